Context: an optimization exercise on an open-source flow, tuned for small area. The choices shown serve that exercise and are no tape-out recipe. RTL that was checked went through simulation tests only; none was proved equivalent to the original. Order is by start time. A run may have started before the one above it ended, and the first run may already hold edits. Not every run is shown, and edits may drop behaviour that the tests do not exercise. For run 3, only the layout was checked, not whether the RTL still works. The clock port is modelled as an ideal driver; clocking choices that lean on that would not hold on a real chip. Power figures rest on the tool's default switching activity, not on a simulated workload.

==> flow/design.v <==
module Core (clk, addr_to_sram, read_data_sram, write_data, write_enable, sram_req, rom_req, addr_rom, read_data_rom, sram_op_done, clr, reg_write_enable, reg_read_index_1, reg_read_index_2, reg_write_index, reg_write_data, reg_read_data_1, reg_read_data_2);
	input clk, clr, sram_op_done;  
	output reg[18:0] addr_to_sram;
	output reg[17:0] addr_rom;  
	input[7:0] read_data_sram, read_data_rom;  
	output reg write_enable, sram_req, rom_req;  
	output reg[7:0] write_data;  
	output reg reg_write_enable;
	output reg[3:0] reg_read_index_1, reg_read_index_2, reg_write_index;
	output reg[18:0] reg_write_data;
	input[18:0] reg_read_data_1, reg_read_data_2;
	parameter ADD = 5'b00000;
	parameter SUB = 5'b00001;
	parameter CMP = 5'b00010;
	parameter AND = 5'b00011;
	parameter OR = 5'b00100;
	parameter XOR = 5'b00101;
	parameter MOV = 5'b00110;
	parameter BLT = 5'b00111;
	parameter BLTE = 5'b01000;
	parameter LOAD = 5'b01001;
	parameter STORE = 5'b01010;
	parameter JR = 5'b01011;
	parameter BE = 5'b01100;
	parameter BNE = 5'b01101;
	parameter SHIFTLI = 5'b01110;
	parameter SHIFTRI = 5'b01111;
	parameter INC = 5'b11111;
	parameter ADDI = 5'b10000;
	parameter SUBI = 5'b10001;
	parameter CMPI = 5'b10010;
	parameter ANDI = 5'b10011;
	parameter ORI = 5'b10100;
	parameter XORI = 5'b10101;
	parameter MOVI = 5'b10110;
	parameter LOADI = 5'b10111;
	parameter STOREI = 5'b11000;
	parameter JA = 5'b11001;
	parameter BEI = 5'b11010;
	parameter BNEI = 5'b11011;
	parameter BLTI = 5'b11100;
	parameter BLTEI = 5'b11101;
	parameter JS = 5'b11110;	
	parameter FETCH1 = 0;
	parameter DECODE1 = 1;
	parameter FETCH2 = 2;
	parameter DECODE2 = 3;
	parameter FETCH3 = 15;
	parameter DECODE3 = 16;
	parameter FETCH4 = 17;
	parameter DECODE4 = 18;
	parameter OPERATION = 4;
	parameter BRANCH = 5;
	parameter LOADSTATE = 6;
	parameter STORESTATE = 7;
	parameter I_OPERATION = 8;
	parameter I_BRANCH = 9;
	parameter I_LOAD = 10;
	parameter I_STORE = 11;
	parameter I_STORE2 = 19;
	parameter LOADSTATE2 = 12;
	parameter I_LOAD2 = 13;
	parameter STORESTATE2 = 14;
	reg[4:0] state; 
	reg[17:0] PC; 
	reg neg_flag; 
	reg zero_flag; 
	reg[4:0] OPCODE; 
	reg[19:0] immd; 
	reg load_sram; 
	always @ (*) begin
		addr_rom = 19'd0;
		sram_req = 1'b0;
		write_enable = 0;
		reg_write_data = 0;
		write_data = 0;
		reg_write_enable = 0;
		rom_req = 0;
		addr_to_sram = 0;
			if(state == FETCH1) begin
				rom_req = 1'b1;
				addr_rom = PC;
			end
			else if(state == DECODE1) begin
			end
			else if(state == FETCH2) begin
				rom_req = 1;
				addr_rom = PC;
			end
			else if(state == DECODE2) begin
			end
			if(state == FETCH3) begin
				rom_req = 1;
				addr_rom = PC;
			end
			else if(state == DECODE3) begin
			end
			else if(state == FETCH4) begin
				rom_req = 1;
				addr_rom = PC;
			end
			else if(state == DECODE4) begin
			end
			else if(state == OPERATION) begin
				reg_write_enable = 1'b1;
				case(OPCODE)
					ADD: begin
							reg_write_data = reg_read_data_1 + reg_read_data_2;
					end
					SUB: begin
							reg_write_data = reg_read_data_1 - reg_read_data_2;
					end
					CMP: begin
							reg_write_data = reg_read_data_1 - reg_read_data_2;
					end
					AND: begin
							reg_write_data = reg_read_data_1 & reg_read_data_2;
					end
					OR: begin
							reg_write_data = reg_read_data_1 | reg_read_data_2;
					end
					XOR: begin
							reg_write_data = reg_read_data_1 ^ reg_read_data_2;
					end
					MOV: begin
							reg_write_data = reg_read_data_2;
					end
					SHIFTLI: begin
							reg_write_data = reg_read_data_1 << reg_read_index_2;
					end
					SHIFTRI: begin
							reg_write_data = reg_read_data_1 >> reg_read_index_2;
					end
					INC: begin
							reg_write_data = reg_read_data_1 + 1'b1;
					end
				endcase
				if(OPCODE == CMP) begin
					reg_write_enable = 1'b0;
				end
			end
			else if(state == I_BRANCH) begin
				if(OPCODE == JS) begin
						reg_write_data = PC;  
						reg_write_enable = 1;
				end
			end
			else if(state == LOADSTATE) begin
				if(reg_read_data_2 <= 20'hF)
					sram_req = 1'b1;
				else
					rom_req = 1;
				addr_to_sram = {reg_read_data_2};  
				addr_rom = {reg_read_data_2};
			end
			else if(state == LOADSTATE2) begin
				reg_write_data = load_sram ? read_data_sram : read_data_rom;  
				reg_write_enable = 1;
			end
			else if(state == I_LOAD) begin
				if(immd <= 20'hF)
					sram_req = 1'b1;
				else
					rom_req = 1;
				addr_to_sram = {immd};
				addr_rom = {immd};
			end
			else if(state == I_LOAD2) begin
				reg_write_data = load_sram ? read_data_sram : read_data_rom;  
				reg_write_enable = 1;
			end
			else if(state == STORESTATE) begin
				sram_req = 1'b1;
				write_enable = 1;
				addr_to_sram = {reg_read_data_2};
				write_data = reg_read_data_1[7:0];
			end 
			else if(state == I_STORE) begin
				sram_req = 1'b1;
				addr_to_sram = {immd};
				write_data = reg_read_data_1[7:0];
				write_enable = 1;
			end
			else if(state == I_OPERATION) begin
				reg_write_enable = 1'b1;
				case(OPCODE)
					ADDI: begin
							reg_write_data = reg_read_data_1 + immd;
					end
					SUBI:begin
							reg_write_data = reg_read_data_1 - immd;
					end
					CMPI: begin
							reg_write_data = reg_read_data_1 - immd;
					end
					ANDI: begin
							reg_write_data = reg_read_data_1 & immd;
					end
					ORI: begin
							reg_write_data = reg_read_data_1 | immd;
					end
					XORI: begin
							reg_write_data = reg_read_data_1 ^ immd;
					end
					MOVI: begin
							reg_write_data = immd;
					end
				endcase
				if(OPCODE == CMPI) begin
					reg_write_enable = 1'b0;
				end
			end
	end
	always @ (posedge clk or negedge clr) begin
			if(~clr) begin
				state <= FETCH1;
				PC <= 0;
			end
			else if(state == FETCH1) begin
				state <= DECODE1;
				PC <= PC + 1'b1;
			end
			else if(state == DECODE1) begin
				OPCODE <= read_data_rom[7:3];
				state <= FETCH2;
			end
			else if(state == FETCH2) begin
				state <= DECODE2;
				PC <= PC + 1'b1;
			end
			else if(state == DECODE2) begin
					reg_read_index_1 <= read_data_rom[7:4];	
					reg_read_index_2 <= read_data_rom[3:0];
					reg_write_index <= read_data_rom[7:4];
					immd[19:16] <= read_data_rom[3:0];
					if(OPCODE == INC || OPCODE <= MOV || OPCODE == SHIFTLI || OPCODE == SHIFTRI) begin
						state <= OPERATION;
					end
					else if(OPCODE[4] == 1'b1) begin
						state <= FETCH3;
					end
					else if(OPCODE == LOAD) begin
						state <= LOADSTATE;
					end
					else if(OPCODE == STORE) begin
						state <= STORESTATE;
					end
					else begin
						state <= BRANCH;
					end
			end
			else if(state == FETCH3) begin
				state <= DECODE3;
				PC <= PC + 1'b1;
			end
			else if(state == DECODE3) begin
				state <= FETCH4;
				immd[15:8] <= read_data_rom;
			end
			else if(state == FETCH4) begin
				state <= DECODE4;
				PC <= PC + 1'b1;
			end
			else if(state == DECODE4) begin
				immd[7:0] <= read_data_rom;
				if(OPCODE <= MOVI) 
					state <= I_OPERATION;
				else if(OPCODE == LOADI)
					state <= I_LOAD;
				else if(OPCODE == STOREI)
					state <= I_STORE;
				else begin
					if(OPCODE == JS) 
						reg_write_index <= 4'd3;
					state <= I_BRANCH;
				end
			end
			else if(state == OPERATION || state == I_OPERATION) begin
				if(reg_write_data == 0) begin
					zero_flag <= 1; 
				end
				else begin
					zero_flag <= 0;
				end
				if(reg_write_data[18] == 1'b1) begin
					neg_flag <= 1;
				end
				else begin
					neg_flag <= 0;
				end
				state <= FETCH1;
			end
			else if(state == BRANCH) begin
				case(OPCODE)
					BLT: begin
						if(neg_flag) 
							PC <= reg_read_data_1;
					end
					BLTE: begin
						if(neg_flag || zero_flag) 
							PC <= reg_read_data_1;
					end
					JR: begin
						PC <= reg_read_data_1;
					end
					BE: begin
						if(zero_flag)
							PC <= reg_read_data_1;
					end
					BNE: begin
						if(!zero_flag) 
							PC <= reg_read_data_1;
					end
				endcase
				state <= FETCH1;
			end 
			else if(state == I_BRANCH) begin
				case(OPCODE)
					BLTI: begin
						if(neg_flag) 
							PC <= immd;
					end
					BLTEI: begin
						if(neg_flag || zero_flag) 
							PC <= immd;
					end
					JA: begin
						PC <= immd;
					end
					JS: begin
						PC <= immd;
					end
					BEI: begin
						if(zero_flag)
							PC <= immd;
					end
					BNEI: begin
						if(!zero_flag) 
							PC <= immd;
					end
				endcase
				state <= FETCH1;
			end
			else if(state == STORESTATE) begin
				state <= STORESTATE2;
			end
			else if(state == STORESTATE2) begin
				if(sram_op_done)
					state <= FETCH1;
				else
					state <= STORESTATE;
			end
			else if(state == I_STORE) begin
				state <= I_STORE2;
			end
			else if(state == I_STORE2) begin
				if(sram_op_done)
					state <= FETCH1;
				else
					state <= I_STORE;
			end
			else if(state == LOADSTATE) begin
				if(reg_read_data_2 <= 20'hF)
					load_sram <= 1'b1;
				else 
					load_sram <= 1'b0;
				state <= LOADSTATE2;
			end
			else if(state == LOADSTATE2) begin
				if((sram_op_done && load_sram) || ~load_sram)
					state <= FETCH1;
				else 
					state <= LOADSTATE;
			end
			else if(state == I_LOAD) begin
				if(immd <= 20'hF)
					load_sram <= 1'b1;
				else
					load_sram <= 1'b0;
				state <= I_LOAD2;
			end
			else if(state == I_LOAD2) begin
				if((sram_op_done && load_sram) || ~load_sram)
					state <= FETCH1;
				else
					state <= I_LOAD;
			end
	end
endmodule
module Register_File (clk,
					  we,
					  read_index_1,
					  read_index_2,
					  write_index,
					  write_data,
					  read_data_1,
					  read_data_2);
	input clk, we;
	input[3:0] read_index_1, read_index_2, write_index;
	input[18:0] write_data;
	output reg[18:0] read_data_1, read_data_2;
	reg [15:0] sp;
	reg [15:0] fp;
	reg [18:0] ra;
	reg [18:0] a0;
	reg [18:0] a1;
	reg [15:0] m0;
	reg [15:0] m1;
	reg [15:0] rv;
	reg [15:0] v0;
	reg [15:0] v1;
	reg [15:0] p0;
	reg [15:0] p1;
	reg [15:0] p2;
	reg [15:0] p3;
	reg [15:0] p4;
	always@(*) 
	begin
		case(read_index_1)
			0: read_data_1 = 0;
			1: read_data_1 = sp;
			2: read_data_1 = fp;
			3: read_data_1 = ra;
			4: read_data_1 = a0;
			5: read_data_1 = a1;
			6: read_data_1 = m0;
			7: read_data_1 = m1;
			8: read_data_1 = rv;
			9: read_data_1 = v0;
			10: read_data_1 = v1;
			11: read_data_1 = p0;
			12: read_data_1 = p1;
			13: read_data_1 = p2;
			14: read_data_1 = p3;
			15: read_data_1 = p4;
		endcase
	end
	always@(*) 
	begin
		case(read_index_2)
			0: read_data_2 = 0;
			1: read_data_2 = sp;
			2: read_data_2 = fp;
			3: read_data_2 = ra;
			4: read_data_2 = a0;
			5: read_data_2 = a1;
			6: read_data_2 = m0;
			7: read_data_2 = m1;
			8: read_data_2 = rv;
			9: read_data_2 = v0;
			10: read_data_2 = v1;
			11: read_data_2 = p0;
			12: read_data_2 = p1;
			13: read_data_2 = p2;
			14: read_data_2 = p3;
			15: read_data_2 = p4;
		endcase
	end
	always@(posedge clk)begin
		if(we) begin
			case(write_index)
				1: sp <= write_data;
				2: fp <= write_data;
				3: ra <= write_data;
				4: a0 <= write_data;
				5: a1 <= write_data;
				6: m0 <= write_data;
				7: m1 <= write_data;
				8: rv <= write_data;
				9: v0 <= write_data;
				10: v1 <= write_data;
				11: p0 <= write_data;
				12: p1 <= write_data;
				13: p2 <= write_data;
				14: p3 <= write_data;
				15: p4 <= write_data;
		endcase
	end
	end
endmodule
module IOController(clk, clr, mem_data, button, data_ready, we, write_data, req, addr, LED, audio_req, start, stopPos, audio_done, audio_addr);
	input clk, clr;
	input[7:0] mem_data;
	input[7:0] button;
	input data_ready;
	output reg we;
	output reg [7:0] write_data;
	output reg req;
	output reg[18:0] addr;
	output reg LED;	
	input audio_req;
	output reg start;
	output reg[18:0] stopPos;
	input audio_done;
	input[18:0] audio_addr;
	parameter BUTTON0 = 1;
	parameter BUTTON1 = 2;
	parameter BUTTON2 = 3;
	parameter BUTTON3 = 4;
	parameter BUTTON4 = 5;
	parameter BUTTON5 = 6;
	parameter BUTTON6 = 7;
	parameter BUTTON7 = 14;
	parameter WAITCORE = 8;
	parameter WAITPOSITION = 9;
	parameter GETPOSITION = 10;
	parameter STARTAUDIO = 11;
	parameter STARTAUDIO2 = 12;
	parameter WAITAUDIO = 13;
	reg[9:0] counter;
	reg[4:0] state;
	reg but8;
	always@(*) begin
		we  = 0;
		write_data = 0;
		addr = 0;
		req = 0;
		LED = 0;
		start = 0;
		case(state)
				BUTTON0:begin
					write_data = 8'd1;  
					we = 1;		
					req = 1;
				end
				BUTTON1:begin
					write_data = 8'd2;  
					we = 1;	
					req = 1;
				end
				BUTTON2:begin
					write_data = 8'd3;  
					we = 1;	
					req = 1;
				end
				BUTTON3:begin
					write_data = 8'd4;  
					we = 1;	
					req = 1;
				end
				BUTTON4:begin
					write_data = 8'd5;  
					we = 1;	
					req = 1;
				end
				BUTTON5:begin
					write_data = 8'd6;  
					we = 1;	
					req = 1;
				end
				BUTTON6:begin
					write_data = 8'd7;  
					we = 1;
					req = 1;
				end
				BUTTON7:begin
					if(but8 == 1) begin
						write_data = 8'd0;
					end
					else
						write_data = 8'd1;
					addr = 2;
					we = 1;
					req = 1;
				end
				WAITPOSITION: begin
				end
				GETPOSITION:begin
					req = 1;
					addr = 1;
				end
				STARTAUDIO: begin
					start = 1;
				end
				WAITAUDIO: begin
					req = audio_req;
					addr = audio_addr;
				end
				WAITCORE: begin
					LED = 1;
					if(counter == 0) begin
						req = 1;
					end
				end
		endcase
	end
	always@(posedge clk or negedge clr) begin
		if(~clr) begin
			state <= 0;
			counter <= 0;
			but8 <= 0;
			stopPos <= 0;
		end
		else begin
			case(state)
				0: begin
					if(button[0]) begin
						state <= BUTTON0;
					end
					else if(button[1]) begin
						state <= BUTTON1;
					end
					else if(button[2]) begin
						state <= BUTTON2;
					end
					else if(button[3]) begin
						state <= BUTTON3;
					end
						else if(button[4]) begin
						state <= BUTTON4;
					end
					else if(button[5]) begin  
						state <= BUTTON5;
					end
					else if(button[6]) begin  
						state <= BUTTON6;
					end
					else if(button[7]) begin
						state <= BUTTON7;
					end
				end
				BUTTON0:begin
					state <= WAITCORE;	
				end
				BUTTON1:begin
					state <= WAITCORE;	
				end
				BUTTON2:begin
					state <= WAITCORE;	
				end
				BUTTON3:begin
					state <= WAITCORE;	
				end
				BUTTON4:begin
					state <= WAITCORE;	
				end
				BUTTON5:begin
					state <= WAITCORE;	
				end
				BUTTON6:begin
					state <= GETPOSITION;
					counter <= 0;
				end
				BUTTON7: begin
					state <= 0;
					but8 <= ~but8;
				end
				WAITPOSITION: begin
					counter <= counter + 1'b1;
					if(counter == 100) begin
						state <= GETPOSITION;
					end
				end
				GETPOSITION:begin
					state <= STARTAUDIO;
				end
				STARTAUDIO: begin
					state <= WAITAUDIO;
					stopPos <= mem_data * 16000;  
				end
				WAITAUDIO: begin
					if(audio_done)
						state <= 0;
				end
				WAITCORE:begin
					counter <= counter + 1'b1;
					if(mem_data == 0) begin
						state <= 0;
					end
				end
			endcase
		end
	end
endmodule
module MemoryController (clk, sram_we, sram_addr, sram_data_in, sram_data_out, rom_data, rom_oe, rom_ce, rom_addr,
core_we, core_sram_addr, core_rom_addr, core_sram_req, core_rom_req, core_write_data, core_op_done, core_sram_data, 
core_rom_data, IO_we, IO_addr, IO_req, IO_write_data, IO_data, EN, clr, IO_ready);
	input clk, clr;
	output reg sram_we;
	output reg[18:0] sram_addr;
	input[7:0] sram_data_in;
	output reg[7:0] sram_data_out;
	output EN;
	input[7:0] rom_data;
	output reg rom_oe;
	output reg rom_ce;
	output reg[17:0] rom_addr;
	input core_we;
	input[18:0] core_sram_addr;
	input[17:0] core_rom_addr;
	input core_sram_req;
	input core_rom_req;
	input[7:0] core_write_data;
	output reg core_op_done;
	output reg[7:0] core_sram_data;
	output reg[7:0] core_rom_data;
	input IO_we;
	input[18:0] IO_addr;
	input IO_req;
	input[7:0] IO_write_data;
	output reg[7:0] IO_data;
	output reg IO_ready;
	reg[1:0] sram_state;
	parameter IO = 0;
	parameter CORE = 1;
	parameter IDLE = 2;
	assign EN = ~sram_we ? 1'b1 : 1'b0;
	always@(*) begin
		IO_data = 0;
		core_sram_data = 0;
		core_op_done = 0;
		IO_ready = 0;
		core_rom_data = rom_data;
		if(sram_we) begin  
			if(sram_state == IO) begin
				IO_data = sram_data_in;
				IO_ready = 1;
			end
			else if(sram_state == CORE) begin
				core_sram_data = sram_data_in;
				core_op_done = 1;
			end
		end
		else begin
			if(sram_state == IO) begin
				IO_ready = 1;
			end
			else if(sram_state == CORE) begin
				core_op_done = 1;
			end
		end
	end
	always@(posedge clk or negedge clr) begin
		if(~clr) begin
			sram_state <= IDLE;
			rom_addr <= 0;
			rom_ce <= 1;
			rom_oe <= 1;
			sram_we <= 1;
			sram_addr <= 0;
			sram_data_out <= 0;
		end
		else begin
			if(core_rom_req) begin
				rom_ce <= 0;
				rom_oe <= 0;
				rom_addr <= core_rom_addr;
			end
			else begin
				rom_ce <= 1;
				rom_oe <= 1;
			end
			if(sram_state == IDLE) begin
				if(IO_req) begin
					sram_addr <= IO_addr;
					sram_we <= ~IO_we;
					sram_state <= IO;
					if(IO_we) begin
						sram_data_out <= IO_write_data;
					end
				end
				else if(core_sram_req) begin
					sram_addr <= core_sram_addr;
					sram_we <= ~core_we;
					sram_state <= CORE;
					if(core_we) begin
						sram_data_out <= core_write_data;
					end
				end
			end
			else begin
				if(IO_req) begin
					sram_addr <= IO_addr;
					sram_we <= ~IO_we;
					sram_state <= IO;
					if(IO_we) begin
						sram_data_out <= IO_write_data;
					end
				end
				else if(core_sram_req) begin
					sram_addr <= core_sram_addr;
					sram_we <= ~core_we;
					sram_state <= CORE;
					if(core_we) begin
						sram_data_out <= core_write_data;
					end
				end
				else begin
					sram_state <= IDLE;
				end
			end
		end
	end
endmodule
module audioController(clk, clr, mem_data, addr, data, NC, gain, stop, req, data_ready, start, stopPos, done);
	input clk, clr;
	input[7:0] mem_data;
	output reg[18:0] addr;
	output reg data;
	output NC, gain, stop;
	output reg req;
	input data_ready;
	input start;
	input[18:0] stopPos;
	output reg done;
	assign NC = 0;  
	assign gain  = 0;  
	assign stop = 0;  
	reg[18:0] currentPosition;
	reg[2:0] bitCounter;
	reg[6:0] counter;
	reg[7:0] data_saved;
	always@(*) begin
		req = 0;
		if(bitCounter == 0 && addr <= currentPosition)
			req = 1;
	end
	always@(posedge clk or negedge clr) begin
		if(~clr) begin
			counter <= 0;
			addr <= 0;
			bitCounter <= 0;
			currentPosition <= 0;
			data <= 0;
			data_saved = 0;
		end
		else if(start) begin
			addr <= 0;
			currentPosition <= stopPos;
			done <= 0;
		end
		else begin
			if(addr <= currentPosition) begin
				counter <= counter + 1'b1;
				if(data_ready) begin
					data_saved = mem_data;
				end
				if(counter == 78) begin
					data = data_saved[bitCounter];
					bitCounter <= bitCounter + 1'b1;
					if(bitCounter == 7) begin
						addr <= addr + 1'b1;
					end	
					counter <= 0;
				end
			end
			else
				done <= 1;
		end
	end
endmodule
module top (input clk,
			input clr,
			input[7:0] sram_data_in,
			input[7:0] rom_data,
			output sram_we,
			output[18:0] sram_addr,
			output[7:0] sram_data_out,
			output rom_oe,
			output rom_ce,
			output[17:0] rom_addr,
			output EN,
			output LED,
			output sram_oe,
			output sram_ce,
			output sram_NC,
			output rom_pgm,
			output audio_stop,
			output audio_gain,
			output audio_NC,
			output audio_data,
			input[7:0] buttons
			);
	assign sram_oe = 0;  
	assign sram_ce = 0;  
	assign sram_NC = 1;  
	assign rom_pgm = 1;  
	wire core_we, core_sram_req, core_rom_req, core_op_done;
	wire[18:0] core_sram_addr;
	wire[17:0] core_rom_addr;
	wire[7:0] core_write_data, core_sram_data, core_rom_data;
	wire IO_we, IO_req, IO_ready;
	wire[7:0] IO_data, IO_write_data;
	wire[18:0] IO_addr;
	wire[18:0] audio_addr;
	wire audio_req;
	wire start;
	wire[18:0] stopPos;
	wire audio_done;
	IOController _IOController(.clk(clk), 
							   .clr(clr), 
							   .mem_data(IO_data), 
							   .button(buttons), 
							   .data_ready(IO_ready), 
							   .we(IO_we), 
							   .write_data(IO_write_data), 
							   .req(IO_req), 
							   .addr(IO_addr), 
							   .LED(LED),
							   .audio_req(audio_req),
							   .start(start),
							   .stopPos(stopPos),
								.audio_done(audio_done),
								.audio_addr(audio_addr));
	audioController _audioController(.clk(clk),
			.clr(clr),
			.mem_data(IO_data),
			.addr(audio_addr),
			.data(audio_data), 
			.NC(audio_NC), 
			.gain(audio_gain), 
			.stop(audio_stop), 
			.req(audio_req), 
			.data_ready(IO_ready),
			.start(start), 
			.stopPos(stopPos), 
			.done(audio_done)); 
 MemoryController _MemoryController(.clk(clk), 
									.sram_we(sram_we), 
									.sram_addr(sram_addr), 
									.sram_data_in(sram_data_in), 
									.sram_data_out(sram_data_out), 
									.rom_data(rom_data), 
									.rom_oe(rom_oe), 
									.rom_ce(rom_ce), 
									.rom_addr(rom_addr),
									.core_we(core_we), 
									.core_sram_addr(core_sram_addr), 
									.core_rom_addr(core_rom_addr), 
									.core_sram_req(core_sram_req), 
									.core_rom_req(core_rom_req), 
									.core_write_data(core_write_data), 
									.core_op_done(core_op_done), 
									.core_sram_data(core_sram_data), 
									.core_rom_data(core_rom_data), 
									.IO_we(IO_we), 
									.IO_addr(IO_addr), 
									.IO_req(IO_req), 
									.IO_write_data(IO_write_data), 
									.IO_data(IO_data), 
									.IO_ready(IO_ready),
									.EN(EN), 
									.clr(clr));
	wire reg_write_enable;
	wire[3:0] reg_read_index_1, reg_read_index_2, reg_write_index;
	wire[18:0] reg_write_data, reg_read_data_1, reg_read_data_2;
	Core _Core(.clk(clk), 
			   .addr_to_sram(core_sram_addr),
			   .read_data_sram(core_sram_data),
 			   .write_data(core_write_data), 
               .write_enable(core_we), 
               .sram_req(core_sram_req), 
			   .rom_req(core_rom_req), 
			   .addr_rom(core_rom_addr), 
			   .read_data_rom(core_rom_data), 
			   .sram_op_done(core_op_done), 
			   .clr(clr), 
			   .reg_write_enable(reg_write_enable), 
			   .reg_read_index_1(reg_read_index_1), 
			   .reg_read_index_2(reg_read_index_2), 
			   .reg_write_index(reg_write_index), 
			   .reg_write_data(reg_write_data), 
			   .reg_read_data_1(reg_read_data_1), 
			   .reg_read_data_2(reg_read_data_2));
	Register_File _RegisterFile(.clk(clk),
		  					    .we(reg_write_enable),
		  					    .read_index_1(reg_read_index_1),
		  					    .read_index_2(reg_read_index_2),
		  					    .write_index(reg_write_index),
		  					    .write_data(reg_write_data),
		  					    .read_data_1(reg_read_data_1),
		  					    .read_data_2(reg_read_data_2));
endmodule
==> flow/run.sh <==
#!/bin/bash
# synth_recipe.tcl (not shown) runs the flow's synth.tcl, then flattens the netlist and writes it again
# the make line also repeats each setting of config.mk as NAME=value (left out here)
make -C /OpenROAD-flow-scripts/flow DESIGN_CONFIG=/design/flow/config.mk WORK_HOME=/design/flow/orfs CLKGATE_MAP_FILE= SYNTH_SCRIPT=/design/flow/synth_recipe.tcl finish
==> flow/config.mk <==
export PLATFORM = sky130hd
export DESIGN_NAME = top
export DESIGN_NICKNAME = top
export VERILOG_FILES = /design/flow/design.v
export SDC_FILE = /design/flow/constraint.sdc
export NUM_CORES = 4
export LEC_CHECK = 0
export CAP_MARGIN = 20
export CORE_MARGIN = 2
export CORE_UTILIZATION = 40
export PLACE_DENSITY = 0.6
export SLEW_MARGIN = 20
==> flow/constraint.sdc <==
create_clock -name core_clock -period 10.0 [get_ports {clk}]
set_input_delay 2.0000 -clock core_clock [delete_from_list [all_inputs] [get_ports {clk}]]
set_output_delay 2.0000 -clock core_clock [all_outputs]
set_load 0.01 [all_outputs]
==> metrics.yaml, run 1 <==
outcome:
  status: "timing/DRC/antenna clean"
detailed_routing:
  wirelength_um: 124000
  vias: 28100
  drt_first_pass_iters: 6
  antenna_left: 0
  avgRoutedWirePerCell_um: 28.4
  viasPerCell: 6.47
  drtIter0Drc: 4390
  drc_errors: 0
setup_path:
  start_kind: "register"
  critPathMaxFanout: 58
  cp.required_ps: 10450
  path_common_cell: "a21oi_1"
  worst-setup-path-type: "reg2reg"
  cp.arrival_ps: 8630
  slowest_stage: "nor4_1"
  end_kind: "register"
  cp_slowest_stage_delay_ps: 880
timing:
  max_slew_margin_pct: 20.5
  hold_violations: 0
  rsz0062_at_grt: "false"
  timing.setup.tns_ps: 0
  drv_slew: 0
  max_freq_mhz: 122
  tightest_slew_ps: 1190
  setup_viol: 0
  post-route-period-util_pct: 81.8
  clock_skew_ps: 60.7
  fin_crit_ps: 8180
synthesis:
  yosysTopAreaCell: "edfxtp_1"
  synth_edf_count: 286
  ys_seq_area_share_pct: 39.7
  yosys.area.top_type_share_pct: 27.7
  synth_flop_cell: "edfxtp_1"
  yosys.cell_types.count: 103
  synthTopCellsByArea: "edfxtp_1 28%, dfrtp_1 12%, ha_1 6.5%"
  ys_ff_latch: 435
  yosys_warnings: 5
  syn-mean-instance-area_sq_um: 9.53
  netlist_area_sq_mm: 0.0310
  async_flop_share_pct: 34.3
  syn_inst: 3252
clock_tree:
  clkSlewWorstSetupHoldPaths_ps: 60
  clockBufferDepth: 3
  cts_max_level: 2
  clock_latency_ps: 640
  cts_resized: 0
  cts-root-buf: "clkbuf_16"
  postCtsSetupBuffers: 0
  clock-sinks: 435
  cts_hold_buf: 0
  cts_tree: "yes"
  cts_buffers: 51
power_and_ir_drop:
  switching_power_mw: 2.99
  seq_power_share_pct: 33.0
  p_int_mw: 4.31
  power_frac_clock_pct: 25.7
  swShare_pct: 40.9
  p_leak_nw: 13.4
  p_per_area_mw_per_mm2: 210
  vdd_drop_max_mv: 0.126
  power_frac_comb_pct: 41.4
finish:
  drive_above_1_share_pct: 10.6
  final_cell_area_sq_mm: 0.0347
  nFillCells: 7440
  final_cell_mix: "334 x nand2_1, 286 x edfxtp_1, 209 x a21oi_1, 206 x o21ai_0, 192 x nor2_1"
  utilization_pct: 45.0
  final_nets: 3474
  mostFrequentLayoutCell: "nand2_1"
  seqCellArea_sq_mm: 0.0123
  area_growth_syn_to_layout_pct: 11.9
  multiInputGateArea_sq_mm: 0.0172
placed_design:
  dp_hpwl_um: 89800
  io_buffer_count: 76
  place_area_sq_mm: 0.0330
  place_congestion: 1.00
floorplanning:
  dieHeight_um: 282
  dieArea_sq_mm: 0.0798
  die_x_um: 282
  initial_core_util_pct: 40.2
  num_rows: 102
  io_pins: 84
  coreArea_sq_mm: 0.0771
global_routing:
  grt_pass1_wl_um: 180000
  grt_start_max_net_pins: 71
  grt_pass1_vias: 26100
  antenna_found_initial: 7
  track_usage_pct: 30.6
  grt-ovfl-total: 0
job:
  max_cap_violations: 0
hold_path:
  hp-class: "reg2reg"
==> per-layer routing <==
| metal | GRT usage (%) | up-vias | share of wire (%) |
|---|---|---|---|
| met5 | 0 | - | 0.057 |
| met4 | 14.2 | 10 | 5.3 |
| met3 | 8.39 | 368 | 12 |
| met2 | 44.6 | 1845 | 42 |
| met1 | 42.0 | 13600 | 41 |
| li1 | - | 12300 | - |
==> area by class of cell <==
class	count	area share, %
timing repair buffer	184	4.61
clock inverter	40	1.10
multi-input combinational	2436	49.5
antenna	2	0.0144
clock buffer	55	3.78
inverter	156	1.69
tap	1040	3.75
sequential	435	35.5
==> worst max-delay path: cells and delay by family (launching register included) <==
family          cells  cell delay [ps]
compound gates     13             3040
simple gates        7             2640
flops               1              760
buf+inv             3              750
fa+ha+maj           2              550
xor+xnor            1              210
==> sequential cells by signal (all words and copies together) (netlist names), 12 cells and up <==
name,count
_audioController.addr,19
_RegisterFile.m0,16
_RegisterFile.fp,16
_RegisterFile.p2,16
_RegisterFile.v1,16
_RegisterFile.p1,16
_RegisterFile.p4,16
_RegisterFile.p0,16
_IOController.stopPos,12
_MemoryController.rom_addr,18
_RegisterFile.p3,16
_RegisterFile.a1,19
_RegisterFile.m1,16
_RegisterFile.ra,19
_Core.immd,16
_Core.PC,18
_RegisterFile.a0,19
_RegisterFile.sp,16
_RegisterFile.rv,16
_RegisterFile.v0,16
_MemoryController.sram_addr,19
_audioController.currentPosition,12
==> synth_stat cells (19+ instances only) <==
| master | count |
|---|---|
| and3_1 | 37 |
| nand3_1 | 91 |
| a22oi_1 | 64 |
| nand2_1 | 334 |
| nand2b_1 | 37 |
| a21oi_1 | 210 |
| nand3b_1 | 29 |
| o21ai_0 | 208 |
| o211ai_1 | 19 |
| nor3_1 | 69 |
| a32oi_1 | 21 |
| nor2_1 | 208 |
| nand4_1 | 29 |
| mux4_2 | 28 |
| inv_1 | 148 |
| a21o_1 | 26 |
| edfxtp_1 | 286 |
| clkbuf_1 | 142 |
| or3_1 | 20 |
| mux2_2 | 46 |
| mux2i_1 | 108 |
| a211oi_1 | 22 |
| a31oi_1 | 40 |
| xnor2_1 | 68 |
| a221oi_1 | 39 |
| buf_4 | 21 |
| nor2b_1 | 46 |
| o22ai_1 | 35 |
| nor4_1 | 21 |
| a22o_1 | 23 |
| fa_1 | 22 |
| ha_1 | 162 |
| dfrtp_1 | 146 |
| a32o_1 | 19 |
| xor2_1 | 21 |
| buf_2 | 44 |
==> cell families (layout without fill, tap and decap cells) <==
family / after synthesis / in the layout / synth area share (%)
simple gates: 1017 / 1017 / 16.2
compound gates: 948 / 948 / 20.7
flops: 435 / 435 / 39.7
buf+inv: 386 / 435 / 5.38
mux: 191 / 191 / 7.54
fa+ha+maj: 184 / 184 / 7.96
xor+xnor: 89 / 89 / 2.51
other cells: 2 / 9 / 0.0242
==> stage by stage <==
stage / setup WS, ps / total power, mW / std cells / hold slack, ps
floorplan: 4140 / 4.25 / 3257 / 439
global placement: 2330 / 5.35 / 4248 / 457
detailed placement: 2150 / 5.36 / 4249 / 463
CTS: 2130 / 7.24 / 4344 / 478
global route: 1570 / 7.62 / 4348 / 495
finish: 1820 / 7.30 / 4348 / 473
==> worst paths after layout <==
path                                               start                             to  slack (ps)  cells past startpoint
setup / recovery               _Core.reg_read_index_2[1]                _Core.zero_flag        1820                     26
hold / removal             _MemoryController.rom_addr[7]  _MemoryController.rom_addr[7]         470                      2
setup reg to reg               _Core.reg_read_index_2[1]                _Core.zero_flag        1820                     26
hold reg to reg            _MemoryController.rom_addr[7]  _MemoryController.rom_addr[7]         470                      2
max in group asynchronous                            clr       _audioController.addr[9]        7540                      2
min in group asynchronous                            clr                 _Core.state[0]        1270                      1
==> power by group through the flow <==
stage	sequential (mW)	combinational (mW)	clock (mW)
after floorplan	2.35	1.90	0
after global placement	2.43	2.92	0
after detailed placement	2.43	2.92	0
after CTS	2.40	2.94	1.90
after global routing	2.43	3.23	1.96
final	2.41	3.02	1.87
==> run 2: changes to the inputs <==
==> flow/design.v (replaced) <==
module Core (clk, clr, rom_data, sram_data, op_done,
	rom_req, rom_addr, sram_req, we, sram_addr, write_data);
	input clk, clr;
	input [7:0] rom_data;
	input [7:0] sram_data;    
	input op_done;            
	output rom_req;
	output [17:0] rom_addr;
	output sram_req, we;
	output [18:0] sram_addr;
	output [7:0] write_data;
	parameter LOAD = 5'd9;
	parameter STORE = 5'd10;
	parameter JS = 5'd30;
	parameter INC = 5'd31;
	parameter FETCH1 = 4'd0;
	parameter DECODE1 = 4'd1;
	parameter FETCH2 = 4'd2;
	parameter DECODE2 = 4'd3;
	parameter FETCH3 = 4'd4;
	parameter DECODE3 = 4'd5;
	parameter FETCH4 = 4'd6;
	parameter DECODE4 = 4'd7;
	parameter OPERATION = 4'd8;
	parameter BRANCH = 4'd9;
	parameter LOADSTATE = 4'd10;
	parameter LOADSTATE2 = 4'd11;
	parameter STORESTATE = 4'd12;
	parameter STORESTATE2 = 4'd13;
	reg [3:0] state;
	reg [17:0] PC;
	reg [4:0] OPCODE;
	reg [19:0] immd;
	reg [3:0] index;      
	reg neg_flag, zero_flag;
	reg load_sram;
	reg same;             
	wire fetch = ~state[3] & ~state[0];
	wire low_addr = immd[19:4] == 16'd0;
	wire is_inc = OPCODE == INC;
	wire is_shift = OPCODE[4:1] == 4'b0111;
	wire is_js = OPCODE == JS;
	wire is_reg_branch = OPCODE == 5'd7 || OPCODE == 5'd8 || OPCODE == 5'd11 ||
	                     OPCODE == 5'd12 || OPCODE == 5'd13;
	wire hi_from_rom = (OPCODE[4] & ~is_inc) | is_shift;
	wire [18:0] rdata;
	wire [3:0] read_index = (state == DECODE2) ?
		(is_reg_branch ? rom_data[7:4] : (is_inc ? 4'd0 : rom_data[3:0])) : index;
	wire sub = ~OPCODE[3] & (OPCODE[2:0] == 3'd1 || OPCODE[2:0] == 3'd2);
	wire [18:0] b = immd[18:0];
	wire [18:0] sum = rdata + (b ^ {19{sub}}) + {18'd0, sub | is_inc};
	reg [18:0] result;
	always @(*) begin
		if (OPCODE[3]) begin
			if (OPCODE[4])
				result = sum;                        
			else if (OPCODE[0])
				result = rdata >> immd[19:16];       
			else
				result = rdata << immd[19:16];       
		end
		else begin
			case (OPCODE[2:0])
				3'd3: result = rdata & b;
				3'd4: result = rdata | b;
				3'd5: result = rdata ^ b;
				3'd6: result = b;
				default: result = sum;               
			endcase
		end
	end
	wire [7:0] load_byte = load_sram ? sram_data : rom_data;
	wire reg_we = (state == OPERATION && OPCODE[3:0] != 4'd2) ||
	              (state == BRANCH && is_js) || state == LOADSTATE2;
	wire [18:0] reg_wdata = (state == OPERATION) ? result :
	                        (state == BRANCH) ? {1'b0, PC} : {11'd0, load_byte};
	Register_File _RegisterFile(.clk(clk), .we(reg_we), .read_index(read_index),
		.write_index(index), .write_data(reg_wdata), .read_data(rdata));
	reg taken;
	always @(*) begin
		case (OPCODE)
			5'd7, 5'd28: taken = neg_flag;                   
			5'd8, 5'd29: taken = neg_flag | zero_flag;       
			5'd12, 5'd26: taken = zero_flag;                 
			5'd13, 5'd27: taken = ~zero_flag;                
			default: taken = 1'b1;                           
		endcase
	end
	assign rom_req = fetch | (state == LOADSTATE & ~low_addr);
	assign rom_addr = fetch ? PC : immd[17:0];
	assign sram_req = (state == LOADSTATE & low_addr) | state == STORESTATE;
	assign we = state == STORESTATE;
	assign sram_addr = immd[18:0];
	assign write_data = rdata[7:0];
	always @(posedge clk or negedge clr) begin
		if (~clr) begin
			state <= FETCH1;
			PC <= 18'd0;
		end
		else begin
			if (fetch) begin
				PC <= PC + 1'b1;
				state <= state + 1'b1;
			end
			else case (state)
				DECODE1: state <= FETCH2;
				DECODE2: begin
					if (OPCODE == INC || OPCODE <= 5'd6 || is_shift)
						state <= OPERATION;
					else if (OPCODE[4])
						state <= FETCH3;
					else if (OPCODE == LOAD)
						state <= LOADSTATE;
					else if (OPCODE == STORE)
						state <= STORESTATE;
					else
						state <= BRANCH;
				end
				DECODE3: state <= FETCH4;
				DECODE4: begin
					if (OPCODE[3:0] <= 4'd6)
						state <= OPERATION;
					else if (OPCODE[3:0] == 4'd7)
						state <= LOADSTATE;
					else if (OPCODE[3:0] == 4'd8)
						state <= STORESTATE;
					else
						state <= BRANCH;
				end
				BRANCH: begin
					if (taken)
						PC <= immd[17:0];
					state <= FETCH1;
				end
				LOADSTATE: state <= LOADSTATE2;
				LOADSTATE2: state <= (load_sram & ~op_done) ? LOADSTATE : FETCH1;
				STORESTATE: state <= STORESTATE2;
				STORESTATE2: state <= op_done ? FETCH1 : STORESTATE;
				default: state <= FETCH1;            
			endcase
		end
	end
	always @(posedge clk) begin
		case (state)
			DECODE1: OPCODE <= rom_data[7:3];
			DECODE2: begin
				index <= is_js ? 4'd3 : rom_data[7:4];
				same <= ~OPCODE[4] & (rom_data[7:4] == rom_data[3:0]);
				immd[19] <= hi_from_rom & rom_data[3];
				immd[18:16] <= hi_from_rom ? rom_data[2:0] : rdata[18:16];
				immd[15:0] <= rdata[15:0];
			end
			DECODE3: immd[15:8] <= rom_data;
			DECODE4: immd[7:0] <= rom_data;
			OPERATION: begin
				zero_flag <= result == 19'd0;
				neg_flag <= result[18];
			end
			LOADSTATE: load_sram <= low_addr;
			LOADSTATE2: if (same) immd[3:0] <= 4'd0;
			default: ;
		endcase
	end
endmodule
module Register_File (clk, we, read_index, write_index, write_data, read_data);
	input clk, we;
	input [3:0] read_index, write_index;
	input [18:0] write_data;
	output reg [18:0] read_data;
	reg [18:0] r [1:15];
	genvar k;
	generate
		for (k = 1; k < 16; k = k + 1) begin : regs
			if (k >= 3 && k <= 5) begin : wide
				always @(posedge clk)
					if (we && write_index == k)
						r[k] <= write_data;
			end
			else begin : narrow
				always @(posedge clk)
					if (we && write_index == k)
						r[k][15:0] <= write_data[15:0];
			end
		end
	endgenerate
	always @(*) begin
		read_data = 19'd0;
		case (read_index)
			4'd1: read_data[15:0] = r[1][15:0];
			4'd2: read_data[15:0] = r[2][15:0];
			4'd3: read_data = r[3];
			4'd4: read_data = r[4];
			4'd5: read_data = r[5];
			4'd6: read_data[15:0] = r[6][15:0];
			4'd7: read_data[15:0] = r[7][15:0];
			4'd8: read_data[15:0] = r[8][15:0];
			4'd9: read_data[15:0] = r[9][15:0];
			4'd10: read_data[15:0] = r[10][15:0];
			4'd11: read_data[15:0] = r[11][15:0];
			4'd12: read_data[15:0] = r[12][15:0];
			4'd13: read_data[15:0] = r[13][15:0];
			4'd14: read_data[15:0] = r[14][15:0];
			4'd15: read_data[15:0] = r[15][15:0];
			default: read_data = 19'd0;
		endcase
	end
endmodule
module IOController (clk, clr, button, mem_data, req, we, addr, write_data, LED,
	audio_req, audio_addr, audio_done, start, stop_len);
	input clk, clr;
	input [7:0] button;
	input [7:0] mem_data;
	output req, we;
	output [18:0] addr;
	output [7:0] write_data;
	output LED;
	input audio_req;
	input [18:0] audio_addr;
	input audio_done;
	output start;
	output reg [7:0] stop_len;
	parameter IDLE = 4'd0;
	parameter BUTTON6 = 4'd7;
	parameter BUTTON7 = 4'd8;
	parameter WAITCORE = 4'd9;
	parameter GETPOSITION = 4'd10;
	parameter STARTAUDIO = 4'd11;
	parameter WAITAUDIO = 4'd12;
	reg [3:0] state;
	reg [9:0] counter;
	reg but8;
	wire s_button = (state != IDLE) & (~state[3] | state == BUTTON7);
	wire s_waitcore = state == WAITCORE;
	wire s_getpos = state == GETPOSITION;
	wire s_waitaudio = state == WAITAUDIO;
	assign we = s_button;
	assign write_data = {5'd0, state[2:1], state[3] ? ~but8 : state[0]};
	assign req = s_button | s_getpos | (s_waitaudio & audio_req) | (s_waitcore & counter == 10'd0);
	assign addr = s_waitaudio ? audio_addr : {17'd0, state == BUTTON7, s_getpos};
	assign LED = s_waitcore;
	assign start = state == STARTAUDIO;
	always @(posedge clk or negedge clr) begin
		if (~clr) begin
			state <= IDLE;
			counter <= 10'd0;
			but8 <= 1'b0;
			stop_len <= 8'd0;
		end
		else begin
			case (state)
				IDLE: begin
					if (button[0]) state <= 4'd1;
					else if (button[1]) state <= 4'd2;
					else if (button[2]) state <= 4'd3;
					else if (button[3]) state <= 4'd4;
					else if (button[4]) state <= 4'd5;
					else if (button[5]) state <= 4'd6;
					else if (button[6]) state <= 4'd7;
					else if (button[7]) state <= BUTTON7;
				end
				BUTTON6: begin
					state <= GETPOSITION;
					counter <= 10'd0;
				end
				BUTTON7: begin
					state <= IDLE;
					but8 <= ~but8;
				end
				WAITCORE: begin
					counter <= counter + 1'b1;
					state <= IDLE;
				end
				GETPOSITION: state <= STARTAUDIO;
				STARTAUDIO: begin
					state <= WAITAUDIO;
					stop_len <= mem_data;
				end
				WAITAUDIO: begin
					if (audio_done)
						state <= IDLE;
				end
				default: state <= WAITCORE;  
			endcase
		end
	end
endmodule
module MemoryController (clk, clr, sram_we, sram_addr, sram_data_in, sram_data_out,
	rom_oe, rom_ce, rom_addr, EN,
	core_rom_req, core_rom_addr, core_sram_req, core_we, core_sram_addr, core_write_data,
	core_op_done, core_sram_data,
	IO_req, IO_we, IO_addr, IO_write_data, IO_data, IO_ready);
	input clk, clr;
	output reg sram_we;
	output reg [18:0] sram_addr;
	input [7:0] sram_data_in;
	output reg [7:0] sram_data_out;
	output rom_oe, rom_ce;
	output reg [17:0] rom_addr;
	output EN;
	input core_rom_req;
	input [17:0] core_rom_addr;
	input core_sram_req, core_we;
	input [18:0] core_sram_addr;
	input [7:0] core_write_data;
	output core_op_done;
	output [7:0] core_sram_data;
	input IO_req, IO_we;
	input [18:0] IO_addr;
	input [7:0] IO_write_data;
	output [7:0] IO_data;
	output IO_ready;
	reg own_io, own_core, rom_off;
	assign EN = ~sram_we;
	assign rom_oe = rom_off;
	assign rom_ce = rom_off;
	assign IO_ready = own_io;
	assign core_op_done = own_core;
	assign IO_data = (own_io & sram_we) ? sram_data_in : 8'd0;
	assign core_sram_data = (own_core & sram_we) ? sram_data_in : 8'd0;
	always @(posedge clk or negedge clr) begin
		if (~clr) begin
			own_io <= 1'b0;
			own_core <= 1'b0;
			rom_off <= 1'b1;
			rom_addr <= 18'd0;
			sram_we <= 1'b1;
			sram_addr <= 19'd0;
			sram_data_out <= 8'd0;
		end
		else begin
			rom_off <= ~core_rom_req;
			if (core_rom_req)
				rom_addr <= core_rom_addr;
			own_io <= IO_req;
			own_core <= ~IO_req & core_sram_req;
			if (IO_req) begin
				sram_addr <= IO_addr;
				sram_we <= ~IO_we;
				if (IO_we)
					sram_data_out <= IO_write_data;
			end
			else if (core_sram_req) begin
				sram_addr <= core_sram_addr;
				sram_we <= ~core_we;
				if (core_we)
					sram_data_out <= core_write_data;
			end
		end
	end
endmodule
module audioController (clk, clr, mem_data, data_ready, start, stop_len, addr, req, done, data);
	input clk, clr;
	input [7:0] mem_data;
	input data_ready;
	input start;
	input [7:0] stop_len;
	output reg [18:0] addr;
	output req;
	output reg done;
	output reg data;
	reg [7:0] len;           
	reg [2:0] bitCounter;
	reg [6:0] counter;
	reg [7:0] data_saved;
	wire [11:0] endpos = {len[4:0], 7'd0} - {len, 1'b0} - {4'd0, len};
	wire active = addr <= {endpos, 7'd0};
	wire [7:0] sample = data_ready ? mem_data : data_saved;
	assign req = (bitCounter == 3'd0) & active;
	always @(posedge clk or negedge clr) begin
		if (~clr) begin
			counter <= 7'd0;
			addr <= 19'd0;
			bitCounter <= 3'd0;
			len <= 8'd0;
			data <= 1'b0;
			data_saved <= 8'd0;
		end
		else if (start) begin
			addr <= 19'd0;
			len <= stop_len;
		end
		else if (active) begin
			counter <= counter + 1'b1;
			data_saved <= sample;
			if (counter == 7'd78) begin
				data <= sample[bitCounter];
				bitCounter <= bitCounter + 1'b1;
				if (bitCounter == 3'd7)
					addr <= addr + 1'b1;
				counter <= 7'd0;
			end
		end
	end
	always @(posedge clk)
		done <= ~start & ~active;
endmodule
module top (input clk,
			input clr,
			input[7:0] sram_data_in,
			input[7:0] rom_data,
			output sram_we,
			output[18:0] sram_addr,
			output[7:0] sram_data_out,
			output rom_oe,
			output rom_ce,
			output[17:0] rom_addr,
			output EN,
			output LED,
			output sram_oe,
			output sram_ce,
			output sram_NC,
			output rom_pgm,
			output audio_stop,
			output audio_gain,
			output audio_NC,
			output audio_data,
			input[7:0] buttons
			);
	assign sram_oe = 1'b0;
	assign sram_ce = 1'b0;
	assign sram_NC = 1'b1;
	assign rom_pgm = 1'b1;
	assign audio_stop = 1'b0;
	assign audio_gain = 1'b0;
	assign audio_NC = 1'b0;
	wire core_rom_req, core_sram_req, core_we, core_op_done;
	wire [17:0] core_rom_addr;
	wire [18:0] core_sram_addr;
	wire [7:0] core_write_data, core_sram_data;
	wire IO_req, IO_we, IO_ready;
	wire [18:0] IO_addr;
	wire [7:0] IO_write_data, IO_data;
	wire start, audio_req, audio_done;
	wire [7:0] stop_len;
	wire [18:0] audio_addr;
	Core _Core(.clk(clk), .clr(clr),
		.rom_data(rom_data), .sram_data(core_sram_data), .op_done(core_op_done),
		.rom_req(core_rom_req), .rom_addr(core_rom_addr),
		.sram_req(core_sram_req), .we(core_we), .sram_addr(core_sram_addr),
		.write_data(core_write_data));
	MemoryController _MemoryController(.clk(clk), .clr(clr),
		.sram_we(sram_we), .sram_addr(sram_addr), .sram_data_in(sram_data_in),
		.sram_data_out(sram_data_out), .rom_oe(rom_oe), .rom_ce(rom_ce), .rom_addr(rom_addr),
		.EN(EN),
		.core_rom_req(core_rom_req), .core_rom_addr(core_rom_addr),
		.core_sram_req(core_sram_req), .core_we(core_we), .core_sram_addr(core_sram_addr),
		.core_write_data(core_write_data), .core_op_done(core_op_done), .core_sram_data(core_sram_data),
		.IO_req(IO_req), .IO_we(IO_we), .IO_addr(IO_addr), .IO_write_data(IO_write_data),
		.IO_data(IO_data), .IO_ready(IO_ready));
	IOController _IOController(.clk(clk), .clr(clr), .button(buttons),
		.mem_data(IO_data), .req(IO_req), .we(IO_we), .addr(IO_addr),
		.write_data(IO_write_data), .LED(LED),
		.audio_req(audio_req), .audio_addr(audio_addr), .audio_done(audio_done),
		.start(start), .stop_len(stop_len));
	audioController _audioController(.clk(clk), .clr(clr),
		.mem_data(IO_data), .data_ready(IO_ready), .start(start), .stop_len(stop_len),
		.addr(audio_addr), .req(audio_req), .done(audio_done), .data(audio_data));
endmodule
--- a/flow/config.mk
+++ b/flow/config.mk
@@ -5,8 +5,9 @@
 export SDC_FILE = /design/flow/constraint.sdc
 export NUM_CORES = 4
 export LEC_CHECK = 0
+export ABC_AREA = 1
 export CAP_MARGIN = 20
 export CORE_MARGIN = 2
-export CORE_UTILIZATION = 40
-export PLACE_DENSITY = 0.6
+export CORE_UTILIZATION = 60
+export PLACE_DENSITY = 0.75
 export SLEW_MARGIN = 20
==> metrics.yaml, run 2 <==
outcome:
  status: "timing/DRC/antenna clean"
setup_path:
  cp.arrival_ps: 8570  # -60 ps
  cp_slowest_stage_delay_ps: 760  # -120 ps
  start_kind: "primary input"
  end_kind: "register"
  slowest_stage: "nor2_4"
  critPathMaxFanout: 27  # -53%
  cp.required_ps: 10260  # -190 ps
  path_common_cell: "nand2_1"
  r2r_setup_slack_ps: 1930  # +110 ps
  worst-setup-path-type: "in2reg"
detailed_routing:
  wirelength_um: 83000  # -33%
  drc_errors: 0  # unchanged
  drt_first_pass_iters: 6  # unchanged
  avgRoutedWirePerCell_um: 24.0  # -16%
  antenna_left: 0  # unchanged
  drtIter0Drc: 3379  # -23%
  viasPerCell: 6.28  # -2.9%
  vias: 21700  # -23%
global_routing:
  antenna_found_initial: 2  # -5
  grt-ovfl-total: 0  # unchanged
  track_usage_pct: 39.9  # +9.3 points
  grt_pass1_wl_um: 125000  # -31%
  grt_start_max_net_pins: 76  # +7.0%
  grt_pass1_vias: 20300  # -22%
clock_tree:
  clkSlewWorstSetupHoldPaths_ps: 60  # about the same
  clock_latency_ps: 600  # -40 ps
  clock-sinks: 423  # -2.8%
  cts_buffers: 44  # -14%
  clockBufferDepth: 3  # unchanged
  cts_resized: 0  # unchanged
  cts_tree: "yes"
  cts_hold_buf: 0  # unchanged
  cts-root-buf: "clkbuf_16"
  postCtsSetupBuffers: 0  # unchanged
  cts_max_level: 2  # unchanged
synthesis:
  yosysTopAreaCell: "edfxtp_1"
  ys_seq_area_share_pct: 49.4  # +9.6 points
  syn_inst: 2847  # -12%
  ys_top_cells_by_count: "624 x nand2_1, 374 x nand3_1, 282 x edfxtp_1"
  syn-mean-instance-area_sq_um: 8.53  # -10%
  synthTopCellsByArea: "edfxtp_1 35%, dfrtp_1 14%, nand2_1 9.6%"
  netlist_area_sq_mm: 0.0243  # -22%
  async_flop_share_pct: 33.1  # -1.2 points
  yosys.cell_types.count: 69  # -33%
  yosys.area.top_type_share_pct: 34.9  # +7.2 points
  synth_flop_cell: "edfxtp_1"
  synth_most_common_cell: "nand2_1"
  ys_ff_latch: 423  # -2.8%
  synth_edf_count: 282  # -1.4%
  yosys_warnings: 6  # +1
floorplanning:
  num_rows: 73  # -28%
  die_x_um: 205  # -27%
  dieArea_sq_mm: 0.0421  # -47%
  dieHeight_um: 205  # -27%
  coreArea_sq_mm: 0.0398  # -48%
  io_pins: 84  # unchanged
  initial_core_util_pct: 61.0  # +21 points
finish:
  diodes: 0  # -2
  final_cell_mix: "624 x nand2_1, 374 x nand3_1, 282 x edfxtp_1, 277 x inv_1, 232 x nor2_1"
  top_regs: "_Core._RegisterFile.r (249), _Core.immd (20)"
  nFillCells: 3196  # -57%
  largest_reg_flops: 249
  regMostFlops: "_Core._RegisterFile.r"
  area_growth_syn_to_layout_pct: 11.1
  drive_above_1_share_pct: 6.62  # -4.0 points
  final_nets: 3020  # -13%
  mostFrequentLayoutCell: "nand2_1"
placed_design:
  dp_hpwl_um: 59100  # -34%
  io_buffer_count: 76  # unchanged
  pre_cts_ws_ps: 1230  # -922 ps
  place_congestion: 1.04  # +3.1%
power_and_ir_drop:
  swShare_pct: 51.8  # +11 points
  vdd_drop_max_mv: 0.225  # +79%
  power_frac_clock_pct: 16.3  # -9.4 points
  p_leak_nw: 11.8  # -12%
  p_per_area_mw_per_mm2: 381  # +81%
  seq_power_share_pct: 24.0  # -9.0 points
  switching_power_mw: 5.33  # +78%
  p_int_mw: 4.97  # +15%
  power_frac_comb_pct: 59.7  # +18 points
timing:
  hold_violations: 0  # unchanged
  max_slew_margin_pct: 21.1  # +0.62 points
  max_freq_mhz: 120  # -1.6%
  fin_crit_ps: 8310  # +131 ps
  timing.setup.tns_ps: 0  # unchanged
  worst_slack_ps: 1690  # -131 ps
  clock_skew_ps: 21.5  # -39.2 ps
  drv_slew: 0  # unchanged
  hold_slack_ps: 466  # -7.08 ps
  post-route-period-util_pct: 83.1  # +1.3 points
  rsz0062_at_grt: "false"
  setup_viol: 0  # unchanged
  tightest_slew_ps: 1180  # -12.7 ps
hold_path:
  hp-class: "reg2reg"
job:
  max_cap_violations: 0  # unchanged
[run 2: changes by cell type after synthesis, moves of 62 or more]
cell	before	now
a21oi_1	210	104
a22oi_1	64	2
clkbuf_1	142	66
ha_1	162	95
inv_1	148	277
mux2i_1	108	8
nand2_1	334	624
nand3_1	91	374
[run 2: worst paths after layout]
path | from | endpoint | cells after the start
setup / recovery | rom_data[0] | _Core._RegisterFile.r[4][17] | 32
hold / removal | _IOController.but8 | _IOController.but8 | 1
setup reg to reg | _Core.OPCODE[3] | _Core._RegisterFile.r[4][17] | 35
hold reg to reg | _IOController.but8 | _IOController.but8 | 1
max in group asynchronous | clr | _IOController.counter[8] | 2
min in group asynchronous | clr | _audioController.addr[17] | 1
[run 2: routing by layer]
metal	track usage (%)	up-vias	routed length (um)
li1	-	9790	-
met1	55.8	10400	32500
met2	59.0	1364	36400
met3	10.3	211	10600
met4	17.2	0	3580
met5	0	-	0
[run 2: cell families after synthesis]
logic type      share of synthesized area, %
compound gates                          11.4
flops                                   49.4
xor+xnor                                1.83
mux                                    0.330
fa+ha+maj                               5.14
other cells                           0.0309
simple gates                            24.5
buf+inv                                 7.36
[run 2: metrics by stage]
stage | power (mW) | cell area [sq um] | util, % | cells
after floorplan | 6.40 | 24300 | - | 2852
after global placement | 8.25 | 25500 | 63.9 | 3372
after detailed placement | 8.38 | 25500 | 64.1 | 3374
after CTS | 10.1 | 27000 | 67.7 | 3456
after global routing | 10.9 | 27000 | 67.8 | 3457
final | 10.3 | 27000 | 67.8 | 3457
[run 2: power groups by stage]
stage	combinational, mW	clock [mW]	sequential, mW
finish	6.15	1.68	2.47
global route	6.63	1.74	2.49
CTS	5.94	1.68	2.46
detailed placement	5.90	0	2.49
global placement	5.77	0	2.48
floorplan	4.00	0	2.40
[run 2: final cells by class]
cell class | count | area [sq um] | area share [%]
multi-input cells | 2004 | 10600 | 39.2
repair buffers | 128 | 1190 | 4.42
clock buffers | 55 | 1140 | 4.23
flip-flops and latches | 423 | 12000 | 44.4
inverters | 295 | 1110 | 4.12
clock inverters | 27 | 308 | 1.14
well taps | 525 | 657 | 2.43
[run 2: critical path: cells and delay by family]
family                   cells  cell delay, ps
AND/OR/NAND/NOR             17            2600
AO/OA/AOI/OAI               10            2440
buffers and inverters        3             920
adder cells (fa/ha/maj)      1             310
XOR/XNOR                     1             280
==> run 3: changes to the inputs <==
--- a/flow/design.v
+++ b/flow/design.v
@@ -1,11 +1,11 @@
 module Core (clk, clr, rom_data, sram_data, op_done,
-	rom_req, rom_addr, sram_req, we, sram_addr, write_data);
+	rom_addr, rom_off, sram_req, we, sram_addr, write_data);
 	input clk, clr;
 	input [7:0] rom_data;
 	input [7:0] sram_data;    
 	input op_done;            
-	output rom_req;
-	output [17:0] rom_addr;
+	output reg [17:0] rom_addr;
+	output reg rom_off;       
 	output sram_req, we;
 	output [18:0] sram_addr;
 	output [7:0] write_data;
@@ -28,52 +28,70 @@
 	parameter STORESTATE = 4'd12;
 	parameter STORESTATE2 = 4'd13;
 	reg [3:0] state;
-	reg [17:0] PC;
 	reg [4:0] OPCODE;
 	reg [19:0] immd;
 	reg [3:0] index;      
 	reg neg_flag, zero_flag;
 	reg load_sram;
 	reg same;             
+	reg seq;              
+	reg pc_in_immd;       
 	wire fetch = ~state[3] & ~state[0];
 	wire low_addr = immd[19:4] == 16'd0;
+	wire rom_load = state == LOADSTATE & ~low_addr;
+	wire [17:0] pc;
+	wire [18:0] pc_c;
+	assign pc_c[0] = seq;
+	genvar i;
+	generate
+		for (i = 0; i < 18; i = i + 1) begin : pcinc
+			assign pc[i] = rom_addr[i] ^ pc_c[i];
+			assign pc_c[i+1] = rom_addr[i] & pc_c[i];
+		end
+	endgenerate
 	wire is_inc = OPCODE == INC;
 	wire is_shift = OPCODE[4:1] == 4'b0111;
 	wire is_js = OPCODE == JS;
+	wire is_mov = ~OPCODE[3] & OPCODE[2:0] == 3'd6;    
 	wire is_reg_branch = OPCODE == 5'd7 || OPCODE == 5'd8 || OPCODE == 5'd11 ||
 	                     OPCODE == 5'd12 || OPCODE == 5'd13;
 	wire hi_from_rom = (OPCODE[4] & ~is_inc) | is_shift;
 	wire [18:0] rdata;
 	wire [3:0] read_index = (state == DECODE2) ?
-		(is_reg_branch ? rom_data[7:4] : (is_inc ? 4'd0 : rom_data[3:0])) : index;
+		(is_reg_branch ? rom_data[7:4] : (is_inc ? 4'd0 : rom_data[3:0])) :
+		(is_mov ? 4'd0 : index);
 	wire sub = ~OPCODE[3] & (OPCODE[2:0] == 3'd1 || OPCODE[2:0] == 3'd2);
-	wire [18:0] b = immd[18:0];
-	wire [18:0] sum = rdata + (b ^ {19{sub}}) + {18'd0, sub | is_inc};
-	reg [18:0] result;
-	always @(*) begin
-		if (OPCODE[3]) begin
-			if (OPCODE[4])
-				result = sum;                        
-			else if (OPCODE[0])
-				result = rdata >> immd[19:16];       
-			else
-				result = rdata << immd[19:16];       
+	wire [18:0] b = immd[18:0] ^ {19{sub}};
+	wire [18:0] p = rdata ^ b;
+	wire [18:0] g = rdata & b;
+	wire [19:0] c;
+	assign c[0] = sub | is_inc;
+	generate
+		for (i = 0; i < 19; i = i + 1) begin : carry
+			assign c[i+1] = g[i] | (p[i] & c[i]);
 		end
-		else begin
-			case (OPCODE[2:0])
-				3'd3: result = rdata & b;
-				3'd4: result = rdata | b;
-				3'd5: result = rdata ^ b;
-				3'd6: result = b;
-				default: result = sum;               
-			endcase
+	endgenerate
+	wire op_and = ~OPCODE[3] & OPCODE[2:0] == 3'd3;
+	wire op_or = ~OPCODE[3] & OPCODE[2:0] == 3'd4;
+	wire op_xor = ~OPCODE[3] & OPCODE[2:0] == 3'd5;
+	wire [18:0] logic_r = ((p & {19{~op_and}}) | (g & {19{op_and | op_or}})) ^
+	                      (c[18:0] & {19{~(op_and | op_or | op_xor)}});
+	wire shr = OPCODE[0];
+	wire [18:0] rrev, srev;
+	wire [18:0] shl_in = shr ? rrev : rdata;
+	wire [18:0] shl_out = shl_in << immd[19:16];
+	generate
+		for (i = 0; i < 19; i = i + 1) begin : rev
+			assign rrev[i] = rdata[18-i];
+			assign srev[i] = shl_out[18-i];
 		end
-	end
+	endgenerate
+	wire [18:0] result = (OPCODE[3] & ~OPCODE[4]) ? (shr ? srev : shl_out) : logic_r;
 	wire [7:0] load_byte = load_sram ? sram_data : rom_data;
 	wire reg_we = (state == OPERATION && OPCODE[3:0] != 4'd2) ||
 	              (state == BRANCH && is_js) || state == LOADSTATE2;
 	wire [18:0] reg_wdata = (state == OPERATION) ? result :
-	                        (state == BRANCH) ? {1'b0, PC} : {11'd0, load_byte};
+	                        (state == BRANCH) ? {1'b0, pc} : {11'd0, load_byte};
 	Register_File _RegisterFile(.clk(clk), .we(reg_we), .read_index(read_index),
 		.write_index(index), .write_data(reg_wdata), .read_data(rdata));
 	reg taken;
@@ -86,8 +104,6 @@
 			default: taken = 1'b1;                           
 		endcase
 	end
-	assign rom_req = fetch | (state == LOADSTATE & ~low_addr);
-	assign rom_addr = fetch ? PC : immd[17:0];
 	assign sram_req = (state == LOADSTATE & low_addr) | state == STORESTATE;
 	assign we = state == STORESTATE;
 	assign sram_addr = immd[18:0];
@@ -95,13 +111,26 @@
 	always @(posedge clk or negedge clr) begin
 		if (~clr) begin
 			state <= FETCH1;
-			PC <= 18'd0;
+			rom_addr <= 18'd0;
+			rom_off <= 1'b1;
+			seq <= 1'b0;
+			pc_in_immd <= 1'b0;
 		end
 		else begin
-			if (fetch) begin
-				PC <= PC + 1'b1;
+			seq <= 1'b1;
+			rom_off <= ~(fetch | rom_load);
+			if (fetch)
+				rom_addr <= pc_in_immd ? immd[17:0] : pc;
+			else if (rom_load)
+				rom_addr <= immd[17:0];
+			if (fetch)
+				pc_in_immd <= 1'b0;
+			else if (state == BRANCH)
+				pc_in_immd <= taken;
+			else if (state == LOADSTATE)
+				pc_in_immd <= ~low_addr;
+			if (fetch)
 				state <= state + 1'b1;
-			end
 			else case (state)
 				DECODE1: state <= FETCH2;
 				DECODE2: begin
@@ -127,11 +156,6 @@
 					else
 						state <= BRANCH;
 				end
-				BRANCH: begin
-					if (taken)
-						PC <= immd[17:0];
-					state <= FETCH1;
-				end
 				LOADSTATE: state <= LOADSTATE2;
 				LOADSTATE2: state <= (load_sram & ~op_done) ? LOADSTATE : FETCH1;
 				STORESTATE: state <= STORESTATE2;
@@ -156,8 +180,12 @@
 				zero_flag <= result == 19'd0;
 				neg_flag <= result[18];
 			end
-			LOADSTATE: load_sram <= low_addr;
-			LOADSTATE2: if (same) immd[3:0] <= 4'd0;
+			LOADSTATE: begin
+				load_sram <= low_addr;
+				if (~low_addr)
+					immd[17:0] <= pc;               
+			end
+			LOADSTATE2: if (same & load_sram) immd[3:0] <= 4'd0;
 			default: ;
 		endcase
 	end
@@ -227,8 +255,18 @@
 	parameter STARTAUDIO = 4'd11;
 	parameter WAITAUDIO = 4'd12;
 	reg [3:0] state;
-	reg [9:0] counter;
+	reg [9:0] counter;       
 	reg but8;
+	wire [9:0] counter_inc;
+	wire [10:0] cc;
+	assign cc[0] = state == WAITCORE;
+	genvar i;
+	generate
+		for (i = 0; i < 10; i = i + 1) begin : cinc
+			assign counter_inc[i] = counter[i] ^ cc[i];
+			assign cc[i+1] = counter[i] & cc[i];
+		end
+	endgenerate
 	wire s_button = (state != IDLE) & (~state[3] | state == BUTTON7);
 	wire s_waitcore = state == WAITCORE;
 	wire s_getpos = state == GETPOSITION;
@@ -247,6 +285,8 @@
 			stop_len <= 8'd0;
 		end
 		else begin
+			counter <= counter_inc & {10{state != BUTTON6}};
+			but8 <= but8 ^ (state == BUTTON7);
 			case (state)
 				IDLE: begin
 					if (button[0]) state <= 4'd1;
@@ -258,18 +298,9 @@
 					else if (button[6]) state <= 4'd7;
 					else if (button[7]) state <= BUTTON7;
 				end
-				BUTTON6: begin
-					state <= GETPOSITION;
-					counter <= 10'd0;
-				end
-				BUTTON7: begin
-					state <= IDLE;
-					but8 <= ~but8;
-				end
-				WAITCORE: begin
-					counter <= counter + 1'b1;
-					state <= IDLE;
-				end
+				BUTTON6: state <= GETPOSITION;
+				BUTTON7: state <= IDLE;
+				WAITCORE: state <= IDLE;
 				GETPOSITION: state <= STARTAUDIO;
 				STARTAUDIO: begin
 					state <= WAITAUDIO;
@@ -284,21 +315,15 @@
 		end
 	end
 endmodule
-module MemoryController (clk, clr, sram_we, sram_addr, sram_data_in, sram_data_out,
-	rom_oe, rom_ce, rom_addr, EN,
-	core_rom_req, core_rom_addr, core_sram_req, core_we, core_sram_addr, core_write_data,
-	core_op_done, core_sram_data,
+module MemoryController (clk, clr, sram_we, sram_addr, sram_data_in, sram_data_out, EN,
+	core_sram_req, core_we, core_sram_addr, core_write_data, core_op_done, core_sram_data,
 	IO_req, IO_we, IO_addr, IO_write_data, IO_data, IO_ready);
 	input clk, clr;
 	output reg sram_we;
 	output reg [18:0] sram_addr;
 	input [7:0] sram_data_in;
 	output reg [7:0] sram_data_out;
-	output rom_oe, rom_ce;
-	output reg [17:0] rom_addr;
 	output EN;
-	input core_rom_req;
-	input [17:0] core_rom_addr;
 	input core_sram_req, core_we;
 	input [18:0] core_sram_addr;
 	input [7:0] core_write_data;
@@ -309,10 +334,8 @@
 	input [7:0] IO_write_data;
 	output [7:0] IO_data;
 	output IO_ready;
-	reg own_io, own_core, rom_off;
+	reg own_io, own_core;
 	assign EN = ~sram_we;
-	assign rom_oe = rom_off;
-	assign rom_ce = rom_off;
 	assign IO_ready = own_io;
 	assign core_op_done = own_core;
 	assign IO_data = (own_io & sram_we) ? sram_data_in : 8'd0;
@@ -321,16 +344,11 @@
 		if (~clr) begin
 			own_io <= 1'b0;
 			own_core <= 1'b0;
-			rom_off <= 1'b1;
-			rom_addr <= 18'd0;
 			sram_we <= 1'b1;
 			sram_addr <= 19'd0;
 			sram_data_out <= 8'd0;
 		end
 		else begin
-			rom_off <= ~core_rom_req;
-			if (core_rom_req)
-				rom_addr <= core_rom_addr;
 			own_io <= IO_req;
 			own_core <= ~IO_req & core_sram_req;
 			if (IO_req) begin
@@ -362,9 +380,54 @@
 	reg [2:0] bitCounter;
 	reg [6:0] counter;
 	reg [7:0] data_saved;
-	wire [11:0] endpos = {len[4:0], 7'd0} - {len, 1'b0} - {4'd0, len};
-	wire active = addr <= {endpos, 7'd0};
+	wire [9:0] len3;
+	wire [11:0] endpos;
+	wire [10:0] c3;
+	wire [12:0] bw;
+	assign c3[0] = 1'b0;
+	assign bw[0] = 1'b0;
+	genvar i;
+	generate
+		for (i = 0; i < 10; i = i + 1) begin : times3
+			wire x = (i < 8) ? len[i] : 1'b0;
+			wire y = (i >= 1 && i < 9) ? len[i-1] : 1'b0;
+			assign len3[i] = x ^ y ^ c3[i];
+			assign c3[i+1] = (x & y) | (c3[i] & (x ^ y));
+		end
+		for (i = 0; i < 12; i = i + 1) begin : minus
+			wire x = (i >= 7) ? len[i-7] : 1'b0;
+			wire y = (i < 10) ? len3[i] : 1'b0;
+			assign endpos[i] = x ^ y ^ bw[i];
+			assign bw[i+1] = (~x & y) | (bw[i] & ~(x ^ y));
+		end
+	endgenerate
+	wire [12:0] gt;
+	assign gt[0] = |addr[6:0];
+	generate
+		for (i = 0; i < 12; i = i + 1) begin : cmp
+			assign gt[i+1] = (addr[i+7] & ~endpos[i]) | (~(addr[i+7] ^ endpos[i]) & gt[i]);
+		end
+	endgenerate
+	wire active = ~gt[12];
 	wire [7:0] sample = data_ready ? mem_data : data_saved;
+	wire run = ~start & active;
+	wire bit_end = run & counter == 7'd78;
+	wire [19:0] ac;
+	wire [7:0] cc;
+	assign ac[0] = bit_end & bitCounter == 3'd7;
+	assign cc[0] = run;
+	wire [18:0] addr_inc;
+	wire [6:0] counter_inc;
+	generate
+		for (i = 0; i < 19; i = i + 1) begin : ainc
+			assign addr_inc[i] = addr[i] ^ ac[i];
+			assign ac[i+1] = addr[i] & ac[i];
+		end
+		for (i = 0; i < 7; i = i + 1) begin : cinc
+			assign counter_inc[i] = counter[i] ^ cc[i];
+			assign cc[i+1] = counter[i] & cc[i];
+		end
+	endgenerate
 	assign req = (bitCounter == 3'd0) & active;
 	always @(posedge clk or negedge clr) begin
 		if (~clr) begin
@@ -375,20 +438,16 @@
 			data <= 1'b0;
 			data_saved <= 8'd0;
 		end
-		else if (start) begin
-			addr <= 19'd0;
-			len <= stop_len;
-		end
-		else if (active) begin
-			counter <= counter + 1'b1;
-			data_saved <= sample;
-			if (counter == 7'd78) begin
+		else begin
+			addr <= addr_inc & {19{~start}};
+			counter <= counter_inc & {7{~bit_end}};
+			bitCounter <= bitCounter + bit_end;
+			if (start)
+				len <= stop_len;
+			if (run)
+				data_saved <= sample;
+			if (bit_end)
 				data <= sample[bitCounter];
-				bitCounter <= bitCounter + 1'b1;
-				if (bitCounter == 3'd7)
-					addr <= addr + 1'b1;
-				counter <= 7'd0;
-			end
 		end
 	end
 	always @(posedge clk)
@@ -423,8 +482,9 @@
 	assign audio_stop = 1'b0;
 	assign audio_gain = 1'b0;
 	assign audio_NC = 1'b0;
-	wire core_rom_req, core_sram_req, core_we, core_op_done;
-	wire [17:0] core_rom_addr;
+	assign rom_oe = rom_off;
+	assign rom_ce = rom_off;
+	wire core_sram_req, core_we, core_op_done, rom_off;
 	wire [18:0] core_sram_addr;
 	wire [7:0] core_write_data, core_sram_data;
 	wire IO_req, IO_we, IO_ready;
@@ -435,14 +495,12 @@
 	wire [18:0] audio_addr;
 	Core _Core(.clk(clk), .clr(clr),
 		.rom_data(rom_data), .sram_data(core_sram_data), .op_done(core_op_done),
-		.rom_req(core_rom_req), .rom_addr(core_rom_addr),
+		.rom_addr(rom_addr), .rom_off(rom_off),
 		.sram_req(core_sram_req), .we(core_we), .sram_addr(core_sram_addr),
 		.write_data(core_write_data));
 	MemoryController _MemoryController(.clk(clk), .clr(clr),
 		.sram_we(sram_we), .sram_addr(sram_addr), .sram_data_in(sram_data_in),
-		.sram_data_out(sram_data_out), .rom_oe(rom_oe), .rom_ce(rom_ce), .rom_addr(rom_addr),
-		.EN(EN),
-		.core_rom_req(core_rom_req), .core_rom_addr(core_rom_addr),
+		.sram_data_out(sram_data_out), .EN(EN),
 		.core_sram_req(core_sram_req), .core_we(core_we), .core_sram_addr(core_sram_addr),
 		.core_write_data(core_write_data), .core_op_done(core_op_done), .core_sram_data(core_sram_data),
 		.IO_req(IO_req), .IO_we(IO_we), .IO_addr(IO_addr), .IO_write_data(IO_write_data),
==> flow/flow/run.sh (new file) <==
#!/bin/bash
# Own layout flow: the standard flow, except that synthesis maps the logic
# with an area-oriented ABC script (flow/area.abc) and leaves adders to ABC
# instead of extracting half/full adder cells. Registers, their names and cell
# types are those of the standard synthesis (ABC maps only combinational logic).
set -euo pipefail
W=$PWD
{
	echo "proc abc {args} { set i [lsearch \$args -script]; lset args [expr {\$i + 1}] $W/flow/area.abc; yosys abc {*}\$args }"
	cat synth_recipe.tcl
} > my_synth.tcl
sed -e "s#SYNTH_SCRIPT=[^ ]*#SYNTH_SCRIPT=$W/my_synth.tcl ADDER_MAP_FILE=#" standard.sh > my_standard.sh
grep -q "my_synth.tcl ADDER_MAP_FILE=" my_standard.sh
bash my_standard.sh finish > flow.log 2>&1
test -s out/final.def
==> flow/flow/area.abc (new file) <==
strash
dc2
dch -f
amap
mfs2
strash
dch -f
amap
topo
==> flow/standard.sh (new file) <==
#!/bin/bash
# synth_recipe.tcl (not shown) runs the flow's synth.tcl, then flattens the netlist and writes it again
# the make line also repeats each setting of config.mk as NAME=value (left out here)
make -C /OpenROAD-flow-scripts/flow DESIGN_CONFIG=/design/flow/config.mk WORK_HOME=/design/flow/orfs CLKGATE_MAP_FILE= SYNTH_SCRIPT=/design/flow/synth_recipe.tcl "${@:-finish}"
==> flow/config.mk (replaced) <==
export PLATFORM = sky130hd
export DESIGN_NAME = top
export DESIGN_NICKNAME = top
export VERILOG_FILES = /design/flow/design.v
export SDC_FILE = /design/flow/constraint.sdc
export NUM_CORES = 4
export LEC_CHECK = 0
export CAP_MARGIN = 20
export CORE_MARGIN = 2
export CORE_UTILIZATION = 40
export PLACE_DENSITY = 0.6
export SLEW_MARGIN = 20
removed: flow/run.sh
==> metrics.yaml, run 3 <==
power_and_ir_drop:
  power_frac_comb_pct: 48.8  # -11 points
  switching_power_mw: 3.43  # -36%
  vdd_drop_max_mv: 0.187  # -17%
  power_frac_clock_pct: 20.6  # +4.3 points
  p_int_mw: 4.35  # -12%
  p_leak_nw: 7.86  # -33%
  p_per_area_mw_per_mm2: 345  # -9.5%
  seq_power_share_pct: 30.6  # +6.6 points
  swShare_pct: 44.1  # -7.6 points
synthesis:
  syn_inst: 1749  # -39%
  yosysTopAreaCell: "edfxtp_1"
  synthTopCellsByArea: "edfxtp_1 45%, dfrtp_1 16%, nor2_1 4.7%"
  synth_edf_count: 282  # unchanged
  ys_top_cells_by_count: "282 x edfxtp_1, 236 x nor2_1, 164 x clkinv_1"
  synth_flop_cell: "edfxtp_1"
  netlist_area_sq_mm: 0.0188  # -22%
  synth_mux_area_share_pct: 0  # -0.33 points
  ys_seq_area_share_pct: 61.5  # +12 points
  yosys_warnings: 6  # unchanged
  synth_most_common_cell: "edfxtp_1"
  yosys.cell_types.count: 53  # -23%
  yosys.area.top_type_share_pct: 44.9  # +10 points
  synth-simple-area-share_pct: 13.2  # -11 points
  ys_ff_latch: 407  # -3.8%
  syn-mean-instance-area_sq_um: 10.8  # +26%
  async_flop_share_pct: 30.5  # -2.6 points
  synth_adder_area_share_pct: 0  # -5.1 points
  synth_compound_area_share_pct: 21.6  # +10 points
  synth_top_family_by_area: "compound AO/OA/AOI/OAI gates"
  synth_xor_xnor_area_share_pct: 0  # -1.8 points
setup_path:
  start_kind: "register"
  startpoint: "_Core.OPCODE[0]"
  worst-setup-path-type: "reg2reg"
  cp_top_family: "compound AO/OA/AOI/OAI gates"
  path_common_cell: "nor2_1"
  slowest_stage: "o21ai_0"
  end_kind: "register"
  cp.arrival_ps: 9380  # +810 ps
  path_buf_inv: 8  # +5
  cp_slowest_stage_delay_ps: 590  # -170 ps
  reg2reg_from: "_Core.OPCODE[0]"
  critPathMaxFanout: 26  # -3.7%
  cp.required_ps: 10410  # +150 ps
detailed_routing:
  drt_first_pass_iters: 6  # unchanged
  viasPerCell: 6.14  # -2.4%
  antenna_left: 0  # unchanged
  wirelength_um: 63200  # -24%
  drtIter0Drc: 2111  # -38%
  avgRoutedWirePerCell_um: 24.4  # +1.6%
  drc_errors: 0  # unchanged
  vias: 15900  # -27%
clock_tree:
  clock-sinks: 407  # -3.8%
  clock_latency_ps: 610  # about the same
  cts_max_level: 2  # unchanged
  postCtsSetupBuffers: 0  # unchanged
  cts-root-buf: "clkbuf_16"
  cts_buffers: 44  # unchanged
  cts_tree: "yes"
  cts_hold_buf: 0  # unchanged
  clkSlewWorstSetupHoldPaths_ps: 60  # about the same
  clockBufferDepth: 3  # unchanged
timing:
  hold_violations: 0  # unchanged
  rsz0062_at_grt: "false"
  tightest_slew_ps: 1010  # -162 ps
  setup_viol: 0  # unchanged
  post-route-period-util_pct: 89.6  # +6.5 points
  timing.setup.tns_ps: 0  # unchanged
  max_freq_mhz: 112  # -7.3%
  clock_skew_ps: 76.7  # +55.2 ps
  fin_crit_ps: 8960  # +653 ps
  drv_slew: 0  # unchanged
  max_slew_margin_pct: 31.9  # +11 points
floorplanning:
  initial_core_util_pct: 40.5  # -21 points
  coreArea_sq_mm: 0.0466  # +17%
  num_rows: 79  # +8.2%
  dieHeight_um: 221  # +7.7%
  die_x_um: 221  # +7.7%
  io_pins: 84  # unchanged
  dieArea_sq_mm: 0.0488  # +16%
finish:
  drive_above_1_share_pct: 9.08  # +2.5 points
  regMostFlops: "_Core._RegisterFile.r"
  diodes: 0  # unchanged
  nFillCells: 4185  # +31%
  largest_reg_flops: 249  # unchanged
  mostFrequentLayoutCell: "edfxtp_1"
  area_growth_syn_to_layout_pct: 19.6
  final_nets: 1977  # -35%
  stdcell_count: 2590  # -25%
  final_cell_mix: "282 x edfxtp_1, 223 x nor2_1, 169 x clkinv_1, 150 x nand2_1, 142 x o21ai_0"
  top_regs: "_Core._RegisterFile.r (249), _Core.immd (20)"
global_routing:
  grt-ovfl-total: 0  # unchanged
  antenna_found_initial: 1  # -1
  track_usage_pct: 25.2  # -15 points
  grt_pass1_vias: 14800  # -27%
  grt_pass1_wl_um: 93400  # -25%
  grt_start_max_net_pins: 64  # -16%
placed_design:
  dp_hpwl_um: 43500  # -26%
  placed_cells: 2512  # -26%
  place_congestion: 0.971  # -6.3%
  io_buffer_count: 76  # unchanged
outcome:
  status: "timing/DRC/antenna clean"
job:
  max_cap_violations: 0  # unchanged
hold_path:
  hp-start: "_audioController.counter[6]"
  hp-class: "reg2reg"
## run 3: changes by cell type after synthesis, sizes merged, moves of 56 or more
cell	delta
buf	-56
clkbuf	-66
clkinv	+156
ha	-95
inv	-287
nand2	-489
nand3	-351
o21ai	-103
o22ai	+61
## run 3: cell type report
type	instances	area (sq um)	share of cell area [%]
flip-flops and latches	407	11600	51.5
multi-input cells	1176	6770	30.1
repair buffers	158	1370	6.10
clock buffers	60	1210	5.38
well taps	607	759	3.37
inverters	164	616	2.73
clock inverters	18	200	0.889
## run 3: repair_timing
action                                  CTS  global route
gates resized for setup                   0             1
hold endpoints to repair                  0             0
endpoints found under the setup margin    0             1
## run 3: cells by family (layout without fill, tap and decap cells)
group | count (synthesis) | in the layout
AOI/OAI and AO/OA | 598 | 598
DFF | 407 | 407
other | 2 | 8
buffers and inverters | 172 | 400
and+or+nand+nor | 570 | 570
## run 3: path summary, 6_finish.rpt
kind	cells past startpoint	slack (ps)	endpoint
setup / recovery	48	1040	_Core.zero_flag
hold / removal	1	470	_audioController.counter[6]
setup reg to reg	48	1040	_Core.zero_flag
hold reg to reg	1	470	_audioController.counter[6]
max in group asynchronous	2	7120	_Core.rom_addr[9]
min in group asynchronous	1	1480	_IOController.state[2]
## run 3: through the flow
stage	setup slack, ps	hold WS [ps]	cell area [sq um]	total power [mW]	util [%]
floorplan	413	431	18900	4.61	-
global placement	614	461	21100	6.07	45.3
detailed placement	405	470	21100	6.09	45.3
CTS	1010	477	22500	7.70	48.4
global route	93.0	517	22500	8.20	48.4
finish	1040	472	22500	7.78	48.4
## run 3: worst reg2reg max path, delay by kind of cell, from the launching register on
kind            cells  cell delay, ps
compound gates     20            4010
buf+inv             8            1460
simple gates       20            2890
flops               1             400
## run 3: metal layers
metal / track usage (%) / wire length, um
met1: 34.2 / 26200
met3: 4.25 / 5360
met5: 0 / 0
met2: 41.0 / 29600
met4: 8.66 / 2070
## run 3: power groups by stage
stage / logic (mW) / clock network, mW / registers (mW)
3_3_place_gp: 3.66 / 0 / 2.40
5_1_grt: 4.11 / 1.69 / 2.40
4_1_cts: 3.70 / 1.63 / 2.38
6_report: 3.80 / 1.60 / 2.38
2_1_floorplan: 2.24 / 0 / 2.36
3_5_place_dp: 3.69 / 0 / 2.41
==> run 4: changes to the inputs <==
--- a/flow/design.v
+++ b/flow/design.v
@@ -5,7 +5,7 @@
 	input [7:0] sram_data;    
 	input op_done;            
 	output reg [17:0] rom_addr;
-	output reg rom_off;       
+	output rom_off;           
 	output sram_req, we;
 	output [18:0] sram_addr;
 	output [7:0] write_data;
@@ -32,7 +32,6 @@
 	reg [19:0] immd;
 	reg [3:0] index;      
 	reg neg_flag, zero_flag;
-	reg load_sram;
 	reg same;             
 	reg seq;              
 	reg pc_in_immd;       
@@ -87,7 +86,7 @@
 		end
 	endgenerate
 	wire [18:0] result = (OPCODE[3] & ~OPCODE[4]) ? (shr ? srev : shl_out) : logic_r;
-	wire [7:0] load_byte = load_sram ? sram_data : rom_data;
+	wire [7:0] load_byte = pc_in_immd ? rom_data : sram_data;
 	wire reg_we = (state == OPERATION && OPCODE[3:0] != 4'd2) ||
 	              (state == BRANCH && is_js) || state == LOADSTATE2;
 	wire [18:0] reg_wdata = (state == OPERATION) ? result :
@@ -104,6 +103,7 @@
 			default: taken = 1'b1;                           
 		endcase
 	end
+	assign rom_off = ~((~state[3] & state[0]) | (state == LOADSTATE2 & pc_in_immd));
 	assign sram_req = (state == LOADSTATE & low_addr) | state == STORESTATE;
 	assign we = state == STORESTATE;
 	assign sram_addr = immd[18:0];
@@ -112,13 +112,11 @@
 		if (~clr) begin
 			state <= FETCH1;
 			rom_addr <= 18'd0;
-			rom_off <= 1'b1;
 			seq <= 1'b0;
 			pc_in_immd <= 1'b0;
 		end
 		else begin
 			seq <= 1'b1;
-			rom_off <= ~(fetch | rom_load);
 			if (fetch)
 				rom_addr <= pc_in_immd ? immd[17:0] : pc;
 			else if (rom_load)
@@ -157,7 +155,7 @@
 						state <= BRANCH;
 				end
 				LOADSTATE: state <= LOADSTATE2;
-				LOADSTATE2: state <= (load_sram & ~op_done) ? LOADSTATE : FETCH1;
+				LOADSTATE2: state <= (~pc_in_immd & ~op_done) ? LOADSTATE : FETCH1;
 				STORESTATE: state <= STORESTATE2;
 				STORESTATE2: state <= op_done ? FETCH1 : STORESTATE;
 				default: state <= FETCH1;            
@@ -181,11 +179,10 @@
 				neg_flag <= result[18];
 			end
 			LOADSTATE: begin
-				load_sram <= low_addr;
 				if (~low_addr)
 					immd[17:0] <= pc;               
 			end
-			LOADSTATE2: if (same & load_sram) immd[3:0] <= 4'd0;
+			LOADSTATE2: if (same & ~pc_in_immd) immd[3:0] <= 4'd0;
 			default: ;
 		endcase
 	end
@@ -244,7 +241,7 @@
 	output LED;
 	input audio_req;
 	input [18:0] audio_addr;
-	input audio_done;
+	input audio_done;        
 	output start;
 	output reg [7:0] stop_len;
 	parameter IDLE = 4'd0;
@@ -254,6 +251,7 @@
 	parameter GETPOSITION = 4'd10;
 	parameter STARTAUDIO = 4'd11;
 	parameter WAITAUDIO = 4'd12;
+	parameter ENDAUDIO = 4'd13;
 	reg [3:0] state;
 	reg [9:0] counter;       
 	reg but8;
@@ -306,9 +304,10 @@
 					state <= WAITAUDIO;
 					stop_len <= mem_data;
 				end
+				ENDAUDIO: state <= IDLE;
 				WAITAUDIO: begin
 					if (audio_done)
-						state <= IDLE;
+						state <= ENDAUDIO;
 				end
 				default: state <= WAITCORE;  
 			endcase
@@ -374,7 +373,7 @@
 	input [7:0] stop_len;
 	output reg [18:0] addr;
 	output req;
-	output reg done;
+	output done;
 	output reg data;
 	reg [7:0] len;           
 	reg [2:0] bitCounter;
@@ -450,8 +449,7 @@
 				data <= sample[bitCounter];
 		end
 	end
-	always @(posedge clk)
-		done <= ~start & ~active;
+	assign done = ~active;
 endmodule
 module top (input clk,
 			input clr,
==> flow/flow/run.sh (replaced) <==
#!/bin/bash
# Own layout flow: the standard flow (standard.sh, ORFS), with these changes:
#  - synthesis maps the logic with an area-oriented ABC script (flow/area.abc)
#    and leaves adders to ABC instead of extracting half/full adder cells;
#    registers, their names and cell types are the standard synthesis's
#    (ABC maps only combinational logic);
#  - port buffers are buf_1 cells;
#  - clock tree synthesis uses small clock buffers and no dummy loads.
# Each tool's output goes to flow.log here and to ORFS's own logs under orfs/logs.
set -euo pipefail
W=$PWD
{
	echo "proc abc {args} { set i [lsearch \$args -script]; lset args [expr {\$i + 1}] $W/flow/area.abc; yosys abc {*}\$args }"
	cat synth_recipe.tcl
} > my_synth.tcl
CTS="-sink_clustering_enable -repair_clock_nets -dont_use_dummy_load -buf_list sky130_fd_sc_hd__clkbuf_4"
sed -e "s#SYNTH_SCRIPT=[^ ]*#SYNTH_SCRIPT=$W/my_synth.tcl ADDER_MAP_FILE= 'CTS_ARGS=$CTS' 'BUFFER_PORTS_ARGS=-buffer_cell sky130_fd_sc_hd__buf_1'#" standard.sh > my_standard.sh
grep -q "my_synth.tcl ADDER_MAP_FILE=" my_standard.sh
bash my_standard.sh finish > flow.log 2>&1
test -s out/final.def
==> flow/flow/area.abc (replaced) <==
strash
dc2
dch -f
amap
mfs2
strash
dc2
dch -f
amap
mfs2
strash
dch -f
amap
topo
--- a/flow/config.mk
+++ b/flow/config.mk
@@ -7,6 +7,6 @@
 export LEC_CHECK = 0
 export CAP_MARGIN = 20
 export CORE_MARGIN = 2
-export CORE_UTILIZATION = 40
-export PLACE_DENSITY = 0.6
+export CORE_UTILIZATION = 60
+export PLACE_DENSITY = 0.75
 export SLEW_MARGIN = 20
==> metrics.yaml, run 4 <==
clock_tree:
  clock_latency_ps: 830  # +220 ps
  cts-root-buf: "clkbuf_4"
  clock-sinks: 404  # -0.74%
  cts_max_level: 3  # +1
  cts_tree: "yes"
  cts_buffers: 99  # +130%
  clockBufferDepth: 3  # unchanged
  clkSlewWorstSetupHoldPaths_ps: 60  # about the same
hold_path:
  hp-class: "reg2reg"
  hp-start: "_IOController.counter[9]"
  whs_path_depth: 1  # unchanged
  worstHoldEndpoint: "_IOController.counter[9]"
finish:
  largest_reg_flops: 249  # unchanged
  drive_above_1_share_pct: 9.90  # +0.83 points
  regMostFlops: "_Core._RegisterFile.r"
  mostFrequentLayoutCell: "edfxtp_1"
  final_cell_area_sq_mm: 0.0208  # -7.6%
  final_cell_mix: "281 x edfxtp_1, 246 x nor2_1, 156 x nand2_1, 153 x clkinv_1, 139 x o21ai_0"
  nFillCells: 2350  # -44%
  top_regs: "_Core._RegisterFile.r (249), _Core.immd (20)"
  area_growth_syn_to_layout_pct: 11.6
  stdcell_count: 2377  # -8.2%
  final_nets: 2007  # +1.5%
  utilization_pct: 68.1  # +20 points
timing:
  timing.setup.tns_ps: 0  # unchanged
  drv_slew: 0  # unchanged
  hold_violations: 0  # unchanged
  clock_skew_ps: 97.1  # +20.5 ps
  fin_crit_ps: 8690  # -273 ps
  tightest_slew_ps: 1130  # +117 ps
  worst_slack_ps: 1310  # +273 ps
  max_freq_mhz: 115  # +3.1%
  max_slew_margin_pct: 24.7  # -7.3 points
  setup_viol: 0  # unchanged
  post-route-period-util_pct: 86.9  # -2.7 points
  rsz0062_at_grt: "false"
  hold_slack_ps: 478  # +5.36 ps
setup_path:
  worst-setup-path-type: "reg2reg"
  rr_endpoint: "_Core.zero_flag"
  end_kind: "register"
  cp.required_ps: 10580  # +170 ps
  cp.arrival_ps: 9270  # -110 ps
  worst_r2r_path_depth: 43  # -10%
  start_kind: "register"
  slowest_stage: "a222oi_1"
  cp_slowest_stage_delay_ps: 470  # -120 ps
  reg2reg_from: "_Core.OPCODE[0]"
  r2r_setup_slack_ps: 1310  # +270 ps
  critPathMaxFanout: 41  # +58%
detailed_routing:
  drt_first_pass_iters: 11  # +5
  drtIter0Drc: 2348  # +11%
  antenna_left: 0  # unchanged
  vias: 16300  # +2.7%
  wirelength_um: 62800  # -0.68%
  drc_errors: 0  # unchanged
  viasPerCell: 6.87  # +12%
  avgRoutedWirePerCell_um: 26.4  # +8.2%
synthesis:
  ys_top_cells_by_count: "281 x edfxtp_1, 254 x nor2_1, 156 x nand2_1"
  synthTopCellsByArea: "edfxtp_1 45%, dfrtp_1 16%, nor2_1 5.1%"
  synth_most_common_cell: "edfxtp_1"
  synth_edf_count: 281  # -0.35%
  syn-mean-instance-area_sq_um: 10.8  # about the same
  synth_flop_cell: "edfxtp_1"
  async_flop_share_pct: 30.4  # about the same
  ys_seq_area_share_pct: 61.7  # +0.19 points
  yosys_warnings: 6  # unchanged
  syn_inst: 1731  # -1.0%
  ys_ff_latch: 404  # -0.74%
  yosys.area.top_type_share_pct: 45.2  # +0.27 points
  yosysTopAreaCell: "edfxtp_1"
  yosys.cell_types.count: 44  # -17%
  netlist_area_sq_mm: 0.0187  # -0.96%
placed_design:
  dp_hpwl_um: 45000  # +3.5%
  pre_cts_ws_ps: 817  # +412 ps
  place_congestion: 1.04  # +6.9%
  place_area_sq_mm: 0.0200  # -5.1%
  io_buffer_count: 76  # unchanged
  placed_cells: 2275  # -9.4%
global_routing:
  met1_usage_pct: 48.0  # +14 points
  use_met2_pct: 61.7  # +21 points
  grt_pass1_wl_um: 94200  # +0.87%
  use_met3_pct: 8.43  # +4.2 points
  track_usage_pct: 38.7  # +14 points
  grt_busiest_layer: "met2"
  antenna_found_initial: 3  # +2
  grt_pass1_vias: 15900  # +7.4%
  grt_start_max_net_pins: 65  # +1.6%
  grt-ovfl-total: 0  # unchanged
floorplanning:
  num_rows: 64  # -19%
  coreArea_sq_mm: 0.0306  # -34%
  dieHeight_um: 180  # -18%
  initial_core_util_pct: 61.0  # +21 points
  io_pins: 84  # unchanged
  die_x_um: 180  # -18%
  dieArea_sq_mm: 0.0325  # -33%
power_and_ir_drop:
  p_leak_nw: 7.41  # -5.7%
  p_per_area_mw_per_mm2: 337  # -2.3%
  vdd_drop_max_mv: 0.199  # +6.3%
  finalPower_mw: 7.02  # -9.7%
outcome:
  status: "timing/DRC/antenna clean"
job:
  max_cap_violations: 0  # unchanged
## run 4: cell types whose count changed after synthesis, moves of 6 or more
| cell | change |
|---|---|
| nor3_1 | -29 |
| nor2_1 | +18 |
| a22oi_1 | +14 |
| a221o_1 | -12 |
| clkinv_1 | -11 |
| nor4_1 | -11 |
| o32ai_1 | +8 |
| a32oi_1 | +6 |
| nand2_1 | +6 |
| nor2b_1 | -6 |
## run 4: cell families after synthesis
| kind of cell | Yosys count | synth area share, % |
|---|---|---|
| AOI/OAI and AO/OA | 611 | 22.2 |
| DFF | 404 | 61.7 |
| buffers and inverters | 161 | 3.40 |
| other | 2 | 0.0402 |
| and+or+nand+nor | 553 | 12.7 |
## run 4: cell type report
class                           instances  area [sq um]  share of cell area [%]
Antenna cell                            2          5.00                  0.0240
Inverter                              153           574                    2.76
Clock buffer                           99           743                    3.57
Sequential cell                       404         11500                    55.3
Multi-Input combinational cell       1172          6630                    31.9
Timing Repair Buffer                  151           852                    4.09
Tap cell                              396           495                    2.38
## run 4: metal layers
layer	part of all wire, %	vias up
met2	47	1115
li1	-	7203
met4	7.4	0
met5	0	-
met3	10	296
met1	36	7707
## run 4: where the power goes
part           internal, mW  switching (mW)  total [mW]
logic                  1.17            2.45        3.62
registers              2.16           0.219        2.38
clock network         0.447           0.576        1.02
## run 4: critical path: cells and delay by family (launching register included)
family / cells / cell delay (ps)
AOI/OAI and AO/OA: 20 / 4570
and+or+nand+nor: 18 / 2490
DFF: 1 / 390
buffers and inverters: 5 / 1010
## run 4: worst max-delay path by stage
stage	from	end	slack (ps)	cells after the start
2_1_floorplan	_Core.OPCODE[0]	_Core.zero_flag	1370	40
3_3_place_gp	rom_data[0]	_Core._RegisterFile.r[10][15]	1110	33
3_5_place_dp	rom_data[3]	_Core._RegisterFile.r[12][15]	820	35
4_1_cts	_audioController.len[2]	_audioController.addr[18]	1080	54
5_1_grt	_audioController.len[3]	_audioController.addr[18]	90	52
6_report	_Core.OPCODE[0]	_Core.zero_flag	1310	43
## run 4: timing repair
action,in CTS,in global routing
buffers inserted,0,0
resized for setup,0,2
hold buffers,0,0
hold endpoints to repair,0,0
endpoints found under the setup margin,0,3
==> run 5: changes to the inputs <==
--- a/flow/design.v
+++ b/flow/design.v
@@ -1,9 +1,9 @@
-module Core (clk, clr, rom_data, sram_data, op_done,
+module Core (clk, clr, rom_data, sram_data_in, io_owns_sram,
 	rom_addr, rom_off, sram_req, we, sram_addr, write_data);
 	input clk, clr;
 	input [7:0] rom_data;
-	input [7:0] sram_data;    
-	input op_done;            
+	input [7:0] sram_data_in;
+	input io_owns_sram;
 	output reg [17:0] rom_addr;
 	output rom_off;           
 	output sram_req, we;
@@ -86,7 +86,7 @@
 		end
 	endgenerate
 	wire [18:0] result = (OPCODE[3] & ~OPCODE[4]) ? (shr ? srev : shl_out) : logic_r;
-	wire [7:0] load_byte = pc_in_immd ? rom_data : sram_data;
+	wire [7:0] load_byte = pc_in_immd ? rom_data : (io_owns_sram ? 8'd0 : sram_data_in);
 	wire reg_we = (state == OPERATION && OPCODE[3:0] != 4'd2) ||
 	              (state == BRANCH && is_js) || state == LOADSTATE2;
 	wire [18:0] reg_wdata = (state == OPERATION) ? result :
@@ -155,9 +155,9 @@
 						state <= BRANCH;
 				end
 				LOADSTATE: state <= LOADSTATE2;
-				LOADSTATE2: state <= (~pc_in_immd & ~op_done) ? LOADSTATE : FETCH1;
+				LOADSTATE2: state <= (~pc_in_immd & io_owns_sram) ? LOADSTATE : FETCH1;
 				STORESTATE: state <= STORESTATE2;
-				STORESTATE2: state <= op_done ? FETCH1 : STORESTATE;
+				STORESTATE2: state <= io_owns_sram ? STORESTATE : FETCH1;
 				default: state <= FETCH1;            
 			endcase
 		end
@@ -315,7 +315,7 @@
 	end
 endmodule
 module MemoryController (clk, clr, sram_we, sram_addr, sram_data_in, sram_data_out, EN,
-	core_sram_req, core_we, core_sram_addr, core_write_data, core_op_done, core_sram_data,
+	core_sram_req, core_we, core_sram_addr, core_write_data,
 	IO_req, IO_we, IO_addr, IO_write_data, IO_data, IO_ready);
 	input clk, clr;
 	output reg sram_we;
@@ -326,30 +326,24 @@
 	input core_sram_req, core_we;
 	input [18:0] core_sram_addr;
 	input [7:0] core_write_data;
-	output core_op_done;
-	output [7:0] core_sram_data;
 	input IO_req, IO_we;
 	input [18:0] IO_addr;
 	input [7:0] IO_write_data;
 	output [7:0] IO_data;
 	output IO_ready;
-	reg own_io, own_core;
+	reg own_io;           
 	assign EN = ~sram_we;
 	assign IO_ready = own_io;
-	assign core_op_done = own_core;
 	assign IO_data = (own_io & sram_we) ? sram_data_in : 8'd0;
-	assign core_sram_data = (own_core & sram_we) ? sram_data_in : 8'd0;
 	always @(posedge clk or negedge clr) begin
 		if (~clr) begin
 			own_io <= 1'b0;
-			own_core <= 1'b0;
 			sram_we <= 1'b1;
 			sram_addr <= 19'd0;
 			sram_data_out <= 8'd0;
 		end
 		else begin
 			own_io <= IO_req;
-			own_core <= ~IO_req & core_sram_req;
 			if (IO_req) begin
 				sram_addr <= IO_addr;
 				sram_we <= ~IO_we;
@@ -482,9 +476,9 @@
 	assign audio_NC = 1'b0;
 	assign rom_oe = rom_off;
 	assign rom_ce = rom_off;
-	wire core_sram_req, core_we, core_op_done, rom_off;
+	wire core_sram_req, core_we, rom_off;
 	wire [18:0] core_sram_addr;
-	wire [7:0] core_write_data, core_sram_data;
+	wire [7:0] core_write_data;
 	wire IO_req, IO_we, IO_ready;
 	wire [18:0] IO_addr;
 	wire [7:0] IO_write_data, IO_data;
@@ -492,7 +486,7 @@
 	wire [7:0] stop_len;
 	wire [18:0] audio_addr;
 	Core _Core(.clk(clk), .clr(clr),
-		.rom_data(rom_data), .sram_data(core_sram_data), .op_done(core_op_done),
+		.rom_data(rom_data), .sram_data_in(sram_data_in), .io_owns_sram(IO_ready),
 		.rom_addr(rom_addr), .rom_off(rom_off),
 		.sram_req(core_sram_req), .we(core_we), .sram_addr(core_sram_addr),
 		.write_data(core_write_data));
@@ -500,7 +494,7 @@
 		.sram_we(sram_we), .sram_addr(sram_addr), .sram_data_in(sram_data_in),
 		.sram_data_out(sram_data_out), .EN(EN),
 		.core_sram_req(core_sram_req), .core_we(core_we), .core_sram_addr(core_sram_addr),
-		.core_write_data(core_write_data), .core_op_done(core_op_done), .core_sram_data(core_sram_data),
+		.core_write_data(core_write_data),
 		.IO_req(IO_req), .IO_we(IO_we), .IO_addr(IO_addr), .IO_write_data(IO_write_data),
 		.IO_data(IO_data), .IO_ready(IO_ready));
 	IOController _IOController(.clk(clk), .clr(clr), .button(buttons),
--- a/flow/flow/run.sh
+++ b/flow/flow/run.sh
@@ -13,7 +13,7 @@
 	echo "proc abc {args} { set i [lsearch \$args -script]; lset args [expr {\$i + 1}] $W/flow/area.abc; yosys abc {*}\$args }"
 	cat synth_recipe.tcl
 } > my_synth.tcl
-CTS="-sink_clustering_enable -repair_clock_nets -dont_use_dummy_load -buf_list sky130_fd_sc_hd__clkbuf_4"
+CTS="-sink_clustering_enable -repair_clock_nets -dont_use_dummy_load -buf_list sky130_fd_sc_hd__clkbuf_16 -sink_clustering_size 36 -sink_clustering_max_diameter 80"
 sed -e "s#SYNTH_SCRIPT=[^ ]*#SYNTH_SCRIPT=$W/my_synth.tcl ADDER_MAP_FILE= 'CTS_ARGS=$CTS' 'BUFFER_PORTS_ARGS=-buffer_cell sky130_fd_sc_hd__buf_1'#" standard.sh > my_standard.sh
 grep -q "my_synth.tcl ADDER_MAP_FILE=" my_standard.sh
 bash my_standard.sh finish > flow.log 2>&1
==> metrics.yaml, run 5 <==
finish:
  utilization_pct: 67.7  # -0.36 points
  top_regs: "_Core._RegisterFile.r (249), _Core.immd (20)"
  final_nets: 1944  # -3.1%
  area_growth_syn_to_layout_pct: 10.6
  final_cell_area_sq_mm: 0.0208  # -0.27%
  mostFrequentLayoutCell: "edfxtp_1"
  final_cell_mix: "281 x edfxtp_1, 242 x nor2_1, 171 x nand2_1, 153 x clkinv_1, 121 x dfrtp_1"
  drive_above_1_share_pct: 6.42  # -3.5 points
  stdcell_count: 2313  # -2.7%
  largest_reg_flops: 249  # unchanged
  regMostFlops: "_Core._RegisterFile.r"
floorplanning:
  io_pins: 84  # unchanged
  dieHeight_um: 181  # +0.30%
  initial_core_util_pct: 61.2  # +0.22 points
  num_rows: 64  # unchanged
  coreArea_sq_mm: 0.0307  # +0.26%
  die_x_um: 181  # +0.30%
  dieArea_sq_mm: 0.0327  # +0.61%
power_and_ir_drop:
  vdd_drop_max_mv: 0.193  # -3.1%
  finalPower_mw: 7.36  # +4.9%
  p_leak_nw: 7.17  # -3.2%
  p_per_area_mw_per_mm2: 355  # +5.2%
hold_path:
  hp-start: "_IOController.but8"
  hp-class: "reg2reg"
  worstHoldEndpoint: "_IOController.but8"
  whs_path_depth: 1  # unchanged
detailed_routing:
  drt_first_pass_iters: 8  # -3
  viasPerCell: 6.94  # +1.1%
  vias: 16100  # -1.6%
  wirelength_um: 59800  # -4.7%
  avgRoutedWirePerCell_um: 25.9  # -2.0%
  drtIter0Drc: 2464  # +4.9%
  drc_errors: 0  # unchanged
  antenna_left: 0  # unchanged
clock_tree:
  cts-root-buf: "clkbuf_16"
  clockBufferDepth: 3  # unchanged
  cts_resized: 0  # unchanged
  clock-sinks: 403  # -0.25%
  cts_hold_buf: 0  # unchanged
  clkSlewWorstSetupHoldPaths_ps: 110  # +50 ps
  cts_tree: "yes"
  cts_buffers: 21  # -79%
  clock_latency_ps: 580  # -250 ps
  cts_max_level: 1  # -2
  postCtsSetupBuffers: 0  # unchanged
setup_path:
  slowest_stage: "a32oi_1"
  end_kind: "register"
  rr_endpoint: "_Core.zero_flag"
  path_buf_inv: 5  # unchanged
  path_common_cell: "nor2_1"
  worst_r2r_path_depth: 44  # +2.3%
  cp_slowest_stage_delay_ps: 550  # +80 ps
  r2r_setup_slack_ps: 780  # -530 ps
  cp.arrival_ps: 9590  # +320 ps
  worst-setup-path-type: "in2reg"
  start_kind: "primary input"
  reg2reg_from: "_Core.OPCODE[1]"
  cp.required_ps: 10340  # -240 ps
  critPathMaxFanout: 16  # -61%
  cp_top_family: "compound AO/OA/AOI/OAI gates"
synthesis:
  ys_ff_latch: 403  # -0.25%
  yosys.cell_types.count: 51  # +16%
  syn_inst: 1753  # +1.3%
  ys_top_cells_by_count: "281 x edfxtp_1, 250 x nor2_1, 171 x nand2_1"
  synth_most_common_cell: "edfxtp_1"
  syn-mean-instance-area_sq_um: 10.7  # -0.64%
  yosys.area.top_type_share_pct: 44.9  # -0.28 points
  synthTopCellsByArea: "edfxtp_1 45%, dfrtp_1 16%, nor2_1 5.0%"
  synth_edf_count: 281  # unchanged
  async_flop_share_pct: 30.3  # -0.17 points
  synth_flop_cell: "edfxtp_1"
  yosys_warnings: 6  # unchanged
  netlist_area_sq_mm: 0.0188  # +0.62%
  ys_seq_area_share_pct: 61.2  # -0.52 points
  yosysTopAreaCell: "edfxtp_1"
timing:
  tightest_slew_ps: 1120  # -10.4 ps
  clock_skew_ps: 83.3  # -13.9 ps
  hold_violations: 0  # unchanged
  max_slew_margin_pct: 25.0  # +0.35 points
  post-route-period-util_pct: 92.5  # +5.6 points
  max_freq_mhz: 108  # -6.0%
  drv_slew: 0  # unchanged
  setup_viol: 0  # unchanged
  rsz0062_at_grt: "true"
  fin_crit_ps: 9250  # +559 ps
job:
  max_cap_violations: 0  # unchanged
global_routing:
  grt_start_max_net_pins: 79  # +22%
  antenna_found_initial: 1  # -2
  grt_pass1_vias: 14800  # -6.8%
  track_usage_pct: 36.2  # -2.5 points
  grt_pass1_wl_um: 90100  # -4.3%
  grt-ovfl-total: 0  # unchanged
outcome:
  status: "timing/DRC/antenna clean"
placed_design:
  place_area_sq_mm: 0.0202  # +0.66%
  place_congestion: 1.01  # -2.8%
  placed_cells: 2290  # +0.66%
  io_buffer_count: 76  # unchanged
  dp_hpwl_um: 42000  # -6.6%
-- run 5: worst reg2reg max path, delay by kind of cell (launching register included) --
kind	cells	cell delay (ps)
simple gates	18	2880
buf+inv	7	1500
compound gates	19	4120
flops	1	520
-- run 5: worst max-delay path by stage --
stage,from,end,slack (ps),depth (start not counted)
finish,rom_data[1],_Core.zero_flag,750,39
global route,_audioController.len[2],_audioController.addr[18],-50,54
CTS,_Core.state[0],_Core._RegisterFile.r[1][15],750,34
detailed placement,rom_data[1],_Core._RegisterFile.r[6][15],250,34
global placement,rom_data[1],_Core._RegisterFile.r[12][14],850,33
floorplan,_Core.OPCODE[0],_Core.zero_flag,1490,40
-- run 5: power breakdown --
| group | switching [mW] | leakage [nW] | internal, mW |
|---|---|---|---|
| logic | 2.69 | 2.80 | 1.30 |
| registers | 0.249 | 4.12 | 2.25 |
| clock network | 0.507 | 0.259 | 0.375 |
| total | 3.45 | 7.17 | 3.92 |
-- run 5: routing by layer --
metal / vias up / GRT usage, % / share of wire (%)
li1: 7095 / - / -
met1: 7691 / 54.6 / 40
met2: 1127 / 53.3 / 43
met3: 145 / 7.24 / 13
met4: 0 / 11.6 / 3.6
met5: - / 0 / 0
-- run 5: logic make-up (layout without fill, tap and decap cells) --
group | after synthesis | in the layout | share of synthesized area [%]
AO/OA/AOI/OAI | 595 | 595 | 21.7
AND/OR/NAND/NOR | 592 | 592 | 13.6
flip-flops | 403 | 403 | 61.2
other | 2 | 9 | 0.0400
buffers and inverters | 161 | 318 | 3.38
-- run 5: metrics by stage --
stage	hold slack, ps	setup slack (ps)	setup TNS [ps]
3_5_place_dp	470	255	0
2_1_floorplan	442	1490	0
6_report	493	750	0
4_1_cts	489	745	0
5_1_grt	508	-49.9	-49.9
3_3_place_gp	459	846	0
-- run 5: final cells by class --
| class | count | area, sq um |
|---|---|---|
| diodes | 1 | 2.50 |
| multi-input cells | 1195 | 6850 |
| inverters | 153 | 574 |
| clock buffers | 21 | 526 |
| fillers | 2347 | 9910 |
| well taps | 396 | 495 |
| repair buffers | 144 | 827 |
| flip-flops and latches | 403 | 11500 |
==> run 6: changes to the inputs <==
--- a/flow/flow/run.sh
+++ b/flow/flow/run.sh
@@ -13,7 +13,7 @@
 	echo "proc abc {args} { set i [lsearch \$args -script]; lset args [expr {\$i + 1}] $W/flow/area.abc; yosys abc {*}\$args }"
 	cat synth_recipe.tcl
 } > my_synth.tcl
-CTS="-sink_clustering_enable -repair_clock_nets -dont_use_dummy_load -buf_list sky130_fd_sc_hd__clkbuf_16 -sink_clustering_size 36 -sink_clustering_max_diameter 80"
+CTS="-sink_clustering_enable -repair_clock_nets -dont_use_dummy_load -buf_list sky130_fd_sc_hd__clkbuf_8 -sink_clustering_size 18 -sink_clustering_max_diameter 60"
 sed -e "s#SYNTH_SCRIPT=[^ ]*#SYNTH_SCRIPT=$W/my_synth.tcl ADDER_MAP_FILE= 'CTS_ARGS=$CTS' 'BUFFER_PORTS_ARGS=-buffer_cell sky130_fd_sc_hd__buf_1'#" standard.sh > my_standard.sh
 grep -q "my_synth.tcl ADDER_MAP_FILE=" my_standard.sh
 bash my_standard.sh finish > flow.log 2>&1
==> metrics.yaml, run 6 <==
timing:
  tightest_slew_ps: 1140  # +20.3 ps
  post-route-period-util_pct: 91.7  # -0.82 points
  rsz0062_at_grt: "true"
  max_freq_mhz: 109  # +0.90%
  max_slew_margin_pct: 23.4  # -1.6 points
  hold_slack_ps: 492  # -0.855 ps
  hold_violations: 0  # unchanged
  setup_viol: 0  # unchanged
  worst_slack_ps: 833  # +82.4 ps
  clock_skew_ps: 76.2  # -7.10 ps
  drv_slew: 0  # unchanged
  fin_crit_ps: 9170  # -82.4 ps
detailed_routing:
  vias: 16100  # +0.46%
  antenna_left: 0  # unchanged
  drtIter0Drc: 2402  # -2.5%
  drt_first_pass_iters: 6  # -2
  drc_errors: 0  # unchanged
  wirelength_um: 59700  # -0.24%
  avgRoutedWirePerCell_um: 25.6  # -0.84%
  viasPerCell: 6.93  # -0.14%
synthesis:
  yosys.area.top_type_share_pct: 44.9  # unchanged
  ys_ff_latch: 403  # unchanged
  yosysTopAreaCell: "edfxtp_1"
  yosys_warnings: 6  # unchanged
  syn_inst: 1753  # unchanged
  syn-mean-instance-area_sq_um: 10.7  # unchanged
  ys_top_cells_by_count: "281 x edfxtp_1, 250 x nor2_1, 171 x nand2_1"
  ys_seq_area_share_pct: 61.2  # unchanged
  synthTopCellsByArea: "edfxtp_1 45%, dfrtp_1 16%, nor2_1 5.0%"
  synth_most_common_cell: "edfxtp_1"
  yosys.cell_types.count: 51  # unchanged
  synth_edf_count: 281  # unchanged
  synth_flop_cell: "edfxtp_1"
  async_flop_share_pct: 30.3  # unchanged
  netlist_area_sq_mm: 0.0188  # unchanged
finish:
  mostFrequentLayoutCell: "edfxtp_1"
  final_cell_mix: "281 x edfxtp_1, 242 x nor2_1, 171 x nand2_1, 153 x clkinv_1, 121 x dfrtp_1"
  multiInputGateArea_sq_mm: 0.00685  # about the same
  top_regs: "_Core._RegisterFile.r (249), _Core.immd (20)"
  largest_reg_flops: 249  # unchanged
  final_nets: 1958  # +0.72%
  area_growth_syn_to_layout_pct: 10.4
  drive_above_1_share_pct: 7.15  # +0.73 points
  seqCellArea_sq_mm: 0.0115  # unchanged
  nFillCells: 2369  # +0.94%
  regMostFlops: "_Core._RegisterFile.r"
setup_path:
  slowest_stage: "a32oi_1"
  cp_slowest_stage_delay_ps: 550  # about the same
  r2r_setup_slack_ps: 850  # +70 ps
  end_kind: "register"
  worst_r2r_path_depth: 44  # unchanged
  worst-setup-path-type: "in2reg"
  rr_endpoint: "_Core.zero_flag"
  path_common_cell: "nor2_1"
  reg2reg_from: "_Core.OPCODE[1]"
  cp.required_ps: 10350  # about the same
  critPathMaxFanout: 16  # unchanged
  start_kind: "primary input"
  cp.arrival_ps: 9520  # -70 ps
clock_tree:
  postCtsSetupBuffers: 0  # unchanged
  clock-sinks: 403  # unchanged
  cts-root-buf: "clkbuf_8"
  cts_tree: "yes"
  cts_buffers: 35  # +67%
  clockBufferDepth: 3  # unchanged
  cts_resized: 0  # unchanged
  cts_max_level: 2  # +1
  clkSlewWorstSetupHoldPaths_ps: 90  # -20 ps
  cts_hold_buf: 0  # unchanged
  clock_latency_ps: 590  # about the same
global_routing:
  track_usage_pct: 36.4  # +0.13 points
  antenna_found_initial: 0  # -1
  grt_pass1_vias: 14900  # +1.0%
  grt_busiest_layer: "met1"
  grt_start_max_net_pins: 79  # unchanged
  met1_usage_pct: 54.8  # +0.19 points
  grt_pass1_wl_um: 90500  # +0.41%
  use_met3_pct: 6.99  # -0.24 points
  use_met2_pct: 53.2  # -0.091 points
  grt-ovfl-total: 0  # unchanged
placed_design:
  pre_cts_ws_ps: 255  # unchanged
  dp_hpwl_um: 42000  # unchanged
  place_congestion: 1.01  # unchanged
  io_buffer_count: 76  # unchanged
power_and_ir_drop:
  vdd_drop_max_mv: 0.205  # +6.4%
  p_per_area_mw_per_mm2: 353  # -0.61%
  p_leak_nw: 7.17  # about the same
floorplanning:
  initial_core_util_pct: 61.2  # unchanged
  dieArea_sq_mm: 0.0327  # unchanged
  coreArea_sq_mm: 0.0307  # unchanged
  io_pins: 84  # unchanged
  dieHeight_um: 181  # unchanged
  num_rows: 64  # unchanged
  die_x_um: 181  # unchanged
job:
  max_cap_violations: 0  # unchanged
hold_path:
  hp-start: "_IOController.but8"
  whs_path_depth: 1  # unchanged
  hp-class: "reg2reg"
  worstHoldEndpoint: "_IOController.but8"
outcome:
  status: "timing/DRC/antenna clean"
-- run 6: cell counts after synthesis --
Identical to the previous run, type by type.
-- run 6: logic make-up (layout without fill, tap and decap cells) --
logic type	after synthesis	after routing	share of synthesized area, %
AO/OA/AOI/OAI	595	595	21.7
other	2	9	0.0400
AND/OR/NAND/NOR	592	592	13.6
flip-flops	403	403	61.2
buffers and inverters	161	332	3.38
-- run 6: worst max-delay path by stage --
stage,end,start,cells after the start
finish,_Core.zero_flag,rom_data[1],39
global route,_audioController.addr[18],_audioController.len[2],54
CTS,_Core._RegisterFile.r[15][15],_Core.state[0],34
detailed placement,_Core._RegisterFile.r[6][15],rom_data[1],34
global placement,_Core._RegisterFile.r[12][14],rom_data[1],33
floorplan,_Core.zero_flag,_Core.OPCODE[0],40
-- run 6: worst max-delay path: cells and delay by family --
| kind | cells | cell delay [ps] |
|---|---|---|
| buffers and inverters | 5 | 1240 |
| AND/OR/NAND/NOR | 16 | 2320 |
| AO/OA/AOI/OAI | 18 | 3980 |
-- run 6: where the power goes --
group	switching [mW]	internal (mW)
registers	0.250	2.25
clock network	0.509	0.315
logic	2.69	1.30
-- run 6: through the flow --
stage / area, sq um / TNS (ps) / utilization [%] / power [mW] / std cells
global placement: 20100 / 0 / 65.7 / 6.30 / 2289
finish: 20700 / 0 / 67.6 / 7.31 / 2327
global route: 20700 / -6.36 / 67.6 / 7.72 / 2326
detailed placement: 20200 / 0 / 65.7 / 6.35 / 2290
floorplan: 18800 / 0 / - / 4.92 / 1759
CTS: 20600 / 0 / 67.3 / 7.16 / 2325
-- run 6: layout make-up --
class	instances	area share [%]
diodes	1	0.0121
multi-input cells	1195	33.1
repair buffers	144	3.99
well taps	396	2.39
flip-flops and latches	403	55.5
clock buffers	35	2.32
inverters	153	2.77
-- run 6: metal layers --
layer  share of wire (%)  up-vias  wire, um
met1                  41     7750     24400
met3                  12      164      7240
met5                   0        -         0
li1                    -     7130         -
met4                 3.9        0      2310
met2                  43     1088     25800
==> run 7: changes to the inputs <==
==> flow/flow/area.abc (replaced) <==
strash
&get -n
&deepsyn -T 30
&put
dch -f
amap
mfs2
strash
dch -f
amap
topo
--- a/flow/config.mk
+++ b/flow/config.mk
@@ -8,5 +8,6 @@
 export CAP_MARGIN = 20
 export CORE_MARGIN = 2
 export CORE_UTILIZATION = 60
+export GPL_TIMING_DRIVEN = 0
 export PLACE_DENSITY = 0.75
 export SLEW_MARGIN = 20
==> metrics.yaml, run 7 <==
outcome:
  status: "timing/DRC/antenna clean"
global_routing:
  grt_start_max_net_pins: 32  # -59%
  track_usage_pct: 35.1  # -1.2 points
  grt_pass1_vias: 14900  # +0.10%
  grt_pass1_wl_um: 86700  # -4.2%
  grt-ovfl-total: 0  # unchanged
  antenna_found_initial: 0  # unchanged
timing:
  setup_viol: 0  # unchanged
  timing.setup.tns_ps: 0  # unchanged
  hold_slack_ps: 489  # -3.03 ps
  max_slew_margin_pct: 21.1  # -2.3 points
  worst_slack_ps: 665  # -167 ps
  max_freq_mhz: 107  # -1.8%
  rsz0062_at_grt: "false"
  post-route-period-util_pct: 93.3  # +1.7 points
  clock_skew_ps: 110  # +33.8 ps
  hold_violations: 0  # unchanged
  drv_slew: 0  # unchanged
  tightest_slew_ps: 1180  # +39.3 ps
  fin_crit_ps: 9330  # +167 ps
detailed_routing:
  wirelength_um: 57600  # -3.5%
  antenna_left: 0  # unchanged
  drc_errors: 0  # unchanged
  drtIter0Drc: 1896  # -21%
  avgRoutedWirePerCell_um: 25.5  # -0.72%
  drt_first_pass_iters: 8  # +2
  viasPerCell: 6.91  # -0.30%
  vias: 15600  # -3.1%
synthesis:
  synth_adder_area_share_pct: 0  # unchanged
  synth_most_common_cell: "edfxtp_1"
  yosysTopAreaCell: "edfxtp_1"
  synth_top_family_by_area: "compound AO/OA/AOI/OAI gates"
  yosys.cell_types.count: 51  # unchanged
  ys_ff_latch: 403  # unchanged
  synth-simple-area-share_pct: 12.2  # -1.4 points
  yosys_warnings: 6  # unchanged
  yosys.area.top_type_share_pct: 45.7  # +0.73 points
  ys_top_cells_by_count: "281 x edfxtp_1, 214 x nor2_1, 162 x clkinv_1"
  synth_compound_area_share_pct: 21.9  # +0.21 points
  syn-mean-instance-area_sq_um: 10.9  # +2.1%
  synthTopCellsByArea: "edfxtp_1 46%, dfrtp_1 16%, nor2_1 4.3%"
  synth_xor_xnor_area_share_pct: 0  # unchanged
  synth_flop_cell: "edfxtp_1"
  ys_seq_area_share_pct: 62.2  # +1.0 points
  synth_mux_area_share_pct: 0  # unchanged
  synth_edf_count: 281  # unchanged
  async_flop_share_pct: 30.3  # unchanged
  syn_inst: 1690  # -3.6%
  netlist_area_sq_mm: 0.0185  # -1.6%
hold_path:
  hp-start: "_audioController.counter[6]"
  hp-class: "reg2reg"
power_and_ir_drop:
  vdd_drop_max_mv: 0.203  # -1.2%
  p_leak_nw: 7.05  # -1.6%
  p_per_area_mw_per_mm2: 331  # -6.2%
finish:
  regMostFlops: "_Core._RegisterFile.r"
  seqCellArea_sq_mm: 0.0115  # about the same
  largest_reg_flops: 249  # unchanged
  nFillCells: 2290  # -3.3%
  final_nets: 1893  # -3.3%
  final_cell_area_sq_mm: 0.0207  # -0.19%
  final_cell_mix: "281 x edfxtp_1, 191 x nor2_1, 160 x clkinv_1, 145 x nand2_1, 133 x o21ai_0"
  top_regs: "_Core._RegisterFile.r (249), _Core.immd (20)"
  diodes: 0  # -1
  mostFrequentLayoutCell: "edfxtp_1"
  area_growth_syn_to_layout_pct: 12.0
  drive_above_1_share_pct: 9.01  # +1.9 points
  utilization_pct: 68.0  # +0.41 points
  multiInputGateArea_sq_mm: 0.00671  # -2.1%
clock_tree:
  clock-sinks: 403  # unchanged
  cts_tree: "yes"
  clock_latency_ps: 600  # about the same
  cts_max_level: 2  # unchanged
  cts-root-buf: "clkbuf_8"
  cts_hold_buf: 0  # unchanged
  cts_buffers: 34  # -2.9%
  clkSlewWorstSetupHoldPaths_ps: 80  # about the same
  clockBufferDepth: 3  # unchanged
setup_path:
  critPathMaxFanout: 9  # -7
  cp_slowest_stage_delay_ps: 480  # -70 ps
  slowest_stage: "dfrtp_2"
  worst-setup-path-type: "reg2reg"
  r2r_setup_slack_ps: 670  # -180 ps
  end_kind: "register"
  start_kind: "register"
  reg2reg_from: "_Core.state[0]"
  cp.required_ps: 10350  # about the same
  startpoint: "_Core.state[0]"
  path_common_cell: "a22oi_1"
  cp.arrival_ps: 9680  # +160 ps
floorplanning:
  initial_core_util_pct: 60.7  # -0.51 points
  dieArea_sq_mm: 0.0322  # -1.6%
  num_rows: 64  # unchanged
  io_pins: 84  # unchanged
  coreArea_sq_mm: 0.0304  # -0.78%
  dieHeight_um: 179  # -0.79%
  die_x_um: 179  # -0.79%
placed_design:
  io_buffer_count: 76  # unchanged
  pre_cts_ws_ps: -1210  # -1470 ps
  place_area_sq_mm: 0.0201  # -0.42%
  dp_hpwl_um: 41300  # -1.8%
  place_congestion: 0.951  # -5.7%
job:
  max_cap_violations: 0  # unchanged
[run 7: critical path: cells and delay by family (launching register included)]
family          cells  cell delay [ps]
simple gates       10             2090
flops               1              480
compound gates     23             5240
buf+inv             7             1340
[run 7: power by group]
group	total, mW	switching [mW]	leakage [nW]	internal [mW]
Combinational	3.58	2.43	2.69	1.15
Clock	0.807	0.501	0.244	0.306
Sequential	2.45	0.244	4.12	2.21
[run 7: logic make-up (layout without fill, tap and decap cells)]
family | Yosys count | in the layout
flops | 403 | 403
buf+inv | 170 | 339
simple gates | 516 | 516
compound gates | 599 | 599
other cells | 2 | 8
[run 7: final timing paths]
| path | endpoint | cells past startpoint |
|---|---|---|
| min in group asynchronous | _Core.rom_addr[2] | 1 |
| worst max-delay path | _Core.zero_flag | 40 |
| worst min register to register | _audioController.counter[6] | 1 |
| worst max register to register | _Core.zero_flag | 40 |
| worst min-delay path | _audioController.counter[6] | 1 |
| max in group asynchronous | _Core.rom_addr[12] | 3 |
[run 7: repair_timing]
item                       4_1_cts  5_1_grt
pin swaps                        1        0
gates resized for setup          5       13
setup buffers                    3        0
setup endpoints to repair      101       43
cloned                           0        0
[run 7: area by class of cell]
type                       instances  share of cell area (%)
sequential                       403                    55.6
multi-input combinational       1123                    32.4
timing repair buffer             135                    4.11
inverter                         162                    2.96
tap                              396                    2.40
clock buffer                      34                    2.26
buffer                             8                   0.290
[run 7: through the flow]
stage               std cells  total power [mW]
floorplan                1696              4.62
finish                   2261              6.84
detailed placement       2223              5.89
global placement         2168              5.67
CTS                      2260              6.70
global route             2261              7.21
[run 7: routing by layer]
layer	global-route usage (%)	vias to the layer above	wire, um
met5	0	-	0
met4	17.2	0	3090
met3	5.33	203	5460
met2	57.2	913	27300
met1	46.5	7583	21700
li1	-	6928	-
==> run 8: changes to the inputs <==
--- a/flow/flow/run.sh
+++ b/flow/flow/run.sh
@@ -14,7 +14,7 @@
 	cat synth_recipe.tcl
 } > my_synth.tcl
 CTS="-sink_clustering_enable -repair_clock_nets -dont_use_dummy_load -buf_list sky130_fd_sc_hd__clkbuf_8 -sink_clustering_size 18 -sink_clustering_max_diameter 60"
-sed -e "s#SYNTH_SCRIPT=[^ ]*#SYNTH_SCRIPT=$W/my_synth.tcl ADDER_MAP_FILE= 'CTS_ARGS=$CTS' 'BUFFER_PORTS_ARGS=-buffer_cell sky130_fd_sc_hd__buf_1'#" standard.sh > my_standard.sh
+sed -e "s#SYNTH_SCRIPT=[^ ]*#SYNTH_SCRIPT=$W/my_synth.tcl ADDER_MAP_FILE= 'CTS_ARGS=$CTS' 'BUFFER_PORTS_ARGS=-buffer_cell sky130_fd_sc_hd__buf_1' PRE_FLOORPLAN_TCL=$W/flow/small_bufs.tcl PRE_GLOBAL_PLACE_TCL=$W/flow/small_bufs.tcl PRE_RESIZE_TCL=$W/flow/small_bufs.tcl PRE_CTS_TCL=$W/flow/small_bufs.tcl PRE_GLOBAL_ROUTE_TCL=$W/flow/small_bufs.tcl#" standard.sh > my_standard.sh
 grep -q "my_synth.tcl ADDER_MAP_FILE=" my_standard.sh
 bash my_standard.sh finish > flow.log 2>&1
 test -s out/final.def
==> flow/flow/small_bufs.tcl (new file) <==
# Repair buffers: the smaller sizes only.
set_dont_use {sky130_fd_sc_hd__buf_6 sky130_fd_sc_hd__buf_8 sky130_fd_sc_hd__buf_12 sky130_fd_sc_hd__buf_16}
==> metrics.yaml, run 8 <==
finish:
  final_cell_mix: "281 x edfxtp_1, 192 x nor2_1, 160 x clkinv_1, 145 x nand2_1, 132 x o21ai_0"
  area_growth_syn_to_layout_pct: 11.6
  final_nets: 1892  # -0.053%
  final_cell_area_sq_mm: 0.0206  # -0.38%
  diodes: 0  # unchanged
  drive_above_1_share_pct: 8.74  # -0.26 points
  utilization_pct: 67.7  # -0.25 points
  largest_reg_flops: 249  # unchanged
  mostFrequentLayoutCell: "edfxtp_1"
  regMostFlops: "_Core._RegisterFile.r"
  top_regs: "_Core._RegisterFile.r (249), _Core.immd (20)"
detailed_routing:
  avgRoutedWirePerCell_um: 25.4  # -0.29%
  vias: 15600  # -0.38%
  drt_first_pass_iters: 10  # +2
  antenna_left: 0  # unchanged
  drc_errors: 0  # unchanged
  viasPerCell: 6.89  # -0.34%
  wirelength_um: 57400  # -0.34%
  drtIter0Drc: 1944  # +2.5%
setup_path:
  slowest_stage: "dfrtp_2"
  end_kind: "register"
  worst_r2r_path_depth: 40  # unchanged
  cp.arrival_ps: 9760  # +80 ps
  crit_end: "_Core.zero_flag"
  r2r_setup_slack_ps: 590  # -70 ps
  reg2reg_from: "_Core.state[0]"
  worst-setup-path-type: "reg2reg"
  path_common_cell: "a22oi_1"
  critPathMaxFanout: 9  # unchanged
  rr_endpoint: "_Core.zero_flag"
  cp_slowest_stage_delay_ps: 480  # about the same
  cp.required_ps: 10350  # about the same
  start_kind: "register"
  startpoint: "_Core.state[0]"
floorplanning:
  dieArea_sq_mm: 0.0322  # unchanged
  initial_core_util_pct: 60.7  # unchanged
  io_pins: 84  # unchanged
  num_rows: 64  # unchanged
  coreArea_sq_mm: 0.0304  # unchanged
  dieHeight_um: 179  # unchanged
  die_x_um: 179  # unchanged
placed_design:
  dp_hpwl_um: 41200  # -0.29%
  pre_cts_ws_ps: -1130  # +78.8 ps
  place_congestion: 0.951  # unchanged
  place_area_sq_mm: 0.0200  # -0.32%
  io_buffer_count: 76  # unchanged
power_and_ir_drop:
  seq_power_share_pct: 35.9  # about the same
  p_per_area_mw_per_mm2: 331  # +0.13%
  swShare_pct: 46.5  # +0.064 points
  power_frac_comb_pct: 52.1  # -0.3 points
  switching_power_mw: 3.18  # -0.11%
  p_leak_nw: 7.06  # +0.11%
  vdd_drop_max_mv: 0.250  # +23%
  power_frac_clock_pct: 11.9  # about the same
  p_int_mw: 3.65  # -0.36%
synthesis:
  yosys_warnings: 6  # unchanged
  synth_edf_count: 281  # unchanged
  syn_inst: 1690  # unchanged
  async_flop_share_pct: 30.3  # unchanged
  netlist_area_sq_mm: 0.0185  # unchanged
  synth_flop_cell: "edfxtp_1"
  ys_top_cells_by_count: "281 x edfxtp_1, 214 x nor2_1, 162 x clkinv_1"
  synthTopCellsByArea: "edfxtp_1 46%, dfrtp_1 16%, nor2_1 4.3%"
  yosys.area.top_type_share_pct: 45.7  # unchanged
  syn-mean-instance-area_sq_um: 10.9  # unchanged
  ys_seq_area_share_pct: 62.2  # unchanged
  yosys.cell_types.count: 51  # unchanged
  synth_most_common_cell: "edfxtp_1"
  ys_ff_latch: 403  # unchanged
  yosysTopAreaCell: "edfxtp_1"
timing:
  fin_crit_ps: 9410  # +71.8 ps
  drv_slew: 0  # unchanged
  max_freq_mhz: 106  # -0.76%
  timing.setup.tns_ps: 0  # unchanged
  hold_slack_ps: 491  # +1.27 ps
  clock_skew_ps: 116  # +6.42 ps
  post-route-period-util_pct: 94.1  # +0.72 points
  tightest_slew_ps: 1170  # -9.51 ps
  worst_slack_ps: 593  # -71.8 ps
  hold_violations: 0  # unchanged
  setup_viol: 0  # unchanged
  max_slew_margin_pct: 21.7  # +0.64 points
clock_tree:
  cts_tree: "yes"
  clkSlewWorstSetupHoldPaths_ps: 90  # about the same
  clock_latency_ps: 600  # about the same
  cts_buffers: 34  # unchanged
  clock-sinks: 403  # unchanged
  cts_hold_buf: 0  # unchanged
global_routing:
  grt_start_max_net_pins: 33  # +3.1%
  grt_pass1_vias: 14700  # -1.3%
  track_usage_pct: 35.0  # -0.090 points
  grt_pass1_wl_um: 86600  # -0.14%
  grt-ovfl-total: 0  # unchanged
  antenna_found_initial: 0  # unchanged
outcome:
  status: "timing/DRC/antenna clean"
hold_path:
  hp-start: "_audioController.counter[6]"
  hp-class: "reg2reg"
job:
  max_cap_violations: 0  # unchanged
run 8: cells by family (layout without fill, tap and decap cells):
group	Yosys count	count (layout)	synth area share, %
AND/OR/NAND/NOR	516	516	12.2
other	2	8	0.0407
buffers and inverters	170	338	3.62
AO/OA/AOI/OAI	599	599	21.9
flip-flops	403	403	62.2
run 8: final cells by class:
class                   instances  area (sq um)
flip-flops and latches        403         11500
fillers                      2264          9820
multi-input cells            1123          6700
repair buffers                134           782
inverters                     162           613
well taps                     396           495
clock buffers                  34           468
plain buffers                   8          60.1
run 8: how the worst min path moves through the flow:
stage	to	slack [ps]	cells past startpoint
finish	_audioController.counter[6]	490	1
CTS	_audioController.counter[6]	490	1
global route	_audioController.counter[6]	510	1
detailed placement	_audioController.counter[6]	480	1
floorplan	_audioController.counter[6]	450	1
global placement	_audioController.counter[6]	470	1
run 8: worst max-delay path, delay by kind of cell, from the launching register on:
kind            cells  cell delay (ps)
compound gates     23             5330
simple gates       10             2080
buf+inv             7             1300
flops               1              480
run 8: repair_timing:
item,CTS,global route
resized for setup,6,13
pin swaps,1,0
setup buffers,3,0
endpoints found under the setup margin,86,44
run 8: power by group through the flow:
stage               combinational [mW]  clock [mW]  sequential, mW
floorplan                         2.17           0            2.44
global placement                  3.19           0            2.48
detailed placement                3.39           0            2.48
CTS                               3.43       0.813            2.44
global route                      3.84       0.874            2.48
finish                            3.56       0.814            2.45
run 8: per-layer routing:
layer  part of all wire (%)  routed length (um)  global-route usage (%)
met5                      0                   0                       0
met4                    5.3                3040                    18.0
met3                    9.9                5670                    5.94
met2                     48               27400                    56.8
met1                     37               21300                    46.0
run 8: stage by stage:
stage          power (mW)  cells
3_5_place_dp         5.87   2223
2_1_floorplan        4.62   1696
6_report             6.82   2260
4_1_cts              6.68   2260
5_1_grt              7.19   2260
3_3_place_gp         5.67   2168
==> run 9: changes to the inputs <==
--- a/flow/flow/run.sh
+++ b/flow/flow/run.sh
@@ -14,7 +14,7 @@
 	cat synth_recipe.tcl
 } > my_synth.tcl
 CTS="-sink_clustering_enable -repair_clock_nets -dont_use_dummy_load -buf_list sky130_fd_sc_hd__clkbuf_8 -sink_clustering_size 18 -sink_clustering_max_diameter 60"
-sed -e "s#SYNTH_SCRIPT=[^ ]*#SYNTH_SCRIPT=$W/my_synth.tcl ADDER_MAP_FILE= 'CTS_ARGS=$CTS' 'BUFFER_PORTS_ARGS=-buffer_cell sky130_fd_sc_hd__buf_1' PRE_FLOORPLAN_TCL=$W/flow/small_bufs.tcl PRE_GLOBAL_PLACE_TCL=$W/flow/small_bufs.tcl PRE_RESIZE_TCL=$W/flow/small_bufs.tcl PRE_CTS_TCL=$W/flow/small_bufs.tcl PRE_GLOBAL_ROUTE_TCL=$W/flow/small_bufs.tcl#" standard.sh > my_standard.sh
+sed -e "s#SYNTH_SCRIPT=[^ ]*#SYNTH_SCRIPT=$W/my_synth.tcl ADDER_MAP_FILE= 'CTS_ARGS=$CTS' 'BUFFER_PORTS_ARGS=-buffer_cell sky130_fd_sc_hd__buf_1'#" standard.sh > my_standard.sh
 grep -q "my_synth.tcl ADDER_MAP_FILE=" my_standard.sh
 bash my_standard.sh finish > flow.log 2>&1
 test -s out/final.def
--- a/flow/config.mk
+++ b/flow/config.mk
@@ -5,9 +5,9 @@
 export SDC_FILE = /design/flow/constraint.sdc
 export NUM_CORES = 4
 export LEC_CHECK = 0
-export CAP_MARGIN = 20
+export CAP_MARGIN = 0
 export CORE_MARGIN = 2
 export CORE_UTILIZATION = 60
 export GPL_TIMING_DRIVEN = 0
 export PLACE_DENSITY = 0.75
-export SLEW_MARGIN = 20
+export SLEW_MARGIN = 0
removed: flow/flow/small_bufs.tcl
==> metrics.yaml, run 9 <==
detailed_routing:
  drt_first_pass_iters: 8  # -2
  vias: 15700  # +0.85%
  wirelength_um: 57600  # +0.41%
  drtIter0Drc: 1998  # +2.8%
  antenna_left: 0  # unchanged
  viasPerCell: 6.93  # +0.63%
  avgRoutedWirePerCell_um: 25.4  # +0.19%
  drc_errors: 0  # unchanged
synthesis:
  yosys.area.top_type_share_pct: 45.7  # unchanged
  syn-mean-instance-area_sq_um: 10.9  # unchanged
  yosys_warnings: 6  # unchanged
  synth_most_common_cell: "edfxtp_1"
  yosysTopAreaCell: "edfxtp_1"
  syn_inst: 1690  # unchanged
  synth_flop_cell: "edfxtp_1"
  synth_edf_count: 281  # unchanged
  ys_seq_area_share_pct: 62.2  # unchanged
  ys_top_cells_by_count: "281 x edfxtp_1, 214 x nor2_1, 162 x clkinv_1"
  ys_ff_latch: 403  # unchanged
  yosys.cell_types.count: 51  # unchanged
  netlist_area_sq_mm: 0.0185  # unchanged
  synthTopCellsByArea: "edfxtp_1 46%, dfrtp_1 16%, nor2_1 4.3%"
  async_flop_share_pct: 30.3  # unchanged
hold_path:
  worstHoldEndpoint: "_audioController.counter[6]"
  hp-start: "_audioController.counter[6]"
  hp-class: "reg2reg"
  whs_path_depth: 1  # unchanged
timing:
  tightest_slew_ps: 1330  # +156 ps
  post-route-period-util_pct: 93.5  # -0.53 points
  hold_violations: 0  # unchanged
  clock_skew_ps: 106  # -10.9 ps
  max_slew_margin_pct: 11.6  # -10 points
  setup_viol: 0  # unchanged
  drv_slew: 0  # unchanged
  fin_crit_ps: 9350  # -53.2 ps
  max_freq_mhz: 107  # +0.57%
setup_path:
  slowest_stage: "nor3_4"
  cp.required_ps: 10290  # -60 ps
  reg2reg_from: "_Core.state[0]"
  rr_endpoint: "_Core._RegisterFile.r[3][17]"
  start_kind: "primary input"
  cp.arrival_ps: 9640  # -120 ps
  worst-setup-path-type: "in2reg"
  cp_slowest_stage_delay_ps: 680  # +200 ps
  critPathMaxFanout: 9  # unchanged
  path_common_cell: "a22oi_1"
  worst_r2r_path_depth: 40  # unchanged
  end_kind: "register"
  r2r_setup_slack_ps: 680  # +90 ps
floorplanning:
  coreArea_sq_mm: 0.0304  # unchanged
  die_x_um: 179  # unchanged
  dieArea_sq_mm: 0.0322  # unchanged
  io_pins: 84  # unchanged
  num_rows: 64  # unchanged
  initial_core_util_pct: 60.7  # unchanged
  dieHeight_um: 179  # unchanged
finish:
  area_growth_syn_to_layout_pct: 12.7
  utilization_pct: 68.4  # +0.72 points
  mostFrequentLayoutCell: "edfxtp_1"
  largest_reg_flops: 249  # unchanged
  final_cell_mix: "281 x edfxtp_1, 194 x nor2_1, 159 x clkinv_1, 145 x nand2_1, 132 x o21ai_0"
  regMostFlops: "_Core._RegisterFile.r"
  final_nets: 1897  # +0.26%
  multiInputGateArea_sq_mm: 0.00660  # -1.4%
  seqCellArea_sq_mm: 0.0115  # unchanged
  diodes: 0  # unchanged
  nFillCells: 2278  # +0.62%
  top_regs: "_Core._RegisterFile.r (249), _Core.immd (20)"
  final_cell_area_sq_mm: 0.0208  # +1.1%
  drive_above_1_share_pct: 8.67  # -0.077 points
power_and_ir_drop:
  power_frac_clock_pct: 11.7  # -0.2 points
  swShare_pct: 46.3  # -0.21 points
  p_int_mw: 3.68  # +1.0%
  p_leak_nw: 7.11  # +0.65%
  seq_power_share_pct: 35.8  # about the same
  p_per_area_mw_per_mm2: 330  # -0.40%
  vdd_drop_max_mv: 0.197  # -21%
  switching_power_mw: 3.18  # +0.20%
  power_frac_comb_pct: 52.5  # +0.4 points
clock_tree:
  clockBufferDepth: 3
  cts_buffers: 34  # unchanged
  clkSlewWorstSetupHoldPaths_ps: 90  # about the same
  cts_max_level: 2
  cts_hold_buf: 0  # unchanged
  cts_tree: "yes"
  clock_latency_ps: 590  # about the same
  clock-sinks: 403  # unchanged
  cts-root-buf: "clkbuf_8"
job:
  max_cap_violations: 0  # unchanged
global_routing:
  grt_pass1_wl_um: 86800  # +0.32%
  grt-ovfl-total: 0  # unchanged
  antenna_found_initial: 0  # unchanged
  track_usage_pct: 35.1  # +0.040 points
  grt_start_max_net_pins: 42  # +27%
  grt_pass1_vias: 14900  # +1.2%
placed_design:
  place_congestion: 0.951  # unchanged
  place_area_sq_mm: 0.0202  # +0.93%
  dp_hpwl_um: 41700  # +1.3%
  io_buffer_count: 76  # unchanged
outcome:
  status: "timing/DRC/antenna clean"
## run 9: timing repair
| action | 4_1_cts | 5_1_grt |
|---|---|---|
| pin swaps | 1 | 1 |
| endpoints found under the hold margin | 0 | 0 |
| buffers inserted | 2 | 6 |
| gates resized for setup | 8 | 16 |
| endpoints found under the setup margin | 116 | 59 |
| cloned | 0 | 0 |
## run 9: cell type report
cell class              count  share of cell area [%]
plain buffers               8                   0.288
clock buffers              34                    2.25
inverters                 162                    2.98
multi-input cells        1123                    31.7
flip-flops and latches    403                    55.2
well taps                 396                    2.38
repair buffers            139                    5.21
## run 9: cells by family (layout without fill, tap and decap cells)
kind of cell	count (synthesis)	in the layout	synth area share (%)
AOI/OAI and AO/OA	599	599	21.9
DFF	403	403	62.2
other	2	8	0.0407
and+or+nand+nor	516	516	12.2
buffers and inverters	170	343	3.62
## run 9: power groups by stage
stage / logic, mW / registers, mW / clock network (mW)
finish: 3.61 / 2.46 / 0.802
global placement: 3.19 / 2.48 / 0
global route: 3.89 / 2.48 / 0.861
detailed placement: 3.42 / 2.48 / 0
floorplan: 2.17 / 2.44 / 0
CTS: 3.46 / 2.45 / 0.804
## run 9: worst max-delay path: cells and delay by family
kind	cells	cell delay [ps]
and+or+nand+nor	8	1980
AOI/OAI and AO/OA	21	5070
buffers and inverters	2	570
## run 9: routing by layer
layer / vias to the layer above / part of all wire, % / GRT usage [%]
met5: - / 0 / 0
met4: 0 / 5.4 / 17.0
met3: 205 / 9.1 / 4.62
met2: 953 / 48 / 57.1
met1: 7613 / 38 / 47.1
li1: 6929 / - / -
## run 9: worst max path at each step
| stage | slack, ps | end | depth (start not counted) | startpoint |
|---|---|---|---|---|
| after floorplan | 1540 | _Core.zero_flag | 35 | _Core.OPCODE[0] |
| after global placement | -3790 | _Core.zero_flag | 32 | _Core.OPCODE[0] |
| after detailed placement | -1480 | _Core._RegisterFile.r[2][15] | 35 | _Core.state[0] |
| after CTS | 20 | _Core.zero_flag | 39 | _Core.OPCODE[0] |
| after global routing | -40 | _Core._RegisterFile.r[3][17] | 40 | _Core.state[0] |
| final | 650 | _Core._RegisterFile.r[3][17] | 31 | rom_data[0] |
## run 9: metrics by stage
stage	power, mW	setup TNS (ps)	std cells	hold slack (ps)	setup WS (ps)
final	6.87	0	2265	494	647
after global routing	7.23	-116	2265	518	-40.8
after CTS	6.71	0	2259	496	22.9
after detailed placement	5.90	-74410	2223	482	-1480
after global placement	5.67	-725440	2168	467	-3790
after floorplan	4.62	0	1696	448	1540
==> run 10: changes to the inputs <==
--- a/flow/flow/run.sh
+++ b/flow/flow/run.sh
@@ -14,7 +14,7 @@
 	cat synth_recipe.tcl
 } > my_synth.tcl
 CTS="-sink_clustering_enable -repair_clock_nets -dont_use_dummy_load -buf_list sky130_fd_sc_hd__clkbuf_8 -sink_clustering_size 18 -sink_clustering_max_diameter 60"
-sed -e "s#SYNTH_SCRIPT=[^ ]*#SYNTH_SCRIPT=$W/my_synth.tcl ADDER_MAP_FILE= 'CTS_ARGS=$CTS' 'BUFFER_PORTS_ARGS=-buffer_cell sky130_fd_sc_hd__buf_1'#" standard.sh > my_standard.sh
+sed -e "s#SYNTH_SCRIPT=[^ ]*#SYNTH_SCRIPT=$W/my_synth.tcl ADDER_MAP_FILE= 'CTS_ARGS=$CTS' 'BUFFER_PORTS_ARGS=-buffer_cell sky130_fd_sc_hd__buf_1' PRE_FLOORPLAN_TCL=$W/flow/small_bufs.tcl PRE_GLOBAL_PLACE_TCL=$W/flow/small_bufs.tcl PRE_RESIZE_TCL=$W/flow/small_bufs.tcl PRE_CTS_TCL=$W/flow/small_bufs.tcl PRE_GLOBAL_ROUTE_TCL=$W/flow/small_bufs.tcl#" standard.sh > my_standard.sh
 grep -q "my_synth.tcl ADDER_MAP_FILE=" my_standard.sh
 bash my_standard.sh finish > flow.log 2>&1
 test -s out/final.def
==> flow/flow/small_bufs.tcl (new file) <==
# Repair buffers: the smaller sizes only.
set_dont_use {sky130_fd_sc_hd__buf_4 sky130_fd_sc_hd__buf_6 sky130_fd_sc_hd__buf_8 sky130_fd_sc_hd__buf_12 sky130_fd_sc_hd__buf_16 sky130_fd_sc_hd__bufbuf_8 sky130_fd_sc_hd__bufbuf_16}
--- a/flow/config.mk
+++ b/flow/config.mk
@@ -5,9 +5,9 @@
 export SDC_FILE = /design/flow/constraint.sdc
 export NUM_CORES = 4
 export LEC_CHECK = 0
-export CAP_MARGIN = 0
+export CAP_MARGIN = 20
 export CORE_MARGIN = 2
 export CORE_UTILIZATION = 60
 export GPL_TIMING_DRIVEN = 0
 export PLACE_DENSITY = 0.75
-export SLEW_MARGIN = 0
+export SLEW_MARGIN = 20
==> metrics.yaml, run 10 <==
clock_tree:
  clkSlewWorstSetupHoldPaths_ps: 90  # about the same
  cts_hold_buf: 0  # unchanged
  cts_tree: "yes"
  clock-sinks: 403  # unchanged
  clock_latency_ps: 650  # +60 ps
  cts_buffers: 31  # -8.8%
global_routing:
  grt-ovfl-total: 0  # unchanged
  met1_usage_pct: 46.1  # -0.99 points
  grt_pass1_wl_um: 86800  # about the same
  grt_busiest_layer: "met2"
  use_met2_pct: 57.3  # +0.20 points
  use_met3_pct: 4.76  # +0.14 points
  antenna_found_initial: 1  # +1
  track_usage_pct: 34.9  # -0.19 points
  grt_start_max_net_pins: 33  # -21%
  grt_pass1_vias: 14800  # -0.70%
finish:
  drive_above_1_share_pct: 8.76  # +0.091 points
  multiInputGateArea_sq_mm: 0.00671  # +1.6%
  mostFrequentLayoutCell: "edfxtp_1"
  top_regs: "_Core._RegisterFile.r (249), _Core.immd (20)"
  final_nets: 1889  # -0.42%
  area_growth_syn_to_layout_pct: 10.3
  final_cell_area_sq_mm: 0.0204  # -2.1%
  nFillCells: 2314  # +1.6%
  largest_reg_flops: 249  # unchanged
  regMostFlops: "_Core._RegisterFile.r"
  final_cell_mix: "281 x edfxtp_1, 191 x nor2_1, 160 x clkinv_1, 145 x nand2_1, 131 x o21ai_0"
  seqCellArea_sq_mm: 0.0115  # unchanged
timing:
  timing.setup.tns_ps: 0  # unchanged
  drv_slew: 0  # unchanged
  max_freq_mhz: 106  # -0.52%
  setup_viol: 0  # unchanged
  rsz0062_at_grt: "false"
  fin_crit_ps: 9400  # +48.9 ps
  tightest_slew_ps: 1130  # -191 ps
  hold_violations: 0  # unchanged
  post-route-period-util_pct: 94.0  # +0.49 points
  clock_skew_ps: 90.8  # -14.8 ps
  max_slew_margin_pct: 24.1  # +12 points
setup_path:
  cp.required_ps: 10360  # +70 ps
  start_kind: "register"
  slowest_stage: "nor2_1"
  worst-setup-path-type: "reg2reg"
  cp.arrival_ps: 9760  # +120 ps
  path_common_cell: "a22oi_1"
  critPathMaxFanout: 14  # +5
  end_kind: "register"
  cp_slowest_stage_delay_ps: 890  # +210 ps
power_and_ir_drop:
  swShare_pct: 46.9  # +0.58 points
  finalPower_mw: 6.76  # -1.5%
  power_frac_clock_pct: 11.3  # -0.4 points
  seq_power_share_pct: 36.3  # +0.5 points
  p_leak_nw: 6.97  # -1.9%
  power_frac_comb_pct: 52.4  # about the same
  p_int_mw: 3.59  # -2.5%
  switching_power_mw: 3.17  # -0.26%
  vdd_drop_max_mv: 0.267  # +36%
  p_per_area_mw_per_mm2: 332  # +0.68%
floorplanning:
  initial_core_util_pct: 60.7  # unchanged
  coreArea_sq_mm: 0.0304  # unchanged
  die_x_um: 179  # unchanged
  io_pins: 84  # unchanged
  dieHeight_um: 179  # unchanged
  dieArea_sq_mm: 0.0322  # unchanged
  num_rows: 64  # unchanged
outcome:
  status: "timing/DRC/antenna clean"
detailed_routing:
  vias: 15600  # -0.71%
  drtIter0Drc: 1944  # -2.7%
  antenna_left: 0  # unchanged
  drt_first_pass_iters: 9  # +1
  wirelength_um: 57400  # -0.37%
  avgRoutedWirePerCell_um: 25.4  # about the same
  viasPerCell: 6.90  # -0.41%
  drc_errors: 0  # unchanged
synthesis:
  yosys_warnings: 6  # unchanged
  syn_inst: 1690  # unchanged
  async_flop_share_pct: 30.3  # unchanged
  yosys.cell_types.count: 51  # unchanged
  yosysTopAreaCell: "edfxtp_1"
  netlist_area_sq_mm: 0.0185  # unchanged
  synth_edf_count: 281  # unchanged
  ys_top_cells_by_count: "281 x edfxtp_1, 214 x nor2_1, 162 x clkinv_1"
  synthTopCellsByArea: "edfxtp_1 46%, dfrtp_1 16%, nor2_1 4.3%"
  synth_flop_cell: "edfxtp_1"
  ys_ff_latch: 403  # unchanged
  ys_seq_area_share_pct: 62.2  # unchanged
  synth_most_common_cell: "edfxtp_1"
  yosys.area.top_type_share_pct: 45.7  # unchanged
  syn-mean-instance-area_sq_um: 10.9  # unchanged
placed_design:
  dp_hpwl_um: 41100  # -1.5%
  place_area_sq_mm: 0.0198  # -1.9%
  place_congestion: 0.951  # unchanged
  io_buffer_count: 76  # unchanged
job:
  max_cap_violations: 0  # unchanged
hold_path:
  hp-class: "reg2reg"
## run 10: cell counts after synthesis
Identical to the previous run, type by type.
## run 10: path summary, 6_finish.rpt
kind	from	endpoint	slack (ps)	cells after the start
setup reg to reg	_Core.OPCODE[0]	_Core.zero_flag	600	29
hold / removal	_audioController.counter[6]	_audioController.counter[6]	490	1
min in group asynchronous	clr	_Core.rom_addr[2]	1300	1
max in group asynchronous	clr	_MemoryController.sram_addr[14]	6950	3
hold reg to reg	_audioController.counter[6]	_audioController.counter[6]	490	1
setup / recovery	_Core.OPCODE[0]	_Core.zero_flag	600	29
## run 10: critical path, delay by kind of cell, from the launching register on
kind,cells,cell delay [ps]
and+or+nand+nor,5,2470
buffers and inverters,4,1950
DFF,1,440
AOI/OAI and AO/OA,20,4310
## run 10: timing repair
item / 4_1_cts / 5_1_grt
buffers inserted: 3 / 0
pin swaps: 1 / 0
gates cloned: 0 / 0
resized for setup: 6 / 16
endpoints found under the setup margin: 101 / 44
## run 10: routing by layer
layer / share of wire, % / wire length (um) / vias up
met5: 0 / 0 / -
met2: 48 / 27500 / 986
met4: 5.6 / 3240 / 0
li1: - / - / 6903
met1: 37 / 21000 / 7499
met3: 9.8 / 5650 / 200
## run 10: area by class of cell
class / count / share of cell area (%)
Antenna cell: 1 / 0.0123
Buffer: 8 / 0.295
Clock buffer: 31 / 2.09
Inverter: 162 / 3.01
Multi-Input combinational cell: 1123 / 32.9
Sequential cell: 403 / 56.4
Tap cell: 396 / 2.43
Timing Repair Buffer: 134 / 2.82
## run 10: kinds of logic after synthesis
group | count (synthesis) | share of synthesized area [%]
compound gates | 599 | 21.9
buf+inv | 170 | 3.62
other cells | 2 | 0.0407
simple gates | 516 | 12.2
flops | 403 | 62.2
## run 10: stage by stage
step | setup WS [ps] | std cells | utilization (%) | hold WS (ps)
global route | 17.2 | 2257 | 67.0 | 504
CTS | 20.1 | 2257 | 66.6 | 489
finish | 598 | 2258 | 67.0 | 492
global placement | -3790 | 2168 | 63.4 | 467
floorplan | 1540 | 1696 | - | 448
detailed placement | -1190 | 2223 | 65.1 | 471
## run 10: power by group through the flow
stage	logic (mW)	clock network (mW)	registers, mW
2_1_floorplan	2.17	0	2.44
3_3_place_gp	3.19	0	2.48
3_5_place_dp	3.35	0	2.48
4_1_cts	3.40	0.766	2.44
5_1_grt	3.83	0.825	2.48
6_report	3.54	0.767	2.46
==> run 11: changes to the inputs <==
==> flow/flow/run.sh (replaced) <==
#!/bin/bash
# Own layout flow: the standard flow (standard.sh, ORFS), with these changes:
#  - synthesis maps the logic with an area-oriented ABC script (flow/area.abc)
#    and leaves adders to ABC instead of extracting half/full adder cells;
#    registers, their names and cell types are the standard synthesis's
#    (ABC maps only combinational logic);
#  - port buffers are buf_1 cells;
#  - clock tree synthesis uses small clock buffers and no dummy loads.
# Each tool's output goes to flow.log here and to ORFS's own logs under orfs/logs.
set -euo pipefail
W=$PWD
{
	echo "proc abc {args} { set i [lsearch \$args -script]; lset args [expr {\$i + 1}] $W/flow/area.abc; yosys abc {*}\$args }"
	cat synth_recipe.tcl
} > my_synth.tcl
CTS="-sink_clustering_enable -repair_clock_nets -dont_use_dummy_load -buf_list sky130_fd_sc_hd__clkbuf_8 -sink_clustering_size 20 -sink_clustering_max_diameter 40"
sed -e "s#SYNTH_SCRIPT=[^ ]*#SYNTH_SCRIPT=$W/my_synth.tcl ADDER_MAP_FILE= SYNTH_INSBUF=0 'CTS_ARGS=$CTS' 'BUFFER_PORTS_ARGS=-buffer_cell sky130_fd_sc_hd__buf_1' PRE_FLOORPLAN_TCL=$W/flow/small_bufs.tcl PRE_GLOBAL_PLACE_TCL=$W/flow/small_bufs.tcl PRE_RESIZE_TCL=$W/flow/small_bufs.tcl PRE_CTS_TCL=$W/flow/small_bufs.tcl PRE_GLOBAL_ROUTE_TCL=$W/flow/small_bufs.tcl#" standard.sh > my_standard.sh
grep -q "my_synth.tcl ADDER_MAP_FILE=" my_standard.sh
bash my_standard.sh finish > flow.log 2>&1
test -s out/final.def
==> metrics.yaml, run 11 <==
synthesis:
  netlist_area_sq_mm: 0.0184  # -0.33%
  ys_seq_area_share_pct: 62.4  # +0.20 points
  synth_most_common_cell: "edfxtp_1"
  syn_inst: 1682  # -0.47%
  synth_flop_cell: "edfxtp_1"
  yosysTopAreaCell: "edfxtp_1"
  async_flop_share_pct: 30.3  # unchanged
  yosys.area.top_type_share_pct: 45.8  # +0.15 points
  yosys.cell_types.count: 50  # -2.0%
  ys_top_cells_by_count: "281 x edfxtp_1, 214 x nor2_1, 162 x clkinv_1"
  synthTopCellsByArea: "edfxtp_1 46%, dfrtp_1 16%, nor2_1 4.4%"
  yosys_warnings: 6  # unchanged
  synth_edf_count: 281  # unchanged
  syn-mean-instance-area_sq_um: 10.9  # +0.15%
  ys_ff_latch: 403  # unchanged
power_and_ir_drop:
  vdd_drop_max_mv: 0.184  # -31%
  p_per_area_mw_per_mm2: 338  # +1.9%
  finalPower_mw: 6.96  # +2.9%
  p_leak_nw: 7.08  # +1.6%
finish:
  final_nets: 1903  # +0.74%
  area_growth_syn_to_layout_pct: 11.8
  nFillCells: 2289  # -1.1%
  stdcell_count: 2271  # +0.58%
  utilization_pct: 67.6  # +0.67 points
  final_cell_area_sq_mm: 0.0206  # +1.0%
  mostFrequentLayoutCell: "edfxtp_1"
  drive_above_1_share_pct: 9.33  # +0.57 points
  largest_reg_flops: 249  # unchanged
  top_regs: "_Core._RegisterFile.r (249), _Core.immd (20)"
  diodes: 0  # -1
  regMostFlops: "_Core._RegisterFile.r"
  final_cell_mix: "281 x edfxtp_1, 192 x nor2_1, 160 x clkinv_1, 144 x nand2_1, 133 x o21ai_0"
setup_path:
  critPathMaxFanout: 28  # +14
  start_kind: "register"
  cp_slowest_stage_delay_ps: 500  # -390 ps
  reg2reg_from: "_Core.OPCODE[0]"
  worst-setup-path-type: "reg2reg"
  cp.arrival_ps: 9760  # about the same
  startpoint: "_Core.OPCODE[0]"
  cp_top_family: "compound AO/OA/AOI/OAI gates"
  cp.required_ps: 10410  # +50 ps
  path_buf_inv: 8  # +4
  path_common_cell: "a22oi_1"
  slowest_stage: "edfxtp_1"
  end_kind: "register"
placed_design:
  place_area_sq_mm: 0.0198  # -0.27%
  placed_cells: 2216  # -0.31%
  io_buffer_count: 76  # unchanged
  place_congestion: 0.945  # -0.59%
  dp_hpwl_um: 40900  # -0.25%
clock_tree:
  clock_latency_ps: 630  # -20 ps
  cts_buffers: 48  # +55%
  clkSlewWorstSetupHoldPaths_ps: 60  # -30 ps
  cts_tree: "yes"
  clock-sinks: 403  # unchanged
hold_path:
  hp-class: "reg2reg"
  hp-start: "_Core.OPCODE[2]"
floorplanning:
  num_rows: 64  # unchanged
  dieArea_sq_mm: 0.0321  # -0.32%
  dieHeight_um: 179  # -0.16%
  io_pins: 84  # unchanged
  die_x_um: 179  # -0.16%
  coreArea_sq_mm: 0.0304  # unchanged
  initial_core_util_pct: 60.5  # -0.20 points
detailed_routing:
  vias: 15600  # +0.077%
  viasPerCell: 6.87  # -0.50%
  drtIter0Drc: 2002  # +3.0%
  avgRoutedWirePerCell_um: 25.4  # -0.25%
  wirelength_um: 57600  # +0.33%
  drt_first_pass_iters: 8  # -1
  drc_errors: 0  # unchanged
  antenna_left: 0  # unchanged
outcome:
  status: "timing/DRC/antenna clean"
global_routing:
  use_met3_pct: 6.06  # +1.3 points
  grt_busiest_layer: "met2"
  antenna_found_initial: 1  # unchanged
  grt_start_max_net_pins: 33  # unchanged
  grt-ovfl-total: 0  # unchanged
  grt_pass1_wl_um: 85400  # -1.6%
  track_usage_pct: 36.1  # +1.3 points
  met1_usage_pct: 46.9  # +0.82 points
  grt_pass1_vias: 14700  # -0.92%
  use_met2_pct: 58.4  # +1.1 points
timing:
  hold_violations: 0  # unchanged
  tightest_slew_ps: 1200  # +65.3 ps
  fin_crit_ps: 9350  # -56.4 ps
  setup_viol: 0  # unchanged
  timing.setup.tns_ps: 0  # unchanged
  drv_slew: 0  # unchanged
  post-route-period-util_pct: 93.5  # -0.56 points
  clock_skew_ps: 87.5  # -3.28 ps
  max_freq_mhz: 107  # +0.60%
  max_slew_margin_pct: 19.7  # -4.4 points
job:
  max_cap_violations: 0  # unchanged
[run 11: changes by cell type in the layout (fill, tap and decap cells not counted), moves of 2 or more]
cell      delta
buf_4        -8
clkbuf_8    +17
o21ai_0      +2
o21ai_1      -2
buf_2        +3
[run 11: metrics by stage]
stage          worst slack [ps]  hold slack, ps
2_1_floorplan              1540             448
3_3_place_gp              -3370             464
3_5_place_dp              -1330             480
4_1_cts                    93.9             469
5_1_grt                   -89.2             506
6_report                    654             453
[run 11: final cells by class]
cell class | count | area [sq um] | area share [%]
sequential | 403 | 11500 | 55.8
multi-input combinational | 1123 | 6720 | 32.6
clock buffer | 48 | 661 | 3.21
inverter | 162 | 614 | 2.98
timing repair buffer | 139 | 599 | 2.91
tap | 396 | 495 | 2.41
[run 11: kinds of logic (layout without fill, tap and decap cells)]
logic type | after synthesis | after routing | synth area share (%)
AND/OR/NAND/NOR | 516 | 516 | 12.2
other | 2 | 8 | 0.0408
AO/OA/AOI/OAI | 599 | 599 | 22.0
flip-flops | 403 | 403 | 62.4
buffers and inverters | 162 | 349 | 3.30
[run 11: where the power goes]
part / switching [mW] / internal [mW]
combinational: 2.44 / 1.11
sequential: 0.235 / 2.21
clock: 0.539 / 0.424
total: 3.22 / 3.74
[run 11: repair_timing]
action	4_1_cts	5_1_grt
setup buffers	1	5
resized for setup	10	14
hold buffers	0	0
endpoints found under the setup margin	116	57
pin swaps	0	2
[run 11: worst paths after layout]
kind | to | slack, ps | depth (start not counted)
min reg2reg | _Core.state[1] | 450 | 1
max reg2reg | _Core.zero_flag | 650 | 39
max in group asynchronous | _MemoryController.sram_addr[18] | 6920 | 3
min | _Core.state[1] | 450 | 1
min in group asynchronous | _IOController.stop_len[5] | 1300 | 1
max | _Core.zero_flag | 650 | 39
[run 11: metal layers]
layer	part of all wire (%)	vias to the layer above
li1	-	6945
met1	37	7466
met2	47	976
met3	10	213
met4	5.4	0
met5	0	-
==> run 12: changes to the inputs <==
==> flow/flow/run.sh (replaced) <==
#!/bin/bash
# Own layout flow: the standard flow (standard.sh, ORFS), with these changes:
#  - synthesis maps the logic with an area-oriented ABC script (flow/area.abc)
#    and leaves adders to ABC instead of extracting half/full adder cells;
#    registers, their names and cell types are the standard synthesis's
#    (ABC maps only combinational logic);
#  - port buffers are buf_1 cells;
#  - clock tree synthesis uses small clock buffers and no dummy loads.
# Each tool's output goes to flow.log here and to ORFS's own logs under orfs/logs.
set -euo pipefail
W=$PWD
{
	echo "proc abc {args} { set i [lsearch \$args -script]; lset args [expr {\$i + 1}] $W/flow/area.abc; yosys abc {*}\$args }"
	cat synth_recipe.tcl
} > my_synth.tcl
CTS="-sink_clustering_enable -repair_clock_nets -dont_use_dummy_load -buf_list sky130_fd_sc_hd__clkbuf_8 -sink_clustering_size 18 -sink_clustering_max_diameter 60"
sed -e "s#SYNTH_SCRIPT=[^ ]*#SYNTH_SCRIPT=$W/my_synth.tcl ADDER_MAP_FILE= 'CTS_ARGS=$CTS' 'BUFFER_PORTS_ARGS=-buffer_cell sky130_fd_sc_hd__buf_1' PRE_FLOORPLAN_TCL=$W/flow/small_bufs.tcl PRE_GLOBAL_PLACE_TCL=$W/flow/small_bufs.tcl PRE_RESIZE_TCL=$W/flow/small_bufs.tcl PRE_CTS_TCL=$W/flow/small_bufs.tcl PRE_GLOBAL_ROUTE_TCL=$W/flow/small_bufs.tcl#" standard.sh > my_standard.sh
grep -q "my_synth.tcl ADDER_MAP_FILE=" my_standard.sh
bash my_standard.sh finish > flow.log 2>&1
test -s out/final.def
--- a/flow/config.mk
+++ b/flow/config.mk
@@ -7,7 +7,7 @@
 export LEC_CHECK = 0
 export CAP_MARGIN = 20
 export CORE_MARGIN = 2
-export CORE_UTILIZATION = 60
+export CORE_UTILIZATION = 65
 export GPL_TIMING_DRIVEN = 0
-export PLACE_DENSITY = 0.75
+export PLACE_DENSITY = 0.8
 export SLEW_MARGIN = 20
==> metrics.yaml, run 12 <==
outcome:
  status: "timing/DRC/antenna clean"
detailed_routing:
  viasPerCell: 7.14  # +3.9%
  drt_first_pass_iters: 8  # unchanged
  wirelength_um: 60800  # +5.6%
  avgRoutedWirePerCell_um: 27.0  # +6.4%
  drc_errors: 0  # unchanged
  drtIter0Drc: 2437  # +22%
  antenna_left: 0  # unchanged
  vias: 16100  # +3.2%
setup_path:
  cp.arrival_ps: 9790  # +30 ps
  worst_r2r_path_depth: 39  # unchanged
  reg2reg_from: "_Core.OPCODE[0]"
  cp.required_ps: 10300  # -110 ps
  end_kind: "register"
  r2r_setup_slack_ps: 520  # -140 ps
  slowest_stage: "nor2_1"
  cp_slowest_stage_delay_ps: 600  # +100 ps
  worst-setup-path-type: "reg2reg"
  start_kind: "register"
  path_common_cell: "a22oi_1"
  critPathMaxFanout: 28  # unchanged
  rr_endpoint: "_Core.zero_flag"
synthesis:
  yosys_warnings: 6  # unchanged
  ys_seq_area_share_pct: 62.2  # -0.20 points
  syn-mean-instance-area_sq_um: 10.9  # -0.15%
  syn_inst: 1690  # +0.48%
  yosys.cell_types.count: 51  # +2.0%
  ys_top_cells_by_count: "281 x edfxtp_1, 214 x nor2_1, 162 x clkinv_1"
  synthTopCellsByArea: "edfxtp_1 46%, dfrtp_1 16%, nor2_1 4.3%"
  netlist_area_sq_mm: 0.0185  # +0.33%
  yosysTopAreaCell: "edfxtp_1"
  yosys.area.top_type_share_pct: 45.7  # -0.15 points
  synth_most_common_cell: "edfxtp_1"
  async_flop_share_pct: 30.3  # unchanged
  synth_edf_count: 281  # unchanged
  synth_flop_cell: "edfxtp_1"
  ys_ff_latch: 403  # unchanged
floorplanning:
  num_rows: 61  # -4.7%
  die_x_um: 173  # -3.7%
  dieHeight_um: 173  # -3.7%
  io_pins: 84  # unchanged
  dieArea_sq_mm: 0.0298  # -7.2%
  initial_core_util_pct: 66.3  # +5.8 points
  coreArea_sq_mm: 0.0279  # -8.4%
placed_design:
  io_buffer_count: 76  # unchanged
  place_congestion: 0.969  # +2.5%
  dp_hpwl_um: 42400  # +3.5%
clock_tree:
  clock-sinks: 403  # unchanged
  cts_tree: "yes"
  cts_buffers: 34  # -29%
  clock_latency_ps: 590  # -40 ps
  clkSlewWorstSetupHoldPaths_ps: 90  # +30 ps
global_routing:
  grt_pass1_vias: 15400  # +4.7%
  grt_start_max_net_pins: 33  # unchanged
  track_usage_pct: 40.2  # +4.0 points
  grt_pass1_wl_um: 90600  # +6.1%
  antenna_found_initial: 1  # unchanged
  grt-ovfl-total: 0  # unchanged
timing:
  post-route-period-util_pct: 94.8  # +1.4 points
  clock_skew_ps: 92.5  # +5.02 ps
  max_slew_margin_pct: 20.8  # +1.0 points
  tightest_slew_ps: 1190  # -11.2 ps
  setup_viol: 0  # unchanged
  hold_slack_ps: 490  # +36.7 ps
  max_freq_mhz: 105  # -1.4%
  hold_violations: 0  # unchanged
  drv_slew: 0  # unchanged
  fin_crit_ps: 9480  # +136 ps
finish:
  nFillCells: 1914  # -16%
  top_regs: "_Core._RegisterFile.r (249), _Core.immd (20)"
  regMostFlops: "_Core._RegisterFile.r"
  largest_reg_flops: 249  # unchanged
  utilization_pct: 73.4  # +5.7 points
  area_growth_syn_to_layout_pct: 10.6
  mostFrequentLayoutCell: "edfxtp_1"
  final_cell_mix: "281 x edfxtp_1, 189 x nor2_1, 160 x clkinv_1, 146 x nand2_1, 133 x o21ai_0"
  drive_above_1_share_pct: 9.33  # unchanged
  final_nets: 1903  # unchanged
hold_path:
  hp-class: "reg2reg"
  hp-start: "_MemoryController.sram_data_out[5]"
  whs_path_depth: 2  # +1
  worstHoldEndpoint: "_MemoryController.sram_data_out[5]"
power_and_ir_drop:
  vdd_drop_max_mv: 0.243  # +32%
  p_leak_nw: 7.04  # -0.60%
  p_per_area_mw_per_mm2: 338  # +0.10%
job:
  max_cap_violations: 0  # unchanged
-- run 12: how the worst max path moves through the flow --
stage	start	to	slack (ps)	cells past startpoint
2_1_floorplan	_Core.OPCODE[0]	_Core.zero_flag	1540	35
3_3_place_gp	_Core.OPCODE[0]	_Core.zero_flag	-3580	30
3_5_place_dp	_Core.OPCODE[0]	_Core.zero_flag	-1620	37
4_1_cts	_Core.OPCODE[0]	_Core.zero_flag	10	37
5_1_grt	_Core.OPCODE[0]	_Core.zero_flag	-70	39
6_report	_Core.OPCODE[0]	_Core.zero_flag	520	39
-- run 12: report_power, final --
part           total [mW]  switching (mW)  internal, mW
sequential           2.45           0.241          2.21
combinational        3.63            2.51          1.12
clock               0.833           0.526         0.307
total                6.92            3.28          3.64
-- run 12: through the flow --
step | cells | total power, mW | cell area (sq um) | setup slack [ps] | TNS, ps
floorplan | 1696 | 4.62 | 18500 | 1540 | 0
global placement | 2150 | 5.67 | 19300 | -3580 | -617790
detailed placement | 2206 | 5.87 | 19800 | -1620 | -102630
CTS | 2242 | 6.71 | 20300 | 14.5 | 0
global route | 2253 | 7.23 | 20400 | -72.5 | -72.5
finish | 2255 | 6.92 | 20400 | 518 | 0
-- run 12: repair_timing --
action	4_1_cts	5_1_grt
resized for setup	10	12
buffers inserted	2	9
hold buffers	0	0
endpoints found under the setup margin	116	59
pin swaps	1	2
-- run 12: logic make-up (layout without fill, tap and decap cells) --
kind of cell	Yosys count	in the layout	synth area share [%]
simple gates	516	516	12.2
buf+inv	170	349	3.62
flops	403	403	62.2
other cells	2	10	0.0407
compound gates	599	599	21.9
-- run 12: area by class of cell --
type	count	area, sq um	share of cell area, %
diodes	2	5.00	0.0245
plain buffers	8	60.1	0.294
clock buffers	34	468	2.29
inverters	162	613	3.00
multi-input cells	1123	6700	32.8
flip-flops and latches	403	11500	56.2
well taps	378	473	2.31
repair buffers	145	629	3.08
-- run 12: critical path, delay by kind of cell, from the launching register on --
kind            cells  cell delay (ps)
buf+inv             6             1260
simple gates       12             2540
flops               1              510
compound gates     21             4930
-- run 12: per-layer routing --
metal,part of all wire [%],global-route usage [%],vias up
met5,0,0,-
met4,6.2,21.2,0
met3,11,7.61,280
met2,47,67.0,1242
met1,35,50.3,7634
li1,-,-,6944
==> run 13: changes to the inputs <==
--- a/flow/flow/run.sh
+++ b/flow/flow/run.sh
@@ -14,7 +14,7 @@
 	cat synth_recipe.tcl
 } > my_synth.tcl
 CTS="-sink_clustering_enable -repair_clock_nets -dont_use_dummy_load -buf_list sky130_fd_sc_hd__clkbuf_8 -sink_clustering_size 18 -sink_clustering_max_diameter 60"
-sed -e "s#SYNTH_SCRIPT=[^ ]*#SYNTH_SCRIPT=$W/my_synth.tcl ADDER_MAP_FILE= 'CTS_ARGS=$CTS' 'BUFFER_PORTS_ARGS=-buffer_cell sky130_fd_sc_hd__buf_1' PRE_FLOORPLAN_TCL=$W/flow/small_bufs.tcl PRE_GLOBAL_PLACE_TCL=$W/flow/small_bufs.tcl PRE_RESIZE_TCL=$W/flow/small_bufs.tcl PRE_CTS_TCL=$W/flow/small_bufs.tcl PRE_GLOBAL_ROUTE_TCL=$W/flow/small_bufs.tcl#" standard.sh > my_standard.sh
+sed -e "s#SYNTH_SCRIPT=[^ ]*#SYNTH_SCRIPT=$W/my_synth.tcl ADDER_MAP_FILE= SYNTH_INSBUF=0 'CTS_ARGS=$CTS' 'BUFFER_PORTS_ARGS=-buffer_cell sky130_fd_sc_hd__buf_1' PRE_FLOORPLAN_TCL=$W/flow/small_bufs.tcl PRE_GLOBAL_PLACE_TCL=$W/flow/small_bufs.tcl PRE_RESIZE_TCL=$W/flow/small_bufs.tcl PRE_CTS_TCL=$W/flow/small_bufs.tcl PRE_GLOBAL_ROUTE_TCL=$W/flow/small_bufs.tcl#" standard.sh > my_standard.sh
 grep -q "my_synth.tcl ADDER_MAP_FILE=" my_standard.sh
 bash my_standard.sh finish > flow.log 2>&1
 test -s out/final.def
--- a/flow/config.mk
+++ b/flow/config.mk
@@ -7,7 +7,7 @@
 export LEC_CHECK = 0
 export CAP_MARGIN = 20
 export CORE_MARGIN = 2
-export CORE_UTILIZATION = 65
+export CORE_UTILIZATION = 60
 export GPL_TIMING_DRIVEN = 0
-export PLACE_DENSITY = 0.8
+export PLACE_DENSITY = 0.75
 export SLEW_MARGIN = 20
==> metrics.yaml, run 13 <==
outcome:
  status: "timing/DRC/antenna clean"
synthesis:
  ys_seq_area_share_pct: 62.4  # +0.20 points
  synth_edf_count: 281  # unchanged
  yosys.cell_types.count: 50  # -2.0%
  synthTopCellsByArea: "edfxtp_1 46%, dfrtp_1 16%, nor2_1 4.4%"
  synth_flop_cell: "edfxtp_1"
  synth-simple-area-share_pct: 12.2  # +0.040 points
  ys_ff_latch: 403  # unchanged
  yosysTopAreaCell: "edfxtp_1"
  synth_compound_area_share_pct: 22.0  # +0.072 points
  syn_inst: 1682  # -0.47%
  synth_adder_area_share_pct: 0  # unchanged
  yosys.area.top_type_share_pct: 45.8  # +0.15 points
  netlist_area_sq_mm: 0.0184  # -0.33%
  async_flop_share_pct: 30.3  # unchanged
  synth_mux_area_share_pct: 0  # unchanged
  ys_top_cells_by_count: "281 x edfxtp_1, 214 x nor2_1, 162 x clkinv_1"
  synth_most_common_cell: "edfxtp_1"
  synth_top_family_by_area: "compound AO/OA/AOI/OAI gates"
  syn-mean-instance-area_sq_um: 10.9  # +0.15%
  yosys_warnings: 6  # unchanged
  synth_xor_xnor_area_share_pct: 0  # unchanged
detailed_routing:
  wirelength_um: 58100  # -4.5%
  antenna_left: 0  # unchanged
  avgRoutedWirePerCell_um: 25.7  # -4.6%
  viasPerCell: 6.91  # -3.2%
  drt_first_pass_iters: 6  # -2
  drc_errors: 0  # unchanged
  drtIter0Drc: 2101  # -14%
  vias: 15600  # -3.1%
clock_tree:
  cts_tree: "yes"
  cts_buffers: 35  # +2.9%
  clock_latency_ps: 600  # about the same
  clock-sinks: 403  # unchanged
  clkSlewWorstSetupHoldPaths_ps: 90  # about the same
placed_design:
  pre_cts_ws_ps: -1330  # +295 ps
  dp_hpwl_um: 40900  # -3.4%
  place_area_sq_mm: 0.0198  # -0.11%
  place_congestion: 0.945  # -2.5%
  io_buffer_count: 76  # unchanged
global_routing:
  grt_pass1_wl_um: 85800  # -5.2%
  use_met3_pct: 5.85  # -1.8 points
  grt-ovfl-total: 0  # unchanged
  use_met2_pct: 58.9  # -8.1 points
  track_usage_pct: 36.2  # -3.9 points
  grt_busiest_layer: "met2"
  met1_usage_pct: 47.2  # -3.1 points
  grt_start_max_net_pins: 33  # unchanged
  antenna_found_initial: 0  # -1
  grt_pass1_vias: 14600  # -4.8%
setup_path:
  end_kind: "register"
  worst-setup-path-type: "in2reg"
  slowest_stage: "o221ai_2"
  worst_r2r_path_depth: 39  # unchanged
  path_common_cell: "a22oi_1"
  cp.arrival_ps: 9770  # -20 ps
  cp_slowest_stage_delay_ps: 660  # +60 ps
  start_kind: "primary input"
  critPathMaxFanout: 9  # -68%
  cp.required_ps: 10320  # +20 ps
finish:
  final_nets: 1889  # -0.74%
  top_regs: "_Core._RegisterFile.r (249), _Core.immd (20)"
  drive_above_1_share_pct: 8.76  # -0.57 points
  final_cell_area_sq_mm: 0.0204  # -0.20%
  regMostFlops: "_Core._RegisterFile.r"
  diodes: 0  # -2
  largest_reg_flops: 249  # unchanged
  area_growth_syn_to_layout_pct: 10.8
  mostFrequentLayoutCell: "edfxtp_1"
  utilization_pct: 67.0  # -6.3 points
  final_cell_mix: "281 x edfxtp_1, 190 x nor2_1, 160 x clkinv_1, 144 x nand2_1, 133 x o21ai_0"
power_and_ir_drop:
  vdd_drop_max_mv: 0.212  # -13%
  p_leak_nw: 6.98  # -0.77%
  finalPower_mw: 6.84  # -1.1%
  p_per_area_mw_per_mm2: 335  # -0.94%
floorplanning:
  initial_core_util_pct: 60.5  # -5.8 points
  num_rows: 64  # +4.9%
  die_x_um: 179  # +3.8%
  dieArea_sq_mm: 0.0321  # +7.8%
  dieHeight_um: 179  # +3.8%
  coreArea_sq_mm: 0.0304  # +9.2%
  io_pins: 84  # unchanged
timing:
  rsz0062_at_grt: "false"
  hold_violations: 0  # unchanged
  drv_slew: 0  # unchanged
  hold_slack_ps: 499  # +9.40 ps
  worst_slack_ps: 553  # +35.4 ps
  post-route-period-util_pct: 94.5  # -0.35 points
  max_freq_mhz: 106  # +0.37%
  max_slew_margin_pct: 25.9  # +5.1 points
  setup_viol: 0  # unchanged
  clock_skew_ps: 103  # +10.2 ps
  fin_crit_ps: 9450  # -35.4 ps
  tightest_slew_ps: 1100  # -83.9 ps
hold_path:
  hp-class: "reg2reg"
  whs_path_depth: 1  # -1
job:
  max_cap_violations: 0  # unchanged
## run 13: changes by cell type after synthesis, sizes merged
| cell | before | now |
|---|---|---|
| buf | 8 | 0 |
## run 13: what timing repair did
action / in CTS / in global routing
endpoints found under the setup margin: 102 / 56
pin swaps: 0 / 2
endpoints found under the hold margin: 0 / 0
hold buffers: 0 / 0
setup buffers: 1 / 4
gates resized for setup: 8 / 14
## run 13: metal layers
layer,wire length [um],share of wire (%),vias to the layer above
met5,0,0,-
met4,3070,5.3,0
met3,5800,10,196
met2,27300,47,920
met1,21900,38,7557
li1,-,-,6924
## run 13: final cells by class
| class | count | area [sq um] |
|---|---|---|
| Sequential cell | 403 | 11500 |
| Timing Repair Buffer | 138 | 596 |
| Fill cell | 2303 | 10000 |
| Multi-Input combinational cell | 1123 | 6720 |
| Clock buffer | 35 | 482 |
| Inverter | 162 | 612 |
| Tap cell | 396 | 495 |
## run 13: metrics by stage
stage | TNS [ps] | std cells
6_report | 0 | 2257
5_1_grt | 0 | 2257
4_1_cts | 0 | 2252
3_5_place_dp | -67010 | 2216
3_3_place_gp | -612690 | 2160
2_1_floorplan | 0 | 1688
## run 13: critical path: cells and delay by family
| kind | cells | cell delay (ps) |
|---|---|---|
| AND/OR/NAND/NOR | 7 | 2020 |
| AO/OA/AOI/OAI | 20 | 4690 |
| buffers and inverters | 4 | 1030 |
## run 13: power breakdown
| group | switching [mW] | internal (mW) | total (mW) |
|---|---|---|---|
| Clock | 0.508 | 0.315 | 0.822 |
| Sequential | 0.238 | 2.21 | 2.45 |
| Combinational | 2.46 | 1.11 | 3.57 |
## run 13: final timing paths
| check | end | startpoint | slack [ps] |
|---|---|---|---|
| setup reg to reg | _Core.zero_flag | _Core.state[0] | 690 |
| hold reg to reg | _audioController.counter[6] | _audioController.counter[6] | 500 |
| max in group asynchronous | _Core.rom_addr[14] | clr | 6920 |
| hold / removal | _audioController.counter[6] | _audioController.counter[6] | 500 |
| setup / recovery | _Core.zero_flag | rom_data[0] | 550 |
| min in group asynchronous | _IOController.stop_len[5] | clr | 1360 |
## run 13: kinds of logic after synthesis
kind of cell | after synthesis
and+or+nand+nor | 516
other | 2
buffers and inverters | 162
AOI/OAI and AO/OA | 599
DFF | 403
==> run 14: changes to the inputs <==
--- a/flow/flow/run.sh
+++ b/flow/flow/run.sh
@@ -14,7 +14,7 @@
 	cat synth_recipe.tcl
 } > my_synth.tcl
 CTS="-sink_clustering_enable -repair_clock_nets -dont_use_dummy_load -buf_list sky130_fd_sc_hd__clkbuf_8 -sink_clustering_size 18 -sink_clustering_max_diameter 60"
-sed -e "s#SYNTH_SCRIPT=[^ ]*#SYNTH_SCRIPT=$W/my_synth.tcl ADDER_MAP_FILE= SYNTH_INSBUF=0 'CTS_ARGS=$CTS' 'BUFFER_PORTS_ARGS=-buffer_cell sky130_fd_sc_hd__buf_1' PRE_FLOORPLAN_TCL=$W/flow/small_bufs.tcl PRE_GLOBAL_PLACE_TCL=$W/flow/small_bufs.tcl PRE_RESIZE_TCL=$W/flow/small_bufs.tcl PRE_CTS_TCL=$W/flow/small_bufs.tcl PRE_GLOBAL_ROUTE_TCL=$W/flow/small_bufs.tcl#" standard.sh > my_standard.sh
+sed -e "s#SYNTH_SCRIPT=[^ ]*#SYNTH_SCRIPT=$W/my_synth.tcl ADDER_MAP_FILE= SYNTH_INSBUF=0 'CTS_ARGS=$CTS' 'BUFFER_PORTS_ARGS=-buffer_cell sky130_fd_sc_hd__buf_1' PRE_FLOORPLAN_TCL=$W/flow/small_bufs.tcl PRE_GLOBAL_PLACE_TCL=$W/flow/small_bufs.tcl PRE_RESIZE_TCL=$W/flow/small_bufs.tcl PRE_CTS_TCL=$W/flow/small_bufs.tcl PRE_GLOBAL_ROUTE_TCL=$W/flow/small_bufs.tcl POST_CTS_TCL=$W/flow/recover.tcl#" standard.sh > my_standard.sh
 grep -q "my_synth.tcl ADDER_MAP_FILE=" my_standard.sh
 bash my_standard.sh finish > flow.log 2>&1
 test -s out/final.def
==> flow/flow/recover.tcl (new file) <==
# Downsize cells off the critical paths, then legalize again.
estimate_parasitics -placement
repair_timing -recover_power 100
detailed_placement
check_placement -verbose
==> metrics.yaml, run 14 <==
outcome:
  status: "timing/DRC/antenna clean"
setup_path:
  path_common_cell: "a22oi_1"
  slowest_stage: "nor2_4"
  end_kind: "register"
  critPathMaxFanout: 19  # +10
  start_kind: "primary input"
  cp.arrival_ps: 9740  # -30 ps
  cp_slowest_stage_delay_ps: 730  # +70 ps
  cp_top_family: "compound AO/OA/AOI/OAI gates"
  worst-setup-path-type: "in2reg"
  path_buf_inv: 3  # -1
  cp.required_ps: 10340  # +20 ps
placed_design:
  io_buffer_count: 76  # unchanged
  placed_cells: 2216  # unchanged
  dp_hpwl_um: 40900  # unchanged
  pre_cts_ws_ps: -1330  # unchanged
  place_congestion: 0.945  # unchanged
timing:
  setup_viol: 0  # unchanged
  max_slew_margin_pct: 24.9  # -1.0 points
  clock_skew_ps: 110  # +7.73 ps
  tightest_slew_ps: 1120  # +18.5 ps
  worst_slack_ps: 600  # +46.2 ps
  fin_crit_ps: 9400  # -46.2 ps
  post-route-period-util_pct: 94.0  # -0.46 points
  drv_slew: 0  # unchanged
  max_freq_mhz: 106  # +0.49%
  hold_violations: 0  # unchanged
synthesis:
  synth_most_common_cell: "edfxtp_1"
  yosys_warnings: 6  # unchanged
  ys_seq_area_share_pct: 62.4  # unchanged
  syn-mean-instance-area_sq_um: 10.9  # unchanged
  syn_inst: 1682  # unchanged
  netlist_area_sq_mm: 0.0184  # unchanged
  ys_ff_latch: 403  # unchanged
  yosysTopAreaCell: "edfxtp_1"
  synthTopCellsByArea: "edfxtp_1 46%, dfrtp_1 16%, nor2_1 4.4%"
  async_flop_share_pct: 30.3  # unchanged
  synth_edf_count: 281  # unchanged
  ys_top_cells_by_count: "281 x edfxtp_1, 214 x nor2_1, 162 x clkinv_1"
  synth_flop_cell: "edfxtp_1"
  yosys.cell_types.count: 50  # unchanged
  yosys.area.top_type_share_pct: 45.8  # unchanged
detailed_routing:
  drtIter0Drc: 2122  # +1.0%
  antenna_left: 0  # unchanged
  wirelength_um: 58200  # +0.19%
  vias: 15600  # +0.019%
  drc_errors: 0  # unchanged
  viasPerCell: 6.90  # -0.11%
  avgRoutedWirePerCell_um: 25.7  # about the same
  drt_first_pass_iters: 6  # unchanged
finish:
  regMostFlops: "_Core._RegisterFile.r"
  nFillCells: 2325  # +0.96%
  largest_reg_flops: 249  # unchanged
  stdcell_count: 2260  # +0.13%
  diodes: 0  # unchanged
  final_nets: 1892  # +0.16%
  drive_above_1_share_pct: 7.24  # -1.5 points
  final_cell_mix: "281 x edfxtp_1, 195 x nor2_1, 160 x clkinv_1, 144 x nand2_1, 137 x o21ai_0"
  area_growth_syn_to_layout_pct: 10.6
  mostFrequentLayoutCell: "edfxtp_1"
  top_regs: "_Core._RegisterFile.r (249), _Core.immd (20)"
floorplanning:
  io_pins: 84  # unchanged
  num_rows: 64  # unchanged
  die_x_um: 179  # unchanged
  initial_core_util_pct: 60.5  # unchanged
  dieHeight_um: 179  # unchanged
  dieArea_sq_mm: 0.0321  # unchanged
  coreArea_sq_mm: 0.0304  # unchanged
global_routing:
  antenna_found_initial: 1  # +1
  grt_pass1_wl_um: 85700  # -0.16%
  grt_start_max_net_pins: 33  # unchanged
  grt_pass1_vias: 14600  # -0.034%
  track_usage_pct: 36.2  # -0.056 points
  grt-ovfl-total: 0  # unchanged
clock_tree:
  clkSlewWorstSetupHoldPaths_ps: 90  # about the same
  cts_tree: "yes"
  clock-sinks: 403  # unchanged
  clock_latency_ps: 600  # about the same
power_and_ir_drop:
  switching_power_mw: 3.20  # about the same
  swShare_pct: 46.9  # about the same
  p_int_mw: 3.62  # -0.22%
  power_frac_clock_pct: 12.1  # about the same
  p_per_area_mw_per_mm2: 335  # about the same
  vdd_drop_max_mv: 0.211  # -0.49%
  seq_power_share_pct: 35.9  # about the same
  power_frac_comb_pct: 52.1  # about the same
  finalPower_mw: 6.83  # -0.15%
  p_leak_nw: 6.92  # -0.96%
hold_path:
  hp-class: "reg2reg"
job:
  max_cap_violations: 0  # unchanged
==> run 14: kinds of logic (layout without fill, tap and decap cells) <==
kind of cell	Yosys count	count (layout)	synth area share, %
compound gates	599	599	22.0
buf+inv	162	338	3.30
flops	403	403	62.4
other cells	2	8	0.0408
simple gates	516	516	12.2
==> run 14: final timing paths <==
check,from,endpoint,slack [ps],depth (start not counted)
worst max-delay path,rom_data[0],_Core.zero_flag,600,31
worst min-delay path,_audioController.counter[6],_audioController.counter[6],500,1
worst max register to register,_Core.state[0],_Core.zero_flag,650,39
worst min register to register,_audioController.counter[6],_audioController.counter[6],500,1
max in group asynchronous,clr,_MemoryController.sram_addr[14],7170,4
min in group asynchronous,clr,_IOController.stop_len[5],1380,1
==> run 14: area by class of cell <==
type	count	area [sq um]	area share (%)
Sequential cell	403	11500	56.4
Multi-Input combinational cell	1123	6670	32.8
Inverter	162	612	3.00
Timing Repair Buffer	141	609	2.99
Tap cell	396	495	2.43
Clock buffer	35	482	2.37
==> run 14: worst register-to-register path, delay by kind of cell, from the launching register on <==
kind | cells | cell delay, ps
AND/OR/NAND/NOR | 10 | 2000
AO/OA/AOI/OAI | 23 | 5440
buffers and inverters | 6 | 1200
flip-flops | 1 | 500
==> run 14: metrics by stage <==
stage / hold WS, ps / setup TNS (ps) / util, % / area [sq um]
finish: 499 / 0 / 66.9 / 20400
global route: 524 / -47.2 / 66.9 / 20400
detailed placement: 480 / -67010 / 64.9 / 19800
global placement: 464 / -612690 / 63.2 / 19200
floorplan: 448 / 0 / - / 18400
==> run 14: layer usage <==
| layer | track usage, % | vias to the layer above | routed length [um] |
|---|---|---|---|
| met5 | 0 | - | 0 |
| met4 | 18.9 | 0 | 3320 |
| met3 | 6.09 | 215 | 6060 |
| li1 | - | 6927 | - |
| met2 | 58.9 | 960 | 27200 |
| met1 | 46.9 | 7498 | 21600 |
==> run 14: power groups by stage <==
stage          Combinational, mW  Clock (mW)  Sequential [mW]
6_report                    3.55       0.825             2.45
5_1_grt                     3.83       0.880             2.48
3_5_place_dp                3.38           0             2.48
3_3_place_gp                3.20           0             2.47
2_1_floorplan               2.17           0             2.44
==> run 15: changes to the inputs <==
--- a/flow/flow/run.sh
+++ b/flow/flow/run.sh
@@ -1,12 +1,16 @@
 #!/bin/bash
-# Own layout flow: the standard flow (standard.sh, ORFS), with these changes:
+# Own layout flow: the standard flow (standard.sh, ORFS) with these changes:
 #  - synthesis maps the logic with an area-oriented ABC script (flow/area.abc)
 #    and leaves adders to ABC instead of extracting half/full adder cells;
 #    registers, their names and cell types are the standard synthesis's
-#    (ABC maps only combinational logic);
-#  - port buffers are buf_1 cells;
-#  - clock tree synthesis uses small clock buffers and no dummy loads.
-# Each tool's output goes to flow.log here and to ORFS's own logs under orfs/logs.
+#    (ABC maps only combinational logic); no pass-through output buffers;
+#  - port buffers are buf_1 cells, and repair buffers the smaller sizes
+#    (flow/small_bufs.tcl);
+#  - clock tree synthesis uses clkbuf_8 cells on clusters of at most 18
+#    flip-flops, and no dummy loads;
+#  - after clock tree synthesis, cells off the critical paths are downsized
+#    (flow/recover.tcl).
+# make's output goes to flow.log here; ORFS keeps each step's log under orfs/logs.
 set -euo pipefail
 W=$PWD
 {
==> metrics.yaml, run 15 <==
finish:
  largest_reg_flops: 249  # unchanged
  utilization_pct: 66.9  # unchanged
  area_growth_syn_to_layout_pct: 10.6  # unchanged
  diodes: 0  # unchanged
  final_nets: 1892  # unchanged
  final_cell_area_sq_mm: 0.0204  # unchanged
  final_cell_mix: "281 x edfxtp_1, 195 x nor2_1, 160 x clkinv_1, 144 x nand2_1, 137 x o21ai_0"
  nFillCells: 2325  # unchanged
  regMostFlops: "_Core._RegisterFile.r"
  drive_above_1_share_pct: 7.24  # unchanged
  mostFrequentLayoutCell: "edfxtp_1"
  top_regs: "_Core._RegisterFile.r (249), _Core.immd (20)"
  stdcell_count: 2260  # unchanged
setup_path:
  path_common_cell: "a22oi_1"
  end_kind: "register"
  cp.required_ps: 10340  # about the same
  start_kind: "primary input"
  critPathMaxFanout: 19  # unchanged
  worst-setup-path-type: "in2reg"
  cp_slowest_stage_delay_ps: 730  # about the same
  cp.arrival_ps: 9740  # about the same
  slowest_stage: "nor2_4"
clock_tree:
  clkSlewWorstSetupHoldPaths_ps: 90  # about the same
  cts_tree: "yes"
  clock_latency_ps: 600  # about the same
  clock-sinks: 403  # unchanged
detailed_routing:
  antenna_left: 0  # unchanged
  wirelength_um: 58200  # unchanged
  viasPerCell: 6.90  # unchanged
  avgRoutedWirePerCell_um: 25.7  # unchanged
  vias: 15600  # unchanged
  drt_first_pass_iters: 6  # unchanged
  drc_errors: 0  # unchanged
  drtIter0Drc: 2122  # unchanged
power_and_ir_drop:
  swShare_pct: 46.9  # unchanged
  p_int_mw: 3.62  # unchanged
  power_frac_comb_pct: 52.1  # about the same
  vdd_drop_max_mv: 0.211  # unchanged
  power_frac_clock_pct: 12.1  # about the same
  p_per_area_mw_per_mm2: 335  # unchanged
  switching_power_mw: 3.20  # unchanged
  seq_power_share_pct: 35.9  # about the same
  p_leak_nw: 6.92  # unchanged
timing:
  setup_viol: 0  # unchanged
  clock_skew_ps: 110  # unchanged
  timing.setup.tns_ps: 0  # unchanged
  drv_slew: 0  # unchanged
  hold_slack_ps: 499  # unchanged
  hold_violations: 0  # unchanged
  max_slew_margin_pct: 24.9  # unchanged
  fin_crit_ps: 9400  # unchanged
  tightest_slew_ps: 1120  # unchanged
  max_freq_mhz: 106  # unchanged
  post-route-period-util_pct: 94.0  # unchanged
synthesis:
  yosys_warnings: 6  # unchanged
  synth_flop_cell: "edfxtp_1"
  synthTopCellsByArea: "edfxtp_1 46%, dfrtp_1 16%, nor2_1 4.4%"
  netlist_area_sq_mm: 0.0184  # unchanged
  async_flop_share_pct: 30.3  # unchanged
  syn-mean-instance-area_sq_um: 10.9  # unchanged
  ys_seq_area_share_pct: 62.4  # unchanged
  syn_inst: 1682  # unchanged
  ys_top_cells_by_count: "281 x edfxtp_1, 214 x nor2_1, 162 x clkinv_1"
  yosysTopAreaCell: "edfxtp_1"
  synth_edf_count: 281  # unchanged
  ys_ff_latch: 403  # unchanged
  synth_most_common_cell: "edfxtp_1"
  yosys.area.top_type_share_pct: 45.8  # unchanged
  yosys.cell_types.count: 50  # unchanged
floorplanning:
  num_rows: 64  # unchanged
  coreArea_sq_mm: 0.0304  # unchanged
  dieArea_sq_mm: 0.0321  # unchanged
  io_pins: 84  # unchanged
  dieHeight_um: 179  # unchanged
  initial_core_util_pct: 60.5  # unchanged
  die_x_um: 179  # unchanged
global_routing:
  antenna_found_initial: 1  # unchanged
  grt-ovfl-total: 0  # unchanged
  track_usage_pct: 36.2  # unchanged
  grt_pass1_wl_um: 85700  # unchanged
  grt_start_max_net_pins: 33  # unchanged
  grt_pass1_vias: 14600  # unchanged
placed_design:
  place_area_sq_mm: 0.0198  # unchanged
  placed_cells: 2216  # unchanged
  dp_hpwl_um: 40900  # unchanged
  io_buffer_count: 76  # unchanged
  place_congestion: 0.945  # unchanged
hold_path:
  hp-class: "reg2reg"
job:
  max_cap_violations: 0  # unchanged
outcome:
  status: "timing/DRC/antenna clean"
## run 15: cell counts in the layout (fill, tap and decap cells not counted)
No cell type changed its count.
## run 15: power by group through the flow
stage | Combinational, mW | Clock (mW) | Sequential (mW)
detailed placement | 3.38 | 0 | 2.48
floorplan | 2.17 | 0 | 2.44
global placement | 3.20 | 0 | 2.47
finish | 3.55 | 0.825 | 2.45
global route | 3.83 | 0.880 | 2.48
## run 15: final timing paths
path	start	end	cells after the start	slack, ps
worst max-delay path	rom_data[0]	_Core.zero_flag	31	600
worst min-delay path	_audioController.counter[6]	_audioController.counter[6]	1	500
worst max register to register	_Core.state[0]	_Core.zero_flag	39	650
worst min register to register	_audioController.counter[6]	_audioController.counter[6]	1	500
max in group asynchronous	clr	_MemoryController.sram_addr[14]	4	7170
min in group asynchronous	clr	_IOController.stop_len[5]	1	1380
## run 15: cells by family after synthesis
logic type	count (synthesis)	share of synthesized area (%)
compound gates	599	22.0
other cells	2	0.0408
flops	403	62.4
buf+inv	162	3.30
simple gates	516	12.2
## run 15: worst max-delay path, delay by kind of cell
kind	cells	cell delay (ps)
AO/OA/AOI/OAI	21	4990
buffers and inverters	3	730
AND/OR/NAND/NOR	7	2000
## run 15: layout make-up
| cell class | count | area, sq um | share of cell area (%) |
|---|---|---|---|
| Tap cell | 396 | 495 | 2.43 |
| Sequential cell | 403 | 11500 | 56.4 |
| Inverter | 162 | 612 | 3.00 |
| Clock buffer | 35 | 482 | 2.37 |
| Multi-Input combinational cell | 1123 | 6670 | 32.8 |
| Timing Repair Buffer | 141 | 609 | 2.99 |
## run 15: stage by stage
| step | total power, mW | setup slack (ps) |
|---|---|---|
| 5_1_grt | 7.19 | -47.2 |
| 2_1_floorplan | 4.61 | 1540 |
| 3_3_place_gp | 5.68 | -3370 |
| 6_report | 6.83 | 600 |
| 3_5_place_dp | 5.86 | -1330 |
## run 15: per-layer routing
layer | GRT usage, % | vias to the layer above | share of wire, %
met3 | 6.09 | 215 | 10
met1 | 46.9 | 7498 | 37
met5 | 0 | - | 0
li1 | - | 6927 | -
met4 | 18.9 | 0 | 5.7
met2 | 58.9 | 960 | 47
==> run 16: changes to the inputs <==
--- a/flow/flow/run.sh
+++ b/flow/flow/run.sh
@@ -17,7 +17,7 @@
 	echo "proc abc {args} { set i [lsearch \$args -script]; lset args [expr {\$i + 1}] $W/flow/area.abc; yosys abc {*}\$args }"
 	cat synth_recipe.tcl
 } > my_synth.tcl
-CTS="-sink_clustering_enable -repair_clock_nets -dont_use_dummy_load -buf_list sky130_fd_sc_hd__clkbuf_8 -sink_clustering_size 18 -sink_clustering_max_diameter 60"
+CTS="-sink_clustering_enable -repair_clock_nets -dont_use_dummy_load -buf_list sky130_fd_sc_hd__clkbuf_8 -sink_clustering_size 18 -sink_clustering_max_diameter 80"
 sed -e "s#SYNTH_SCRIPT=[^ ]*#SYNTH_SCRIPT=$W/my_synth.tcl ADDER_MAP_FILE= SYNTH_INSBUF=0 'CTS_ARGS=$CTS' 'BUFFER_PORTS_ARGS=-buffer_cell sky130_fd_sc_hd__buf_1' PRE_FLOORPLAN_TCL=$W/flow/small_bufs.tcl PRE_GLOBAL_PLACE_TCL=$W/flow/small_bufs.tcl PRE_RESIZE_TCL=$W/flow/small_bufs.tcl PRE_CTS_TCL=$W/flow/small_bufs.tcl PRE_GLOBAL_ROUTE_TCL=$W/flow/small_bufs.tcl POST_CTS_TCL=$W/flow/recover.tcl#" standard.sh > my_standard.sh
 grep -q "my_synth.tcl ADDER_MAP_FILE=" my_standard.sh
 bash my_standard.sh finish > flow.log 2>&1
==> metrics.yaml, run 16 <==
synthesis:
  synth_compound_area_share_pct: 22.0  # unchanged
  synth_edf_count: 281  # unchanged
  syn-mean-instance-area_sq_um: 10.9  # unchanged
  yosys.area.top_type_share_pct: 45.8  # unchanged
  yosysTopAreaCell: "edfxtp_1"
  ys_top_cells_by_count: "281 x edfxtp_1, 214 x nor2_1, 162 x clkinv_1"
  synth_adder_area_share_pct: 0  # unchanged
  synth-simple-area-share_pct: 12.2  # unchanged
  ys_seq_area_share_pct: 62.4  # unchanged
  async_flop_share_pct: 30.3  # unchanged
  synth_most_common_cell: "edfxtp_1"
  synth_xor_xnor_area_share_pct: 0  # unchanged
  syn_inst: 1682  # unchanged
  netlist_area_sq_mm: 0.0184  # unchanged
  ys_ff_latch: 403  # unchanged
  synth_flop_cell: "edfxtp_1"
  synth_mux_area_share_pct: 0  # unchanged
  synth_top_family_by_area: "compound AO/OA/AOI/OAI gates"
  yosys_warnings: 6  # unchanged
  yosys.cell_types.count: 50  # unchanged
  synthTopCellsByArea: "edfxtp_1 46%, dfrtp_1 16%, nor2_1 4.4%"
setup_path:
  worst-setup-path-type: "in2reg"
  path_buf_inv: 3  # unchanged
  critPathMaxFanout: 19  # unchanged
  slowest_stage: "nor2_4"
  path_common_cell: "a22oi_1"
  cp.arrival_ps: 9770  # +30 ps
  end_kind: "register"
  cp.required_ps: 10350  # about the same
  cp_slowest_stage_delay_ps: 740  # about the same
  start_kind: "primary input"
  cp_top_family: "compound AO/OA/AOI/OAI gates"
floorplanning:
  num_rows: 64  # unchanged
  coreArea_sq_mm: 0.0304  # unchanged
  dieArea_sq_mm: 0.0321  # unchanged
  initial_core_util_pct: 60.5  # unchanged
  dieHeight_um: 179  # unchanged
  io_pins: 84  # unchanged
  die_x_um: 179  # unchanged
placed_design:
  io_buffer_count: 76  # unchanged
  place_area_sq_mm: 0.0198  # unchanged
  place_congestion: 0.945  # unchanged
  dp_hpwl_um: 40900  # unchanged
timing:
  drv_slew: 0  # unchanged
  fin_crit_ps: 9420  # +18.7 ps
  tightest_slew_ps: 1130  # +8.39 ps
  clock_skew_ps: 84.3  # -26.2 ps
  post-route-period-util_pct: 94.2  # +0.19 points
  setup_viol: 0  # unchanged
  max_slew_margin_pct: 24.3  # -0.56 points
  hold_slack_ps: 502  # +3.18 ps
  max_freq_mhz: 106  # -0.20%
  hold_violations: 0  # unchanged
  timing.setup.tns_ps: 0  # unchanged
global_routing:
  grt_start_max_net_pins: 33  # unchanged
  grt_pass1_vias: 14500  # -0.86%
  track_usage_pct: 35.7  # -0.50 points
  grt_pass1_wl_um: 84800  # -1.0%
  antenna_found_initial: 0  # -1
  grt-ovfl-total: 0  # unchanged
clock_tree:
  clock-sinks: 403  # unchanged
  clock_latency_ps: 640  # +40 ps
  clkSlewWorstSetupHoldPaths_ps: 110  # +20 ps
  cts_tree: "yes"
finish:
  regMostFlops: "_Core._RegisterFile.r"
  nFillCells: 2351  # +1.1%
  final_cell_mix: "281 x edfxtp_1, 197 x nor2_1, 160 x clkinv_1, 144 x nand2_1, 137 x o21ai_0"
  final_cell_area_sq_mm: 0.0203  # -0.50%
  drive_above_1_share_pct: 6.89  # -0.35 points
  final_nets: 1885  # -0.37%
  diodes: 0  # unchanged
  area_growth_syn_to_layout_pct: 10.0
  largest_reg_flops: 249  # unchanged
  mostFrequentLayoutCell: "edfxtp_1"
  top_regs: "_Core._RegisterFile.r (249), _Core.immd (20)"
power_and_ir_drop:
  p_per_area_mw_per_mm2: 332  # -1.0%
  p_leak_nw: 6.87  # -0.67%
  vdd_drop_max_mv: 0.186  # -12%
detailed_routing:
  drtIter0Drc: 1960  # -7.6%
  drc_errors: 0  # unchanged
  wirelength_um: 57400  # -1.4%
  viasPerCell: 6.86  # -0.61%
  vias: 15500  # -0.92%
  avgRoutedWirePerCell_um: 25.5  # -1.1%
  drt_first_pass_iters: 8  # +2
  antenna_left: 0  # unchanged
hold_path:
  hp-class: "reg2reg"
job:
  max_cap_violations: 0  # unchanged
outcome:
  status: "timing/DRC/antenna clean"
[run 16: cell counts after synthesis]
No cell type changed its count.
[run 16: final timing paths]
path                                        startpoint  slack (ps)                               to  cells past startpoint
setup / recovery                           rom_data[0]         580                  _Core.zero_flag                     31
hold / removal             _audioController.counter[6]         500      _audioController.counter[6]                      1
setup reg to reg                        _Core.state[0]         590                  _Core.zero_flag                     39
hold reg to reg            _audioController.counter[6]         500      _audioController.counter[6]                      1
max in group asynchronous                          clr        7280  _MemoryController.sram_addr[14]                      4
min in group asynchronous                          clr        1340      _audioController.counter[6]                      1
[run 16: through the flow]
| step | worst slack, ps | cells | power [mW] | utilization (%) |
|---|---|---|---|---|
| floorplan | 1540 | 1688 | 4.61 | - |
| global placement | -3370 | 2160 | 5.68 | 63.2 |
| detailed placement | -1330 | 2216 | 5.86 | 64.9 |
| global route | -12.7 | 2253 | 7.09 | 66.6 |
| finish | 581 | 2253 | 6.72 | 66.6 |
[run 16: worst register-to-register path: cells and delay by family (launching register included)]
family	cells	cell delay (ps)
simple gates	10	2040
flops	1	510
compound gates	23	5410
buf+inv	6	1210
[run 16: kinds of logic (layout without fill, tap and decap cells)]
family | Yosys count | in the layout
AO/OA/AOI/OAI | 599 | 599
flip-flops | 403 | 403
buffers and inverters | 162 | 331
AND/OR/NAND/NOR | 516 | 516
other | 2 | 8
[run 16: area by class of cell]
class | instances | area, sq um | share of cell area [%]
well taps | 396 | 495 | 2.45
clock buffers | 27 | 372 | 1.83
repair buffers | 142 | 616 | 3.04
multi-input cells | 1123 | 6670 | 32.9
inverters | 162 | 612 | 3.02
flip-flops and latches | 403 | 11500 | 56.7
[run 16: layer usage]
| layer | track usage, % | wire length (um) | vias to the layer above |
|---|---|---|---|
| li1 | - | - | 6909 |
| met1 | 46.7 | 21700 | 7421 |
| met2 | 58.3 | 26800 | 931 |
| met3 | 5.53 | 5620 | 196 |
| met4 | 18.0 | 3230 | 0 |
| met5 | 0 | 0 | - |
[run 16: report_power, final]
part / internal [mW] / switching, mW
combinational: 1.10 / 2.45
clock: 0.242 / 0.486
sequential: 2.21 / 0.237
total: 3.55 / 3.17
==> run 17: changes to the inputs <==
--- a/flow/flow/run.sh
+++ b/flow/flow/run.sh
@@ -17,7 +17,7 @@
 	echo "proc abc {args} { set i [lsearch \$args -script]; lset args [expr {\$i + 1}] $W/flow/area.abc; yosys abc {*}\$args }"
 	cat synth_recipe.tcl
 } > my_synth.tcl
-CTS="-sink_clustering_enable -repair_clock_nets -dont_use_dummy_load -buf_list sky130_fd_sc_hd__clkbuf_8 -sink_clustering_size 18 -sink_clustering_max_diameter 80"
+CTS="-sink_clustering_enable -repair_clock_nets -dont_use_dummy_load -buf_list sky130_fd_sc_hd__clkbuf_8 -tree_buf sky130_fd_sc_hd__clkbuf_4 -root_buf sky130_fd_sc_hd__clkbuf_4 -sink_clustering_size 18 -sink_clustering_max_diameter 60"
 sed -e "s#SYNTH_SCRIPT=[^ ]*#SYNTH_SCRIPT=$W/my_synth.tcl ADDER_MAP_FILE= SYNTH_INSBUF=0 'CTS_ARGS=$CTS' 'BUFFER_PORTS_ARGS=-buffer_cell sky130_fd_sc_hd__buf_1' PRE_FLOORPLAN_TCL=$W/flow/small_bufs.tcl PRE_GLOBAL_PLACE_TCL=$W/flow/small_bufs.tcl PRE_RESIZE_TCL=$W/flow/small_bufs.tcl PRE_CTS_TCL=$W/flow/small_bufs.tcl PRE_GLOBAL_ROUTE_TCL=$W/flow/small_bufs.tcl POST_CTS_TCL=$W/flow/recover.tcl#" standard.sh > my_standard.sh
 grep -q "my_synth.tcl ADDER_MAP_FILE=" my_standard.sh
 bash my_standard.sh finish > flow.log 2>&1
==> metrics.yaml, run 17 <==
outcome:
  status: "timing/DRC/antenna clean"
synthesis:
  yosys_warnings: 6  # unchanged
  synth_flop_cell: "edfxtp_1"
  ys_ff_latch: 403  # unchanged
  ys_top_cells_by_count: "281 x edfxtp_1, 214 x nor2_1, 162 x clkinv_1"
  ys_seq_area_share_pct: 62.4  # unchanged
  netlist_area_sq_mm: 0.0184  # unchanged
  syn_inst: 1682  # unchanged
  syn-mean-instance-area_sq_um: 10.9  # unchanged
  synth_most_common_cell: "edfxtp_1"
  synth_edf_count: 281  # unchanged
  async_flop_share_pct: 30.3  # unchanged
  yosys.cell_types.count: 50  # unchanged
  yosysTopAreaCell: "edfxtp_1"
  synthTopCellsByArea: "edfxtp_1 46%, dfrtp_1 16%, nor2_1 4.4%"
  yosys.area.top_type_share_pct: 45.8  # unchanged
global_routing:
  use_met2_pct: 58.9  # +0.53 points
  grt_start_max_net_pins: 33  # unchanged
  use_met3_pct: 6.40  # +0.87 points
  grt-ovfl-total: 0  # unchanged
  grt_pass1_vias: 14700  # +1.1%
  met1_usage_pct: 46.9  # +0.20 points
  track_usage_pct: 36.3  # +0.56 points
  grt_busiest_layer: "met2"
  grt_pass1_wl_um: 85900  # +1.2%
  antenna_found_initial: 1  # +1
timing:
  hold_slack_ps: 499  # -2.93 ps
  rsz0062_at_grt: "false"
  post-route-period-util_pct: 93.0  # -1.2 points
  max_slew_margin_pct: 23.7  # -0.57 points
  hold_violations: 0  # unchanged
  max_freq_mhz: 107  # +1.3%
  timing.setup.tns_ps: 0  # unchanged
  tightest_slew_ps: 1140  # +8.57 ps
  drv_slew: 0  # unchanged
  clock_skew_ps: 153  # +69.1 ps
  setup_viol: 0  # unchanged
  fin_crit_ps: 9300  # -116 ps
  worst_slack_ps: 697  # +116 ps
floorplanning:
  initial_core_util_pct: 60.5  # unchanged
  dieArea_sq_mm: 0.0321  # unchanged
  die_x_um: 179  # unchanged
  coreArea_sq_mm: 0.0304  # unchanged
  num_rows: 64  # unchanged
  dieHeight_um: 179  # unchanged
  io_pins: 84  # unchanged
setup_path:
  path_common_cell: "a22oi_1"
  crit_end: "_Core.zero_flag"
  cp.required_ps: 10500  # +150 ps
  r2r_setup_slack_ps: 700  # +110 ps
  reg2reg_from: "_Core.state[0]"
  rr_endpoint: "_Core.zero_flag"
  cp.arrival_ps: 9800  # +30 ps
  worst_r2r_path_depth: 40  # +2.6%
  cp_slowest_stage_delay_ps: 500  # -240 ps
  slowest_stage: "dfrtp_2"
  worst-setup-path-type: "reg2reg"
  start_kind: "register"
  critPathMaxFanout: 9  # -10
  startpoint: "_Core.state[0]"
  end_kind: "register"
finish:
  regMostFlops: "_Core._RegisterFile.r"
  mostFrequentLayoutCell: "edfxtp_1"
  final_nets: 1892  # +0.37%
  utilization_pct: 66.8  # +0.25 points
  top_regs: "_Core._RegisterFile.r (249), _Core.immd (20)"
  largest_reg_flops: 249  # unchanged
  final_cell_area_sq_mm: 0.0203  # +0.38%
  drive_above_1_share_pct: 7.19  # +0.30 points
  area_growth_syn_to_layout_pct: 10.5
  final_cell_mix: "281 x edfxtp_1, 196 x nor2_1, 160 x clkinv_1, 144 x nand2_1, 137 x o21ai_0"
  stdcell_count: 2261  # +0.36%
detailed_routing:
  viasPerCell: 6.91  # +0.76%
  drtIter0Drc: 2042  # +4.2%
  wirelength_um: 58300  # +1.6%
  drc_errors: 0  # unchanged
  avgRoutedWirePerCell_um: 25.8  # +1.3%
  drt_first_pass_iters: 9  # +1
  vias: 15600  # +1.1%
  antenna_left: 0  # unchanged
clock_tree:
  clock_latency_ps: 760  # +120 ps
  cts_tree: "yes"
  clock-sinks: 403  # unchanged
  clkSlewWorstSetupHoldPaths_ps: 90  # -20 ps
power_and_ir_drop:
  vdd_drop_max_mv: 0.213  # +15%
  finalPower_mw: 6.81  # +1.3%
  p_leak_nw: 6.90  # +0.47%
  p_per_area_mw_per_mm2: 335  # +0.94%
placed_design:
  place_congestion: 0.945  # unchanged
  io_buffer_count: 76  # unchanged
  pre_cts_ws_ps: -1330  # unchanged
  place_area_sq_mm: 0.0198  # unchanged
  dp_hpwl_um: 40900  # unchanged
  placed_cells: 2216  # unchanged
hold_path:
  hp-class: "reg2reg"
job:
  max_cap_violations: 0  # unchanged
[run 17: cell families after synthesis]
kind of cell	Yosys count	synth area share [%]
AO/OA/AOI/OAI	599	22.0
AND/OR/NAND/NOR	516	12.2
flip-flops	403	62.4
buffers and inverters	162	3.30
other	2	0.0408
[run 17: per-layer routing]
layer | up-vias | part of all wire, %
met3 | 203 | 11
met1 | 7504 | 37
met5 | - | 0
met2 | 986 | 47
li1 | 6937 | -
met4 | 0 | 5.6
[run 17: power by group]
part           leakage (nW)  total (mW)  switching [mW]  internal [mW]
Sequential             4.12        2.45           0.239           2.21
Clock                 0.239       0.800           0.512          0.289
Combinational          2.54        3.56            2.46           1.10
Total                  6.90        6.81            3.21           3.60
[run 17: cell type report]
| cell class | count | area (sq um) |
|---|---|---|
| Tap cell | 396 | 495 |
| Fill cell | 2329 | 10100 |
| Timing Repair Buffer | 141 | 608 |
| Multi-Input combinational cell | 1123 | 6680 |
| Clock buffer | 35 | 450 |
| Inverter | 162 | 612 |
| Antenna cell | 1 | 2.50 |
| Sequential cell | 403 | 11500 |
[run 17: critical path, delay by kind of cell (launching register included)]
family          cells  cell delay [ps]
flops               1              500
compound gates     23             5200
simple gates       10             1950
buf+inv             7             1430
[run 17: worst min-delay path by stage]
| stage | startpoint | to | slack, ps | depth (start not counted) |
|---|---|---|---|---|
| 6_report | _audioController.counter[6] | _audioController.counter[6] | 500 | 1 |
| 5_1_grt | _MemoryController.sram_data_out[4] | _MemoryController.sram_data_out[4] | 520 | 2 |
| 3_5_place_dp | _audioController.counter[6] | _audioController.counter[6] | 480 | 1 |
| 2_1_floorplan | _audioController.counter[6] | _audioController.counter[6] | 450 | 1 |
| 3_3_place_gp | _audioController.counter[6] | _audioController.counter[6] | 460 | 1 |
==> run 18: changes to the inputs <==
--- a/flow/flow/run.sh
+++ b/flow/flow/run.sh
@@ -17,7 +17,7 @@
 	echo "proc abc {args} { set i [lsearch \$args -script]; lset args [expr {\$i + 1}] $W/flow/area.abc; yosys abc {*}\$args }"
 	cat synth_recipe.tcl
 } > my_synth.tcl
-CTS="-sink_clustering_enable -repair_clock_nets -dont_use_dummy_load -buf_list sky130_fd_sc_hd__clkbuf_8 -tree_buf sky130_fd_sc_hd__clkbuf_4 -root_buf sky130_fd_sc_hd__clkbuf_4 -sink_clustering_size 18 -sink_clustering_max_diameter 60"
+CTS="-sink_clustering_enable -repair_clock_nets -dont_use_dummy_load -buf_list sky130_fd_sc_hd__clkbuf_8 -sink_clustering_size 18 -sink_clustering_max_diameter 70"
 sed -e "s#SYNTH_SCRIPT=[^ ]*#SYNTH_SCRIPT=$W/my_synth.tcl ADDER_MAP_FILE= SYNTH_INSBUF=0 'CTS_ARGS=$CTS' 'BUFFER_PORTS_ARGS=-buffer_cell sky130_fd_sc_hd__buf_1' PRE_FLOORPLAN_TCL=$W/flow/small_bufs.tcl PRE_GLOBAL_PLACE_TCL=$W/flow/small_bufs.tcl PRE_RESIZE_TCL=$W/flow/small_bufs.tcl PRE_CTS_TCL=$W/flow/small_bufs.tcl PRE_GLOBAL_ROUTE_TCL=$W/flow/small_bufs.tcl POST_CTS_TCL=$W/flow/recover.tcl#" standard.sh > my_standard.sh
 grep -q "my_synth.tcl ADDER_MAP_FILE=" my_standard.sh
 bash my_standard.sh finish > flow.log 2>&1
==> metrics.yaml, run 18 <==
timing:
  tightest_slew_ps: 1100  # -42.0 ps
  hold_violations: 0  # unchanged
  post-route-period-util_pct: 93.7  # +0.69 points
  fin_crit_ps: 9370  # +69.0 ps
  clock_skew_ps: 93.0  # -60.5 ps
  hold_slack_ps: 498  # -1.73 ps
  max_slew_margin_pct: 26.5  # +2.8 points
  drv_slew: 0  # unchanged
  setup_viol: 0  # unchanged
  max_freq_mhz: 107  # -0.74%
  timing.setup.tns_ps: 0  # unchanged
placed_design:
  io_buffer_count: 76  # unchanged
  place_congestion: 0.945  # unchanged
  dp_hpwl_um: 40900  # unchanged
floorplanning:
  num_rows: 64  # unchanged
  dieHeight_um: 179  # unchanged
  dieArea_sq_mm: 0.0321  # unchanged
  die_x_um: 179  # unchanged
  io_pins: 84  # unchanged
  initial_core_util_pct: 60.5  # unchanged
  coreArea_sq_mm: 0.0304  # unchanged
clock_tree:
  clock_latency_ps: 640  # -120 ps
  cts_tree: "yes"
  clock-sinks: 403  # unchanged
  clkSlewWorstSetupHoldPaths_ps: 110  # +20 ps
setup_path:
  rr_endpoint: "_Core.zero_flag"
  path_common_cell: "a22oi_1"
  worst-setup-path-type: "in2reg"
  cp_slowest_stage_delay_ps: 730  # +230 ps
  r2r_setup_slack_ps: 650  # -50 ps
  start_kind: "primary input"
  worst_r2r_path_depth: 39  # -2.5%
  end_kind: "register"
  cp.arrival_ps: 9710  # -90 ps
  critPathMaxFanout: 19  # +10
  cp.required_ps: 10340  # -160 ps
  reg2reg_from: "_Core.state[0]"
  slowest_stage: "nor2_4"
synthesis:
  yosys.area.top_type_share_pct: 45.8  # unchanged
  synth_flop_cell: "edfxtp_1"
  yosysTopAreaCell: "edfxtp_1"
  ys_top_cells_by_count: "281 x edfxtp_1, 214 x nor2_1, 162 x clkinv_1"
  ys_seq_area_share_pct: 62.4  # unchanged
  async_flop_share_pct: 30.3  # unchanged
  synth_edf_count: 281  # unchanged
  yosys.cell_types.count: 50  # unchanged
  yosys_warnings: 6  # unchanged
  netlist_area_sq_mm: 0.0184  # unchanged
  synthTopCellsByArea: "edfxtp_1 46%, dfrtp_1 16%, nor2_1 4.4%"
  ys_ff_latch: 403  # unchanged
  syn-mean-instance-area_sq_um: 10.9  # unchanged
  syn_inst: 1682  # unchanged
  synth_most_common_cell: "edfxtp_1"
hold_path:
  worstHoldEndpoint: "_audioController.counter[6]"
  hp-class: "reg2reg"
  whs_path_depth: 1  # unchanged
  hp-start: "_audioController.counter[6]"
global_routing:
  grt-ovfl-total: 0  # unchanged
  grt_pass1_vias: 14500  # -1.4%
  grt_start_max_net_pins: 33  # unchanged
  antenna_found_initial: 0  # -1
  grt_pass1_wl_um: 85100  # -0.93%
  track_usage_pct: 35.8  # -0.49 points
finish:
  drive_above_1_share_pct: 6.84  # -0.35 points
  top_regs: "_Core._RegisterFile.r (249), _Core.immd (20)"
  multiInputGateArea_sq_mm: 0.00667  # -0.13%
  area_growth_syn_to_layout_pct: 10.1
  seqCellArea_sq_mm: 0.0115  # unchanged
  regMostFlops: "_Core._RegisterFile.r"
  diodes: 0  # -1
  nFillCells: 2352  # +0.99%
  largest_reg_flops: 249  # unchanged
  final_cell_mix: "281 x edfxtp_1, 197 x nor2_1, 160 x clkinv_1, 144 x nand2_1, 137 x o21ai_0"
  final_nets: 1886  # -0.32%
  mostFrequentLayoutCell: "edfxtp_1"
detailed_routing:
  wirelength_um: 57700  # -1.1%
  antenna_left: 0  # unchanged
  viasPerCell: 6.89  # -0.27%
  drc_errors: 0  # unchanged
  wl_met2_um: 27100  # -0.77%
  avgRoutedWirePerCell_um: 25.6  # -0.78%
  top_layer: "met4"
  vias: 15500  # -0.58%
  drtIter0Drc: 1978  # -3.1%
  drt_first_pass_iters: 6  # -3
  m1WireLength_um: 21900  # +1.8%
  met3_length_um: 5500  # -12%
power_and_ir_drop:
  p_per_area_mw_per_mm2: 332  # -0.88%
  vdd_drop_max_mv: 0.187  # -12%
  finalPower_mw: 6.73  # -1.2%
  p_leak_nw: 6.87  # -0.48%
job:
  max_cap_violations: 0  # unchanged
outcome:
  status: "timing/DRC/antenna clean"
## run 18: per-stage QoR
step	cell area, sq um	worst slack, ps	cells	utilization (%)
after floorplan	18400	1540	1688	-
after global placement	19200	-3370	2160	63.2
after detailed placement	19800	-1330	2216	64.9
after global routing	20300	-40.4	2254	66.6
final	20300	628	2254	66.6
## run 18: critical path, delay by kind of cell
family / cells / cell delay, ps
AO/OA/AOI/OAI: 21 / 4920
AND/OR/NAND/NOR: 7 / 2020
buffers and inverters: 3 / 750
## run 18: where the power goes
part | switching (mW) | internal (mW) | total (mW) | leakage (nW)
clock network | 0.487 | 0.250 | 0.738 | 0.201
registers | 0.238 | 2.21 | 2.45 | 4.12
logic | 2.44 | 1.10 | 3.55 | 2.55
total | 3.17 | 3.56 | 6.73 | 6.87
## run 18: cells by family (layout without fill, tap and decap cells)
family                 after synthesis  after routing  share of synthesized area (%)
AOI/OAI and AO/OA                  599            599                           22.0
and+or+nand+nor                    516            516                           12.2
DFF                                403            403                           62.4
buffers and inverters              162            332                           3.30
other                                2              8                         0.0408
## run 18: how the worst max path moves through the flow
| stage | from | endpoint | slack, ps |
|---|---|---|---|
| global route | _Core.state[0] | _Core.zero_flag | -40 |
| floorplan | _Core.OPCODE[0] | _Core.zero_flag | 1540 |
| finish | rom_data[0] | _Core.zero_flag | 630 |
| global placement | _Core.OPCODE[0] | _Core.zero_flag | -3370 |
| detailed placement | _Core.OPCODE[0] | _Core._RegisterFile.r[2][15] | -1330 |
## run 18: final cells by class
cell class              count  area share (%)
clock buffers              28            1.90
repair buffers            142            3.04
flip-flops and latches    403            56.7
multi-input cells        1123            32.9
well taps                 396            2.44
inverters                 162            3.02
## run 18: per-layer routing
metal	vias up	GRT usage [%]
li1	6917	-
met1	7541	47.0
met2	887	58.4
met3	194	5.34
met4	0	17.9
met5	-	0
==> run 19: changes to the inputs <==
--- a/flow/flow/run.sh
+++ b/flow/flow/run.sh
@@ -17,7 +17,7 @@
 	echo "proc abc {args} { set i [lsearch \$args -script]; lset args [expr {\$i + 1}] $W/flow/area.abc; yosys abc {*}\$args }"
 	cat synth_recipe.tcl
 } > my_synth.tcl
-CTS="-sink_clustering_enable -repair_clock_nets -dont_use_dummy_load -buf_list sky130_fd_sc_hd__clkbuf_8 -sink_clustering_size 18 -sink_clustering_max_diameter 70"
+CTS="-sink_clustering_enable -repair_clock_nets -dont_use_dummy_load -buf_list sky130_fd_sc_hd__clkbuf_8 -tree_buf sky130_fd_sc_hd__clkbuf_4 -root_buf sky130_fd_sc_hd__clkbuf_4 -sink_clustering_size 18 -sink_clustering_max_diameter 80"
 sed -e "s#SYNTH_SCRIPT=[^ ]*#SYNTH_SCRIPT=$W/my_synth.tcl ADDER_MAP_FILE= SYNTH_INSBUF=0 'CTS_ARGS=$CTS' 'BUFFER_PORTS_ARGS=-buffer_cell sky130_fd_sc_hd__buf_1' PRE_FLOORPLAN_TCL=$W/flow/small_bufs.tcl PRE_GLOBAL_PLACE_TCL=$W/flow/small_bufs.tcl PRE_RESIZE_TCL=$W/flow/small_bufs.tcl PRE_CTS_TCL=$W/flow/small_bufs.tcl PRE_GLOBAL_ROUTE_TCL=$W/flow/small_bufs.tcl POST_CTS_TCL=$W/flow/recover.tcl#" standard.sh > my_standard.sh
 grep -q "my_synth.tcl ADDER_MAP_FILE=" my_standard.sh
 bash my_standard.sh finish > flow.log 2>&1
==> metrics.yaml, run 19 <==
finish:
  mostFrequentLayoutCell: "edfxtp_1"
  top_regs: "_Core._RegisterFile.r (249), _Core.immd (20)"
  drive_above_1_share_pct: 6.94  # +0.10 points
  regMostFlops: "_Core._RegisterFile.r"
  final_nets: 1887  # +0.053%
  utilization_pct: 66.5  # -0.086 points
  final_cell_mix: "281 x edfxtp_1, 198 x nor2_1, 159 x clkinv_1, 144 x nand2_1, 137 x o21ai_0"
  multiInputGateArea_sq_mm: 0.00666  # about the same
  largest_reg_flops: 249  # unchanged
  area_growth_syn_to_layout_pct: 9.94
  seqCellArea_sq_mm: 0.0115  # unchanged
  nFillCells: 2354  # +0.085%
setup_path:
  cp.arrival_ps: 9890  # +180 ps
  start_kind: "register"
  end_kind: "register"
  path_common_cell: "a22oi_1"
  cp_top_family: "compound AO/OA/AOI/OAI gates"
  slowest_stage: "dfrtp_2"
  path_buf_inv: 7  # +4
  path_depth: 40  # +29%
  cp.required_ps: 10510  # +170 ps
  cp_slowest_stage_delay_ps: 510  # -220 ps
  rr_endpoint: "_Core.zero_flag"
  worst-setup-path-type: "reg2reg"
  r2r_setup_slack_ps: 620  # -30 ps
  critPathMaxFanout: 9  # -10
  reg2reg_from: "_Core.state[0]"
  worst_r2r_path_depth: 40  # +2.6%
global_routing:
  antenna_found_initial: 1  # +1
  grt_pass1_wl_um: 84900  # -0.24%
  grt_pass1_vias: 14500  # +0.041%
  grt_start_max_net_pins: 33  # unchanged
  grt-ovfl-total: 0  # unchanged
  track_usage_pct: 35.7  # -0.084 points
synthesis:
  syn_inst: 1682  # unchanged
  syn-mean-instance-area_sq_um: 10.9  # unchanged
  synth_most_common_cell: "edfxtp_1"
  ys_ff_latch: 403  # unchanged
  async_flop_share_pct: 30.3  # unchanged
  netlist_area_sq_mm: 0.0184  # unchanged
  synth_edf_count: 281  # unchanged
  ys_top_cells_by_count: "281 x edfxtp_1, 214 x nor2_1, 162 x clkinv_1"
  synth_flop_cell: "edfxtp_1"
  yosysTopAreaCell: "edfxtp_1"
  yosys.cell_types.count: 50  # unchanged
  synthTopCellsByArea: "edfxtp_1 46%, dfrtp_1 16%, nor2_1 4.4%"
  yosys.area.top_type_share_pct: 45.8  # unchanged
  ys_seq_area_share_pct: 62.4  # unchanged
  yosys_warnings: 6  # unchanged
floorplanning:
  dieHeight_um: 179  # unchanged
  die_x_um: 179  # unchanged
  num_rows: 64  # unchanged
  dieArea_sq_mm: 0.0321  # unchanged
  coreArea_sq_mm: 0.0304  # unchanged
  initial_core_util_pct: 60.5  # unchanged
  io_pins: 84  # unchanged
timing:
  rsz0062_at_grt: "false"
  setup_viol: 0  # unchanged
  max_freq_mhz: 107  # about the same
  tightest_slew_ps: 1140  # +40.4 ps
  max_slew_margin_pct: 23.8  # -2.7 points
  clock_skew_ps: 108  # +15.3 ps
  post-route-period-util_pct: 93.8  # about the same
  fin_crit_ps: 9380  # +8.87 ps
  hold_violations: 0  # unchanged
  drv_slew: 0  # unchanged
  timing.setup.tns_ps: 0  # unchanged
placed_design:
  io_buffer_count: 76  # unchanged
  place_congestion: 0.945  # unchanged
  dp_hpwl_um: 40900  # unchanged
detailed_routing:
  drtIter0Drc: 2037  # +3.0%
  m1WireLength_um: 21200  # -3.6%
  vias: 15500  # -0.21%
  met3_length_um: 6180  # +12%
  wirelength_um: 57400  # -0.46%
  top_layer: "met4"
  drt_first_pass_iters: 9  # +3
  wl_met2_um: 27100  # +0.10%
  drc_errors: 0  # unchanged
  viasPerCell: 6.87  # -0.30%
  avgRoutedWirePerCell_um: 25.4  # -0.55%
  antenna_left: 0  # unchanged
power_and_ir_drop:
  p_per_area_mw_per_mm2: 331  # -0.28%
  p_leak_nw: 6.87  # about the same
  finalPower_mw: 6.70  # -0.41%
  vdd_drop_max_mv: 0.186  # -0.83%
hold_path:
  hp-start: "_audioController.counter[6]"
  hp-class: "reg2reg"
  whs_path_depth: 1  # unchanged
  worstHoldEndpoint: "_audioController.counter[6]"
clock_tree:
  cts_tree: "yes"
  clkSlewWorstSetupHoldPaths_ps: 110  # about the same
  clock_latency_ps: 830  # +190 ps
  clock-sinks: 403  # unchanged
job:
  max_cap_violations: 0  # unchanged
outcome:
  status: "timing/DRC/antenna clean"
-- run 19: cell types whose count changed in the layout (fill, tap and decap cells not counted), sizes merged --
cell,change
buf,+3
clkbuf,-2
clkinv,-1
diode,+1
inv,+1
-- run 19: logic make-up after synthesis --
group	count (synthesis)	synth area share (%)
other cells	2	0.0408
flops	403	62.4
simple gates	516	12.2
compound gates	599	22.0
buf+inv	162	3.30
-- run 19: routing by layer --
metal / GRT usage, % / up-vias
met5: 0 / -
met4: 16.5 / 0
met3: 5.26 / 183
met2: 58.9 / 950
met1: 47.0 / 7454
li1: - / 6919
-- run 19: area by class of cell --
class,instances,share of cell area [%]
Timing Repair Buffer,144,3.08
Antenna cell,1,0.0124
Multi-Input combinational cell,1123,32.9
Clock buffer,27,1.74
Inverter,162,3.02
Sequential cell,403,56.8
Tap cell,396,2.45
-- run 19: worst max path at each step --
stage	from	endpoint	slack, ps
floorplan	_Core.OPCODE[0]	_Core.zero_flag	1540
global placement	_Core.OPCODE[0]	_Core.zero_flag	-3370
detailed placement	_Core.OPCODE[0]	_Core._RegisterFile.r[2][15]	-1330
global route	_Core.state[0]	_Core.zero_flag	10
finish	_Core.state[0]	_Core.zero_flag	620
-- run 19: worst register-to-register path, delay by kind of cell, from the launching register on --
family / cells / cell delay [ps]
DFF: 1 / 510
and+or+nand+nor: 10 / 1970
buffers and inverters: 7 / 1390
AOI/OAI and AO/OA: 23 / 5230
-- run 19: power by group --
part,internal [mW],switching [mW],total (mW)
combinational,1.10,2.44,3.55
sequential,2.21,0.235,2.44
clock,0.226,0.488,0.714
-- run 19: metrics by stage --
step                      instance area, sq um  hold WS (ps)  setup WS [ps]  std cells
after floorplan                          18400           448           1540       1688
after global placement                   19200           464          -3370       2160
after detailed placement                 19800           480          -1330       2216
after global routing                     20200           539           10.8       2256
final                                    20200           503            619       2256
==> run 20: changes to the inputs <==
--- a/flow/flow/run.sh
+++ b/flow/flow/run.sh
@@ -17,7 +17,7 @@
 	echo "proc abc {args} { set i [lsearch \$args -script]; lset args [expr {\$i + 1}] $W/flow/area.abc; yosys abc {*}\$args }"
 	cat synth_recipe.tcl
 } > my_synth.tcl
-CTS="-sink_clustering_enable -repair_clock_nets -dont_use_dummy_load -buf_list sky130_fd_sc_hd__clkbuf_8 -tree_buf sky130_fd_sc_hd__clkbuf_4 -root_buf sky130_fd_sc_hd__clkbuf_4 -sink_clustering_size 18 -sink_clustering_max_diameter 80"
+CTS="-sink_clustering_enable -repair_clock_nets -dont_use_dummy_load -buf_list sky130_fd_sc_hd__clkbuf_8 -tree_buf sky130_fd_sc_hd__clkbuf_4 -root_buf sky130_fd_sc_hd__clkbuf_4 -sink_clustering_size 16 -sink_clustering_max_diameter 100"
 sed -e "s#SYNTH_SCRIPT=[^ ]*#SYNTH_SCRIPT=$W/my_synth.tcl ADDER_MAP_FILE= SYNTH_INSBUF=0 'CTS_ARGS=$CTS' 'BUFFER_PORTS_ARGS=-buffer_cell sky130_fd_sc_hd__buf_1' PRE_FLOORPLAN_TCL=$W/flow/small_bufs.tcl PRE_GLOBAL_PLACE_TCL=$W/flow/small_bufs.tcl PRE_RESIZE_TCL=$W/flow/small_bufs.tcl PRE_CTS_TCL=$W/flow/small_bufs.tcl PRE_GLOBAL_ROUTE_TCL=$W/flow/small_bufs.tcl POST_CTS_TCL=$W/flow/recover.tcl#" standard.sh > my_standard.sh
 grep -q "my_synth.tcl ADDER_MAP_FILE=" my_standard.sh
 bash my_standard.sh finish > flow.log 2>&1
==> metrics.yaml, run 20 <==
synthesis:
  syn-mean-instance-area_sq_um: 10.9  # unchanged
  async_flop_share_pct: 30.3  # unchanged
  synth_most_common_cell: "edfxtp_1"
  ys_top_cells_by_count: "281 x edfxtp_1, 214 x nor2_1, 162 x clkinv_1"
  ys_ff_latch: 403  # unchanged
  syn_inst: 1682  # unchanged
  synth_edf_count: 281  # unchanged
  synthTopCellsByArea: "edfxtp_1 46%, dfrtp_1 16%, nor2_1 4.4%"
  yosysTopAreaCell: "edfxtp_1"
  yosys.cell_types.count: 50  # unchanged
  yosys.area.top_type_share_pct: 45.8  # unchanged
  ys_seq_area_share_pct: 62.4  # unchanged
  synth_flop_cell: "edfxtp_1"
  netlist_area_sq_mm: 0.0184  # unchanged
  yosys_warnings: 6  # unchanged
hold_path:
  hp-start: "_MemoryController.sram_data_out[5]"
  hp-class: "reg2reg"
  worstHoldEndpoint: "_MemoryController.sram_data_out[5]"
  whs_path_depth: 2  # +1
timing:
  hold_slack_ps: 501  # -1.33 ps
  drv_slew: 0  # unchanged
  post-route-period-util_pct: 93.2  # -0.63 points
  setup_viol: 0  # unchanged
  max_freq_mhz: 107  # +0.68%
  max_slew_margin_pct: 20.3  # -3.5 points
  hold_violations: 0  # unchanged
  worst_slack_ps: 683  # +63.3 ps
  clock_skew_ps: 88.8  # -19.5 ps
  fin_crit_ps: 9320  # -63.3 ps
  tightest_slew_ps: 1190  # +52.3 ps
  timing.setup.tns_ps: 0  # unchanged
floorplanning:
  die_x_um: 179  # unchanged
  num_rows: 64  # unchanged
  dieArea_sq_mm: 0.0321  # unchanged
  coreArea_sq_mm: 0.0304  # unchanged
  dieHeight_um: 179  # unchanged
  io_pins: 84  # unchanged
  initial_core_util_pct: 60.5  # unchanged
setup_path:
  end_kind: "register"
  start_kind: "register"
  r2r_setup_slack_ps: 680  # +60 ps
  slowest_stage: "nor2_4"
  cp_slowest_stage_delay_ps: 730  # +220 ps
  path_common_cell: "a22oi_1"
  rr_endpoint: "_Core._RegisterFile.r[5][17]"
  worst-setup-path-type: "reg2reg"
  worst_r2r_path_depth: 37  # -7.5%
  critPathMaxFanout: 28  # +19
  cp.required_ps: 10510  # about the same
  cp.arrival_ps: 9830  # -60 ps
  reg2reg_from: "_Core.OPCODE[0]"
placed_design:
  placed_cells: 2216  # unchanged
  place_congestion: 0.945  # unchanged
  io_buffer_count: 76  # unchanged
  dp_hpwl_um: 40900  # unchanged
  pre_cts_ws_ps: -1330  # unchanged
  place_area_sq_mm: 0.0198  # unchanged
detailed_routing:
  met3_length_um: 5910  # -4.3%
  wl_met2_um: 27100  # about the same
  m1WireLength_um: 21400  # +1.1%
  top_layer: "met4"
  drtIter0Drc: 2018  # -0.93%
  vias: 15500  # +0.16%
  drc_errors: 0  # unchanged
  antenna_left: 0  # unchanged
  viasPerCell: 6.89  # +0.21%
  avgRoutedWirePerCell_um: 25.4  # about the same
  drt_first_pass_iters: 8  # -1
  wirelength_um: 57400  # about the same
global_routing:
  track_usage_pct: 35.7  # +0.042 points
  grt-ovfl-total: 0  # unchanged
  grt_pass1_wl_um: 85000  # +0.11%
  grt_start_max_net_pins: 33  # unchanged
  antenna_found_initial: 2  # +1
  grt_pass1_vias: 14500  # +0.28%
finish:
  top_regs: "_Core._RegisterFile.r (249), _Core.immd (20)"
  final_cell_mix: "281 x edfxtp_1, 198 x nor2_1, 160 x clkinv_1, 144 x nand2_1, 136 x o21ai_0"
  stdcell_count: 2255  # -0.044%
  regMostFlops: "_Core._RegisterFile.r"
  utilization_pct: 66.6  # about the same
  mostFrequentLayoutCell: "edfxtp_1"
  area_growth_syn_to_layout_pct: 10.0  # about the same
  final_cell_area_sq_mm: 0.0203  # about the same
  drive_above_1_share_pct: 6.84  # -0.10 points
  nFillCells: 2339  # -0.64%
  final_nets: 1886  # -0.053%
  largest_reg_flops: 249  # unchanged
clock_tree:
  clock-sinks: 403  # unchanged
  cts_tree: "yes"
  clkSlewWorstSetupHoldPaths_ps: 120  # about the same
  clock_latency_ps: 850  # +20 ps
power_and_ir_drop:
  p_leak_nw: 6.87  # about the same
  p_per_area_mw_per_mm2: 332  # +0.18%
  vdd_drop_max_mv: 0.163  # -12%
  finalPower_mw: 6.72  # +0.28%
outcome:
  status: "timing/DRC/antenna clean"
job:
  max_cap_violations: 0  # unchanged
-- run 20: area by class of cell --
class                           count  area (sq um)  share of cell area (%)
Multi-Input combinational cell   1123          6670                    32.9
Tap cell                          396           495                    2.45
Timing Repair Buffer              141           609                    3.01
Inverter                          162           612                    3.02
Clock buffer                       29           380                    1.88
Sequential cell                   403         11500                    56.7
Antenna cell                        1          2.50                  0.0123
-- run 20: how the worst max path moves through the flow --
stage,start,end,cells past startpoint
floorplan,_Core.OPCODE[0],_Core.zero_flag,35
global placement,_Core.OPCODE[0],_Core.zero_flag,32
detailed placement,_Core.OPCODE[0],_Core._RegisterFile.r[2][15],33
global route,_Core.state[0],_Core._RegisterFile.r[5][17],38
finish,_Core.OPCODE[0],_Core._RegisterFile.r[5][17],37
-- run 20: cell families (layout without fill, tap and decap cells) --
group	Yosys count	after routing	share of synthesized area, %
AOI/OAI and AO/OA	599	599	22.0
and+or+nand+nor	516	516	12.2
DFF	403	403	62.4
buffers and inverters	162	332	3.30
other	2	9	0.0408
-- run 20: power by group --
part           switching [mW]  internal, mW
Combinational            2.44          1.10
Clock                   0.495         0.243
Sequential              0.237          2.21
Total                    3.17          3.55
-- run 20: per-layer routing --
metal  GRT usage (%)  up-vias
met3            4.73      190
met5               0        -
met1            47.2     7459
li1                -     6917
met2            58.5      965
met4            18.0        0
-- run 20: critical path: cells and delay by family, from the launching register on --
kind	cells	cell delay [ps]
AOI/OAI and AO/OA	24	5680
and+or+nand+nor	11	2300
DFF	1	540
buffers and inverters	2	440
==> run 21: changes to the inputs <==
--- a/flow/design.v
+++ b/flow/design.v
@@ -373,25 +373,25 @@
 	reg [2:0] bitCounter;
 	reg [6:0] counter;
 	reg [7:0] data_saved;
+	wire [9:0] a3 = {2'd0, len};
+	wire [9:0] b3 = {1'b0, len, 1'b0};
 	wire [9:0] len3;
-	wire [11:0] endpos;
 	wire [10:0] c3;
-	wire [12:0] bw;
 	assign c3[0] = 1'b0;
+	wire [11:0] a4 = {len[4:0], 7'd0};
+	wire [11:0] b4 = {2'd0, len3};
+	wire [11:0] endpos;
+	wire [12:0] bw;
 	assign bw[0] = 1'b0;
 	genvar i;
 	generate
 		for (i = 0; i < 10; i = i + 1) begin : times3
-			wire x = (i < 8) ? len[i] : 1'b0;
-			wire y = (i >= 1 && i < 9) ? len[i-1] : 1'b0;
-			assign len3[i] = x ^ y ^ c3[i];
-			assign c3[i+1] = (x & y) | (c3[i] & (x ^ y));
+			assign len3[i] = a3[i] ^ b3[i] ^ c3[i];
+			assign c3[i+1] = (a3[i] & b3[i]) | (c3[i] & (a3[i] ^ b3[i]));
 		end
 		for (i = 0; i < 12; i = i + 1) begin : minus
-			wire x = (i >= 7) ? len[i-7] : 1'b0;
-			wire y = (i < 10) ? len3[i] : 1'b0;
-			assign endpos[i] = x ^ y ^ bw[i];
-			assign bw[i+1] = (~x & y) | (bw[i] & ~(x ^ y));
+			assign endpos[i] = a4[i] ^ b4[i] ^ bw[i];
+			assign bw[i+1] = (~a4[i] & b4[i]) | (bw[i] & ~(a4[i] ^ b4[i]));
 		end
 	endgenerate
 	wire [12:0] gt;
--- a/flow/flow/run.sh
+++ b/flow/flow/run.sh
@@ -7,7 +7,7 @@
 #  - port buffers are buf_1 cells, and repair buffers the smaller sizes
 #    (flow/small_bufs.tcl);
 #  - clock tree synthesis uses clkbuf_8 cells on clusters of at most 18
-#    flip-flops, and no dummy loads;
+#    flip-flops within 80 um, and no dummy loads;
 #  - after clock tree synthesis, cells off the critical paths are downsized
 #    (flow/recover.tcl).
 # make's output goes to flow.log here; ORFS keeps each step's log under orfs/logs.
@@ -17,7 +17,7 @@
 	echo "proc abc {args} { set i [lsearch \$args -script]; lset args [expr {\$i + 1}] $W/flow/area.abc; yosys abc {*}\$args }"
 	cat synth_recipe.tcl
 } > my_synth.tcl
-CTS="-sink_clustering_enable -repair_clock_nets -dont_use_dummy_load -buf_list sky130_fd_sc_hd__clkbuf_8 -tree_buf sky130_fd_sc_hd__clkbuf_4 -root_buf sky130_fd_sc_hd__clkbuf_4 -sink_clustering_size 16 -sink_clustering_max_diameter 100"
+CTS="-sink_clustering_enable -repair_clock_nets -dont_use_dummy_load -buf_list sky130_fd_sc_hd__clkbuf_8 -sink_clustering_size 18 -sink_clustering_max_diameter 80"
 sed -e "s#SYNTH_SCRIPT=[^ ]*#SYNTH_SCRIPT=$W/my_synth.tcl ADDER_MAP_FILE= SYNTH_INSBUF=0 'CTS_ARGS=$CTS' 'BUFFER_PORTS_ARGS=-buffer_cell sky130_fd_sc_hd__buf_1' PRE_FLOORPLAN_TCL=$W/flow/small_bufs.tcl PRE_GLOBAL_PLACE_TCL=$W/flow/small_bufs.tcl PRE_RESIZE_TCL=$W/flow/small_bufs.tcl PRE_CTS_TCL=$W/flow/small_bufs.tcl PRE_GLOBAL_ROUTE_TCL=$W/flow/small_bufs.tcl POST_CTS_TCL=$W/flow/recover.tcl#" standard.sh > my_standard.sh
 grep -q "my_synth.tcl ADDER_MAP_FILE=" my_standard.sh
 bash my_standard.sh finish > flow.log 2>&1
==> metrics.yaml, run 21 <==
synthesis:
  netlist_area_sq_mm: 0.0184  # unchanged
  yosys.cell_types.count: 50  # unchanged
  yosysTopAreaCell: "edfxtp_1"
  yosys_warnings: 6  # unchanged
  syn_inst: 1682  # unchanged
  yosys.area.top_type_share_pct: 45.8  # unchanged
  synth_edf_count: 281  # unchanged
  synth_flop_cell: "edfxtp_1"
  async_flop_share_pct: 30.3  # unchanged
  ys_seq_area_share_pct: 62.4  # unchanged
  synth_most_common_cell: "edfxtp_1"
  syn-mean-instance-area_sq_um: 10.9  # unchanged
  synthTopCellsByArea: "edfxtp_1 46%, dfrtp_1 16%, nor2_1 4.4%"
  ys_top_cells_by_count: "281 x edfxtp_1, 214 x nor2_1, 162 x clkinv_1"
  ys_ff_latch: 403  # unchanged
setup_path:
  crit_end: "_Core.zero_flag"
  cp_slowest_stage_delay_ps: 910  # +180 ps
  worst_r2r_path_depth: 35  # -5.4%
  critPathMaxFanout: 28  # unchanged
  reg2reg_from: "_Core.OPCODE[0]"
  r2r_setup_slack_ps: 390  # -290 ps
  rr_endpoint: "_Core.zero_flag"
  slowest_stage: "a2111oi_0"
  cp.arrival_ps: 10030  # +200 ps
  path_common_cell: "a22oi_1"
  startpoint: "_Core.OPCODE[0]"
  end_kind: "register"
  cp.required_ps: 10420  # -90 ps
  worst-setup-path-type: "reg2reg"
  start_kind: "register"
timing:
  max_freq_mhz: 104  # -3.0%
  hold_slack_ps: 488  # -12.9 ps
  setup_viol: 0  # unchanged
  drv_slew: 0  # unchanged
  hold_violations: 0  # unchanged
  tightest_slew_ps: 1150  # -40.0 ps
  clock_skew_ps: 89.2  # +0.401 ps
  max_slew_margin_pct: 21.3  # +0.98 points
  fin_crit_ps: 9610  # +291 ps
  post-route-period-util_pct: 96.1  # +2.9 points
floorplanning:
  coreArea_sq_mm: 0.0304  # unchanged
  io_pins: 84  # unchanged
  dieHeight_um: 179  # unchanged
  die_x_um: 179  # unchanged
  dieArea_sq_mm: 0.0321  # unchanged
  initial_core_util_pct: 60.5  # unchanged
  num_rows: 64  # unchanged
finish:
  final_nets: 1896  # +0.53%
  mostFrequentLayoutCell: "edfxtp_1"
  drive_above_1_share_pct: 7.17  # +0.34 points
  final_cell_area_sq_mm: 0.0203  # +0.34%
  area_growth_syn_to_layout_pct: 10.4
  regMostFlops: "_Core._RegisterFile.r"
  top_regs: "_Core._RegisterFile.r (249), _Core.immd (20)"
  largest_reg_flops: 249  # unchanged
  stdcell_count: 2264  # +0.40%
  final_cell_mix: "281 x edfxtp_1, 196 x nor2_1, 158 x clkinv_1, 145 x nand2_1, 136 x o21ai_0"
  diodes: 0  # -1
clock_tree:
  clkSlewWorstSetupHoldPaths_ps: 110  # about the same
  cts_tree: "yes"
  clock_latency_ps: 640  # -210 ps
  clock-sinks: 403  # unchanged
power_and_ir_drop:
  switching_power_mw: 3.20  # +0.95%
  finalPower_mw: 6.76  # +0.60%
  p_leak_nw: 6.90  # +0.53%
  swShare_pct: 47.3  # +0.16 points
  power_frac_comb_pct: 53.0  # +0.4 points
  seq_power_share_pct: 36.3  # about the same
  vdd_drop_max_mv: 0.186  # +14%
  power_frac_clock_pct: 10.7  # -0.3 points
  p_per_area_mw_per_mm2: 333  # +0.26%
  p_int_mw: 3.56  # +0.29%
detailed_routing:
  drc_errors: 0  # unchanged
  viasPerCell: 6.86  # -0.47%
  vias: 15500  # -0.071%
  antenna_left: 0  # unchanged
  drt_first_pass_iters: 9  # +1
  drtIter0Drc: 2116  # +4.9%
  wirelength_um: 57200  # -0.29%
  avgRoutedWirePerCell_um: 25.3  # -0.68%
global_routing:
  grt_pass1_vias: 14600  # +0.26%
  antenna_found_initial: 1  # -1
  track_usage_pct: 35.5  # -0.21 points
  grt_pass1_wl_um: 84700  # -0.31%
  grt_start_max_net_pins: 35  # +6.1%
  grt-ovfl-total: 0  # unchanged
placed_design:
  place_area_sq_mm: 0.0198  # about the same
  io_buffer_count: 76  # unchanged
  placed_cells: 2214  # -0.090%
  place_congestion: 0.972  # +2.8%
  dp_hpwl_um: 40900  # about the same
hold_path:
  whs_path_depth: 2  # unchanged
  hp-class: "reg2reg"
outcome:
  status: "timing/DRC/antenna clean"
job:
  max_cap_violations: 0  # unchanged
-- run 21: cells by family (layout without fill, tap and decap cells) --
logic type | after synthesis | in the layout | share of synthesized area [%]
buffers and inverters | 162 | 342 | 3.30
other | 2 | 8 | 0.0408
flip-flops | 403 | 403 | 62.4
AO/OA/AOI/OAI | 599 | 599 | 22.0
AND/OR/NAND/NOR | 516 | 516 | 12.2
-- run 21: how the worst min path moves through the flow --
stage | startpoint | endpoint | slack [ps]
after global routing | _MemoryController.sram_addr[0] | _MemoryController.sram_addr[0] | 540
after detailed placement | _MemoryController.sram_data_out[6] | _MemoryController.sram_data_out[6] | 470
after global placement | _audioController.counter[6] | _audioController.counter[6] | 460
after floorplan | _audioController.counter[6] | _audioController.counter[6] | 450
final | _MemoryController.sram_data_out[6] | _MemoryController.sram_data_out[6] | 490
-- run 21: final cells by class --
cell class,instances,area (sq um)
clock buffers,27,372
fillers,2352,10100
inverters,162,618
multi-input cells,1123,6700
flip-flops and latches,403,11500
well taps,396,495
repair buffers,153,658
-- run 21: through the flow --
stage	TNS, ps	util [%]	setup slack, ps
5_1_grt	-203	66.8	-63.1
3_3_place_gp	-596940	63.2	-3310
6_report	0	66.8	392
2_1_floorplan	0	-	1540
3_5_place_dp	-72190	64.9	-1400
-- run 21: power by group through the flow --
stage / Sequential (mW) / Clock, mW / Combinational (mW)
floorplan: 2.44 / 0 / 2.17
global placement: 2.48 / 0 / 3.20
finish: 2.45 / 0.726 / 3.58
detailed placement: 2.48 / 0 / 3.37
global route: 2.48 / 0.785 / 3.86
-- run 21: critical path: cells and delay by family (launching register included) --
| family | cells | cell delay (ps) |
|---|---|---|
| flops | 1 | 500 |
| simple gates | 7 | 1210 |
| compound gates | 20 | 5820 |
| buf+inv | 8 | 1830 |
-- run 21: per-layer routing --
metal / up-vias / share of wire (%) / global-route usage [%]
li1: 6923 / - / -
met1: 7344 / 36 / 44.9
met2: 1015 / 47 / 58.8
met3: 238 / 10 / 6.11
met4: 0 / 6.1 / 18.8
met5: - / 0 / 0
==> run 22: changes to the inputs <==
==> flow/flow/small_bufs.tcl (replaced) <==
# Repair buffers: the smaller sizes only.
set_dont_use {sky130_fd_sc_hd__buf_4 sky130_fd_sc_hd__buf_6 sky130_fd_sc_hd__buf_8 sky130_fd_sc_hd__buf_12 sky130_fd_sc_hd__buf_16 sky130_fd_sc_hd__bufbuf_8 sky130_fd_sc_hd__bufbuf_16 sky130_fd_sc_hd__clkbuf_16}
--- a/flow/config.mk
+++ b/flow/config.mk
@@ -9,5 +9,5 @@
 export CORE_MARGIN = 2
 export CORE_UTILIZATION = 60
 export GPL_TIMING_DRIVEN = 0
-export PLACE_DENSITY = 0.75
+export PLACE_DENSITY = 0.65
 export SLEW_MARGIN = 20
==> metrics.yaml, run 22 <==
setup_path:
  end_kind: "register"
  cp.required_ps: 10370  # -50 ps
  cp_slowest_stage_delay_ps: 610  # -300 ps
  cp.arrival_ps: 9710  # -320 ps
  slowest_stage: "nor3_2"
  r2r_setup_slack_ps: 660  # +270 ps
  start_kind: "register"
  path_common_cell: "a22oi_1"
  worst-setup-path-type: "reg2reg"
  critPathMaxFanout: 9  # -68%
global_routing:
  grt_start_max_net_pins: 32  # -8.6%
  antenna_found_initial: 0  # -1
  track_usage_pct: 35.7  # +0.15 points
  grt_pass1_vias: 14500  # -0.35%
  grt-ovfl-total: 0  # unchanged
  grt_pass1_wl_um: 84500  # -0.25%
synthesis:
  syn-mean-instance-area_sq_um: 10.9  # unchanged
  ys_top_cells_by_count: "281 x edfxtp_1, 214 x nor2_1, 162 x clkinv_1"
  synth_xor_xnor_area_share_pct: 0  # unchanged
  async_flop_share_pct: 30.3  # unchanged
  yosysTopAreaCell: "edfxtp_1"
  synthTopCellsByArea: "edfxtp_1 46%, dfrtp_1 16%, nor2_1 4.4%"
  ys_ff_latch: 403  # unchanged
  synth_edf_count: 281  # unchanged
  synth_compound_area_share_pct: 22.0  # unchanged
  yosys.cell_types.count: 50  # unchanged
  synth_adder_area_share_pct: 0  # unchanged
  syn_inst: 1682  # unchanged
  yosys.area.top_type_share_pct: 45.8  # unchanged
  synth_mux_area_share_pct: 0  # unchanged
  synth-simple-area-share_pct: 12.2  # unchanged
  netlist_area_sq_mm: 0.0184  # unchanged
  synth_most_common_cell: "edfxtp_1"
  ys_seq_area_share_pct: 62.4  # unchanged
  yosys_warnings: 6  # unchanged
  synth_flop_cell: "edfxtp_1"
  synth_top_family_by_area: "compound AO/OA/AOI/OAI gates"
power_and_ir_drop:
  finalPower_mw: 6.77  # about the same
  p_per_area_mw_per_mm2: 334  # +0.41%
  p_leak_nw: 6.85  # -0.75%
  vdd_drop_max_mv: 0.188  # +1.1%
finish:
  stdcell_count: 2253  # -0.49%
  final_nets: 1885  # -0.58%
  diodes: 0  # unchanged
  utilization_pct: 66.6  # -0.23 points
  largest_reg_flops: 249  # unchanged
  drive_above_1_share_pct: 7.05  # -0.12 points
  regMostFlops: "_Core._RegisterFile.r"
  mostFrequentLayoutCell: "edfxtp_1"
  final_cell_mix: "281 x edfxtp_1, 193 x nor2_1, 158 x clkinv_1, 145 x nand2_1, 136 x o21ai_0"
  area_growth_syn_to_layout_pct: 10.0
  top_regs: "_Core._RegisterFile.r (249), _Core.immd (20)"
floorplanning:
  num_rows: 64  # unchanged
  initial_core_util_pct: 60.5  # unchanged
  io_pins: 84  # unchanged
  dieArea_sq_mm: 0.0321  # unchanged
  dieHeight_um: 179  # unchanged
  coreArea_sq_mm: 0.0304  # unchanged
  die_x_um: 179  # unchanged
detailed_routing:
  viasPerCell: 6.88  # +0.39%
  drt_first_pass_iters: 6  # -3
  drc_errors: 0  # unchanged
  drtIter0Drc: 1832  # -13%
  wirelength_um: 57900  # +1.1%
  antenna_left: 0  # unchanged
  avgRoutedWirePerCell_um: 25.7  # +1.6%
  vias: 15500  # -0.097%
outcome:
  status: "timing/DRC/antenna clean"
timing:
  fin_crit_ps: 9340  # -267 ps
  setup_viol: 0  # unchanged
  max_slew_margin_pct: 16.7  # -4.7 points
  hold_slack_ps: 501  # +12.4 ps
  post-route-period-util_pct: 93.4  # -2.7 points
  max_freq_mhz: 107  # +2.9%
  tightest_slew_ps: 1250  # +94.9 ps
  drv_slew: 0  # unchanged
  hold_violations: 0  # unchanged
  clock_skew_ps: 63.1  # -26.1 ps
  rsz0062_at_grt: "false"
clock_tree:
  clkSlewWorstSetupHoldPaths_ps: 110  # about the same
  clock-sinks: 403  # unchanged
  cts_tree: "yes"
  clock_latency_ps: 630  # about the same
placed_design:
  placed_cells: 2212  # -0.090%
  io_buffer_count: 76  # unchanged
  place_congestion: 0.961  # -1.1%
  dp_hpwl_um: 41400  # +1.1%
job:
  max_cap_violations: 0  # unchanged
hold_path:
  hp-class: "reg2reg"
==> run 22: layer usage <==
layer,vias up,wire (um),GRT usage (%)
li1,6888,-,-
met1,7457,21400,45.0
met2,953,27700,59.9
met3,207,5760,6.06
met4,0,3040,17.7
met5,-,0,0
==> run 22: cell type report <==
class	count	area, sq um
clock buffers	27	372
fillers	2313	10200
inverters	162	621
multi-input cells	1123	6690
flip-flops and latches	403	11500
well taps	396	495
repair buffers	142	596
==> run 22: path summary, 6_finish.rpt <==
kind | endpoint | depth (start not counted) | start
setup reg to reg | _Core._RegisterFile.r[5][17] | 34 | _Core.state[0]
setup / recovery | _Core._RegisterFile.r[5][17] | 34 | _Core.state[0]
hold reg to reg | _audioController.counter[6] | 1 | _audioController.counter[6]
max in group asynchronous | _audioController.len[5] | 4 | clr
min in group asynchronous | _audioController.counter[1] | 1 | clr
hold / removal | _audioController.counter[6] | 1 | _audioController.counter[6]
==> run 22: stage by stage <==
stage	cell area, sq um	setup slack [ps]	TNS, ps
final	20300	659	0
after global routing	20300	8.69	0
after detailed placement	19700	-1350	-76360
after global placement	19200	-3300	-605430
after floorplan	18400	1540	0
==> run 22: critical path, delay by kind of cell (launching register included) <==
| kind | cells | cell delay, ps |
|---|---|---|
| DFF | 1 | 480 |
| AOI/OAI and AO/OA | 17 | 3910 |
| buffers and inverters | 7 | 2270 |
| and+or+nand+nor | 10 | 2390 |
==> run 22: cell families (layout without fill, tap and decap cells) <==
logic type      Yosys count  count (layout)
buf+inv                 162             331
flops                   403             403
compound gates          599             599
simple gates            516             516
other cells               2               8
==> run 22: power by group <==
group	internal, mW	switching [mW]
Combinational	1.11	2.47
Clock	0.242	0.497
Sequential	2.21	0.239
==> run 23: changes to the inputs <==
--- a/flow/flow/run.sh
+++ b/flow/flow/run.sh
@@ -7,7 +7,7 @@
 #  - port buffers are buf_1 cells, and repair buffers the smaller sizes
 #    (flow/small_bufs.tcl);
 #  - clock tree synthesis uses clkbuf_8 cells on clusters of at most 18
-#    flip-flops within 80 um, and no dummy loads;
+#    flip-flops within 60 um, and no dummy loads;
 #  - after clock tree synthesis, cells off the critical paths are downsized
 #    (flow/recover.tcl).
 # make's output goes to flow.log here; ORFS keeps each step's log under orfs/logs.
@@ -17,7 +17,7 @@
 	echo "proc abc {args} { set i [lsearch \$args -script]; lset args [expr {\$i + 1}] $W/flow/area.abc; yosys abc {*}\$args }"
 	cat synth_recipe.tcl
 } > my_synth.tcl
-CTS="-sink_clustering_enable -repair_clock_nets -dont_use_dummy_load -buf_list sky130_fd_sc_hd__clkbuf_8 -sink_clustering_size 18 -sink_clustering_max_diameter 80"
+CTS="-sink_clustering_enable -repair_clock_nets -dont_use_dummy_load -buf_list sky130_fd_sc_hd__clkbuf_8 -sink_clustering_size 18 -sink_clustering_max_diameter 60"
 sed -e "s#SYNTH_SCRIPT=[^ ]*#SYNTH_SCRIPT=$W/my_synth.tcl ADDER_MAP_FILE= SYNTH_INSBUF=0 'CTS_ARGS=$CTS' 'BUFFER_PORTS_ARGS=-buffer_cell sky130_fd_sc_hd__buf_1' PRE_FLOORPLAN_TCL=$W/flow/small_bufs.tcl PRE_GLOBAL_PLACE_TCL=$W/flow/small_bufs.tcl PRE_RESIZE_TCL=$W/flow/small_bufs.tcl PRE_CTS_TCL=$W/flow/small_bufs.tcl PRE_GLOBAL_ROUTE_TCL=$W/flow/small_bufs.tcl POST_CTS_TCL=$W/flow/recover.tcl#" standard.sh > my_standard.sh
 grep -q "my_synth.tcl ADDER_MAP_FILE=" my_standard.sh
 bash my_standard.sh finish > flow.log 2>&1
==> flow/flow/small_bufs.tcl (replaced) <==
# Repair buffers: the smaller sizes only.
set_dont_use {sky130_fd_sc_hd__buf_4 sky130_fd_sc_hd__buf_6 sky130_fd_sc_hd__buf_8 sky130_fd_sc_hd__buf_12 sky130_fd_sc_hd__buf_16 sky130_fd_sc_hd__bufbuf_8 sky130_fd_sc_hd__bufbuf_16}
==> metrics.yaml, run 23 <==
power_and_ir_drop:
  vdd_drop_max_mv: 0.190  # +0.93%
  finalPower_mw: 6.86  # +1.3%
  p_leak_nw: 6.93  # +1.2%
  p_per_area_mw_per_mm2: 336  # +0.68%
placed_design:
  pre_cts_ws_ps: -1350  # unchanged
  dp_hpwl_um: 41400  # unchanged
  io_buffer_count: 76  # unchanged
  place_congestion: 0.961  # unchanged
finish:
  largest_reg_flops: 249  # unchanged
  diodes: 0  # unchanged
  final_nets: 1897  # +0.64%
  regMostFlops: "_Core._RegisterFile.r"
  area_growth_syn_to_layout_pct: 10.8
  drive_above_1_share_pct: 7.65  # +0.60 points
  final_cell_mix: "281 x edfxtp_1, 193 x nor2_1, 158 x clkinv_1, 145 x nand2_1, 136 x o21ai_0"
  multiInputGateArea_sq_mm: 0.00669  # unchanged
  top_regs: "_Core._RegisterFile.r (249), _Core.immd (20)"
  nFillCells: 2292  # -0.91%
  seqCellArea_sq_mm: 0.0115  # about the same
  mostFrequentLayoutCell: "edfxtp_1"
synthesis:
  synth_edf_count: 281  # unchanged
  synthTopCellsByArea: "edfxtp_1 46%, dfrtp_1 16%, nor2_1 4.4%"
  synth_most_common_cell: "edfxtp_1"
  yosys_warnings: 6  # unchanged
  syn_inst: 1682  # unchanged
  netlist_area_sq_mm: 0.0184  # unchanged
  ys_ff_latch: 403  # unchanged
  ys_seq_area_share_pct: 62.4  # unchanged
  yosysTopAreaCell: "edfxtp_1"
  yosys.area.top_type_share_pct: 45.8  # unchanged
  syn-mean-instance-area_sq_um: 10.9  # unchanged
  ys_top_cells_by_count: "281 x edfxtp_1, 214 x nor2_1, 162 x clkinv_1"
  yosys.cell_types.count: 50  # unchanged
  async_flop_share_pct: 30.3  # unchanged
  synth_flop_cell: "edfxtp_1"
setup_path:
  worst-setup-path-type: "reg2reg"
  worst_r2r_path_depth: 39  # +15%
  cp_slowest_stage_delay_ps: 520  # -90 ps
  start_kind: "register"
  path_buf_inv: 6  # -1
  r2r_setup_slack_ps: 750  # +90 ps
  critPathMaxFanout: 9  # unchanged
  path_common_cell: "a22oi_1"
  end_kind: "register"
  slowest_stage: "dfrtp_1"
  cp.arrival_ps: 9610  # -100 ps
  cp.required_ps: 10360  # about the same
  crit_end: "_Core.zero_flag"
  rr_endpoint: "_Core.zero_flag"
  path_depth: 39  # +15%
  cp_top_family: "compound AO/OA/AOI/OAI gates"
  startpoint: "_Core.state[0]"
  reg2reg_from: "_Core.state[0]"
clock_tree:
  clock-sinks: 403  # unchanged
  cts_tree: "yes"
  clkSlewWorstSetupHoldPaths_ps: 70  # -40 ps
  clock_latency_ps: 600  # -30 ps
floorplanning:
  num_rows: 64  # unchanged
  die_x_um: 179  # unchanged
  dieArea_sq_mm: 0.0321  # unchanged
  dieHeight_um: 179  # unchanged
  coreArea_sq_mm: 0.0304  # unchanged
  io_pins: 84  # unchanged
  initial_core_util_pct: 60.5  # unchanged
timing:
  max_freq_mhz: 108  # +1.0%
  worst_slack_ps: 751  # +92.4 ps
  tightest_slew_ps: 1200  # -47.9 ps
  drv_slew: 0  # unchanged
  fin_crit_ps: 9250  # -92.4 ps
  max_slew_margin_pct: 20.0  # +3.3 points
  post-route-period-util_pct: 92.5  # -0.92 points
  hold_violations: 0  # unchanged
  clock_skew_ps: 104  # +40.7 ps
  setup_viol: 0  # unchanged
  rsz0062_at_grt: "false"
global_routing:
  antenna_found_initial: 0  # unchanged
  grt_start_max_net_pins: 32  # unchanged
  grt_pass1_wl_um: 85000  # +0.54%
  track_usage_pct: 35.9  # +0.27 points
  grt_pass1_vias: 14600  # +0.41%
  grt-ovfl-total: 0  # unchanged
detailed_routing:
  vias: 15500  # +0.058%
  wirelength_um: 58000  # +0.29%
  viasPerCell: 6.85  # -0.47%
  avgRoutedWirePerCell_um: 25.6  # -0.24%
  drtIter0Drc: 1995  # +8.9%
  antenna_left: 0  # unchanged
  drc_errors: 0  # unchanged
  drt_first_pass_iters: 6  # unchanged
hold_path:
  hp-class: "reg2reg"
job:
  max_cap_violations: 0  # unchanged
outcome:
  status: "timing/DRC/antenna clean"
## run 23: cell counts after synthesis
No cell type changed its count.
## run 23: metal layers
layer | wire, um | part of all wire (%) | up-vias | global-route usage (%)
li1 | - | - | 6912 | -
met1 | 21500 | 37 | 7477 | 44.9
met2 | 27600 | 48 | 912 | 59.9
met3 | 5750 | 9.9 | 213 | 6.83
met4 | 3160 | 5.4 | 0 | 18.4
met5 | 0 | 0 | - | 0
## run 23: power breakdown
part / internal, mW / total [mW] / switching (mW) / leakage, nW
clock: 0.314 / 0.819 / 0.505 / 0.252
combinational: 1.11 / 3.59 / 2.48 / 2.56
sequential: 2.21 / 2.45 / 0.239 / 4.12
## run 23: area by class of cell
class / instances / area share (%)
tap: 396 / 2.43
multi-input combinational: 1123 / 32.8
clock buffer: 35 / 2.36
inverter: 162 / 3.04
timing repair buffer: 146 / 3.02
sequential: 403 / 56.3
## run 23: metrics by stage
stage	TNS [ps]	hold WS (ps)	area, sq um	std cells	util, %
after floorplan	0	448	18400	1688	-
after global placement	-605430	464	19200	2160	63.2
after detailed placement	-76360	481	19700	2212	64.9
after global routing	0	528	20400	2265	67.0
final	0	495	20400	2265	67.0
## run 23: cells by family (layout without fill, tap and decap cells)
logic type / count (synthesis) / count (layout) / share of synthesized area [%]
AOI/OAI and AO/OA: 599 / 599 / 22.0
and+or+nand+nor: 516 / 516 / 12.2
DFF: 403 / 403 / 62.4
buffers and inverters: 162 / 343 / 3.30
other: 2 / 8 / 0.0408
## run 23: worst reg2reg max path: cells and delay by family, from the launching register on
kind / cells / cell delay [ps]
AOI/OAI and AO/OA: 23 / 5350
buffers and inverters: 6 / 1130
DFF: 1 / 520
and+or+nand+nor: 10 / 2090
## run 23: how the worst min path moves through the flow
stage	from	endpoint	cells after the start
floorplan	_audioController.counter[6]	_audioController.counter[6]	1
detailed placement	_MemoryController.sram_addr[0]	_MemoryController.sram_addr[0]	2
finish	_audioController.counter[6]	_audioController.counter[6]	1
global placement	_audioController.counter[6]	_audioController.counter[6]	1
global route	_MemoryController.sram_addr[0]	_MemoryController.sram_addr[0]	2
==> run 24: changes to the inputs <==
--- a/flow/flow/run.sh
+++ b/flow/flow/run.sh
@@ -17,7 +17,7 @@
 	echo "proc abc {args} { set i [lsearch \$args -script]; lset args [expr {\$i + 1}] $W/flow/area.abc; yosys abc {*}\$args }"
 	cat synth_recipe.tcl
 } > my_synth.tcl
-CTS="-sink_clustering_enable -repair_clock_nets -dont_use_dummy_load -buf_list sky130_fd_sc_hd__clkbuf_8 -sink_clustering_size 18 -sink_clustering_max_diameter 60"
+CTS="-sink_clustering_enable -repair_clock_nets -dont_use_dummy_load -buf_list sky130_fd_sc_hd__clkbuf_8 -tree_buf sky130_fd_sc_hd__clkbuf_4 -root_buf sky130_fd_sc_hd__clkbuf_4 -sink_clustering_size 16 -sink_clustering_max_diameter 70"
 sed -e "s#SYNTH_SCRIPT=[^ ]*#SYNTH_SCRIPT=$W/my_synth.tcl ADDER_MAP_FILE= SYNTH_INSBUF=0 'CTS_ARGS=$CTS' 'BUFFER_PORTS_ARGS=-buffer_cell sky130_fd_sc_hd__buf_1' PRE_FLOORPLAN_TCL=$W/flow/small_bufs.tcl PRE_GLOBAL_PLACE_TCL=$W/flow/small_bufs.tcl PRE_RESIZE_TCL=$W/flow/small_bufs.tcl PRE_CTS_TCL=$W/flow/small_bufs.tcl PRE_GLOBAL_ROUTE_TCL=$W/flow/small_bufs.tcl POST_CTS_TCL=$W/flow/recover.tcl#" standard.sh > my_standard.sh
 grep -q "my_synth.tcl ADDER_MAP_FILE=" my_standard.sh
 bash my_standard.sh finish > flow.log 2>&1
==> metrics.yaml, run 24 <==
timing:
  tightest_slew_ps: 1180  # -16.5 ps
  post-route-period-util_pct: 93.2  # +0.74 points
  fin_crit_ps: 9320  # +73.6 ps
  max_freq_mhz: 107  # -0.79%
  hold_violations: 0  # unchanged
  max_slew_margin_pct: 21.0  # +1.0 points
  clock_skew_ps: 133  # +28.7 ps
  setup_viol: 0  # unchanged
  hold_slack_ps: 495  # +0.155 ps
  drv_slew: 0  # unchanged
  rsz0062_at_grt: "false"
detailed_routing:
  drt_first_pass_iters: 6  # unchanged
  vias: 15600  # +0.68%
  wirelength_um: 58100  # +0.13%
  drc_errors: 0  # unchanged
  antenna_left: 0  # unchanged
  viasPerCell: 6.89  # +0.59%
  drtIter0Drc: 1984  # -0.55%
  avgRoutedWirePerCell_um: 25.6  # about the same
floorplanning:
  dieArea_sq_mm: 0.0321  # unchanged
  die_x_um: 179  # unchanged
  num_rows: 64  # unchanged
  coreArea_sq_mm: 0.0304  # unchanged
  initial_core_util_pct: 60.5  # unchanged
  dieHeight_um: 179  # unchanged
  io_pins: 84  # unchanged
finish:
  top_regs: "_Core._RegisterFile.r (249), _Core.immd (20)"
  area_growth_syn_to_layout_pct: 10.7  # about the same
  utilization_pct: 67.0  # about the same
  regMostFlops: "_Core._RegisterFile.r"
  largest_reg_flops: 249  # unchanged
  mostFrequentLayoutCell: "edfxtp_1"
  drive_above_1_share_pct: 7.65  # about the same
  final_nets: 1898  # +0.053%
  final_cell_mix: "281 x edfxtp_1, 194 x nor2_1, 159 x clkinv_1, 144 x nand2_1, 137 x o21ai_0"
setup_path:
  path_common_cell: "a22oi_1"
  end_kind: "register"
  critPathMaxFanout: 9  # unchanged
  worst-setup-path-type: "reg2reg"
  cp.required_ps: 10450  # +90 ps
  cp_slowest_stage_delay_ps: 530  # about the same
  slowest_stage: "nor2_1"
  start_kind: "register"
  cp.arrival_ps: 9780  # +170 ps
placed_design:
  place_congestion: 0.961  # unchanged
  io_buffer_count: 76  # unchanged
  dp_hpwl_um: 41400  # unchanged
synthesis:
  ys_ff_latch: 403  # unchanged
  syn-mean-instance-area_sq_um: 10.9  # unchanged
  ys_seq_area_share_pct: 62.4  # unchanged
  synth_edf_count: 281  # unchanged
  synthTopCellsByArea: "edfxtp_1 46%, dfrtp_1 16%, nor2_1 4.4%"
  synth_flop_cell: "edfxtp_1"
  netlist_area_sq_mm: 0.0184  # unchanged
  yosysTopAreaCell: "edfxtp_1"
  syn_inst: 1682  # unchanged
  ys_top_cells_by_count: "281 x edfxtp_1, 214 x nor2_1, 162 x clkinv_1"
  yosys_warnings: 6  # unchanged
  yosys.area.top_type_share_pct: 45.8  # unchanged
  yosys.cell_types.count: 50  # unchanged
  async_flop_share_pct: 30.3  # unchanged
  synth_most_common_cell: "edfxtp_1"
global_routing:
  track_usage_pct: 35.9  # about the same
  met1_usage_pct: 45.0  # +0.058 points
  grt-ovfl-total: 0  # unchanged
  use_met2_pct: 60.1  # +0.18 points
  grt_pass1_wl_um: 84900  # about the same
  grt_busiest_layer: "met2"
  grt_start_max_net_pins: 32  # unchanged
  antenna_found_initial: 1  # +1
  grt_pass1_vias: 14600  # +0.38%
  use_met3_pct: 6.66  # -0.17 points
clock_tree:
  cts_tree: "yes"
  clock-sinks: 403  # unchanged
  clock_latency_ps: 730  # +130 ps
  clkSlewWorstSetupHoldPaths_ps: 80  # about the same
power_and_ir_drop:
  vdd_drop_max_mv: 0.173  # -9.3%
  p_leak_nw: 6.92  # -0.12%
  p_per_area_mw_per_mm2: 335  # -0.28%
hold_path:
  hp-class: "reg2reg"
job:
  max_cap_violations: 0  # unchanged
outcome:
  status: "timing/DRC/antenna clean"
## run 24: cell count changes in the layout (fill, tap and decap cells not counted)
cell	before	now
clkbuf_8	35	30
nand2_2	1	2
o21ai_0	136	137
nand2_1	145	144
nor2_2	7	6
buf_2	38	39
nor2_1	193	194
o21ai_1	5	4
clkbuf_4	2	7
inv_2	1	0
clkinv_1	158	159
diode_2	0	1
nor3_4	2	3
nor3_2	6	5
## run 24: path summary, 6_finish.rpt
kind / slack [ps] / cells past startpoint / endpoint / startpoint
worst min-delay path: 500 / 1 / _audioController.counter[6] / _audioController.counter[6]
worst max register to register: 680 / 39 / _Core.zero_flag / _Core.state[0]
max in group asynchronous: 6280 / 4 / _audioController.len[3] / clr
worst min register to register: 500 / 1 / _audioController.counter[6] / _audioController.counter[6]
min in group asynchronous: 1320 / 1 / _audioController.counter[1] / clr
worst max-delay path: 680 / 39 / _Core.zero_flag / _Core.state[0]
## run 24: kinds of logic after synthesis
| kind of cell | Yosys count | share of synthesized area, % |
|---|---|---|
| AO/OA/AOI/OAI | 599 | 22.0 |
| buffers and inverters | 162 | 3.30 |
| flip-flops | 403 | 62.4 |
| other | 2 | 0.0408 |
| AND/OR/NAND/NOR | 516 | 12.2 |
## run 24: layout make-up
| cell class | count | area [sq um] |
|---|---|---|
| flip-flops and latches | 403 | 11500 |
| fillers | 2306 | 10100 |
| multi-input cells | 1123 | 6690 |
| repair buffers | 147 | 622 |
| inverters | 162 | 621 |
| well taps | 396 | 495 |
| clock buffers | 35 | 450 |
| diodes | 1 | 2.50 |
## run 24: metal layers
metal / vias to the layer above / routed length, um / part of all wire, %
met3: 214 / 5720 / 9.8
li1: 6924 / - / -
met4: 0 / 3060 / 5.3
met5: - / 0 / 0
met1: 7538 / 21400 / 37
met2: 943 / 27900 / 48
## run 24: where the power goes
part	internal (mW)	total (mW)	switching, mW
clock	0.289	0.795	0.506
combinational	1.11	3.59	2.48
sequential	2.21	2.45	0.239
## run 24: critical path, delay by kind of cell (launching register included)
kind,cells,cell delay [ps]
compound gates,22,5020
flops,1,510
simple gates,11,2400
buf+inv,6,1200
## run 24: per-stage QoR
step,cell area (sq um),setup TNS [ps],setup slack (ps),cells,power [mW]
after floorplan,18400,0,1540,1688,4.61
after global placement,19200,-605430,-3300,2160,5.68
after detailed placement,19700,-76360,-1350,2212,5.86
after global routing,20400,0,6.37,2267,7.19
final,20400,0,678,2267,6.83
==> run 25: changes to the inputs <==
--- a/flow/flow/run.sh
+++ b/flow/flow/run.sh
@@ -17,7 +17,7 @@
 	echo "proc abc {args} { set i [lsearch \$args -script]; lset args [expr {\$i + 1}] $W/flow/area.abc; yosys abc {*}\$args }"
 	cat synth_recipe.tcl
 } > my_synth.tcl
-CTS="-sink_clustering_enable -repair_clock_nets -dont_use_dummy_load -buf_list sky130_fd_sc_hd__clkbuf_8 -tree_buf sky130_fd_sc_hd__clkbuf_4 -root_buf sky130_fd_sc_hd__clkbuf_4 -sink_clustering_size 16 -sink_clustering_max_diameter 70"
+CTS="-sink_clustering_enable -repair_clock_nets -dont_use_dummy_load -buf_list sky130_fd_sc_hd__clkbuf_8 -tree_buf sky130_fd_sc_hd__clkbuf_4 -root_buf sky130_fd_sc_hd__clkbuf_4 -sink_clustering_size 18 -sink_clustering_max_diameter 60"
 sed -e "s#SYNTH_SCRIPT=[^ ]*#SYNTH_SCRIPT=$W/my_synth.tcl ADDER_MAP_FILE= SYNTH_INSBUF=0 'CTS_ARGS=$CTS' 'BUFFER_PORTS_ARGS=-buffer_cell sky130_fd_sc_hd__buf_1' PRE_FLOORPLAN_TCL=$W/flow/small_bufs.tcl PRE_GLOBAL_PLACE_TCL=$W/flow/small_bufs.tcl PRE_RESIZE_TCL=$W/flow/small_bufs.tcl PRE_CTS_TCL=$W/flow/small_bufs.tcl PRE_GLOBAL_ROUTE_TCL=$W/flow/small_bufs.tcl POST_CTS_TCL=$W/flow/recover.tcl#" standard.sh > my_standard.sh
 grep -q "my_synth.tcl ADDER_MAP_FILE=" my_standard.sh
 bash my_standard.sh finish > flow.log 2>&1
==> metrics.yaml, run 25 <==
global_routing:
  grt_busiest_layer: "met2"
  use_met3_pct: 7.02  # +0.36 points
  grt_start_max_net_pins: 32  # unchanged
  met1_usage_pct: 44.9  # -0.058 points
  antenna_found_initial: 1  # unchanged
  grt-ovfl-total: 0  # unchanged
  grt_pass1_vias: 14600  # -0.37%
  use_met2_pct: 60.1  # about the same
  grt_pass1_wl_um: 85100  # +0.14%
  track_usage_pct: 35.9  # unchanged
synthesis:
  synth_flop_cell: "edfxtp_1"
  synth_xor_xnor_area_share_pct: 0  # unchanged
  netlist_area_sq_mm: 0.0184  # unchanged
  async_flop_share_pct: 30.3  # unchanged
  syn_inst: 1682  # unchanged
  yosys.cell_types.count: 50  # unchanged
  yosys.area.top_type_share_pct: 45.8  # unchanged
  ys_seq_area_share_pct: 62.4  # unchanged
  synth_most_common_cell: "edfxtp_1"
  synth_compound_area_share_pct: 22.0  # unchanged
  synth-simple-area-share_pct: 12.2  # unchanged
  synth_edf_count: 281  # unchanged
  synth_adder_area_share_pct: 0  # unchanged
  synth_mux_area_share_pct: 0  # unchanged
  synthTopCellsByArea: "edfxtp_1 46%, dfrtp_1 16%, nor2_1 4.4%"
  synth_top_family_by_area: "compound AO/OA/AOI/OAI gates"
  syn-mean-instance-area_sq_um: 10.9  # unchanged
  yosysTopAreaCell: "edfxtp_1"
  yosys_warnings: 6  # unchanged
  ys_top_cells_by_count: "281 x edfxtp_1, 214 x nor2_1, 162 x clkinv_1"
  ys_ff_latch: 403  # unchanged
timing:
  hold_violations: 0  # unchanged
  clock_skew_ps: 140  # +7.78 ps
  fin_crit_ps: 9290  # -31.1 ps
  setup_viol: 0  # unchanged
  tightest_slew_ps: 1180  # -4.09 ps
  worst_slack_ps: 709  # +31.1 ps
  max_freq_mhz: 108  # +0.33%
  post-route-period-util_pct: 92.9  # -0.31 points
  max_slew_margin_pct: 21.2  # +0.27 points
  drv_slew: 0  # unchanged
placed_design:
  dp_hpwl_um: 41400  # unchanged
  place_congestion: 0.961  # unchanged
  io_buffer_count: 76  # unchanged
  pre_cts_ws_ps: -1350  # unchanged
hold_path:
  hp-start: "_audioController.counter[6]"
  whs_path_depth: 1  # unchanged
  worstHoldEndpoint: "_audioController.counter[6]"
  hp-class: "reg2reg"
setup_path:
  cp.arrival_ps: 9790  # about the same
  worst-setup-path-type: "reg2reg"
  reg2reg_from: "_Core.state[0]"
  start_kind: "register"
  cp_top_family: "compound AO/OA/AOI/OAI gates"
  critPathMaxFanout: 9  # unchanged
  r2r_setup_slack_ps: 710  # +30 ps
  slowest_stage: "dfrtp_1"
  cp_slowest_stage_delay_ps: 520  # about the same
  end_kind: "register"
  worst_r2r_path_depth: 39  # unchanged
  cp.required_ps: 10500  # +50 ps
  path_common_cell: "a22oi_1"
  path_buf_inv: 6  # unchanged
  rr_endpoint: "_Core.zero_flag"
floorplanning:
  io_pins: 84  # unchanged
  die_x_um: 179  # unchanged
  initial_core_util_pct: 60.5  # unchanged
  num_rows: 64  # unchanged
  coreArea_sq_mm: 0.0304  # unchanged
  dieHeight_um: 179  # unchanged
  dieArea_sq_mm: 0.0321  # unchanged
finish:
  final_cell_mix: "281 x edfxtp_1, 193 x nor2_1, 158 x clkinv_1, 145 x nand2_1, 136 x o21ai_0"
  seqCellArea_sq_mm: 0.0115  # unchanged
  mostFrequentLayoutCell: "edfxtp_1"
  area_growth_syn_to_layout_pct: 10.4
  nFillCells: 2313  # +0.30%
  utilization_pct: 66.8  # -0.16 points
  largest_reg_flops: 249  # unchanged
  final_nets: 1892  # -0.32%
  top_regs: "_Core._RegisterFile.r (249), _Core.immd (20)"
  regMostFlops: "_Core._RegisterFile.r"
  drive_above_1_share_pct: 7.24  # -0.40 points
  multiInputGateArea_sq_mm: 0.00668  # -0.19%
detailed_routing:
  drc_errors: 0  # unchanged
  vias: 15500  # -0.93%
  viasPerCell: 6.84  # -0.67%
  drtIter0Drc: 2050  # +3.3%
  avgRoutedWirePerCell_um: 25.6  # -0.13%
  antenna_left: 0  # unchanged
  drt_first_pass_iters: 9  # +3
  wirelength_um: 57900  # -0.39%
power_and_ir_drop:
  finalPower_mw: 6.81  # -0.34%
  p_per_area_mw_per_mm2: 335  # -0.11%
  vdd_drop_max_mv: 0.189  # +9.6%
  p_leak_nw: 6.89  # -0.47%
clock_tree:
  clock_latency_ps: 750  # +20 ps
  clock-sinks: 403  # unchanged
  cts_tree: "yes"
  clkSlewWorstSetupHoldPaths_ps: 70  # about the same
job:
  max_cap_violations: 0  # unchanged
outcome:
  status: "timing/DRC/antenna clean"
-- run 25: cell counts after synthesis --
No cell type changed its count.
-- run 25: worst max-delay path by stage --
stage                    startpoint                       endpoint  slack, ps  cells past startpoint
global placement    _Core.OPCODE[0]                _Core.zero_flag      -3300                     32
global route         _Core.state[0]   _Core._RegisterFile.r[5][17]        -20                     39
finish               _Core.state[0]                _Core.zero_flag        710                     39
floorplan           _Core.OPCODE[0]                _Core.zero_flag       1540                     35
detailed placement  _Core.OPCODE[0]  _Core._RegisterFile.r[13][15]      -1350                     33
-- run 25: worst reg2reg max path: cells and delay by family, from the launching register on --
kind                   cells  cell delay (ps)
buffers and inverters      6             1270
DFF                        1              520
AOI/OAI and AO/OA         23             5470
and+or+nand+nor           10             1900
-- run 25: cell type report --
class,count,area share [%]
Sequential cell,403,56.5
Multi-Input combinational cell,1123,32.9
Inverter,162,3.04
Timing Repair Buffer,141,2.90
Tap cell,396,2.44
Clock buffer,35,2.22
Antenna cell,1,0.0123
-- run 25: report_power, final --
group          leakage (nW)  switching [mW]  internal [mW]
Sequential             4.12           0.239           2.21
Clock                 0.239           0.503          0.289
Combinational          2.53            2.47           1.10
Total                  6.89            3.21           3.60
-- run 25: cells by family (layout without fill, tap and decap cells) --
kind of cell    count (synthesis)  count (layout)
other cells                     2               9
buf+inv                       162             338
flops                         403             403
simple gates                  516             516
compound gates                599             599
-- run 25: stage by stage --
stage          instances  cell area (sq um)  hold WS (ps)  setup TNS (ps)
6_report            2261              20300           495               0
5_1_grt             2261              20300           528           -73.0
3_5_place_dp        2212              19700           481          -76360
3_3_place_gp        2160              19200           464         -605430
2_1_floorplan       1688              18400           448               0
-- run 25: metal layers --
metal | wire, um | up-vias
met5 | 0 | -
met4 | 3050 | 0
met3 | 5470 | 207
met2 | 27800 | 899
met1 | 21600 | 7451
li1 | - | 6917
==> run 26: changes to the inputs <==
--- a/flow/flow/run.sh
+++ b/flow/flow/run.sh
@@ -7,7 +7,7 @@
 #  - port buffers are buf_1 cells, and repair buffers the smaller sizes
 #    (flow/small_bufs.tcl);
 #  - clock tree synthesis uses clkbuf_8 cells on clusters of at most 18
-#    flip-flops within 60 um, and no dummy loads;
+#    flip-flops within 60 um, clkbuf_4 cells above them, and no dummy loads;
 #  - after clock tree synthesis, cells off the critical paths are downsized
 #    (flow/recover.tcl).
 # make's output goes to flow.log here; ORFS keeps each step's log under orfs/logs.
==> metrics.yaml, run 26 <==
synthesis:
  netlist_area_sq_mm: 0.0184  # unchanged
  yosysTopAreaCell: "edfxtp_1"
  yosys.cell_types.count: 50  # unchanged
  synth_edf_count: 281  # unchanged
  yosys_warnings: 6  # unchanged
  ys_ff_latch: 403  # unchanged
  syn-mean-instance-area_sq_um: 10.9  # unchanged
  async_flop_share_pct: 30.3  # unchanged
  synth_most_common_cell: "edfxtp_1"
  yosys.area.top_type_share_pct: 45.8  # unchanged
  synthTopCellsByArea: "edfxtp_1 46%, dfrtp_1 16%, nor2_1 4.4%"
  ys_top_cells_by_count: "281 x edfxtp_1, 214 x nor2_1, 162 x clkinv_1"
  synth_flop_cell: "edfxtp_1"
  ys_seq_area_share_pct: 62.4  # unchanged
  syn_inst: 1682  # unchanged
finish:
  drive_above_1_share_pct: 7.24  # unchanged
  nFillCells: 2313  # unchanged
  final_cell_area_sq_mm: 0.0203  # unchanged
  final_nets: 1892  # unchanged
  regMostFlops: "_Core._RegisterFile.r"
  stdcell_count: 2261  # unchanged
  area_growth_syn_to_layout_pct: 10.4  # unchanged
  largest_reg_flops: 249  # unchanged
  final_cell_mix: "281 x edfxtp_1, 193 x nor2_1, 158 x clkinv_1, 145 x nand2_1, 136 x o21ai_0"
  mostFrequentLayoutCell: "edfxtp_1"
  top_regs: "_Core._RegisterFile.r (249), _Core.immd (20)"
hold_path:
  hp-class: "reg2reg"
global_routing:
  grt_pass1_wl_um: 85100  # unchanged
  track_usage_pct: 35.9  # unchanged
  antenna_found_initial: 1  # unchanged
  grt_start_max_net_pins: 32  # unchanged
  grt-ovfl-total: 0  # unchanged
  grt_pass1_vias: 14600  # unchanged
power_and_ir_drop:
  vdd_drop_max_mv: 0.189  # unchanged
  p_per_area_mw_per_mm2: 335  # unchanged
  p_leak_nw: 6.89  # unchanged
  finalPower_mw: 6.81  # unchanged
floorplanning:
  dieArea_sq_mm: 0.0321  # unchanged
  initial_core_util_pct: 60.5  # unchanged
  coreArea_sq_mm: 0.0304  # unchanged
  die_x_um: 179  # unchanged
  dieHeight_um: 179  # unchanged
  io_pins: 84  # unchanged
  num_rows: 64  # unchanged
setup_path:
  slowest_stage: "dfrtp_1"
  cp_top_family: "compound AO/OA/AOI/OAI gates"
  critPathMaxFanout: 9  # unchanged
  start_kind: "register"
  end_kind: "register"
  worst-setup-path-type: "reg2reg"
  cp_slowest_stage_delay_ps: 520  # about the same
  cp.required_ps: 10500  # about the same
  path_common_cell: "a22oi_1"
  path_buf_inv: 6  # unchanged
  cp.arrival_ps: 9790  # about the same
clock_tree:
  clock_latency_ps: 750  # about the same
  cts_tree: "yes"
  clkSlewWorstSetupHoldPaths_ps: 70  # about the same
  clock-sinks: 403  # unchanged
timing:
  max_freq_mhz: 108  # unchanged
  max_slew_margin_pct: 21.2  # unchanged
  fin_crit_ps: 9290  # unchanged
  setup_viol: 0  # unchanged
  drv_slew: 0  # unchanged
  hold_violations: 0  # unchanged
  tightest_slew_ps: 1180  # unchanged
  clock_skew_ps: 140  # unchanged
  post-route-period-util_pct: 92.9  # unchanged
placed_design:
  io_buffer_count: 76  # unchanged
  place_congestion: 0.961  # unchanged
  place_area_sq_mm: 0.0197  # unchanged
  dp_hpwl_um: 41400  # unchanged
  placed_cells: 2212  # unchanged
detailed_routing:
  drc_errors: 0  # unchanged
  viasPerCell: 6.84  # unchanged
  antenna_left: 0  # unchanged
  drt_first_pass_iters: 9  # unchanged
  wl_met2_um: 27800  # unchanged
  avgRoutedWirePerCell_um: 25.6  # unchanged
  m1WireLength_um: 21600  # unchanged
  vias: 15500  # unchanged
  met3_length_um: 5470  # unchanged
  wirelength_um: 57900  # unchanged
  top_layer: "met4"
  drtIter0Drc: 2050  # unchanged
job:
  max_cap_violations: 0  # unchanged
outcome:
  status: "timing/DRC/antenna clean"
[run 26: cell counts after synthesis]
No cell type changed its count.
[run 26: final timing paths]
path	from	end	slack (ps)	depth (start not counted)
min reg2reg	_audioController.counter[6]	_audioController.counter[6]	490	1
max reg2reg	_Core.state[0]	_Core.zero_flag	710	39
min	_audioController.counter[6]	_audioController.counter[6]	490	1
max	_Core.state[0]	_Core.zero_flag	710	39
min in group asynchronous	clr	_Core.seq	1340	1
max in group asynchronous	clr	_audioController.addr[14]	6290	4
[run 26: stage by stage]
step	setup TNS (ps)	util, %	setup slack [ps]	hold slack, ps
2_1_floorplan	0	-	1540	448
3_3_place_gp	-605430	63.2	-3300	464
3_5_place_dp	-76360	64.9	-1350	481
5_1_grt	-73.0	66.8	-24.4	528
6_report	0	66.8	709	495
[run 26: cell families after synthesis]
| group | after synthesis | synth area share (%) |
|---|---|---|
| DFF | 403 | 62.4 |
| AOI/OAI and AO/OA | 599 | 22.0 |
| other | 2 | 0.0408 |
| buffers and inverters | 162 | 3.30 |
| and+or+nand+nor | 516 | 12.2 |
[run 26: cell type report]
cell class | count | area [sq um] | share of cell area [%]
Tap cell | 396 | 495 | 2.44
Inverter | 162 | 618 | 3.04
Clock buffer | 35 | 450 | 2.22
Antenna cell | 1 | 2.50 | 0.0123
Timing Repair Buffer | 141 | 589 | 2.90
Multi-Input combinational cell | 1123 | 6680 | 32.9
Sequential cell | 403 | 11500 | 56.5
[run 26: routing by layer]
metal,track usage [%],vias to the layer above
met3,7.02,207
met4,17.7,0
met2,60.1,899
met5,0,-
met1,44.9,7451
li1,-,6917
[run 26: power by group]
group	leakage (nW)	switching [mW]	total, mW	internal (mW)
clock network	0.239	0.503	0.792	0.289
registers	4.12	0.239	2.45	2.21
logic	2.53	2.47	3.57	1.10

[static timing again, ports no longer ideal]
The flow's constraints put no driver on any port. The routed layouts listed below were extracted and timed again, unchanged, in two steps. Step 1 (the two cells are an assumption about what drives the block):
set clk [get_ports {clk}]
set_driving_cell -lib_cell sky130_fd_sc_hd__clkbuf_16 $clk
set_driving_cell -lib_cell sky130_fd_sc_hd__buf_2 [delete_from_list [all_inputs] $clk]
Step 2 also shifts input and output timing later by t, the mid clock arrival at the registers, as if the neighbouring blocks saw the same clock. a / b / c = no drivers / after step 1 / after step 2; a / b = the first two.
run	shift t [ns]	setup WS [ns]	hold slack, ns	worst register clock-pin slew, ns	worst slew at a driven data input, ns
run 1	0.675	1.820 / 1.820 / 1.820	0.473 / 0.473 / 0.473	0.07 / 0.07	0.08
run 2	0.649	1.689 / 1.719 / 1.070	0.466 / 0.466 / 0.466	0.07 / 0.07	0.04
run 3	0.628	1.036 / 1.036 / 0.466	0.472 / 0.472 / 0.472	0.07 / 0.07	0.06
run 4	0.838	1.309 / 1.309 / 0.674	0.478 / 0.478 / 0.478	0.08 / 0.08	0.04
run 5	0.590	0.750 / 0.761 / 0.172	0.493 / 0.493 / 0.493	0.12 / 0.12	0.07
run 6	0.600	0.833 / 0.841 / 0.241	0.492 / 0.492 / 0.492	0.11 / 0.11	0.07
run 7	0.592	0.665 / 0.665 / 0.202	0.489 / 0.489 / 0.489	0.12 / 0.12	0.06
run 8	0.587	0.593 / 0.593 / 0.064	0.491 / 0.491 / 0.491	0.11 / 0.11	0.07
run 9	0.582	0.647 / 0.626 / 0.044	0.494 / 0.494 / 0.494	0.11 / 0.11	0.06
run 10	0.651	0.598 / 0.598 / 0.102	0.492 / 0.492 / 0.492	0.11 / 0.11	0.07
run 11	0.634	0.654 / 0.654 / 0.082	0.453 / 0.453 / 0.453	0.11 / 0.11	0.06
run 12	0.591	0.518 / 0.501 / -0.090	0.490 / 0.490 / 0.490	0.12 / 0.12	0.10
run 13	0.595	0.553 / 0.540 / -0.054	0.499 / 0.499 / 0.499	0.11 / 0.11	0.06
run 14	0.599	0.600 / 0.581 / -0.018	0.499 / 0.499 / 0.499	0.11 / 0.11	0.06
run 15	0.599	0.600 / 0.581 / -0.018	0.499 / 0.499 / 0.499	0.11 / 0.11	0.06
run 16	0.654	0.581 / 0.563 / -0.091	0.502 / 0.502 / 0.502	0.12 / 0.12	0.07
run 17	0.728	0.697 / 0.697 / 0.018	0.499 / 0.499 / 0.499	0.11 / 0.11	0.07
run 18	0.647	0.628 / 0.617 / -0.031	0.498 / 0.498 / 0.498	0.12 / 0.12	0.06
run 19	0.822	0.619 / 0.619 / -0.043	0.503 / 0.503 / 0.503	0.12 / 0.12	0.07
run 20	0.854	0.683 / 0.683 / 0.057	0.501 / 0.501 / 0.501	0.12 / 0.12	0.06
run 21	0.643	0.392 / 0.392 / 0.138	0.488 / 0.488 / 0.488	0.12 / 0.12	0.06
run 22	0.647	0.659 / 0.659 / 0.164	0.501 / 0.501 / 0.501	0.12 / 0.12	0.07
run 23	0.603	0.751 / 0.751 / 0.256	0.495 / 0.495 / 0.495	0.11 / 0.11	0.07
run 24	0.706	0.678 / 0.678 / 0.253	0.495 / 0.495 / 0.495	0.11 / 0.11	0.07
run 25	0.720	0.709 / 0.709 / 0.347	0.495 / 0.495 / 0.495	0.11 / 0.11	0.07
run 26	0.720	0.709 / 0.709 / 0.347	0.495 / 0.495 / 0.495	0.11 / 0.11	0.07
With both steps, setup timing fails in 7 of these runs, where it was met with ideal ports. The setup slack of run 17, which loses most, moves by 0.000 ns with the drivers and by -0.679 ns with both steps.
